Background: an optimization exercise with open tools, aiming at small area, a short achievable clock period and few clock cycles. Do not read the settings as production practice.
At most, simulation tests tie the RTL to the original design; equivalence was not proved.
The runs stand in the order in which they began. Some may have run side by side, so a run need not build on the results above it, and the first need not be the original design.
Some runs may be left out. An edit can pass the tests and still lose a function that they never use.
For runs 2, 5 to 7, 10, 14, 15, 17, 31, 38 and 41 to 45, only the layout was checked, not whether the RTL still works.

===== flow/design.v =====
`timescale 1ns / 1ns
module HLSM34 (Clk, Rst, Start, Done, a, b, c, d, zero, z);
	input Clk, Rst, Start;
	output reg Done;
	reg [3:0] State;
	input [63:0] a;
	input [63:0] b;
	input [63:0] c;
	input [63:0] d;
	input [63:0] zero;
	output reg [63:0] z;
	reg [63:0] e;
	reg [63:0] f;
	reg [63:0] g;
	reg gEQz;
	always @(posedge Clk) begin
		if (Rst) begin
			z <= 0; e <= 0; f <= 0; g <= 0; gEQz <= 0; 
			State <= 0; Done <= 0;
		end
		else begin
			Done <= 0;
			case (State)
				0 : begin if (Start) State <= 2; end
				1 : begin Done <= 1; State <= 0; end
				2 : begin
					f <= c / d;
					State <= State + 1;
				end
				3 : begin
					State <= State + 1;
				end
				4 : begin
					State <= State + 1;
				end
				5 : begin
					g <= a % b;
					State <= State + 1;
				end
				6 : begin
					e <= a / b;
					gEQz <= g == zero;
					State <= State + 1;
				end
				7 : begin
					z <= gEQz ? e : f;
					State <= 1;
				end
			endcase
		end
	end
endmodule

===== flow/run.sh =====
#!/bin/bash
# synth_recipe.tcl (not shown) runs the flow's synth.tcl, then flattens the netlist and writes it again
# the make line also repeats each setting of config.mk as NAME=value (left out here)
make -C /OpenROAD-flow-scripts/flow DESIGN_CONFIG=/design/flow/config.mk WORK_HOME=/design/flow/orfs CLKGATE_MAP_FILE= SYNTH_SCRIPT=/design/flow/synth_recipe.tcl finish

===== flow/constraint.sdc =====
create_clock -name core_clock -period 300.0 [get_ports {Clk}]
set_input_delay 60.0000 -clock core_clock [delete_from_list [all_inputs] [get_ports {Clk}]]
set_output_delay 60.0000 -clock core_clock [all_outputs]
set_load 0.01 [all_outputs]

===== flow/config.mk =====
export PLATFORM = sky130hd
export DESIGN_NAME = HLSM34
export DESIGN_NICKNAME = HLSM34
export VERILOG_FILES = /design/flow/design.v
export SDC_FILE = /design/flow/constraint.sdc
export NUM_CORES = 8
export LEC_CHECK = 0
export CAP_MARGIN = 20
export CORE_MARGIN = 2
export CORE_UTILIZATION = 40
export SETUP_SLACK_MARGIN = 5
export SLEW_MARGIN = 20

==> summary.txt, run 1 <==
* Seq/Total Area, Yosys at 0.0206
* PortBufs at around 390
* H-Tree Depth at 2
* 1st-pass router iterations at 9
* FF-to-FF End: f[38]
* Commonest cells in the netlist: nand2_1, nor2_1, ha_1
* RSZ-0062 raised after global routing: no
* Die Wd at about 800 um
* Via count at between 300k and 400k
* Top_reg_cell synth: dfxtp_1
* Crit path from: b[37]
* Fin util at 0.446
* Total core area at 633000 um2
* WP depth at 730
* Global Route Usage Sum at 0.453
* CTS Buf Count at 36
* Vias in the first global route at around 300k
* CP dominant cell by count: ha_1
* Share of cells above drive strength 1 at 0.0833
* Post-synth EDFFs at 0
* DP Area at about 280000 um2
* # fillers at roughly 67000
* First-pass GRT wire length at ~2200000 um
* Root buf cell: clkbuf_16
* CTS tree: built
* Crit Path Max Fanout at slightly below 70
* Final setup vio count at 0
* Max-slew violation count at 0
* Slew @ Worst Pin at 1410 ps
* Critical Path RT at 300490 ps
* Worst Setup End Kind: register
* Max cap viols at 0
* Fin crit share at 0.967
* CP arrival at between 200000 and 300000 ps
* Crit path largest cell delay at between 900 and 1000 ps
* Slew headroom at 0.0462
* Async SR Flop Fraction at 0
* Synthesized area per cell at approximately 6.6 um2
* # DRC at 0
* Final wirelength at 1550000 um
* Multi-input logic area at 241000 um2
* Initial antenna violation count at 141
* Mapped Cells at around 39000
* Final Hold Vio Count at 0
* Vias/cell at 6.79
* P&R area growth vs syn at 11.0%
* Path depth of the worst reg2reg path at 7
* R2R Setup Slk at 295350 ps
* Critical path endpoint: g[46]
* Tightest Hold Check Type: reg2reg
* Num rows at roughly 300
* Slowest-stage cell, CP: o31ai_1
* NumNets Final at between 40000 and 50000
* Fin area at 282000 um2
* Dpl hpwl at between 1000000 and 1500000 um
* Yosys cell types at 94
* Non-Filler Instances at 48200
* Count leader, synth: nand2_1
* Tmin final at between 200000 and 300000 ps
* Number of synthesis warnings at 1
* Starting DRT DRC Count at roughly 44000
* Top area cells in the synthesized netlist: ha_1, a21oi_1, nand2_1
* Gpl congestion at between 1 and 1.5
* GR Overflow Total at 0
* Antenna-violating nets left at 0
* Share of the synthesized area in the top cell type at 0.205
* Top Ports at between 300 and 400
* CTS Sinks at 262
* Cell Area, Synth at ~250000 um2
* Synth area leader: ha_1
* Hold Path Origin: f[28]
* Outcome: finished clean
* Starting Density at 0.402
* Endpoint, Worst Hold: f[28]
* Final Skew at between 60 and 70 ps
* Max clock buf depth at 3
* Placed Instances at 48100
* Worst r2r src: State[0]
* Largest net degree at the start of global routing at about 100
* WS Path Type: in2reg
* Top Family by Delay on Critical Path: compound AO/OA/AOI/OAI gates
* FMAX at between 3 and 4 MHz
* Routed len/inst at approximately 32 um
* Clock-pin slew on the worst setup and hold paths at roughly 60 ps
* Buffers and inverters on the worst path at 63
* Hold Path Depth at 2
* Register Area at around 5200 um2
* Clk Latency, worst-skew pair at about 710 ps
* Critical Path Start Type: input pin
* Die Footprint at about 640000 um2
* Die extent in y at between 800 and 900 um
* Synth Register Bits at approximately 260
## flip-flops by register name, summed over array words and instances (netlist names)
name	count
Done	1
State	4
e	64
f	64
g	64
gEQz	1
z	64
## through the flow
stage	hold slack (ps)	setup slack, ps	TNS (ps)
finish	452	9900	0
detailed placement	444	-4170	-213910
CTS	451	5150	0
floorplan	431	50220	0
global placement	440	-7720	-453110
global route	462	5170	0
## logic make-up (layout without fill, tap and decap cells)
family          count (synthesis)  count (layout)  synth area share
buf+inv                      2664            3729            0.0394
compound gates              13200           13200             0.338
flops                         262             262            0.0206
simple gates                14700           14700             0.265
other cells                     0              87                 0
fa+ha+maj                    4168            4168             0.205
xor+xnor                     3169            3169             0.109
mux                           529             529            0.0221
## cells in the final DEF, fill, tap and decap left out, types with 261 or more instances in the layout
| master | count |
|---|---|
| or3_1 | 410 |
| mux2_2 | 268 |
| a31oi_1 | 610 |
| and2_1 | 297 |
| ha_1 | 4167 |
| a211oi_1 | 458 |
| o21bai_1 | 433 |
| dfxtp_1 | 261 |
| nand4_1 | 476 |
| buf_4 | 1903 |
| nand2_1 | 4812 |
| nand3_1 | 996 |
| xor2_1 | 1253 |
| o31ai_1 | 320 |
| o211ai_1 | 419 |
| o21a_1 | 918 |
| xnor2_1 | 1916 |
| nor2_1 | 4340 |
| inv_1 | 1246 |
| clkdlybuf4s50_1 | 385 |
| o21ai_0 | 2369 |
| or2_2 | 297 |
| nor3_1 | 1012 |
| a21oi_1 | 3627 |
| nand2b_1 | 411 |
| nor2b_1 | 515 |
| and3_1 | 311 |
| a21o_1 | 1561 |
## routing by layer
layer  GRT usage  up-vias  part of all wire
met5           0        -           0.00038
met4       0.333       88             0.091
met3       0.126     5433              0.12
met2       0.666    21500              0.40
met1       0.563   155000              0.39
li1            -   145000                 -
## timing repair
action	in CTS	in global routing
endpoints found under the setup margin	66	67
endpoints found under the hold margin	0	0
setup buffers	5	9
cloned	0	2
pin swaps	2	7
gates resized for setup	48	129
hold buffers	0	0
## area by class of cell
class / count / area share
multi-input cells: 35800 / 0.855
repair buffers: 2335 / 0.0668
well taps: 8379 / 0.0372
flip-flops and latches: 262 / 0.0186
inverters: 1330 / 0.0180
clock buffers: 45 / 0.00342
diodes: 87 / 0.000772
clock inverters: 19 / 0.000719
Testbench counts, summed over its fixed seeds: cycles 64,000.
Power of run 1 is not shown: the default activity estimate is doubtful for this run.
==> run 2: changes to the inputs <==
==> flow/design.v (replaced) <==
`timescale 1ns / 1ns
module HLSM34 (Clk, Rst, Start, Done, a, b, c, d, zero, z);
	input Clk, Rst, Start;
	output reg Done;
	input [63:0] a;
	input [63:0] b;
	input [63:0] c;
	input [63:0] d;
	input [63:0] zero;
	output [63:0] z;
	localparam M  = 8;               
	localparam QW = 64 + 2*M - 1;    
	localparam CW = 3;               
	localparam SW = $clog2(2*M);     
	reg          busy;               
	reg          ph;                 
	reg          first;              
	reg          okr;                
	reg [CW-1:0] cnt;                
	reg [SW-1:0] shr;                
	reg [67:0]   ws, wc;             
	reg [63:0]   B;                  
	reg [QW-1:0] Q;                  
	assign z = Q[63:0];
	reg [63:0] Bn;
	reg [5:0]  s;
	integer l;
	always @(*) begin
		Bn = B;
		for (l = 5; l >= 0; l = l - 1) begin
			s[l] = ~|(Bn >> (64 - (1 << l)));
			if (s[l]) Bn = Bn << (1 << l);
		end
	end
	wire [6:0]    nmin = ({1'b0, s} + 7'd3) >> 1;                 
	wire [CW-1:0] cf   = (nmin + M - 1) / M;               
	wire [7:0]    shf  = 2 * M * cf - 2 - s;
	wire [CW-1:0] cur  = first ? cf - 1'b1 : cnt;
	wire [SW-1:0] shc  = first ? shf[SW-1:0] : shr;
	wire          last = (cur == 0);
	reg ge1, lt2;
	reg cy1, cy2;
	integer k;
	always @(*) begin
		cy1 = 1'b1; cy2 = 1'b0;
		for (k = 1; k <= 64; k = k + 1) begin
			cy1 = (ws[k] & wc[k]) | (ws[k] & cy1) | (wc[k] & cy1);
			cy2 = (B[k-1] & wc[k]) | (B[k-1] & cy2) | (wc[k] & cy2);
		end
		ge1 = cy1;
		lt2 = cy2;
	end
	wire okc = ge1 & lt2;
	wire ok  = first ? okc : okr;
	wire [69:0] D1 = {3'b000, Bn, 3'b000};    
	wire [69:0] D2 = {2'b00, Bn, 4'b0000};    
	wire [2:0]  dh = Bn[62:60];
	wire [67:0] rs [0:M];
	wire [67:0] rc [0:M];
	wire [2*M-1:0] P, N;
	assign rs[0] = ws;
	assign rc[0] = wc;
	genvar i;
	generate
		for (i = 0; i < M; i = i + 1) begin : stage
			wire [69:0] ys = {rs[i], 2'b00};
			wire [69:0] yc = {rc[i], 2'b00};
			wire signed [6:0] est = ys[69:63] + yc[69:63];
			reg signed [6:0] m2, m1, m0, mn1;
			always @(*) begin
				case (dh)
					3'd0: begin m2 = 12; m1 = 4; m0 = -5; mn1 = -13; end
					3'd1: begin m2 = 14; m1 = 4; m0 = -5; mn1 = -15; end
					3'd2: begin m2 = 15; m1 = 4; m0 = -5; mn1 = -16; end
					3'd3: begin m2 = 16; m1 = 4; m0 = -5; mn1 = -17; end
					3'd4: begin m2 = 18; m1 = 6; m0 = -7; mn1 = -19; end
					3'd5: begin m2 = 19; m1 = 6; m0 = -7; mn1 = -20; end
					3'd6: begin m2 = 20; m1 = 6; m0 = -7; mn1 = -21; end
					default: begin m2 = 22; m1 = 6; m0 = -7; mn1 = -23; end
				endcase
			end
			wire g2  = est >= m2;
			wire g1  = est >= m1;
			wire g0  = est >= m0;
			wire gn1 = est >= mn1;
			wire pos = g1;                   
			wire neg = ~g0;                  
			wire two = g2 | ~gn1;            
			wire one = (g1 & ~g2) | (gn1 & ~g0);
			wire [69:0] mq = ({70{one}} & D1) | ({70{two}} & D2);
			wire [69:0] t  = mq ^ {70{pos}};
			wire [69:0] sm = ys ^ yc ^ t;
			wire [69:0] cr = {(ys[68:0] & yc[68:0]) | (ys[68:0] & t[68:0]) | (yc[68:0] & t[68:0]), pos};
			assign rs[i+1] = sm[67:0];
			assign rc[i+1] = cr[67:0];
			assign P[2*(M-1-i) +: 2] = {pos & two, pos & one};
			assign N[2*(M-1-i) +: 2] = {neg & two, neg & one};
		end
	endgenerate
	wire [67:0] fs = rs[M];
	wire [67:0] fc = rc[M];
	wire [67:0] fsum = fs + fc;
	wire        wneg = fsum[67];
	wire [67:0] zx = (fs ^ fc) ^ {fs[66:0] | fc[66:0], 1'b0};
	wire        wzero = ~|zx;
	wire          corr = last & wneg;
	wire [2*M:0]  V = {1'b0, P} - {1'b0, N} - corr;
	wire [QW-1:0] Qb  = first ? {QW{1'b0}} : Q;
	wire [QW-1:0] Qb1 = Qb - 1'b1;
	wire [QW-1:0] Qn  = {(V[2*M] ? Qb1[QW-1-2*M:0] : Qb[QW-1-2*M:0]), V[2*M-1:0]};
	wire [QW-1:0] Qs  = last ? (Qn >> shc) : Qn;
	wire [2*M-1:0] lowmask = ~({2*M{1'b1}} << shc);
	wire          lowz = ~|(V[2*M-1:0] & lowmask);
	wire          eq  = wzero & lowz & ok;
	wire skip = first & ~ph & ~okc;          
	wire tocd = ~ph & (skip | (last & ~eq));
	always @(posedge Clk) begin
		Q <= Qs;
		if (!busy) begin
			ws <= {3'b000, a, 1'b1};
			wc <= {3'b111, ~zero, 1'b1};
			B  <= b;
		end else if (tocd) begin
			ws <= {3'b000, c, 1'b0};
			wc <= 68'd0;
			B  <= d;
		end else begin
			ws <= rs[M];
			wc <= rc[M];
			B  <= Bn;
		end
		first <= !busy || tocd;
		cnt   <= cur - 1'b1;
		shr   <= shc;
		okr   <= ok;
	end
	always @(posedge Clk) begin
		if (Rst) begin
			busy <= 0; ph <= 0; Done <= 0;
		end else begin
			Done <= 0;
			if (!busy) begin
				if (Start) begin busy <= 1; ph <= 0; end
			end else if (tocd) begin
				ph <= 1;
			end else if (last) begin
				busy <= 0; Done <= 1;
			end
		end
	end
endmodule
==> summary.txt, run 2 <==
* WP depth at 1
* Cell Area, Synth at 50600 um2
* H-Tree Depth at 2
* Slew headroom at 0.139
* Worst Setup End Kind: primary output
* Multi-input logic area at ~41000 um2
* Critical Path Start Type: register
* Buffers and inverters on the worst path at 1
* Worst Hold Slack at about 450 ps
* Worst r2r src: B[47]
* Gpl congestion at between 1 and 1.5
* Register Area at between 5000 and 6000 um2
* Reg with most FFs: wc
* Final setup vio count at 0
* Path depth of the worst reg2reg path at between 150 and 200
* Clock-pin slew on the worst setup and hold paths at around 60 ps
* Async SR Flop Fraction at 0
* Critical Path RT at roughly 240000 ps
* Hold Path Depth at 1
* Global Route Usage Sum at 0.328
* Antenna-violating nets left at 0
* GR Overflow Total at 0
* Via count at about 50000
* CTS Buf Count at 37
* Vias/cell at about 6
* Final wirelength at around 220000 um
* Most common cell after layout, fill and taps aside: xnor2_1
* NumNets Final at around 7700
* PortBufs at about 390
* CTS hold repair buffers at 0
* Top area cells in the synthesized netlist: fa_1, dfxtp_1, xnor2_1
* Max clock buf depth at 3
* CTS tree: built
* Routed len/inst at around 27 um
* Starting DRT DRC Count at 6053
* Final Skew at about 66 ps
* FMAX at 16.2 MHz
* Yosys cell types at slightly above 100
* Initial antenna violation count at 12
* WS Path Type: reg2out
* Top Family by Delay on Critical Path: buffers and inverters
* Num rows at 130
* R2R Setup Slk at 244860 ps
* CTS Sinks at ~280
* Outcome: finished clean
* Endpoint, Worst Hold: cnt[0]
* Synth area leader: fa_1
* Die Wd at between 300 and 400 um
* FF-to-FF End: Q[63]
* Max-slew violation count at 0
* Slowest-stage cell, CP: clkdlybuf4s50_1
* Die Footprint at approximately 130000 um2
* Post-synth EDFFs at 0
* 1st-pass router iterations at 6
* Die extent in y at ~360 um
* Number of flip-flops in the largest register at 68
* # DRC at 0
* Synth Register Bits at around 280
* Worst-path cell chain: clkdlybuf4s50_1
* Number of synthesis warnings at 1
* Count leader, synth: xnor2_1
* Vias in the first global route at about 48000
* Largest registers: wc: 68 flops, ws: 67 flops
* Root buf cell: clkbuf_16
* Mapped Cells at approximately 6300
* First-pass GRT wire length at around 320000 um
* Top_reg_cell synth: dfxtp_1
* Crit Path Max Fanout at 13
* Final Hold Vio Count at 0
* Cts repair resizes at 0
* Synthesized area per cell at approximately 8.0 um2
* RSZ-0062 raised after global routing: no
* P&R area growth vs syn at 13.6%
* Top Ports at between 300 and 400
* Crit path largest cell delay at between 600 and 700 ps
* Fin crit share at 0.206
* Max cap viols at 0
* Share of the synthesized area in the top cell type at 0.201
* Share of cells above drive strength 1 at 0.0555
* Dpl hpwl at approximately 170000 um
* Largest net degree at the start of global routing at 90
* Seq/Total Area, Yosys at 0.109
* CP arrival at 1850 ps
* Tmin final at approximately 60000 ps
* Tightest Hold Check Type: reg2reg
* Commonest cells in the netlist: xnor2_1, o22ai_1, inv_1
* Number of post-CTS setup repair buffers at 0
* Most frequent cells in the layout: xnor2_1, o22ai_1, inv_1
* Hold Path Origin: cnt[0]
* Clk Latency, worst-skew pair at around 630 ps
* Total core area at 126000 um2
* Setup total negative slack at 0 ps
* Starting Density at 0.403
* Slew @ Worst Pin at around 1300 ps
* # fillers at 12600
[run 2: layer usage]
| metal | wire length, um | vias to the layer above | GRT usage | share of wire |
|---|---|---|---|---|
| li1 | - | 22300 | - | - |
| met1 | 94300 | 24600 | 0.464 | 0.43 |
| met2 | 92100 | 2805 | 0.482 | 0.42 |
| met5 | 113 | - | 0 | 0.00051 |
| met3 | 24000 | 467 | 0.0738 | 0.11 |
| met4 | 9450 | 16 | 0.127 | 0.043 |
[run 2: cell families (layout without fill, tap and decap cells)]
group,Yosys count,in the layout,share of synthesized area
xor gates and xnor gates,651,651,0.114
other,0,3,0
DFF,275,275,0.109
muxes,261,261,0.0531
and+or+nand+nor,1447,1447,0.128
buffers and inverters,1064,1213,0.0811
AOI/OAI and AO/OA,1749,1749,0.219
adders and majority gates,894,894,0.296
[run 2: layout make-up]
class                   instances  share of cell area
diodes                          3            0.000131
clock buffers                  49              0.0181
clock inverters                19             0.00394
inverters                     588              0.0384
multi-input cells            5002               0.718
flip-flops and latches        275              0.0959
well taps                    1650              0.0359
repair buffers                557              0.0896
[run 2: how the worst max path moves through the flow]
stage	startpoint	to	slack, ps
after floorplan	Q[26]	z[26]	239560
after global placement	Q[52]	z[52]	238830
after detailed placement	Q[52]	z[52]	238810
after CTS	Q[52]	z[52]	238150
final	Q[52]	z[52]	238150
after global routing	Q[52]	z[52]	238070
[run 2: stage by stage]
step | util | cell area (um2) | worst slack [ps] | std cells
floorplan | - | 50600 | 239560 | 6341
detailed placement | 0.448 | 56200 | 238810 | 8072
finish | 0.458 | 57500 | 238150 | 8143
CTS | 0.458 | 57500 | 238150 | 8140
global route | 0.458 | 57500 | 238070 | 8140
global placement | 0.448 | 56200 | 238830 | 8072
Power of run 2 is not shown: default switching activity piles up to over one toggle a cycle in this logic, so the estimate is an artifact.
==> run 3: changes to the inputs <==
--- a/flow/design.v
+++ b/flow/design.v
@@ -11,6 +11,6 @@
 	localparam M  = 8;               
 	localparam QW = 64 + 2*M - 1;    
-	localparam CW = 3;               
-	localparam SW = $clog2(2*M);     
+	localparam CW = 3;  
+	localparam SW = 4;     
 	reg          busy;               
 	reg          ph;                 
==> summary.txt, run 3 <==
* Setup total negative slack at 0 ps
* CTS tree: built
* Slew @ Worst Pin at 1280 ps
* Initial antenna violation count at 12
* Tmin final at about 60000 ps
* CTS Sinks at 275
* Routed len/inst at roughly 27 um
* Clock-pin slew on the worst setup and hold paths at 60 ps
* PortBufs at approximately 390
* Crit path from: Q[52]
* Most frequent cells in the layout: xnor2_1, o22ai_1, inv_1
* Post-synth EDFFs at 0
* Largest registers: wc: 68 flops, ws: 67 flops
* Worst r2r src: B[47]
* Worst Hold Slack at 449 ps
* Slew headroom at 0.139
* Crit path largest cell delay at about 660 ps
* Clk Latency, worst-skew pair at roughly 630 ps
* Yosys cell types at 102
* Starting Density at 0.403
* Worst-path cell chain: clkdlybuf4s50_1
* RSZ-0062 raised after global routing: no
* FMAX at ~16 MHz
* Final setup vio count at 0
* Buffers and inverters on the worst path at 1
* Commonest cells in the netlist: xnor2_1, o22ai_1, inv_1
* Via count at approximately 50000
* CTS Buf Count at 37
* Max clock buf depth at 3
* Most common cell after layout, fill and taps aside: xnor2_1
* Hold Path Depth at 1
* First-pass GRT wire length at between 300000 and 400000 um
* Die Footprint at ~130000 um2
* GR Overflow Total at 0
* Slowest-stage cell, CP: clkdlybuf4s50_1
* Async SR Flop Fraction at 0
* Gpl congestion at 1.04
* Top area cells in the synthesized netlist: fa_1, dfxtp_1, xnor2_1
* Top Ports at between 300 and 400
* Crit Path Max Fanout at 13
* Mapped Cells at about 6300
* Share of cells above drive strength 1 at 0.0555
* CP arrival at 1850 ps
* Number of flip-flops in the largest register at 68
* Outcome: finished clean
* FF-to-FF End: Q[63]
* Cell Area, Synth at about 51000 um2
* Vias/cell at 6.17
* Worst Setup End Kind: primary output
* Top Family by Delay on Critical Path: buffers and inverters
* Global Route Usage Sum at 0.328
* H-Tree Depth at 2
* Critical Path RT at 240000 ps
* NumNets Final at approximately 7700
* Number of post-CTS setup repair buffers at 0
* Synth Register Bits at around 280
* Top_reg_cell synth: dfxtp_1
* 1st-pass router iterations at 6
* Path depth of the worst reg2reg path at roughly 190
* Cts repair resizes at 0
* Share of the synthesized area in the top cell type at 0.201
* Max-slew violation count at 0
* Max cap viols at 0
* CTS hold repair buffers at 0
* Final Hold Vio Count at 0
* Synthesized area per cell at 7.98 um2
* Critical Path Start Type: register
* WS Path Type: reg2out
* Die Wd at approximately 360 um
* Num rows at between 100 and 150
* Final wirelength at between 200000 and 250000 um
* Antenna-violating nets left at 0
* Dpl hpwl at roughly 170000 um
* Tightest Hold Check Type: reg2reg
* Final Skew at about 66 ps
* Fin crit share at 0.206
* # DRC at 0
* R2R Setup Slk at 244860 ps
* Root buf cell: clkbuf_16
* Synth area leader: fa_1
* Endpoint, Worst Hold: cnt[0]
* Count leader, synth: xnor2_1
* Largest net degree at the start of global routing at 90
* Seq/Total Area, Yosys at 0.109
* Reg with most FFs: wc
* Total core area at roughly 130000 um2
* Number of synthesis warnings at 1
* P&R area growth vs syn at 13.6%
* Vias in the first global route at between 40000 and 50000
* Hold Path Origin: cnt[0]
* Starting DRT DRC Count at between 6000 and 7000
* Die extent in y at 360 um
run 3: cell counts after synthesis:
Identical to the previous run, type by type.
run 3: worst max-delay path by stage:
stage,endpoint,slack [ps],cells after the start
global placement,z[52],238830,1
CTS,z[52],238150,1
detailed placement,z[52],238810,1
global route,z[52],238070,1
finish,z[52],238150,1
floorplan,z[26],239560,0
run 3: logic make-up after synthesis:
group / share of synthesized area
AO/OA/AOI/OAI: 0.219
XOR/XNOR: 0.114
adder cells (fa/ha/maj): 0.296
buffers and inverters: 0.0811
flip-flops: 0.109
multiplexers: 0.0531
AND/OR/NAND/NOR: 0.128
run 3: per-stage QoR:
step	cells	instance area (um2)	util	setup WS [ps]
floorplan	6341	50600	-	239560
global placement	8072	56200	0.448	238830
detailed placement	8072	56200	0.448	238810
CTS	8140	57500	0.458	238150
global route	8140	57500	0.458	238070
finish	8143	57500	0.458	238150
run 3: final cells by class:
class,instances,area [um2]
Fill cell,12600,68100
Multi-Input combinational cell,5002,41300
Sequential cell,275,5510
Timing Repair Buffer,557,5150
Inverter,588,2210
Tap cell,1650,2060
Clock buffer,49,1040
Clock inverter,19,226
Antenna cell,3,7.51
run 3: routing by layer:
layer,GRT usage,up-vias,share of wire
met2,0.482,2805,0.42
met4,0.127,16,0.043
met1,0.464,24600,0.43
li1,-,22300,-
met5,0,-,0.00051
met3,0.0738,467,0.11
Testbench counts for the RTL of run 3, summed over its fixed seeds: cycles 36,716.
Power of run 3 is left out for the same reason.
==> run 4: changes to the inputs <==
--- a/flow/design.v
+++ b/flow/design.v
@@ -10,5 +10,5 @@
 	output [63:0] z;
 	localparam M  = 8;               
-	localparam QW = 64 + 2*M - 1;    
+	localparam QW = 64 + 2*M;        
 	localparam CW = 3;  
 	localparam SW = 4;     
@@ -39,17 +39,12 @@
 	wire [SW-1:0] shc  = first ? shf[SW-1:0] : shr;
 	wire          last = (cur == 0);
-	reg ge1, lt2;
-	reg cy1, cy2;
+	reg lt2;
 	integer k;
 	always @(*) begin
-		cy1 = 1'b1; cy2 = 1'b0;
-		for (k = 1; k <= 64; k = k + 1) begin
-			cy1 = (ws[k] & wc[k]) | (ws[k] & cy1) | (wc[k] & cy1);
-			cy2 = (B[k-1] & wc[k]) | (B[k-1] & cy2) | (wc[k] & cy2);
-		end
-		ge1 = cy1;
-		lt2 = cy2;
+		lt2 = 1'b0;
+		for (k = 1; k <= 64; k = k + 1)
+			lt2 = (B[k-1] & wc[k]) | (B[k-1] & lt2) | (wc[k] & lt2);
 	end
-	wire okc = ge1 & lt2;
+	wire okc = lt2;
 	wire ok  = first ? okc : okr;
 	wire [69:0] D1 = {3'b000, Bn, 3'b000};    
@@ -90,8 +85,8 @@
 			wire [69:0] mq = ({70{one}} & D1) | ({70{two}} & D2);
 			wire [69:0] t  = mq ^ {70{pos}};
-			wire [69:0] sm = ys ^ yc ^ t;
-			wire [69:0] cr = {(ys[68:0] & yc[68:0]) | (ys[68:0] & t[68:0]) | (yc[68:0] & t[68:0]), pos};
-			assign rs[i+1] = sm[67:0];
-			assign rc[i+1] = cr[67:0];
+			wire [67:0] sm, cr;
+			csa68 u_csa (.x(ys[67:0]), .y(yc[67:0]), .t(t[67:0]), .s(sm), .c(cr));
+			assign rs[i+1] = sm;
+			assign rc[i+1] = {cr[66:0], pos};
 			assign P[2*(M-1-i) +: 2] = {pos & two, pos & one};
 			assign N[2*(M-1-i) +: 2] = {neg & two, neg & one};
@@ -100,17 +95,52 @@
 	wire [67:0] fs = rs[M];
 	wire [67:0] fc = rc[M];
-	wire [67:0] fsum = fs + fc;
-	wire        wneg = fsum[67];
-	wire [67:0] zx = (fs ^ fc) ^ {fs[66:0] | fc[66:0], 1'b0};
-	wire        wzero = ~|zx;
+	wire [67:0] fg = fs & fc;
+	wire [67:0] fp = fs | fc;
+	wire [67:0] fx = fs ^ fc;
+	reg  [66:0] G, Pp, Gn, Pn;
+	integer lv, jj;
+	always @(*) begin
+		G = fg[66:0]; Pp = fp[66:0];
+		for (lv = 0; lv < 7; lv = lv + 1) begin
+			Gn = G; Pn = Pp;
+			for (jj = 0; jj < 67; jj = jj + 1)
+				if (jj >= (1 << lv)) begin
+					Gn[jj] = G[jj] | (Pp[jj] & G[jj - (1 << lv)]);
+					Pn[jj] = Pp[jj] & Pp[jj - (1 << lv)];
+				end
+			G = Gn; Pp = Pn;
+		end
+	end
+	wire        wneg  = fx[67] ^ G[66];
+	wire        wzero = ~|(fx ^ {fp[66:0], 1'b0});
 	wire          corr = last & wneg;
-	wire [2*M:0]  V = {1'b0, P} - {1'b0, N} - corr;
-	wire [QW-1:0] Qb  = first ? {QW{1'b0}} : Q;
-	wire [QW-1:0] Qb1 = Qb - 1'b1;
-	wire [QW-1:0] Qn  = {(V[2*M] ? Qb1[QW-1-2*M:0] : Qb[QW-1-2*M:0]), V[2*M-1:0]};
-	wire [QW-1:0] Qs  = last ? (Qn >> shc) : Qn;
+	reg [2*M-1:0] V;
+	reg           vc;
+	integer kk;
+	always @(*) begin
+		vc = ~corr;
+		for (kk = 0; kk < 2*M; kk = kk + 1) begin
+			V[kk] = P[kk] ^ ~N[kk] ^ vc;
+			vc    = (P[kk] & ~N[kk]) | (P[kk] & vc) | (~N[kk] & vc);
+		end
+	end
+	wire vneg = ~vc;
+	localparam HW = QW - 2*M;
+	wire [HW-1:0] Qb = Q[HW-1:0] & {HW{~first}};
+	reg  [HW:0]   az;                        
+	integer jz;
+	always @(*) begin
+		az[0] = 1'b1;
+		for (jz = 0; jz < HW; jz = jz + 1)
+			az[jz+1] = az[jz] & ~Qb[jz];
+	end
+	wire [HW-1:0] Qh = Qb ^ ({HW{vneg}} & az[HW-1:0]);
+	wire [QW-1:0] Qn = {Qh, V};
+	wire [SW-1:0] sa = last ? shc : {SW{1'b0}};
+	wire [QW-1:0] Qr = Qn >> sa;
+	wire [QW-1:0] Qs = {Qn[QW-1:64], Qr[63:0]};
 	wire [2*M-1:0] lowmask = ~({2*M{1'b1}} << shc);
-	wire          lowz = ~|(V[2*M-1:0] & lowmask);
-	wire          eq  = wzero & lowz & ok;
+	wire          lowz = ~|(V & lowmask);
+	wire          eq  = wzero & lowz & ok & ~Qh[HW-1];    
 	wire skip = first & ~ph & ~okc;          
 	wire tocd = ~ph & (skip | (last & ~eq));
@@ -150,2 +180,8 @@
 	end
 endmodule
+module csa68 (x, y, t, s, c);
+	input  [67:0] x, y, t;
+	output [67:0] s, c;
+	assign s = x ^ y ^ t;
+	assign c = (x & y) | (x & t) | (y & t);
+endmodule
--- a/flow/config.mk
+++ b/flow/config.mk
@@ -11,2 +11,4 @@
 export SETUP_SLACK_MARGIN = 5
 export SLEW_MARGIN = 20
+export SYNTH_HIERARCHICAL = 1
+export SYNTH_MINIMUM_KEEP_SIZE = 0
==> summary.txt, run 4 <==
* CP arrival at 1900 ps
* WP depth at 1
* Tmin final at 61900 ps
* RSZ-0062 raised after global routing: no
* 1st-pass router iterations at 8
* Gpl congestion at around 1.0
* Top area cells in the synthesized netlist: fa_1, dfxtp_1, xnor2_1
* CTS tree: built
* Vias/cell at between 6 and 7
* Routed len/inst at approximately 29 um
* Die extent in y at between 300 and 400 um
* Top_reg_cell synth: dfxtp_1
* Final wirelength at between 200000 and 250000 um
* Via count at roughly 47000
* Yosys cell types at 95
* Starting DRT DRC Count at about 5400
* Post-synth EDFFs at 0
* Cell Area, Synth at ~50000 um2
* Dpl hpwl at 170000 um
* Die Footprint at roughly 120000 um2
* Critical Path Start Type: register
* # fillers at between 10000 and 15000
* Clock-pin slew on the worst setup and hold paths at around 60 ps
* Buffers and inverters on the worst path at 1
* Starting Density at 0.404
* Setup total negative slack at 0 ps
* H-Tree Depth at 2
* Path depth of the worst reg2reg path at around 200
* Final Hold Vio Count at 0
* Critical path endpoint: z[58]
* Final setup vio count at 0
* Post-place setup slack at 238740 ps
* Max clock buf depth at 3
* CTS Buf Count at 39
* Antenna-violating nets left at 0
* Number of post-CTS setup repair buffers at 0
* Max-slew violation count at 0
* Final Skew at between 30 and 40 ps
* Crit path from: Q[58]
* Total core area at between 100000 and 150000 um2
* PnR worst setup slack at approximately 240000 ps
* Slowest-stage cell, CP: clkdlybuf4s50_1
* Max cap viols at 0
* Critical Path RT at approximately 240000 ps
* Vias in the first global route at between 40000 and 50000
* PortBufs at 387
* Most frequent cells in the layout: xnor2_1, fa_1, o22ai_1
* Synth Register Bits at between 200 and 300
* Slew @ Worst Pin at 1210 ps
* Worst-path cell chain: clkdlybuf4s50_1
* NumNets Final at 7000
* Async SR Flop Fraction at 0
* GR Overflow Total at 0
* Initial antenna violation count at 13
* FF-to-FF End: ws[41]
* CTS Sinks at 276
* # DRC at 0
* P&R area growth vs syn at 14.2%
* Share of cells above drive strength 1 at 0.0651
* CTS hold repair buffers at 0
* Worst Setup End Kind: primary output
* Outcome: finished clean
* Slew headroom at 0.195
* Number of synthesis warnings at 7
* Top Ports at 388
* Share of the synthesized area in the top cell type at 0.234
* Global Route Usage Sum at 0.343
* Mapped Cells at around 5700
* Most common cell after layout, fill and taps aside: xnor2_1
* Seq/Total Area, Yosys at 0.114
* Crit Path Max Fanout at 8
* Fin crit share at 0.206
* Worst Hold Slack at around 450 ps
* WS Path Type: reg2out
* Worst r2r src: B[28]
* Cts repair resizes at 0
* Clk Latency, worst-skew pair at ~630 ps
* Synthesized area per cell at between 8 and 9 um2
* First-pass GRT wire length at roughly 320000 um
* Fin util at 0.462
* Register Area at 5530 um2
* FMAX at between 15 and 20 MHz
* Multi-input logic area at 40300 um2
* Top Family by Delay on Critical Path: buffers and inverters
* Count leader, synth: xnor2_1
* R2R Setup Slk at between 200000 and 250000 ps
* Synth area leader: fa_1
* Commonest cells in the netlist: xnor2_1, fa_1, o22ai_1
* Die Wd at roughly 350 um
* Num rows at roughly 130
* Largest net degree at the start of global routing at about 160
* Crit path largest cell delay at about 700 ps
* Largest registers: wc: 68 flops, ws: 68 flops
* Root buf cell: clkbuf_16
* Tightest Hold Check Type: reg2reg
==> run 4: changes by cell type in the layout (fill, tap and decap cells not counted), moves of 55 or more <==
cell	previous run	this run
nor2_1	493	384
fa_1	508	568
a22oi_1	34	164
mux2i_1	241	302
ha_1	378	282
o22ai_1	590	448
inv_1	575	279
nand2_1	479	380
a21oi_1	361	306
==> run 4: how the worst min path moves through the flow <==
stage            from     end  slack, ps  cells past startpoint
2_1_floorplan  cnt[0]  cnt[0]        410                      1
3_3_place_gp   cnt[0]  cnt[0]        430                      1
3_5_place_dp   cnt[0]  cnt[0]        440                      1
4_1_cts        cnt[0]  cnt[0]        450                      1
5_1_grt        cnt[0]  cnt[0]        480                      1
6_report       cnt[0]  cnt[0]        450                      1
==> run 4: cell type report <==
| cell class | instances | share of cell area |
|---|---|---|
| clock inverter | 19 | 0.00440 |
| inverter | 285 | 0.0193 |
| timing repair buffer | 564 | 0.0940 |
| sequential | 276 | 0.0997 |
| clock buffer | 51 | 0.0199 |
| multi-input combinational | 4661 | 0.726 |
| tap | 1612 | 0.0363 |
| antenna | 3 | 0.000135 |
==> run 4: Yosys stat by module, one instance, submodules excluded <==
module | flip-flops and latches | cells inside | area, um2
HLSM34 | 276 | 5114 | 37700
csa68 | 0 | 68 | 1360
==> run 4: metal layers <==
metal  global-route usage  up-vias  routed length, um
li1                     -    20500                  -
met5                    0        -                291
met2                0.500     2801              91400
met4                0.139       18              10100
met1                0.457    23400              88700
met3                0.124      504              28200
==> run 4: cells by family after synthesis <==
| logic type | Yosys count | share of synthesized area |
|---|---|---|
| compound gates | 1605 | 0.217 |
| xor+xnor | 616 | 0.111 |
| fa+ha+maj | 856 | 0.308 |
| buf+inv | 752 | 0.0622 |
| flops | 276 | 0.114 |
| mux | 355 | 0.0744 |
| other cells | 1 | 0.0000772 |
| simple gates | 1197 | 0.113 |
==> run 4: per-stage QoR <==
| step | std cells | area (um2) |
|---|---|---|
| detailed placement | 7398 | 54100 |
| finish | 7471 | 55500 |
| global placement | 7398 | 54100 |
| CTS | 7468 | 55500 |
| global route | 7468 | 55500 |
| floorplan | 5689 | 48700 |
Testbench counts for the RTL of run 4, summed over its fixed seeds: cycles 36,923.
Power of run 4 is left out for the same reason.
==> run 5: changes to the inputs <==
--- a/flow/design.v
+++ b/flow/design.v
@@ -115,15 +115,32 @@
 	wire        wzero = ~|(fx ^ {fp[66:0], 1'b0});
 	wire          corr = last & wneg;
+	wire [M-1:0] dnz, dng;                   
+	genvar di;
+	generate
+		for (di = 0; di < M; di = di + 1) begin : dig
+			assign dnz[di] = |P[2*(M-1-di) +: 2] | |N[2*(M-1-di) +: 2];
+			assign dng[di] = |N[2*(M-1-di) +: 2];
+		end
+	endgenerate
+	reg [M:0]     bw;                        
+	reg [M-1:0]   hv, hs;                    
 	reg [2*M-1:0] V;
-	reg           vc;
 	integer kk;
 	always @(*) begin
-		vc = ~corr;
-		for (kk = 0; kk < 2*M; kk = kk + 1) begin
-			V[kk] = P[kk] ^ ~N[kk] ^ vc;
-			vc    = (P[kk] & ~N[kk]) | (P[kk] & vc) | (~N[kk] & vc);
-		end
-	end
-	wire vneg = ~vc;
+		hv[M-1] = 1'b0; hs[M-1] = 1'b0;
+		hv[M-2] = 1'b0; hs[M-2] = 1'b0;
+		for (kk = M - 3; kk >= 0; kk = kk - 1) begin
+			hv[kk] = hv[kk+1] | dnz[kk+1];
+			hs[kk] = dnz[kk+1] ? dng[kk+1] : hs[kk+1];
+		end
+		bw[M]   = corr;
+		bw[M-1] = corr;
+		bw[M-2] = dnz[M-1] ? dng[M-1] : corr;
+		for (kk = M - 3; kk >= 0; kk = kk - 1)
+			bw[kk] = hv[kk] ? hs[kk] : bw[M-2];
+		for (kk = 0; kk < M; kk = kk + 1)
+			V[2*(M-1-kk) +: 2] = P[2*(M-1-kk) +: 2] - N[2*(M-1-kk) +: 2] - bw[kk];
+	end
+	wire vneg = dnz[0] ? dng[0] : bw[0];
 	localparam HW = QW - 2*M;
 	wire [HW-1:0] Qb = Q[HW-1:0] & {HW{~first}};
==> flow/flow/run.sh (new file) <==
#!/bin/bash
# Layout flow: the standard flow, except that
#  - synthesis maps the logic with an area-oriented ABC script
#    (flow/abc_area.script) instead of ORFS's delay-oriented one;
#    everything else in synthesis (registers included) is unchanged;
#  - the port buffers are buf_2 cells.
# Each step's full output goes to its own log file in this folder.
set -euo pipefail
rm -rf scripts
mkdir scripts
cp -r "$FLOW_HOME/scripts/." scripts/
cp flow/abc_area.script scripts/abc_speed.script
bash standard.sh SCRIPTS_DIR="$PWD/scripts" synth > synth.log 2>&1
bash standard.sh "BUFFER_PORTS_ARGS=-buffer_cell sky130_fd_sc_hd__buf_2" finish > layout.log 2>&1
==> flow/flow/abc_area.script (new file) <==
&get -n
&st
&dch
&nf -a
&put
buffer -c
topo
stime -c
upsize -c
dnsize -c
==> flow/standard.sh (new file) <==
#!/bin/bash
# synth_recipe.tcl (not shown) runs the flow's synth.tcl, then flattens the netlist and writes it again
# the make line also repeats each setting of config.mk as NAME=value (left out here)
make -C /OpenROAD-flow-scripts/flow DESIGN_CONFIG=/design/flow/config.mk WORK_HOME=/design/flow/orfs CLKGATE_MAP_FILE= SYNTH_SCRIPT=/design/flow/synth_recipe.tcl "${@:-finish}"
removed: flow/run.sh
==> summary.txt, run 5 <==
* Top_reg_cell synth: dfxtp_1
* Die Footprint at roughly 120000 um2
* Slowest-stage cell, CP: dfxtp_1
* Clk Latency, worst-skew pair at roughly 640 ps
* Final wirelength at 189000 um
* # fillers at approximately 11000
* CTS tree: built
* Gpl congestion at between 1 and 1.5
* Top Ports at ~390
* Outcome: finished clean
* Final Hold Vio Count at 0
* Worst Hold Slack at approximately 460 ps
* Most frequent cells in the layout: o22ai_1, xnor2_1, fa_1
* Most common cell after layout, fill and taps aside: o22ai_1
* CP arrival at ~1200 ps
* CTS Sinks at 276
* Final setup vio count at 0
* Worst-path cell chain: buf_2
* Dpl hpwl at between 100000 and 150000 um
* Count leader, synth: o22ai_1
* Max clock buf depth at 3
* Die extent in y at around 340 um
* P&R area growth vs syn at 10.8%
* RSZ-0062 raised after global routing: no
* Global Route Usage Sum at 0.320
* CTS Buf Count at 38
* PortBufs at about 390
* First-pass GRT wire length at between 200000 and 300000 um
* WS Path Type: reg2out
* Commonest cells in the netlist: o22ai_1, xnor2_1, fa_1
* Root buf cell: clkbuf_16
* Slew @ Worst Pin at approximately 1100 ps
* Tightest Hold Check Type: reg2reg
* Fin crit share at 0.204
* Cts repair resizes at 0
* Max cap viols at 0
* Number of synthesis warnings at 7
* Largest net degree at the start of global routing at 88
* Synthesized area per cell at roughly 9 um2
* GR Overflow Total at 0
* Crit path largest cell delay at ~420 ps
* Crit Path Max Fanout at 3
* Starting DRT DRC Count at between 4000 and 5000
* Synth area leader: fa_1
* Starting Density at 0.402
* Num rows at around 120
* Largest registers: wc: 68 flops, ws: 68 flops
* Number of post-CTS setup repair buffers at 0
* Worst Setup End Kind: primary output
* Total core area at 112000 um2
* Max-slew violation count at 0
* Cell Area, Synth at approximately 45000 um2
* Final Skew at between 40 and 50 ps
* Seq/Total Area, Yosys at 0.123
* # DRC at 0
* H-Tree Depth at 2
* Setup total negative slack at 0 ps
* Clock-pin slew on the worst setup and hold paths at 60 ps
* Share of cells above drive strength 1 at 0.135
* Vias/cell at 6.21
* Yosys cell types at 64
* Critical Path Start Type: register
* Top area cells in the synthesized netlist: fa_1, dfxtp_1, xnor2_1
* Synth Register Bits at roughly 280
* Top Family by Delay on Critical Path: flip-flops
* 1st-pass router iterations at 6
* Die Wd at roughly 340 um
* Routed len/inst at 28.1 um
* Fin util at 0.445
* NumNets Final at approximately 6300
* Vias in the first global route at between 40000 and 50000
* Buffers and inverters on the worst path at 1
* Critical Path RT at between 200000 and 250000 ps
* Post-synth EDFFs at 0
* Share of the synthesized area in the top cell type at 0.249
* Async SR Flop Fraction at 0
* CTS hold repair buffers at 0
* Via count at 41700
* Slew headroom at 0.249
* R2R Setup Slk at roughly 250000 ps
* Initial antenna violation count at 6
* Tmin final at between 60000 and 70000 ps
* FMAX at roughly 16 MHz
* Antenna-violating nets left at 0
* Mapped Cells at 4999
-- run 5: cell count changes after synthesis, sizes merged, moves of 53 or more --
cell	delta
o221ai	-53
nand2	-107
o22ai	+153
buf	-85
nor3b	+55
inv	-64
a221o	+120
nor2b	+91
nor2	-162
a22oi	-141
-- run 5: layout make-up --
type,instances,area [um2],area share
Multi-Input combinational cell,4126,37400,0.750
Timing Repair Buffer,518,2930,0.0588
Sequential cell,276,5530,0.111
Tap cell,1500,1880,0.0376
Antenna cell,1,2.50,0.0000502
Clock buffer,49,1040,0.0209
Clock inverter,19,221,0.00444
Inverter,222,843,0.0169
-- run 5: layer usage --
layer	global-route usage	wire length, um
met3	0.0579	16500
met2	0.509	84800
met1	0.416	75600
met4	0.166	11800
met5	0	28
-- run 5: cells by family after synthesis --
group           share of synthesized area
other cells                     0.0000833
buf+inv                            0.0537
mux                                0.0745
xor+xnor                            0.128
simple gates                       0.0970
flops                               0.123
fa+ha+maj                           0.328
compound gates                      0.196
-- run 5: modules after synthesis (local to each module, per instance) --
module	area, um2	cells	copies in the design	flops+latches
HLSM34	34100	4455	1	276
csa68	1360	68	8	0
-- run 5: worst paths after layout --
path,startpoint,to,cells after the start
setup reg to reg,B[59],ws[29],179
hold reg to reg,cnt[0],cnt[0],1
hold / removal,cnt[0],cnt[0],1
setup / recovery,Q[0],z[0],1
-- run 5: metrics by stage --
stage	instance area, um2	cells	worst slack, ps
final	49900	6711	238770
after global routing	49900	6710	238760
after CTS	49900	6710	238760
after detailed placement	48600	6642	239370
after global placement	48600	6641	239390
after floorplan	45100	5030	239530
Power of run 5 is left out for the same reason.
==> run 6: changes to the inputs <==
==> flow/run.sh (new file) <==
#!/bin/bash
# synth_recipe.tcl (not shown) runs the flow's synth.tcl, then flattens the netlist and writes it again
# the make line also repeats each setting of config.mk as NAME=value (left out here)
make -C /OpenROAD-flow-scripts/flow DESIGN_CONFIG=/design/flow/config.mk WORK_HOME=/design/flow/orfs CLKGATE_MAP_FILE= SYNTH_SCRIPT=/design/flow/synth_recipe.tcl finish
removed: flow/flow/run.sh
removed: flow/flow/abc_area.script
removed: flow/standard.sh
==> summary.txt, run 6 <==
* Outcome: finished clean
* Cell Area, Synth at about 50000 um2
* P&R area growth vs syn at 14.1%
* Top Ports at approximately 390
* DP Area at approximately 56000 um2
* Final wirelength at approximately 230000 um
* Async SR Flop Fraction at 0
* Most common cell after layout, fill and taps aside: fa_1
* Most frequent cells in the layout: fa_1, xnor2_1, o22ai_1
* Cts repair resizes at 0
* CTS tree: built
* Max clock buf depth at 3
* Top Family by Delay on Critical Path: buffers and inverters
* Slowest-stage cell, CP: clkdlybuf4s50_1
* Fin crit share at 0.206
* First-pass GRT wire length at between 300000 and 400000 um
* Seq/Total Area, Yosys at 0.111
* CTS Sinks at ~280
* Initial antenna violation count at 13
* Commonest cells in the netlist: fa_1, xnor2_1, o22ai_1
* Count leader, synth: fa_1
* Starting Density at 0.403
* Total core area at 124000 um2
* Largest registers: wc: 68 flops, ws: 68 flops
* Non-Filler Instances at ~7800
* Placed Instances at ~7700
* Largest net degree at the start of global routing at approximately 160
* Tmin final at slightly above 60000 ps
* Share of the synthesized area in the top cell type at 0.225
* Die Wd at around 360 um
* Max cap viols at 0
* Share of cells above drive strength 1 at 0.0685
* Critical Path RT at ~240000 ps
* Fin area at ~57000 um2
* # DRC at 0
* Max-slew violation count at 0
* Final Skew at between 20 and 30 ps
* Mapped Cells at slightly below 6000
* Gpl congestion at 1.03
* Top_reg_cell synth: dfxtp_1
* Number of post-CTS setup repair buffers at 0
* Top area cells in the synthesized netlist: fa_1, dfxtp_1, xnor2_1
* Num rows at about 130
* Final Hold Vio Count at 0
* Crit path largest cell delay at between 600 and 700 ps
* Post-synth EDFFs at 0
* H-Tree Depth at 2
* CTS hold repair buffers at 0
* Worst-path cell chain: clkdlybuf4s50_1
* Critical Path Start Type: register
* FMAX at roughly 16 MHz
* WS Path Type: reg2out
* Setup total negative slack at 0 ps
* PortBufs at 387
* Global Route Usage Sum at 0.356
* Clock-pin slew on the worst setup and hold paths at 60 ps
* Dpl hpwl at around 180000 um
* Die Footprint at between 100000 and 150000 um2
* Synth Register Bits at between 200 and 300
* Vias/cell at between 6 and 7
* Antenna-violating nets left at 0
* Die extent in y at between 300 and 400 um
* Clk Latency, worst-skew pair at 620 ps
* Vias in the first global route at around 48000
* Slew headroom at 0.193
* 1st-pass router iterations at 7
* Final setup vio count at 0
* Worst Setup End Kind: primary output
* Buffers and inverters on the worst path at 1
* Via count at roughly 50000
* Routed len/inst at around 30 um
* GR Overflow Total at 0
* RSZ-0062 raised after global routing: no
* NumNets Final at ~7300
* Multi-input logic area at around 42000 um2
* CTS Buf Count at 38
* Crit Path Max Fanout at 12
* Tightest Hold Check Type: reg2reg
* Number of synthesis warnings at 7
* Register Area at about 5500 um2
* CP arrival at 1790 ps
* # fillers at ~12000
* Slew @ Worst Pin at between 1000 and 1500 ps
* Synth area leader: fa_1
* Root buf cell: clkbuf_16
* Starting DRT DRC Count at approximately 5600
* Synthesized area per cell at ~8.4 um2
* Yosys cell types at a little under 100
==> run 6: cell count changes in the layout (fill, tap and decap cells not counted), moves of 105 or more <==
cell / previous run / this run
a221o_1: 130 / 13
a22oi_1: 23 / 173
buf_2: 387 / 0
clkdlybuf4s50_1: 0 / 387
nand2_1: 272 / 377
nand3_1: 53 / 161
nor2_1: 221 / 443
o22ai_1: 601 / 471
==> run 6: routing by layer <==
metal | wire, um | share of wire | GRT usage
met1 | 87100 | 0.37 | 0.433
met2 | 104000 | 0.44 | 0.560
met3 | 23900 | 0.10 | 0.0865
met4 | 18500 | 0.079 | 0.238
met5 | 171 | 0.00073 | 0
==> run 6: worst paths after layout <==
path	start	endpoint	slack, ps	cells past startpoint
max	Q[58]	z[58]	238210	1
min	cnt[0]	cnt[0]	460	1
max reg2reg	B[58]	ws[36]	247930	141
min reg2reg	cnt[0]	cnt[0]	460	1
==> run 6: layout make-up <==
type                            count  share of cell area
Clock buffer                       49              0.0187
Sequential cell                   276              0.0973
Multi-Input combinational cell   4900               0.731
Clock inverter                     18             0.00328
Inverter                          289              0.0191
Timing Repair Buffer              581              0.0942
Antenna cell                        6            0.000264
Tap cell                         1637              0.0360
==> run 6: cell families after synthesis <==
group	count (synthesis)	synth area share
flip-flops	276	0.111
multiplexers	289	0.0599
AND/OR/NAND/NOR	1405	0.132
XOR/XNOR	617	0.108
other	1	0.0000753
buffers and inverters	775	0.0632
AO/OA/AOI/OAI	1710	0.229
adder cells (fa/ha/maj)	847	0.297
==> run 6: per-stage QoR <==
step                       util  setup slack, ps  hold WS (ps)
after detailed placement  0.449           238830           439
final                     0.460           238210           461
after floorplan               -           239400           414
after global routing      0.460           238140           479
after global placement    0.449           238870           435
after CTS                 0.459           238190           451
==> run 6: Yosys stat by module (local to each module, per instance) <==
module	copies in the design	cells	flip-flops and latches
csa68	8	68	0
HLSM34	1	5376	276
Power of run 6 is left out for the same reason.
==> run 7: changes to the inputs <==
--- a/flow/design.v
+++ b/flow/design.v
@@ -162,14 +162,16 @@
 	wire skip = first & ~ph & ~okc;          
 	wire tocd = ~ph & (skip | (last & ~eq));
+	wire early = (|zero[63:60]) & ~(|b[63:60]);
+	wire ldcd  = busy ? tocd : early;
 	always @(posedge Clk) begin
 		Q <= Qs;
-		if (!busy) begin
+		if (ldcd) begin
+			ws <= {3'b000, c, 1'b0};
+			wc <= 68'd0;
+			B  <= d;
+		end else if (!busy) begin
 			ws <= {3'b000, a, 1'b1};
 			wc <= {3'b111, ~zero, 1'b1};
 			B  <= b;
-		end else if (tocd) begin
-			ws <= {3'b000, c, 1'b0};
-			wc <= 68'd0;
-			B  <= d;
 		end else begin
 			ws <= rs[M];
@@ -188,5 +190,5 @@
 			Done <= 0;
 			if (!busy) begin
-				if (Start) begin busy <= 1; ph <= 0; end
+				if (Start) begin busy <= 1; ph <= early; end
 			end else if (tocd) begin
 				ph <= 1;
==> flow/flow/run.sh (new file) <==
#!/bin/bash
# Layout flow: the standard flow, except that
#  - synthesis maps the logic with an area-oriented ABC script
#    (flow/abc_area.script) instead of ORFS's delay-oriented one;
#    everything else in synthesis (registers included) is unchanged;
#  - the port buffers are buf_2 cells.
# Each step's full output goes to its own log file in this folder.
set -euo pipefail
rm -rf scripts
mkdir scripts
cp -r "$FLOW_HOME/scripts/." scripts/
cp flow/abc_area.script scripts/abc_speed.script
bash standard.sh SCRIPTS_DIR="$PWD/scripts" synth > synth.log 2>&1
bash standard.sh "BUFFER_PORTS_ARGS=-buffer_cell sky130_fd_sc_hd__buf_2" finish > layout.log 2>&1
==> flow/flow/abc_area.script (new file) <==
&get -n
&st
&dch
&nf -a
&put
buffer -c
topo
stime -c
upsize -c
dnsize -c
==> flow/standard.sh (new file) <==
#!/bin/bash
# synth_recipe.tcl (not shown) runs the flow's synth.tcl, then flattens the netlist and writes it again
# the make line also repeats each setting of config.mk as NAME=value (left out here)
make -C /OpenROAD-flow-scripts/flow DESIGN_CONFIG=/design/flow/config.mk WORK_HOME=/design/flow/orfs CLKGATE_MAP_FILE= SYNTH_SCRIPT=/design/flow/synth_recipe.tcl "${@:-finish}"
removed: flow/run.sh
==> summary.txt, run 7 <==
* Largest net degree at the start of global routing at 91
* Antenna-violating nets left at 0
* Die Wd at 344 um
* Tmin final at just over 60000 ps
* Top Ports at just under 400
* Buffers and inverters on the worst path at 3
* Starting Density at 0.404
* Vias in the first global route at roughly 42000
* Fin util at 0.447
* Tightest Hold Check Type: reg2reg
* Worst-path cell chain: buf_2, nor4_1, a21oi_1, a21oi_4, buf_4, buf_4, mux2_2
* First-pass GRT wire length at between 200000 and 300000 um
* Mapped Cells at 5280
* Slew @ Worst Pin at approximately 1100 ps
* Die Footprint at between 100000 and 150000 um2
* Slew headroom at 0.246
* Global Route Usage Sum at 0.307
* Final setup vio count at 0
* Placed Instances at roughly 7000
* Count leader, synth: fa_1
* CTS Buf Count at 37
* Initial antenna violation count at 4
* Yosys cell types at 69
* Final Hold Vio Count at 0
* Commonest cells in the netlist: fa_1, o22ai_1, xnor2_1
* Final Skew at approximately 28 ps
* Via count at between 40000 and 50000
* Starting DRT DRC Count at approximately 4300
* Share of cells above drive strength 1 at 0.149
* Synth Register Bits at between 200 and 300
* Die extent in y at 344 um
* Largest registers: wc: 68 flops, ws: 68 flops
* # DRC at 0
* Top Family by Delay on Critical Path: buffers and inverters
* Share of the synthesized area in the top cell type at 0.243
* 1st-pass router iterations at 8
* Multi-input logic area at about 38000 um2
* Root buf cell: clkbuf_16
* WP depth at 7
* Top_reg_cell synth: dfxtp_1
* Max cap viols at 0
* CP dominant cell by count: buf_4
* Top area cells in the synthesized netlist: fa_1, dfxtp_1, xnor2_1
* Max-slew violation count at 0
* Number of post-CTS setup repair buffers at 0
* Critical Path Start Type: input pin
* Total core area at 114000 um2
* Setup total negative slack at 0 ps
* Cts repair resizes at 0
* NumNets Final at 6628
* Fin area at around 51000 um2
* Most frequent cells in the layout: fa_1, o22ai_1, xnor2_1
* Number of synthesis warnings at 7
* Clk Latency, worst-skew pair at 640 ps
* Crit path largest cell delay at 640 ps
* Max clock buf depth at 3
* Path depth of the worst reg2reg path at about 170
* CP arrival at 62550 ps
* FF-to-FF End: ws[31]
* H-Tree Depth at 2
* Seq/Total Area, Yosys at 0.120
* Slowest-stage cell, CP: buf_4
* Outcome: finished clean
* CTS hold repair buffers at 0
* Routed len/inst at 26.3 um
* Gpl congestion at 0.985
* Crit Path Max Fanout at 51
* Worst Setup End Kind: register
* Cell Area, Synth at 46200 um2
* Async SR Flop Fraction at 0
* Fin crit share at 0.207
* Register Area at 5530 um2
* Vias/cell at about 6.0
* RSZ-0062 raised after global routing: no
* Most common cell after layout, fill and taps aside: fa_1
* Post-synth EDFFs at 0
* Critical path endpoint: ws[31]
* CTS tree: built
* PortBufs at 387
* DP Area at 49800 um2
* CTS Sinks at about 280
* Synthesized area per cell at between 8 and 9 um2
* Critical Path RT at 300510 ps
* Worst r2r src: B[58]
* Synth area leader: fa_1
* WS Path Type: in2reg
* # fillers at 11300
* Clock-pin slew on the worst setup and hold paths at approximately 60 ps
* P&R area growth vs syn at 10.6%
* FMAX at ~16 MHz
* Num rows at around 120
* Final wirelength at 184000 um
* Crit path from: b[60]
* GR Overflow Total at 0
* Dpl hpwl at about 140000 um
* Non-Filler Instances at roughly 7000
* R2R Setup Slk at 247250 ps
run 7: worst min-delay path by stage:
stage	start	endpoint	slack, ps	cells past startpoint
after floorplan	cnt[0]	cnt[0]	410	1
after global placement	cnt[0]	cnt[0]	430	1
after detailed placement	cnt[0]	cnt[0]	440	1
after CTS	cnt[0]	cnt[0]	450	1
after global routing	cnt[0]	cnt[0]	470	1
final	cnt[0]	cnt[0]	450	1
run 7: modules after synthesis, one instance, submodules excluded:
module  cell area (um2)  flip-flops and latches  copies in the design  cells inside
HLSM34            35300                     276                     1          4736
csa68              1360                       0                     8            68
run 7: stage by stage:
step                      hold slack [ps]  worst slack (ps)
after floorplan                       414            238450
after global placement                428            237380
after detailed placement              441            237400
after CTS                             450            238030
after global routing                  466            237860
final                                 448            237960
run 7: routing by layer:
metal / GRT usage / vias to the layer above / part of all wire
met5: 0 / - / 0.00015
met4: 0.136 / 4 / 0.049
met3: 0.0528 / 364 / 0.086
met2: 0.481 / 2159 / 0.45
met1: 0.414 / 20700 / 0.42
li1: - / 18800 / -
run 7: final cells by class:
type / instances / share of cell area
Timing Repair Buffer: 519 / 0.0580
Multi-Input combinational cell: 4352 / 0.752
Tap cell: 1512 / 0.0371
Inverter: 277 / 0.0205
Clock inverter: 21 / 0.00458
Sequential cell: 276 / 0.108
Antenna cell: 5 / 0.000245
Clock buffer: 44 / 0.0196
run 7: kinds of logic (layout without fill, tap and decap cells):
logic type / count (synthesis) / in the layout / share of synthesized area
other: 1 / 37 / 0.0000812
XOR/XNOR: 650 / 650 / 0.123
multiplexers: 499 / 499 / 0.113
buffers and inverters: 683 / 861 / 0.0566
adder cells (fa/ha/maj): 842 / 842 / 0.319
flip-flops: 276 / 276 / 0.120
AO/OA/AOI/OAI: 1321 / 1321 / 0.171
AND/OR/NAND/NOR: 1008 / 1008 / 0.0970
Power of run 7 is left out for the same reason.
==> run 8: changes to the inputs <==
--- a/flow/design.v
+++ b/flow/design.v
@@ -163,20 +163,29 @@
 	wire tocd = ~ph & (skip | (last & ~eq));
 	wire early = (|zero[63:60]) & ~(|b[63:60]);
-	wire ldcd  = busy ? tocd : early;
+	wire [7:0] ldg;
+	genvar gi;
+	generate
+		for (gi = 0; gi < 8; gi = gi + 1) begin : ldsel
+			ld_sel u_ld (.zhi(zero[63:60]), .bhi(b[63:60]), .busy(busy), .tocd(tocd), .ldcd(ldg[gi]));
+		end
+	endgenerate
+	wire [67:0] ldw;                         
+	wire [63:0] ldb;
+	generate
+		for (gi = 0; gi < 68; gi = gi + 1) begin : ldw_b
+			assign ldw[gi] = ldg[gi / 17];
+		end
+		for (gi = 0; gi < 64; gi = gi + 1) begin : ldb_b
+			assign ldb[gi] = ldg[4 + gi / 16];
+		end
+	endgenerate
+	wire [67:0] ws_n = busy ? rs[M] : {3'b000, a, 1'b1};
+	wire [67:0] wc_n = busy ? rc[M] : {3'b111, ~zero, 1'b1};
+	wire [63:0] B_n  = busy ? Bn : b;
 	always @(posedge Clk) begin
 		Q <= Qs;
-		if (ldcd) begin
-			ws <= {3'b000, c, 1'b0};
-			wc <= 68'd0;
-			B  <= d;
-		end else if (!busy) begin
-			ws <= {3'b000, a, 1'b1};
-			wc <= {3'b111, ~zero, 1'b1};
-			B  <= b;
-		end else begin
-			ws <= rs[M];
-			wc <= rc[M];
-			B  <= Bn;
-		end
+		ws <= (ldw & {3'b000, c, 1'b0}) | (~ldw & ws_n);
+		wc <= ~ldw & wc_n;
+		B  <= (ldb & d) | (~ldb & B_n);
 		first <= !busy || tocd;
 		cnt   <= cur - 1'b1;
@@ -205,2 +214,8 @@
 	assign c = (x & y) | (x & t) | (y & t);
 endmodule
+module ld_sel (zhi, bhi, busy, tocd, ldcd);
+	input  [3:0] zhi, bhi;
+	input        busy, tocd;
+	output       ldcd;
+	assign ldcd = busy ? tocd : ((|zhi) & ~(|bhi));
+endmodule
==> summary.txt, run 8 <==
* P&R area growth vs syn at 10.8%
* Cell Area, Synth at around 46000 um2
* Seq/Total Area, Yosys at 0.120
* R2R Setup Slk at roughly 250000 ps
* Top area cells in the synthesized netlist: fa_1, dfxtp_1, ha_1
* CTS Sinks at roughly 280
* Share of cells above drive strength 1 at 0.124
* Cts repair resizes at 0
* First-pass GRT wire length at between 200000 and 300000 um
* CTS hold repair buffers at 0
* Worst Setup End Kind: register
* 1st-pass router iterations at 8
* Top Ports at 388
* CP arrival at 61860 ps
* Highest metal used: met5
* Die Footprint at between 100000 and 150000 um2
* Async SR Flop Fraction at 0
* Max cap viols at 0
* Vias/cell at 6.10
* Yosys cell types at 75
* Critical Path Start Type: input pin
* Largest registers: wc: 68 flops, ws: 68 flops
* Commonest cells in the netlist: fa_1, nand2_1, o22ai_1
* GR Overflow Total at 0
* Mapped Cells at about 5300
* Crit Path Max Fanout at between 50 and 60
* Starting DRT DRC Count at ~4600
* WS Path Type: in2reg
* # DRC at 0
* Dpl hpwl at about 160000 um
* NumNets Final at around 6600
* Setup total negative slack at 0 ps
* CTS tree: built
* Synthesized area per cell at a little under 9 um2
* Starting Density at 0.404
* Share of the synthesized area in the top cell type at 0.243
* Number of synthesis warnings at 7
* PortBufs at ~390
* Total core area at ~110000 um2
* Tightest Hold Check Type: reg2reg
* Count leader, synth: fa_1
* Critical Path RT at approximately 300000 ps
* Slew @ Worst Pin at 1240 ps
* Synth area leader: fa_1
* CTS Buf Count at 40
* Antenna-violating nets left at 0
* Die extent in y at between 300 and 400 um
* RSZ-0062 raised after global routing: no
* Slew headroom at 0.174
* Root buf cell: clkbuf_16
* Number of post-CTS setup repair buffers at 0
* Routed len/inst at 28.2 um
* Global Route Usage Sum at 0.331
* Vias in the first global route at around 42000
* Met2 wire len at approximately 86000 um
* Clk Latency, worst-skew pair at approximately 660 ps
* Outcome: finished clean
* Synth Register Bits at about 280
* Initial antenna violation count at 18
* Max-slew violation count at 0
* # fillers at ~11000
* Gpl congestion at approximately 1
* FMAX at roughly 16 MHz
* M1 WL at 78900 um
* Die Wd at about 340 um
* Most frequent cells in the layout: fa_1, nand2_1, o22ai_1
* Most common cell after layout, fill and taps aside: fa_1
* Fin crit share at 0.205
* Tmin final at around 61000 ps
* H-Tree Depth at 2
* Final wirelength at about 200000 um
* Via count at between 40000 and 50000
* Max clock buf depth at 3
* Post-synth EDFFs at 0
* Final Skew at about 56 ps
* Top_reg_cell synth: dfxtp_1
* Met3 routed WL at 23300 um
* Final Hold Vio Count at 0
* Final setup vio count at 0
* Num rows at 124
* Largest net degree at the start of global routing at between 150 and 200
* Clock-pin slew on the worst setup and hold paths at 60 ps
==> run 8: cell count changes after synthesis, moves of 118 or more <==
cell     change
o22ai_1    -128
o21ai_0    +124
nand2_1    +193
mux2_2     -142
nor2_1     -165
a21oi_1    -122
a22oi_1    +118
==> run 8: cell families after synthesis <==
family | Yosys count | synth area share
other cells | 1 | 0.0000812
buf+inv | 629 | 0.0513
simple gates | 1093 | 0.108
xor+xnor | 650 | 0.123
flops | 276 | 0.120
mux | 381 | 0.0837
compound gates | 1444 | 0.195
fa+ha+maj | 842 | 0.319
==> run 8: path summary, 6_finish.rpt <==
check / endpoint / cells past startpoint / from
worst max-delay path: ws[39] / 5 / b[61]
worst min-delay path: cnt[0] / 1 / cnt[0]
worst max register to register: ws[39] / 187 / B[45]
worst min register to register: cnt[0] / 1 / cnt[0]
==> run 8: layer usage <==
| layer | GRT usage | vias up |
|---|---|---|
| li1 | - | 19000 |
| met1 | 0.430 | 21100 |
| met2 | 0.500 | 2394 |
| met3 | 0.107 | 450 |
| met4 | 0.149 | 22 |
| met5 | 0 | - |
==> run 8: final cells by class <==
class	instances	area, um2	area share
Clock inverter	21	231	0.00453
Multi-Input combinational cell	4442	38700	0.758
Clock buffer	49	1090	0.0214
Inverter	217	815	0.0159
Antenna cell	19	47.5	0.000930
Timing Repair Buffer	498	2780	0.0544
Tap cell	1512	1890	0.0370
Sequential cell	276	5530	0.108
==> run 8: stage by stage <==
| stage | util | setup slack [ps] | cell area (um2) | hold slack [ps] | cells |
|---|---|---|---|---|---|
| after detailed placement | 0.435 | 238050 | 49800 | 438 | 6945 |
| after global placement | 0.435 | 238120 | 49800 | 430 | 6945 |
| after global routing | 0.447 | 238590 | 51100 | 492 | 7015 |
| final | 0.447 | 238630 | 51100 | 463 | 7034 |
| after floorplan | - | 238510 | 46300 | 414 | 5347 |
| after CTS | 0.447 | 238720 | 51100 | 457 | 7015 |
==> run 8: modules after synthesis, one instance, submodules excluded <==
module | flops+latches | cells inside | times used | cell area [um2]
HLSM34 | 276 | 4740 | 1 | 35000
csa68 | 0 | 68 | 8 | 1360
ld_sel | 0 | 4 | 8 | 30.0
==> run 8: worst max-delay path, stage by stage <==
cell and delay (ps):
buf_2 150, or4_1 590, o31ai_4 320, buf_4 530, o21ai_0 210
Testbench counts for the RTL of run 8, summed over its fixed seeds: cycles 35,184.
Power of run 8 is left out for the same reason.
==> run 9: changes to the inputs <==
==> flow/flow/run.sh (replaced) <==
#!/bin/bash
# Layout flow: the standard flow, except that
#  - synthesis maps the logic with an area-oriented ABC script
#    (flow/abc_area.script) instead of ORFS's delay-oriented one;
#    everything else in synthesis (registers included) is unchanged;
#  - the port buffers are buf_1 cells.
# Each step's full output goes to its own log file in this folder.
set -euo pipefail
rm -rf scripts
mkdir scripts
cp -r "$FLOW_HOME/scripts/." scripts/
cp flow/abc_area.script scripts/abc_speed.script
bash standard.sh SCRIPTS_DIR="$PWD/scripts" synth > synth.log 2>&1
bash standard.sh "BUFFER_PORTS_ARGS=-buffer_cell sky130_fd_sc_hd__buf_1" finish > layout.log 2>&1
==> summary.txt, run 9 <==
* Slew headroom at 0.230
* Buffers and inverters on the worst path at 2
* Most frequent cells in the layout: fa_1, nand2_1, o22ai_1
* H-Tree Depth at 2
* Root buf cell: clkbuf_16
* Via count at between 40000 and 50000
* Async SR Flop Fraction at 0
* Fin area at a little over 50000 um2
* Die Footprint at 118000 um2
* Largest registers: wc: 68 flops, ws: 68 flops
* Clock-pin slew on the worst setup and hold paths at about 60 ps
* Final Skew at roughly 38 ps
* Final wirelength at just under 200000 um
* Final setup vio count at 0
* CTS Sinks at about 280
* Tightest Hold Check Type: reg2reg
* Routed len/inst at 28.1 um
* Number of post-CTS setup repair buffers at 0
* Antenna-violating nets left at 0
* Count leader, synth: fa_1
* Yosys cell types at 75
* Non-Filler Instances at approximately 7000
* Crit Path Max Fanout at just over 50
* RSZ-0062 raised after global routing: no
* Clk Latency, worst-skew pair at around 660 ps
* Starting DRT DRC Count at 4861
* Mapped Cells at approximately 5300
* Synth area leader: fa_1
* DP Area at roughly 49000 um2
* CTS tree: built
* Seq/Total Area, Yosys at 0.120
* P&R area growth vs syn at 10.0%
* Dpl hpwl at 158000 um
* Max clock buf depth at 3
* GR Overflow Total at 0
* Critical Path RT at around 300000 ps
* First-pass GRT wire length at roughly 290000 um
* Cts repair resizes at 0
* Starting Density at 0.404
* Outcome: finished clean
* Most common cell after layout, fill and taps aside: fa_1
* Number of synthesis warnings at 7
* Die Wd at approximately 340 um
* Max cap viols at 0
* Tmin final at ~61000 ps
* CTS hold repair buffers at 0
* Max-slew violation count at 0
* Initial antenna violation count at 16
* Global Route Usage Sum at 0.329
* FMAX at roughly 16 MHz
* NumNets Final at 6647
* Num rows at 124
* Share of cells above drive strength 1 at 0.0553
* Largest net degree at the start of global routing at a little under 90
* Synth Register Bits at roughly 280
* CTS Buf Count at 40
* Setup total negative slack at 0 ps
* PortBufs at a little under 400
* Placed Instances at about 7000
* Crit path largest cell delay at 600 ps
* Total core area at approximately 110000 um2
* Gpl congestion at ~1.0
* Vias/cell at just over 6
* Critical Path Start Type: input pin
* 1st-pass router iterations at 9
* Post-synth EDFFs at 0
* Final Hold Vio Count at 0
* Top Family by Delay on Critical Path: buffers and inverters
* WS Path Type: in2reg
* # DRC at 0
* Worst Setup End Kind: register
* Top area cells in the synthesized netlist: fa_1, dfxtp_1, ha_1
* Fin crit share at 0.205
* Commonest cells in the netlist: fa_1, nand2_1, o22ai_1
* CP arrival at approximately 62000 ps
* Worst-path cell chain: buf_1, or4_1, o31ai_4, buf_4, o21ai_0
* Vias in the first global route at 41900
* Share of the synthesized area in the top cell type at 0.243
* Synthesized area per cell at slightly below 9 um2
* Slowest-stage cell, CP: or4_1
* Cell Area, Synth at 46200 um2
* Slew @ Worst Pin at approximately 1200 ps
* Die extent in y at 344 um
* Top_reg_cell synth: dfxtp_1
* Top Ports at around 390
[run 9: cells by family after synthesis]
logic type               share of synthesized area
adder cells (fa/ha/maj)                      0.319
buffers and inverters                       0.0513
flip-flops                                   0.120
other                                    0.0000812
AO/OA/AOI/OAI                                0.195
XOR/XNOR                                     0.123
AND/OR/NAND/NOR                              0.108
multiplexers                                0.0837
[run 9: worst reg2reg max path: cells and delay by family, from the launching register on]
kind	cells	cell delay [ps]
compound gates	55	14290
simple gates	54	11520
fa+ha+maj	29	11270
buf+inv	27	10540
xor+xnor	15	3800
mux	4	1600
flops	1	520
[run 9: final cells by class]
type	count	area, um2
fill	11300	63500
timing repair buffer	505	2340
multi-input combinational	4442	38700
antenna	19	47.5
inverter	217	815
clock buffer	48	1070
sequential	276	5530
clock inverter	26	352
tap	1512	1890
[run 9: final timing paths]
path,endpoint,cells past startpoint,slack (ps),startpoint
worst max-delay path,ws[37],5,238560,b[60]
worst min-delay path,cnt[0],1,470,cnt[0]
worst max register to register,ws[37],184,246340,B[35]
worst min register to register,cnt[0],1,470,cnt[0]
[run 9: per-stage QoR]
| step | util | hold WS [ps] | worst slack, ps |
|---|---|---|---|
| 6_report | 0.444 | 467 | 238560 |
| 5_1_grt | 0.444 | 466 | 238500 |
| 4_1_cts | 0.444 | 459 | 238630 |
| 3_5_place_dp | 0.431 | 441 | 237950 |
| 3_3_place_gp | 0.431 | 430 | 238050 |
| 2_1_floorplan | - | 414 | 238510 |
[run 9: routing by layer]
layer	track usage	routed length, um	share of wire	vias up
li1	-	-	-	19000
met1	0.437	80300	0.41	21300
met2	0.493	85600	0.43	2349
met3	0.0913	21400	0.11	440
met4	0.155	10300	0.052	12
met5	0	89	0.00045	-
[run 9: Yosys stat by module, one instance, submodules excluded]
module / flip-flops and latches / cells inside / area [um2]
ld_sel: 0 / 4 / 30.0
csa68: 0 / 68 / 1360
HLSM34: 276 / 4740 / 35000
Power of run 9 is left out for the same reason.
==> run 10: changes to the inputs <==
--- a/flow/design.v
+++ b/flow/design.v
@@ -163,8 +163,8 @@
 	wire tocd = ~ph & (skip | (last & ~eq));
 	wire early = (|zero[63:60]) & ~(|b[63:60]);
-	wire [7:0] ldg;
+	wire [15:0] ldg;
 	genvar gi;
 	generate
-		for (gi = 0; gi < 8; gi = gi + 1) begin : ldsel
+		for (gi = 0; gi < 16; gi = gi + 1) begin : ldsel
 			ld_sel u_ld (.zhi(zero[63:60]), .bhi(b[63:60]), .busy(busy), .tocd(tocd), .ldcd(ldg[gi]));
 		end
@@ -174,8 +174,8 @@
 	generate
 		for (gi = 0; gi < 68; gi = gi + 1) begin : ldw_b
-			assign ldw[gi] = ldg[gi / 17];
+			assign ldw[gi] = ldg[gi / 9];
 		end
 		for (gi = 0; gi < 64; gi = gi + 1) begin : ldb_b
-			assign ldb[gi] = ldg[4 + gi / 16];
+			assign ldb[gi] = ldg[8 + gi / 8];
 		end
 	endgenerate
==> flow/flow/abc_area.script (replaced) <==
&get -n
&st
&dch
&nf -a
&put
buffer -c
topo
stime -c
upsize -c
dnsize -c
&get -n
&st
&dch
&nf -a
&put
buffer -c
topo
stime -c
upsize -c
dnsize -c
==> summary.txt, run 10 <==
* Fin util at 0.443
* H-Tree Depth at 2
* Slowest-stage cell, CP: o31ai_4
* Post-synth EDFFs at 0
* Slew headroom at 0.221
* Synth Register Bits at 276
* GR Overflow Total at 0
* Starting Density at 0.402
* Crit path from: b[61]
* Most common cell after layout, fill and taps aside: fa_1
* Crit path largest cell delay at around 940 ps
* P&R area growth vs syn at 10.2%
* Clk Latency, worst-skew pair at between 600 and 700 ps
* Post-place setup slack at around 240000 ps
* Die extent in y at between 300 and 400 um
* Root buf cell: clkbuf_16
* First-pass GRT wire length at between 200000 and 300000 um
* Final Hold Vio Count at 0
* Async SR Flop Fraction at 0
* Number of post-CTS setup repair buffers at 0
* PortBufs at about 390
* Count leader, synth: fa_1
* Share of cells above drive strength 1 at 0.0585
* Cts repair resizes at 0
* Worst Setup End Kind: register
* Max-slew violation count at 0
* Setup total negative slack at 0 ps
* WS Path Type: in2reg
* Final wirelength at 192000 um
* Vias/cell at roughly 6.1
* Final setup vio count at 0
* Most frequent cells in the layout: fa_1, o22ai_1, nand2_1
* Largest registers: wc: 68 flops, ws: 68 flops
* NumNets Final at approximately 6700
* Largest net degree at the start of global routing at between 100 and 150
* CTS tree: built
* RSZ-0062 raised after global routing: no
* Final Skew at approximately 23 ps
* FMAX at 16.2 MHz
* Fin area at 50500 um2
* Mapped Cells at approximately 5400
* Global Route Usage Sum at 0.322
* Tmin final at 61740 ps
* Die Wd at about 340 um
* Seq/Total Area, Yosys at 0.121
* CTS hold repair buffers at 0
* Top area cells in the synthesized netlist: fa_1, dfxtp_1, ha_1
* Top_reg_cell synth: dfxtp_1
* # DRC at 0
* Starting DRT DRC Count at approximately 4500
* Fin crit share at 0.206
* Num rows at approximately 120
* Dpl hpwl at 151000 um
* Total core area at 114000 um2
* Routed len/inst at between 20 and 30 um
* Tightest Hold Check Type: reg2reg
* Crit Path Max Fanout at 18
* CTS Buf Count at 39
* Number of synthesis warnings at 7
* Die Footprint at 117000 um2
* Gpl congestion at just over 1
* 1st-pass router iterations at 6
* Yosys cell types at around 80
* Worst r2r src: B[36]
* Clock-pin slew on the worst setup and hold paths at around 60 ps
* Hold Path Origin: cnt[0]
* Vias in the first global route at 42800
* Top Ports at 388
* DP Area at around 49000 um2
* Synthesized area per cell at ~8.5 um2
* Worst-path cell chain: buf_1, or4_1, o31ai_4, o21ai_0
* CP arrival at slightly above 60000 ps
* Via count at 43500
* PnR worst setup slack at between 200000 and 250000 ps
* Outcome: finished clean
* Critical Path RT at roughly 300000 ps
* Antenna-violating nets left at 0
* Cell Area, Synth at between 40000 and 50000 um2
* Max cap viols at 0
* Initial antenna violation count at 10
* Commonest cells in the netlist: fa_1, o22ai_1, nand2_1
* Synth area leader: fa_1
* Share of the synthesized area in the top cell type at 0.245
* Critical Path Start Type: input pin
* CTS Sinks at roughly 280
* Slew @ Worst Pin at ~1200 ps
* Max clock buf depth at 3
[run 10: cell types whose count changed after synthesis, sizes merged, moves of 34 or more]
cell / before / now
a21oi: 250 / 345
xor2: 255 / 310
nand2: 438 / 498
o22ai: 412 / 537
a21o: 74 / 34
xnor2: 395 / 331
mux2i: 339 / 235
o21ai: 349 / 422
a22oi: 137 / 18
clkbuf: 343 / 377
[run 10: cell families after synthesis]
group / share of synthesized area
adders and majority gates: 0.322
other: 0.0000818
and+or+nand+nor: 0.113
AOI/OAI and AO/OA: 0.211
DFF: 0.121
xor gates and xnor gates: 0.122
buffers and inverters: 0.0515
muxes: 0.0594
[run 10: critical path, delay by kind of cell]
family,cells,cell delay [ps]
simple gates,1,670
compound gates,2,1170
buf+inv,1,330
[run 10: worst paths after layout]
check	endpoint	slack, ps	cells past startpoint
worst max-delay path	B[34]	238260	4
worst min-delay path	cnt[0]	480	1
worst max register to register	B[32]	246030	188
worst min register to register	cnt[0]	480	1
[run 10: final cells by class]
class	instances	area (um2)
Antenna cell	3	7.51
Clock buffer	48	1070
Clock inverter	22	277
Fill cell	11400	63500
Inverter	205	772
Multi-Input combinational cell	4515	38400
Sequential cell	276	5530
Tap cell	1512	1890
Timing Repair Buffer	526	2530
[run 10: per-layer routing]
layer	global-route usage	vias to the layer above	wire, um
met5	0	-	115
met4	0.156	16	10800
met3	0.0641	459	17000
met2	0.510	2208	86500
met1	0.420	21500	77900
li1	-	19300	-
[run 10: metrics by stage]
stage / hold WS, ps / instances
2_1_floorplan: 414 / 5418
3_3_place_gp: 443 / 7031
3_5_place_dp: 463 / 7032
4_1_cts: 471 / 7102
5_1_grt: 505 / 7104
6_report: 485 / 7107
[run 10: Yosys stat by module (local to each module, per instance)]
module / times used / flip-flops and latches
HLSM34: 1 / 276
csa68: 8 / 0
ld_sel: 16 / 0
Power of run 10 is left out for the same reason.
==> run 11: changes to the inputs <==
--- a/flow/design.v
+++ b/flow/design.v
@@ -163,8 +163,8 @@
 	wire tocd = ~ph & (skip | (last & ~eq));
 	wire early = (|zero[63:60]) & ~(|b[63:60]);
-	wire [15:0] ldg;
+	wire [7:0] ldg;
 	genvar gi;
 	generate
-		for (gi = 0; gi < 16; gi = gi + 1) begin : ldsel
+		for (gi = 0; gi < 8; gi = gi + 1) begin : ldsel
 			ld_sel u_ld (.zhi(zero[63:60]), .bhi(b[63:60]), .busy(busy), .tocd(tocd), .ldcd(ldg[gi]));
 		end
@@ -174,8 +174,8 @@
 	generate
 		for (gi = 0; gi < 68; gi = gi + 1) begin : ldw_b
-			assign ldw[gi] = ldg[gi / 9];
+			assign ldw[gi] = ldg[gi / 17];
 		end
 		for (gi = 0; gi < 64; gi = gi + 1) begin : ldb_b
-			assign ldb[gi] = ldg[8 + gi / 8];
+			assign ldb[gi] = ldg[4 + gi / 16];
 		end
 	endgenerate
==> flow/flow/abc_area.script (replaced) <==
&get -n
&st
&dch
&nf -a
&put
buffer -c
topo
stime -c
upsize -c
dnsize -c
--- a/flow/config.mk
+++ b/flow/config.mk
@@ -9,4 +9,5 @@
 export CORE_MARGIN = 2
 export CORE_UTILIZATION = 40
+export CTS_BUF_LIST = sky130_fd_sc_hd__clkbuf_8
 export SETUP_SLACK_MARGIN = 5
 export SLEW_MARGIN = 20
==> summary.txt, run 11 <==
* Worst r2r src: B[60]
* GR Overflow Total at 0
* Fin crit share at 0.205
* Max-slew violation count at 0
* Number of post-CTS setup repair buffers at 0
* First-pass GRT wire length at 287000 um
* CTS hold repair buffers at 0
* Setup total negative slack at 0 ps
* Synth Register Bits at about 280
* Clk Latency, worst-skew pair at ~840 ps
* Top Ports at 388
* Routed len/inst at between 20 and 30 um
* FMAX at 16.3 MHz
* NumNets Final at ~6700
* Share of cells above drive strength 1 at 0.0600
* Top Family by Delay on Critical Path: flip-flops
* PnR worst setup slack at between 200000 and 250000 ps
* Top_reg_cell synth: dfxtp_1
* Mapped Cells at ~5300
* Most frequent cells in the layout: fa_1, nand2_1, o22ai_1
* Max cap viols at 0
* Post-synth EDFFs at 0
* Starting Density at 0.404
* 1st-pass router iterations at 8
* Seq/Total Area, Yosys at 0.120
* Cts repair resizes at 0
* Crit path from: Q[4]
* Vias/cell at about 6
* Via count at ~43000
* Hold Path Origin: cnt[0]
* Final Hold Vio Count at 0
* Largest registers: wc: 68 flops, ws: 68 flops
* Final setup vio count at 0
* Max clock buf depth at 3
* Worst Setup End Kind: primary output
* Final Skew at 77.1 ps
* Async SR Flop Fraction at 0
* Starting DRT DRC Count at roughly 4600
* Die Footprint at 118000 um2
* Endpoint, Worst Hold: cnt[0]
* Clock-pin slew on the worst setup and hold paths at 60 ps
* Tmin final at between 60000 and 70000 ps
* Crit path largest cell delay at approximately 350 ps
* Initial antenna violation count at 16
* Hold Path Depth at 1
* Slowest-stage cell, CP: dfxtp_1
* Crit Path Max Fanout at 2
* Global Route Usage Sum at 0.329
* Commonest cells in the netlist: fa_1, nand2_1, o22ai_1
* Count leader, synth: fa_1
* Top area cells in the synthesized netlist: fa_1, dfxtp_1, ha_1
* Outcome: finished clean
* Critical Path RT at around 240000 ps
* Die Wd at ~340 um
* RSZ-0062 raised after global routing: no
* Post-place setup slack at around 240000 ps
* Dpl hpwl at ~160000 um
* # fillers at 11300
* Path depth of the worst reg2reg path at around 180
* # DRC at 0
* Largest net degree at the start of global routing at 87
* CTS Buf Count at 58
* P&R area growth vs syn at 10.1%
* Worst-path cell chain: buf_1
* CP arrival at 1450 ps
* Slew @ Worst Pin at about 1200 ps
* Gpl congestion at about 1.0
* Die extent in y at approximately 340 um
* Final wirelength at 198000 um
* Cell Area, Synth at 46200 um2
* Synthesized area per cell at roughly 8.7 um2
* H-Tree Depth at 2
* Most common cell after layout, fill and taps aside: fa_1
* Number of synthesis warnings at 7
* Share of the synthesized area in the top cell type at 0.243
* Total core area at ~110000 um2
* CTS tree: built
* WS Path Type: reg2out
* PortBufs at 387
* Root buf cell: clkbuf_8
* Num rows at 124
* Vias in the first global route at 42000
* Critical Path Start Type: register
* R2R Setup Slk at between 200000 and 250000 ps
* CTS Sinks at around 280
* Synth area leader: fa_1
* Yosys cell types at 75
* FF-to-FF End: ws[37]
* Antenna-violating nets left at 0
* Buffers and inverters on the worst path at 1
* Tightest Hold Check Type: reg2reg
* Slew headroom at 0.222
* Fin util at 0.444
* Worst Hold Slack at ~460 ps
run 11: cell types whose count changed after synthesis, sizes merged, moves of 27 or more:
| cell | change |
|---|---|
| mux2i | +104 |
| o22ai | -125 |
| clkbuf | -34 |
| a21oi | -95 |
| a21o | +40 |
| xor2 | -55 |
| o21ai | -73 |
| xnor2 | +64 |
| a22oi | +119 |
| nand2 | -60 |
| nand3 | +27 |
run 11: how the worst max path moves through the flow:
| stage | to | depth (start not counted) |
|---|---|---|
| 5_1_grt | z[4] | 1 |
| 2_1_floorplan | wc[51] | 5 |
| 4_1_cts | z[1] | 1 |
| 3_5_place_dp | ws[37] | 5 |
| 6_report | z[4] | 1 |
| 3_3_place_gp | ws[34] | 5 |
run 11: logic make-up after synthesis:
family          share of synthesized area
simple gates                        0.108
fa+ha+maj                           0.319
buf+inv                            0.0513
mux                                0.0837
compound gates                      0.195
flops                               0.120
other cells                     0.0000812
xor+xnor                            0.123
run 11: per-module statistics from Yosys, one instance, submodules excluded:
module	copies in the design	flops+latches	cells inside
HLSM34	1	276	4740
csa68	8	0	68
ld_sel	8	0	4
run 11: area by class of cell:
| cell class | count | area, um2 | share of cell area |
|---|---|---|---|
| sequential | 276 | 5530 | 0.109 |
| timing repair buffer | 504 | 2330 | 0.0459 |
| clock buffer | 71 | 977 | 0.0192 |
| tap | 1512 | 1890 | 0.0372 |
| multi-input combinational | 4442 | 38800 | 0.763 |
| antenna | 14 | 35.0 | 0.000689 |
| inverter | 217 | 815 | 0.0160 |
| clock inverter | 37 | 487 | 0.00958 |
run 11: stage by stage:
stage | instance area [um2] | std cells
after floorplan | 46300 | 5347
after global placement | 49300 | 6951
after detailed placement | 49300 | 6951
after CTS | 50800 | 7059
after global routing | 50800 | 7062
final | 50800 | 7073
run 11: routing by layer:
layer | GRT usage | vias to the layer above | share of wire
met5 | 0 | - | 0.00043
met4 | 0.155 | 14 | 0.054
met2 | 0.493 | 2445 | 0.43
met1 | 0.433 | 21300 | 0.40
met3 | 0.0976 | 496 | 0.11
li1 | - | 19000 | -
Testbench counts for the RTL of run 11, summed over its fixed seeds: cycles 35,184.
Power of run 11 is left out for the same reason.
==> run 12: changes to the inputs <==
--- a/flow/config.mk
+++ b/flow/config.mk
@@ -8,6 +8,5 @@
 export CAP_MARGIN = 20
 export CORE_MARGIN = 2
-export CORE_UTILIZATION = 40
-export CTS_BUF_LIST = sky130_fd_sc_hd__clkbuf_8
+export CORE_UTILIZATION = 55
 export SETUP_SLACK_MARGIN = 5
 export SLEW_MARGIN = 20
==> summary.txt, run 12 <==
* Slowest-stage cell, CP: or4_1
* Multi-input logic area at 38800 um2
* Crit Path Max Fanout at 24
* Fin util at 0.602
* Final setup vio count at 0
* Setup total negative slack at 0 ps
* CTS Sinks at approximately 280
* Routed len/inst at just under 30 um
* Most common cell after layout, fill and taps aside: fa_1
* Endpoint, Worst Hold: cnt[0]
* Max cap viols at 0
* Commonest cells in the netlist: fa_1, nand2_1, o22ai_1
* H-Tree Depth at 2
* Starting Density at 0.553
* Max clock buf depth at 3
* Buffers and inverters on the worst path at 2
* Most frequent cells in the layout: fa_1, nand2_1, o22ai_1
* FMAX at ~16 MHz
* Tightest Hold Check Type: reg2reg
* Critical Path Start Type: input pin
* Cts repair resizes at 0
* Async SR Flop Fraction at 0
* Crit path largest cell delay at ~600 ps
* Top area cells in the synthesized netlist: fa_1, dfxtp_1, ha_1
* Starting DRT DRC Count at about 5000
* Outcome: finished clean
* Slew @ Worst Pin at roughly 1300 ps
* 1st-pass router iterations at 6
* # fillers at 7732
* Initial antenna violation count at 4
* Worst Setup End Kind: register
* Clk Latency, worst-skew pair at 640 ps
* Max-slew violation count at 0
* Largest registers: wc: 68 flops, ws: 68 flops
* Final Hold Vio Count at 0
* Antenna-violating nets left at 0
* Total core area at roughly 83000 um2
* WS Path Type: in2reg
* Top Ports at ~390
* Clock-pin slew on the worst setup and hold paths at 50 ps
* Vias/cell at about 6.6
* Final wirelength at roughly 200000 um
* Cell Area, Synth at between 40000 and 50000 um2
* Tmin final at 61280 ps
* Largest net degree at the start of global routing at 136
* PortBufs at between 300 and 400
* Num rows at 106
* Die Wd at just under 300 um
* Register Area at roughly 5500 um2
* Worst r2r src: B[43]
* Count leader, synth: fa_1
* GR Overflow Total at 0
* Share of cells above drive strength 1 at 0.0548
* Synthesized area per cell at 8.68 um2
* Number of synthesis warnings at 7
* CTS hold repair buffers at 0
* Final Skew at 33.5 ps
* Die extent in y at a little under 300 um
* R2R Setup Slk at ~250000 ps
* RSZ-0062 raised after global routing: no
* P&R area growth vs syn at 8.70%
* Synth area leader: fa_1
* Placed Instances at about 6500
* Yosys cell types at 75
* Worst-path cell chain: buf_1, or4_1, o31ai_4, buf_4, a211oi_1, a21o_1
* Die Footprint at ~86000 um2
* Vias in the first global route at around 42000
* Slew headroom at 0.149
* Root buf cell: clkbuf_16
* Via count at around 44000
* Hold Path Depth at 1
* NumNets Final at around 6600
* Fin crit share at 0.204
* Synth Register Bits at 276
* # DRC at 0
* Post-synth EDFFs at 0
* Path depth of the worst reg2reg path at around 190
* Gpl congestion at 1.08
* CP arrival at a little over 60000 ps
* Seq/Total Area, Yosys at 0.120
* Mapped Cells at 5316
* Critical Path RT at approximately 300000 ps
* CTS tree: built
* FF-to-FF End: ws[11]
* First-pass GRT wire length at 283000 um
* Global Route Usage Sum at 0.448
* Share of the synthesized area in the top cell type at 0.243
* Number of post-CTS setup repair buffers at 0
* Non-Filler Instances at ~6600
* Top_reg_cell synth: dfxtp_1
* Dpl hpwl at ~150000 um
* CTS Buf Count at 39
* Top Family by Delay on Critical Path: compound AO/OA/AOI/OAI gates
* Hold Path Origin: cnt[0]
-- run 12: cell counts after synthesis --
No cell type changed its count.
-- run 12: how the worst max path moves through the flow --
stage               start     end  slack [ps]  cells after the start
global placement    b[60]   B[51]      238130                      6
finish              b[60]   B[53]      238720                      6
detailed placement  b[61]   B[53]      238080                      6
CTS                 b[60]   B[53]      238720                      6
global route        b[61]   B[53]      238630                      6
floorplan           b[61]  wc[51]      238510                      5
-- run 12: kinds of logic after synthesis --
kind of cell,count (synthesis),synth area share
AND/OR/NAND/NOR,1093,0.108
multiplexers,381,0.0837
AO/OA/AOI/OAI,1444,0.195
XOR/XNOR,650,0.123
flip-flops,276,0.120
buffers and inverters,629,0.0513
other,1,0.0000812
adder cells (fa/ha/maj),842,0.319
-- run 12: per-module statistics from Yosys, one instance, submodules excluded --
module	cells	flip-flops and latches	copies in the design	area [um2]
HLSM34	4740	276	1	35000
ld_sel	4	0	8	30.0
csa68	68	0	8	1360
-- run 12: layout make-up --
| cell class | count | area share |
|---|---|---|
| multi-input cells | 4442 | 0.772 |
| diodes | 2 | 0.0000997 |
| clock inverters | 18 | 0.00479 |
| repair buffers | 507 | 0.0475 |
| clock buffers | 51 | 0.0217 |
| well taps | 1080 | 0.0269 |
| flip-flops and latches | 276 | 0.110 |
| inverters | 217 | 0.0162 |
-- run 12: through the flow --
| step | hold slack (ps) | setup WS (ps) | area (um2) |
|---|---|---|---|
| floorplan | 414 | 238510 | 46300 |
| global placement | 431 | 238130 | 48800 |
| detailed placement | 448 | 238080 | 48800 |
| CTS | 455 | 238720 | 50100 |
| global route | 469 | 238630 | 50200 |
| finish | 450 | 238720 | 50200 |
-- run 12: per-layer routing --
layer | vias to the layer above | track usage | part of all wire
li1 | 19000 | - | -
met1 | 21400 | 0.612 | 0.40
met2 | 2807 | 0.637 | 0.41
met3 | 534 | 0.133 | 0.13
met4 | 8 | 0.237 | 0.063
met5 | - | 0 | 0.00029
Power of run 12 is left out for the same reason.
==> run 13: changes to the inputs <==
==> flow/flow/abc_area.script (replaced) <==
&get -n
&st
&dch
&nf -a
&put
buffer -c
topo
stime -c
upsize -c
dnsize -c
&get -n
&st
&dch
&nf -a
&put
buffer -c
topo
stime -c
upsize -c
dnsize -c
==> summary.txt, run 13 <==
* Die Wd at about 290 um
* Top Ports at slightly below 400
* Crit Path Max Fanout at 50
* Largest net degree at the start of global routing at 89
* Slew @ Worst Pin at 1180 ps
* Final setup vio count at 0
* Post-synth EDFFs at 0
* Worst Setup End Kind: register
* 1st-pass router iterations at 6
* Slew headroom at 0.194
* Die extent in y at about 290 um
* Outcome: finished clean
* Clock-pin slew on the worst setup and hold paths at approximately 60 ps
* Share of cells above drive strength 1 at 0.0530
* Met2 wire len at about 80000 um
* Dpl hpwl at 150000 um
* Seq/Total Area, Yosys at 0.121
* CTS hold repair buffers at 0
* Final Skew at ~16 ps
* Critical Path RT at around 300000 ps
* Gpl congestion at roughly 1.1
* CTS tree: built
* Async SR Flop Fraction at 0
* Routed len/inst at around 29 um
* Starting Density at 0.556
* CP arrival at 61770 ps
* Die Footprint at 85300 um2
* Vias/cell at ~6.6
* Highest metal used: met5
* H-Tree Depth at 2
* Fin crit share at 0.204
* WS Path Type: in2reg
* Antenna-violating nets left at 0
* Cts repair resizes at 0
* P&R area growth vs syn at 8.73%
* Met3 routed WL at ~22000 um
* M1 WL at approximately 76000 um
* PortBufs at 387
* Tightest Hold Check Type: reg2reg
* Clk Latency, worst-skew pair at 590 ps
* Max-slew violation count at 0
* Via count at around 44000
* Initial antenna violation count at 8
* Tmin final at about 61000 ps
* # DRC at 0
* GR Overflow Total at 0
* Max clock buf depth at 3
* Synth Register Bits at 276
* Critical Path Start Type: input pin
* CTS Buf Count at 37
* Final Hold Vio Count at 0
* Synth area leader: fa_1
* Number of post-CTS setup repair buffers at 0
* Commonest cells in the netlist: fa_1, xnor2_1, nand2_1
* Final wirelength at 190000 um
* CTS Sinks at about 280
* Vias in the first global route at approximately 42000
* Number of synthesis warnings at 7
* Cell Area, Synth at around 46000 um2
* Synthesized area per cell at approximately 8.5 um2
* RSZ-0062 raised after global routing: no
* Mapped Cells at 5396
* Most frequent cells in the layout: fa_1, xnor2_1, nand2_1
* Top area cells in the synthesized netlist: fa_1, dfxtp_1, xnor2_1
* Top_reg_cell synth: dfxtp_1
* Setup total negative slack at 0 ps
* Starting DRT DRC Count at around 5300
* NumNets Final at around 6700
* Num rows at 105
* Count leader, synth: fa_1
* Global Route Usage Sum at 0.440
* Largest registers: wc: 68 flops, ws: 68 flops
* Yosys cell types at 83
* FMAX at approximately 16 MHz
* Total core area at around 82000 um2
* Share of the synthesized area in the top cell type at 0.246
* First-pass GRT wire length at 281000 um
* Most common cell after layout, fill and taps aside: fa_1
* Root buf cell: clkbuf_16
* Max cap viols at 0
## run 13: changes by cell type after synthesis, sizes merged, moves of 20 or more
cell / change
a21o: -28
nor2: +55
nor2b: -30
nand2: +112
a21oi: +78
o21ai: +80
mux2: -25
a211oi: -20
o22ai: +31
xnor2: +159
mux2i: -104
nand3: -29
xor2: -163
## run 13: cell type report
class | instances | area [um2]
clock inverters | 18 | 226
inverters | 215 | 812
fillers | 7546 | 32500
flip-flops and latches | 276 | 5530
diodes | 4 | 10.0
clock buffers | 49 | 1040
multi-input cells | 4526 | 38200
well taps | 1070 | 1340
repair buffers | 519 | 2490
## run 13: worst paths after layout
kind | startpoint | end | slack [ps] | cells past startpoint
min reg2reg | cnt[0] | cnt[0] | 450 | 1
min | cnt[0] | cnt[0] | 450 | 1
max reg2reg | B[48] | ws[11] | 243910 | 183
max | b[60] | ws[11] | 238670 | 5
## run 13: stage by stage
| stage | instance area (um2) | worst slack [ps] | instances | utilization | hold slack [ps] |
|---|---|---|---|---|---|
| 4_1_cts | 49600 | 238530 | 6670 | 0.604 | 450 |
| 5_1_grt | 49600 | 238530 | 6676 | 0.604 | 470 |
| 6_report | 49600 | 238670 | 6677 | 0.604 | 451 |
| 3_3_place_gp | 48300 | 237990 | 6603 | 0.588 | 431 |
| 2_1_floorplan | 45800 | 238500 | 5427 | - | 414 |
| 3_5_place_dp | 48300 | 237920 | 6603 | 0.588 | 440 |
## run 13: Yosys stat by module (local to each module, per instance)
module	cells inside	times used	cell area [um2]
csa68	68	8	1360
ld_sel	4	8	30.0
HLSM34	4820	1	34500
## run 13: logic make-up after synthesis
kind of cell / count (synthesis) / synth area share
flops: 276 / 0.121
buf+inv: 625 / 0.0516
fa+ha+maj: 842 / 0.323
other cells: 1 / 0.0000822
simple gates: 1177 / 0.114
compound gates: 1577 / 0.210
mux: 252 / 0.0557
xor+xnor: 646 / 0.124
## run 13: per-layer routing
layer	track usage	up-vias
met1	0.597	21500
met4	0.219	8
met3	0.0998	509
met2	0.661	2770
li1	-	19200
met5	0	-
## run 13: critical path, stage by stage
cell,delay [ps]
buf_1,180
or4_1,590
o31ai_4,190
buf_4,530
o21ai_0,210
Power of run 13 is left out for the same reason.
==> run 14: changes to the inputs <==
--- a/flow/design.v
+++ b/flow/design.v
@@ -162,10 +162,10 @@
 	wire skip = first & ~ph & ~okc;          
 	wire tocd = ~ph & (skip | (last & ~eq));
-	wire early = (|zero[63:60]) & ~(|b[63:60]);
+	wire early = (|zero[63:62]) & ~(|b[63:62]);
 	wire [7:0] ldg;
 	genvar gi;
 	generate
 		for (gi = 0; gi < 8; gi = gi + 1) begin : ldsel
-			ld_sel u_ld (.zhi(zero[63:60]), .bhi(b[63:60]), .busy(busy), .tocd(tocd), .ldcd(ldg[gi]));
+			ld_sel u_ld (.zhi(zero[63:62]), .bhi(b[63:62]), .busy(busy), .tocd(tocd), .ldcd(ldg[gi]));
 		end
 	endgenerate
@@ -215,5 +215,5 @@
 endmodule
 module ld_sel (zhi, bhi, busy, tocd, ldcd);
-	input  [3:0] zhi, bhi;
+	input  [1:0] zhi, bhi;
 	input        busy, tocd;
 	output       ldcd;
==> flow/flow/abc_area.script (replaced) <==
&get -n
&st
&dch
&nf -a
&put
buffer -c
topo
stime -c
upsize -c
dnsize -c
==> summary.txt, run 14 <==
* Max-slew violation count at 0
* # DRC at 0
* CTS Buf Count at 38
* Cts repair resizes at 0
* Vias in the first global route at about 41000
* Final Hold Vio Count at 0
* Dpl hpwl at around 150000 um
* Starting DRT DRC Count at around 5200
* FF-to-FF End: ws[15]
* Number of post-CTS setup repair buffers at 0
* Synth Register Bits at between 200 and 300
* First-pass GRT wire length at 275000 um
* Clock-pin slew on the worst setup and hold paths at approximately 60 ps
* WS Path Type: in2reg
* Critical Path RT at 300450 ps
* Top area cells in the synthesized netlist: fa_1, dfxtp_1, xnor2_1
* GR Overflow Total at 0
* H-Tree Depth at 2
* Tmin final at 61270 ps
* Synth area leader: fa_1
* Via count at about 43000
* Most frequent cells in the layout: fa_1, xnor2_1, o22ai_1
* Fin crit share at 0.204
* Starting Density at 0.553
* Setup total negative slack at 0 ps
* Final wirelength at between 150000 and 200000 um
* Slew @ Worst Pin at between 1000 and 1500 ps
* Global Route Usage Sum at 0.430
* RSZ-0062 raised after global routing: no
* CP arrival at slightly above 60000 ps
* Largest net degree at the start of global routing at between 150 and 200
* P&R area growth vs syn at 8.64%
* Max cap viols at 0
* Cell Area, Synth at roughly 46000 um2
* CTS tree: built
* Async SR Flop Fraction at 0
* R2R Setup Slk at approximately 240000 ps
* Number of synthesis warnings at 7
* Antenna-violating nets left at 0
* PortBufs at 387
* Gpl congestion at 1.04
* 1st-pass router iterations at 9
* Top_reg_cell synth: dfxtp_1
* Largest registers: wc: 68 flops, ws: 68 flops
* Tightest Hold Check Type: reg2reg
* Total core area at ~83000 um2
* CTS Sinks at 276
* Hold Path Origin: cnt[0]
* Count leader, synth: fa_1
* Path depth of the worst reg2reg path at 182
* Worst Hold Slack at roughly 480 ps
* Max clock buf depth at 3
* Die Wd at 293 um
* Worst Setup End Kind: register
* Crit Path Max Fanout at 50
* Critical path endpoint: ws[15]
* Mapped Cells at between 5000 and 6000
* Yosys cell types at 72
* Share of cells above drive strength 1 at 0.0576
* Root buf cell: clkbuf_16
* Initial antenna violation count at 5
* Final setup vio count at 0
* Crit path from: zero[63]
* Top Ports at 388
* Post-synth EDFFs at 0
* Worst r2r src: B[43]
* Vias/cell at approximately 6.6
* Clk Latency, worst-skew pair at 610 ps
* Die extent in y at a little under 300 um
* Most common cell after layout, fill and taps aside: fa_1
* Final Skew at between 15 and 20 ps
* NumNets Final at roughly 6600
* Synthesized area per cell at about 8.7 um2
* CTS hold repair buffers at 0
* Share of the synthesized area in the top cell type at 0.243
* Num rows at around 110
* Die Footprint at between 80000 and 90000 um2
* Critical Path Start Type: input pin
* Outcome: finished clean
* Seq/Total Area, Yosys at 0.120
* Commonest cells in the netlist: fa_1, xnor2_1, o22ai_1
* FMAX at 16.3 MHz
* Slew headroom at 0.228
* Routed len/inst at approximately 29 um
## run 14: cell types whose count changed after synthesis, sizes merged, moves of 27 or more
cell and change:
o21ai -78, nand3 +43, nand2 -131, mux2 +28, nor2 -80, a21o +64
a21oi -27, buf +29, a211oi -28, clkbuf -27, mux2i +107
## run 14: critical path, cell delays in order
cell and delay, ps:
buf_1 470, nor2_1 180, o41ai_4 270, buf_4 530, o21ai_0 220
## run 14: cell families after synthesis
logic type               after synthesis  synth area share
AO/OA/AOI/OAI                       1472             0.197
XOR/XNOR                             656             0.125
adder cells (fa/ha/maj)              842             0.320
buffers and inverters                629            0.0515
flip-flops                           276             0.120
multiplexers                         387            0.0853
other                                  1         0.0000814
AND/OR/NAND/NOR                     1029             0.102
## run 14: worst min path at each step
stage	cells past startpoint	endpoint
detailed placement	1	cnt[0]
global placement	1	cnt[0]
floorplan	1	cnt[0]
CTS	1	cnt[0]
global route	1	cnt[0]
finish	1	cnt[0]
## run 14: per-layer routing
layer  vias up  routed length [um]  part of all wire  global-route usage
met2      2475               79700              0.42               0.637
met5         -                  33           0.00018                   0
met3       426               21000              0.11               0.107
met1     21300               77600              0.41               0.594
met4         6                9940             0.053               0.190
li1      18900                   -                 -                   -
## run 14: layout make-up
type	count	area, um2
flip-flops and latches	276	5530
clock buffers	51	1090
inverters	217	816
fillers	7843	33200
diodes	2	5.00
clock inverters	19	220
repair buffers	508	2380
multi-input cells	4418	38700
well taps	1080	1350
## run 14: Yosys stat by module (local to each module, per instance)
| module | cells inside | cell area, um2 | times used | flip-flops and latches |
|---|---|---|---|---|
| HLSM34 | 4724 | 35000 | 1 | 276 |
| csa68 | 68 | 1360 | 8 | 0 |
| ld_sel | 3 | 23.8 | 8 | 0 |
## run 14: through the flow
stage / cell area, um2 / cells / utilization / setup WS (ps)
after detailed placement: 48700 / 6499 / 0.585 / 238110
final: 50000 / 6571 / 0.601 / 238730
after CTS: 50000 / 6569 / 0.601 / 238730
after global routing: 50000 / 6569 / 0.601 / 238670
after floorplan: 46200 / 5323 / - / 238900
after global placement: 48700 / 6498 / 0.585 / 238150
Power of run 14 is left out for the same reason.
==> run 15: changes to the inputs <==
--- a/flow/design.v
+++ b/flow/design.v
@@ -47,4 +47,11 @@
 	end
 	wire okc = lt2;
+	reg [63:0] tzm;
+	integer kz;
+	always @(*) begin
+		tzm[0] = ~B[0];
+		for (kz = 1; kz < 64; kz = kz + 1) tzm[kz] = tzm[kz-1] & ~B[kz];
+	end
+	wire tzok = ~|(~(ws[64:1] ^ wc[64:1]) & tzm);
 	wire ok  = first ? okc : okr;
 	wire [69:0] D1 = {3'b000, Bn, 3'b000};    
@@ -160,12 +167,12 @@
 	wire          lowz = ~|(V & lowmask);
 	wire          eq  = wzero & lowz & ok & ~Qh[HW-1];    
-	wire skip = first & ~ph & ~okc;          
+	wire skip = first & ~ph & ~(okc & tzok);          
 	wire tocd = ~ph & (skip | (last & ~eq));
-	wire early = (|zero[63:62]) & ~(|b[63:62]);
+	wire early = (|zero[63:60]) & ~(|b[63:60]);
 	wire [7:0] ldg;
 	genvar gi;
 	generate
 		for (gi = 0; gi < 8; gi = gi + 1) begin : ldsel
-			ld_sel u_ld (.zhi(zero[63:62]), .bhi(b[63:62]), .busy(busy), .tocd(tocd), .ldcd(ldg[gi]));
+			ld_sel u_ld (.zhi(zero[63:60]), .bhi(b[63:60]), .busy(busy), .tocd(tocd), .ldcd(ldg[gi]));
 		end
 	endgenerate
@@ -215,5 +222,5 @@
 endmodule
 module ld_sel (zhi, bhi, busy, tocd, ldcd);
-	input  [1:0] zhi, bhi;
+	input  [3:0] zhi, bhi;
 	input        busy, tocd;
 	output       ldcd;
==> flow/flow/abc_area.script (replaced) <==
&get -n
&st
&dch
&nf -a
&put
buffer -c
topo
stime -c
upsize -c
dnsize -c
&get -n
&st
&dch
&nf -a
&put
buffer -c
topo
stime -c
upsize -c
dnsize -c
==> summary.txt, run 15 <==
* Synth Register Bits at 276
* Largest net degree at the start of global routing at 101
* Tightest Hold Check Type: reg2reg
* Critical Path RT at between 300000 and 400000 ps
* Die Wd at 295 um
* Share of cells above drive strength 1 at 0.0489
* First-pass GRT wire length at between 200000 and 300000 um
* CP arrival at about 62000 ps
* Outcome: finished clean
* CTS Buf Count at 36
* Via count at between 40000 and 50000
* Worst Setup End Kind: register
* Top area cells in the synthesized netlist: fa_1, dfxtp_1, xnor2_1
* H-Tree Depth at 2
* CTS Sinks at roughly 280
* Most frequent cells in the layout: xnor2_1, fa_1, o22ai_1
* Largest registers: wc: 68 flops, ws: 68 flops
* Synth area leader: fa_1
* Dpl hpwl at about 140000 um
* Top_reg_cell synth: dfxtp_1
* Cts repair resizes at 0
* Crit path largest cell delay at 610 ps
* Max clock buf depth at 3
* Clk Latency, worst-skew pair at 590 ps
* Max cap viols at 0
* Gpl congestion at 0.992
* Routed len/inst at between 20 and 30 um
* Root buf cell: clkbuf_16
* Buffers and inverters on the worst path at 2
* Initial antenna violation count at 6
* Slew headroom at 0.188
* Tmin final at 61440 ps
* Fin crit share at 0.205
* PortBufs at about 390
* Starting Density at 0.555
* CTS hold repair buffers at 0
* 1st-pass router iterations at 6
* Clock-pin slew on the worst setup and hold paths at about 50 ps
* Final Hold Vio Count at 0
* Share of the synthesized area in the top cell type at 0.241
* Count leader, synth: xnor2_1
* Max-slew violation count at 0
* WS Path Type: in2reg
* Number of post-CTS setup repair buffers at 0
* # fillers at 7643
* Die Footprint at 86800 um2
* Worst Hold Slack at 439 ps
* Commonest cells in the netlist: xnor2_1, fa_1, o22ai_1
* GR Overflow Total at 0
* Critical Path Start Type: input pin
* Global Route Usage Sum at 0.419
* Async SR Flop Fraction at 0
* Seq/Total Area, Yosys at 0.119
* Post-synth EDFFs at 0
* Antenna-violating nets left at 0
* Vias in the first global route at between 40000 and 50000
* Multi-input logic area at slightly below 40000 um2
* Final wirelength at 184000 um
* Num rows at ~110
* Starting DRT DRC Count at around 4600
* Slowest-stage cell, CP: or4_1
* Top Family by Delay on Critical Path: buffers and inverters
* P&R area growth vs syn at 8.54%
* Number of synthesis warnings at 7
* Most common cell after layout, fill and taps aside: xnor2_1
* CTS tree: built
* # DRC at 0
* Setup total negative slack at 0 ps
* Vias/cell at 6.45
* Total core area at around 84000 um2
* Register Area at between 5000 and 6000 um2
* Cell Area, Synth at between 40000 and 50000 um2
* Worst-path cell chain: buf_1, or4_1, o31ai_4, buf_4, o21ai_0
* Mapped Cells at roughly 5500
* Crit Path Max Fanout at about 50
* Die extent in y at between 200 and 300 um
* Final setup vio count at 0
* NumNets Final at between 6000 and 7000
* Slew @ Worst Pin at 1220 ps
* Top Ports at 388
* RSZ-0062 raised after global routing: no
* Yosys cell types at between 70 and 80
* Final Skew at about 35 ps
* Synthesized area per cell at approximately 8.4 um2
* FMAX at 16.3 MHz
==> run 15: cells by family after synthesis <==
family,share of synthesized area
flip-flops,0.119
AND/OR/NAND/NOR,0.108
multiplexers,0.0549
XOR/XNOR,0.134
other,0.0000807
buffers and inverters,0.0523
adder cells (fa/ha/maj),0.317
AO/OA/AOI/OAI,0.214
==> run 15: per-module statistics from Yosys, one instance, submodules excluded <==
module,times used,cells
ld_sel,8,4
csa68,8,68
HLSM34,1,4949
==> run 15: routing by layer <==
metal | routed length (um) | GRT usage | up-vias
met5 | 53 | 0 | -
met4 | 11800 | 0.236 | 8
met3 | 16500 | 0.0875 | 489
met2 | 82900 | 0.660 | 2409
met1 | 72700 | 0.535 | 21700
li1 | - | - | 19700
==> run 15: final timing paths <==
kind | slack [ps] | from | cells past startpoint | to
hold reg to reg | 440 | cnt[0] | 1 | cnt[0]
setup / recovery | 238560 | b[61] | 5 | ws[24]
setup reg to reg | 244480 | B[34] | 177 | B[18]
hold / removal | 440 | cnt[0] | 1 | cnt[0]
==> run 15: worst register-to-register path: cells and delay by family, from the launching register on <==
| family | cells | cell delay [ps] |
|---|---|---|
| buffers and inverters | 20 | 9580 |
| adders and majority gates | 29 | 11270 |
| muxes | 1 | 750 |
| DFF | 1 | 480 |
| and+or+nand+nor | 60 | 16940 |
| AOI/OAI and AO/OA | 53 | 13030 |
| xor gates and xnor gates | 14 | 3400 |
==> run 15: area by class of cell <==
class	instances	share of cell area
Inverter	220	0.0165
Clock buffer	48	0.0198
Multi-Input combinational cell	4634	0.772
Tap cell	1134	0.0281
Timing Repair Buffer	533	0.0512
Antenna cell	2	0.0000992
Sequential cell	276	0.110
Clock inverter	14	0.00288
==> run 15: through the flow <==
stage	setup WS (ps)	cells	cell area, um2	util
after floorplan	238500	5556	46600	-
after global placement	237960	6793	49200	0.588
after detailed placement	237890	6796	49300	0.589
after CTS	238510	6858	50400	0.602
after global routing	238510	6859	50400	0.603
final	238560	6861	50400	0.603
Power of run 15 is left out for the same reason.
==> run 16: changes to the inputs <==
--- a/flow/design.v
+++ b/flow/design.v
@@ -47,11 +47,11 @@
 	end
 	wire okc = lt2;
-	reg [63:0] tzm;
+	reg [7:0] tzm;                           
 	integer kz;
 	always @(*) begin
 		tzm[0] = ~B[0];
-		for (kz = 1; kz < 64; kz = kz + 1) tzm[kz] = tzm[kz-1] & ~B[kz];
-	end
-	wire tzok = ~|(~(ws[64:1] ^ wc[64:1]) & tzm);
+		for (kz = 1; kz < 8; kz = kz + 1) tzm[kz] = tzm[kz-1] & ~B[kz];
+	end
+	wire tzok = ~|((ws[8:1] ^ ~wc[8:1]) & tzm);
 	wire ok  = first ? okc : okr;
 	wire [69:0] D1 = {3'b000, Bn, 3'b000};    
@@ -167,5 +167,5 @@
 	wire          lowz = ~|(V & lowmask);
 	wire          eq  = wzero & lowz & ok & ~Qh[HW-1];    
-	wire skip = first & ~ph & ~(okc & tzok);          
+	wire skip = first & ~ph & ~(okc & tzok);  
 	wire tocd = ~ph & (skip | (last & ~eq));
 	wire early = (|zero[63:60]) & ~(|b[63:60]);
==> summary.txt, run 16 <==
* Outcome: finished clean
* Synthesized area per cell at ~8.5 um2
* Global Route Usage Sum at 0.411
* Routed len/inst at 26.8 um
* Tightest Hold Check Type: reg2reg
* Die Wd at approximately 290 um
* Commonest cells in the netlist: fa_1, o22ai_1, nand2_1
* NumNets Final at between 6000 and 7000
* Number of post-CTS setup repair buffers at 0
* CTS tree: built
* Endpoint, Worst Hold: okr
* Antenna-violating nets left at 0
* P&R area growth vs syn at 8.32%
* Most frequent cells in the layout: fa_1, o22ai_1, nand2_1
* Total core area at 82400 um2
* Starting Density at 0.557
* Share of cells above drive strength 1 at 0.0559
* Fin util at 0.604
* Synth Register Bits at between 200 and 300
* Mapped Cells at between 5000 and 6000
* Top area cells in the synthesized netlist: fa_1, dfxtp_1, xnor2_1
* Most common cell after layout, fill and taps aside: fa_1
* Top Ports at just under 400
* Slew @ Worst Pin at between 1000 and 1500 ps
* GR Overflow Total at 0
* Clk Latency, worst-skew pair at approximately 600 ps
* Yosys cell types at 89
* Cell Area, Synth at about 46000 um2
* Cts repair resizes at 0
* Max cap viols at 0
* Count leader, synth: fa_1
* CTS Sinks at 276
* Crit path largest cell delay at just over 600 ps
* Initial antenna violation count at 4
* Critical Path RT at roughly 300000 ps
* Slew headroom at 0.236
* Via count at 42800
* Vias in the first global route at roughly 42000
* Crit Path Max Fanout at 51
* Number of synthesis warnings at 7
* Gpl congestion at 1.01
* Async SR Flop Fraction at 0
* Max clock buf depth at 3
* Setup total negative slack at 0 ps
* Tmin final at between 60000 and 70000 ps
* CP arrival at a little over 60000 ps
* Path depth of the worst reg2reg path at around 180
* Largest registers: wc: 68 flops, ws: 68 flops
* Top_reg_cell synth: dfxtp_1
* R2R Setup Slk at roughly 240000 ps
* Final setup vio count at 0
* Dpl hpwl at roughly 140000 um
* Vias/cell at ~6.4
* Worst Setup End Kind: register
* Hold Path Origin: okr
* Worst r2r src: B[36]
* Final Skew at between 20 and 30 ps
* Seq/Total Area, Yosys at 0.120
* FF-to-FF End: ws[46]
* Final wirelength at between 150000 and 200000 um
* RSZ-0062 raised after global routing: no
* Die Footprint at about 86000 um2
* PortBufs at ~390
* CTS Buf Count at 35
* Starting DRT DRC Count at between 4000 and 5000
* Hold Path Depth at 2
* # DRC at 0
* Largest net degree at the start of global routing at 106
* Max-slew violation count at 0
* Worst Hold Slack at between 400 and 500 ps
* First-pass GRT wire length at 268000 um
* Worst-path cell chain: buf_1, or4_1, o31ai_4, buf_4, o21ai_0
* FMAX at roughly 16 MHz
* Num rows at between 100 and 150
* Critical Path Start Type: input pin
* Die extent in y at roughly 290 um
* Post-synth EDFFs at 0
* Clock-pin slew on the worst setup and hold paths at 60 ps
* CTS hold repair buffers at 0
* Fin crit share at 0.205
* Synth area leader: fa_1
* H-Tree Depth at 2
* Slowest-stage cell, CP: or4_1
* 1st-pass router iterations at 6
* Share of the synthesized area in the top cell type at 0.244
* PnR worst setup slack at 238580 ps
* Root buf cell: clkbuf_16
* WS Path Type: in2reg
* Post-place setup slack at between 200000 and 250000 ps
* Final Hold Vio Count at 0
-- run 16: cell types whose count changed in the layout (fill, tap and decap cells not counted), sizes merged, moves of 16 or more --
| cell | before | now |
|---|---|---|
| nand2 | 490 | 522 |
| mux2 | 16 | 41 |
| nor2b | 60 | 104 |
| nand3 | 48 | 31 |
| nor2 | 356 | 282 |
| a21oi | 368 | 334 |
| xnor2 | 565 | 459 |
| buf | 533 | 517 |
| xor2 | 147 | 197 |
-- run 16: stage by stage --
| stage | area [um2] | instances |
|---|---|---|
| after global routing | 49700 | 6655 |
| after floorplan | 46000 | 5431 |
| after CTS | 49700 | 6655 |
| final | 49700 | 6659 |
| after detailed placement | 48500 | 6591 |
| after global placement | 48500 | 6591 |
-- run 16: worst max-delay path: cells and delay by family --
family	cells	cell delay, ps
compound gates	2	470
buf+inv	2	720
simple gates	1	610
-- run 16: worst max path at each step --
stage           from      to  slack [ps]  cells past startpoint
6_report       b[61]  ws[46]      238580                      5
4_1_cts        b[61]  ws[46]      238640                      5
2_1_floorplan  b[61]  wc[55]      238510                      5
5_1_grt        b[60]  ws[40]      238490                      5
3_3_place_gp   b[61]  ws[36]      238120                      5
3_5_place_dp   b[61]  ws[44]      238040                      5
-- run 16: area by class of cell --
type	count	area, um2
Antenna cell	4	10.0
Clock buffer	44	930
Clock inverter	20	263
Inverter	210	795
Sequential cell	276	5530
Timing Repair Buffer	517	2430
Fill cell	7646	32700
Multi-Input combinational cell	4518	38400
Tap cell	1070	1340
-- run 16: per-module statistics from Yosys, one instance, submodules excluded --
module	flip-flops and latches	area, um2	copies in the design	cells
csa68	0	1360	8	68
HLSM34	276	34800	1	4824
ld_sel	0	30.0	8	4
-- run 16: kinds of logic after synthesis --
family	count (synthesis)	share of synthesized area
flops	276	0.120
compound gates	1609	0.212
other cells	1	0.0000817
simple gates	1105	0.109
mux	274	0.0609
fa+ha+maj	842	0.321
buf+inv	637	0.0523
xor+xnor	656	0.125
-- run 16: per-layer routing --
| metal | share of wire | track usage | vias up |
|---|---|---|---|
| li1 | - | - | 19200 |
| met1 | 0.40 | 0.529 | 20900 |
| met2 | 0.45 | 0.649 | 2247 |
| met3 | 0.096 | 0.101 | 430 |
| met4 | 0.055 | 0.200 | 4 |
| met5 | 0.00016 | 0 | - |
Testbench counts for the RTL of run 16, summed over its fixed seeds: cycles 33,977.
Power of run 16 is left out for the same reason.
==> run 17: changes to the inputs <==
--- a/flow/design.v
+++ b/flow/design.v
@@ -169,10 +169,12 @@
 	wire skip = first & ~ph & ~(okc & tzok);  
 	wire tocd = ~ph & (skip | (last & ~eq));
-	wire early = (|zero[63:60]) & ~(|b[63:60]);
-	wire [7:0] ldg;
+	wire zhi   = |zero[63:60];
+	wire bhi   = |b[63:60];
+	wire early = zhi & ~bhi;
+	wire [11:0] ldg;
 	genvar gi;
 	generate
-		for (gi = 0; gi < 8; gi = gi + 1) begin : ldsel
-			ld_sel u_ld (.zhi(zero[63:60]), .bhi(b[63:60]), .busy(busy), .tocd(tocd), .ldcd(ldg[gi]));
+		for (gi = 0; gi < 12; gi = gi + 1) begin : ldsel
+			ld_sel u_ld (.zhi(zhi), .bhi(bhi), .busy(busy), .tocd(tocd), .ldcd(ldg[gi]));
 		end
 	endgenerate
@@ -181,8 +183,8 @@
 	generate
 		for (gi = 0; gi < 68; gi = gi + 1) begin : ldw_b
-			assign ldw[gi] = ldg[gi / 17];
+			assign ldw[gi] = ldg[gi / 12];
 		end
 		for (gi = 0; gi < 64; gi = gi + 1) begin : ldb_b
-			assign ldb[gi] = ldg[4 + gi / 16];
+			assign ldb[gi] = ldg[6 + gi / 11];
 		end
 	endgenerate
@@ -222,7 +224,6 @@
 endmodule
 module ld_sel (zhi, bhi, busy, tocd, ldcd);
-	input  [3:0] zhi, bhi;
-	input        busy, tocd;
-	output       ldcd;
-	assign ldcd = busy ? tocd : ((|zhi) & ~(|bhi));
+	input  zhi, bhi, busy, tocd;
+	output ldcd;
+	assign ldcd = busy ? tocd : (zhi & ~bhi);
 endmodule
==> summary.txt, run 17 <==
* Slew @ Worst Pin at between 1000 and 1500 ps
* Mapped Cells at 5309
* CTS Buf Count at 34
* Largest registers: wc: 68 flops, ws: 68 flops
* Final Skew at 34.6 ps
* Critical Path RT at roughly 300000 ps
* Most common cell after layout, fill and taps aside: fa_1
* Crit Path Max Fanout at 24
* Die extent in y at 292 um
* Synthesized area per cell at 8.59 um2
* FMAX at between 15 and 20 MHz
* Multi-input logic area at 38100 um2
* PortBufs at between 300 and 400
* Number of post-CTS setup repair buffers at 0
* P&R area growth vs syn at 8.42%
* Seq/Total Area, Yosys at 0.121
* Final Hold Vio Count at 0
* Critical Path Start Type: input pin
* CTS Sinks at 276
* Setup total negative slack at 0 ps
* Outcome: finished clean
* Clk Latency, worst-skew pair at 590 ps
* GR Overflow Total at 0
* Share of the synthesized area in the top cell type at 0.246
* Yosys cell types at 79
* Worst Setup End Kind: register
* Routed len/inst at approximately 28 um
* Top area cells in the synthesized netlist: fa_1, dfxtp_1, xnor2_1
* Starting DRT DRC Count at a little under 5000
* CP arrival at roughly 62000 ps
* Count leader, synth: fa_1
* Max cap viols at 0
* Max clock buf depth at 3
* 1st-pass router iterations at 6
* NumNets Final at between 6000 and 7000
* Vias in the first global route at 40900
* First-pass GRT wire length at about 270000 um
* Max-slew violation count at 0
* # DRC at 0
* Die Wd at ~290 um
* Starting Density at 0.555
* Fin crit share at 0.206
* Commonest cells in the netlist: fa_1, xnor2_1, nand2_1
* Global Route Usage Sum at 0.429
* Via count at around 43000
* Cts repair resizes at 0
* Root buf cell: clkbuf_16
* Top Ports at 388
* WS Path Type: in2reg
* CTS tree: built
* # fillers at about 7600
* Cell Area, Synth at 45600 um2
* Final setup vio count at 0
* Post-synth EDFFs at 0
* Final wirelength at approximately 180000 um
* Die Footprint at 85200 um2
* Num rows at 105
* Clock-pin slew on the worst setup and hold paths at 60 ps
* CTS hold repair buffers at 0
* Vias/cell at between 6 and 7
* Tightest Hold Check Type: reg2reg
* Number of synthesis warnings at 7
* Largest net degree at the start of global routing at 102
* Antenna-violating nets left at 0
* RSZ-0062 raised after global routing: no
* Initial antenna violation count at 5
* Synth area leader: fa_1
* Share of cells above drive strength 1 at 0.0523
* Synth Register Bits at 276
* H-Tree Depth at 2
* Most frequent cells in the layout: fa_1, xnor2_1, nand2_1
* Tmin final at a little over 60000 ps
* Register Area at roughly 5500 um2
* Async SR Flop Fraction at 0
* Total core area at between 80000 and 90000 um2
* Slew headroom at 0.294
* Gpl congestion at approximately 1.0
* Dpl hpwl at roughly 150000 um
* Top_reg_cell synth: dfxtp_1
-- run 17: cell types whose count changed after synthesis, sizes merged, moves of 54 or more --
cell / previous run / this run
o22ai: 536 / 438
a22oi: 24 / 120
xnor2: 459 / 539
xor2: 197 / 122
nand2: 522 / 464
a21oi: 334 / 280
-- run 17: through the flow --
| step | cells | utilization | setup slack [ps] | hold slack (ps) | area (um2) |
|---|---|---|---|---|---|
| after global routing | 6595 | 0.602 | 238070 | 454 | 49400 |
| after detailed placement | 6537 | 0.589 | 237680 | 429 | 48400 |
| after floorplan | 5340 | - | 238310 | 414 | 45700 |
| after global placement | 6536 | 0.589 | 237540 | 434 | 48300 |
| final | 6596 | 0.602 | 238180 | 437 | 49400 |
| after CTS | 6595 | 0.602 | 238270 | 437 | 49400 |
-- run 17: path summary, 6_finish.rpt --
check                             from  slack [ps]  cells after the start  endpoint
worst max-delay path             b[62]      238180                      7    ws[45]
worst min-delay path            cnt[0]         440                      1    cnt[0]
worst max register to register   B[55]      244100                    183    ws[45]
worst min register to register  cnt[0]         440                      1    cnt[0]
-- run 17: cell families after synthesis --
kind of cell / Yosys count / synth area share
AO/OA/AOI/OAI: 1538 / 0.206
AND/OR/NAND/NOR: 1064 / 0.102
adder cells (fa/ha/maj): 842 / 0.323
XOR/XNOR: 661 / 0.127
buffers and inverters: 617 / 0.0511
multiplexers: 310 / 0.0688
flip-flops: 276 / 0.121
other: 1 / 0.0000823
-- run 17: worst max-delay path, stage by stage --
cell and delay [ps]:
buf_1 80, or4_1 520, buf_4 300, nand2b_1 230, o21ai_2 590, buf_4 370
o21ai_0 140
-- run 17: layout make-up --
class	instances	share of cell area
Timing Repair Buffer	535	0.0523
Clock buffer	48	0.0193
Tap cell	1070	0.0271
Antenna cell	1	0.0000506
Inverter	209	0.0159
Clock inverter	10	0.00203
Multi-Input combinational cell	4447	0.771
Sequential cell	276	0.112
-- run 17: layer usage --
layer,part of all wire,routed length [um],up-vias,GRT usage
met5,0.00028,52,-,0
met4,0.059,10900,8,0.207
met3,0.11,20900,448,0.124
met2,0.41,76500,2518,0.615
met1,0.41,76300,20800,0.592
li1,-,-,18900,-
-- run 17: per-module statistics from Yosys (local to each module, per instance) --
module	cell area, um2	flops+latches
ld_sel	18.8	0
csa68	1360	0
HLSM34	34500	276
Power of run 17 is left out for the same reason.
==> run 18: changes to the inputs <==
--- a/flow/design.v
+++ b/flow/design.v
@@ -169,12 +169,10 @@
 	wire skip = first & ~ph & ~(okc & tzok);  
 	wire tocd = ~ph & (skip | (last & ~eq));
-	wire zhi   = |zero[63:60];
-	wire bhi   = |b[63:60];
-	wire early = zhi & ~bhi;
-	wire [11:0] ldg;
+	wire early = (|zero[63:60]) & ~(|b[63:60]);
+	wire [7:0] ldg;
 	genvar gi;
 	generate
-		for (gi = 0; gi < 12; gi = gi + 1) begin : ldsel
-			ld_sel u_ld (.zhi(zhi), .bhi(bhi), .busy(busy), .tocd(tocd), .ldcd(ldg[gi]));
+		for (gi = 0; gi < 8; gi = gi + 1) begin : ldsel
+			ld_sel u_ld (.zhi(zero[63:60]), .bhi(b[63:60]), .busy(busy), .tocd(tocd), .ldcd(ldg[gi]));
 		end
 	endgenerate
@@ -183,8 +181,8 @@
 	generate
 		for (gi = 0; gi < 68; gi = gi + 1) begin : ldw_b
-			assign ldw[gi] = ldg[gi / 12];
+			assign ldw[gi] = ldg[gi / 17];
 		end
 		for (gi = 0; gi < 64; gi = gi + 1) begin : ldb_b
-			assign ldb[gi] = ldg[6 + gi / 11];
+			assign ldb[gi] = ldg[4 + gi / 16];
 		end
 	endgenerate
@@ -224,6 +222,7 @@
 endmodule
 module ld_sel (zhi, bhi, busy, tocd, ldcd);
-	input  zhi, bhi, busy, tocd;
-	output ldcd;
-	assign ldcd = busy ? tocd : (zhi & ~bhi);
+	input  [3:0] zhi, bhi;
+	input        busy, tocd;
+	output       ldcd;
+	assign ldcd = busy ? tocd : ((|zhi) & ~(|bhi));
 endmodule
==> flow/flow/run.sh (replaced) <==
#!/bin/bash
# Layout flow: the standard flow, except that synthesis
#  - maps the logic with an area-oriented ABC script (flow/abc_area.script)
#    instead of ORFS's delay-oriented one, and
#  - extracts only full adders (extract_fa -fa); half adders are left to ABC;
# everything else in synthesis (registers included) is unchanged; and the
# port buffers are buf_1 cells.  Each step's full output goes to its own log
# file in this folder.
set -euo pipefail
rm -rf scripts
mkdir scripts
cp -r "$FLOW_HOME/scripts/." scripts/
cp flow/abc_area.script scripts/abc_speed.script
sed -i 's/extract_fa {\*}\[dont_use_extract_fa_args\]/extract_fa -fa/' scripts/synth.tcl
grep -q '^ *extract_fa -fa$' scripts/synth.tcl
bash standard.sh SCRIPTS_DIR="$PWD/scripts" synth > synth.log 2>&1
bash standard.sh "BUFFER_PORTS_ARGS=-buffer_cell sky130_fd_sc_hd__buf_1" finish > layout.log 2>&1
==> summary.txt, run 18 <==
* Max clock buf depth at 3
* Dpl hpwl at around 140000 um
* Synthesized area per cell at around 8.2 um2
* Clk Latency, worst-skew pair at between 600 and 700 ps
* GR Layer Usage met3 at 0.119
* Final wirelength at between 150000 and 200000 um
* Fin util at 0.608
* Slowest-stage cell, CP: or4_1
* Number of post-CTS setup repair buffers at 0
* Critical Path RT at about 300000 ps
* Num rows at 102
* Vias in the first global route at slightly above 40000
* Met1 global-route usage at 0.590
* Die Wd at 285 um
* Tmin final at ~61000 ps
* Async SR Flop Fraction at 0
* Starting DRT DRC Count at around 5800
* RSZ-0062 raised after global routing: no
* Count leader, synth: nand2_1
* Root buf cell: clkbuf_16
* P&R area growth vs syn at 9.19%
* Worst-path cell chain: buf_1, or4_1, o31ai_4, buf_4, o21ai_0
* Layer with the highest usage: met2
* Clock-pin slew on the worst setup and hold paths at roughly 60 ps
* Cell Area, Synth at between 40000 and 50000 um2
* Register Area at 5530 um2
* GR Overflow Total at 0
* Largest net degree at the start of global routing at 104
* CTS Sinks at between 200 and 300
* NumNets Final at ~6300
* Multi-input logic area at between 30000 and 40000 um2
* Most frequent cells in the layout: nand2_1, fa_1, o22ai_1
* Crit Path Max Fanout at 32
* Via count at 43700
* Outcome: finished clean
* Synth Register Bits at 276
* Setup total negative slack at 0 ps
* Top area cells in the synthesized netlist: fa_1, dfxtp_1, xnor2_1
* Max-slew violation count at 0
* Tightest Hold Check Type: reg2reg
* Post-synth EDFFs at 0
* Final Skew at 29.2 ps
* CTS Buf Count at 37
* Final setup vio count at 0
* Starting Density at 0.557
* CTS tree: built
* WS Path Type: in2reg
* Largest registers: wc: 68 flops, ws: 68 flops
* Yosys cell types at 99
* FMAX at 16.3 MHz
* Routed len/inst at 27.4 um
* Final Hold Vio Count at 0
* Most common cell after layout, fill and taps aside: nand2_1
* Seq/Total Area, Yosys at 0.128
* Share of cells above drive strength 1 at 0.0617
* Slew headroom at 0.197
* Mapped Cells at 5286
* CTS hold repair buffers at 0
* Non-Filler Instances at roughly 6500
* 1st-pass router iterations at 7
* H-Tree Depth at 2
* CP arrival at a little over 60000 ps
* Total core area at 77700 um2
* Global Route Usage Sum at 0.433
* Grt met2 use at 0.658
* Synth area leader: fa_1
* Buffers and inverters on the worst path at 2
* Die Footprint at a little over 80000 um2
* Max cap viols at 0
* Die extent in y at around 280 um
* Cts repair resizes at 0
* Slew @ Worst Pin at between 1000 and 1500 ps
* Critical Path Start Type: input pin
* Antenna-violating nets left at 0
* Placed Instances at roughly 6500
* Top Family by Delay on Critical Path: compound AO/OA/AOI/OAI gates
* PortBufs at approximately 390
* Crit path largest cell delay at about 600 ps
* Top_reg_cell synth: dfxtp_1
* Commonest cells in the netlist: nand2_1, fa_1, o22ai_1
* Top Ports at between 300 and 400
* First-pass GRT wire length at about 270000 um
* Vias/cell at 6.69
* # DRC at 0
* Fin crit share at 0.205
* Gpl congestion at ~1.0
* Number of synthesis warnings at 7
* Initial antenna violation count at 10
* Worst Setup End Kind: register
* Share of the synthesized area in the top cell type at 0.259
* # fillers at around 7300
-- run 18: worst register-to-register path: cells and delay by family, from the launching register on --
kind	cells	cell delay [ps]
XOR/XNOR	18	5440
buffers and inverters	20	9590
AND/OR/NAND/NOR	63	16070
multiplexers	1	240
flip-flops	1	620
AO/OA/AOI/OAI	54	11870
adder cells (fa/ha/maj)	17	7760
-- run 18: cells by family (layout without fill, tap and decap cells) --
logic type,Yosys count,in the layout,share of synthesized area
AOI/OAI and AO/OA,1745,1745,0.245
xor gates and xnor gates,683,683,0.138
adders and majority gates,564,564,0.260
buffers and inverters,465,625,0.0415
DFF,276,276,0.128
muxes,231,231,0.0539
other,1,38,0.0000867
and+or+nand+nor,1321,1321,0.134
-- run 18: final timing paths --
kind              start  endpoint  slack, ps  cells past startpoint
setup / recovery  b[61]    ws[54]     238520                      5
hold reg to reg     okr       okr        480                      2
setup reg to reg  B[40]    wc[10]     248320                    173
hold / removal      okr       okr        480                      2
-- run 18: per-layer routing --
metal	share of wire	vias to the layer above	routed length [um]
li1	-	19000	-
met1	0.40	21300	71200
met2	0.44	2886	78200
met3	0.12	463	22000
met4	0.043	4	7660
met5	0.00012	-	21
-- run 18: final cells by class --
| cell class | count | share of cell area |
|---|---|---|
| Antenna cell | 6 | 0.000318 |
| Clock buffer | 49 | 0.0225 |
| Clock inverter | 15 | 0.00506 |
| Inverter | 32 | 0.00270 |
| Multi-Input combinational cell | 4576 | 0.771 |
| Sequential cell | 276 | 0.117 |
| Tap cell | 1040 | 0.0275 |
| Timing Repair Buffer | 529 | 0.0541 |
-- run 18: modules after synthesis, one instance, submodules excluded --
module	flops+latches	copies in the design	cells
csa68	0	8	68
ld_sel	0	8	4
HLSM34	276	1	4710
-- run 18: stage by stage --
stage,worst slack [ps],instance area (um2),hold WS [ps]
after floorplan,238510,43400,427
after CTS,238540,47200,460
final,238520,47300,478
after global placement,237980,45900,445
after detailed placement,237930,45900,445
after global routing,238410,47200,510
Testbench counts for the RTL of run 18, summed over its fixed seeds: cycles 33,977.
Power of run 18 is left out for the same reason.
==> run 19: changes to the inputs <==
--- a/flow/design.v
+++ b/flow/design.v
@@ -69,20 +69,20 @@
 			wire [69:0] yc = {rc[i], 2'b00};
 			wire signed [6:0] est = ys[69:63] + yc[69:63];
-			reg signed [6:0] m2, m1, m0, mn1;
+			reg signed [6:0] m2, mn1;
 			always @(*) begin
 				case (dh)
-					3'd0: begin m2 = 12; m1 = 4; m0 = -5; mn1 = -13; end
-					3'd1: begin m2 = 14; m1 = 4; m0 = -5; mn1 = -15; end
-					3'd2: begin m2 = 15; m1 = 4; m0 = -5; mn1 = -16; end
-					3'd3: begin m2 = 16; m1 = 4; m0 = -5; mn1 = -17; end
-					3'd4: begin m2 = 18; m1 = 6; m0 = -7; mn1 = -19; end
-					3'd5: begin m2 = 19; m1 = 6; m0 = -7; mn1 = -20; end
-					3'd6: begin m2 = 20; m1 = 6; m0 = -7; mn1 = -21; end
-					default: begin m2 = 22; m1 = 6; m0 = -7; mn1 = -23; end
+					3'd0: begin m2 = 12; mn1 = -13; end
+					3'd1: begin m2 = 14; mn1 = -15; end
+					3'd2: begin m2 = 15; mn1 = -16; end
+					3'd3: begin m2 = 16; mn1 = -17; end
+					3'd4: begin m2 = 18; mn1 = -19; end
+					3'd5: begin m2 = 20; mn1 = -20; end
+					3'd6: begin m2 = 20; mn1 = -21; end
+					default: begin m2 = 22; mn1 = -23; end
 				endcase
 			end
 			wire g2  = est >= m2;
-			wire g1  = est >= m1;
-			wire g0  = est >= m0;
+			wire g1  = dh[2] ? (est >= 6) : (est >= 4);
+			wire g0  = dh[2] ? (est >= -8) : (est >= -5);
 			wire gn1 = est >= mn1;
 			wire pos = g1;                   
==> summary.txt, run 19 <==
* Outcome: finished clean
* Cell Area, Synth at 43300 um2
* Root buf cell: clkbuf_16
* Total core area at 77700 um2
* Die Footprint at slightly above 80000 um2
* Worst Setup End Kind: register
* Largest net degree at the start of global routing at between 70 and 80
* Synthesized area per cell at between 8 and 9 um2
* CP arrival at between 60000 and 70000 ps
* # fillers at roughly 7300
* Share of cells above drive strength 1 at 0.0618
* Hold Path Origin: okr
* Final Hold Vio Count at 0
* CTS tree: built
* Slew @ Worst Pin at roughly 1200 ps
* Num rows at 102
* Top Family by Delay on Critical Path: compound AO/OA/AOI/OAI gates
* Fin crit share at 0.205
* Synth Register Bits at between 200 and 300
* Critical Path Start Type: input pin
* Initial antenna violation count at 5
* Via count at roughly 43000
* P&R area growth vs syn at 8.94%
* Crit Path Max Fanout at 32
* RSZ-0062 raised after global routing: no
* Final wirelength at roughly 180000 um
* Dpl hpwl at between 100000 and 150000 um
* Max cap viols at 0
* Slowest-stage cell, CP: o31ai_4
* Critical Path RT at around 300000 ps
* Top Ports at slightly below 400
* Clock-pin slew on the worst setup and hold paths at approximately 60 ps
* Count leader, synth: nand2_1
* R2R Setup Slk at 247190 ps
* Max-slew violation count at 0
* Endpoint, Worst Hold: okr
* Number of synthesis warnings at 7
* WS Path Type: in2reg
* CTS Sinks at ~280
* Die Wd at 285 um
* Worst-path cell chain: buf_1, or4_1, o31ai_4, o21ai_0
* Top_reg_cell synth: dfxtp_1
* Mapped Cells at about 5300
* Number of post-CTS setup repair buffers at 0
* Async SR Flop Fraction at 0
* Starting DRT DRC Count at between 5000 and 6000
* Post-synth EDFFs at 0
* Hold Path Depth at 2
* FF-to-FF End: ws[14]
* Clk Latency, worst-skew pair at approximately 600 ps
* Most common cell after layout, fill and taps aside: nand2_1
* Vias in the first global route at approximately 41000
* Cts repair resizes at 0
* H-Tree Depth at 2
* Path depth of the worst reg2reg path at 164
* Final setup vio count at 0
* Synth area leader: fa_1
* Slew headroom at 0.222
* Top area cells in the synthesized netlist: fa_1, dfxtp_1, xnor2_1
* Vias/cell at roughly 6.6
* Global Route Usage Sum at 0.430
* Setup total negative slack at 0 ps
* Share of the synthesized area in the top cell type at 0.259
* # DRC at 0
* Starting Density at 0.557
* Commonest cells in the netlist: nand2_1, fa_1, o22ai_1
* NumNets Final at 6324
* FMAX at roughly 16 MHz
* Largest registers: wc: 68 flops, ws: 68 flops
* Gpl congestion at 1.01
* Most frequent cells in the layout: nand2_1, fa_1, o22ai_1
* Buffers and inverters on the worst path at 1
* Tmin final at between 60000 and 70000 ps
* Tightest Hold Check Type: reg2reg
* CTS hold repair buffers at 0
* Worst r2r src: B[37]
* Antenna-violating nets left at 0
* PortBufs at 387
* Routed len/inst at about 27 um
* Crit path largest cell delay at 830 ps
* Yosys cell types at 96
* CTS Buf Count at 36
* Max clock buf depth at 3
* 1st-pass router iterations at 9
* Final Skew at between 20 and 25 ps
* GR Overflow Total at 0
* Die extent in y at about 280 um
* Seq/Total Area, Yosys at 0.128
* First-pass GRT wire length at around 270000 um
[run 19: cell types whose count changed after synthesis, sizes merged, moves of 19 or more]
cell    change
a211oi     +51
a21oi      -37
mux2i      +30
nand3      +19
nor2       +65
o21a       -49
o21ai      -35
[run 19: kinds of logic after synthesis]
kind of cell               share of synthesized area
AOI/OAI and AO/OA                              0.229
xor gates and xnor gates                       0.138
adders and majority gates                      0.261
buffers and inverters                         0.0418
DFF                                            0.128
muxes                                         0.0647
other                                      0.0000866
and+or+nand+nor                                0.138
[run 19: routing by layer]
metal  global-route usage  share of wire
met1                0.606           0.41
met2                0.632           0.42
met3               0.0973           0.11
met4                0.187          0.050
met5                    0       0.000073
[run 19: layout make-up]
| type | instances | area [um2] | area share |
|---|---|---|---|
| antenna | 1 | 2.50 | 0.0000530 |
| clock buffer | 41 | 950 | 0.0201 |
| clock inverter | 22 | 315 | 0.00668 |
| inverter | 32 | 125 | 0.00265 |
| multi-input combinational | 4571 | 36400 | 0.772 |
| sequential | 276 | 5530 | 0.117 |
| tap | 1040 | 1300 | 0.0276 |
| timing repair buffer | 524 | 2540 | 0.0539 |
[run 19: worst min-delay path: cells and delay by family (launching register included)]
kind	cells	cell delay, ps
AND/OR/NAND/NOR	1	50
flip-flops	1	310
AO/OA/AOI/OAI	1	70
[run 19: worst max-delay path by stage]
stage               endpoint  start  cells after the start
finish                 B[59]  b[61]                      4
global route           B[50]  b[61]                      6
CTS                    B[59]  b[61]                      4
detailed placement     B[59]  b[61]                      4
global placement       B[54]  b[61]                      6
floorplan             wc[51]  b[61]                      5
[run 19: through the flow]
| stage | cell area [um2] | utilization | instances | worst slack (ps) | hold slack, ps |
|---|---|---|---|---|---|
| after floorplan | 43400 | - | 5314 | 238510 | 427 |
| after global placement | 45800 | 0.590 | 6439 | 238050 | 446 |
| after detailed placement | 45800 | 0.590 | 6440 | 237960 | 448 |
| after CTS | 47100 | 0.606 | 6503 | 238590 | 464 |
| after global routing | 47200 | 0.607 | 6507 | 238390 | 500 |
| final | 47200 | 0.607 | 6507 | 238560 | 467 |
[run 19: per-module statistics from Yosys (local to each module, per instance)]
| module | area (um2) | flip-flops and latches | copies in the design | cells |
|---|---|---|---|---|
| HLSM34 | 32200 | 276 | 1 | 4707 |
| csa68 | 1360 | 0 | 8 | 68 |
| ld_sel | 30.0 | 0 | 8 | 4 |
Testbench counts for the RTL of run 19, summed over its fixed seeds: cycles 33,977.
Power of run 19 is left out for the same reason.
==> run 20: changes to the inputs <==
--- a/flow/config.mk
+++ b/flow/config.mk
@@ -6,9 +6,9 @@
 export NUM_CORES = 8
 export LEC_CHECK = 0
-export CAP_MARGIN = 20
+export CAP_MARGIN = 5
 export CORE_MARGIN = 2
 export CORE_UTILIZATION = 55
 export SETUP_SLACK_MARGIN = 5
-export SLEW_MARGIN = 20
+export SLEW_MARGIN = 5
 export SYNTH_HIERARCHICAL = 1
 export SYNTH_MINIMUM_KEEP_SIZE = 0
==> summary.txt, run 20 <==
* Total core area at ~80000 um2
* Final setup vio count at 0
* Multi-input logic area at about 36000 um2
* Max clock buf depth at 3
* FMAX at between 15 and 20 MHz
* Vias/cell at ~6.6
* CTS Sinks at 276
* # fillers at 7241
* Top Ports at about 390
* Worst r2r src: B[37]
* Number of synthesis warnings at 7
* CTS hold repair buffers at 0
* Synth Register Bits at between 200 and 300
* Final Skew at between 10 and 15 ps
* Placed Instances at ~6400
* CTS tree: built
* Cts repair resizes at 0
* Die Footprint at 81000 um2
* Critical Path RT at ~300000 ps
* Die Wd at 285 um
* Buffers and inverters on the worst path at 1
* Tmin final at between 60000 and 70000 ps
* Share of cells above drive strength 1 at 0.0613
* Post-synth EDFFs at 0
* WS Path Type: in2reg
* First-pass GRT wire length at about 270000 um
* Slew @ Worst Pin at ~1300 ps
* Starting Density at 0.557
* Top Family by Delay on Critical Path: compound AO/OA/AOI/OAI gates
* Setup total negative slack at 0 ps
* Dpl hpwl at between 100000 and 150000 um
* Root buf cell: clkbuf_16
* Crit path from: b[61]
* CP arrival at 61870 ps
* # DRC at 0
* Share of the synthesized area in the top cell type at 0.259
* Number of post-CTS setup repair buffers at 0
* Worst-path cell chain: buf_1, or4_1, o31ai_4, o21ai_0
* Critical Path Start Type: input pin
* Initial antenna violation count at 2
* Max-slew violation count at 0
* Final Hold Vio Count at 0
* Num rows at 102
* Slowest-stage cell, CP: o31ai_4
* H-Tree Depth at 2
* Outcome: finished clean
* WP depth at 4
* Commonest cells in the netlist: nand2_1, fa_1, o22ai_1
* Global Route Usage Sum at 0.430
* Non-Filler Instances at roughly 6500
* Most frequent cells in the layout: nand2_1, fa_1, o22ai_1
* Fin crit share at 0.205
* FF-to-FF End: ws[14]
* Path depth of the worst reg2reg path at roughly 170
* CTS Buf Count at 36
* P&R area growth vs syn at 8.71%
* Fin util at 0.606
* Largest registers: wc: 68 flops, ws: 68 flops
* Vias in the first global route at a little over 40000
* Worst Setup End Kind: register
* Synth area leader: fa_1
* PortBufs at just under 400
* Cell Area, Synth at 43300 um2
* Yosys cell types at 96
* Antenna-violating nets left at 0
* Max cap viols at 0
* Routed len/inst at approximately 27 um
* Slew headroom at 0.105
* RSZ-0062 raised after global routing: no
* 1st-pass router iterations at 6
* Top_reg_cell synth: dfxtp_1
* Count leader, synth: nand2_1
* Via count at approximately 43000
* GR Overflow Total at 0
* DP Area at around 46000 um2
* Register Area at between 5000 and 6000 um2
* Die extent in y at approximately 280 um
* Async SR Flop Fraction at 0
* Fin area at ~47000 um2
* Starting DRT DRC Count at slightly above 5000
* Most common cell after layout, fill and taps aside: nand2_1
* R2R Setup Slk at 246400 ps
* Final wirelength at roughly 180000 um
* Synthesized area per cell at between 8 and 9 um2
* Clk Latency, worst-skew pair at slightly below 600 ps
* Largest net degree at the start of global routing at 76
* Gpl congestion at between 1 and 1.5
* Hold Path Origin: okr
* Clock-pin slew on the worst setup and hold paths at 60 ps
* Mapped Cells at ~5300
* Crit path largest cell delay at around 840 ps
* Crit Path Max Fanout at 32
* Tightest Hold Check Type: reg2reg
* Top area cells in the synthesized netlist: fa_1, dfxtp_1, xnor2_1
* Seq/Total Area, Yosys at 0.128
* NumNets Final at ~6300
* Critical path endpoint: B[61]
[run 20: changes by cell type in the layout (fill, tap and decap cells not counted)]
cell / before / now
buf_12: 5 / 1
bufinv_16: 6 / 3
clkbuf_1: 2 / 4
clkbuf_8: 3 / 7
clkinv_2: 10 / 9
clkinv_4: 2 / 3
clkinvlp_4: 4 / 3
inv_6: 1 / 2
[run 20: Yosys stat by module, one instance, submodules excluded]
module / cells inside / flip-flops and latches / cell area (um2)
HLSM34: 4707 / 276 / 32200
csa68: 68 / 0 / 1360
ld_sel: 4 / 0 / 30.0
[run 20: logic make-up after synthesis]
| family | Yosys count | synth area share |
|---|---|---|
| AO/OA/AOI/OAI | 1640 | 0.229 |
| XOR/XNOR | 680 | 0.138 |
| adder cells (fa/ha/maj) | 569 | 0.261 |
| buffers and inverters | 467 | 0.0418 |
| flip-flops | 276 | 0.128 |
| multiplexers | 276 | 0.0647 |
| other | 1 | 0.0000866 |
| AND/OR/NAND/NOR | 1374 | 0.138 |
[run 20: area by class of cell]
| type | count | share of cell area |
|---|---|---|
| inverter | 32 | 0.00266 |
| sequential | 276 | 0.117 |
| timing repair buffer | 520 | 0.0523 |
| clock buffer | 47 | 0.0215 |
| multi-input combinational | 4571 | 0.773 |
| antenna | 1 | 0.0000532 |
| tap | 1040 | 0.0276 |
| clock inverter | 19 | 0.00489 |
[run 20: worst reg2reg max path: cells and delay by family, from the launching register on]
| family | cells | cell delay [ps] |
|---|---|---|
| muxes | 2 | 1450 |
| AOI/OAI and AO/OA | 52 | 12700 |
| DFF | 1 | 450 |
| buffers and inverters | 16 | 7280 |
| adders and majority gates | 19 | 8550 |
| and+or+nand+nor | 63 | 18190 |
| xor gates and xnor gates | 16 | 4820 |
[run 20: how the worst min path moves through the flow]
stage	depth (start not counted)	end	slack [ps]
after detailed placement	2	okr	450
after floorplan	2	okr	430
after global placement	2	okr	450
after CTS	2	okr	460
after global routing	2	okr	480
final	2	okr	460
[run 20: per-layer routing]
layer	track usage	up-vias	routed length [um]
met5	0	-	16
met3	0.105	442	20500
met1	0.601	21000	72600
li1	-	19000	-
met2	0.629	2748	74600
met4	0.189	2	9160
[run 20: through the flow]
step	hold slack (ps)	worst slack [ps]
finish	461	238540
global route	485	238420
CTS	464	238580
detailed placement	448	237980
global placement	446	238050
floorplan	427	238510
Power of run 20 is left out for the same reason.
==> run 21: changes to the inputs <==
--- a/flow/config.mk
+++ b/flow/config.mk
@@ -6,9 +6,9 @@
 export NUM_CORES = 8
 export LEC_CHECK = 0
-export CAP_MARGIN = 5
+export CAP_MARGIN = 20
 export CORE_MARGIN = 2
-export CORE_UTILIZATION = 55
+export CORE_UTILIZATION = 65
 export SETUP_SLACK_MARGIN = 5
-export SLEW_MARGIN = 5
+export SLEW_MARGIN = 20
 export SYNTH_HIERARCHICAL = 1
 export SYNTH_MINIMUM_KEEP_SIZE = 0
==> summary.txt, run 21 <==
* Clk Latency, worst-skew pair at 600 ps
* Post-synth EDFFs at 0
* CTS hold repair buffers at 0
* Async SR Flop Fraction at 0
* Initial antenna violation count at 15
* Number of synthesis warnings at 7
* Slowest-stage cell, CP: or4_1
* Buffers and inverters on the worst path at 2
* Crit path largest cell delay at around 600 ps
* Dpl hpwl at 128000 um
* CTS Buf Count at 37
* Via count at around 44000
* Starting DRT DRC Count at 6694
* PortBufs at 387
* # DRC at 0
* Top_reg_cell synth: dfxtp_1
* Final wirelength at 169000 um
* GR Overflow Total at 0
* Placed Instances at ~6300
* Die Footprint at between 60000 and 70000 um2
* Count leader, synth: nand2_1
* Yosys cell types at 96
* RSZ-0062 raised after global routing: no
* Routed len/inst at between 20 and 30 um
* Global Route Usage Sum at 0.486
* Vias/cell at 7.00
* Antenna-violating nets left at 0
* Die Wd at about 260 um
* 1st-pass router iterations at 11
* Final Hold Vio Count at 0
* Fin area at around 47000 um2
* Fin util at 0.713
* Share of cells above drive strength 1 at 0.0611
* First-pass GRT wire length at roughly 250000 um
* Fin crit share at 0.204
* Final setup vio count at 0
* Critical Path Start Type: input pin
* DP Area at about 46000 um2
* Commonest cells in the netlist: nand2_1, fa_1, o22ai_1
* Outcome: finished clean
* Setup total negative slack at 0 ps
* Worst-path cell chain: buf_1, or4_1, o31ai_4, buf_4, o21ai_0
* FMAX at roughly 16 MHz
* Critical Path RT at between 300000 and 400000 ps
* Tightest Hold Check Type: reg2reg
* Vias in the first global route at about 42000
* Crit Path Max Fanout at 50
* Top Family by Delay on Critical Path: buffers and inverters
* Seq/Total Area, Yosys at 0.128
* Non-Filler Instances at around 6300
* Tmin final at a little over 60000 ps
* CTS tree: built
* NumNets Final at about 6300
* Synth Register Bits at about 280
* Largest net degree at the start of global routing at between 200 and 250
* Most common cell after layout, fill and taps aside: nand2_1
* Slew headroom at 0.0877
* CTS Sinks at around 280
* Mapped Cells at roughly 5300
* Final Skew at between 20 and 30 ps
* Cts repair resizes at 0
* WS Path Type: in2reg
* Root buf cell: clkbuf_16
* Max cap viols at 0
* Cell Area, Synth at 43300 um2
* Gpl congestion at 1.06
* Worst Setup End Kind: register
* CP arrival at about 60000 ps
* Top area cells in the synthesized netlist: fa_1, dfxtp_1, xnor2_1
* Clock-pin slew on the worst setup and hold paths at about 60 ps
* Starting Density at 0.657
* Synth area leader: fa_1
* Max clock buf depth at 3
* Synthesized area per cell at just over 8 um2
* P&R area growth vs syn at 8.50%
* Total core area at 65900 um2
* Number of post-CTS setup repair buffers at 0
* Most frequent cells in the layout: nand2_1, fa_1, o22ai_1
* Top Ports at 388
* Max-slew violation count at 0
* Largest registers: wc: 68 flops, ws: 68 flops
* Die extent in y at approximately 260 um
* Num rows at 94
* Share of the synthesized area in the top cell type at 0.259
* Slew @ Worst Pin at about 1400 ps
* H-Tree Depth at 2
run 21: worst paths after layout:
kind	startpoint	to	slack (ps)	cells past startpoint
setup reg to reg	B[36]	ws[3]	247320	168
hold / removal	cnt[0]	cnt[0]	470	1
hold reg to reg	cnt[0]	cnt[0]	470	1
setup / recovery	b[61]	ws[3]	238700	5
run 21: metrics by stage:
stage / hold slack [ps] / setup WS [ps]
floorplan: 427 / 238510
CTS: 474 / 238450
global placement: 461 / 237930
detailed placement: 465 / 237840
finish: 474 / 238700
global route: 496 / 238560
run 21: kinds of logic (layout without fill, tap and decap cells):
family                     count (synthesis)  count (layout)  synth area share
AOI/OAI and AO/OA                       1640            1640             0.229
xor gates and xnor gates                 680             680             0.138
adders and majority gates                569             569             0.261
buffers and inverters                    467             619            0.0418
DFF                                      276             276             0.128
muxes                                    276             276            0.0647
other                                      1              40         0.0000866
and+or+nand+nor                         1374            1374             0.138
run 21: worst register-to-register path: cells and delay by family, from the launching register on:
| kind | cells | cell delay [ps] |
|---|---|---|
| compound gates | 56 | 14710 |
| xor+xnor | 16 | 4220 |
| fa+ha+maj | 19 | 8580 |
| buf+inv | 13 | 6020 |
| flops | 1 | 420 |
| mux | 1 | 930 |
| simple gates | 63 | 17670 |
run 21: routing by layer:
layer,up-vias,part of all wire,GRT usage
met5,-,0.00041,0
met4,12,0.063,0.250
met3,674,0.14,0.162
met2,3449,0.42,0.706
met1,21300,0.38,0.645
li1,19000,-,-
run 21: cell type report:
cell class              instances  area [um2]
inverters                      32         125
fillers                      5386       18900
well taps                     864        1080
diodes                          8        20.0
multi-input cells            4571       36400
clock inverters                24         307
repair buffers                520        2560
clock buffers                  43         958
flip-flops and latches        276        5530
run 21: modules after synthesis (local to each module, per instance):
module,copies in the design,cells
HLSM34,1,4707
ld_sel,8,4
csa68,8,68
Power of run 21 is left out for the same reason.
==> run 22: changes to the inputs <==
--- a/flow/config.mk
+++ b/flow/config.mk
@@ -8,5 +8,7 @@
 export CAP_MARGIN = 20
 export CORE_MARGIN = 2
-export CORE_UTILIZATION = 65
+export CORE_UTILIZATION = 60
+export CTS_CLUSTER_DIAMETER = 100
+export CTS_CLUSTER_SIZE = 24
 export SETUP_SLACK_MARGIN = 5
 export SLEW_MARGIN = 20
==> summary.txt, run 22 <==
* Number of post-CTS setup repair buffers at 0
* Cell Area, Synth at ~43000 um2
* Final Skew at 32.7 ps
* Worst Hold Slack at slightly below 500 ps
* Die Footprint at 74300 um2
* Outcome: finished clean
* Clk Latency, worst-skew pair at approximately 630 ps
* GR Overflow Total at 0
* Top area cells in the synthesized netlist: fa_1, dfxtp_1, xnor2_1
* Slew headroom at 0.210
* Initial antenna violation count at 10
* Cts repair resizes at 0
* FMAX at about 16 MHz
* Starting Density at 0.606
* Post-synth EDFFs at 0
* RSZ-0062 raised after global routing: no
* CP arrival at approximately 62000 ps
* Worst Setup End Kind: register
* Seq/Total Area, Yosys at 0.128
* Share of cells above drive strength 1 at 0.0579
* Synth area leader: fa_1
* 1st-pass router iterations at 7
* Starting DRT DRC Count at approximately 5700
* Final wirelength at between 150000 and 200000 um
* Die extent in y at around 270 um
* Global Route Usage Sum at 0.450
* Crit Path Max Fanout at 51
* P&R area growth vs syn at 7.75%
* # fillers at about 6500
* Share of the synthesized area in the top cell type at 0.259
* Most common cell after layout, fill and taps aside: nand2_1
* NumNets Final at 6310
* Critical Path Start Type: input pin
* Critical Path RT at between 300000 and 400000 ps
* Num rows at 98
* H-Tree Depth at 1
* Largest net degree at the start of global routing at 95
* Register Area at roughly 5500 um2
* First-pass GRT wire length at ~260000 um
* Mapped Cells at around 5300
* DP Area at ~46000 um2
* CTS Buf Count at 23
* Clock-pin slew on the worst setup and hold paths at approximately 90 ps
* Vias/cell at about 6.8
* PortBufs at 387
* Routed len/inst at approximately 27 um
* Max-slew violation count at 0
* CTS hold repair buffers at 0
* Synthesized area per cell at between 8 and 9 um2
* Commonest cells in the netlist: nand2_1, fa_1, o22ai_1
* Count leader, synth: nand2_1
* Top_reg_cell synth: dfxtp_1
* Gpl congestion at 1.05
* WS Path Type: in2reg
* Yosys cell types at between 90 and 100
* Setup total negative slack at 0 ps
* Number of synthesis warnings at 7
* Largest registers: wc: 68 flops, ws: 68 flops
* Fin util at 0.653
* Total core area at a little over 70000 um2
* Tmin final at 61250 ps
* Root buf cell: clkbuf_16
* Die Wd at around 270 um
* Multi-input logic area at between 30000 and 40000 um2
* CTS Sinks at approximately 280
* Max clock buf depth at 3
* Top Ports at 388
* Antenna-violating nets left at 0
* Most frequent cells in the layout: nand2_1, fa_1, o22ai_1
* Dpl hpwl at ~130000 um
* Slew @ Worst Pin at ~1200 ps
* Fin crit share at 0.204
* Final setup vio count at 0
* Max cap viols at 0
* Final Hold Vio Count at 0
* Vias in the first global route at just over 40000
* # DRC at 0
* Synth Register Bits at ~280
* Tightest Hold Check Type: reg2reg
* Async SR Flop Fraction at 0
* Fin area at 46700 um2
* Via count at around 44000
* CTS tree: built
run 22: per-module statistics from Yosys, one instance, submodules excluded:
module	cells	flip-flops and latches	area, um2	copies in the design
ld_sel	4	0	30.0	8
csa68	68	0	1360	8
HLSM34	4707	276	32200	1
run 22: path summary, 6_finish.rpt:
check | start | endpoint | depth (start not counted) | slack, ps
max | b[61] | ws[36] | 5 | 238750
min | cnt[0] | cnt[0] | 1 | 490
max reg2reg | B[36] | ws[36] | 169 | 247970
min reg2reg | cnt[0] | cnt[0] | 1 | 490
run 22: through the flow:
step           worst slack, ps  cells
6_report                238750   6400
5_1_grt                 238670   6399
4_1_cts                 238460   6389
3_5_place_dp            237820   6348
3_3_place_gp            237930   6347
2_1_floorplan           238510   5314
run 22: cell families after synthesis:
kind of cell | synth area share
simple gates | 0.138
xor+xnor | 0.138
flops | 0.128
compound gates | 0.229
other cells | 0.0000866
buf+inv | 0.0418
mux | 0.0647
fa+ha+maj | 0.261
run 22: per-layer routing:
| layer | part of all wire | vias up | track usage |
|---|---|---|---|
| li1 | - | 19000 | - |
| met1 | 0.40 | 21100 | 0.626 |
| met2 | 0.42 | 2946 | 0.650 |
| met3 | 0.13 | 520 | 0.122 |
| met4 | 0.055 | 8 | 0.212 |
| met5 | 0.00036 | - | 0 |
run 22: layout make-up:
type | instances | share of cell area
antenna | 7 | 0.000375
clock buffer | 26 | 0.0130
clock inverter | 15 | 0.00488
inverter | 32 | 0.00268
multi-input combinational | 4571 | 0.780
sequential | 276 | 0.119
tap | 950 | 0.0255
timing repair buffer | 523 | 0.0547
run 22: worst max-delay path: stages:
cell and delay, ps:
buf_1 180, or4_1 610, o31ai_4 200, buf_4 490, o21ai_0 200
Power of run 22 is left out for the same reason.
==> run 23: changes to the inputs <==
--- a/flow/config.mk
+++ b/flow/config.mk
@@ -10,5 +10,5 @@
 export CORE_UTILIZATION = 60
 export CTS_CLUSTER_DIAMETER = 100
-export CTS_CLUSTER_SIZE = 24
+export CTS_CLUSTER_SIZE = 30
 export SETUP_SLACK_MARGIN = 5
 export SLEW_MARGIN = 20
==> summary.txt, run 23 <==
* Die extent in y at 273 um
* Number of post-CTS setup repair buffers at 0
* Final Hold Vio Count at 0
* Vias in the first global route at a little over 40000
* Gpl congestion at around 1.0
* # fillers at ~6500
* CTS hold repair buffers at 0
* Starting DRT DRC Count at approximately 5700
* Commonest cells in the netlist: nand2_1, fa_1, o22ai_1
* Via count at 43600
* Max cap viols at 0
* Global Route Usage Sum at 0.450
* Register Area at ~5500 um2
* Synthesized area per cell at a little over 8 um2
* Fin crit share at 0.204
* Number of synthesis warnings at 7
* 1st-pass router iterations at 9
* Most frequent cells in the layout: nand2_1, fa_1, o22ai_1
* Vias/cell at just under 7
* Clock-pin slew on the worst setup and hold paths at roughly 80 ps
* Final setup vio count at 0
* CTS tree: built
* P&R area growth vs syn at 7.69%
* CTS Sinks at between 200 and 300
* WS Path Type: in2reg
* Async SR Flop Fraction at 0
* Num rows at 98
* Count leader, synth: nand2_1
* Multi-input logic area at between 30000 and 40000 um2
* Path depth of the worst reg2reg path at between 150 and 200
* Critical Path RT at around 300000 ps
* Slew headroom at 0.202
* Post-synth EDFFs at 0
* CP arrival at between 60000 and 70000 ps
* Top area cells in the synthesized netlist: fa_1, dfxtp_1, xnor2_1
* GR Overflow Total at 0
* H-Tree Depth at 1
* Clk Latency, worst-skew pair at between 600 and 700 ps
* Cell Area, Synth at between 40000 and 50000 um2
* Antenna-violating nets left at 0
* FMAX at around 16 MHz
* Initial antenna violation count at 11
* Outcome: finished clean
* Yosys cell types at 96
* Seq/Total Area, Yosys at 0.128
* Total core area at about 70000 um2
* Tightest Hold Check Type: reg2reg
* Top_reg_cell synth: dfxtp_1
* Top Ports at 388
* Max-slew violation count at 0
* Starting Density at 0.606
* Final Skew at 40.3 ps
* Most common cell after layout, fill and taps aside: nand2_1
* Synth area leader: fa_1
* Slew @ Worst Pin at around 1200 ps
* Root buf cell: clkbuf_16
* Largest registers: wc: 68 flops, ws: 68 flops
* Final wirelength at 170000 um
* Routed len/inst at between 20 and 30 um
* PortBufs at 387
* Max clock buf depth at 3
* Setup total negative slack at 0 ps
* Die Wd at between 200 and 300 um
* Hold Path Depth at 1
* Largest net degree at the start of global routing at 95
* Critical Path Start Type: input pin
* Worst Setup End Kind: register
* NumNets Final at approximately 6300
* Tmin final at a little over 60000 ps
* RSZ-0062 raised after global routing: no
* Die Footprint at 74300 um2
* Cts repair resizes at 0
* Crit Path Max Fanout at 50
* Share of cells above drive strength 1 at 0.0577
* Mapped Cells at about 5300
* Dpl hpwl at 130000 um
* Share of the synthesized area in the top cell type at 0.259
* # DRC at 0
* Synth Register Bits at ~280
* First-pass GRT wire length at around 260000 um
* CTS Buf Count at 22
-- run 23: cell counts after synthesis --
No cell type changed its count.
-- run 23: critical path, stage by stage --
cell	delay [ps]
buf_1	180
or4_1	600
o31ai_4	180
buf_4	490
o21ai_0	220
-- run 23: Yosys stat by module (local to each module, per instance) --
module | flops+latches | cell area [um2] | cells inside
csa68 | 0 | 1360 | 68
HLSM34 | 276 | 32200 | 4707
ld_sel | 0 | 30.0 | 4
-- run 23: cells by family after synthesis --
group / synth area share
AOI/OAI and AO/OA: 0.229
and+or+nand+nor: 0.138
xor gates and xnor gates: 0.138
adders and majority gates: 0.261
buffers and inverters: 0.0418
muxes: 0.0647
DFF: 0.128
other: 0.0000866
-- run 23: layout make-up --
class | instances | share of cell area
clock buffers | 23 | 0.0119
multi-input cells | 4571 | 0.781
flip-flops and latches | 276 | 0.119
clock inverters | 17 | 0.00542
repair buffers | 523 | 0.0547
inverters | 32 | 0.00268
diodes | 7 | 0.000376
well taps | 950 | 0.0255
-- run 23: worst paths after layout --
path,from,slack (ps),end
setup / recovery,b[61],238750,ws[2]
hold / removal,cnt[0],480,cnt[0]
setup reg to reg,B[36],247840,ws[2]
hold reg to reg,cnt[0],480,cnt[0]
-- run 23: per-layer routing --
metal | up-vias | GRT usage | wire length [um]
met5 | - | 0 | 67
met4 | 10 | 0.202 | 9410
met3 | 537 | 0.122 | 22000
met2 | 2974 | 0.655 | 71600
met1 | 21100 | 0.626 | 67400
li1 | 19000 | - | -
-- run 23: through the flow --
step | util | setup WS (ps) | cells | hold slack, ps | instance area (um2)
CTS | 0.651 | 238450 | 6388 | 475 | 46500
global placement | 0.639 | 237930 | 6347 | 459 | 45700
finish | 0.652 | 238750 | 6399 | 481 | 46600
floorplan | - | 238510 | 5314 | 427 | 43400
global route | 0.652 | 238660 | 6398 | 495 | 46600
detailed placement | 0.639 | 237820 | 6348 | 453 | 45700
Power of run 23 is left out for the same reason.
==> run 24: changes to the inputs <==
--- a/flow/flow/abc_area.script
+++ b/flow/flow/abc_area.script
@@ -19,2 +19,12 @@
 upsize -c
 dnsize -c
+&get -n
+&st
+&dch
+&nf -a
+&put
+buffer -c
+topo
+stime -c
+upsize -c
+dnsize -c
--- a/flow/config.mk
+++ b/flow/config.mk
@@ -10,5 +10,5 @@
 export CORE_UTILIZATION = 60
 export CTS_CLUSTER_DIAMETER = 100
-export CTS_CLUSTER_SIZE = 30
+export CTS_CLUSTER_SIZE = 24
 export SETUP_SLACK_MARGIN = 5
 export SLEW_MARGIN = 20
==> summary.txt, run 24 <==
* P&R area growth vs syn at 7.27%
* Die Footprint at 73900 um2
* Root buf cell: clkbuf_16
* Largest registers: wc: 68 flops, ws: 68 flops
* Global Route Usage Sum at 0.459
* Synth Register Bits at 276
* Path depth of the worst reg2reg path at 178
* PnR worst setup slack at 238620 ps
* Seq/Total Area, Yosys at 0.128
* CP arrival at approximately 62000 ps
* Cell Area, Synth at around 43000 um2
* Commonest cells in the netlist: nand2_1, fa_1, o22ai_1
* FMAX at between 15 and 20 MHz
* Most frequent cells in the layout: nand2_1, fa_1, o22ai_1
* RSZ-0062 raised after global routing: no
* 1st-pass router iterations at 9
* Post-synth EDFFs at 0
* Grt met2 use at 0.678
* CTS tree: built
* Max-slew violation count at 0
* Vias/cell at 6.84
* Tightest Hold Check Type: reg2reg
* Num rows at 98
* Dpl hpwl at 133000 um
* Total core area at between 70000 and 80000 um2
* Fin crit share at 0.205
* Final Hold Vio Count at 0
* CTS hold repair buffers at 0
* Synthesized area per cell at ~8.2 um2
* Crit Path Max Fanout at 50
* Top Ports at a little under 400
* # fillers at around 6400
* Starting DRT DRC Count at around 5500
* H-Tree Depth at 1
* Initial antenna violation count at 4
* Max cap viols at 0
* CTS Buf Count at 19
* GR Overflow Total at 0
* Synth area leader: fa_1
* Gpl congestion at around 1.0
* Async SR Flop Fraction at 0
* Slew @ Worst Pin at between 1000 and 1500 ps
* Max clock buf depth at 3
* Register Area at between 5000 and 6000 um2
* CTS Sinks at about 280
* Multi-input logic area at 36100 um2
* Met1 global-route usage at 0.620
* Count leader, synth: nand2_1
* Largest net degree at the start of global routing at around 110
* Vias in the first global route at 41400
* R2R Setup Slk at 248980 ps
* Final Skew at 28.0 ps
* Slew headroom at 0.217
* Via count at 43600
* PortBufs at 387
* Critical path endpoint: wc[11]
* Share of cells above drive strength 1 at 0.0528
* Mapped Cells at 5271
* Cts repair resizes at 0
* Top area cells in the synthesized netlist: fa_1, dfxtp_1, xnor2_1
* Layer with the highest usage: met2
* Critical Path RT at between 300000 and 400000 ps
* WS Path Type: in2reg
* Crit path from: b[61]
* NumNets Final at around 6300
* FF-to-FF End: wc[42]
* Antenna-violating nets left at 0
* Worst Hold Slack at 490 ps
* Setup total negative slack at 0 ps
* Die extent in y at around 270 um
* Most common cell after layout, fill and taps aside: nand2_1
* # DRC at 0
* Number of post-CTS setup repair buffers at 0
* Top_reg_cell synth: dfxtp_1
* Starting Density at 0.604
* First-pass GRT wire length at around 260000 um
* Number of synthesis warnings at 7
* Die Wd at between 200 and 300 um
* Routed len/inst at around 27 um
* Yosys cell types at between 90 and 100
* Clock-pin slew on the worst setup and hold paths at ~90 ps
* Final wirelength at between 150000 and 200000 um
* Clk Latency, worst-skew pair at around 600 ps
* Share of the synthesized area in the top cell type at 0.261
* Outcome: finished clean
* Worst r2r src: B[36]
* Final setup vio count at 0
* Tmin final at a little over 60000 ps
* Post-place setup slack at approximately 240000 ps
* Worst Setup End Kind: register
* GR Layer Usage met3 at 0.136
* Critical Path Start Type: input pin
[run 24: kinds of logic (layout without fill, tap and decap cells)]
kind of cell | count (synthesis) | in the layout | synth area share
flops | 276 | 276 | 0.128
compound gates | 1781 | 1781 | 0.249
other cells | 1 | 36 | 0.0000871
mux | 232 | 232 | 0.0542
xor+xnor | 669 | 669 | 0.136
buf+inv | 474 | 591 | 0.0420
fa+ha+maj | 563 | 563 | 0.261
simple gates | 1275 | 1275 | 0.129
[run 24: worst max-delay path, cell delays in order]
cell,delay [ps]
buf_1,240
or4_1,630
o31ai_4,190
buf_4,490
a21oi_1,110
o21a_1,150
[run 24: how the worst min path moves through the flow]
stage	start	end	slack (ps)	cells past startpoint
after floorplan	okr	okr	440	2
after global placement	okr	okr	440	2
after detailed placement	okr	okr	460	2
after CTS	okr	okr	480	2
after global routing	okr	okr	500	2
final	okr	okr	490	2
[run 24: final cells by class]
type / instances / share of cell area
multi-input cells: 4552 / 0.783
flip-flops and latches: 276 / 0.120
repair buffers: 526 / 0.0552
well taps: 950 / 0.0257
clock buffers: 20 / 0.0104
clock inverters: 11 / 0.00306
inverters: 34 / 0.00290
diodes: 4 / 0.000217
[run 24: per-module statistics from Yosys, one instance, submodules excluded]
| module | area (um2) | flip-flops and latches | cells | copies in the design |
|---|---|---|---|---|
| csa68 | 1360 | 0 | 68 | 8 |
| ld_sel | 30.0 | 0 | 4 | 8 |
| HLSM34 | 31900 | 276 | 4695 | 1 |
[run 24: metal layers]
metal | wire (um) | up-vias
met5 | 13 | -
met4 | 10000 | 2
met3 | 22300 | 514
met2 | 72900 | 2977
met1 | 67700 | 21200
li1 | - | 19000
[run 24: stage by stage]
| stage | util | cells | cell area [um2] |
|---|---|---|---|
| final | 0.648 | 6373 | 46200 |
| after global routing | 0.648 | 6369 | 46200 |
| after CTS | 0.647 | 6365 | 46100 |
| after detailed placement | 0.638 | 6334 | 45400 |
| after global placement | 0.638 | 6334 | 45400 |
| after floorplan | - | 5302 | 43200 |
Power of run 24 is left out for the same reason.
==> run 25: changes to the inputs <==
--- a/flow/config.mk
+++ b/flow/config.mk
@@ -6,5 +6,5 @@
 export NUM_CORES = 8
 export LEC_CHECK = 0
-export CAP_MARGIN = 20
+export CAP_MARGIN = 10
 export CORE_MARGIN = 2
 export CORE_UTILIZATION = 60
@@ -12,5 +12,5 @@
 export CTS_CLUSTER_SIZE = 24
 export SETUP_SLACK_MARGIN = 5
-export SLEW_MARGIN = 20
+export SLEW_MARGIN = 10
 export SYNTH_HIERARCHICAL = 1
 export SYNTH_MINIMUM_KEEP_SIZE = 0
==> summary.txt, run 25 <==
* NumNets Final at approximately 6300
* Commonest cells in the netlist: nand2_1, fa_1, o22ai_1
* # DRC at 0
* PortBufs at a little under 400
* Via count at ~44000
* Most frequent cells in the layout: nand2_1, fa_1, o22ai_1
* Critical Path RT at 300500 ps
* Dpl hpwl at approximately 130000 um
* Crit Path Max Fanout at 50
* Final wirelength at 173000 um
* CTS hold repair buffers at 0
* Global Route Usage Sum at 0.459
* Yosys cell types at 97
* Clock-pin slew on the worst setup and hold paths at roughly 90 ps
* Die Wd at roughly 270 um
* Seq/Total Area, Yosys at 0.128
* Final Hold Vio Count at 0
* PnR worst setup slack at 238600 ps
* Number of synthesis warnings at 7
* Worst Setup End Kind: register
* H-Tree Depth at 1
* CTS tree: built
* P&R area growth vs syn at 7.06%
* Tightest Hold Check Type: reg2reg
* Mapped Cells at 5271
* RSZ-0062 raised after global routing: no
* Number of post-CTS setup repair buffers at 0
* Post-place setup slack at 238050 ps
* Most common cell after layout, fill and taps aside: nand2_1
* Gpl congestion at between 1 and 1.5
* Count leader, synth: nand2_1
* Cts repair resizes at 0
* Top area cells in the synthesized netlist: fa_1, dfxtp_1, xnor2_1
* Worst-path cell chain: buf_1, or4_1, o31ai_4, buf_4, a21oi_1, o21a_1
* Share of the synthesized area in the top cell type at 0.261
* Max cap viols at 0
* Top Ports at slightly below 400
* Total core area at between 70000 and 80000 um2
* Cell Area, Synth at 43000 um2
* CTS Sinks at ~280
* Clk Latency, worst-skew pair at ~600 ps
* Root buf cell: clkbuf_16
* Routed len/inst at around 27 um
* 1st-pass router iterations at 9
* Final setup vio count at 0
* Crit path largest cell delay at ~640 ps
* Vias in the first global route at 41400
* First-pass GRT wire length at 259000 um
* FMAX at approximately 16 MHz
* Critical Path Start Type: input pin
* Slowest-stage cell, CP: or4_1
* Starting Density at 0.604
* Setup total negative slack at 0 ps
* CP arrival at a little over 60000 ps
* Slew headroom at 0.133
* Die Footprint at 73900 um2
* Fin crit share at 0.205
* Post-synth EDFFs at 0
* Buffers and inverters on the worst path at 2
* WS Path Type: in2reg
* Largest net degree at the start of global routing at ~110
* Synth Register Bits at approximately 280
* Outcome: finished clean
* Top_reg_cell synth: dfxtp_1
* Tmin final at approximately 60000 ps
* Largest registers: wc: 68 flops, ws: 68 flops
* Share of cells above drive strength 1 at 0.0519
* Die extent in y at between 200 and 300 um
* Async SR Flop Fraction at 0
* Max clock buf depth at 3
* Vias/cell at about 6.9
* GR Overflow Total at 0
* Max-slew violation count at 0
* Synthesized area per cell at ~8.2 um2
* Initial antenna violation count at 4
* Num rows at 98
* Slew @ Worst Pin at 1290 ps
* Antenna-violating nets left at 0
* Final Skew at about 28 ps
* Top Family by Delay on Critical Path: buffers and inverters
* Synth area leader: fa_1
* Starting DRT DRC Count at about 5300
* CTS Buf Count at 19
[run 25: routing by layer]
| layer | track usage | routed length [um] | vias up |
|---|---|---|---|
| li1 | - | - | 19000 |
| met2 | 0.678 | 73000 | 3086 |
| met3 | 0.136 | 22200 | 525 |
| met1 | 0.620 | 67800 | 21200 |
| met4 | 0.211 | 9900 | 2 |
| met5 | 0 | 13 | - |
[run 25: modules after synthesis, one instance, submodules excluded]
module	flip-flops and latches	copies in the design	cell area, um2
HLSM34	276	1	31900
csa68	0	8	1360
ld_sel	0	8	30.0
[run 25: worst min-delay path, delay by kind of cell, from the launching register on]
kind,cells,cell delay (ps)
flops,1,320
simple gates,2,140
[run 25: cell families (layout without fill, tap and decap cells)]
kind of cell,after synthesis,in the layout,share of synthesized area
xor gates and xnor gates,669,669,0.136
buffers and inverters,474,587,0.0420
muxes,232,232,0.0542
adders and majority gates,563,563,0.261
AOI/OAI and AO/OA,1781,1781,0.249
DFF,276,276,0.128
other,1,36,0.0000871
and+or+nand+nor,1275,1275,0.129
[run 25: stage by stage]
step           hold WS (ps)   util  cells  area, um2
6_report                491  0.647   6369      46100
5_1_grt                 497  0.647   6365      46100
4_1_cts                 480  0.647   6365      46100
3_5_place_dp            458  0.638   6334      45400
3_3_place_gp            444  0.638   6334      45400
2_1_floorplan           436      -   5302      43200
[run 25: final cells by class]
type / count / area (um2)
Multi-Input combinational cell: 4552 / 36100
Tap cell: 950 / 1190
Inverter: 34 / 134
Fill cell: 6402 / 25200
Antenna cell: 4 / 10.0
Clock buffer: 20 / 479
Timing Repair Buffer: 522 / 2470
Clock inverter: 11 / 141
Sequential cell: 276 / 5530
[run 25: worst paths after layout]
| kind | end | cells after the start | startpoint | slack [ps] |
|---|---|---|---|---|
| min reg2reg | okr | 2 | okr | 490 |
| max reg2reg | wc[11] | 177 | B[36] | 248530 |
| min | okr | 2 | okr | 490 |
| max | wc[11] | 6 | b[61] | 238600 |
Power of run 25 is left out for the same reason.
==> run 26: changes to the inputs <==
==> flow/flow/abc_area.script (replaced) <==
&get -n
&st
&dch
&nf -a
&put
buffer -c
topo
dnsize -c
&get -n
&st
&dch
&nf -a
&put
buffer -c
topo
dnsize -c
==> summary.txt, run 26 <==
* Outcome: finished clean
* Die Wd at roughly 270 um
* Antenna-violating nets left at 0
* Top_reg_cell synth: dfxtp_1
* # fillers at 6467
* RSZ-0062 raised after global routing: no
* DP Area at roughly 46000 um2
* 1st-pass router iterations at 6
* Most common cell after layout, fill and taps aside: nand2_1
* Dpl hpwl at ~130000 um
* Slew @ Worst Pin at ~1200 ps
* Worst r2r src: B[36]
* Share of the synthesized area in the top cell type at 0.261
* Number of synthesis warnings at 7
* Synth area leader: fa_1
* First-pass GRT wire length at around 260000 um
* Die extent in y at roughly 270 um
* Max clock buf depth at 3
* CTS tree: built
* FF-to-FF End: ws[44]
* Cell Area, Synth at 43000 um2
* # DRC at 0
* Synthesized area per cell at approximately 8.1 um2
* R2R Setup Slk at about 250000 ps
* WS Path Type: in2reg
* Final setup vio count at 0
* Most frequent cells in the layout: nand2_1, fa_1, o22ai_1
* CP arrival at around 62000 ps
* Fin crit share at 0.205
* Num rows at about 100
* Routed len/inst at ~27 um
* Largest registers: wc: 68 flops, ws: 68 flops
* Max cap viols at 0
* P&R area growth vs syn at 7.58%
* Number of post-CTS setup repair buffers at 0
* Seq/Total Area, Yosys at 0.129
* Clock-pin slew on the worst setup and hold paths at 90 ps
* Max-slew violation count at 0
* Hold Path Origin: okr
* Top area cells in the synthesized netlist: fa_1, dfxtp_1, xnor2_1
* Top Family by Delay on Critical Path: compound AO/OA/AOI/OAI gates
* Die Footprint at about 74000 um2
* Final wirelength at ~170000 um
* Worst Setup End Kind: register
* Mapped Cells at approximately 5300
* Vias/cell at 6.80
* Vias in the first global route at 41000
* Gpl congestion at between 1 and 1.5
* Starting Density at 0.603
* Critical Path RT at roughly 300000 ps
* Slew headroom at 0.167
* Commonest cells in the netlist: nand2_1, fa_1, o22ai_1
* Setup total negative slack at 0 ps
* Final Hold Vio Count at 0
* Largest net degree at the start of global routing at roughly 170
* GR Overflow Total at 0
* Yosys cell types at 71
* CTS Sinks at ~280
* Crit path largest cell delay at between 900 and 1000 ps
* Synth Register Bits at about 280
* Buffers and inverters on the worst path at 1
* Total core area at slightly above 70000 um2
* Worst-path cell chain: buf_1, or4_1, o31ai_4, o21ai_0
* Tmin final at 61610 ps
* Crit Path Max Fanout at 32
* Share of cells above drive strength 1 at 0.0504
* Global Route Usage Sum at 0.456
* Root buf cell: clkbuf_16
* Path depth of the worst reg2reg path at roughly 170
* H-Tree Depth at 1
* CTS Buf Count at 21
* Count leader, synth: nand2_1
* CTS hold repair buffers at 0
* Slowest-stage cell, CP: o31ai_4
* Via count at between 40000 and 50000
* PortBufs at 387
* Hold Path Depth at 2
* FMAX at about 16 MHz
* Starting DRT DRC Count at 5626
* Cts repair resizes at 0
* Initial antenna violation count at 9
* Clk Latency, worst-skew pair at 600 ps
* Endpoint, Worst Hold: okr
* Post-synth EDFFs at 0
* Async SR Flop Fraction at 0
* Fin area at 46200 um2
* NumNets Final at 6304
* Final Skew at ~27 ps
* Tightest Hold Check Type: reg2reg
* Top Ports at 388
* Critical Path Start Type: input pin
run 26: modules after synthesis (local to each module, per instance):
module	flip-flops and latches	times used
ld_sel	0	8
HLSM34	276	1
csa68	0	8
run 26: through the flow:
| step | hold slack (ps) | util | setup slack [ps] | cells |
|---|---|---|---|---|
| after floorplan | 427 | - | 238470 | 5314 |
| after global placement | 452 | 0.639 | 237940 | 6347 |
| after detailed placement | 455 | 0.639 | 237860 | 6348 |
| after CTS | 479 | 0.649 | 238480 | 6383 |
| after global routing | 517 | 0.649 | 238290 | 6388 |
| final | 494 | 0.649 | 238390 | 6389 |
run 26: layer usage:
metal | GRT usage | vias up | share of wire
li1 | - | 19000 | -
met1 | 0.626 | 21000 | 0.39
met2 | 0.661 | 2964 | 0.42
met3 | 0.130 | 527 | 0.13
met4 | 0.221 | 8 | 0.059
met5 | 0.00770 | - | 0.00065
run 26: worst max-delay path by stage:
stage,start,slack [ps],depth (start not counted),to
floorplan,b[61],238470,5,wc[51]
global placement,b[61],237940,6,B[50]
detailed placement,b[61],237860,4,B[52]
CTS,b[61],238480,4,B[52]
global route,b[61],238290,4,B[52]
finish,b[61],238390,4,B[57]
run 26: cell type report:
cell class                 count  area (um2)  area share
multi-input combinational   4571       36200       0.783
inverter                      32         125     0.00271
antenna                        6        15.0    0.000325
clock buffer                  22         539      0.0117
sequential                   276        5530       0.120
clock inverter                13         166     0.00360
tap                          950        1190      0.0257
timing repair buffer         519        2480      0.0537
run 26: cell families after synthesis:
kind of cell	after synthesis	synth area share
adders and majority gates	569	0.263
buffers and inverters	467	0.0408
and+or+nand+nor	1374	0.137
DFF	276	0.129
xor gates and xnor gates	680	0.139
AOI/OAI and AO/OA	1640	0.228
muxes	276	0.0649
other	1	0.0000872
run 26: worst min-delay path, cell delays in order (launching register included):
cell and delay, ps:
dfxtp_1 330, nand2_1 50, o31ai_1 80
Power of run 26 is left out for the same reason.
==> run 27: changes to the inputs <==
==> flow/flow/abc_area.script (replaced) <==
&get -n
&st
&dch
&nf -a
&put
topo
dnsize -c
&get -n
&st
&dch
&nf -a
&put
topo
dnsize -c
==> summary.txt, run 27 <==
* Outcome: finished clean
* Synth area leader: fa_1
* # fillers at roughly 6000
* Antenna-violating nets left at 0
* PortBufs at just under 400
* Largest registers: wc: 68 flops, ws: 68 flops
* Fin crit share at 0.205
* Worst Setup End Kind: register
* Path depth of the worst reg2reg path at 173
* Starting DRT DRC Count at around 6200
* Cell Area, Synth at between 40000 and 50000 um2
* Top Ports at around 390
* Critical path endpoint: ws[50]
* Worst r2r src: B[59]
* R2R Setup Slk at approximately 250000 ps
* Top_reg_cell synth: dfxtp_1
* Multi-input logic area at approximately 36000 um2
* GR Overflow Total at 0
* CTS tree: built
* Root buf cell: clkbuf_16
* Die Footprint at 71000 um2
* Global Route Usage Sum at 0.477
* Commonest cells in the netlist: nand2_1, fa_1, o22ai_1
* H-Tree Depth at 1
* Mapped Cells at between 4000 and 5000
* Starting Density at 0.604
* Crit path from: b[61]
* CTS Buf Count at 21
* FMAX at approximately 16 MHz
* Total core area at between 60000 and 70000 um2
* Synthesized area per cell at between 8 and 9 um2
* Final Hold Vio Count at 0
* Final setup vio count at 0
* Gpl congestion at between 1 and 1.5
* First-pass GRT wire length at ~260000 um
* P&R area growth vs syn at 11.9%
* CTS hold repair buffers at 0
* Critical Path RT at 300440 ps
* Most common cell after layout, fill and taps aside: nand2_1
* # DRC at 0
* Via count at roughly 44000
* Max clock buf depth at 3
* Clk Latency, worst-skew pair at 600 ps
* Most frequent cells in the layout: nand2_1, fa_1, o22ai_1
* Tightest Hold Check Type: reg2reg
* CP arrival at approximately 62000 ps
* Share of the synthesized area in the top cell type at 0.271
* NumNets Final at 6319
* Yosys cell types at 66
* RSZ-0062 raised after global routing: no
* Register Area at 5530 um2
* Clock-pin slew on the worst setup and hold paths at approximately 100 ps
* Top area cells in the synthesized netlist: fa_1, dfxtp_1, xnor2_1
* Fin util at 0.676
* Tmin final at between 60000 and 70000 ps
* Seq/Total Area, Yosys at 0.134
* Final Skew at between 20 and 30 ps
* Dpl hpwl at 130000 um
* Number of post-CTS setup repair buffers at 0
* Count leader, synth: nand2_1
* Final wirelength at approximately 170000 um
* Vias in the first global route at 41600
* Slew @ Worst Pin at between 1000 and 1500 ps
* Synth Register Bits at 276
* Die extent in y at 267 um
* Routed len/inst at approximately 27 um
* Max cap viols at 0
* FF-to-FF End: B[44]
* Slew headroom at 0.193
* Setup total negative slack at 0 ps
* Critical Path Start Type: input pin
* Initial antenna violation count at 15
* Post-synth EDFFs at 0
* Async SR Flop Fraction at 0
* Share of cells above drive strength 1 at 0.0426
* Crit Path Max Fanout at 51
* WS Path Type: in2reg
* Num rows at 96
* 1st-pass router iterations at 9
* Die Wd at 267 um
* Max-slew violation count at 0
* Cts repair resizes at 0
* CTS Sinks at approximately 280
* Number of synthesis warnings at 7
* Hold Path Depth at 2
* Vias/cell at 6.97
* Largest net degree at the start of global routing at between 90 and 100
[run 27: cell count changes after synthesis, sizes merged]
cell,before,now
inv,31,0
buf,77,0
clkinv,1,32
clkbuf,358,0
[run 27: Yosys stat by module (local to each module, per instance)]
module  flip-flops and latches  area (um2)  cells  times used
HLSM34                     276       30300   4272           1
csa68                        0        1360     68           8
ld_sel                       0        25.0      4           8
[run 27: layout make-up]
class / count / share of cell area
Clock buffer: 21 / 0.0114
Inverter: 32 / 0.00270
Clock inverter: 13 / 0.00424
Tap cell: 882 / 0.0238
Timing Repair Buffer: 534 / 0.0555
Sequential cell: 276 / 0.119
Antenna cell: 12 / 0.000649
Multi-Input combinational cell: 4571 / 0.782
[run 27: logic make-up (layout without fill, tap and decap cells)]
kind of cell	Yosys count	after routing	synth area share
buffers and inverters	32	600	0.00290
other	1	44	0.0000907
AO/OA/AOI/OAI	1640	1640	0.237
flip-flops	276	276	0.134
XOR/XNOR	680	680	0.144
AND/OR/NAND/NOR	1374	1374	0.142
multiplexers	276	276	0.0674
adder cells (fa/ha/maj)	569	569	0.273
[run 27: worst min-delay path by stage]
stage	from	end	slack (ps)
2_1_floorplan	okr	okr	430
3_3_place_gp	okr	okr	440
3_5_place_dp	okr	okr	450
4_1_cts	okr	okr	470
5_1_grt	okr	okr	510
6_report	okr	okr	470
[run 27: worst max-delay path: stages]
cell and delay (ps):
buf_1 190, or4_1 620, o31ai_4 200, buf_4 490, o21ai_0 200
[run 27: metrics by stage]
| stage | hold WS [ps] | cells | worst slack [ps] | area (um2) |
|---|---|---|---|---|
| global placement | 444 | 6294 | 238150 | 45500 |
| global route | 508 | 6337 | 238570 | 46300 |
| detailed placement | 447 | 6294 | 238070 | 45500 |
| CTS | 468 | 6328 | 238690 | 46200 |
| floorplan | 427 | 4879 | 223240 | 41500 |
| finish | 466 | 6341 | 238650 | 46300 |
[run 27: metal layers]
metal  routed length [um]  GRT usage
met2                73200      0.704
met5                   17          0
met3                22300      0.128
met4                12200      0.281
met1                64200      0.628
Power of run 27 is left out for the same reason.
==> run 28: changes to the inputs <==
--- a/flow/design.v
+++ b/flow/design.v
@@ -92,8 +92,8 @@
 			wire [69:0] mq = ({70{one}} & D1) | ({70{two}} & D2);
 			wire [69:0] t  = mq ^ {70{pos}};
-			wire [67:0] sm, cr;
-			csa68 u_csa (.x(ys[67:0]), .y(yc[67:0]), .t(t[67:0]), .s(sm), .c(cr));
-			assign rs[i+1] = sm;
-			assign rc[i+1] = {cr[66:0], pos};
+			wire [67:2] sm, cr;
+			csa66 u_csa (.x(ys[67:2]), .y(yc[67:2]), .t(t[67:2]), .s(sm), .c(cr));
+			assign rs[i+1] = {sm, t[1:0]};
+			assign rc[i+1] = {cr[66:2], 2'b00, pos};
 			assign P[2*(M-1-i) +: 2] = {pos & two, pos & one};
 			assign N[2*(M-1-i) +: 2] = {neg & two, neg & one};
@@ -215,7 +215,7 @@
 	end
 endmodule
-module csa68 (x, y, t, s, c);
-	input  [67:0] x, y, t;
-	output [67:0] s, c;
+module csa66 (x, y, t, s, c);
+	input  [65:0] x, y, t;
+	output [65:0] s, c;
 	assign s = x ^ y ^ t;
 	assign c = (x & y) | (x & t) | (y & t);
==> flow/flow/abc_area.script (replaced) <==
&get -n
&st
&dch
&nf -a
&put
buffer -c
topo
stime -c
upsize -c
dnsize -c
&get -n
&st
&dch
&nf -a
&put
buffer -c
topo
stime -c
upsize -c
dnsize -c
&get -n
&st
&dch
&nf -a
&put
buffer -c
topo
stime -c
upsize -c
dnsize -c
==> summary.txt, run 28 <==
* Gpl congestion at about 1.1
* RSZ-0062 raised after global routing: no
* Cell Area, Synth at 42800 um2
* Crit path largest cell delay at 600 ps
* Max clock buf depth at 3
* Starting Density at 0.609
* Share of the synthesized area in the top cell type at 0.255
* Commonest cells in the netlist: nand2_1, xnor2_1, o22ai_1
* Largest net degree at the start of global routing at 82
* Antenna-violating nets left at 0
* Slowest-stage cell, CP: or4_1
* NumNets Final at a little over 6000
* Max-slew violation count at 0
* Clk Latency, worst-skew pair at 590 ps
* Reg with most FFs: wc
* Top Ports at roughly 390
* Starting DRT DRC Count at 5853
* WP depth at 5
* Buffers and inverters on the worst path at 2
* Die Footprint at between 70000 and 80000 um2
* Max cap viols at 0
* Die Wd at around 270 um
* # fillers at roughly 6200
* Worst-path cell chain: buf_1, or4_1, o31ai_4, buf_4, o21ai_0
* Worst Setup End Kind: register
* Synthesized area per cell at between 8 and 9 um2
* FF-to-FF End: ws[36]
* CP arrival at roughly 62000 ps
* Critical Path RT at approximately 300000 ps
* Final Skew at around 26 ps
* P&R area growth vs syn at 7.16%
* Vias/cell at between 6 and 7
* Endpoint, Worst Hold: okr
* Seq/Total Area, Yosys at 0.129
* Synth Register Bits at ~280
* 1st-pass router iterations at 7
* CTS Sinks at 275
* Share of cells above drive strength 1 at 0.0543
* FMAX at roughly 16 MHz
* Hold Path Depth at 2
* Tmin final at about 61000 ps
* Final setup vio count at 0
* Cts repair resizes at 0
* Final wirelength at 170000 um
* Tightest Hold Check Type: reg2reg
* GR Overflow Total at 0
* Critical Path Start Type: input pin
* Most frequent cells in the layout: nand2_1, xnor2_1, o22ai_1
* WS Path Type: in2reg
* Mapped Cells at between 5000 and 6000
* Top area cells in the synthesized netlist: fa_1, dfxtp_1, xnor2_1
* Dpl hpwl at 130000 um
* Largest registers: wc: 68 flops, ws: 67 flops
* Total core area at between 70000 and 80000 um2
* Root buf cell: clkbuf_16
* Via count at 43500
* Num rows at 97
* Top Family by Delay on Critical Path: buffers and inverters
* Worst r2r src: B[34]
* Clock-pin slew on the worst setup and hold paths at ~90 ps
* Crit Path Max Fanout at roughly 50
* Path depth of the worst reg2reg path at about 180
* Slew @ Worst Pin at ~1300 ps
* Top_reg_cell synth: dfxtp_1
* R2R Setup Slk at 246280 ps
* First-pass GRT wire length at between 200000 and 300000 um
* PnR worst setup slack at 238630 ps
* Routed len/inst at roughly 27 um
* Post-place setup slack at roughly 240000 ps
* Yosys cell types at 95
* CTS Buf Count at 20
* Synth area leader: fa_1
* Fin crit share at 0.205
* Number of flip-flops in the largest register at 68
* Vias in the first global route at 40900
* Setup total negative slack at 0 ps
* Die extent in y at approximately 270 um
* Post-synth EDFFs at 0
* Final Hold Vio Count at 0
* Slew headroom at 0.130
* Async SR Flop Fraction at 0
* # DRC at 0
* Number of synthesis warnings at 7
* Most common cell after layout, fill and taps aside: nand2_1
* Global Route Usage Sum at 0.452
* Number of post-CTS setup repair buffers at 0
* Initial antenna violation count at 6
* Count leader, synth: nand2_1
* CTS hold repair buffers at 0
* PortBufs at around 390
* Hold Path Origin: okr
* Fin util at 0.652
* Outcome: finished clean
* CTS tree: built
* H-Tree Depth at 1
-- run 28: changes by cell type after synthesis, moves of 29 or more --
cell      change
a211oi_1     -45
xnor2_1     +136
nand2_1      -32
or2_2        +36
clkbuf_1    +352
or2_0        -31
buf_1        +76
and2_0       -29
o21a_1       +38
xor2_1      -149
inv_1        +32
clkinv_1     -31
-- run 28: routing by layer --
layer | track usage | part of all wire | up-vias
met1 | 0.620 | 0.39 | 21000
met3 | 0.112 | 0.13 | 529
met4 | 0.226 | 0.060 | 6
li1 | - | - | 18900
met2 | 0.664 | 0.42 | 3047
met5 | 0 | 0.00021 | -
-- run 28: cell families (layout without fill, tap and decap cells) --
group,after synthesis,after routing,synth area share
AO/OA/AOI/OAI,1735,1735,0.248
AND/OR/NAND/NOR,1316,1316,0.133
XOR/XNOR,667,667,0.137
adder cells (fa/ha/maj),545,545,0.255
buffers and inverters,473,585,0.0423
flip-flops,275,275,0.129
multiplexers,241,241,0.0568
other,1,16,0.0000877
-- run 28: worst max-delay path by stage --
stage          start      to  slack [ps]
4_1_cts        b[61]  ws[36]      238660
3_5_place_dp   b[61]  ws[36]      238090
2_1_floorplan  b[61]  wc[10]      238510
6_report       b[61]  ws[36]      238630
5_1_grt        b[61]  ws[35]      238560
3_3_place_gp   b[61]  wc[47]      238160
-- run 28: modules after synthesis, one instance, submodules excluded --
| module | cell area [um2] | cells inside | times used |
|---|---|---|---|
| csa66 | 1320 | 66 | 8 |
| HLSM34 | 32000 | 4693 | 1 |
| ld_sel | 30.0 | 4 | 8 |
-- run 28: stage by stage --
stage                     area, um2  hold WS, ps  instances
after detailed placement      45100          454       6283
after global placement        45100          450       6283
after global routing          45800          510       6319
after CTS                     45800          480       6315
after floorplan               42800          427       5266
final                         45800          492       6320
-- run 28: worst min-delay path, delay by kind of cell (launching register included) --
| kind | cells | cell delay [ps] |
|---|---|---|
| flops | 1 | 320 |
| compound gates | 1 | 90 |
| simple gates | 1 | 50 |
-- run 28: cell type report --
type	instances	area, um2	share of cell area
multi-input combinational	4518	35800	0.781
sequential	275	5510	0.120
timing repair buffer	518	2470	0.0540
tap	940	1180	0.0257
clock buffer	21	526	0.0115
clock inverter	11	195	0.00426
inverter	35	134	0.00292
antenna	2	5.00	0.000109
Testbench counts for the RTL of run 28, summed over its fixed seeds: cycles 33,977.
Power of run 28 is left out for the same reason.
==> run 29: changes to the inputs <==
--- a/flow/config.mk
+++ b/flow/config.mk
@@ -8,7 +8,8 @@
 export CAP_MARGIN = 10
 export CORE_MARGIN = 2
-export CORE_UTILIZATION = 60
+export CORE_UTILIZATION = 70
 export CTS_CLUSTER_DIAMETER = 100
 export CTS_CLUSTER_SIZE = 24
+export PLACE_DENSITY = 0.8
 export SETUP_SLACK_MARGIN = 5
 export SLEW_MARGIN = 10
==> summary.txt, run 29 <==
* Routed len/inst at 27.5 um
* Clock-pin slew on the worst setup and hold paths at roughly 100 ps
* 1st-pass router iterations at 10
* RSZ-0062 raised after global routing: no
* Slew @ Worst Pin at around 1300 ps
* Cts repair resizes at 0
* Global Route Usage Sum at 0.527
* Fin crit share at 0.205
* Max-slew violation count at 0
* R2R Setup Slk at approximately 250000 ps
* Synth Register Bits at about 280
* FF-to-FF End: wc[47]
* Clk Latency, worst-skew pair at around 600 ps
* Path depth of the worst reg2reg path at around 180
* Die Wd at between 200 and 300 um
* Final Hold Vio Count at 0
* Async SR Flop Fraction at 0
* CTS hold repair buffers at 0
* Tightest Hold Check Type: reg2reg
* Buffers and inverters on the worst path at 2
* CTS tree: built
* Outcome: finished clean
* Critical Path Start Type: input pin
* CTS Sinks at 275
* CP arrival at roughly 62000 ps
* Share of the synthesized area in the top cell type at 0.255
* Vias/cell at between 7 and 8
* Critical Path RT at about 300000 ps
* Top area cells in the synthesized netlist: fa_1, dfxtp_1, xnor2_1
* Most frequent cells in the layout: nand2_1, xnor2_1, o22ai_1
* Largest registers: wc: 68 flops, ws: 67 flops
* Setup total negative slack at 0 ps
* Num rows at 90
* Count leader, synth: nand2_1
* Synthesized area per cell at approximately 8.1 um2
* Gpl congestion at approximately 1.1
* Vias in the first global route at approximately 43000
* Tmin final at 61450 ps
* CTS Buf Count at 19
* Critical path endpoint: wc[47]
* Share of cells above drive strength 1 at 0.0527
* First-pass GRT wire length at roughly 250000 um
* Crit path largest cell delay at around 600 ps
* Die extent in y at roughly 250 um
* Max clock buf depth at 3
* WS Path Type: in2reg
* Top Ports at about 390
* Reg with most FFs: wc
* Root buf cell: clkbuf_16
* H-Tree Depth at 1
* Fin area at approximately 45000 um2
* Post-place setup slack at 237720 ps
* WP depth at 6
* Placed Instances at ~6100
* NumNets Final at approximately 6200
* Via count at between 40000 and 50000
* PnR worst setup slack at about 240000 ps
* Slew headroom at 0.150
* Total core area at a little over 60000 um2
* Antenna-violating nets left at 0
* Number of flip-flops in the largest register at approximately 70
* Worst r2r src: B[35]
* Cell Area, Synth at 42800 um2
* Starting Density at 0.709
* Mapped Cells at between 5000 and 6000
* Die Footprint at approximately 63000 um2
* Final setup vio count at 0
* Dpl hpwl at around 130000 um
* Top_reg_cell synth: dfxtp_1
* Seq/Total Area, Yosys at 0.129
* GR Overflow Total at 0
* Initial antenna violation count at 10
* DP Area at approximately 45000 um2
* Crit Path Max Fanout at 51
* Crit path from: b[61]
* Post-synth EDFFs at 0
* Slowest-stage cell, CP: or4_1
* Worst Setup End Kind: register
* # DRC at 0
* FMAX at roughly 16 MHz
* Final Skew at between 20 and 30 ps
* Number of post-CTS setup repair buffers at 0
* Starting DRT DRC Count at 7819
* Most common cell after layout, fill and taps aside: nand2_1
* Number of synthesis warnings at 7
* Worst-path cell chain: buf_1, or4_1, o31ai_4, buf_4, a21oi_1, o21a_1
* Non-Filler Instances at between 6000 and 7000
* Yosys cell types at 95
* Final wirelength at approximately 170000 um
* Synth area leader: fa_1
* Max cap viols at 0
* Hold Path Depth at 2
* Largest net degree at the start of global routing at approximately 150
* PortBufs at ~390
* P&R area growth vs syn at 6.36%
* Top Family by Delay on Critical Path: buffers and inverters
* Commonest cells in the netlist: nand2_1, xnor2_1, o22ai_1
==> run 29: cell counts after synthesis <==
Identical to the previous run, type by type.
==> run 29: worst reg2reg max path, delay by kind of cell, from the launching register on <==
family	cells	cell delay (ps)
AO/OA/AOI/OAI	61	15390
XOR/XNOR	17	5310
adder cells (fa/ha/maj)	15	6620
buffers and inverters	16	6930
flip-flops	1	490
multiplexers	2	630
AND/OR/NAND/NOR	70	16700
==> run 29: logic make-up after synthesis <==
logic type               Yosys count  share of synthesized area
adder cells (fa/ha/maj)          545                      0.255
multiplexers                     241                     0.0568
XOR/XNOR                         667                      0.137
flip-flops                       275                      0.129
buffers and inverters            473                     0.0423
AO/OA/AOI/OAI                   1735                      0.248
AND/OR/NAND/NOR                 1316                      0.133
other                              1                  0.0000877
==> run 29: layer usage <==
layer	global-route usage	routed length (um)
met1	0.663	58300
met2	0.758	69200
met3	0.207	27800
met4	0.334	13800
met5	0	27
==> run 29: how the worst min path moves through the flow <==
stage | start | to
2_1_floorplan | okr | okr
3_3_place_gp | okr | okr
3_5_place_dp | okr | okr
4_1_cts | okr | okr
5_1_grt | cnt[0] | cnt[0]
6_report | okr | okr
==> run 29: final cells by class <==
class / count / area (um2)
Fill cell: 4618 / 14900
Sequential cell: 275 / 5510
Inverter: 35 / 134
Antenna cell: 8 / 20.0
Tap cell: 782 / 978
Clock inverter: 10 / 153
Clock buffer: 19 / 475
Timing Repair Buffer: 511 / 2400
Multi-Input combinational cell: 4518 / 35800
==> run 29: Yosys stat by module, one instance, submodules excluded <==
| module | copies in the design | flip-flops and latches |
|---|---|---|
| ld_sel | 8 | 0 |
| csa66 | 8 | 0 |
| HLSM34 | 1 | 275 |
==> run 29: metrics by stage <==
stage	hold slack, ps	util
floorplan	427	-
global placement	444	0.743
detailed placement	445	0.743
CTS	469	0.753
global route	522	0.754
finish	473	0.754
Power of run 29 is left out for the same reason.
==> run 30: changes to the inputs <==
--- a/flow/config.mk
+++ b/flow/config.mk
@@ -8,8 +8,8 @@
 export CAP_MARGIN = 10
 export CORE_MARGIN = 2
-export CORE_UTILIZATION = 70
+export CORE_UTILIZATION = 60
 export CTS_CLUSTER_DIAMETER = 100
 export CTS_CLUSTER_SIZE = 24
-export PLACE_DENSITY = 0.8
+export PLACE_DENSITY = 0.75
 export SETUP_SLACK_MARGIN = 5
 export SLEW_MARGIN = 10
==> summary.txt, run 30 <==
* Outcome: finished clean
* Tightest Hold Check Type: reg2reg
* FMAX at between 15 and 20 MHz
* Share of the synthesized area in the top cell type at 0.255
* CTS tree: built
* ANT cells at 0
* NumNets Final at slightly above 6000
* Dpl hpwl at roughly 130000 um
* Via count at between 40000 and 50000
* Post-synth EDFFs at 0
* Global Route Usage Sum at 0.450
* Synthesized area per cell at a little over 8 um2
* Fin crit share at 0.204
* Tmin final at between 60000 and 70000 ps
* Number of flip-flops in the largest register at 68
* Gpl congestion at 1.04
* Cts repair resizes at 0
* Multi-input logic area at between 30000 and 40000 um2
* CTS Buf Count at 19
* Final Hold Vio Count at 0
* Largest registers: wc: 68 flops, ws: 67 flops
* Max clock buf depth at 3
* Die Wd at 271 um
* Num rows at between 90 and 100
* Number of post-CTS setup repair buffers at 0
* Synth area leader: fa_1
* R2R Setup Slk at 248140 ps
* Top_reg_cell synth: dfxtp_1
* Worst Setup End Kind: register
* Async SR Flop Fraction at 0
* Vias/cell at about 6.9
* Clock-pin slew on the worst setup and hold paths at around 100 ps
* 1st-pass router iterations at 7
* CTS Sinks at between 200 and 300
* Final wirelength at around 170000 um
* Critical Path Start Type: input pin
* Non-Filler Instances at roughly 6300
* Most frequent cells in the layout: nand2_1, xnor2_1, o22ai_1
* Setup total negative slack at 0 ps
* Placed Instances at between 6000 and 7000
* Largest net degree at the start of global routing at around 140
* Max cap viols at 0
* Total core area at around 70000 um2
* Routed len/inst at 26.7 um
* WS Path Type: in2reg
* P&R area growth vs syn at 6.78%
* # fillers at 6300
* Mapped Cells at approximately 5300
* Starting Density at 0.609
* Cell Area, Synth at between 40000 and 50000 um2
* CTS hold repair buffers at 0
* Slew headroom at 0.172
* Die Footprint at ~73000 um2
* Starting DRT DRC Count at between 5000 and 6000
* Seq/Total Area, Yosys at 0.129
* Worst Hold Slack at just under 500 ps
* Root buf cell: clkbuf_16
* H-Tree Depth at 1
* # DRC at 0
* Fin area at between 40000 and 50000 um2
* Synth Register Bits at about 280
* Initial antenna violation count at 2
* Number of synthesis warnings at 7
* Antenna-violating nets left at 0
* Crit Path Max Fanout at 48
* Top Ports at approximately 390
* RSZ-0062 raised after global routing: no
* Vias in the first global route at 40900
* DP Area at 45100 um2
* Final setup vio count at 0
* Slew @ Worst Pin at ~1200 ps
* Most common cell after layout, fill and taps aside: nand2_1
* Commonest cells in the netlist: nand2_1, xnor2_1, o22ai_1
* Yosys cell types at 95
* Reg with most FFs: wc
* Final Skew at 36.2 ps
* Max-slew violation count at 0
* Die extent in y at around 270 um
* Critical Path RT at between 300000 and 400000 ps
* First-pass GRT wire length at roughly 250000 um
* Clk Latency, worst-skew pair at 580 ps
* Register Area at 5510 um2
* Share of cells above drive strength 1 at 0.0533
* PortBufs at between 300 and 400
* Top area cells in the synthesized netlist: fa_1, dfxtp_1, xnor2_1
* GR Overflow Total at 0
* CP arrival at roughly 60000 ps
* Count leader, synth: nand2_1
run 30: per-layer routing:
layer	GRT usage	wire length, um
met1	0.619	65100
met3	0.118	22900
met4	0.172	7820
met2	0.678	72900
met5	0	16
run 30: critical path, cell delays in order:
cell and delay, ps:
buf_1 160, or4_1 600, o31ai_4 190, buf_4 490, a21oi_1 130, o21ai_0 130
nand2_1 80
run 30: final cells by class:
| class | instances | share of cell area |
|---|---|---|
| multi-input cells | 4518 | 0.785 |
| flip-flops and latches | 275 | 0.121 |
| repair buffers | 511 | 0.0525 |
| well taps | 940 | 0.0257 |
| clock buffers | 20 | 0.0105 |
| clock inverters | 10 | 0.00304 |
| inverters | 35 | 0.00293 |
run 30: logic make-up (layout without fill, tap and decap cells):
| logic type | count (synthesis) | in the layout | share of synthesized area |
|---|---|---|---|
| adder cells (fa/ha/maj) | 545 | 545 | 0.255 |
| AO/OA/AOI/OAI | 1735 | 1735 | 0.248 |
| flip-flops | 275 | 275 | 0.129 |
| buffers and inverters | 473 | 576 | 0.0423 |
| XOR/XNOR | 667 | 667 | 0.137 |
| multiplexers | 241 | 241 | 0.0568 |
| AND/OR/NAND/NOR | 1316 | 1316 | 0.133 |
| other | 1 | 14 | 0.0000877 |
run 30: worst paths after layout:
kind         start  endpoint  cells after the start
max          b[61]     ws[1]                      7
max reg2reg  B[35]     ws[1]                    182
min reg2reg    okr       okr                      2
min            okr       okr                      2
run 30: through the flow:
stage	setup slack, ps	util
finish	238650	0.650
global route	238540	0.650
CTS	238670	0.650
detailed placement	238070	0.641
global placement	238170	0.641
floorplan	238510	-
run 30: modules after synthesis (local to each module, per instance):
module	flops+latches	area, um2	cells inside	copies in the design
HLSM34	275	32000	4693	1
csa66	0	1320	66	8
ld_sel	0	30.0	4	8
Power of run 30 is left out for the same reason.
==> run 31: changes to the inputs <==
--- a/flow/design.v
+++ b/flow/design.v
@@ -19,5 +19,5 @@
 	reg [CW-1:0] cnt;                
 	reg [SW-1:0] shr;                
-	reg [67:0]   ws, wc;             
+	reg [66:0]   ws, wc;             
 	reg [63:0]   B;                  
 	reg [QW-1:0] Q;                  
@@ -43,6 +43,6 @@
 	always @(*) begin
 		lt2 = 1'b0;
-		for (k = 1; k <= 64; k = k + 1)
-			lt2 = (B[k-1] & wc[k]) | (B[k-1] & lt2) | (wc[k] & lt2);
+		for (k = 0; k < 64; k = k + 1)
+			lt2 = (B[k] & wc[k]) | (B[k] & lt2) | (wc[k] & lt2);
 	end
 	wire okc = lt2;
@@ -53,11 +53,11 @@
 		for (kz = 1; kz < 8; kz = kz + 1) tzm[kz] = tzm[kz-1] & ~B[kz];
 	end
-	wire tzok = ~|((ws[8:1] ^ ~wc[8:1]) & tzm);
+	wire tzok = ~|((ws[7:0] ^ ~wc[7:0]) & tzm);
 	wire ok  = first ? okc : okr;
-	wire [69:0] D1 = {3'b000, Bn, 3'b000};    
-	wire [69:0] D2 = {2'b00, Bn, 4'b0000};    
+	wire [68:0] D1 = {3'b000, Bn, 2'b00};     
+	wire [68:0] D2 = {2'b00, Bn, 3'b000};     
 	wire [2:0]  dh = Bn[62:60];
-	wire [67:0] rs [0:M];
-	wire [67:0] rc [0:M];
+	wire [66:0] rs [0:M];
+	wire [66:0] rc [0:M];
 	wire [2*M-1:0] P, N;
 	assign rs[0] = ws;
@@ -66,7 +66,8 @@
 	generate
 		for (i = 0; i < M; i = i + 1) begin : stage
-			wire [69:0] ys = {rs[i], 2'b00};
-			wire [69:0] yc = {rc[i], 2'b00};
-			wire signed [6:0] est = ys[69:63] + yc[69:63];
+			wire        inj = (i == 0) & first & ~ph;
+			wire [68:0] ys = {rs[i], inj, 1'b0};
+			wire [68:0] yc = {rc[i], inj, 1'b0};
+			wire signed [6:0] est = ys[68:62] + yc[68:62];
 			reg signed [6:0] m2, mn1;
 			always @(*) begin
@@ -90,26 +91,26 @@
 			wire two = g2 | ~gn1;            
 			wire one = (g1 & ~g2) | (gn1 & ~g0);
-			wire [69:0] mq = ({70{one}} & D1) | ({70{two}} & D2);
-			wire [69:0] t  = mq ^ {70{pos}};
-			wire [67:2] sm, cr;
-			csa66 u_csa (.x(ys[67:2]), .y(yc[67:2]), .t(t[67:2]), .s(sm), .c(cr));
+			wire [68:0] mq = ({69{one}} & D1) | ({69{two}} & D2);
+			wire [68:0] t  = mq ^ {69{pos}};
+			wire [66:2] sm, cr;
+			csa65 u_csa (.x(ys[66:2]), .y(yc[66:2]), .t(t[66:2]), .s(sm), .c(cr));
 			assign rs[i+1] = {sm, t[1:0]};
-			assign rc[i+1] = {cr[66:2], 2'b00, pos};
+			assign rc[i+1] = {cr[65:2], inj, 1'b0, pos};
 			assign P[2*(M-1-i) +: 2] = {pos & two, pos & one};
 			assign N[2*(M-1-i) +: 2] = {neg & two, neg & one};
 		end
 	endgenerate
-	wire [67:0] fs = rs[M];
-	wire [67:0] fc = rc[M];
-	wire [67:0] fg = fs & fc;
-	wire [67:0] fp = fs | fc;
-	wire [67:0] fx = fs ^ fc;
-	reg  [66:0] G, Pp, Gn, Pn;
+	wire [66:0] fs = rs[M];
+	wire [66:0] fc = rc[M];
+	wire [66:0] fg = fs & fc;
+	wire [66:0] fp = fs | fc;
+	wire [66:0] fx = fs ^ fc;
+	reg  [65:0] G, Pp, Gn, Pn;
 	integer lv, jj;
 	always @(*) begin
-		G = fg[66:0]; Pp = fp[66:0];
+		G = fg[65:0]; Pp = fp[65:0];
 		for (lv = 0; lv < 7; lv = lv + 1) begin
 			Gn = G; Pn = Pp;
-			for (jj = 0; jj < 67; jj = jj + 1)
+			for (jj = 0; jj < 66; jj = jj + 1)
 				if (jj >= (1 << lv)) begin
 					Gn[jj] = G[jj] | (Pp[jj] & G[jj - (1 << lv)]);
@@ -119,6 +120,6 @@
 		end
 	end
-	wire        wneg  = fx[67] ^ G[66];
-	wire        wzero = ~|(fx ^ {fp[66:0], 1'b0});
+	wire        wneg  = fx[66] ^ G[65];
+	wire        wzero = ~|(fx ^ {fp[65:0], 1'b0});
 	wire          corr = last & wneg;
 	wire [M-1:0] dnz, dng;                   
@@ -177,8 +178,8 @@
 		end
 	endgenerate
-	wire [67:0] ldw;                         
+	wire [66:0] ldw;                         
 	wire [63:0] ldb;
 	generate
-		for (gi = 0; gi < 68; gi = gi + 1) begin : ldw_b
+		for (gi = 0; gi < 67; gi = gi + 1) begin : ldw_b
 			assign ldw[gi] = ldg[gi / 17];
 		end
@@ -187,10 +188,10 @@
 		end
 	endgenerate
-	wire [67:0] ws_n = busy ? rs[M] : {3'b000, a, 1'b1};
-	wire [67:0] wc_n = busy ? rc[M] : {3'b111, ~zero, 1'b1};
+	wire [66:0] ws_n = busy ? rs[M] : {3'b000, a};
+	wire [66:0] wc_n = busy ? rc[M] : {3'b111, ~zero};
 	wire [63:0] B_n  = busy ? Bn : b;
 	always @(posedge Clk) begin
 		Q <= Qs;
-		ws <= (ldw & {3'b000, c, 1'b0}) | (~ldw & ws_n);
+		ws <= (ldw & {3'b000, c}) | (~ldw & ws_n);
 		wc <= ~ldw & wc_n;
 		B  <= (ldb & d) | (~ldb & B_n);
@@ -215,7 +216,7 @@
 	end
 endmodule
-module csa66 (x, y, t, s, c);
-	input  [65:0] x, y, t;
-	output [65:0] s, c;
+module csa65 (x, y, t, s, c);
+	input  [64:0] x, y, t;
+	output [64:0] s, c;
 	assign s = x ^ y ^ t;
 	assign c = (x & y) | (x & t) | (y & t);
==> summary.txt, run 31 <==
* PortBufs at 387
* Starting DRT DRC Count at 6200
* Worst Setup End Kind: register
* Fin area at around 45000 um2
* Worst Hold Slack at a little under 500 ps
* Mapped Cells at roughly 5100
* Tmin final at 61800 ps
* Global Route Usage Sum at 0.425
* Top area cells in the synthesized netlist: fa_1, dfxtp_1, xnor2_1
* Tightest Hold Check Type: reg2reg
* H-Tree Depth at 1
* Share of the synthesized area in the top cell type at 0.253
* Root buf cell: clkbuf_16
* Total core area at about 70000 um2
* Critical Path RT at around 300000 ps
* Die Footprint at roughly 73000 um2
* RSZ-0062 raised after global routing: no
* Num rows at a little under 100
* Critical path endpoint: ws[9]
* Top Ports at 388
* Clock-pin slew on the worst setup and hold paths at ~90 ps
* Adder-Cell Fraction of Synth Area at 0.254
* Max-slew violation count at 0
* Commonest cells in the netlist: nand2_1, xnor2_1, o22ai_1
* Initial antenna violation count at 4
* Max cap viols at 0
* Antenna-violating nets left at 0
* DP Area at ~45000 um2
* Path depth of the worst reg2reg path at approximately 170
* Critical Path Start Type: input pin
* Async SR Flop Fraction at 0
* Mux cell area share after synthesis at 0.0633
* 1st-pass router iterations at 8
* Slew @ Worst Pin at 1320 ps
* Seq/Total Area, Yosys at 0.129
* Gpl congestion at a little over 1
* CTS Buf Count at 19
* Hold Path Origin: okr
* CTS tree: built
* Vias in the first global route at 39900
* P&R area growth vs syn at 6.73%
* R2R Setup Slk at roughly 250000 ps
* Fin crit share at 0.206
* Count leader, synth: nand2_1
* NumNets Final at 6101
* Worst r2r src: B[57]
* Vias/cell at ~6.9
* Dpl hpwl at approximately 120000 um
* Setup total negative slack at 0 ps
* First-pass GRT wire length at 243000 um
* Synthesized area per cell at around 8.3 um2
* # DRC at 0
* Crit Path Max Fanout at 20
* Main combinational cell family by area after synthesis: adder cells
* Final Skew at approximately 34 ps
* Clk Latency, worst-skew pair at 600 ps
* Number of post-CTS setup repair buffers at 0
* Outcome: finished clean
* FMAX at between 15 and 20 MHz
* Yosys cell types at around 100
* Simple-Gate Fraction of Synth Area at 0.133
* FF-to-FF End: ws[9]
* Die extent in y at roughly 270 um
* Largest registers: wc: 67 flops, ws: 67 flops
* Share of cells above drive strength 1 at 0.0535
* Compound-cell area share of the yosys netlist at 0.234
* GR Overflow Total at 0
* XOR/XNOR share of the synthesized area at 0.144
* Final setup vio count at 0
* Largest net degree at the start of global routing at 90
* Number of synthesis warnings at 7
* Cell Area, Synth at ~42000 um2
* Most frequent cells in the layout: nand2_1, xnor2_1, o22ai_1
* Starting Density at 0.606
* Cts repair resizes at 0
* Synth area leader: fa_1
* Synth Register Bits at roughly 270
* CP arrival at about 62000 ps
* CTS hold repair buffers at 0
* Final wirelength at approximately 160000 um
* Most common cell after layout, fill and taps aside: nand2_1
* Final Hold Vio Count at 0
* CTS Sinks at around 270
* Via count at 42500
* Post-synth EDFFs at 0
* WS Path Type: in2reg
* Max clock buf depth at 3
* Crit path from: zero[61]
* Slew headroom at 0.0983
* Top_reg_cell synth: dfxtp_1
* Routed len/inst at about 26 um
* Die Wd at between 200 and 300 um
-- run 31: changes by cell type in the layout (fill, tap and decap cells not counted), sizes merged, moves of 17 or more --
cell	previous run	this run
xor2	110	136
a21oi	329	261
nand3	45	65
o21ai	488	450
o21a	45	7
a211oi	17	42
inv	37	54
buf	511	494
nor2	427	389
-- run 31: how the worst min path moves through the flow --
stage	to	depth (start not counted)
floorplan	okr	2
CTS	okr	2
detailed placement	okr	2
finish	okr	2
global route	okr	2
global placement	okr	2
-- run 31: logic make-up after synthesis --
group | Yosys count
other cells | 1
xor+xnor | 699
compound gates | 1597
fa+ha+maj | 540
simple gates | 1289
flops | 274
buf+inv | 471
mux | 265
-- run 31: worst max-delay path, stage by stage --
cell,delay [ps]
buf_1,190
nor4_1,500
o31ai_4,100
buf_4,260
nor2_1,940
a222oi_1,200
inv_1,100
-- run 31: cell type report --
cell class                      instances  area [um2]
Timing Repair Buffer                  494        2260
Clock inverter                         10         140
Inverter                               50         188
Multi-Input combinational cell       4403       35500
Fill cell                            6216       24700
Sequential cell                       274        5490
Clock buffer                           21         493
Tap cell                              940        1180
Antenna cell                            2        5.00
-- run 31: per-stage QoR --
step / std cells / setup WS [ps] / util
finish: 6194 / 238200 / 0.647
floorplan: 5148 / 238250 / -
detailed placement: 6160 / 237680 / 0.637
CTS: 6191 / 238280 / 0.646
global placement: 6160 / 237700 / 0.637
global route: 6194 / 238030 / 0.647
-- run 31: modules after synthesis (local to each module, per instance) --
module  flops+latches  copies in the design  cells  area [um2]
csa65               0                     8     65        1300
HLSM34            274                     1   4584       31800
ld_sel              0                     8      4        30.0
-- run 31: layer usage --
layer / track usage / wire length (um) / vias to the layer above / share of wire
met1: 0.583 / 60900 / 20400 / 0.38
met5: 0 / 29 / - / 0.00018
met2: 0.633 / 67800 / 3115 / 0.43
met4: 0.200 / 9100 / 4 / 0.057
met3: 0.105 / 20500 / 516 / 0.13
li1: - / - / 18400 / -
Power of run 31 is left out for the same reason.
==> run 32: changes to the inputs <==
--- a/flow/design.v
+++ b/flow/design.v
@@ -171,29 +171,31 @@
 	wire tocd = ~ph & (skip | (last & ~eq));
 	wire early = (|zero[63:60]) & ~(|b[63:60]);
-	wire [7:0] ldg;
+	wire [7:0] s_c, s_i, s_r;
 	genvar gi;
 	generate
 		for (gi = 0; gi < 8; gi = gi + 1) begin : ldsel
-			ld_sel u_ld (.zhi(zero[63:60]), .bhi(b[63:60]), .busy(busy), .tocd(tocd), .ldcd(ldg[gi]));
-		end
-	endgenerate
-	wire [66:0] ldw;                         
-	wire [63:0] ldb;
-	generate
-		for (gi = 0; gi < 67; gi = gi + 1) begin : ldw_b
-			assign ldw[gi] = ldg[gi / 17];
-		end
-		for (gi = 0; gi < 64; gi = gi + 1) begin : ldb_b
-			assign ldb[gi] = ldg[4 + gi / 16];
-		end
-	endgenerate
-	wire [66:0] ws_n = busy ? rs[M] : {3'b000, a};
-	wire [66:0] wc_n = busy ? rc[M] : {3'b111, ~zero};
-	wire [63:0] B_n  = busy ? Bn : b;
+			ld_sel u_ld (.zhi(zero[63:60]), .bhi(b[63:60]), .busy(busy), .tocd(tocd),
+				.sc(s_c[gi]), .si(s_i[gi]), .sr(s_r[gi]));
+		end
+	endgenerate
+	wire [66:0] wsc, wsi, wsr;                
+	wire [63:0] bsc, bsi, bsr;                
+	generate
+		for (gi = 0; gi < 67; gi = gi + 1) begin : wsel
+			assign wsc[gi] = s_c[gi / 17];
+			assign wsi[gi] = s_i[gi / 17];
+			assign wsr[gi] = s_r[gi / 17];
+		end
+		for (gi = 0; gi < 64; gi = gi + 1) begin : bsel
+			assign bsc[gi] = s_c[4 + gi / 16];
+			assign bsi[gi] = s_i[4 + gi / 16];
+			assign bsr[gi] = s_r[4 + gi / 16];
+		end
+	endgenerate
 	always @(posedge Clk) begin
 		Q <= Qs;
-		ws <= (ldw & {3'b000, c}) | (~ldw & ws_n);
-		wc <= ~ldw & wc_n;
-		B  <= (ldb & d) | (~ldb & B_n);
+		ws <= (wsc & {3'b000, c}) | (wsi & {3'b000, a}) | (wsr & rs[M]);
+		wc <= (wsi & {3'b111, ~zero}) | (wsr & rc[M]);
+		B  <= (bsc & d) | (bsi & b) | (bsr & Bn);
 		first <= !busy || tocd;
 		cnt   <= cur - 1'b1;
@@ -222,8 +224,11 @@
 	assign c = (x & y) | (x & t) | (y & t);
 endmodule
-module ld_sel (zhi, bhi, busy, tocd, ldcd);
+module ld_sel (zhi, bhi, busy, tocd, sc, si, sr);
 	input  [3:0] zhi, bhi;
 	input        busy, tocd;
-	output       ldcd;
-	assign ldcd = busy ? tocd : ((|zhi) & ~(|bhi));
+	output       sc, si, sr;
+	wire early = (|zhi) & ~(|bhi);
+	assign sc = busy ? tocd : early;
+	assign si = ~busy & ~early;
+	assign sr = busy & ~tocd;
 endmodule
==> summary.txt, run 32 <==
* Mapped Cells at between 5000 and 6000
* Die Wd at 268 um
* Total core area at around 69000 um2
* Routed len/inst at approximately 27 um
* CP arrival at roughly 63000 ps
* Crit path from: b[61]
* Die Footprint at 71700 um2
* Path depth of the worst reg2reg path at about 170
* Fin crit share at 0.208
* GR Overflow Total at 0
* Dpl hpwl at 126000 um
* Starting DRT DRC Count at around 6600
* Slowest-stage cell, CP: a21oi_1
* Max clock buf depth at 3
* CTS Buf Count at 20
* Share of the synthesized area in the top cell type at 0.257
* Most common cell after layout, fill and taps aside: o22ai_1
* Critical Path RT at approximately 300000 ps
* Die extent in y at around 270 um
* Setup total negative slack at 0 ps
* RSZ-0062 raised after global routing: no
* Tmin final at just over 60000 ps
* Gpl congestion at about 1.1
* NumNets Final at 6000
* Tightest Hold Check Type: reg2reg
* PortBufs at roughly 390
* Top area cells in the synthesized netlist: fa_1, dfxtp_1, o22ai_1
* # fillers at 6089
* CTS tree: built
* Slew headroom at 0.0933
* Top Family by Delay on Critical Path: compound AO/OA/AOI/OAI gates
* Global Route Usage Sum at 0.456
* Slew @ Worst Pin at approximately 1300 ps
* Hold Path Origin: okr
* First-pass GRT wire length at 249000 um
* CTS hold repair buffers at 0
* Clock-pin slew on the worst setup and hold paths at 80 ps
* Crit path largest cell delay at 1040 ps
* Cell Area, Synth at 41700 um2
* WS Path Type: in2reg
* R2R Setup Slk at between 200000 and 250000 ps
* Num rows at 96
* Max-slew violation count at 0
* FF-to-FF End: wc[0]
* Clk Latency, worst-skew pair at 600 ps
* Worst r2r src: B[35]
* Largest registers: wc: 67 flops, ws: 67 flops
* CTS Sinks at roughly 270
* Synthesized area per cell at about 8.3 um2
* Share of cells above drive strength 1 at 0.0561
* Crit Path Max Fanout at 16
* FMAX at roughly 16 MHz
* Max cap viols at 0
* Yosys cell types at 96
* P&R area growth vs syn at 7.35%
* Worst-path cell chain: buf_1, nor4_1, a21oi_1, inv_1, o21ai_0
* Final setup vio count at 0
* Synth area leader: fa_1
* Final wirelength at 166000 um
* Final Skew at 60.0 ps
* H-Tree Depth at 1
* Critical Path Start Type: input pin
* Outcome: finished clean
* Final Hold Vio Count at 0
* Hold Path Depth at 2
* Count leader, synth: o22ai_1
* Commonest cells in the netlist: o22ai_1, fa_1, nand2_1
* Seq/Total Area, Yosys at 0.131
* Via count at about 43000
* # DRC at 0
* Number of synthesis warnings at 7
* 1st-pass router iterations at 10
* Top Ports at roughly 390
* Synth Register Bits at ~270
* Async SR Flop Fraction at 0
* Initial antenna violation count at 5
* Most frequent cells in the layout: o22ai_1, fa_1, nand2_1
* Starting Density at 0.608
* Vias/cell at between 7 and 8
* Top_reg_cell synth: dfxtp_1
* Largest net degree at the start of global routing at a little under 90
* Root buf cell: clkbuf_16
* Vias in the first global route at just over 40000
* Worst Setup End Kind: register
* Buffers and inverters on the worst path at 2
* Post-synth EDFFs at 0
* Cts repair resizes at 0
* Endpoint, Worst Hold: okr
* Number of post-CTS setup repair buffers at 0
* Antenna-violating nets left at 0
[run 32: cell types whose count changed in the layout (fill, tap and decap cells not counted), sizes merged, moves of 15 or more]
cell / delta
a31oi: +23
nor2: -41
o21ai: -50
xor2: +183
a222oi: +52
mux2i: -37
o22ai: +15
buf: +21
nand2: -103
inv: +61
a22oi: +52
xnor2: -193
a211oi: -29
[run 32: modules after synthesis (local to each module, per instance)]
module	flip-flops and latches	times used	cells	cell area, um2
HLSM34	274	1	4426	31000
csa65	0	8	65	1300
ld_sel	0	8	7	45.0
[run 32: cell families after synthesis]
group,count (synthesis),synth area share
AND/OR/NAND/NOR,1139,0.122
XOR/XNOR,689,0.145
other,1,0.0000898
AO/OA/AOI/OAI,1615,0.244
flip-flops,274,0.131
adder cells (fa/ha/maj),542,0.259
multiplexers,215,0.0519
buffers and inverters,527,0.0480
[run 32: metal layers]
metal | GRT usage | routed length (um)
met1 | 0.604 | 61900
met2 | 0.661 | 69000
met3 | 0.153 | 24900
met4 | 0.237 | 10500
met5 | 0 | 47
[run 32: stage by stage]
stage                     instance area (um2)  instances  utilization  hold WS [ps]  worst slack [ps]
final                                   44800       6090        0.652           515            237660
after detailed placement                44100       6050        0.642           492            237290
after CTS                               44800       6084        0.652           510            237870
after global placement                  44100       6049        0.641           462            237340
after floorplan                         41800       5014            -           446            238480
after global routing                    44800       6085        0.652           541            237690
[run 32: worst reg2reg max path, delay by kind of cell (launching register included)]
kind	cells	cell delay, ps
AND/OR/NAND/NOR	58	15730
XOR/XNOR	18	5810
adder cells (fa/ha/maj)	13	6350
AO/OA/AOI/OAI	69	17490
buffers and inverters	13	5330
flip-flops	1	560
multiplexers	1	890
[run 32: worst max path at each step]
stage	to	slack [ps]	cells past startpoint
detailed placement	wc[58]	237290	6
finish	wc[58]	237660	5
global placement	wc[59]	237340	6
floorplan	ws[10]	238480	6
global route	wc[62]	237690	6
CTS	wc[60]	237870	6
[run 32: area by class of cell]
class	instances	area, um2	area share
clock buffers	22	528	0.0118
diodes	6	15.0	0.000335
flip-flops and latches	274	5490	0.122
well taps	931	1160	0.0260
multi-input cells	4213	34600	0.772
clock inverters	12	170	0.00380
inverters	117	443	0.00988
repair buffers	515	2430	0.0541
Testbench counts for the RTL of run 32, summed over its fixed seeds: cycles 33,977.
Power of run 32 is left out for the same reason.
==> run 33: changes to the inputs <==
==> flow/flow/run.sh (replaced) <==
#!/bin/bash
# Layout flow: the standard flow, except that synthesis
#  - maps the logic with an area-oriented ABC script (flow/abc_area.script)
#    instead of ORFS's delay-oriented one, and
#  - extracts only full adders (extract_fa -fa); half adders are left to ABC;
# everything else in synthesis (registers included) is unchanged.  In the
# layout the port buffers are buf_1 cells, and repair_timing works on every
# path with less than 238.7 ns of setup slack at the design's 300 ns clock
# (the paths from the inputs and to the outputs, which set the achieved
# period), not only on failing ones.  Each step's full output goes to its own
# log file in this folder.
set -euo pipefail
rm -rf scripts
mkdir scripts
cp -r "$FLOW_HOME/scripts/." scripts/
cp flow/abc_area.script scripts/abc_speed.script
sed -i 's/extract_fa {\*}\[dont_use_extract_fa_args\]/extract_fa -fa/' scripts/synth.tcl
grep -q '^ *extract_fa -fa$' scripts/synth.tcl
bash standard.sh SCRIPTS_DIR="$PWD/scripts" synth > synth.log 2>&1
bash standard.sh "BUFFER_PORTS_ARGS=-buffer_cell sky130_fd_sc_hd__buf_1" SETUP_SLACK_MARGIN=238.7 finish > layout.log 2>&1
==> summary.txt, run 33 <==
* Tightest Hold Check Type: reg2reg
* Outcome: finished clean
* CTS tree: built
* Synth Register Bits at about 270
* Slew @ Worst Pin at 1340 ps
* NumNets Final at about 6000
* PortBufs at 387
* Async SR Flop Fraction at 0
* Final Skew at between 20 and 30 ps
* Mapped Cells at ~5000
* RSZ-0062 raised after global routing: yes
* Vias/cell at approximately 7.1
* CTS Sinks at between 200 and 300
* Max clock buf depth at 3
* GR Overflow Total at 0
* Max-slew violation count at 0
* Initial antenna violation count at 8
* PnR worst setup slack at between 200000 and 250000 ps
* Most common cell after layout, fill and taps aside: o22ai_1
* WS Path Type: in2reg
* DP Area at ~44000 um2
* 1st-pass router iterations at 13
* Global Route Usage Sum at 0.464
* H-Tree Depth at 1
* Yosys cell types at 96
* Post-synth EDFFs at 0
* Final Hold Vio Count at 0
* Final wirelength at 170000 um
* Commonest cells in the netlist: o22ai_1, fa_1, nand2_1
* Total core area at approximately 70000 um2
* Starting Density at 0.608
* Fin crit share at 0.204
* CP arrival at 61790 ps
* Cell Area, Synth at roughly 42000 um2
* Die Footprint at slightly above 70000 um2
* Top Family by Delay on Critical Path: buffers and inverters
* First-pass GRT wire length at between 200000 and 300000 um
* CTS hold repair buffers at 0
* Vias in the first global route at 41100
* Via count at 43100
* # fillers at 6033
* Starting DRT DRC Count at 6680
* # DRC at 0
* Largest registers: wc: 67 flops, ws: 67 flops
* Synth area leader: fa_1
* Slowest-stage cell, CP: nor4_4
* Max cap viols at 0
* Number of synthesis warnings at 7
* Fin area at between 40000 and 50000 um2
* Share of cells above drive strength 1 at 0.0655
* Root buf cell: clkbuf_16
* Antenna-violating nets left at 0
* Buffers and inverters on the worst path at 3
* Num rows at 96
* Share of the synthesized area in the top cell type at 0.257
* Tmin final at roughly 61000 ps
* Worst-path cell chain: clkdlybuf4s15_2, nor4_4, a21oi_4, buf_2, a222oi_1, inv_1
* Die extent in y at roughly 270 um
* Crit path largest cell delay at roughly 600 ps
* Routed len/inst at about 28 um
* Top area cells in the synthesized netlist: fa_1, dfxtp_1, o22ai_1
* Synthesized area per cell at 8.34 um2
* Post-place setup slack at about 240000 ps
* Final setup vio count at 0
* Largest net degree at the start of global routing at 87
* Top_reg_cell synth: dfxtp_1
* Dpl hpwl at 128000 um
* Fin util at 0.658
* Critical Path RT at 300480 ps
* Seq/Total Area, Yosys at 0.131
* Top Ports at approximately 390
* P&R area growth vs syn at 8.23%
* Gpl congestion at 1.04
* CTS Buf Count at 20
* Clock-pin slew on the worst setup and hold paths at approximately 90 ps
* Clk Latency, worst-skew pair at roughly 600 ps
* Crit Path Max Fanout at 10
* Setup total negative slack at 0 ps
* FMAX at 16.3 MHz
* Most frequent cells in the layout: o22ai_1, fa_1, nand2_1
* Die Wd at around 270 um
* Critical Path Start Type: input pin
* Count leader, synth: o22ai_1
* Worst Setup End Kind: register
* Slew headroom at 0.0987
[run 33: cell counts after synthesis]
Identical to the previous run, type by type.
[run 33: path summary, 6_finish.rpt]
path	cells past startpoint	endpoint	from	slack, ps
worst max-delay path	6	ws[25]	b[61]	238690
worst min-delay path	2	okr	okr	490
worst max register to register	178	wc[0]	B[49]	249110
worst min register to register	2	okr	okr	490
[run 33: through the flow]
stage	instances	hold WS [ps]
floorplan	5014	446
global placement	6064	465
detailed placement	6064	468
CTS	6102	490
global route	6111	522
finish	6114	493
[run 33: final cells by class]
type / count / area, um2 / area share
clock inverter: 10 / 158 / 0.00349
clock buffer: 23 / 553 / 0.0122
multi-input combinational: 4213 / 34700 / 0.768
timing repair inverter: 3 / 22.5 / 0.000499
inverter: 117 / 458 / 0.0101
sequential: 274 / 5490 / 0.121
tap: 931 / 1160 / 0.0258
timing repair buffer: 538 / 2620 / 0.0580
antenna: 5 / 12.5 / 0.000277
[run 33: cells by family after synthesis]
| group | share of synthesized area |
|---|---|
| AOI/OAI and AO/OA | 0.244 |
| adders and majority gates | 0.259 |
| and+or+nand+nor | 0.122 |
| xor gates and xnor gates | 0.145 |
| DFF | 0.131 |
| muxes | 0.0519 |
| buffers and inverters | 0.0480 |
| other | 0.0000898 |
[run 33: metal layers]
layer  up-vias  track usage  share of wire
met1     20700        0.613           0.37
met3       675        0.150           0.15
met4        10        0.252          0.065
li1      18200            -              -
met5         -            0        0.00046
met2      3579        0.675           0.42
[run 33: what timing repair did]
item | CTS | global route
endpoints found under the setup margin | 167 | 87
gates resized for setup | 32 | 17
buffers inserted | 3 | 4
gates cloned | 2 | 3
pin swaps | 0 | 4
[run 33: Yosys stat by module, one instance, submodules excluded]
module  cell area, um2  flip-flops and latches  times used
ld_sel            45.0                       0           8
csa65             1300                       0           8
HLSM34           31000                     274           1
[run 33: tightest hold or removal path: stages, from the launching register on]
cell	delay, ps
dfxtp_1	320
nand2_1	40
o31ai_1	90
Power of run 33 is left out for the same reason.
==> run 34: changes to the inputs <==
--- a/flow/flow/run.sh
+++ b/flow/flow/run.sh
@@ -6,5 +6,5 @@
 # everything else in synthesis (registers included) is unchanged.  In the
 # layout the port buffers are buf_1 cells, and repair_timing works on every
-# path with less than 238.7 ns of setup slack at the design's 300 ns clock
+# path with less than 239.2 ns of setup slack at the design's 300 ns clock
 # (the paths from the inputs and to the outputs, which set the achieved
 # period), not only on failing ones.  Each step's full output goes to its own
@@ -18,3 +18,3 @@
 grep -q '^ *extract_fa -fa$' scripts/synth.tcl
 bash standard.sh SCRIPTS_DIR="$PWD/scripts" synth > synth.log 2>&1
-bash standard.sh "BUFFER_PORTS_ARGS=-buffer_cell sky130_fd_sc_hd__buf_1" SETUP_SLACK_MARGIN=238.7 finish > layout.log 2>&1
+bash standard.sh "BUFFER_PORTS_ARGS=-buffer_cell sky130_fd_sc_hd__buf_1" SETUP_SLACK_MARGIN=239.2 finish > layout.log 2>&1
==> summary.txt, run 34 <==
* Crit Path Max Fanout at 2
* Tmin final at around 61000 ps
* CP arrival at 1110 ps
* Top Ports at about 390
* Critical Path Start Type: register
* Post-synth EDFFs at 0
* GR Overflow Total at 0
* P&R area growth vs syn at 14.4%
* 1st-pass router iterations at 9
* Vias/cell at between 7 and 8
* Async SR Flop Fraction at 0
* Most common cell after layout, fill and taps aside: o22ai_1
* Most frequent cells in the layout: o22ai_1, fa_1, nand2_1
* Max cap viols at 0
* CTS Buf Count at 22
* Grt met2 use at 0.686
* Dpl hpwl at approximately 120000 um
* Top Family by Delay on Critical Path: flip-flops
* Routed len/inst at between 20 and 30 um
* Layer with the highest usage: met2
* Slew @ Worst Pin at roughly 1300 ps
* Antenna-violating nets left at 0
* FMAX at 16.4 MHz
* GR Layer Usage met3 at 0.173
* Buffers and inverters on the worst path at 1
* Crit path largest cell delay at approximately 380 ps
* Starting Density at 0.608
* Clk Latency, worst-skew pair at ~610 ps
* Worst Setup End Kind: primary output
* Die Wd at about 270 um
* Setup total negative slack at 0 ps
* Cell Area, Synth at between 40000 and 50000 um2
* Max-slew violation count at 0
* Seq/Total Area, Yosys at 0.131
* Root buf cell: clkbuf_16
* Gpl congestion at 1.04
* Die extent in y at about 270 um
* Num rows at 96
* Outcome: finished clean
* Starting DRT DRC Count at ~7200
* Global Route Usage Sum at 0.477
* Commonest cells in the netlist: o22ai_1, fa_1, nand2_1
* Clock-pin slew on the worst setup and hold paths at around 100 ps
* Count leader, synth: o22ai_1
* Via count at roughly 44000
* Slowest-stage cell, CP: dfxtp_4
* Synthesized area per cell at ~8.3 um2
* Final Hold Vio Count at 0
* Largest registers: wc: 67 flops, ws: 67 flops
* Synth Register Bits at 274
* Worst-path cell chain: buf_6
* Yosys cell types at between 90 and 100
* Placed Instances at 6053
* H-Tree Depth at 1
* Top area cells in the synthesized netlist: fa_1, dfxtp_1, o22ai_1
* # DRC at 0
* WS Path Type: reg2out
* CTS tree: built
* Met1 global-route usage at 0.617
* Final setup vio count at 0
* Top_reg_cell synth: dfxtp_1
* Critical Path RT at between 200000 and 250000 ps
* Final wirelength at around 170000 um
* Share of the synthesized area in the top cell type at 0.257
* Initial antenna violation count at 5
* Total core area at around 70000 um2
* Share of cells above drive strength 1 at 0.130
* Largest net degree at the start of global routing at between 80 and 90
* Fin crit share at 0.204
* Synth area leader: fa_1
* Mapped Cells at approximately 5000
* Non-Filler Instances at approximately 6200
* RSZ-0062 raised after global routing: yes
* CTS hold repair buffers at 0
* Vias in the first global route at between 40000 and 50000
* NumNets Final at 6113
* CTS Sinks at 274
* Die Footprint at ~72000 um2
* Number of synthesis warnings at 7
* PortBufs at 387
* Tightest Hold Check Type: reg2reg
* First-pass GRT wire length at roughly 260000 um
* Max clock buf depth at 3
* Slew headroom at 0.120
* Final Skew at about 25 ps
[run 34: timing repair]
item | CTS | global route
gates resized for setup | 393 | 139
pin swaps | 59 | 59
setup buffers | 56 | 29
gates cloned | 19 | 4
setup endpoints to repair | 260 | 257
endpoints found under the hold margin | 0 | 0
[run 34: final cells by class]
class / instances / area, um2
repair inverters: 5 / 56.3
multi-input cells: 4223 / 35500
fillers: 5654 / 21000
diodes: 2 / 5.00
clock inverters: 14 / 235
clock buffers: 25 / 583
flip-flops and latches: 274 / 5580
well taps: 931 / 1160
repair buffers: 611 / 4100
inverters: 117 / 483
[run 34: Yosys stat by module (local to each module, per instance)]
module  cells inside  times used  flip-flops and latches  area, um2
ld_sel             7           8                       0       45.0
HLSM34          4426           1                     274      31000
csa65             65           8                       0       1300
[run 34: kinds of logic (layout without fill, tap and decap cells)]
| family | count (synthesis) | in the layout | share of synthesized area |
|---|---|---|---|
| adder cells (fa/ha/maj) | 542 | 542 | 0.259 |
| XOR/XNOR | 689 | 689 | 0.145 |
| buffers and inverters | 527 | 772 | 0.0480 |
| multiplexers | 215 | 215 | 0.0519 |
| flip-flops | 274 | 274 | 0.131 |
| AO/OA/AOI/OAI | 1615 | 1625 | 0.244 |
| other | 1 | 15 | 0.0000898 |
| AND/OR/NAND/NOR | 1139 | 1139 | 0.122 |
[run 34: worst paths after layout]
| check | start | slack, ps | depth (start not counted) | to |
|---|---|---|---|---|
| hold reg to reg | ph | 530 | 2 | ph |
| hold / removal | ph | 530 | 2 | ph |
| setup / recovery | Q[6] | 238890 | 1 | z[6] |
| setup reg to reg | B[49] | 248190 | 175 | ws[39] |
[run 34: metrics by stage]
stage / util / instance area, um2 / setup WS [ps] / hold WS [ps]
2_1_floorplan: - / 42000 / 238550 / 446
3_3_place_gp: 0.642 / 44100 / 237640 / 505
3_5_place_dp: 0.642 / 44100 / 237480 / 520
4_1_cts: 0.684 / 47000 / 238890 / 534
5_1_grt: 0.695 / 47700 / 238890 / 559
6_report: 0.695 / 47700 / 238890 / 535
[run 34: routing by layer]
metal	vias to the layer above	wire length (um)
met4	8	12700
li1	18500	-
met5	-	76
met2	3866	72400
met1	21000	62700
met3	813	27100
[run 34: tightest hold or removal path, cell delays in order, from the launching register on]
cell	delay (ps)
dfxtp_1	350
o21ai_0	80
a21oi_1	60
Power of run 34 is left out for the same reason.
==> run 35: changes to the inputs <==
--- a/flow/flow/run.sh
+++ b/flow/flow/run.sh
@@ -6,5 +6,5 @@
 # everything else in synthesis (registers included) is unchanged.  In the
 # layout the port buffers are buf_1 cells, and repair_timing works on every
-# path with less than 239.2 ns of setup slack at the design's 300 ns clock
+# path with less than 238.7 ns of setup slack at the design's 300 ns clock
 # (the paths from the inputs and to the outputs, which set the achieved
 # period), not only on failing ones.  Each step's full output goes to its own
@@ -18,3 +18,3 @@
 grep -q '^ *extract_fa -fa$' scripts/synth.tcl
 bash standard.sh SCRIPTS_DIR="$PWD/scripts" synth > synth.log 2>&1
-bash standard.sh "BUFFER_PORTS_ARGS=-buffer_cell sky130_fd_sc_hd__buf_1" SETUP_SLACK_MARGIN=239.2 finish > layout.log 2>&1
+bash standard.sh "BUFFER_PORTS_ARGS=-buffer_cell sky130_fd_sc_hd__buf_1" SETUP_SLACK_MARGIN=238.7 finish > layout.log 2>&1
==> flow/flow/abc_area.script (replaced) <==
&get -n
&st
&dch
&nf -a
&put
topo
dnsize -c
&get -n
&st
&dch
&nf -a
&put
topo
dnsize -c
==> summary.txt, run 35 <==
* Synth area leader: fa_1
* Outcome: finished clean
* Starting Density at 0.607
* CP arrival at slightly above 60000 ps
* Max-slew violation count at 0
* Initial antenna violation count at 11
* Worst Setup End Kind: register
* Slew @ Worst Pin at approximately 1200 ps
* # fillers at a little under 6000
* Top area cells in the synthesized netlist: fa_1, dfxtp_1, xnor2_1
* Via count at ~42000
* Clock-pin slew on the worst setup and hold paths at about 100 ps
* Num rows at 94
* CTS Sinks at between 200 and 300
* Crit Path Max Fanout at 17
* Worst-path cell chain: buf_2, or4_4, a31o_4, a222oi_1, clkinv_1
* Cell Area, Synth at roughly 40000 um2
* WS Path Type: in2reg
* Routed len/inst at ~27 um
* Die Wd at approximately 260 um
* CTS tree: built
* Yosys cell types at 60
* Seq/Total Area, Yosys at 0.137
* Clk Latency, worst-skew pair at 580 ps
* NumNets Final at roughly 6000
* H-Tree Depth at 1
* Share of the synthesized area in the top cell type at 0.269
* Multi-input logic area at between 30000 and 40000 um2
* CTS hold repair buffers at 0
* Die extent in y at approximately 260 um
* Post-place setup slack at roughly 240000 ps
* Starting DRT DRC Count at ~6500
* Number of synthesis warnings at 7
* Max cap viols at 0
* Buffers and inverters on the worst path at 2
* Final Hold Vio Count at 0
* 1st-pass router iterations at 11
* CTS Buf Count at 17
* Slowest-stage cell, CP: or4_4
* Most frequent cells in the layout: o22ai_1, fa_1, xnor2_1
* Gpl congestion at about 1.0
* FMAX at 16.3 MHz
* Final setup vio count at 0
* Die Footprint at a little under 70000 um2
* Async SR Flop Fraction at 0
* Setup total negative slack at 0 ps
* Dpl hpwl at ~120000 um
* Max clock buf depth at 3
* Mapped Cells at 4600
* First-pass GRT wire length at about 240000 um
* Global Route Usage Sum at 0.466
* Vias/cell at around 7
* Vias in the first global route at between 30000 and 40000
* GR Overflow Total at 0
* Register Area at between 5000 and 6000 um2
* Slew headroom at 0.188
* # DRC at 0
* Post-synth EDFFs at 0
* Top_reg_cell synth: dfxtp_1
* Final wirelength at approximately 160000 um
* Antenna-violating nets left at 0
* PortBufs at approximately 390
* Tmin final at between 60000 and 70000 ps
* Largest net degree at the start of global routing at around 110
* Synth Register Bits at 274
* PnR worst setup slack at about 240000 ps
* Tightest Hold Check Type: reg2reg
* Crit path largest cell delay at approximately 660 ps
* Final Skew at 28.0 ps
* Synthesized area per cell at between 8 and 9 um2
* Share of cells above drive strength 1 at 0.0414
* Root buf cell: clkbuf_16
* Top Ports at around 390
* Count leader, synth: o22ai_1
* Largest registers: wc: 67 flops, ws: 67 flops
* P&R area growth vs syn at 11.4%
* Total core area at 65900 um2
* Most common cell after layout, fill and taps aside: o22ai_1
* Critical Path Start Type: input pin
* Critical Path RT at 300450 ps
* RSZ-0062 raised after global routing: no
* Fin crit share at 0.204
* Fin util at 0.676
* Top Family by Delay on Critical Path: compound AO/OA/AOI/OAI gates
* Commonest cells in the netlist: o22ai_1, fa_1, xnor2_1
run 35: final timing paths:
kind | from | endpoint | slack, ps | cells past startpoint
hold reg to reg | okr | okr | 500 | 2
setup / recovery | zero[61] | ws[32] | 238720 | 5
setup reg to reg | B[52] | ws[32] | 245800 | 174
hold / removal | okr | okr | 500 | 2
run 35: worst min-delay path, stage by stage, from the launching register on:
cell and delay, ps:
dfxtp_1 330, nand2_1 50, o31ai_1 80
run 35: area by class of cell:
class	instances	area share
diodes	8	0.000450
clock buffers	20	0.0100
clock inverters	7	0.00225
inverters	107	0.00947
multi-input cells	4231	0.778
flip-flops and latches	274	0.123
well taps	864	0.0243
repair buffers	501	0.0523
run 35: timing repair:
action                                  CTS  global route
gates resized for setup                  21             6
endpoints found under the setup margin  193            55
setup buffers                             9             0
pin swaps                                 5             0
run 35: per-stage QoR:
stage	hold WS (ps)	instances	cell area (um2)
floorplan	427	4612	40200
global placement	440	5968	43700
detailed placement	462	5968	43700
CTS	487	6004	44400
global route	508	6011	44500
finish	497	6012	44500
run 35: layer usage:
metal  routed length, um  vias up  part of all wire  GRT usage
met5                  13        -          0.000080          0
met3               22600      655              0.14      0.132
li1                    -    18100                 -          -
met1               59900    20200              0.37      0.611
met4               11700        2             0.072      0.277
met2               68900     3398              0.42      0.688
run 35: Yosys stat by module (local to each module, per instance):
module	cell area (um2)	flip-flops and latches	cells inside	copies in the design
ld_sel	41.3	0	7	8
HLSM34	29200	274	4024	1
csa65	1300	0	65	8
run 35: cell families after synthesis:
kind of cell | count (synthesis) | synth area share
AOI/OAI and AO/OA | 1633 | 0.254
and+or+nand+nor | 1148 | 0.125
xor gates and xnor gates | 697 | 0.153
adders and majority gates | 540 | 0.270
DFF | 274 | 0.137
muxes | 200 | 0.0519
buffers and inverters | 107 | 0.0101
other | 1 | 0.0000938
Power of run 35 is left out for the same reason.
==> run 36: changes to the inputs <==
--- a/flow/flow/run.sh
+++ b/flow/flow/run.sh
@@ -6,5 +6,5 @@
 # everything else in synthesis (registers included) is unchanged.  In the
 # layout the port buffers are buf_1 cells, and repair_timing works on every
-# path with less than 238.7 ns of setup slack at the design's 300 ns clock
+# path with less than 238.8 ns of setup slack at the design's 300 ns clock
 # (the paths from the inputs and to the outputs, which set the achieved
 # period), not only on failing ones.  Each step's full output goes to its own
@@ -18,3 +18,3 @@
 grep -q '^ *extract_fa -fa$' scripts/synth.tcl
 bash standard.sh SCRIPTS_DIR="$PWD/scripts" synth > synth.log 2>&1
-bash standard.sh "BUFFER_PORTS_ARGS=-buffer_cell sky130_fd_sc_hd__buf_1" SETUP_SLACK_MARGIN=238.7 finish > layout.log 2>&1
+bash standard.sh "BUFFER_PORTS_ARGS=-buffer_cell sky130_fd_sc_hd__buf_1" SETUP_SLACK_MARGIN=238.8 finish > layout.log 2>&1
==> summary.txt, run 36 <==
* Outcome: finished clean
* Crit Path Max Fanout at 17
* GR Overflow Total at 0
* Die extent in y at between 200 and 300 um
* Synth area leader: fa_1
* Number of synthesis warnings at 7
* Compound-cell area share of the yosys netlist at 0.254
* Final Hold Vio Count at 0
* Path depth of the worst reg2reg path at about 170
* WS Path Type: in2reg
* Tmin final at roughly 61000 ps
* Root buf cell: clkbuf_16
* 1st-pass router iterations at 10
* # DRC at 0
* Via count at 42600
* Max clock buf depth at 3
* Largest registers: wc: 67 flops, ws: 67 flops
* RSZ-0062 raised after global routing: yes
* Clk Latency, worst-skew pair at 580 ps
* Most common cell after layout, fill and taps aside: o22ai_1
* Initial antenna violation count at 7
* NumNets Final at 6000
* Starting DRT DRC Count at 6866
* CTS tree: built
* Yosys cell types at 60
* Die Wd at roughly 260 um
* H-Tree Depth at 1
* Total core area at 65900 um2
* CP arrival at roughly 62000 ps
* Worst r2r src: B[52]
* XOR/XNOR share of the synthesized area at 0.153
* Top area cells in the synthesized netlist: fa_1, dfxtp_1, xnor2_1
* Slew @ Worst Pin at between 1000 and 1500 ps
* Global Route Usage Sum at 0.460
* Critical Path RT at between 300000 and 400000 ps
* Hold Path Depth at 2
* Max-slew violation count at 0
* Cell Area, Synth at approximately 40000 um2
* FF-to-FF End: ws[4]
* R2R Setup Slk at ~240000 ps
* Count leader, synth: o22ai_1
* P&R area growth vs syn at 12.0%
* Fin crit share at 0.204
* Final Skew at 26.5 ps
* PortBufs at roughly 390
* Placed Instances at 5965
* Tightest Hold Check Type: reg2reg
* Synth Register Bits at 274
* Die Footprint at between 60000 and 70000 um2
* Largest net degree at the start of global routing at just over 100
* Non-Filler Instances at approximately 6000
* Starting Density at 0.607
* Synthesized area per cell at 8.69 um2
* Seq/Total Area, Yosys at 0.137
* Routed len/inst at roughly 27 um
* Mapped Cells at 4600
* Hold Path Origin: okr
* Clock-pin slew on the worst setup and hold paths at around 90 ps
* Num rows at 94
* First-pass GRT wire length at ~240000 um
* Dpl hpwl at ~120000 um
* Antenna-violating nets left at 0
* Setup total negative slack at 0 ps
* CTS Sinks at between 200 and 300
* Critical Path Start Type: input pin
* Slew headroom at 0.0687
* Max cap viols at 0
* Mux cell area share after synthesis at 0.0519
* Gpl congestion at 1.07
* Final wirelength at 164000 um
* Share of cells above drive strength 1 at 0.0462
* Post-synth EDFFs at 0
* Worst Setup End Kind: register
* Top Ports at between 300 and 400
* Adder-Cell Fraction of Synth Area at 0.270
* Main combinational cell family by area after synthesis: adder cells
* Top_reg_cell synth: dfxtp_1
* Simple-Gate Fraction of Synth Area at 0.125
* Share of the synthesized area in the top cell type at 0.269
* Final setup vio count at 0
* CTS Buf Count at 18
* Vias in the first global route at between 30000 and 40000
* Commonest cells in the netlist: o22ai_1, fa_1, xnor2_1
* Most frequent cells in the layout: o22ai_1, fa_1, xnor2_1
* FMAX at 16.3 MHz
* Async SR Flop Fraction at 0
* Vias/cell at 7.07
* Endpoint, Worst Hold: okr
[run 36: cell type report]
cell class / count / area (um2)
clock buffer: 19 / 475
timing repair buffer: 504 / 2440
sequential: 274 / 5490
inverter: 107 / 425
multi-input combinational: 4236 / 34700
clock inverter: 8 / 123
fill: 5690 / 21100
tap: 864 / 1080
antenna: 8 / 20.0
[run 36: worst max-delay path, stage by stage]
cell and delay, ps:
buf_2 250, nor4_2 330, buf_4 250, a21oi_4 100
buf_4 270, a222oi_1 300, clkinv_1 140
[run 36: cell families after synthesis]
family          count (synthesis)
other cells                     1
compound gates               1633
mux                           200
buf+inv                       107
fa+ha+maj                     540
flops                         274
simple gates                 1148
xor+xnor                      697
[run 36: worst max-delay path by stage]
stage / start / to / slack (ps) / cells past startpoint
finish: b[60] / ws[33] / 238780 / 7
global route: b[60] / ws[26] / 238730 / 7
CTS: zero[61] / B[35] / 238790 / 6
detailed placement: zero[60] / B[41] / 237680 / 5
global placement: zero[60] / B[33] / 237760 / 5
floorplan: zero[61] / wc[27] / 238670 / 4
[run 36: what timing repair did]
item,CTS,global route
gates resized for setup,40,27
setup endpoints to repair,196,79
hold buffers,0,0
buffers inserted,4,10
gates cloned,1,5
pin swaps,7,13
[run 36: metrics by stage]
step,hold WS [ps],util,setup slack [ps],cell area [um2]
after floorplan,427,-,238670,40300
after global placement,441,0.665,237760,43800
after detailed placement,466,0.665,237680,43800
after CTS,488,0.676,238790,44500
after global routing,501,0.679,238730,44700
final,501,0.680,238780,44800
[run 36: modules after synthesis (local to each module, per instance)]
module  cells inside  cell area (um2)
HLSM34          4024            29200
csa65             65             1300
ld_sel             7             41.3
[run 36: metal layers]
layer | up-vias | GRT usage | part of all wire
met1 | 20300 | 0.601 | 0.37
met3 | 638 | 0.137 | 0.14
li1 | 18200 | - | -
met5 | - | 0 | 0.000073
met4 | 2 | 0.264 | 0.070
met2 | 3465 | 0.678 | 0.42
Power of run 36 is left out for the same reason.
==> run 37: changes to the inputs <==
--- a/flow/flow/run.sh
+++ b/flow/flow/run.sh
@@ -6,5 +6,5 @@
 # everything else in synthesis (registers included) is unchanged.  In the
 # layout the port buffers are buf_1 cells, and repair_timing works on every
-# path with less than 238.8 ns of setup slack at the design's 300 ns clock
+# path with less than 238.7 ns of setup slack at the design's 300 ns clock
 # (the paths from the inputs and to the outputs, which set the achieved
 # period), not only on failing ones.  Each step's full output goes to its own
@@ -18,3 +18,3 @@
 grep -q '^ *extract_fa -fa$' scripts/synth.tcl
 bash standard.sh SCRIPTS_DIR="$PWD/scripts" synth > synth.log 2>&1
-bash standard.sh "BUFFER_PORTS_ARGS=-buffer_cell sky130_fd_sc_hd__buf_1" SETUP_SLACK_MARGIN=238.8 finish > layout.log 2>&1
+bash standard.sh "BUFFER_PORTS_ARGS=-buffer_cell sky130_fd_sc_hd__buf_1" SETUP_SLACK_MARGIN=238.7 finish > layout.log 2>&1
--- a/flow/config.mk
+++ b/flow/config.mk
@@ -6,5 +6,5 @@
 export NUM_CORES = 8
 export LEC_CHECK = 0
-export CAP_MARGIN = 10
+export CAP_MARGIN = 3
 export CORE_MARGIN = 2
 export CORE_UTILIZATION = 60
@@ -13,5 +13,5 @@
 export PLACE_DENSITY = 0.75
 export SETUP_SLACK_MARGIN = 5
-export SLEW_MARGIN = 10
+export SLEW_MARGIN = 3
 export SYNTH_HIERARCHICAL = 1
 export SYNTH_MINIMUM_KEEP_SIZE = 0
==> summary.txt, run 37 <==
* Global Route Usage Sum at 0.466
* Top area cells in the synthesized netlist: fa_1, dfxtp_1, xnor2_1
* Fin crit share at 0.204
* PortBufs at roughly 390
* Worst Setup End Kind: register
* Vias in the first global route at about 40000
* Async SR Flop Fraction at 0
* # DRC at 0
* Final Hold Vio Count at 0
* Max clock buf depth at 3
* Share of cells above drive strength 1 at 0.0414
* Crit path from: zero[61]
* CTS tree: built
* Top_reg_cell synth: dfxtp_1
* FF-to-FF End: wc[60]
* Tightest Hold Check Type: reg2reg
* Die extent in y at around 260 um
* Total core area at 65900 um2
* Initial antenna violation count at 11
* Gpl congestion at between 1 and 1.5
* Outcome: finished clean
* CTS Buf Count at 17
* Mapped Cells at 4600
* Vias/cell at just over 7
* Slew @ Worst Pin at approximately 1300 ps
* FMAX at about 16 MHz
* Max cap viols at 0
* CTS Sinks at between 200 and 300
* Share of the synthesized area in the top cell type at 0.269
* Hold Path Origin: okr
* Top Ports at slightly below 400
* Final setup vio count at 0
* Critical Path RT at approximately 300000 ps
* Via count at 42500
* Yosys cell types at 60
* Largest net degree at the start of global routing at around 110
* Worst Hold Slack at 497 ps
* Clock-pin slew on the worst setup and hold paths at approximately 100 ps
* Slew headroom at 0.133
* Multi-input logic area at around 35000 um2
* Path depth of the worst reg2reg path at 175
* # fillers at ~5800
* Starting DRT DRC Count at around 6300
* Endpoint, Worst Hold: okr
* RSZ-0062 raised after global routing: no
* H-Tree Depth at 1
* WS Path Type: in2reg
* 1st-pass router iterations at 9
* Worst r2r src: B[52]
* Cell Area, Synth at approximately 40000 um2
* Crit Path Max Fanout at 17
* Commonest cells in the netlist: o22ai_1, fa_1, xnor2_1
* Synth area leader: fa_1
* Worst-path cell chain: buf_2, or4_4, a31o_4, a222oi_1, clkinv_1
* Num rows at 94
* Starting Density at 0.607
* Number of synthesis warnings at 7
* Register Area at between 5000 and 6000 um2
* Antenna-violating nets left at 0
* Largest registers: wc: 67 flops, ws: 67 flops
* Dpl hpwl at about 120000 um
* Critical Path Start Type: input pin
* Post-synth EDFFs at 0
* Synthesized area per cell at between 8 and 9 um2
* Final Skew at 27.7 ps
* Seq/Total Area, Yosys at 0.137
* Hold Path Depth at 2
* Crit path largest cell delay at about 660 ps
* Synth Register Bits at 274
* Clk Latency, worst-skew pair at approximately 580 ps
* Routed len/inst at 27.1 um
* GR Overflow Total at 0
* NumNets Final at about 6000
* Setup total negative slack at 0 ps
* Count leader, synth: o22ai_1
* Root buf cell: clkbuf_16
* Max-slew violation count at 0
* Die Footprint at about 69000 um2
* Most frequent cells in the layout: o22ai_1, fa_1, xnor2_1
* Die Wd at 262 um
* Most common cell after layout, fill and taps aside: o22ai_1
* First-pass GRT wire length at 244000 um
* Tmin final at 61260 ps
* CP arrival at 61710 ps
* Slowest-stage cell, CP: or4_4
* P&R area growth vs syn at 11.3%
* Final wirelength at roughly 160000 um
* R2R Setup Slk at roughly 250000 ps
-- run 37: cell types whose count changed in the layout (fill, tap and decap cells not counted), sizes merged --
| cell | delta |
|---|---|
| a31o | -5 |
| buf | -2 |
| clkinv | +1 |
| clkinvlp | -1 |
| diode | -1 |
| inv | -1 |
-- run 37: routing by layer --
layer,global-route usage,wire (um)
met1,0.611,60100
met2,0.688,69100
met3,0.132,22100
met4,0.277,11700
met5,0,13
-- run 37: through the flow --
step / instance area [um2] / instances / utilization / worst slack [ps]
after global routing: 44500 / 6011 / 0.676 / 238700
final: 44500 / 6011 / 0.676 / 238740
after global placement: 43700 / 5968 / 0.664 / 237770
after detailed placement: 43700 / 5968 / 0.664 / 237710
after floorplan: 40200 / 4612 / - / 238670
after CTS: 44400 / 6004 / 0.675 / 238570
-- run 37: cell type report --
class                           count  share of cell area
Inverter                          107             0.00948
Multi-Input combinational cell   4231               0.778
Tap cell                          864              0.0243
Antenna cell                        7            0.000394
Sequential cell                   274               0.123
Timing Repair Buffer              501              0.0523
Clock buffer                       20              0.0100
Clock inverter                      7             0.00225
-- run 37: worst max path at each step --
stage               endpoint  depth (start not counted)
floorplan             ws[10]                          4
global placement       wc[7]                          5
detailed placement     wc[8]                          5
CTS                    B[15]                          6
global route          ws[57]                          7
finish                ws[32]                          5
-- run 37: Yosys stat by module (local to each module, per instance) --
module / area [um2] / cells / flip-flops and latches / times used
HLSM34: 29200 / 4024 / 274 / 1
csa65: 1300 / 65 / 0 / 8
ld_sel: 41.3 / 7 / 0 / 8
-- run 37: logic make-up after synthesis --
family                     after synthesis  synth area share
xor gates and xnor gates               697             0.153
adders and majority gates              540             0.270
other                                    1         0.0000938
and+or+nand+nor                       1148             0.125
buffers and inverters                  107            0.0101
muxes                                  200            0.0519
AOI/OAI and AO/OA                     1633             0.254
DFF                                    274             0.137
-- run 37: critical path, delay by kind of cell --
family | cells | cell delay, ps
compound gates | 2 | 700
buf+inv | 2 | 340
simple gates | 1 | 660
-- run 37: repair_timing --
action,CTS,global route
buffers inserted,9,0
hold buffers,0,0
gates resized for setup,21,6
gates cloned,0,0
pin swaps,5,0
endpoints found under the setup margin,193,55
Power of run 37 is left out for the same reason.
==> run 38: changes to the inputs <==
--- a/flow/design.v
+++ b/flow/design.v
@@ -171,26 +171,9 @@
 	wire tocd = ~ph & (skip | (last & ~eq));
 	wire early = (|zero[63:60]) & ~(|b[63:60]);
-	wire [7:0] s_c, s_i, s_r;
-	genvar gi;
-	generate
-		for (gi = 0; gi < 8; gi = gi + 1) begin : ldsel
-			ld_sel u_ld (.zhi(zero[63:60]), .bhi(b[63:60]), .busy(busy), .tocd(tocd),
-				.sc(s_c[gi]), .si(s_i[gi]), .sr(s_r[gi]));
-		end
-	endgenerate
-	wire [66:0] wsc, wsi, wsr;                
-	wire [63:0] bsc, bsi, bsr;                
-	generate
-		for (gi = 0; gi < 67; gi = gi + 1) begin : wsel
-			assign wsc[gi] = s_c[gi / 17];
-			assign wsi[gi] = s_i[gi / 17];
-			assign wsr[gi] = s_r[gi / 17];
-		end
-		for (gi = 0; gi < 64; gi = gi + 1) begin : bsel
-			assign bsc[gi] = s_c[4 + gi / 16];
-			assign bsi[gi] = s_i[4 + gi / 16];
-			assign bsr[gi] = s_r[4 + gi / 16];
-		end
-	endgenerate
+	wire s_c = busy ? tocd : early;
+	wire s_i = ~busy & ~early;
+	wire s_r = busy & ~tocd;
+	wire [66:0] wsc = {67{s_c}}, wsi = {67{s_i}}, wsr = {67{s_r}};
+	wire [63:0] bsc = {64{s_c}}, bsi = {64{s_i}}, bsr = {64{s_r}};
 	always @(posedge Clk) begin
 		Q <= Qs;
@@ -224,11 +207,2 @@
 	assign c = (x & y) | (x & t) | (y & t);
 endmodule
-module ld_sel (zhi, bhi, busy, tocd, sc, si, sr);
-	input  [3:0] zhi, bhi;
-	input        busy, tocd;
-	output       sc, si, sr;
-	wire early = (|zhi) & ~(|bhi);
-	assign sc = busy ? tocd : early;
-	assign si = ~busy & ~early;
-	assign sr = busy & ~tocd;
-endmodule
--- a/flow/config.mk
+++ b/flow/config.mk
@@ -6,5 +6,5 @@
 export NUM_CORES = 8
 export LEC_CHECK = 0
-export CAP_MARGIN = 3
+export CAP_MARGIN = 10
 export CORE_MARGIN = 2
 export CORE_UTILIZATION = 60
@@ -13,5 +13,5 @@
 export PLACE_DENSITY = 0.75
 export SETUP_SLACK_MARGIN = 5
-export SLEW_MARGIN = 3
+export SLEW_MARGIN = 10
 export SYNTH_HIERARCHICAL = 1
 export SYNTH_MINIMUM_KEEP_SIZE = 0
==> summary.txt, run 38 <==
* RSZ-0062 raised after global routing: no
* PortBufs at between 300 and 400
* 1st-pass router iterations at 8
* Top_reg_cell synth: dfxtp_1
* Starting DRT DRC Count at between 5000 and 6000
* Via count at 41600
* Clock-pin slew on the worst setup and hold paths at about 100 ps
* Vias/cell at around 7
* Mapped Cells at ~4400
* CP arrival at 61760 ps
* Seq/Total Area, Yosys at 0.135
* Max-slew violation count at 0
* Top Family by Delay on Critical Path: buffers and inverters
* Outcome: finished clean
* Most common cell after layout, fill and taps aside: o22ai_1
* Slowest-stage cell, CP: or4_4
* Max cap viols at 0
* Largest registers: wc: 67 flops, ws: 67 flops
* FMAX at 16.3 MHz
* Tightest Hold Check Type: reg2reg
* Count leader, synth: o22ai_1
* P&R area growth vs syn at 11.4%
* Buffers and inverters on the worst path at 4
* Max clock buf depth at 3
* Yosys cell types at 66
* # DRC at 0
* H-Tree Depth at 1
* GR Overflow Total at 0
* CTS Buf Count at 17
* Die extent in y at roughly 260 um
* Slew @ Worst Pin at roughly 1300 ps
* Number of synthesis warnings at 7
* CTS hold repair buffers at 0
* Slew headroom at 0.104
* Largest net degree at the start of global routing at 112
* First-pass GRT wire length at ~250000 um
* WS Path Type: in2reg
* Die Wd at around 260 um
* Final wirelength at between 150000 and 200000 um
* Post-synth EDFFs at 0
* Share of cells above drive strength 1 at 0.0398
* CTS Sinks at between 200 and 300
* Synth area leader: fa_1
* DP Area at around 44000 um2
* Dpl hpwl at 125000 um
* Final setup vio count at 0
* Crit path largest cell delay at 560 ps
* Antenna-violating nets left at 0
* CTS tree: built
* Routed len/inst at approximately 29 um
* Crit Path Max Fanout at 17
* Die Footprint at 69600 um2
* Async SR Flop Fraction at 0
* Gpl congestion at 1.04
* Final Hold Vio Count at 0
* Tmin final at ~60000 ps
* Most frequent cells in the layout: o22ai_1, fa_1, xor2_1
* Synth Register Bits at ~270
* Num rows at 95
* Final Skew at roughly 42 ps
* Fin util at 0.673
* Commonest cells in the netlist: o22ai_1, fa_1, xor2_1
* Total core area at ~67000 um2
* Top area cells in the synthesized netlist: fa_1, dfxtp_1, xor2_1
* Root buf cell: clkbuf_16
* NumNets Final at between 5000 and 6000
* Setup total negative slack at 0 ps
* Cell Area, Synth at between 40000 and 50000 um2
* Top Ports at between 300 and 400
* Initial antenna violation count at 3
* Global Route Usage Sum at 0.467
* Worst Setup End Kind: register
* Critical Path RT at about 300000 ps
* Fin crit share at 0.204
* Synthesized area per cell at roughly 9.2 um2
* Worst-path cell chain: buf_1, or4_4, a21oi_4, buf_12, a21oi_4, buf_12, clkbuf_16, a221o_1
* Fin area at around 45000 um2
* Starting Density at 0.604
* Vias in the first global route at 39600
* Clk Latency, worst-skew pair at just over 600 ps
* Critical Path Start Type: input pin
* Share of the synthesized area in the top cell type at 0.265
==> run 38: cell types whose count changed after synthesis, moves of 47 or more <==
cell       previous run  this run
a22oi_1              92        26
mux2i_1             143       220
xor2_1              195       391
a222oi_1             79        17
a221o_1               3       128
o21ai_0             417       251
and3b_1               0        58
o2bb2ai_1             0        61
and2_0               33        80
nor2_1              381       313
nand2_1             480       341
xnor2_1             502       322
clkinv_1            107        34
a21oi_1             276       229
==> run 38: modules after synthesis (local to each module, per instance) <==
module,area (um2),cells,times used,flops+latches
HLSM34,30100,3884,1,274
csa65,1300,65,8,0
==> run 38: logic make-up after synthesis <==
group | share of synthesized area
fa+ha+maj | 0.266
flops | 0.135
simple gates | 0.129
other cells | 0.0000926
buf+inv | 0.00315
mux | 0.0728
xor+xnor | 0.154
compound gates | 0.239
==> run 38: timing repair <==
action / CTS / global route
gates resized for setup: 9 / 4
setup buffers: 2 / 6
cloned: 2 / 6
pin swaps: 1 / 0
endpoints found under the setup margin: 132 / 113
==> run 38: final cells by class <==
| class | instances | area (um2) |
|---|---|---|
| multi-input cells | 4108 | 35300 |
| fillers | 5662 | 21900 |
| flip-flops and latches | 274 | 5490 |
| repair buffers | 512 | 2580 |
| well taps | 873 | 1090 |
| clock buffers | 19 | 443 |
| inverters | 34 | 130 |
| clock inverters | 8 | 80.1 |
| diodes | 1 | 2.50 |
==> run 38: tightest hold or removal path: cells and delay by family, from the launching register on <==
family,cells,cell delay (ps)
DFF,1,330
AOI/OAI and AO/OA,1,80
and+or+nand+nor,1,50
==> run 38: metrics by stage <==
step	cells	hold slack, ps	worst slack (ps)
4_1_cts	5816	489	238690
3_5_place_dp	5785	453	237430
3_3_place_gp	5785	448	237500
6_report	5829	499	238700
2_1_floorplan	4416	427	233640
5_1_grt	5828	506	238680
==> run 38: worst paths after layout <==
path                 start    end  slack [ps]  cells past startpoint
hold reg to reg        okr    okr         500                      2
setup / recovery  zero[60]  B[31]      238700                      8
setup reg to reg     B[51]  B[31]      245290                    180
hold / removal         okr    okr         500                      2
==> run 38: metal layers <==
layer  up-vias  track usage  wire (um)
met3       617        0.121      22200
met1     20100        0.620      62900
met5         -            0         36
li1      17700            -          -
met4         6        0.268      11800
met2      3196        0.691      70700
Power of run 38 is left out for the same reason.
==> run 39: changes to the inputs <==
--- a/flow/design.v
+++ b/flow/design.v
@@ -171,9 +171,26 @@
 	wire tocd = ~ph & (skip | (last & ~eq));
 	wire early = (|zero[63:60]) & ~(|b[63:60]);
-	wire s_c = busy ? tocd : early;
-	wire s_i = ~busy & ~early;
-	wire s_r = busy & ~tocd;
-	wire [66:0] wsc = {67{s_c}}, wsi = {67{s_i}}, wsr = {67{s_r}};
-	wire [63:0] bsc = {64{s_c}}, bsi = {64{s_i}}, bsr = {64{s_r}};
+	wire [7:0] s_c, s_i, s_r;
+	genvar gi;
+	generate
+		for (gi = 0; gi < 8; gi = gi + 1) begin : ldsel
+			ld_sel u_ld (.zhi(zero[63:60]), .bhi(b[63:60]), .busy(busy), .tocd(tocd),
+				.sc(s_c[gi]), .si(s_i[gi]), .sr(s_r[gi]));
+		end
+	endgenerate
+	wire [66:0] wsc, wsi, wsr;                
+	wire [63:0] bsc, bsi, bsr;                
+	generate
+		for (gi = 0; gi < 67; gi = gi + 1) begin : wsel
+			assign wsc[gi] = s_c[gi / 17];
+			assign wsi[gi] = s_i[gi / 17];
+			assign wsr[gi] = s_r[gi / 17];
+		end
+		for (gi = 0; gi < 64; gi = gi + 1) begin : bsel
+			assign bsc[gi] = s_c[4 + gi / 16];
+			assign bsi[gi] = s_i[4 + gi / 16];
+			assign bsr[gi] = s_r[4 + gi / 16];
+		end
+	endgenerate
 	always @(posedge Clk) begin
 		Q <= Qs;
@@ -207,2 +224,11 @@
 	assign c = (x & y) | (x & t) | (y & t);
 endmodule
+module ld_sel (zhi, bhi, busy, tocd, sc, si, sr);
+	input  [3:0] zhi, bhi;
+	input        busy, tocd;
+	output       sc, si, sr;
+	wire early = (|zhi) & ~(|bhi);
+	assign sc = busy ? tocd : early;
+	assign si = ~busy & ~early;
+	assign sr = busy & ~tocd;
+endmodule
--- a/flow/config.mk
+++ b/flow/config.mk
@@ -8,8 +8,8 @@
 export CAP_MARGIN = 10
 export CORE_MARGIN = 2
-export CORE_UTILIZATION = 60
+export CORE_UTILIZATION = 70
 export CTS_CLUSTER_DIAMETER = 100
 export CTS_CLUSTER_SIZE = 24
-export PLACE_DENSITY = 0.75
+export PLACE_DENSITY = 0.8
 export SETUP_SLACK_MARGIN = 5
 export SLEW_MARGIN = 10
==> summary.txt, run 39 <==
* Seq/Total Area, Yosys at 0.137
* Critical Path RT at approximately 300000 ps
* Outcome: finished clean
* Gpl congestion at between 1 and 1.5
* Fin crit share at 0.204
* Highest metal used: met5
* Routed len/inst at ~28 um
* Tmin final at 61280 ps
* Via count at roughly 44000
* Synth area leader: fa_1
* Synthesized area per cell at between 8 and 9 um2
* Initial antenna violation count at 10
* CTS Buf Count at 20
* WS Path Type: in2reg
* Top area cells in the synthesized netlist: fa_1, dfxtp_1, xnor2_1
* CTS hold repair buffers at 0
* Count leader, synth: o22ai_1
* Share of cells above drive strength 1 at 0.0422
* Final Hold Vio Count at 0
* Multi-input logic area at between 30000 and 40000 um2
* Cell Area, Synth at 40000 um2
* Met2 wire len at 66500 um
* First-pass GRT wire length at 245000 um
* Global Route Usage Sum at 0.538
* Placed Instances at slightly below 6000
* Vias/cell at approximately 7.5
* 1st-pass router iterations at 15
* Yosys cell types at 60
* Path depth of the worst reg2reg path at around 160
* Async SR Flop Fraction at 0
* Tightest Hold Check Type: reg2reg
* Most frequent cells in the layout: o22ai_1, fa_1, xnor2_1
* Number of synthesis warnings at 7
* H-Tree Depth at 1
* Vias in the first global route at about 42000
* Worst Setup End Kind: register
* Slew @ Worst Pin at between 1000 and 1500 ps
* Slew headroom at 0.112
* Die extent in y at roughly 240 um
* Max-slew violation count at 0
* Hold Path Origin: ph
* Total core area at approximately 56000 um2
* P&R area growth vs syn at 11.2%
* Mapped Cells at 4600
* Crit Path Max Fanout at 17
* Endpoint, Worst Hold: ph
* # DRC at 0
* Setup total negative slack at 0 ps
* Met3 routed WL at about 29000 um
* Commonest cells in the netlist: o22ai_1, fa_1, xnor2_1
* Top Ports at 388
* Fin util at 0.788
* Non-Filler Instances at 5901
* Synth Register Bits at about 270
* Hold Path Depth at 2
* GR Overflow Total at 0
* Slowest-stage cell, CP: or4_4
* Final Skew at approximately 54 ps
* Final wirelength at 163000 um
* CTS tree: built
* Top_reg_cell synth: dfxtp_1
* Max clock buf depth at 3
* Dpl hpwl at 120000 um
* Num rows at between 80 and 90
* Starting Density at 0.709
* Largest net degree at the start of global routing at roughly 110
* M1 WL at about 54000 um
* Max cap viols at 0
* Starting DRT DRC Count at 7251
* RSZ-0062 raised after global routing: yes
* Buffers and inverters on the worst path at 2
* CP arrival at between 60000 and 70000 ps
* R2R Setup Slk at 243840 ps
* Critical Path Start Type: input pin
* Register Area at 5490 um2
* FMAX at ~16 MHz
* Antenna-violating nets left at 0
* Die Footprint at roughly 59000 um2
* Top Family by Delay on Critical Path: compound AO/OA/AOI/OAI gates
* Largest registers: wc: 67 flops, ws: 67 flops
* Crit path largest cell delay at roughly 640 ps
* Root buf cell: clkbuf_16
* Final setup vio count at 0
* Die Wd at 243 um
* Post-synth EDFFs at 0
* NumNets Final at roughly 6000
* Most common cell after layout, fill and taps aside: o22ai_1
* Clk Latency, worst-skew pair at ~610 ps
* Worst-path cell chain: clkbuf_2, or4_4, a31o_4, a222oi_1, clkinv_1
* CTS Sinks at about 270
* Worst r2r src: B[52]
* Share of the synthesized area in the top cell type at 0.269
* # fillers at between 4000 and 5000
* FF-to-FF End: ws[29]
* Clock-pin slew on the worst setup and hold paths at about 100 ps
* PortBufs at roughly 390
-- run 39: routing by layer --
layer	track usage	up-vias
met3	0.222	1042
met5	0.0123	-
met4	0.316	12
met2	0.777	4388
met1	0.676	20600
li1	-	18100
-- run 39: worst max-delay path by stage --
stage          startpoint      to  slack (ps)  depth (start not counted)
4_1_cts             b[61]  ws[14]      238630                          6
3_3_place_gp     zero[61]  wc[49]      237980                          5
3_5_place_dp        b[61]    B[0]      237880                          5
6_report         zero[61]  ws[29]      238720                          5
5_1_grt             b[61]    B[0]      238690                          5
2_1_floorplan    zero[61]  ws[10]      238670                          4
-- run 39: cells by family after synthesis --
family	Yosys count	share of synthesized area
muxes	200	0.0519
AOI/OAI and AO/OA	1633	0.254
adders and majority gates	540	0.270
other	1	0.0000938
DFF	274	0.137
buffers and inverters	107	0.0101
and+or+nand+nor	1148	0.125
xor gates and xnor gates	697	0.153
-- run 39: timing repair --
| action | 4_1_cts | 5_1_grt |
|---|---|---|
| buffers inserted | 11 | 0 |
| pin swaps | 4 | 2 |
| gates resized for setup | 7 | 11 |
| setup endpoints to repair | 145 | 100 |
-- run 39: cell type report --
type,instances,share of cell area
inverters,107,0.00949
well taps,756,0.0213
repair buffers,494,0.0510
flip-flops and latches,274,0.123
clock inverters,11,0.00434
diodes,7,0.000394
clock buffers,21,0.0116
multi-input cells,4231,0.779
-- run 39: worst register-to-register path, delay by kind of cell, from the launching register on --
kind | cells | cell delay [ps]
adders and majority gates | 14 | 6630
xor gates and xnor gates | 18 | 4880
and+or+nand+nor | 54 | 16390
buffers and inverters | 19 | 9900
AOI/OAI and AO/OA | 56 | 17770
DFF | 1 | 440
-- run 39: metrics by stage --
step | instance area [um2] | setup slack, ps | hold WS [ps]
6_report | 44400 | 238720 | 547
5_1_grt | 44400 | 238690 | 565
4_1_cts | 44400 | 238630 | 486
3_5_place_dp | 43600 | 237880 | 463
3_3_place_gp | 43600 | 237980 | 456
2_1_floorplan | 40200 | 238670 | 427
-- run 39: Yosys stat by module, one instance, submodules excluded --
module | flip-flops and latches | copies in the design
ld_sel | 0 | 8
csa65 | 0 | 8
HLSM34 | 274 | 1
Testbench counts for the RTL of run 39, summed over its fixed seeds: cycles 33,977.
Power of run 39 is left out for the same reason.
==> run 40: changes to the inputs <==
--- a/flow/config.mk
+++ b/flow/config.mk
@@ -8,8 +8,9 @@
 export CAP_MARGIN = 10
 export CORE_MARGIN = 2
-export CORE_UTILIZATION = 70
+export CORE_UTILIZATION = 60
 export CTS_CLUSTER_DIAMETER = 100
 export CTS_CLUSTER_SIZE = 24
-export PLACE_DENSITY = 0.8
+export GPL_ROUTABILITY_DRIVEN = 0
+export PLACE_DENSITY = 0.75
 export SETUP_SLACK_MARGIN = 5
 export SLEW_MARGIN = 10
==> summary.txt, run 40 <==
* Max cap viols at 0
* Crit path largest cell delay at slightly below 800 ps
* Total core area at roughly 66000 um2
* GR Layer Usage met3 at 0.148
* CP arrival at 61770 ps
* Max clock buf depth at 3
* H-Tree Depth at 1
* Root buf cell: clkbuf_16
* Worst Setup End Kind: register
* Antenna-violating nets left at 0
* Critical Path Start Type: input pin
* Final setup vio count at 0
* Share of cells above drive strength 1 at 0.0413
* Final Hold Vio Count at 0
* P&R area growth vs syn at 11.3%
* Final Skew at between 20 and 25 ps
* Vias/cell at just over 7
* Slowest-stage cell, CP: nor4_1
* Final wirelength at roughly 160000 um
* GR Overflow Total at 0
* Met1 global-route usage at 0.597
* Path depth of the worst reg2reg path at approximately 180
* NumNets Final at roughly 6000
* Seq/Total Area, Yosys at 0.137
* Die Wd at approximately 260 um
* PnR worst setup slack at ~240000 ps
* # DRC at 0
* Worst-path cell chain: buf_1, buf_4, nor4_1, a31o_4, a22oi_1, o21ai_0
* Top Ports at 388
* Most common cell after layout, fill and taps aside: o22ai_1
* CTS Sinks at between 200 and 300
* Outcome: finished clean
* Yosys cell types at 60
* Dpl hpwl at around 120000 um
* Tightest Hold Check Type: reg2reg
* Clk Latency, worst-skew pair at ~570 ps
* 1st-pass router iterations at 10
* Async SR Flop Fraction at 0
* Setup total negative slack at 0 ps
* Number of synthesis warnings at 7
* Die Footprint at a little under 70000 um2
* FMAX at roughly 16 MHz
* Global Route Usage Sum at 0.459
* Via count at ~43000
* PortBufs at between 300 and 400
* Count leader, synth: o22ai_1
* Layer with the highest usage: met2
* Routed len/inst at ~27 um
* Synth Register Bits at around 270
* Crit Path Max Fanout at 16
* Top area cells in the synthesized netlist: fa_1, dfxtp_1, xnor2_1
* Synthesized area per cell at ~8.7 um2
* Tmin final at ~61000 ps
* Mapped Cells at 4600
* Post-synth EDFFs at 0
* Slew headroom at 0.0770
* CTS tree: built
* Hold Path Depth at 2
* Worst Hold Slack at 477 ps
* Starting Density at 0.607
* First-pass GRT wire length at 241000 um
* Clock-pin slew on the worst setup and hold paths at 100 ps
* Starting DRT DRC Count at roughly 6700
* Fin crit share at 0.204
* Largest registers: wc: 67 flops, ws: 67 flops
* Fin util at 0.676
* Max-slew violation count at 0
* Share of the synthesized area in the top cell type at 0.269
* Post-place setup slack at ~240000 ps
* RSZ-0062 raised after global routing: yes
* Synth area leader: fa_1
* Initial antenna violation count at 1
* Grt met2 use at 0.666
* Vias in the first global route at slightly above 40000
* Commonest cells in the netlist: o22ai_1, fa_1, xnor2_1
* Die extent in y at 262 um
* Cell Area, Synth at approximately 40000 um2
* Top_reg_cell synth: dfxtp_1
* Largest net degree at the start of global routing at around 100
* Slew @ Worst Pin at roughly 1400 ps
* CTS Buf Count at 17
* Num rows at 94
* Most frequent cells in the layout: o22ai_1, fa_1, xnor2_1
* CTS hold repair buffers at 0
* Critical Path RT at around 300000 ps
* WS Path Type: in2reg
run 40: cell counts after synthesis:
Identical to the previous run, type by type.
run 40: per-module statistics from Yosys, one instance, submodules excluded:
module	copies in the design	cells	flops+latches	cell area, um2
HLSM34	1	4024	274	29200
csa65	8	65	0	1300
ld_sel	8	7	0	41.3
run 40: path summary, 6_finish.rpt:
| path | from | to | slack [ps] |
|---|---|---|---|
| worst max-delay path | b[61] | B[32] | 238690 |
| worst min register to register | okr | okr | 480 |
| worst min-delay path | okr | okr | 480 |
| worst max register to register | B[53] | ws[18] | 244940 |
run 40: logic make-up after synthesis:
logic type	synth area share
AOI/OAI and AO/OA	0.254
and+or+nand+nor	0.125
xor gates and xnor gates	0.153
adders and majority gates	0.270
DFF	0.137
muxes	0.0519
buffers and inverters	0.0101
other	0.0000938
run 40: worst max-delay path, delay by kind of cell:
kind | cells | cell delay (ps)
and+or+nand+nor | 1 | 780
buffers and inverters | 2 | 290
AOI/OAI and AO/OA | 3 | 680
run 40: per-stage QoR:
stage,std cells,area (um2)
2_1_floorplan,4612,40200
3_3_place_gp,5966,43700
3_5_place_dp,5966,43700
4_1_cts,5997,44400
5_1_grt,5999,44500
6_report,6005,44500
run 40: area by class of cell:
cell class	count	area, um2
Tap cell	864	1080
Fill cell	5668	21400
Timing Repair Buffer	498	2340
Clock buffer	17	425
Multi-Input combinational cell	4232	34600
Antenna cell	6	15.0
Sequential cell	274	5490
Clock inverter	7	106
Inverter	107	422
run 40: per-layer routing:
metal | part of all wire | routed length (um) | vias to the layer above
met5 | 0 | 0 | -
met4 | 0.075 | 12000 | 0
met3 | 0.15 | 23600 | 745
met2 | 0.42 | 67200 | 3544
met1 | 0.36 | 57600 | 20500
li1 | - | - | 18100
run 40: repair_timing:
action                     4_1_cts  5_1_grt
gates resized for setup         16        4
cloned                           0        1
buffers inserted                 7        1
hold endpoints to repair         0        0
setup endpoints to repair      188       19
pin swaps                        5        3
Power of run 40 is left out for the same reason.
==> run 41: changes to the inputs <==
--- a/flow/design.v
+++ b/flow/design.v
@@ -171,14 +171,14 @@
 	wire tocd = ~ph & (skip | (last & ~eq));
 	wire early = (|zero[63:60]) & ~(|b[63:60]);
-	wire [7:0] s_c, s_i, s_r;
+	wire [7:0] s_c, s_i, s_r, s_d;
 	genvar gi;
 	generate
 		for (gi = 0; gi < 8; gi = gi + 1) begin : ldsel
 			ld_sel u_ld (.zhi(zero[63:60]), .bhi(b[63:60]), .busy(busy), .tocd(tocd),
-				.sc(s_c[gi]), .si(s_i[gi]), .sr(s_r[gi]));
+				.ph(ph), .sc(s_c[gi]), .si(s_i[gi]), .sr(s_r[gi]), .sd(s_d[gi]));
 		end
 	endgenerate
 	wire [66:0] wsc, wsi, wsr;                
-	wire [63:0] bsc, bsi, bsr;                
+	wire [63:0] bsd;                          
 	generate
 		for (gi = 0; gi < 67; gi = gi + 1) begin : wsel
@@ -188,7 +188,5 @@
 		end
 		for (gi = 0; gi < 64; gi = gi + 1) begin : bsel
-			assign bsc[gi] = s_c[4 + gi / 16];
-			assign bsi[gi] = s_i[4 + gi / 16];
-			assign bsr[gi] = s_r[4 + gi / 16];
+			assign bsd[gi] = s_d[4 + gi / 16];
 		end
 	endgenerate
@@ -197,5 +195,5 @@
 		ws <= (wsc & {3'b000, c}) | (wsi & {3'b000, a}) | (wsr & rs[M]);
 		wc <= (wsi & {3'b111, ~zero}) | (wsr & rc[M]);
-		B  <= (bsc & d) | (bsi & b) | (bsr & Bn);
+		B  <= (bsd & d) | (~bsd & b);
 		first <= !busy || tocd;
 		cnt   <= cur - 1'b1;
@@ -224,11 +222,12 @@
 	assign c = (x & y) | (x & t) | (y & t);
 endmodule
-module ld_sel (zhi, bhi, busy, tocd, sc, si, sr);
+module ld_sel (zhi, bhi, busy, tocd, ph, sc, si, sr, sd);
 	input  [3:0] zhi, bhi;
-	input        busy, tocd;
-	output       sc, si, sr;
+	input        busy, tocd, ph;
+	output       sc, si, sr, sd;
 	wire early = (|zhi) & ~(|bhi);
 	assign sc = busy ? tocd : early;
 	assign si = ~busy & ~early;
 	assign sr = busy & ~tocd;
+	assign sd = busy ? (ph | tocd) : early;
 endmodule
--- a/flow/config.mk
+++ b/flow/config.mk
@@ -11,5 +11,4 @@
 export CTS_CLUSTER_DIAMETER = 100
 export CTS_CLUSTER_SIZE = 24
-export GPL_ROUTABILITY_DRIVEN = 0
 export PLACE_DENSITY = 0.75
 export SETUP_SLACK_MARGIN = 5
==> summary.txt, run 41 <==
* Total core area at between 60000 and 70000 um2
* Final Hold Vio Count at 0
* Fin area at approximately 45000 um2
* Synthesized area per cell at around 8.7 um2
* Worst Setup End Kind: register
* Slew headroom at 0.0919
* GR Overflow Total at 0
* Crit Path Max Fanout at 16
* FMAX at about 16 MHz
* Cell Area, Synth at ~40000 um2
* Most common cell after layout, fill and taps aside: xnor2_1
* Die Footprint at 70000 um2
* CP arrival at between 60000 and 70000 ps
* Final wirelength at around 170000 um
* WS Path Type: in2reg
* Fin util at 0.677
* RSZ-0062 raised after global routing: yes
* Die extent in y at between 200 and 300 um
* Clock-pin slew on the worst setup and hold paths at 80 ps
* 1st-pass router iterations at 13
* Initial antenna violation count at 8
* Vias in the first global route at 41000
* Fin crit share at 0.204
* Largest registers: wc: 67 flops, ws: 67 flops
* Starting DRT DRC Count at 7081
* Via count at approximately 43000
* Max-slew violation count at 0
* Global Route Usage Sum at 0.490
* Max cap viols at 0
* Num rows at between 90 and 100
* P&R area growth vs syn at 11.6%
* # fillers at roughly 5700
* Top Ports at between 300 and 400
* Final setup vio count at 0
* Most frequent cells in the layout: xnor2_1, fa_1, nand2_1
* Post-place setup slack at between 200000 and 250000 ps
* Routed len/inst at around 29 um
* Dpl hpwl at about 140000 um
* DP Area at approximately 45000 um2
* Critical Path RT at ~300000 ps
* Tmin final at between 60000 and 70000 ps
* PnR worst setup slack at approximately 240000 ps
* Setup total negative slack at 0 ps
* First-pass GRT wire length at between 200000 and 300000 um
* Antenna-violating nets left at 0
* NumNets Final at ~6100
* CTS tree: built
* Gpl congestion at approximately 1.1
* Number of synthesis warnings at 7
* Final Skew at between 20 and 25 ps
* # DRC at 0
* Starting Density at 0.606
* Tightest Hold Check Type: reg2reg
* Mapped Cells at around 4700
* CTS Buf Count at 19
* Critical Path Start Type: input pin
* Slew @ Worst Pin at 1360 ps
* Clk Latency, worst-skew pair at between 500 and 600 ps
* CTS hold repair buffers at 0
* Vias/cell at approximately 7.1
* Share of cells above drive strength 1 at 0.0429
* H-Tree Depth at 1
* Outcome: finished clean
* Max clock buf depth at 3
* Die Wd at approximately 260 um
* CTS Sinks at 274
* Root buf cell: clkbuf_16
* Largest net degree at the start of global routing at between 100 and 150
* PortBufs at 387
-- run 41: layout make-up --
| type | instances | area, um2 | share of cell area |
|---|---|---|---|
| Clock buffer | 20 | 489 | 0.0108 |
| Multi-Input combinational cell | 4279 | 35400 | 0.778 |
| Sequential cell | 274 | 5490 | 0.121 |
| Antenna cell | 4 | 10.0 | 0.000220 |
| Timing Repair Buffer | 503 | 2400 | 0.0528 |
| Clock inverter | 12 | 171 | 0.00377 |
| Tap cell | 873 | 1090 | 0.0240 |
| Inverter | 114 | 438 | 0.00963 |
-- run 41: path summary, 6_finish.rpt --
check             startpoint    end  slack (ps)  depth (start not counted)
setup / recovery       b[60]  B[44]      238730                          5
hold / removal           okr    okr         470                          2
setup reg to reg       B[49]  B[44]      243760                        179
hold reg to reg          okr    okr         470                          2
-- run 41: stage by stage --
step           hold slack, ps  instances
4_1_cts                   466       6074
6_report                  471       6079
5_1_grt                   492       6079
2_1_floorplan             427       4667
3_3_place_gp              441       6033
3_5_place_dp              447       6033
-- run 41: what timing repair did --
| action | CTS | global route |
|---|---|---|
| gates resized for setup | 12 | 4 |
| endpoints found under the hold margin | 0 | 0 |
| pin swaps | 6 | 4 |
| setup endpoints to repair | 166 | 101 |
| setup buffers | 9 | 1 |
-- run 41: routing by layer --
layer	part of all wire	up-vias	wire length, um	global-route usage
li1	-	18300	-	-
met5	0.00011	-	20	0
met2	0.41	3607	72200	0.711
met1	0.37	20700	64700	0.656
met3	0.15	648	26700	0.164
met4	0.061	4	10700	0.243
-- run 41: worst max-delay path, cell delays in order --
cell and delay (ps):
buf_1 250, or4_4 600, o31ai_4 220, buf_6 280, mux2_1 360
Power of run 41 is left out for the same reason.
==> run 42: changes to the inputs <==
--- a/flow/design.v
+++ b/flow/design.v
@@ -91,6 +91,6 @@
 			wire two = g2 | ~gn1;            
 			wire one = (g1 & ~g2) | (gn1 & ~g0);
-			wire [68:0] mq = ({69{one}} & D1) | ({69{two}} & D2);
-			wire [68:0] t  = mq ^ {69{pos}};
+			wire [66:0] t;
+			sel_row u_sel (.n1(~one), .n2(~two), .ps(pos), .nd(~D1[66:0]), .t(t));
 			wire [66:2] sm, cr;
 			csa65 u_csa (.x(ys[66:2]), .y(yc[66:2]), .t(t[66:2]), .s(sm), .c(cr));
@@ -232,2 +232,9 @@
 	assign sd = busy ? (ph | tocd) : early;
 endmodule
+module sel_row (n1, n2, ps, nd, t);
+	input         n1, n2, ps;
+	input  [66:0] nd;
+	output [66:0] t;
+	wire   [66:0] nd2 = {nd[65:0], 1'b1};
+	assign t = ~(({67{n1}} | nd) & ({67{n2}} | nd2)) ^ {67{ps}};
+endmodule
==> summary.txt, run 42 <==
* CTS tree: built
* Clk Latency, worst-skew pair at ~600 ps
* Top Ports at between 300 and 400
* Initial antenna violation count at 8
* Most frequent cells in the layout: xor2_1, o22ai_1, fa_1
* Cell Area, Synth at between 40000 and 50000 um2
* CTS Buf Count at 20
* Starting DRT DRC Count at 6448
* Synthesized area per cell at 8.87 um2
* Final wirelength at around 160000 um
* RSZ-0062 raised after global routing: yes
* Critical Path Start Type: input pin
* # DRC at 0
* Post-place setup slack at ~240000 ps
* Final Hold Vio Count at 0
* Die extent in y at 262 um
* Num rows at 94
* Placed Instances at 5953
* WS Path Type: in2reg
* Number of synthesis warnings at 7
* Gpl congestion at 1.03
* R2R Setup Slk at around 250000 ps
* Worst Setup End Kind: register
* Hold Path Origin: okr
* PnR worst setup slack at approximately 240000 ps
* Starting Density at 0.608
* Path depth of the worst reg2reg path at between 150 and 200
* Routed len/inst at between 20 and 30 um
* Top Family by Delay on Critical Path: buffers and inverters
* Worst r2r src: B[51]
* Crit Path Max Fanout at 16
* 1st-pass router iterations at 10
* Antenna-violating nets left at 0
* Clock-pin slew on the worst setup and hold paths at 100 ps
* Tmin final at 61260 ps
* Die Wd at roughly 260 um
* Crit path largest cell delay at between 500 and 600 ps
* Outcome: finished clean
* Vias in the first global route at approximately 40000
* Fin crit share at 0.204
* Final setup vio count at 0
* Die Footprint at 68800 um2
* Tightest Hold Check Type: reg2reg
* Slowest-stage cell, CP: buf_1
* Slew headroom at 0.143
* Slew @ Worst Pin at between 1000 and 1500 ps
* Share of cells above drive strength 1 at 0.0520
* Non-Filler Instances at about 6000
* Via count at between 40000 and 50000
* Largest net degree at the start of global routing at around 110
* FF-to-FF End: B[9]
* H-Tree Depth at 1
* GR Overflow Total at 0
* Total core area at roughly 66000 um2
* Max clock buf depth at 3
* Dpl hpwl at between 100000 and 150000 um
* WP depth at 5
* Global Route Usage Sum at 0.456
* Final Skew at roughly 32 ps
* P&R area growth vs syn at 12.9%
* CTS Sinks at between 200 and 300
* Buffers and inverters on the worst path at 2
* Mapped Cells at 4512
* First-pass GRT wire length at ~240000 um
* Max-slew violation count at 0
* Setup total negative slack at 0 ps
* CTS hold repair buffers at 0
* Worst-path cell chain: buf_1, or4_4, o21ba_4, clkinv_2, o21ai_0
* NumNets Final at 5982
* Hold Path Depth at 2
* Critical Path RT at 300500 ps
* Most common cell after layout, fill and taps aside: xor2_1
* Largest registers: wc: 67 flops, ws: 67 flops
* Max cap viols at 0
* Vias/cell at 7.03
* Root buf cell: clkbuf_16
* FMAX at around 16 MHz
* CP arrival at slightly above 60000 ps
* Endpoint, Worst Hold: okr
* PortBufs at 387
-- run 42: cell types whose count changed in the layout (fill, tap and decap cells not counted), moves of 64 or more --
cell     previous run  this run
xnor2_1           640        90
xor2_1             57       597
a22oi_1           322        33
a21oi_1           288       224
mux2i_1           118       224
o22ai_1           251       581
-- run 42: through the flow --
stage / area [um2] / hold WS, ps / utilization
final: 45200 / 503 / 0.686
after global routing: 45200 / 535 / 0.686
after CTS: 45200 / 471 / 0.686
after detailed placement: 44300 / 449 / 0.672
after global placement: 44300 / 439 / 0.672
after floorplan: 40500 / 428 / -
-- run 42: area by class of cell --
class | instances | area (um2)
Timing Repair Buffer | 538 | 2700
Clock inverter | 15 | 176
Tap cell | 864 | 1080
Sequential cell | 274 | 5490
Clock buffer | 20 | 500
Inverter | 101 | 390
Fill cell | 5575 | 20700
Antenna cell | 4 | 10.0
Multi-Input combinational cell | 4188 | 34900
-- run 42: how the worst max path moves through the flow --
stage | startpoint | slack, ps | to
finish | b[62] | 238740 | wc[60]
global route | b[62] | 238690 | wc[63]
CTS | Q[43] | 238780 | z[43]
detailed placement | zero[63] | 237590 | wc[49]
global placement | zero[63] | 237700 | wc[34]
floorplan | b[61] | 238440 | B[0]
-- run 42: worst register-to-register path: cells and delay by family, from the launching register on --
kind / cells / cell delay (ps)
compound gates: 48 / 13380
xor+xnor: 16 / 3990
fa+ha+maj: 14 / 6900
buf+inv: 17 / 6740
flops: 1 / 420
mux: 4 / 1800
simple gates: 78 / 21690
-- run 42: timing repair --
item | CTS | global route
endpoints found under the hold margin | 0 | 0
setup buffers | 11 | 0
endpoints found under the setup margin | 195 | 32
pin swaps | 9 | 4
gates resized for setup | 10 | 5
-- run 42: per-layer routing --
metal	part of all wire	vias up	GRT usage
met5	0.00042	-	0
met4	0.061	10	0.217
met3	0.14	606	0.126
met2	0.43	3367	0.683
met1	0.37	20300	0.611
li1	-	17900	-
Power of run 42 is left out for the same reason.
==> run 43: changes to the inputs <==
--- a/flow/design.v
+++ b/flow/design.v
@@ -9,5 +9,5 @@
 	input [63:0] zero;
 	output [63:0] z;
-	localparam M  = 8;               
+	localparam M  = 7;               
 	localparam QW = 64 + 2*M;        
 	localparam CW = 3;  
@@ -91,6 +91,6 @@
 			wire two = g2 | ~gn1;            
 			wire one = (g1 & ~g2) | (gn1 & ~g0);
-			wire [66:0] t;
-			sel_row u_sel (.n1(~one), .n2(~two), .ps(pos), .nd(~D1[66:0]), .t(t));
+			wire [68:0] mq = ({69{one}} & D1) | ({69{two}} & D2);
+			wire [68:0] t  = mq ^ {69{pos}};
 			wire [66:2] sm, cr;
 			csa65 u_csa (.x(ys[66:2]), .y(yc[66:2]), .t(t[66:2]), .s(sm), .c(cr));
@@ -171,14 +171,14 @@
 	wire tocd = ~ph & (skip | (last & ~eq));
 	wire early = (|zero[63:60]) & ~(|b[63:60]);
-	wire [7:0] s_c, s_i, s_r, s_d;
+	wire [7:0] s_c, s_i, s_r;
 	genvar gi;
 	generate
 		for (gi = 0; gi < 8; gi = gi + 1) begin : ldsel
 			ld_sel u_ld (.zhi(zero[63:60]), .bhi(b[63:60]), .busy(busy), .tocd(tocd),
-				.ph(ph), .sc(s_c[gi]), .si(s_i[gi]), .sr(s_r[gi]), .sd(s_d[gi]));
+				.sc(s_c[gi]), .si(s_i[gi]), .sr(s_r[gi]));
 		end
 	endgenerate
 	wire [66:0] wsc, wsi, wsr;                
-	wire [63:0] bsd;                          
+	wire [63:0] bsc, bsi, bsr;                
 	generate
 		for (gi = 0; gi < 67; gi = gi + 1) begin : wsel
@@ -188,5 +188,7 @@
 		end
 		for (gi = 0; gi < 64; gi = gi + 1) begin : bsel
-			assign bsd[gi] = s_d[4 + gi / 16];
+			assign bsc[gi] = s_c[4 + gi / 16];
+			assign bsi[gi] = s_i[4 + gi / 16];
+			assign bsr[gi] = s_r[4 + gi / 16];
 		end
 	endgenerate
@@ -195,5 +197,5 @@
 		ws <= (wsc & {3'b000, c}) | (wsi & {3'b000, a}) | (wsr & rs[M]);
 		wc <= (wsi & {3'b111, ~zero}) | (wsr & rc[M]);
-		B  <= (bsd & d) | (~bsd & b);
+		B  <= (bsc & d) | (bsi & b) | (bsr & Bn);
 		first <= !busy || tocd;
 		cnt   <= cur - 1'b1;
@@ -222,19 +224,11 @@
 	assign c = (x & y) | (x & t) | (y & t);
 endmodule
-module ld_sel (zhi, bhi, busy, tocd, ph, sc, si, sr, sd);
+module ld_sel (zhi, bhi, busy, tocd, sc, si, sr);
 	input  [3:0] zhi, bhi;
-	input        busy, tocd, ph;
-	output       sc, si, sr, sd;
+	input        busy, tocd;
+	output       sc, si, sr;
 	wire early = (|zhi) & ~(|bhi);
 	assign sc = busy ? tocd : early;
 	assign si = ~busy & ~early;
 	assign sr = busy & ~tocd;
-	assign sd = busy ? (ph | tocd) : early;
 endmodule
-module sel_row (n1, n2, ps, nd, t);
-	input         n1, n2, ps;
-	input  [66:0] nd;
-	output [66:0] t;
-	wire   [66:0] nd2 = {nd[65:0], 1'b1};
-	assign t = ~(({67{n1}} | nd) & ({67{n2}} | nd2)) ^ {67{ps}};
-endmodule
==> summary.txt, run 43 <==
* XOR/XNOR share of the synthesized area at 0.150
* Share of cells above drive strength 1 at 0.0561
* FMAX at around 16 MHz
* Synth area leader: fa_1
* Fin crit share at 0.204
* Mapped Cells at around 4300
* Async SR Flop Fraction at 0
* Vias/cell at roughly 7.1
* GR Overflow Total at 0
* Global Route Usage Sum at 0.476
* Post-synth EDFFs at 0
* Top_reg_cell synth: dfxtp_1
* Largest net degree at the start of global routing at 99
* P&R area growth vs syn at 13.2%
* CTS tree: built
* Final Hold Vio Count at 0
* Vias in the first global route at just under 40000
* R2R Setup Slk at 252510 ps
* Clock-pin slew on the worst setup and hold paths at approximately 90 ps
* Die Wd at approximately 250 um
* Commonest cells in the netlist: xnor2_1, o22ai_1, fa_1
* H-Tree Depth at 1
* Number of synthesis warnings at 7
* Die extent in y at between 200 and 300 um
* Top area cells in the synthesized netlist: fa_1, dfxtp_1, xnor2_1
* Via count at 40400
* Clk Latency, worst-skew pair at around 590 ps
* Die Footprint at 64500 um2
* NumNets Final at between 5000 and 6000
* CTS Sinks at ~270
* Max clock buf depth at 3
* Slew headroom at 0.194
* Top Ports at approximately 390
* Final setup vio count at 0
* Largest registers: wc: 67 flops, ws: 67 flops
* Antenna-violating nets left at 0
* Final wirelength at 156000 um
* Total core area at between 60000 and 70000 um2
* Critical Path Start Type: input pin
* Tightest Hold Check Type: reg2reg
* Critical Path RT at about 300000 ps
* Worst Setup End Kind: register
* Max-slew violation count at 0
* Adder-Cell Fraction of Synth Area at 0.252
* Seq/Total Area, Yosys at 0.146
* Main combinational cell family by area after synthesis: adder cells
* Synthesized area per cell at 8.73 um2
* Starting Density at 0.608
* WS Path Type: in2reg
* Most frequent cells in the layout: xnor2_1, o22ai_1, fa_1
* Synth Register Bits at between 200 and 300
* Compound-cell area share of the yosys netlist at 0.251
* Setup total negative slack at 0 ps
* Dpl hpwl at approximately 120000 um
* Num rows at between 90 and 100
* Yosys cell types at 64
* Final Skew at between 20 and 30 ps
* 1st-pass router iterations at 12
* Starting DRT DRC Count at 6306
* Routed len/inst at between 20 and 30 um
* Tmin final at 61260 ps
* CTS Buf Count at 20
* Cell Area, Synth at between 30000 and 40000 um2
* PortBufs at 387
* Share of the synthesized area in the top cell type at 0.251
* Mux cell area share after synthesis at 0.0675
* Simple-Gate Fraction of Synth Area at 0.121
* Outcome: finished clean
* Max cap viols at 0
* CP arrival at ~62000 ps
* Root buf cell: clkbuf_16
* Gpl congestion at 1.05
* Most common cell after layout, fill and taps aside: xnor2_1
* First-pass GRT wire length at ~230000 um
* # fillers at between 5000 and 6000
* RSZ-0062 raised after global routing: no
* Crit Path Max Fanout at 10
* # DRC at 0
* Slew @ Worst Pin at around 1200 ps
* Count leader, synth: xnor2_1
* Initial antenna violation count at 4
run 43: cell count changes in the layout (fill, tap and decap cells not counted), moves of 34 or more:
cell,before,now
o22ai_1,581,491
mux2_1,75,32
conb_1,53,11
xor2_1,597,134
o21ai_1,7,41
a22oi_1,33,89
fa_1,536,470
xnor2_1,90,509
run 43: cells by family (layout without fill, tap and decap cells):
kind of cell | count (synthesis) | count (layout)
flip-flops | 274 | 274
AO/OA/AOI/OAI | 1509 | 1513
XOR/XNOR | 643 | 643
AND/OR/NAND/NOR | 1035 | 1035
buffers and inverters | 108 | 667
other | 1 | 12
multiplexers | 249 | 249
adder cells (fa/ha/maj) | 475 | 475
run 43: critical path: stages:
cell      delay (ps)
buf_4            170
or4_4            660
a31o_2           390
a222oi_1         370
clkinv_1         110
run 43: stage by stage:
step	area, um2	std cells	utilization	setup slack (ps)	hold slack [ps]
CTS	42400	5696	0.686	238630	478
global route	42500	5704	0.688	238660	523
detailed placement	41500	5658	0.673	237830	457
global placement	41500	5658	0.673	237900	441
finish	42500	5705	0.688	238740	487
floorplan	37800	4304	-	238670	427
run 43: worst paths after layout:
| path | from | endpoint | cells after the start |
|---|---|---|---|
| setup reg to reg | B[41] | ws[0] | 168 |
| hold reg to reg | okr | okr | 2 |
| hold / removal | okr | okr | 2 |
| setup / recovery | zero[63] | ws[6] | 5 |
run 43: modules after synthesis (local to each module, per instance):
module	cells	times used	cell area [um2]	flops+latches
ld_sel	7	8	41.3	0
HLSM34	3783	1	28100	274
csa65	65	7	1300	0
run 43: layout make-up:
type / count / area [um2] / share of cell area
Antenna cell: 1 / 2.50 / 0.0000589
Sequential cell: 274 / 5490 / 0.129
Timing Repair Buffer: 527 / 2560 / 0.0603
Inverter: 108 / 425 / 0.0100
Tap cell: 837 / 1050 / 0.0247
Clock buffer: 21 / 526 / 0.0124
Multi-Input combinational cell: 3926 / 32200 / 0.759
Clock inverter: 11 / 191 / 0.00451
run 43: per-layer routing:
metal | vias up | part of all wire | global-route usage | wire (um)
li1 | 17200 | - | - | -
met1 | 19300 | 0.36 | 0.612 | 56500
met2 | 3213 | 0.42 | 0.693 | 64700
met3 | 715 | 0.15 | 0.160 | 23000
met4 | 4 | 0.074 | 0.285 | 11600
met5 | - | 0.00016 | 0 | 25
run 43: timing repair:
action / in CTS / in global routing
cloned: 0 / 4
hold buffers: 0 / 0
pin swaps: 4 / 8
buffers inserted: 6 / 4
endpoints found under the hold margin: 0 / 0
resized for setup: 11 / 20
endpoints found under the setup margin: 132 / 111
Power of run 43 is left out for the same reason.
==> run 44: changes to the inputs <==
--- a/flow/design.v
+++ b/flow/design.v
@@ -9,8 +9,8 @@
 	input [63:0] zero;
 	output [63:0] z;
-	localparam M  = 7;               
+	localparam M  = 9;               
 	localparam QW = 64 + 2*M;        
 	localparam CW = 3;  
-	localparam SW = 4;     
+	localparam SW = 5;     
 	reg          busy;               
 	reg          ph;                 
==> summary.txt, run 44 <==
* Slew @ Worst Pin at between 1500 and 2000 ps
* Tightest Hold Check Type: reg2reg
* Top Ports at between 300 and 400
* Async SR Flop Fraction at 0
* Outcome: complete, but fails checks
* Die Wd at 274 um
* Gpl congestion at between 1 and 1.5
* Die Footprint at approximately 75000 um2
* Count leader, synth: xnor2_1
* Starting Density at 0.603
* Fail Reasons: max-capacitance violations, max-slew violations
* Largest net degree at the start of global routing at about 80
* P&R area growth vs syn at 11.8%
* Die extent in y at between 200 and 300 um
* Clock-pin slew on the worst setup and hold paths at roughly 100 ps
* Via count at 46800
* Largest registers: wc: 67 flops, ws: 67 flops
* Hold Path Origin: cnt[2]
* H-Tree Depth at 1
* Final wirelength at roughly 190000 um
* Top area cells in the synthesized netlist: fa_1, xnor2_1, dfxtp_1
* Synth area leader: fa_1
* Global Route Usage Sum at 0.487
* Most common cell after layout, fill and taps aside: xnor2_1
* Most frequent cells in the layout: xnor2_1, o22ai_1, fa_1
* Vias/cell at slightly above 7
* Worst Setup End Kind: register
* Final Skew at roughly 30 ps
* WS Path Type: in2reg
* Top_reg_cell synth: dfxtp_1
* PortBufs at 387
* Root buf cell: clkbuf_16
* FMAX at about 16 MHz
* Synthesized area per cell at 8.82 um2
* Share of the synthesized area in the top cell type at 0.276
* Max cap viols at 1
* Initial antenna violation count at 19
* Crit Path Max Fanout at 17
* Hold Path Depth at 2
* Num rows at 99
* Slew headroom at -0.169
* Worst r2r src: B[57]
* Setup total negative slack at 0 ps
* Routed len/inst at approximately 29 um
* # DRC at 0
* Max-slew violation count at 5
* Antenna-violating nets left at 0
* Share of cells above drive strength 1 at 0.0475
* R2R Setup Slk at roughly 240000 ps
* NumNets Final at ~6500
* 1st-pass router iterations at 10
* CTS Buf Count at 20
* Post-synth EDFFs at 0
* Number of synthesis warnings at 7
* RSZ-0062 raised after global routing: no
* Cell Area, Synth at about 44000 um2
* Critical Path Start Type: input pin
* Seq/Total Area, Yosys at 0.126
* Synth Register Bits at 275
* # fillers at roughly 6300
* Final setup vio count at 0
* Endpoint, Worst Hold: cnt[2]
* GR Overflow Total at 0
* FF-to-FF End: ws[52]
* First-pass GRT wire length at 276000 um
* Yosys cell types at 67
* Max clock buf depth at 3
* Final Hold Vio Count at 0
* Clk Latency, worst-skew pair at around 600 ps
* Commonest cells in the netlist: xnor2_1, o22ai_1, fa_1
* CTS Sinks at between 200 and 300
* CP arrival at 61740 ps
* Starting DRT DRC Count at roughly 7400
* Vias in the first global route at 43500
* Tmin final at ~60000 ps
* Path depth of the worst reg2reg path at 185
* Critical Path RT at 300480 ps
* Total core area at 72600 um2
* CTS tree: built
* Dpl hpwl at 142000 um
* Mapped Cells at ~5000
* Fin crit share at 0.204
run 44: changes by cell type after synthesis, moves of 6 or more:
cell and delta:
nand3_1 +6, o21ai_0 +56, clkinv_1 +7, xnor2_1 +134, nor2_1 +50, o22ai_1 +118, mux2i_1 +44, o211ai_1 +13
nand2_1 +38, nand4_1 +14, fa_1 +134, o32ai_1 +6, a22oi_1 +11, a21oi_1 +21
run 44: layer usage:
layer,track usage,routed length [um],up-vias
met1,0.624,67700,22600
met3,0.162,26700,809
met4,0.294,14400,14
met2,0.714,78600,3786
li1,-,-,19600
met5,0,90,-
run 44: per-module statistics from Yosys, one instance, submodules excluded:
module  flip-flops and latches  cells inside  copies in the design
HLSM34                     275          4318                     1
csa65                        0            65                     9
ld_sel                       0             7                     8
run 44: repair_timing:
action / CTS / global route
gates cloned: 0 / 2
pin swaps: 6 / 2
setup buffers: 10 / 0
hold buffers: 0 / 0
gates resized for setup: 19 / 6
endpoints found under the setup margin: 179 / 201
run 44: kinds of logic (layout without fill, tap and decap cells):
group	count (synthesis)	in the layout	synth area share
simple gates	1160	1160	0.117
xor+xnor	782	782	0.157
flops	275	275	0.126
other cells	1	26	0.0000857
compound gates	1722	1724	0.245
mux	292	292	0.0677
fa+ha+maj	612	612	0.278
buf+inv	115	678	0.00987
run 44: how the worst max path moves through the flow:
stage             start  cells after the start  slack (ps)  endpoint
3_3_place_gp   zero[61]                      5      237710     wc[0]
4_1_cts           b[61]                      8      238700    ws[13]
3_5_place_dp   zero[61]                      5      237630     B[44]
6_report       zero[61]                      5      238740    ws[17]
5_1_grt           b[61]                      7      238710    ws[52]
2_1_floorplan  zero[61]                      4      238630      B[0]
run 44: critical path, stage by stage:
cell and delay [ps]:
buf_2 260, or4_4 680, a31o_4 330, a222oi_1 350
clkinv_1 110
run 44: through the flow:
step | worst slack, ps | hold slack (ps) | cells | util | area (um2)
6_report | 238740 | 506 | 6508 | 0.674 | 48900
5_1_grt | 238710 | 540 | 6507 | 0.674 | 48900
4_1_cts | 238700 | 506 | 6495 | 0.673 | 48900
3_5_place_dp | 237630 | 490 | 6450 | 0.661 | 48000
3_3_place_gp | 237710 | 466 | 6450 | 0.661 | 48000
2_1_floorplan | 238630 | 454 | 4973 | - | 44200
run 44: cell type report:
cell class                      instances  area, um2  area share
Clock inverter                         12        186     0.00381
Inverter                              115        457     0.00933
Timing Repair Buffer                  528       2580      0.0527
Sequential cell                       275       5510       0.113
Tap cell                              959       1200      0.0245
Multi-Input combinational cell       4585      38400       0.786
Antenna cell                           11       27.5    0.000563
Clock buffer                           23        533      0.0109
Power of run 44 is left out for the same reason.
==> run 45: changes to the inputs <==
--- a/flow/design.v
+++ b/flow/design.v
@@ -9,12 +9,13 @@
 	input [63:0] zero;
 	output [63:0] z;
-	localparam M  = 9;               
+	localparam M  = 8;               
 	localparam QW = 64 + 2*M;        
 	localparam CW = 3;  
-	localparam SW = 5;     
+	localparam SW = 4;     
 	reg          busy;               
 	reg          ph;                 
 	reg          first;              
 	reg          okr;                
+	reg          prer;               
 	reg [CW-1:0] cnt;                
 	reg [SW-1:0] shr;                
@@ -36,5 +37,5 @@
 	wire [CW-1:0] cf   = (nmin + M - 1) / M;               
 	wire [7:0]    shf  = 2 * M * cf - 2 - s;
-	wire [CW-1:0] cur  = first ? cf - 1'b1 : cnt;
+	wire [CW-1:0] cur  = first ? cf - 1'b1 - (ph & prer) : cnt;
 	wire [SW-1:0] shc  = first ? shf[SW-1:0] : shr;
 	wire          last = (cur == 0);
@@ -171,22 +172,24 @@
 	wire tocd = ~ph & (skip | (last & ~eq));
 	wire early = (|zero[63:60]) & ~(|b[63:60]);
-	wire [7:0] s_c, s_i, s_r;
+	wire cpre = ~(|c[63:48]) & ~(|d[63:49]);
+	wire [7:0] s_c, s_i, s_r, s_p;
 	genvar gi;
 	generate
 		for (gi = 0; gi < 8; gi = gi + 1) begin : ldsel
 			ld_sel u_ld (.zhi(zero[63:60]), .bhi(b[63:60]), .busy(busy), .tocd(tocd),
-				.sc(s_c[gi]), .si(s_i[gi]), .sr(s_r[gi]));
-		end
-	endgenerate
-	wire [66:0] wsc, wsi, wsr;                
+				.cpre(cpre), .sc(s_c[gi]), .sp(s_p[gi]), .si(s_i[gi]), .sr(s_r[gi]));
+		end
+	endgenerate
+	wire [66:0] wsc, wsp, wsi, wsr;           
 	wire [63:0] bsc, bsi, bsr;                
 	generate
 		for (gi = 0; gi < 67; gi = gi + 1) begin : wsel
 			assign wsc[gi] = s_c[gi / 17];
+			assign wsp[gi] = s_p[gi / 17];
 			assign wsi[gi] = s_i[gi / 17];
 			assign wsr[gi] = s_r[gi / 17];
 		end
 		for (gi = 0; gi < 64; gi = gi + 1) begin : bsel
-			assign bsc[gi] = s_c[4 + gi / 16];
+			assign bsc[gi] = s_c[4 + gi / 16] | s_p[4 + gi / 16];
 			assign bsi[gi] = s_i[4 + gi / 16];
 			assign bsr[gi] = s_r[4 + gi / 16];
@@ -195,5 +198,7 @@
 	always @(posedge Clk) begin
 		Q <= Qs;
-		ws <= (wsc & {3'b000, c}) | (wsi & {3'b000, a}) | (wsr & rs[M]);
+		ws <= (wsc & {3'b000, c}) | (wsp & {3'b000, c[47:0], 16'd0}) |
+		      (wsi & {3'b000, a}) | (wsr & rs[M]);
+		if (s_c[0] | s_p[0]) prer <= s_p[0];
 		wc <= (wsi & {3'b111, ~zero}) | (wsr & rc[M]);
 		B  <= (bsc & d) | (bsi & b) | (bsr & Bn);
@@ -224,10 +229,12 @@
 	assign c = (x & y) | (x & t) | (y & t);
 endmodule
-module ld_sel (zhi, bhi, busy, tocd, sc, si, sr);
+module ld_sel (zhi, bhi, busy, tocd, cpre, sc, sp, si, sr);
 	input  [3:0] zhi, bhi;
-	input        busy, tocd;
-	output       sc, si, sr;
+	input        busy, tocd, cpre;
+	output       sc, sp, si, sr;
 	wire early = (|zhi) & ~(|bhi);
-	assign sc = busy ? tocd : early;
+	wire ld    = busy ? tocd : early;
+	assign sc = ld & ~cpre;
+	assign sp = ld & cpre;
 	assign si = ~busy & ~early;
 	assign sr = busy & ~tocd;
==> summary.txt, run 45 <==
* Antenna-violating nets left at 0
* Worst Hold Slack at between 400 and 500 ps
* Hold Path Origin: okr
* Max cap viols at 0
* # fillers at around 5600
* Fin crit share at 0.206
* Seq/Total Area, Yosys at 0.136
* Register Area at approximately 5500 um2
* WS Path Type: in2reg
* 1st-pass router iterations at 14
* Cell Area, Synth at ~41000 um2
* Async SR Flop Fraction at 0
* Synth area leader: fa_1
* Dpl hpwl at about 140000 um
* Via count at 45000
* FF-to-FF End: ws[44]
* Slew @ Worst Pin at roughly 1400 ps
* P&R area growth vs syn at 14.1%
* Final Skew at about 28 ps
* Die Footprint at around 70000 um2
* Worst r2r src: B[33]
* Hold Path Depth at 2
* PnR worst setup slack at ~240000 ps
* Crit Path Max Fanout at 8
* Tmin final at about 62000 ps
* Synthesized area per cell at 8.56 um2
* Clk Latency, worst-skew pair at roughly 580 ps
* Number of synthesis warnings at 7
* GR Overflow Total at 0
* Share of the synthesized area in the top cell type at 0.264
* Top area cells in the synthesized netlist: fa_1, dfxtp_1, xnor2_1
* Die extent in y at around 260 um
* Starting Density at 0.606
* RSZ-0062 raised after global routing: yes
* CTS hold repair buffers at 0
* Starting DRT DRC Count at 7208
* Num rows at 95
* Gpl congestion at 1.06
* Final Hold Vio Count at 0
* Post-place setup slack at 237060 ps
* Multi-input logic area at 35900 um2
* Final wirelength at around 180000 um
* # DRC at 0
* H-Tree Depth at 1
* Path depth of the worst reg2reg path at between 150 and 200
* Post-synth EDFFs at 1
* Max clock buf depth at 3
* Most frequent cells in the layout: nand2_1, o22ai_1, fa_1
* Initial antenna violation count at 9
* Vias in the first global route at between 40000 and 50000
* Slowest-stage cell, CP: or4_1
* Crit path largest cell delay at 700 ps
* Yosys cell types at 62
* Total core area at 67000 um2
* CTS Buf Count at 18
* CP dominant cell by count: buf_12
* Root buf cell: clkbuf_16
* FMAX at ~16 MHz
* NumNets Final at 6209
* CTS Sinks at about 280
* First-pass GRT wire length at 271000 um
* Tightest Hold Check Type: reg2reg
* Vias/cell at around 7.2
* Fin util at 0.691
* Global Route Usage Sum at 0.515
* Most common cell after layout, fill and taps aside: nand2_1
* Top_reg_cell synth: dfxtp_1
* Outcome: finished clean
* Setup total negative slack at 0 ps
* Worst Setup End Kind: register
* Routed len/inst at 29.4 um
* Endpoint, Worst Hold: okr
* Commonest cells in the netlist: nand2_1, o22ai_1, fa_1
* Clock-pin slew on the worst setup and hold paths at about 100 ps
* Worst-path cell chain: buf_1, or4_1, nor3_4, buf_12, buf_12, buf_4, nor3_2, or2_4, a22oi_2, o21ai_1
* Largest net degree at the start of global routing at 108
* PortBufs at about 390
* Final setup vio count at 0
* Max-slew violation count at 0
* Die Wd at around 260 um
* Largest registers: wc: 67 flops, ws: 67 flops
* Slew headroom at 0.0909
* R2R Setup Slk at around 240000 ps
* Share of cells above drive strength 1 at 0.0672
* Top Ports at ~390
* Synth Register Bits at about 280
* CTS tree: built
* CP arrival at just over 60000 ps
* Mapped Cells at ~4700
* Count leader, synth: nand2_1
* Critical Path Start Type: input pin
* Critical Path RT at between 300000 and 400000 ps
## run 45: cell types whose count changed in the layout (fill, tap and decap cells not counted), moves of 72 or more
cell / previous run / this run
o21ai_0: 378 / 235
nand2_1: 459 / 548
o22ai_1: 609 / 537
nor2_1: 343 / 502
xnor2_1: 643 / 526
mux2i_1: 260 / 155
## run 45: final cells by class
class,count,area share
Sequential cell,275,0.119
Antenna cell,9,0.000486
Clock buffer,19,0.0103
Clock inverter,11,0.00337
Timing Repair Buffer,561,0.0635
Inverter,59,0.00540
Tap cell,873,0.0236
Multi-Input combinational cell,4435,0.774
## run 45: worst max-delay path, delay by kind of cell
kind	cells	cell delay (ps)
buf+inv	4	550
compound gates	2	240
simple gates	4	1350
## run 45: Yosys stat by module (local to each module, per instance)
| module | flops+latches | cell area (um2) | cells | times used |
|---|---|---|---|---|
| ld_sel | 0 | 37.5 | 6 | 8 |
| HLSM34 | 275 | 29900 | 4178 | 1 |
| csa65 | 0 | 1300 | 65 | 8 |
## run 45: logic make-up (layout without fill, tap and decap cells)
group	Yosys count	count (layout)	synth area share
xor gates and xnor gates	712	712	0.154
DFF	275	275	0.136
AOI/OAI and AO/OA	1560	1563	0.242
muxes	185	185	0.0465
adders and majority gates	543	543	0.266
other	1	22	0.0000923
buffers and inverters	59	650	0.00545
and+or+nand+nor	1411	1419	0.150
## run 45: timing repair
item                       4_1_cts  5_1_grt
resized for setup               63       62
buffers inserted                26       12
gates cloned                     9        4
setup endpoints to repair      181      152
pin swaps                       22       62
## run 45: how the worst max path moves through the flow
stage	from	to	slack (ps)	depth (start not counted)
after CTS	c[52]	B[30]	238300	11
after detailed placement	d[58]	ws[35]	237060	8
after global routing	c[52]	ws[11]	238240	11
after global placement	d[58]	ws[50]	237120	8
final	d[62]	B[27]	238310	10
after floorplan	c[52]	ws[18]	237440	7
## run 45: stage by stage
step	instances	area, um2
floorplan	4758	40900
global placement	6152	44600
detailed placement	6152	44600
CTS	6217	45900
global route	6238	46300
finish	6242	46400
## run 45: metal layers
layer  vias to the layer above  GRT usage  routed length (um)
met1                     21400      0.653               64200
met3                       798      0.191               29300
met5                         -          0                  52
li1                      18800          -                   -
met4                         8      0.343               15600
met2                      3980      0.733               74100
Power of run 45 is left out for the same reason.
==> run 46: changes to the inputs <==
==> flow/design.v: back to that of run 32 <==
--- a/flow/config.mk
+++ b/flow/config.mk
@@ -11,4 +11,5 @@
 export CTS_CLUSTER_DIAMETER = 100
 export CTS_CLUSTER_SIZE = 24
+export GPL_TIMING_DRIVEN = 0
 export PLACE_DENSITY = 0.75
 export SETUP_SLACK_MARGIN = 5
==> summary.txt, run 46 <==
* Crit Path Max Fanout at 16
* Final wirelength at approximately 160000 um
* Largest registers: wc: 67 flops, ws: 67 flops
* Number of synthesis warnings at 7
* FMAX at about 16 MHz
* WS Path Type: in2reg
* # DRC at 0
* Fin crit share at 0.205
* Synth Register Bits at about 270
* Global Route Usage Sum at 0.469
* Synthesized area per cell at approximately 8.7 um2
* Num rows at 94
* CTS tree: built
* Setup total negative slack at 0 ps
* Die Wd at ~260 um
* H-Tree Depth at 1
* Die Footprint at 68700 um2
* CP arrival at approximately 62000 ps
* Max clock buf depth at 3
* Critical Path RT at between 300000 and 400000 ps
* Root buf cell: clkbuf_16
* Final Hold Vio Count at 0
* Clock-pin slew on the worst setup and hold paths at about 90 ps
* Seq/Total Area, Yosys at 0.137
* Gpl congestion at roughly 0.99
* Slew headroom at 0.0859
* Tightest Hold Check Type: reg2reg
* Commonest cells in the netlist: o22ai_1, fa_1, xnor2_1
* CTS Sinks at about 270
* PortBufs at a little under 400
* Routed len/inst at 27.2 um
* 1st-pass router iterations at 9
* Max-slew violation count at 0
* Worst Hold Slack at roughly 510 ps
* Clk Latency, worst-skew pair at 580 ps
* Yosys cell types at 60
* Top_reg_cell synth: dfxtp_1
* Total core area at 65900 um2
* CTS Buf Count at 19
* Tmin final at 61440 ps
* Starting DRT DRC Count at around 6500
* Initial antenna violation count at 6
* Final Skew at about 31 ps
* Worst Setup End Kind: register
* Die extent in y at between 200 and 300 um
* Count leader, synth: o22ai_1
* Dpl hpwl at between 100000 and 150000 um
* Slew @ Worst Pin at 1360 ps
* Share of cells above drive strength 1 at 0.0493
* Final setup vio count at 0
* Vias in the first global route at between 40000 and 50000
* RSZ-0062 raised after global routing: yes
* Vias/cell at 7.07
* Top Ports at 388
* Most frequent cells in the layout: o22ai_1, fa_1, xnor2_1
* Max cap viols at 0
* Outcome: finished clean
* Mapped Cells at 4600
* NumNets Final at around 6000
* Async SR Flop Fraction at 0
* # fillers at between 5000 and 6000
* Synth area leader: fa_1
* GR Overflow Total at 0
* Starting Density at 0.607
* Share of the synthesized area in the top cell type at 0.269
* Cell Area, Synth at ~40000 um2
* Antenna-violating nets left at 0
* Post-synth EDFFs at 0
* Via count at around 42000
* Top area cells in the synthesized netlist: fa_1, dfxtp_1, xnor2_1
* Most common cell after layout, fill and taps aside: o22ai_1
* R2R Setup Slk at between 200000 and 250000 ps
* Critical Path Start Type: input pin
* P&R area growth vs syn at 14.6%
* First-pass GRT wire length at approximately 240000 um
* Largest net degree at the start of global routing at 80
[run 46: cell count changes after synthesis, sizes merged, moves of 11 or more]
cell / change
nor2: -134
nand2: -68
o21ai: +61
clkinv: +48
mux2: +28
xnor2: -24
a41oi: +18
nor3: -18
mux2i: -13
a22o: -12
nand3: -12
o31ai: -12
a21oi: +11
a31oi: +11
[run 46: final timing paths]
| check | cells past startpoint | end | from |
|---|---|---|---|
| max | 5 | B[31] | b[61] |
| min | 2 | okr | okr |
| max reg2reg | 171 | ws[27] | B[52] |
| min reg2reg | 2 | okr | okr |
[run 46: per-module statistics from Yosys, one instance, submodules excluded]
module / cells / cell area, um2 / flip-flops and latches / times used
ld_sel: 7 / 41.3 / 0 / 8
csa65: 65 / 1300 / 0 / 8
HLSM34: 4024 / 29200 / 274 / 1
[run 46: layer usage]
metal,track usage,part of all wire,vias up
li1,-,-,18100
met1,0.616,0.37,20400
met2,0.696,0.42,3267
met3,0.134,0.14,642
met4,0.265,0.070,0
met5,0,0,-
[run 46: logic make-up (layout without fill, tap and decap cells)]
| kind of cell | Yosys count | after routing | synth area share |
|---|---|---|---|
| AO/OA/AOI/OAI | 1633 | 1633 | 0.254 |
| adder cells (fa/ha/maj) | 540 | 540 | 0.270 |
| flip-flops | 274 | 274 | 0.137 |
| XOR/XNOR | 697 | 697 | 0.153 |
| buffers and inverters | 107 | 630 | 0.0101 |
| multiplexers | 200 | 200 | 0.0519 |
| other | 1 | 17 | 0.0000938 |
| AND/OR/NAND/NOR | 1148 | 1148 | 0.125 |
[run 46: what timing repair did]
action | in CTS | in global routing
endpoints found under the setup margin | 195 | 67
pin swaps | 8 | 4
hold buffers | 0 | 0
buffers inserted | 17 | 6
gates resized for setup | 53 | 3
[run 46: through the flow]
step	instances	cell area [um2]	worst slack, ps	util
4_1_cts	5993	45700	238700	0.694
3_3_place_gp	5863	42800	207360	0.649
5_1_grt	6001	45800	238600	0.695
6_report	6003	45800	238560	0.695
3_5_place_dp	5946	44700	237480	0.679
2_1_floorplan	4612	40200	238670	-
[run 46: cell type report]
class | instances | area (um2) | share of cell area
inverter | 107 | 438 | 0.00956
clock buffer | 21 | 503 | 0.0110
clock inverter | 9 | 131 | 0.00287
antenna | 4 | 10.0 | 0.000219
sequential | 274 | 5490 | 0.120
multi-input combinational | 4231 | 34800 | 0.760
timing repair buffer | 493 | 3320 | 0.0725
tap | 864 | 1080 | 0.0236
[run 46: worst max-delay path, stage by stage]
cell	delay [ps]
buf_2	240
nor4_2	960
a21oi_4	280
a22oi_1	240
o21ai_0	130
Testbench counts for the RTL of run 46, summed over its fixed seeds: cycles 33,977.
Power of run 46 is left out for the same reason.

re-timing with driven ports:
No port has a modelled driver above. Below, the same layouts with a new extraction and two added sets of constraints.
Step 1 sets driving cells, clkbuf_16 on the clock port and buf_2 on the other inputs (assumed; they add their load-dependent delay and slew).
Step 2, shift: input delay + t, output delay - t, t = (earliest + latest rising clock arrival at the registers) / 2. This alone moves slack from input paths to output paths.
a / b / c = no drivers / after step 1 / after step 2; a / b = the first two.
run | t, ns | slack for setup (ns) | latest minus earliest clock arrival (ns) | worst register clock-pin slew, ns | worst slew at a driven data input, ns
run 1 | 0.768 | 9.898 / 9.971 / 9.203 | 0.084 / 0.084 | 0.11 / 0.11 | 0.32
run 2 | 0.687 | 238.151 / 238.066 / 238.753 | 0.065 / 0.066 | 0.08 / 0.08 | 0.13
run 3 | 0.687 | 238.151 / 238.066 / 238.753 | 0.065 / 0.066 | 0.08 / 0.08 | 0.13
run 4 | 0.692 | 238.104 / 238.024 / 238.642 | 0.037 / 0.037 | 0.07 / 0.07 | 0.06
run 5 | 0.682 | 238.774 / 238.704 / 239.352 | 0.046 / 0.046 | 0.07 / 0.07 | 0.14
run 6 | 0.689 | 238.212 / 238.135 / 238.824 | 0.026 / 0.025 | 0.07 / 0.07 | 0.18
run 7 | 0.699 | 237.958 / 238.015 / 237.316 | 0.028 / 0.028 | 0.08 / 0.08 | 0.11
run 8 | 0.715 | 238.629 / 238.654 / 237.939 | 0.056 / 0.056 | 0.07 / 0.07 | 0.13
run 9 | 0.715 | 238.563 / 238.588 / 237.873 | 0.038 / 0.038 | 0.07 / 0.07 | 0.12
run 10 | 0.688 | 238.262 / 238.250 / 237.562 | 0.023 / 0.023 | 0.08 / 0.08 | 0.12
run 11 | 0.873 | 238.547 / 238.479 / 237.856 | 0.077 / 0.077 | 0.07 / 0.07 | 0.12
run 12 | 0.691 | 238.721 / 238.739 / 238.081 | 0.033 / 0.034 | 0.07 / 0.07 | 0.08
run 13 | 0.660 | 238.669 / 238.686 / 238.064 | 0.017 / 0.016 | 0.07 / 0.07 | 0.10
run 14 | 0.673 | 238.731 / 238.714 / 238.110 | 0.017 / 0.018 | 0.07 / 0.07 | 0.12
run 15 | 0.642 | 238.558 / 238.598 / 237.956 | 0.035 / 0.036 | 0.07 / 0.07 | 0.12
run 16 | 0.653 | 238.579 / 238.624 / 237.971 | 0.029 / 0.029 | 0.08 / 0.08 | 0.07
run 17 | 0.645 | 238.175 / 238.229 / 237.584 | 0.035 / 0.034 | 0.06 / 0.06 | 0.12
run 18 | 0.673 | 238.515 / 238.570 / 237.898 | 0.029 / 0.029 | 0.07 / 0.07 | 0.11
run 19 | 0.653 | 238.560 / 238.610 / 237.957 | 0.021 / 0.020 | 0.07 / 0.07 | 0.11
run 20 | 0.649 | 238.541 / 238.594 / 237.944 | 0.015 / 0.015 | 0.07 / 0.07 | 0.10
run 21 | 0.652 | 238.702 / 238.694 / 238.042 | 0.029 / 0.030 | 0.08 / 0.08 | 0.11
run 22 | 0.681 | 238.749 / 238.705 / 238.070 | 0.033 / 0.033 | 0.10 / 0.10 | 0.11
run 23 | 0.691 | 238.754 / 238.713 / 238.063 | 0.040 / 0.040 | 0.11 / 0.11 | 0.12
run 24 | 0.656 | 238.621 / 238.645 / 237.989 | 0.028 / 0.028 | 0.10 / 0.10 | 0.15
run 25 | 0.660 | 238.596 / 238.621 / 237.961 | 0.028 / 0.028 | 0.10 / 0.10 | 0.15
run 26 | 0.652 | 238.392 / 238.378 / 237.726 | 0.027 / 0.028 | 0.10 / 0.10 | 0.12
run 27 | 0.646 | 238.647 / 238.690 / 238.044 | 0.030 / 0.030 | 0.10 / 0.10 | 0.11
run 28 | 0.646 | 238.632 / 238.678 / 238.032 | 0.026 / 0.026 | 0.10 / 0.10 | 0.09
run 29 | 0.646 | 238.549 / 238.594 / 237.948 | 0.029 / 0.030 | 0.10 / 0.10 | 0.12
run 30 | 0.640 | 238.654 / 238.706 / 238.066 | 0.036 / 0.036 | 0.11 / 0.11 | 0.09
run 31 | 0.656 | 238.197 / 238.249 / 237.593 | 0.034 / 0.034 | 0.11 / 0.11 | 0.10
run 32 | 0.641 | 237.663 / 237.705 / 237.064 | 0.060 / 0.060 | 0.10 / 0.10 | 0.09
run 33 | 0.646 | 238.689 / 238.722 / 238.084 | 0.029 / 0.030 | 0.10 / 0.10 | 0.09
run 34 | 0.665 | 238.891 / 238.822 / 238.193 | 0.025 / 0.025 | 0.10 / 0.10 | 0.24
run 35 | 0.632 | 238.723 / 238.768 / 238.140 | 0.028 / 0.028 | 0.10 / 0.10 | 0.11
run 36 | 0.629 | 238.776 / 238.771 / 238.188 | 0.026 / 0.026 | 0.10 / 0.10 | 0.09
run 37 | 0.632 | 238.739 / 238.771 / 238.155 | 0.028 / 0.028 | 0.10 / 0.10 | 0.10
run 38 | 0.656 | 238.702 / 238.725 / 238.084 | 0.042 / 0.042 | 0.11 / 0.11 | 0.09
run 39 | 0.649 | 238.717 / 238.726 / 238.077 | 0.055 / 0.054 | 0.10 / 0.10 | 0.09
run 40 | 0.627 | 238.693 / 238.735 / 238.108 | 0.025 / 0.025 | 0.10 / 0.10 | 0.07
run 41 | 0.652 | 238.733 / 238.701 / 238.087 | 0.022 / 0.022 | 0.10 / 0.10 | 0.10
run 42 | 0.651 | 238.739 / 238.709 / 238.126 | 0.032 / 0.032 | 0.10 / 0.10 | 0.13
run 43 | 0.638 | 238.737 / 238.719 / 238.142 | 0.025 / 0.026 | 0.10 / 0.10 | 0.06
run 44 | 0.655 | 238.744 / 238.735 / 238.127 | 0.030 / 0.030 | 0.10 / 0.10 | 0.19
run 45 | 0.632 | 238.313 / 238.326 / 237.694 | 0.028 / 0.028 | 0.10 / 0.10 | 0.14
run 46 | 0.637 | 238.558 / 238.601 / 237.964 | 0.030 / 0.030 | 0.10 / 0.10 | 0.09
The setup slack of run 10, which loses most, moves by -0.012 ns with the drivers and by -0.700 ns with both steps.
